This is an optimization exercise on Yosys and OpenROAD, whose aim is small area, not a production implementation. RTL that was checked went through simulation tests only; none was proved equivalent to the original. The runs stand in the order in which they began. Some may have run side by side, so a run need not build on the results above it, and the first need not be the original design. Some runs may be left out. An edit can pass the tests and still lose a function that they never use. No functional check of the RTL was part of runs 1 to 11.

<file path="design/flow/config.mk">
export PLATFORM = sky130hd
export DESIGN_NAME = neural_compressor_top
export DESIGN_NICKNAME = neural_compressor_top
export VERILOG_FILES = /design/flow/design.v
export SDC_FILE = /design/flow/constraint.sdc
export NUM_CORES = 8
export LEC_CHECK = 0
export CAP_MARGIN = 20
export CORE_MARGIN = 2
export CORE_UTILIZATION = 40
export SLEW_MARGIN = 20
</file>
<file path="design/flow/run.sh">
#!/bin/bash
# synth_recipe.tcl (not shown) runs the flow's synth.tcl, then flattens the netlist and writes it again
# the make line also repeats each setting of config.mk as NAME=value (left out here)
make -C /OpenROAD-flow-scripts/flow DESIGN_CONFIG=/design/flow/config.mk WORK_HOME=/design/flow/orfs CLKGATE_MAP_FILE= SYNTH_SCRIPT=/design/flow/synth_recipe.tcl finish
</file>
<file path="design/flow/design.v">
package neural_compressor_pkg;
    parameter int DATA_WIDTH = 32;         
    parameter int ADDR_WIDTH = 10;         
    parameter int FIFO_DEPTH = 16;         
    parameter int FILTER_ORDER = 4;        
    parameter int WINDOW_SIZE = 32;        
    parameter int SPIKE_THRESHOLD = 32'h00050000;  
    parameter int MAX_RUN_LENGTH = 255;    
    parameter int DELTA_BITS = 16;         
    typedef struct packed {
        logic [DATA_WIDTH-1:0] tdata;
        logic                   tvalid;
        logic                   tlast;
        logic [DATA_WIDTH/8-1:0] tkeep;
    } axis_t;
    typedef struct packed {
        logic [15:0] sample_count;
        logic [15:0] spike_count;
        logic [7:0]  compression_ratio;
        logic        overflow;
    } compress_stats_t;
    parameter logic [5*DATA_WIDTH-1:0] B_COEFF = {
        32'h00000D6B,   
        32'h00000000,   
        32'hFFFF5A5A,   
        32'h00000000,   
        32'h00000D6B    
    };
    parameter logic [5*DATA_WIDTH-1:0] A_COEFF = {
        32'h00003D71,   
        32'hFFFE4CCD,   
        32'h0002B852,   
        32'hFFFD8F5C,   
        32'h00010000    
    };
endpackage
import neural_compressor_pkg::*;
module fixed_point_filter
#(
    parameter int ORDER = FILTER_ORDER
)(
    input  logic                    clk,
    input  logic                    rst_n,
    input  logic [DATA_WIDTH-1:0]   data_in,
    input  logic                    valid_in,
    output logic                    ready_out,
    output logic [DATA_WIDTH-1:0]   data_out,
    output logic                    valid_out,
    input  logic                    ready_in
);
    logic [DATA_WIDTH-1:0] x_delay [0:ORDER];
    logic [DATA_WIDTH-1:0] y_delay [0:ORDER];
    logic signed [63:0] acc_b, acc_a;
    logic signed [63:0] mac_result;
    typedef enum logic [1:0] {
        IDLE,
        COMPUTE_B,
        COMPUTE_A,
        OUTPUT
    } state_t;
    state_t state, next_state;
    logic [2:0] mac_counter;
    function automatic logic signed [63:0] fixed_mult(
        input logic signed [31:0] a,
        input logic signed [31:0] b
    );
        logic signed [63:0] prod;
        prod = $signed(a) * $signed(b);
        fixed_mult = prod >>> 16;  
    endfunction
    always_ff @(posedge clk or negedge rst_n) begin
        if (!rst_n) begin
            state <= IDLE;
            mac_counter <= 0;
        end else begin
            state <= next_state;
            case (state)
                COMPUTE_B, COMPUTE_A: begin
                    if (mac_counter < ORDER)
                        mac_counter <= mac_counter + 1;
                    else
                        mac_counter <= 0;
                end
                default: mac_counter <= 0;
            endcase
        end
    end
    always_comb begin
        next_state = state;
        case (state)
            IDLE: begin
                if (valid_in && ready_out)
                    next_state = COMPUTE_B;
            end
            COMPUTE_B: begin
                if (mac_counter == ORDER)
                    next_state = COMPUTE_A;
            end
            COMPUTE_A: begin
                if (mac_counter == ORDER)
                    next_state = OUTPUT;
            end
            OUTPUT: begin
                if (ready_in)
                    next_state = IDLE;
            end
        endcase
    end
    always_ff @(posedge clk or negedge rst_n) begin
        if (!rst_n) begin
            for (int i = 0; i <= ORDER; i++) begin
                x_delay[i] <= '0;
                y_delay[i] <= '0;
            end
            acc_b <= '0;
            acc_a <= '0;
            data_out <= '0;
            valid_out <= '0;
        end else begin
            case (state)
                IDLE: begin
                    valid_out <= '0;
                    if (valid_in && ready_out) begin
                        for (int i = ORDER; i > 0; i--) begin
                            x_delay[i] <= x_delay[i-1];
                        end
                        x_delay[0] <= data_in;
                        acc_b <= '0;
                        acc_a <= '0;
                    end
                end
                COMPUTE_B: begin
                    acc_b <= acc_b + fixed_mult(neural_compressor_pkg::B_COEFF[mac_counter*DATA_WIDTH +: DATA_WIDTH], x_delay[mac_counter]);
                end
                COMPUTE_A: begin
                    if (mac_counter > 0)
                        acc_a <= acc_a + fixed_mult(neural_compressor_pkg::A_COEFF[mac_counter*DATA_WIDTH +: DATA_WIDTH], y_delay[mac_counter]);
                end
                OUTPUT: begin
                    mac_result = acc_b - acc_a;
                    data_out <= mac_result[31:0];  
                    valid_out <= '1;
                    if (ready_in) begin
                        for (int i = ORDER; i > 0; i--) begin
                            y_delay[i] <= y_delay[i-1];
                        end
                        y_delay[0] <= mac_result[31:0];
                    end
                end
            endcase
        end
    end
    assign ready_out = (state == IDLE);
endmodule
import neural_compressor_pkg::*;
module spike_detector
#(
    parameter int WINDOW = WINDOW_SIZE
)(
    input  logic                    clk,
    input  logic                    rst_n,
    input  logic [DATA_WIDTH-1:0]   data_in,
    input  logic                    valid_in,
    output logic                    ready_out,
    output logic [DATA_WIDTH-1:0]   data_out,
    output logic                    spike_detected,
    output logic                    valid_out,
    input  logic                    ready_in,
    input  logic [DATA_WIDTH-1:0]   threshold,
    output logic [15:0]             spike_count
);
    logic [DATA_WIDTH-1:0] window_buffer [0:WINDOW-1];
    logic [$clog2(WINDOW)-1:0] write_ptr;
    logic window_full;
    logic [$clog2(WINDOW):0] sample_count;
    logic signed [DATA_WIDTH-1:0] mean, variance, std_dev;
    logic signed [63:0] sum, sum_sq;
    logic signed [DATA_WIDTH-1:0] abs_value;
    logic threshold_exceeded;
    logic spike_flag;
    logic [3:0] refractory_counter;  
    always_comb begin
        abs_value = ($signed(data_in) < 0) ? -$signed(data_in) : data_in;
    end
    assign threshold_exceeded = (abs_value > threshold);
    always_ff @(posedge clk or negedge rst_n) begin
        if (!rst_n) begin
            write_ptr <= '0;
            window_full <= '0;
            sample_count <= '0;
            sum <= '0;
            sum_sq <= '0;
            mean <= '0;
            spike_count <= '0;
            spike_flag <= '0;
            refractory_counter <= '0;
            for (int i = 0; i < WINDOW; i++)
                window_buffer[i] <= '0;
        end else if (valid_in && ready_out) begin
            window_buffer[write_ptr] <= data_in;
            write_ptr <= (write_ptr == WINDOW-1) ? '0 : write_ptr + 1;
            if (!window_full) begin
                sample_count <= sample_count + 1;
                window_full <= (sample_count == WINDOW-1);
            end
            if (window_full) begin
                sum = '0;
                for (int i = 0; i < WINDOW; i++) begin
                    sum += $signed(window_buffer[i]);
                end
                mean <= sum / WINDOW;
            end
            if (refractory_counter > 0) begin
                refractory_counter <= refractory_counter - 1;
                spike_flag <= '0;
            end else if (threshold_exceeded && window_full) begin
                spike_flag <= '1;
                spike_count <= spike_count + 1;
                refractory_counter <= 8;  
            end else begin
                spike_flag <= '0;
            end
        end else begin
            spike_flag <= '0;
        end
    end
    always_ff @(posedge clk or negedge rst_n) begin
        if (!rst_n) begin
            data_out <= '0;
            spike_detected <= '0;
            valid_out <= '0;
        end else begin
            if (valid_in && ready_out) begin
                data_out <= data_in;
                spike_detected <= spike_flag;
                valid_out <= '1;
            end else if (ready_in || !valid_in) begin
                valid_out <= '0;
            end
        end
    end
    assign ready_out = ready_in;
endmodule
import neural_compressor_pkg::*;
module delta_compressor
(
    input  logic                    clk,
    input  logic                    rst_n,
    input  logic [DATA_WIDTH-1:0]   data_in,
    input  logic                    spike_in,
    input  logic                    valid_in,
    output logic                    ready_out,
    output logic [DATA_WIDTH-1:0]   compressed_out,
    output logic [1:0]              packet_type,   
    output logic                    valid_out,
    input  logic                    ready_in,
    output neural_compressor_pkg::compress_stats_t         stats
);
    logic [DATA_WIDTH-1:0] prev_value;
    logic signed [DATA_WIDTH-1:0] delta;
    logic [15:0] input_count, output_count, local_spike_count;
    logic first_sample;
    always_comb begin
        delta = $signed(data_in) - $signed(prev_value);
    end
    assign ready_out = ready_in;
    always_ff @(posedge clk or negedge rst_n) begin
        if (!rst_n) begin
            prev_value <= '0;
            compressed_out <= '0;
            packet_type <= '0;
            valid_out <= '0;
            first_sample <= '1;
            input_count <= '0;
            output_count <= '0;
            local_spike_count <= '0;
        end else begin
            if (valid_in && ready_out) begin
                input_count <= input_count + 1;
                if (spike_in) begin
                    compressed_out <= data_in;
                    packet_type <= 2'b10;  
                    valid_out <= '1;
                    output_count <= output_count + 1;
                    local_spike_count <= local_spike_count + 1;
                    prev_value <= data_in;
                    first_sample <= '0;
                end else if (first_sample) begin
                    compressed_out <= data_in;
                    packet_type <= 2'b11;  
                    valid_out <= '1;
                    output_count <= output_count + 1;
                    prev_value <= data_in;
                    first_sample <= '0;
                end else begin
                    compressed_out <= delta;
                    packet_type <= 2'b00;  
                    valid_out <= '1;
                    output_count <= output_count + 1;
                    prev_value <= data_in;
                end
            end else begin
                valid_out <= '0;
            end
        end
    end
    logic [31:0] ratio_calc;
    always_comb begin
        if (input_count > 0)
            ratio_calc = (output_count * 100) / input_count;
        else
            ratio_calc = 100;
    end
    always_ff @(posedge clk or negedge rst_n) begin
        if (!rst_n) begin
            stats <= '0;
        end else begin
            stats.sample_count <= input_count;
            stats.spike_count <= local_spike_count;
            stats.compression_ratio <= ratio_calc[7:0];
            stats.overflow <= (output_count > input_count);  
        end
    end
endmodule
import neural_compressor_pkg::*;
module neural_compressor_top
(
    input  logic        clk,
    input  logic        rst_n,
    input  logic [DATA_WIDTH-1:0]   s_axis_tdata,
    input  logic                    s_axis_tvalid,
    output logic                    s_axis_tready,
    input  logic                    s_axis_tlast,
    output logic [DATA_WIDTH-1:0]   m_axis_tdata,
    output logic [1:0]              m_axis_tuser,   
    output logic                    m_axis_tvalid,
    input  logic                    m_axis_tready,
    output logic                    m_axis_tlast,
    input  logic [DATA_WIDTH-1:0]   cfg_threshold,
    input  logic                    cfg_enable,
    output neural_compressor_pkg::compress_stats_t         stats,
    output logic [15:0]             spike_count
);
    logic [DATA_WIDTH-1:0] filtered_data;
    logic filtered_valid, filtered_ready;
    logic [DATA_WIDTH-1:0] detected_data;
    logic spike_detected;
    logic detected_valid, detected_ready;
    logic [DATA_WIDTH-1:0] compressed_data;
    logic [1:0] packet_type;
    logic compressed_valid, compressed_ready;
    logic s_axis_tvalid_gated;
    assign s_axis_tvalid_gated = s_axis_tvalid && cfg_enable;
    fixed_point_filter u_filter (
        .clk        (clk),
        .rst_n      (rst_n),
        .data_in    (s_axis_tdata),
        .valid_in   (s_axis_tvalid_gated),
        .ready_out  (s_axis_tready),
        .data_out   (filtered_data),
        .valid_out  (filtered_valid),
        .ready_in   (filtered_ready)
    );
    spike_detector u_detector (
        .clk            (clk),
        .rst_n          (rst_n),
        .data_in        (filtered_data),
        .valid_in       (filtered_valid),
        .ready_out      (filtered_ready),
        .data_out       (detected_data),
        .spike_detected (spike_detected),
        .valid_out      (detected_valid),
        .ready_in       (detected_ready),
        .threshold      (cfg_threshold),
        .spike_count    (spike_count)
    );
    delta_compressor u_compressor (
        .clk            (clk),
        .rst_n          (rst_n),
        .data_in        (detected_data),
        .spike_in       (spike_detected),
        .valid_in       (detected_valid),
        .ready_out      (detected_ready),
        .compressed_out (compressed_data),
        .packet_type    (packet_type),
        .valid_out      (compressed_valid),
        .ready_in       (compressed_ready),
        .stats          (stats)
    );
    assign m_axis_tdata = compressed_data;
    assign m_axis_tuser = packet_type;
    assign m_axis_tvalid = compressed_valid;
    assign compressed_ready = m_axis_tready;
    logic tlast_pending;
    always_ff @(posedge clk or negedge rst_n) begin
        if (!rst_n) begin
            tlast_pending <= '0;
            m_axis_tlast <= '0;
        end else begin
            if (s_axis_tvalid && s_axis_tready && s_axis_tlast)
                tlast_pending <= '1;
            if (m_axis_tvalid && m_axis_tready && tlast_pending) begin
                m_axis_tlast <= '1;
                tlast_pending <= '0;
            end else begin
                m_axis_tlast <= '0;
            end
        end
    end
endmodule
</file>
<file path="design/flow/constraint.sdc">
create_clock -name core_clock -period 120.0 [get_ports {clk}]
set_input_delay 24.0000 -clock core_clock [delete_from_list [all_inputs] [get_ports {clk}]]
set_output_delay 24.0000 -clock core_clock [all_outputs]
set_load 0.01 [all_outputs]
</file>
==> reports/results.tsv, run 1 <==
stage	metric	value	unit
synth	synth-simple-area-share	0.139	
sta	setup_ws	19740	ps
floorplanning	rows	177	
global_routing	grt_pass1_wl	444000	um
route	drc	0	
route	ant_nets	0	
clock_tree	numCtsBuffers	81	
clock_tree	clk_pin_slew	60	ps
clock_tree	root_buffer	clkbuf_16	
critical_path	setup.worst_path.start	u_compressor.output_count[5]	
sta	final.setup_skew	83.0	ps
floorplanning	start_util	0.401	
global_routing	grt_overflow	0	
cells_and_area	nNetsFinal	12600	
min_path	min_to	u_compressor.stats[23]	
route	vias	73600	
min_path	hold_path.class	flip-flop to flip-flop	
clock_tree	htreeDepth	3	
route	post_drt_wl_per_cell	20.9	um
global_routing	grt_pass1_vias	76900	
floorplanning	core_area	232000	um2
place	gp_congestion	0.964	
min_path	hold_depth	0	
clock_tree	clk_latency	770	ps
sta	fin_crit	100260	ps
sta	worst_pin_slew	1210	ps
cells_and_area	final_cells	13500	
sta	setup-violations-final	0	
critical_path	cp-start-kind	flip-flop	
critical_path	cp_max_fo	39	
synth	synth_compound_area_frac	0.139	
place	dp_cells	13300	
floorplanning	io_pins	164	
floorplanning	dieArea	237000	um2
synth	synth_top_family_by_area	adder cells	
synth	yosys.area_share.xor_xnor	0.0444	
synth	async_flop_share	1.00	
clock_tree	postCtsHoldBufs	0	
synth	syn_area	93100	um2
route	via_per_inst	5.46	
critical_path	critPathKind	flip-flop to flip-flop	
critical_path	r2r_cells	423	
place	dpl.hpwl	233000	um
critical_path	crit_arrival	100830	ps
route	dr.pass1.iters	6	
critical_path	rrSetupSlack	19740	ps
critical_path	r2r_end	u_compressor.stats[1]	
sta	rsz0062_at_grt	no	
synth	yosysSeqAreaShare	0.173	
critical_path	r2r-start	u_compressor.output_count[5]	
floorplanning	die_x	487	um
critical_path	max_stage_delay	820	ps
sta	finalSetupTns	0	ps
clock_tree	cts_resized	0	
critical_path	cp_slowest_cell	nor3_2	
global_routing	track_usage	0.240	
synth	yosysWarnings	7	
clock_tree	tritoncts	done	
sta	fmax	9.97	MHz
synth	synthMuxAreaShare	0.0418	
sta	finalHoldViolCount	0	
sta	maxSlewViolCount	0	
place	numPortBuffers	163	
synth	ys_types	118	
synth	synthTopCellsByArea	fa_1 25%, dfrtp_1 17%, ha_1 14%	
critical_path	path_common_cell	o21a_1	
critical_path	critPathRequiredTime	120570	ps
synth	syn_inst	10300	
route	first_iter_violations	4759	
critical_path	end_kind	flip-flop	
synth	synth_seq_cells	643	
global_routing	antenna_found_initial	5	
min_path	hp-start	u_compressor.local_spike_count[14]	
global_routing	grt_max_degree	120	
sta	period_share	0.836	
clock_tree	clk_path_buf_depth	3	
clock_tree	clock-sinks	643	
place	dp_slack	21350	ps
synth	synth_top_area_share	0.251	
cells_and_area	drive_gt1_frac	0.0731	
floorplanning	die_y	487	um
synth	synthAdderAreaFrac	0.388	
synth	ys.flop_type	dfrtp_1	
cells_and_area	syn_to_final_growth	8.98	%
sta	relSlewSlack	0.193	
synth	synth_top_area_cell	fa_1	
synth	synth_edf_count	0	
job	maxCapViolations	0	
status	outcome	timing/DRC/antenna clean	
synth	synth.avg_cell_area	9.05	um2
clock_tree	cts_setup_buffers	0	
route	finalWirelength	282000	um
## layout by cell type, fill, tap and decap left out, drive strengths merged, types with 268 or more instances in the layout
master,instances
a21oi,432
dfrtp,642
fa,1168
ha,1014
inv,1563
mux2,311
nand2,1186
nor2,638
nor3,268
o21ai,359
xnor2,321
## registers in the layout (all words and copies together), names as in the netlist, 2 cells and up
signal                          cells
u_compressor.compressed_out        32
u_filter.state                      2
u_detector.sample_count             6
u_compressor.local_spike_count     16
u_filter.acc_a                     32
u_filter.data_out                  32
u_compressor.stats                 41
u_compressor.packet_type            2
u_compressor.prev_value            32
u_filter.x_delay                  160
u_filter.acc_b                     32
u_compressor.input_count           16
u_filter.y_delay                  160
u_detector.refractory_counter       4
u_detector.spike_count             16
u_compressor.output_count          16
u_detector.data_out                32
u_filter.mac_counter                3
## worst max-delay path by stage
stage                                       end  slack (ps)  cells after the start
after global routing      u_compressor.stats[1]       11370                    432
after floorplan           u_compressor.stats[1]       26830                    457
after global placement    u_compressor.stats[1]       23730                    430
final                     u_compressor.stats[1]       19740                    423
after CTS                 u_compressor.stats[1]       20950                    421
after detailed placement  u_compressor.stats[1]       21350                    424
## metrics by stage
stage	utilization	area, um2	hold WS, ps
after floorplan	-	93200	352
after global placement	0.424	98500	363
after detailed placement	0.424	98500	362
after CTS	0.437	101000	376
after global routing	0.437	101000	404
final	0.437	101000	375
## worst max-delay path, delay by kind of cell, from the launching register on
| kind | cells | cell delay, ps |
|---|---|---|
| AO/OA/AOI/OAI | 274 | 62100 |
| flip-flops | 1 | 470 |
| adder cells (fa/ha/maj) | 36 | 11420 |
| AND/OR/NAND/NOR | 84 | 19300 |
| multiplexers | 9 | 3230 |
| buffers and inverters | 20 | 3340 |
## synth_stat cells, types with 210 or more instances
cell	count
dfrtp_1	642
a21o_1	210
clkbuf_1	260
mux2_2	309
nand2_1	1184
nor2_1	638
a21oi_1	430
o21a_1	231
xnor2_1	321
nor3_1	264
o21ai_0	345
ha_1	1014
fa_1	1168
inv_1	1560
## routing by layer
layer / up-vias / global-route usage / routed length, um
li1: 34400 / - / -
met1: 36800 / 0.303 / 117000
met2: 1822 / 0.406 / 135000
met3: 506 / 0.0294 / 13200
met4: 2 / 0.120 / 16100
met5: - / 0 / 11
## cells by family after synthesis
group           Yosys count
simple gates           2830
fa+ha+maj              2186
compound gates         1943
buf+inv                1862
flops                   643
xor+xnor                472
mux                     349
other cells               2
## layout make-up
class	instances	area [um2]
clock buffer	111	2330
clock inverter	37	638
antenna	9	22.5
fill	22600	131000
sequential	643	16100
tap	3043	3810
timing repair buffer	285	2570
multi-input combinational	7787	70200
inverter	1562	5860
Power of run 1 is left out: the tool's default activity adds up to more than one toggle a clock period on the data nets, which glitch-free logic cannot reach.
==> run 2: changes to the inputs <==
==> design/flow/design.v (replaced) <==
package neural_compressor_pkg;
    parameter int DATA_WIDTH = 32;         
    typedef struct packed {
        logic [15:0] sample_count;
        logic [15:0] spike_count;
        logic [7:0]  compression_ratio;
        logic        overflow;
    } compress_stats_t;
endpackage
import neural_compressor_pkg::*;
module fixed_point_filter
(
    input  logic                    clk,
    input  logic                    rst_n,
    input  logic [DATA_WIDTH-1:0]   data_in,
    input  logic                    valid_in,
    output logic                    ready_out,
    output logic [DATA_WIDTH-1:0]   data_out,
    output logic                    valid_out,
    input  logic                    ready_in
);
    logic [3:0] cnt;
    logic       fresh;     
    logic [31:0] xr;       
    logic [10:0] hx;       
    logic [13:0] hf;       
    logic [31:0] yr;       
    logic [31:0] s1, s2, s3, s4;  
    wire idle  = (cnt == 4'd0);
    wire outc  = (cnt == 4'd11);
    wire last  = outc & ~valid_out;
    wire shy   = (~idle & ~outc) | last;
    wire shs   = ((cnt >= 4'd4) & ~outc) | last;
    wire clrh  = idle | outc;
    wire c4    = (cnt == 4'd4);
    assign ready_out = idle;
    assign data_out  = yr;
    always_ff @(posedge clk or negedge rst_n) begin
        if (!rst_n) begin
            cnt       <= 4'd0;
            valid_out <= 1'b0;
            fresh     <= 1'b1;
        end else begin
            valid_out <= outc;
            if (last) fresh <= 1'b0;
            if (idle) begin
                if (valid_in) cnt <= 4'd1;
            end else if (outc) begin
                if (ready_in) cnt <= 4'd0;
            end else begin
                cnt <= cnt + 4'd1;
            end
        end
    end
    wire [3:0] xs  = idle ? data_in[3:0] : xr[7:4];
    wire [3:0] hdx = idle ? 4'd0 : xr[3:0];
    wire [18:0] wx = {xs, hdx, hx};
    wire [7:0] yg  = fresh ? 8'd0 : yr[7:0];
    wire [3:0] fs  = clrh ? yg[3:0] : yg[7:4];
    wire [3:0] hdf = idle ? 4'd0 : yg[3:0];
    wire [21:0] wf = {fs, hdf, hf};
    logic [2:0] c_p0;
    wire  [2:0] ci_p0 = idle ? 3'd5 : c_p0;
    wire  [6:0] z_p0 = {3'd0, ~wx[18:15]} + {3'd0, ~wx[16:13]} + {3'd0, ~wx[14:11]} + {3'd0, ~wx[11:8]} + {3'd0, ~wx[9:6]} + {3'd0, wx[6:3]} + {4'd0, ci_p0};
    wire  [3:0] d_p0 = z_p0[3:0];
    logic [2:0] c_p2;
    wire  [2:0] ci_p2 = idle ? 3'd5 : c_p2;
    wire  [6:0] z_p2 = {3'd0, wx[17:14]} + {3'd0, ~wx[15:12]} + {3'd0, ~wx[13:10]} + {3'd0, wx[11:8]} + {3'd0, wx[9:6]} + {3'd0, ~wx[7:4]} + {3'd0, ~wx[5:2]} + {3'd0, ~wx[3:0]} + {4'd0, ci_p2};
    wire  [3:0] d_p2 = z_p2[3:0];
    logic [2:0] c_g1;
    wire  [2:0] ci_g1 = idle ? 3'd5 : c_g1;
    wire  [6:0] z_g1 = {3'd0, ~wf[19:16]} + {3'd0, ~wf[16:13]} + {3'd0, ~wf[14:11]} + {3'd0, wf[9:6]} + {3'd0, ~wf[6:3]} + {3'd0, ~wf[4:1]} + {4'd0, ci_g1};
    wire  [3:0] d_g1 = z_g1[3:0];
    logic [2:0] c_g2;
    wire  [2:0] ci_g2 = idle ? 3'd3 : c_g2;
    wire  [6:0] z_g2 = {3'd0, wf[20:17]} + {3'd0, wf[17:14]} + {3'd0, wf[15:12]} + {3'd0, ~wf[10:7]} + {3'd0, ~wf[7:4]} + {3'd0, ~wf[5:2]} + {3'd0, wf[3:0]} + {4'd0, ci_g2};
    wire  [3:0] d_g2 = z_g2[3:0];
    logic [3:0] c_g3;
    wire  [3:0] ci_g3 = idle ? 4'd4 : c_g3;
    wire  [7:0] z_g3 = {4'd0, wf[21:18]} + {4'd0, ~wf[19:16]} + {4'd0, wf[17:14]} + {4'd0, ~wf[15:12]} + {4'd0, wf[13:10]} + {4'd0, ~wf[11:8]} + {4'd0, wf[9:6]} + {4'd0, wf[7:4]} + {4'd0, ~wf[4:1]} + {4'd0, ci_g3};
    wire  [3:0] d_g3 = z_g3[3:0];
    logic [2:0] c_g4;
    wire  [2:0] ci_g4 = idle ? 3'd3 : c_g4;
    wire  [6:0] z_g4 = {3'd0, wf[21:18]} + {3'd0, ~wf[17:14]} + {3'd0, ~wf[14:11]} + {3'd0, ~wf[12:9]} + {3'd0, wf[7:4]} + {4'd0, ci_g4};
    wire  [3:0] d_g4 = z_g4[3:0];
    wire [3:0] a1g = fresh ? 4'd0 : s1[3:0];
    wire [3:0] a2g = fresh ? 4'd0 : s2[3:0];
    wire [3:0] a3g = fresh ? 4'd0 : s3[3:0];
    wire [3:0] a4g = fresh ? 4'd0 : s4[3:0];
    logic [0:0] c_sy;
    wire  [0:0] ci_sy = c4 ? 1'd0 : c_sy;
    wire  [4:0] z_sy = {1'd0, a1g} + {1'd0, d_p0} + {4'd0, ci_sy};
    logic [0:0] c_t1;
    wire  [0:0] ci_t1 = c4 ? 1'd1 : c_t1;
    wire  [4:0] z_t1 = {1'd0, a2g} + {1'd0, ~d_g1} + {4'd0, ci_t1};
    logic [1:0] c_t2;
    wire  [1:0] ci_t2 = c4 ? 2'd1 : c_t2;
    wire  [5:0] z_t2 = {2'd0, a3g} + {2'd0, d_p2} + {2'd0, ~d_g2} + {4'd0, ci_t2};
    logic [0:0] c_t3;
    wire  [0:0] ci_t3 = c4 ? 1'd1 : c_t3;
    wire  [4:0] z_t3 = {1'd0, a4g} + {1'd0, ~d_g3} + {4'd0, ci_t3};
    logic [0:0] c_t4;
    wire  [0:0] ci_t4 = c4 ? 1'd1 : c_t4;
    wire  [4:0] z_t4 = {1'd0, d_p0} + {1'd0, ~d_g4} + {4'd0, ci_t4};
    always_ff @(posedge clk) begin
        xr <= idle ? data_in : {{4{xr[31]}}, xr[31:4]};
        hx <= clrh ? 11'd0 : {xr[3:0], hx[10:4]};
        hf <= clrh ? 14'd0 : {yg[3:0], hf[13:4]};
        c_p0 <= z_p0[6:4];
        c_p2 <= z_p2[6:4];
        c_g1 <= z_g1[6:4];
        c_g2 <= z_g2[6:4];
        c_g3 <= z_g3[7:4];
        c_g4 <= z_g4[6:4];
        c_sy <= z_sy[4:4];
        c_t1 <= z_t1[4:4];
        c_t2 <= z_t2[5:4];
        c_t3 <= z_t3[4:4];
        c_t4 <= z_t4[4:4];
        if (shy) yr <= {(cnt <= 4'd3) ? {4{yr[31]}} : z_sy[3:0], yr[31:4]};
        if (shs) begin
            s1 <= {z_t1[3:0], s1[31:4]};
            s2 <= {z_t2[3:0], s2[31:4]};
            s3 <= {z_t3[3:0], s3[31:4]};
            s4 <= {z_t4[3:0], s4[31:4]};
        end
    end
endmodule
import neural_compressor_pkg::*;
module spike_detector
(
    input  logic                    clk,
    input  logic                    rst_n,
    input  logic [DATA_WIDTH-1:0]   data_in,
    input  logic                    valid_in,
    output logic                    spike_detected,
    output logic                    valid_out,
    input  logic                    ready_in,
    input  logic [DATA_WIDTH-1:0]   threshold,
    output logic [15:0]             spike_count
);
    logic [4:0] wcnt;
    logic       window_full;
    logic       spike_flag;
    logic [3:0] refractory_counter;
    wire take = valid_in & ready_in;
    wire        neg = data_in[DATA_WIDTH-1];
    wire [31:0] mag = data_in ^ {32{neg}};
    wire [32:0] cmp = {1'b0, mag} + {1'b0, ~threshold} + {32'd0, neg};
    wire threshold_exceeded = cmp[32];
    always_ff @(posedge clk or negedge rst_n) begin
        if (!rst_n) begin
            wcnt <= '0;
            window_full <= '0;
            spike_count <= '0;
            spike_flag <= '0;
            refractory_counter <= '0;
            spike_detected <= '0;
            valid_out <= '0;
        end else begin
            valid_out <= take | (valid_out & valid_in & ~ready_in);
            if (take) begin
                spike_detected <= spike_flag;
                if (!window_full) begin
                    wcnt <= wcnt + 5'd1;
                    window_full <= (wcnt == 5'd31);
                end
                if (refractory_counter != 4'd0) begin
                    refractory_counter <= refractory_counter - 4'd1;
                    spike_flag <= 1'b0;
                end else if (threshold_exceeded && window_full) begin
                    spike_flag <= 1'b1;
                    spike_count <= spike_count + 16'd1;
                    refractory_counter <= 4'd8;
                end else begin
                    spike_flag <= 1'b0;
                end
            end else begin
                spike_flag <= 1'b0;
            end
        end
    end
endmodule
import neural_compressor_pkg::*;
module delta_compressor
(
    input  logic                    clk,
    input  logic                    rst_n,
    input  logic [DATA_WIDTH-1:0]   data_in,
    input  logic                    spike_in,
    input  logic                    valid_in,
    input  logic                    ready_in,
    output logic [DATA_WIDTH-1:0]   compressed_out,
    output logic [1:0]              packet_type,   
    output logic                    valid_out,
    output neural_compressor_pkg::compress_stats_t stats
);
    logic [DATA_WIDTH-1:0] prev_value;
    logic first_sample;
    logic [15:0] sample_cnt, spike_cnt;
    logic ratio_set;
    wire take = valid_in & ready_in;
    wire raw  = spike_in | first_sample;
    always_ff @(posedge clk) begin
        if (take) prev_value <= data_in;
    end
    always_ff @(posedge clk or negedge rst_n) begin
        if (!rst_n) begin
            compressed_out <= '0;
            packet_type <= '0;
            valid_out <= '0;
            first_sample <= '1;
            sample_cnt <= '0;
            spike_cnt <= '0;
            ratio_set <= '0;
        end else begin
            valid_out <= take;
            ratio_set <= 1'b1;
            sample_cnt <= sample_cnt + {15'd0, valid_out};
            spike_cnt <= spike_cnt + {15'd0, valid_out & packet_type[1] & ~packet_type[0]};
            if (take) begin
                compressed_out <= raw ? data_in : data_in - prev_value;
                packet_type <= {raw, ~spike_in & first_sample};
                first_sample <= 1'b0;
            end
        end
    end
    assign stats.sample_count = sample_cnt;
    assign stats.spike_count = spike_cnt;
    assign stats.compression_ratio = {1'b0, ratio_set, ratio_set, 2'b00, ratio_set, 2'b00};
    assign stats.overflow = 1'b0;
endmodule
import neural_compressor_pkg::*;
module neural_compressor_top
(
    input  logic        clk,
    input  logic        rst_n,
    input  logic [DATA_WIDTH-1:0]   s_axis_tdata,
    input  logic                    s_axis_tvalid,
    output logic                    s_axis_tready,
    input  logic                    s_axis_tlast,
    output logic [DATA_WIDTH-1:0]   m_axis_tdata,
    output logic [1:0]              m_axis_tuser,   
    output logic                    m_axis_tvalid,
    input  logic                    m_axis_tready,
    output logic                    m_axis_tlast,
    input  logic [DATA_WIDTH-1:0]   cfg_threshold,
    input  logic                    cfg_enable,
    output neural_compressor_pkg::compress_stats_t         stats,
    output logic [15:0]             spike_count
);
    logic [DATA_WIDTH-1:0] filtered_data;
    logic filtered_valid;
    logic spike_detected;
    logic detected_valid;
    fixed_point_filter u_filter (
        .clk        (clk),
        .rst_n      (rst_n),
        .data_in    (s_axis_tdata),
        .valid_in   (s_axis_tvalid && cfg_enable),
        .ready_out  (s_axis_tready),
        .data_out   (filtered_data),
        .valid_out  (filtered_valid),
        .ready_in   (m_axis_tready)
    );
    spike_detector u_detector (
        .clk            (clk),
        .rst_n          (rst_n),
        .data_in        (filtered_data),
        .valid_in       (filtered_valid),
        .spike_detected (spike_detected),
        .valid_out      (detected_valid),
        .ready_in       (m_axis_tready),
        .threshold      (cfg_threshold),
        .spike_count    (spike_count)
    );
    delta_compressor u_compressor (
        .clk            (clk),
        .rst_n          (rst_n),
        .data_in        (filtered_data),
        .spike_in       (spike_detected),
        .valid_in       (detected_valid),
        .ready_in       (m_axis_tready),
        .compressed_out (m_axis_tdata),
        .packet_type    (m_axis_tuser),
        .valid_out      (m_axis_tvalid),
        .stats          (stats)
    );
    logic tlast_pending;
    always_ff @(posedge clk or negedge rst_n) begin
        if (!rst_n) begin
            tlast_pending <= '0;
            m_axis_tlast <= '0;
        end else begin
            if (s_axis_tvalid && s_axis_tready && s_axis_tlast)
                tlast_pending <= '1;
            if (m_axis_tvalid && m_axis_tready && tlast_pending) begin
                m_axis_tlast <= '1;
                tlast_pending <= '0;
            end else begin
                m_axis_tlast <= '0;
            end
        end
    end
endmodule
==> reports/results.tsv, run 2 <==
stage	metric	value	unit	change
synth	ys_types	64		was 118
sta	fmax	33.8	MHz	was 9.97 MHz
cells_and_area	layout_common_cells	247 x inv_1, 193 x edfxtp_1, 182 x nand2_1, 171 x ha_1, 156 x clkdlybuf4s50_1		was 1555 x inv_1, 1181 x nand2_1, 1165 x fa_1, 1013 x ha_1, 642 x dfrtp_1
critical_path	cp_max_fo	5		was 39
global_routing	antenna_found_initial	2		was 5
sta	rsz0062_at_grt	no		unchanged
global_routing	track_usage	0.167		was 0.240
floorplanning	io_pins	164		unchanged
critical_path	critPathKind	input port to flip-flop		was flip-flop to flip-flop
place	dpl.hpwl	32400	um	was 233000 um
cells_and_area	nNetsFinal	2355		was 12600
sta	finalHoldViolCount	0		unchanged
floorplanning	start_util	0.406		was 0.401
synth	yosysSeqAreaShare	0.483		was 0.173
synth	synth.avg_cell_area	11.5	um2	was 9.05 um2
synth	synth_edf_count	193		was 0
clock_tree	htreeDepth	2		was 3
sta	setup-violations-final	0		unchanged
synth	syn_inst	1819		was 10300
cells_and_area	syn_to_final_growth	17.9	%	was 8.98%
sta	relSlewSlack	0.332		was 0.193
synth	synth_top_area_cell	edfxtp_1		was fa_1
floorplanning	die_x	232	um	was 487 um
critical_path	crit_arrival	30010	ps	was 100830 ps
floorplanning	core_area	51400	um2	was 232000 um2
place	dp_slack	89860	ps	was 21350 ps
clock_tree	tritoncts	done		unchanged
sta	finalSetupTns	0	ps	unchanged
sta	final.setup_skew	15.4	ps	was 83.0 ps
route	via_per_inst	4.85		was 5.46
synth	ys.flop_type	edfxtp_1		was dfrtp_1
global_routing	grt_pass1_wl	71500	um	was 444000 um
synth	synth_common_cells	249 x inv_1, 193 x edfxtp_1, 183 x nand2_1		was 1560 x inv_1, 1184 x nand2_1, 1168 x fa_1
global_routing	grt_max_degree	75		was 120
cells_and_area	final_common_cell	inv_1		unchanged
clock_tree	clk_latency	570	ps	was 770 ps
route	ant_nets	0		unchanged
route	first_iter_violations	681		was 4759
route	dr.pass1.iters	5		was 6
global_routing	grt_overflow	0		unchanged
clock_tree	numCtsBuffers	42		was 81
synth	syn_area	20900	um2	was 93100 um2
route	drc	0		unchanged
sta	maxSlewViolCount	0		unchanged
clock_tree	cts_setup_buffers	0		unchanged
critical_path	cp-start-kind	input port		was flip-flop
clock_tree	postCtsHoldBufs	0		unchanged
route	post_drt_wl_per_cell	16.0	um	was 20.9 um
sta	setup_ws	90450	ps	was 19740 ps
min_path	hold_path.class	flip-flop to flip-flop		unchanged
synth	synth_seq_cells	380		was 643
sta	holdWs	412	ps	was 375 ps
cells_and_area	drive_gt1_frac	0.0520		was 0.0731
place	numPortBuffers	157		was 163
synth	synth_top_area_share	0.278		was 0.251
global_routing	grt_pass1_vias	13600		was 76900
critical_path	end_kind	flip-flop		unchanged
synth	async_flop_share	0.279		was 1.00
place	gp_congestion	0.860		was 0.964
floorplanning	die_y	232	um	was 487 um
job	maxCapViolations	0		unchanged
clock_tree	clk_pin_slew	60	ps	about the same
cells_and_area	n_antenna_cell	0		was 9
clock_tree	clock-sinks	380		was 643
synth	yosysWarnings	4		was 7
floorplanning	rows	83		was 177
sta	fin_crit	29550	ps	was 100260 ps
synth	synth_most_common_cell	inv_1		unchanged
sta	worst_pin_slew	998	ps	was 1210 ps
clock_tree	cts_resized	0		unchanged
clock_tree	clk_path_buf_depth	3		unchanged
clock_tree	root_buffer	clkbuf_16		unchanged
route	vias	13100		was 73600
status	outcome	timing/DRC/antenna clean		unchanged
synth	synthTopCellsByArea	edfxtp_1 28%, dfrtp_1 12%, fa_1 12%		was fa_1 25%, dfrtp_1 17%, ha_1 14%
route	finalWirelength	43200	um	was 282000 um
sta	period_share	0.246		was 0.836
critical_path	critPathRequiredTime	120460	ps	was 120570 ps
floorplanning	dieArea	54000	um2	was 237000 um2
==> run 2: cell count changes after synthesis, sizes merged, moves of 307 or more <==
cell	previous run	this run
nand2	1186	183
mux2	311	4
fa	1168	126
dfrtp	642	104
a21oi	432	94
inv	1560	249
nor2	638	100
ha	1014	171
==> run 2: logic make-up (layout without fill, tap and decap cells) <==
| kind of cell | count (synthesis) | after routing | share of synthesized area |
|---|---|---|---|
| fa+ha+maj | 297 | 297 | 0.223 |
| mux | 7 | 7 | 0.00360 |
| simple gates | 420 | 420 | 0.0914 |
| compound gates | 274 | 274 | 0.0833 |
| buf+inv | 295 | 492 | 0.0548 |
| xor+xnor | 144 | 144 | 0.0604 |
| other cells | 2 | 7 | 0.000360 |
| flops | 380 | 380 | 0.483 |
==> run 2: final cells by class <==
class	instances	area, um2
Inverter	249	935
Sequential cell	380	10100
Tap cell	680	851
Clock buffer	59	1210
Timing Repair Buffer	166	1660
Fill cell	4677	26800
Clock inverter	18	193
Multi-Input combinational cell	1149	9690
==> run 2: critical path: stages <==
cell and delay, ps:
clkdlybuf4s50_1 400, mux2i_1 490, ha_1 370, inv_1 60, a21oi_1 60, nor2_1 90, nor2_1 60, xnor2_1 130
fa_1 500, inv_1 60, fa_1 530, inv_1 60, fa_1 540, inv_1 60, fa_1 530, fa_1 560
inv_1 40, ha_1 300, xnor2_1 140, ha_1 290, ha_1 330, nor2b_1 140, o21ai_0 200, nand2b_1 80
==> run 2: worst paths after layout <==
check,slack [ps],cells after the start,start,end
min in group asynchronous,23440,1,rst_n,u_compressor.compressed_out[5]
max,90450,24,s_axis_tdata[0],u_filter.c_t2[1]
max in group asynchronous,95330,2,rst_n,tlast_pending
min,410,0,u_filter.s4[28],u_filter.s4[24]
max reg2reg,112640,27,u_filter.cnt[3],u_filter.c_t2[1]
min reg2reg,410,0,u_filter.s4[28],u_filter.s4[24]
==> run 2: metrics by stage <==
step           instances  utilization  area [um2]
3_3_place_gp        2623        0.451       23200
2_1_floorplan       1824            -       20900
6_report            2701        0.479       24600
3_5_place_dp        2624        0.451       23200
5_1_grt             2701        0.479       24600
4_1_cts             2701        0.479       24600
==> run 2: per-layer routing <==
metal,GRT usage,part of all wire
met1,0.229,0.46
met2,0.272,0.47
met3,0.0310,0.044
met4,0.0443,0.022
met5,0,0
Power of run 2 is left out for the same reason.
==> run 3: changes to the inputs <==
--- a/design/flow/design.v
+++ b/design/flow/design.v
@@ -19,3 +19,5 @@
     output logic                    valid_out,
-    input  logic                    ready_in
+    input  logic                    ready_in,
+    input  logic                    taken,
+    output logic [DATA_WIDTH-1:0]   delta_out
 );
@@ -28,2 +30,4 @@
     logic [31:0] s1, s2, s3, s4;  
+    logic [31:0] dr;       
+    logic        dz;       
     wire idle  = (cnt == 4'd0);
@@ -37,2 +41,3 @@
     assign data_out  = yr;
+    assign delta_out = dz ? 32'd0 : dr;
     always_ff @(posedge clk or negedge rst_n) begin
@@ -61,26 +66,3 @@
     wire [21:0] wf = {fs, hdf, hf};
-    logic [2:0] c_p0;
-    wire  [2:0] ci_p0 = idle ? 3'd5 : c_p0;
-    wire  [6:0] z_p0 = {3'd0, ~wx[18:15]} + {3'd0, ~wx[16:13]} + {3'd0, ~wx[14:11]} + {3'd0, ~wx[11:8]} + {3'd0, ~wx[9:6]} + {3'd0, wx[6:3]} + {4'd0, ci_p0};
-    wire  [3:0] d_p0 = z_p0[3:0];
-    logic [2:0] c_p2;
-    wire  [2:0] ci_p2 = idle ? 3'd5 : c_p2;
-    wire  [6:0] z_p2 = {3'd0, wx[17:14]} + {3'd0, ~wx[15:12]} + {3'd0, ~wx[13:10]} + {3'd0, wx[11:8]} + {3'd0, wx[9:6]} + {3'd0, ~wx[7:4]} + {3'd0, ~wx[5:2]} + {3'd0, ~wx[3:0]} + {4'd0, ci_p2};
-    wire  [3:0] d_p2 = z_p2[3:0];
-    logic [2:0] c_g1;
-    wire  [2:0] ci_g1 = idle ? 3'd5 : c_g1;
-    wire  [6:0] z_g1 = {3'd0, ~wf[19:16]} + {3'd0, ~wf[16:13]} + {3'd0, ~wf[14:11]} + {3'd0, wf[9:6]} + {3'd0, ~wf[6:3]} + {3'd0, ~wf[4:1]} + {4'd0, ci_g1};
-    wire  [3:0] d_g1 = z_g1[3:0];
-    logic [2:0] c_g2;
-    wire  [2:0] ci_g2 = idle ? 3'd3 : c_g2;
-    wire  [6:0] z_g2 = {3'd0, wf[20:17]} + {3'd0, wf[17:14]} + {3'd0, wf[15:12]} + {3'd0, ~wf[10:7]} + {3'd0, ~wf[7:4]} + {3'd0, ~wf[5:2]} + {3'd0, wf[3:0]} + {4'd0, ci_g2};
-    wire  [3:0] d_g2 = z_g2[3:0];
-    logic [3:0] c_g3;
-    wire  [3:0] ci_g3 = idle ? 4'd4 : c_g3;
-    wire  [7:0] z_g3 = {4'd0, wf[21:18]} + {4'd0, ~wf[19:16]} + {4'd0, wf[17:14]} + {4'd0, ~wf[15:12]} + {4'd0, wf[13:10]} + {4'd0, ~wf[11:8]} + {4'd0, wf[9:6]} + {4'd0, wf[7:4]} + {4'd0, ~wf[4:1]} + {4'd0, ci_g3};
-    wire  [3:0] d_g3 = z_g3[3:0];
-    logic [2:0] c_g4;
-    wire  [2:0] ci_g4 = idle ? 3'd3 : c_g4;
-    wire  [6:0] z_g4 = {3'd0, wf[21:18]} + {3'd0, ~wf[17:14]} + {3'd0, ~wf[14:11]} + {3'd0, ~wf[12:9]} + {3'd0, wf[7:4]} + {4'd0, ci_g4};
-    wire  [3:0] d_g4 = z_g4[3:0];
+    logic cy1, cy2, cy3, cy4, cy6, cy7, cy8, cy9, cy10, cy12, cy13, cy14, cy16, cy17, cy18, cy19, cy20, cy21, cy22, cy23, cy25, cy26, cy27, cy28, cy29, cy30, cy31, cy33, cy34, cy35, cy36, cy37, cy39, cy40, cy41, cy42, cy43, cy44, cy45, cy46, cy47, cy49, cy50;
     wire [3:0] a1g = fresh ? 4'd0 : s1[3:0];
@@ -89,17 +71,526 @@
     wire [3:0] a4g = fresh ? 4'd0 : s4[3:0];
-    logic [0:0] c_sy;
-    wire  [0:0] ci_sy = c4 ? 1'd0 : c_sy;
-    wire  [4:0] z_sy = {1'd0, a1g} + {1'd0, d_p0} + {4'd0, ci_sy};
-    logic [0:0] c_t1;
-    wire  [0:0] ci_t1 = c4 ? 1'd1 : c_t1;
-    wire  [4:0] z_t1 = {1'd0, a2g} + {1'd0, ~d_g1} + {4'd0, ci_t1};
-    logic [1:0] c_t2;
-    wire  [1:0] ci_t2 = c4 ? 2'd1 : c_t2;
-    wire  [5:0] z_t2 = {2'd0, a3g} + {2'd0, d_p2} + {2'd0, ~d_g2} + {4'd0, ci_t2};
-    logic [0:0] c_t3;
-    wire  [0:0] ci_t3 = c4 ? 1'd1 : c_t3;
-    wire  [4:0] z_t3 = {1'd0, a4g} + {1'd0, ~d_g3} + {4'd0, ci_t3};
-    logic [0:0] c_t4;
-    wire  [0:0] ci_t4 = c4 ? 1'd1 : c_t4;
-    wire  [4:0] z_t4 = {1'd0, d_p0} + {1'd0, ~d_g4} + {4'd0, ci_t4};
+    wire [3:0] dg  = dz ? 4'd0 : dr[3:0];
+    wire ci1 = cy1 & ~idle;
+    wire [4:0] k1;
+    wire [3:0] sm1;
+    assign k1[0] = ci1;
+    assign sm1[0] = wx[18:15][0] ^ wx[16:13][0] ^ k1[0];
+    assign k1[1] = (wx[18:15][0] & wx[16:13][0]) | (k1[0] & (wx[18:15][0] ^ wx[16:13][0]));
+    assign sm1[1] = wx[18:15][1] ^ wx[16:13][1] ^ k1[1];
+    assign k1[2] = (wx[18:15][1] & wx[16:13][1]) | (k1[1] & (wx[18:15][1] ^ wx[16:13][1]));
+    assign sm1[2] = wx[18:15][2] ^ wx[16:13][2] ^ k1[2];
+    assign k1[3] = (wx[18:15][2] & wx[16:13][2]) | (k1[2] & (wx[18:15][2] ^ wx[16:13][2]));
+    assign sm1[3] = wx[18:15][3] ^ wx[16:13][3] ^ k1[3];
+    assign k1[4] = (wx[18:15][3] & wx[16:13][3]) | (k1[3] & (wx[18:15][3] ^ wx[16:13][3]));
+    wire ci2 = cy2 & ~idle;
+    wire [4:0] k2;
+    wire [3:0] sm2;
+    assign k2[0] = ci2;
+    assign sm2[0] = sm1[0] ^ wx[14:11][0] ^ k2[0];
+    assign k2[1] = (sm1[0] & wx[14:11][0]) | (k2[0] & (sm1[0] ^ wx[14:11][0]));
+    assign sm2[1] = sm1[1] ^ wx[14:11][1] ^ k2[1];
+    assign k2[2] = (sm1[1] & wx[14:11][1]) | (k2[1] & (sm1[1] ^ wx[14:11][1]));
+    assign sm2[2] = sm1[2] ^ wx[14:11][2] ^ k2[2];
+    assign k2[3] = (sm1[2] & wx[14:11][2]) | (k2[2] & (sm1[2] ^ wx[14:11][2]));
+    assign sm2[3] = sm1[3] ^ wx[14:11][3] ^ k2[3];
+    assign k2[4] = (sm1[3] & wx[14:11][3]) | (k2[3] & (sm1[3] ^ wx[14:11][3]));
+    wire ci3 = cy3 & ~idle;
+    wire [4:0] k3;
+    wire [3:0] sm3;
+    assign k3[0] = ci3;
+    assign sm3[0] = sm2[0] ^ wx[11:8][0] ^ k3[0];
+    assign k3[1] = (sm2[0] & wx[11:8][0]) | (k3[0] & (sm2[0] ^ wx[11:8][0]));
+    assign sm3[1] = sm2[1] ^ wx[11:8][1] ^ k3[1];
+    assign k3[2] = (sm2[1] & wx[11:8][1]) | (k3[1] & (sm2[1] ^ wx[11:8][1]));
+    assign sm3[2] = sm2[2] ^ wx[11:8][2] ^ k3[2];
+    assign k3[3] = (sm2[2] & wx[11:8][2]) | (k3[2] & (sm2[2] ^ wx[11:8][2]));
+    assign sm3[3] = sm2[3] ^ wx[11:8][3] ^ k3[3];
+    assign k3[4] = (sm2[3] & wx[11:8][3]) | (k3[3] & (sm2[3] ^ wx[11:8][3]));
+    wire ci4 = cy4 & ~idle;
+    wire [4:0] k4;
+    wire [3:0] sm4;
+    assign k4[0] = ci4;
+    assign sm4[0] = sm3[0] ^ wx[9:6][0] ^ k4[0];
+    assign k4[1] = (sm3[0] & wx[9:6][0]) | (k4[0] & (sm3[0] ^ wx[9:6][0]));
+    assign sm4[1] = sm3[1] ^ wx[9:6][1] ^ k4[1];
+    assign k4[2] = (sm3[1] & wx[9:6][1]) | (k4[1] & (sm3[1] ^ wx[9:6][1]));
+    assign sm4[2] = sm3[2] ^ wx[9:6][2] ^ k4[2];
+    assign k4[3] = (sm3[2] & wx[9:6][2]) | (k4[2] & (sm3[2] ^ wx[9:6][2]));
+    assign sm4[3] = sm3[3] ^ wx[9:6][3] ^ k4[3];
+    assign k4[4] = (sm3[3] & wx[9:6][3]) | (k4[3] & (sm3[3] ^ wx[9:6][3]));
+    wire [3:0] n5 = ~sm4;
+    wire ci6 = cy6 | idle;
+    wire [4:0] k6;
+    wire [3:0] sm6;
+    assign k6[0] = ci6;
+    assign sm6[0] = n5[0] ^ wx[6:3][0] ^ k6[0];
+    assign k6[1] = (n5[0] & wx[6:3][0]) | (k6[0] & (n5[0] ^ wx[6:3][0]));
+    assign sm6[1] = n5[1] ^ wx[6:3][1] ^ k6[1];
+    assign k6[2] = (n5[1] & wx[6:3][1]) | (k6[1] & (n5[1] ^ wx[6:3][1]));
+    assign sm6[2] = n5[2] ^ wx[6:3][2] ^ k6[2];
+    assign k6[3] = (n5[2] & wx[6:3][2]) | (k6[2] & (n5[2] ^ wx[6:3][2]));
+    assign sm6[3] = n5[3] ^ wx[6:3][3] ^ k6[3];
+    assign k6[4] = (n5[3] & wx[6:3][3]) | (k6[3] & (n5[3] ^ wx[6:3][3]));
+    wire ci7 = cy7 & ~idle;
+    wire [4:0] k7;
+    wire [3:0] sm7;
+    assign k7[0] = ci7;
+    assign sm7[0] = wx[15:12][0] ^ wx[13:10][0] ^ k7[0];
+    assign k7[1] = (wx[15:12][0] & wx[13:10][0]) | (k7[0] & (wx[15:12][0] ^ wx[13:10][0]));
+    assign sm7[1] = wx[15:12][1] ^ wx[13:10][1] ^ k7[1];
+    assign k7[2] = (wx[15:12][1] & wx[13:10][1]) | (k7[1] & (wx[15:12][1] ^ wx[13:10][1]));
+    assign sm7[2] = wx[15:12][2] ^ wx[13:10][2] ^ k7[2];
+    assign k7[3] = (wx[15:12][2] & wx[13:10][2]) | (k7[2] & (wx[15:12][2] ^ wx[13:10][2]));
+    assign sm7[3] = wx[15:12][3] ^ wx[13:10][3] ^ k7[3];
+    assign k7[4] = (wx[15:12][3] & wx[13:10][3]) | (k7[3] & (wx[15:12][3] ^ wx[13:10][3]));
+    wire ci8 = cy8 & ~idle;
+    wire [4:0] k8;
+    wire [3:0] sm8;
+    assign k8[0] = ci8;
+    assign sm8[0] = sm7[0] ^ wx[7:4][0] ^ k8[0];
+    assign k8[1] = (sm7[0] & wx[7:4][0]) | (k8[0] & (sm7[0] ^ wx[7:4][0]));
+    assign sm8[1] = sm7[1] ^ wx[7:4][1] ^ k8[1];
+    assign k8[2] = (sm7[1] & wx[7:4][1]) | (k8[1] & (sm7[1] ^ wx[7:4][1]));
+    assign sm8[2] = sm7[2] ^ wx[7:4][2] ^ k8[2];
+    assign k8[3] = (sm7[2] & wx[7:4][2]) | (k8[2] & (sm7[2] ^ wx[7:4][2]));
+    assign sm8[3] = sm7[3] ^ wx[7:4][3] ^ k8[3];
+    assign k8[4] = (sm7[3] & wx[7:4][3]) | (k8[3] & (sm7[3] ^ wx[7:4][3]));
+    wire ci9 = cy9 & ~idle;
+    wire [4:0] k9;
+    wire [3:0] sm9;
+    assign k9[0] = ci9;
+    assign sm9[0] = sm8[0] ^ wx[5:2][0] ^ k9[0];
+    assign k9[1] = (sm8[0] & wx[5:2][0]) | (k9[0] & (sm8[0] ^ wx[5:2][0]));
+    assign sm9[1] = sm8[1] ^ wx[5:2][1] ^ k9[1];
+    assign k9[2] = (sm8[1] & wx[5:2][1]) | (k9[1] & (sm8[1] ^ wx[5:2][1]));
+    assign sm9[2] = sm8[2] ^ wx[5:2][2] ^ k9[2];
+    assign k9[3] = (sm8[2] & wx[5:2][2]) | (k9[2] & (sm8[2] ^ wx[5:2][2]));
+    assign sm9[3] = sm8[3] ^ wx[5:2][3] ^ k9[3];
+    assign k9[4] = (sm8[3] & wx[5:2][3]) | (k9[3] & (sm8[3] ^ wx[5:2][3]));
+    wire ci10 = cy10 & ~idle;
+    wire [4:0] k10;
+    wire [3:0] sm10;
+    assign k10[0] = ci10;
+    assign sm10[0] = sm9[0] ^ wx[3:0][0] ^ k10[0];
+    assign k10[1] = (sm9[0] & wx[3:0][0]) | (k10[0] & (sm9[0] ^ wx[3:0][0]));
+    assign sm10[1] = sm9[1] ^ wx[3:0][1] ^ k10[1];
+    assign k10[2] = (sm9[1] & wx[3:0][1]) | (k10[1] & (sm9[1] ^ wx[3:0][1]));
+    assign sm10[2] = sm9[2] ^ wx[3:0][2] ^ k10[2];
+    assign k10[3] = (sm9[2] & wx[3:0][2]) | (k10[2] & (sm9[2] ^ wx[3:0][2]));
+    assign sm10[3] = sm9[3] ^ wx[3:0][3] ^ k10[3];
+    assign k10[4] = (sm9[3] & wx[3:0][3]) | (k10[3] & (sm9[3] ^ wx[3:0][3]));
+    wire [3:0] n11 = ~sm10;
+    wire ci12 = cy12 | idle;
+    wire [4:0] k12;
+    wire [3:0] sm12;
+    assign k12[0] = ci12;
+    assign sm12[0] = n11[0] ^ wx[17:14][0] ^ k12[0];
+    assign k12[1] = (n11[0] & wx[17:14][0]) | (k12[0] & (n11[0] ^ wx[17:14][0]));
+    assign sm12[1] = n11[1] ^ wx[17:14][1] ^ k12[1];
+    assign k12[2] = (n11[1] & wx[17:14][1]) | (k12[1] & (n11[1] ^ wx[17:14][1]));
+    assign sm12[2] = n11[2] ^ wx[17:14][2] ^ k12[2];
+    assign k12[3] = (n11[2] & wx[17:14][2]) | (k12[2] & (n11[2] ^ wx[17:14][2]));
+    assign sm12[3] = n11[3] ^ wx[17:14][3] ^ k12[3];
+    assign k12[4] = (n11[3] & wx[17:14][3]) | (k12[3] & (n11[3] ^ wx[17:14][3]));
+    wire ci13 = cy13 & ~idle;
+    wire [4:0] k13;
+    wire [3:0] sm13;
+    assign k13[0] = ci13;
+    assign sm13[0] = sm12[0] ^ wx[11:8][0] ^ k13[0];
+    assign k13[1] = (sm12[0] & wx[11:8][0]) | (k13[0] & (sm12[0] ^ wx[11:8][0]));
+    assign sm13[1] = sm12[1] ^ wx[11:8][1] ^ k13[1];
+    assign k13[2] = (sm12[1] & wx[11:8][1]) | (k13[1] & (sm12[1] ^ wx[11:8][1]));
+    assign sm13[2] = sm12[2] ^ wx[11:8][2] ^ k13[2];
+    assign k13[3] = (sm12[2] & wx[11:8][2]) | (k13[2] & (sm12[2] ^ wx[11:8][2]));
+    assign sm13[3] = sm12[3] ^ wx[11:8][3] ^ k13[3];
+    assign k13[4] = (sm12[3] & wx[11:8][3]) | (k13[3] & (sm12[3] ^ wx[11:8][3]));
+    wire ci14 = cy14 & ~idle;
+    wire [4:0] k14;
+    wire [3:0] sm14;
+    assign k14[0] = ci14;
+    assign sm14[0] = sm13[0] ^ wx[9:6][0] ^ k14[0];
+    assign k14[1] = (sm13[0] & wx[9:6][0]) | (k14[0] & (sm13[0] ^ wx[9:6][0]));
+    assign sm14[1] = sm13[1] ^ wx[9:6][1] ^ k14[1];
+    assign k14[2] = (sm13[1] & wx[9:6][1]) | (k14[1] & (sm13[1] ^ wx[9:6][1]));
+    assign sm14[2] = sm13[2] ^ wx[9:6][2] ^ k14[2];
+    assign k14[3] = (sm13[2] & wx[9:6][2]) | (k14[2] & (sm13[2] ^ wx[9:6][2]));
+    assign sm14[3] = sm13[3] ^ wx[9:6][3] ^ k14[3];
+    assign k14[4] = (sm13[3] & wx[9:6][3]) | (k14[3] & (sm13[3] ^ wx[9:6][3]));
+    wire [3:0] n15 = ~wf[9:6];
+    wire ci16 = cy16 & ~idle;
+    wire [4:0] k16;
+    wire [3:0] sm16;
+    assign k16[0] = ci16;
+    assign sm16[0] = n15[0] ^ wf[19:16][0] ^ k16[0];
+    assign k16[1] = (n15[0] & wf[19:16][0]) | (k16[0] & (n15[0] ^ wf[19:16][0]));
+    assign sm16[1] = n15[1] ^ wf[19:16][1] ^ k16[1];
+    assign k16[2] = (n15[1] & wf[19:16][1]) | (k16[1] & (n15[1] ^ wf[19:16][1]));
+    assign sm16[2] = n15[2] ^ wf[19:16][2] ^ k16[2];
+    assign k16[3] = (n15[2] & wf[19:16][2]) | (k16[2] & (n15[2] ^ wf[19:16][2]));
+    assign sm16[3] = n15[3] ^ wf[19:16][3] ^ k16[3];
+    assign k16[4] = (n15[3] & wf[19:16][3]) | (k16[3] & (n15[3] ^ wf[19:16][3]));
+    wire ci17 = cy17 & ~idle;
+    wire [4:0] k17;
+    wire [3:0] sm17;
+    assign k17[0] = ci17;
+    assign sm17[0] = sm16[0] ^ wf[16:13][0] ^ k17[0];
+    assign k17[1] = (sm16[0] & wf[16:13][0]) | (k17[0] & (sm16[0] ^ wf[16:13][0]));
+    assign sm17[1] = sm16[1] ^ wf[16:13][1] ^ k17[1];
+    assign k17[2] = (sm16[1] & wf[16:13][1]) | (k17[1] & (sm16[1] ^ wf[16:13][1]));
+    assign sm17[2] = sm16[2] ^ wf[16:13][2] ^ k17[2];
+    assign k17[3] = (sm16[2] & wf[16:13][2]) | (k17[2] & (sm16[2] ^ wf[16:13][2]));
+    assign sm17[3] = sm16[3] ^ wf[16:13][3] ^ k17[3];
+    assign k17[4] = (sm16[3] & wf[16:13][3]) | (k17[3] & (sm16[3] ^ wf[16:13][3]));
+    wire ci18 = cy18 & ~idle;
+    wire [4:0] k18;
+    wire [3:0] sm18;
+    assign k18[0] = ci18;
+    assign sm18[0] = sm17[0] ^ wf[14:11][0] ^ k18[0];
+    assign k18[1] = (sm17[0] & wf[14:11][0]) | (k18[0] & (sm17[0] ^ wf[14:11][0]));
+    assign sm18[1] = sm17[1] ^ wf[14:11][1] ^ k18[1];
+    assign k18[2] = (sm17[1] & wf[14:11][1]) | (k18[1] & (sm17[1] ^ wf[14:11][1]));
+    assign sm18[2] = sm17[2] ^ wf[14:11][2] ^ k18[2];
+    assign k18[3] = (sm17[2] & wf[14:11][2]) | (k18[2] & (sm17[2] ^ wf[14:11][2]));
+    assign sm18[3] = sm17[3] ^ wf[14:11][3] ^ k18[3];
+    assign k18[4] = (sm17[3] & wf[14:11][3]) | (k18[3] & (sm17[3] ^ wf[14:11][3]));
+    wire ci19 = cy19 & ~idle;
+    wire [4:0] k19;
+    wire [3:0] sm19;
+    assign k19[0] = ci19;
+    assign sm19[0] = sm18[0] ^ wf[6:3][0] ^ k19[0];
+    assign k19[1] = (sm18[0] & wf[6:3][0]) | (k19[0] & (sm18[0] ^ wf[6:3][0]));
+    assign sm19[1] = sm18[1] ^ wf[6:3][1] ^ k19[1];
+    assign k19[2] = (sm18[1] & wf[6:3][1]) | (k19[1] & (sm18[1] ^ wf[6:3][1]));
+    assign sm19[2] = sm18[2] ^ wf[6:3][2] ^ k19[2];
+    assign k19[3] = (sm18[2] & wf[6:3][2]) | (k19[2] & (sm18[2] ^ wf[6:3][2]));
+    assign sm19[3] = sm18[3] ^ wf[6:3][3] ^ k19[3];
+    assign k19[4] = (sm18[3] & wf[6:3][3]) | (k19[3] & (sm18[3] ^ wf[6:3][3]));
+    wire ci20 = cy20 & ~idle;
+    wire [4:0] k20;
+    wire [3:0] sm20;
+    assign k20[0] = ci20;
+    assign sm20[0] = sm19[0] ^ wf[4:1][0] ^ k20[0];
+    assign k20[1] = (sm19[0] & wf[4:1][0]) | (k20[0] & (sm19[0] ^ wf[4:1][0]));
+    assign sm20[1] = sm19[1] ^ wf[4:1][1] ^ k20[1];
+    assign k20[2] = (sm19[1] & wf[4:1][1]) | (k20[1] & (sm19[1] ^ wf[4:1][1]));
+    assign sm20[2] = sm19[2] ^ wf[4:1][2] ^ k20[2];
+    assign k20[3] = (sm19[2] & wf[4:1][2]) | (k20[2] & (sm19[2] ^ wf[4:1][2]));
+    assign sm20[3] = sm19[3] ^ wf[4:1][3] ^ k20[3];
+    assign k20[4] = (sm19[3] & wf[4:1][3]) | (k20[3] & (sm19[3] ^ wf[4:1][3]));
+    wire ci21 = cy21 & ~idle;
+    wire [4:0] k21;
+    wire [3:0] sm21;
+    assign k21[0] = ci21;
+    assign sm21[0] = wf[20:17][0] ^ wf[17:14][0] ^ k21[0];
+    assign k21[1] = (wf[20:17][0] & wf[17:14][0]) | (k21[0] & (wf[20:17][0] ^ wf[17:14][0]));
+    assign sm21[1] = wf[20:17][1] ^ wf[17:14][1] ^ k21[1];
+    assign k21[2] = (wf[20:17][1] & wf[17:14][1]) | (k21[1] & (wf[20:17][1] ^ wf[17:14][1]));
+    assign sm21[2] = wf[20:17][2] ^ wf[17:14][2] ^ k21[2];
+    assign k21[3] = (wf[20:17][2] & wf[17:14][2]) | (k21[2] & (wf[20:17][2] ^ wf[17:14][2]));
+    assign sm21[3] = wf[20:17][3] ^ wf[17:14][3] ^ k21[3];
+    assign k21[4] = (wf[20:17][3] & wf[17:14][3]) | (k21[3] & (wf[20:17][3] ^ wf[17:14][3]));
+    wire ci22 = cy22 & ~idle;
+    wire [4:0] k22;
+    wire [3:0] sm22;
+    assign k22[0] = ci22;
+    assign sm22[0] = sm21[0] ^ wf[15:12][0] ^ k22[0];
+    assign k22[1] = (sm21[0] & wf[15:12][0]) | (k22[0] & (sm21[0] ^ wf[15:12][0]));
+    assign sm22[1] = sm21[1] ^ wf[15:12][1] ^ k22[1];
+    assign k22[2] = (sm21[1] & wf[15:12][1]) | (k22[1] & (sm21[1] ^ wf[15:12][1]));
+    assign sm22[2] = sm21[2] ^ wf[15:12][2] ^ k22[2];
+    assign k22[3] = (sm21[2] & wf[15:12][2]) | (k22[2] & (sm21[2] ^ wf[15:12][2]));
+    assign sm22[3] = sm21[3] ^ wf[15:12][3] ^ k22[3];
+    assign k22[4] = (sm21[3] & wf[15:12][3]) | (k22[3] & (sm21[3] ^ wf[15:12][3]));
+    wire ci23 = cy23 & ~idle;
+    wire [4:0] k23;
+    wire [3:0] sm23;
+    assign k23[0] = ci23;
+    assign sm23[0] = sm22[0] ^ wf[3:0][0] ^ k23[0];
+    assign k23[1] = (sm22[0] & wf[3:0][0]) | (k23[0] & (sm22[0] ^ wf[3:0][0]));
+    assign sm23[1] = sm22[1] ^ wf[3:0][1] ^ k23[1];
+    assign k23[2] = (sm22[1] & wf[3:0][1]) | (k23[1] & (sm22[1] ^ wf[3:0][1]));
+    assign sm23[2] = sm22[2] ^ wf[3:0][2] ^ k23[2];
+    assign k23[3] = (sm22[2] & wf[3:0][2]) | (k23[2] & (sm22[2] ^ wf[3:0][2]));
+    assign sm23[3] = sm22[3] ^ wf[3:0][3] ^ k23[3];
+    assign k23[4] = (sm22[3] & wf[3:0][3]) | (k23[3] & (sm22[3] ^ wf[3:0][3]));
+    wire [3:0] n24 = ~sm23;
+    wire ci25 = cy25 & ~idle;
+    wire [4:0] k25;
+    wire [3:0] sm25;
+    assign k25[0] = ci25;
+    assign sm25[0] = n24[0] ^ wf[10:7][0] ^ k25[0];
+    assign k25[1] = (n24[0] & wf[10:7][0]) | (k25[0] & (n24[0] ^ wf[10:7][0]));
+    assign sm25[1] = n24[1] ^ wf[10:7][1] ^ k25[1];
+    assign k25[2] = (n24[1] & wf[10:7][1]) | (k25[1] & (n24[1] ^ wf[10:7][1]));
+    assign sm25[2] = n24[2] ^ wf[10:7][2] ^ k25[2];
+    assign k25[3] = (n24[2] & wf[10:7][2]) | (k25[2] & (n24[2] ^ wf[10:7][2]));
+    assign sm25[3] = n24[3] ^ wf[10:7][3] ^ k25[3];
+    assign k25[4] = (n24[3] & wf[10:7][3]) | (k25[3] & (n24[3] ^ wf[10:7][3]));
+    wire ci26 = cy26 & ~idle;
+    wire [4:0] k26;
+    wire [3:0] sm26;
+    assign k26[0] = ci26;
+    assign sm26[0] = sm25[0] ^ wf[7:4][0] ^ k26[0];
+    assign k26[1] = (sm25[0] & wf[7:4][0]) | (k26[0] & (sm25[0] ^ wf[7:4][0]));
+    assign sm26[1] = sm25[1] ^ wf[7:4][1] ^ k26[1];
+    assign k26[2] = (sm25[1] & wf[7:4][1]) | (k26[1] & (sm25[1] ^ wf[7:4][1]));
+    assign sm26[2] = sm25[2] ^ wf[7:4][2] ^ k26[2];
+    assign k26[3] = (sm25[2] & wf[7:4][2]) | (k26[2] & (sm25[2] ^ wf[7:4][2]));
+    assign sm26[3] = sm25[3] ^ wf[7:4][3] ^ k26[3];
+    assign k26[4] = (sm25[3] & wf[7:4][3]) | (k26[3] & (sm25[3] ^ wf[7:4][3]));
+    wire ci27 = cy27 & ~idle;
+    wire [4:0] k27;
+    wire [3:0] sm27;
+    assign k27[0] = ci27;
+    assign sm27[0] = sm26[0] ^ wf[5:2][0] ^ k27[0];
+    assign k27[1] = (sm26[0] & wf[5:2][0]) | (k27[0] & (sm26[0] ^ wf[5:2][0]));
+    assign sm27[1] = sm26[1] ^ wf[5:2][1] ^ k27[1];
+    assign k27[2] = (sm26[1] & wf[5:2][1]) | (k27[1] & (sm26[1] ^ wf[5:2][1]));
+    assign sm27[2] = sm26[2] ^ wf[5:2][2] ^ k27[2];
+    assign k27[3] = (sm26[2] & wf[5:2][2]) | (k27[2] & (sm26[2] ^ wf[5:2][2]));
+    assign sm27[3] = sm26[3] ^ wf[5:2][3] ^ k27[3];
+    assign k27[4] = (sm26[3] & wf[5:2][3]) | (k27[3] & (sm26[3] ^ wf[5:2][3]));
+    wire ci28 = cy28 & ~idle;
+    wire [4:0] k28;
+    wire [3:0] sm28;
+    assign k28[0] = ci28;
+    assign sm28[0] = wf[21:18][0] ^ wf[17:14][0] ^ k28[0];
+    assign k28[1] = (wf[21:18][0] & wf[17:14][0]) | (k28[0] & (wf[21:18][0] ^ wf[17:14][0]));
+    assign sm28[1] = wf[21:18][1] ^ wf[17:14][1] ^ k28[1];
+    assign k28[2] = (wf[21:18][1] & wf[17:14][1]) | (k28[1] & (wf[21:18][1] ^ wf[17:14][1]));
+    assign sm28[2] = wf[21:18][2] ^ wf[17:14][2] ^ k28[2];
+    assign k28[3] = (wf[21:18][2] & wf[17:14][2]) | (k28[2] & (wf[21:18][2] ^ wf[17:14][2]));
+    assign sm28[3] = wf[21:18][3] ^ wf[17:14][3] ^ k28[3];
+    assign k28[4] = (wf[21:18][3] & wf[17:14][3]) | (k28[3] & (wf[21:18][3] ^ wf[17:14][3]));
+    wire ci29 = cy29 & ~idle;
+    wire [4:0] k29;
+    wire [3:0] sm29;
+    assign k29[0] = ci29;
+    assign sm29[0] = sm28[0] ^ wf[13:10][0] ^ k29[0];
+    assign k29[1] = (sm28[0] & wf[13:10][0]) | (k29[0] & (sm28[0] ^ wf[13:10][0]));
+    assign sm29[1] = sm28[1] ^ wf[13:10][1] ^ k29[1];
+    assign k29[2] = (sm28[1] & wf[13:10][1]) | (k29[1] & (sm28[1] ^ wf[13:10][1]));
+    assign sm29[2] = sm28[2] ^ wf[13:10][2] ^ k29[2];
+    assign k29[3] = (sm28[2] & wf[13:10][2]) | (k29[2] & (sm28[2] ^ wf[13:10][2]));
+    assign sm29[3] = sm28[3] ^ wf[13:10][3] ^ k29[3];
+    assign k29[4] = (sm28[3] & wf[13:10][3]) | (k29[3] & (sm28[3] ^ wf[13:10][3]));
+    wire ci30 = cy30 & ~idle;
+    wire [4:0] k30;
+    wire [3:0] sm30;
+    assign k30[0] = ci30;
+    assign sm30[0] = sm29[0] ^ wf[9:6][0] ^ k30[0];
+    assign k30[1] = (sm29[0] & wf[9:6][0]) | (k30[0] & (sm29[0] ^ wf[9:6][0]));
+    assign sm30[1] = sm29[1] ^ wf[9:6][1] ^ k30[1];
+    assign k30[2] = (sm29[1] & wf[9:6][1]) | (k30[1] & (sm29[1] ^ wf[9:6][1]));
+    assign sm30[2] = sm29[2] ^ wf[9:6][2] ^ k30[2];
+    assign k30[3] = (sm29[2] & wf[9:6][2]) | (k30[2] & (sm29[2] ^ wf[9:6][2]));
+    assign sm30[3] = sm29[3] ^ wf[9:6][3] ^ k30[3];
+    assign k30[4] = (sm29[3] & wf[9:6][3]) | (k30[3] & (sm29[3] ^ wf[9:6][3]));
+    wire ci31 = cy31 & ~idle;
+    wire [4:0] k31;
+    wire [3:0] sm31;
+    assign k31[0] = ci31;
+    assign sm31[0] = sm30[0] ^ wf[7:4][0] ^ k31[0];
+    assign k31[1] = (sm30[0] & wf[7:4][0]) | (k31[0] & (sm30[0] ^ wf[7:4][0]));
+    assign sm31[1] = sm30[1] ^ wf[7:4][1] ^ k31[1];
+    assign k31[2] = (sm30[1] & wf[7:4][1]) | (k31[1] & (sm30[1] ^ wf[7:4][1]));
+    assign sm31[2] = sm30[2] ^ wf[7:4][2] ^ k31[2];
+    assign k31[3] = (sm30[2] & wf[7:4][2]) | (k31[2] & (sm30[2] ^ wf[7:4][2]));
+    assign sm31[3] = sm30[3] ^ wf[7:4][3] ^ k31[3];
+    assign k31[4] = (sm30[3] & wf[7:4][3]) | (k31[3] & (sm30[3] ^ wf[7:4][3]));
+    wire [3:0] n32 = ~sm31;
+    wire ci33 = cy33 & ~idle;
+    wire [4:0] k33;
+    wire [3:0] sm33;
+    assign k33[0] = ci33;
+    assign sm33[0] = n32[0] ^ wf[19:16][0] ^ k33[0];
+    assign k33[1] = (n32[0] & wf[19:16][0]) | (k33[0] & (n32[0] ^ wf[19:16][0]));
+    assign sm33[1] = n32[1] ^ wf[19:16][1] ^ k33[1];
+    assign k33[2] = (n32[1] & wf[19:16][1]) | (k33[1] & (n32[1] ^ wf[19:16][1]));
+    assign sm33[2] = n32[2] ^ wf[19:16][2] ^ k33[2];
+    assign k33[3] = (n32[2] & wf[19:16][2]) | (k33[2] & (n32[2] ^ wf[19:16][2]));
+    assign sm33[3] = n32[3] ^ wf[19:16][3] ^ k33[3];
+    assign k33[4] = (n32[3] & wf[19:16][3]) | (k33[3] & (n32[3] ^ wf[19:16][3]));
+    wire ci34 = cy34 & ~idle;
+    wire [4:0] k34;
+    wire [3:0] sm34;
+    assign k34[0] = ci34;
+    assign sm34[0] = sm33[0] ^ wf[15:12][0] ^ k34[0];
+    assign k34[1] = (sm33[0] & wf[15:12][0]) | (k34[0] & (sm33[0] ^ wf[15:12][0]));
+    assign sm34[1] = sm33[1] ^ wf[15:12][1] ^ k34[1];
+    assign k34[2] = (sm33[1] & wf[15:12][1]) | (k34[1] & (sm33[1] ^ wf[15:12][1]));
+    assign sm34[2] = sm33[2] ^ wf[15:12][2] ^ k34[2];
+    assign k34[3] = (sm33[2] & wf[15:12][2]) | (k34[2] & (sm33[2] ^ wf[15:12][2]));
+    assign sm34[3] = sm33[3] ^ wf[15:12][3] ^ k34[3];
+    assign k34[4] = (sm33[3] & wf[15:12][3]) | (k34[3] & (sm33[3] ^ wf[15:12][3]));
+    wire ci35 = cy35 & ~idle;
+    wire [4:0] k35;
+    wire [3:0] sm35;
+    assign k35[0] = ci35;
+    assign sm35[0] = sm34[0] ^ wf[11:8][0] ^ k35[0];
+    assign k35[1] = (sm34[0] & wf[11:8][0]) | (k35[0] & (sm34[0] ^ wf[11:8][0]));
+    assign sm35[1] = sm34[1] ^ wf[11:8][1] ^ k35[1];
+    assign k35[2] = (sm34[1] & wf[11:8][1]) | (k35[1] & (sm34[1] ^ wf[11:8][1]));
+    assign sm35[2] = sm34[2] ^ wf[11:8][2] ^ k35[2];
+    assign k35[3] = (sm34[2] & wf[11:8][2]) | (k35[2] & (sm34[2] ^ wf[11:8][2]));
+    assign sm35[3] = sm34[3] ^ wf[11:8][3] ^ k35[3];
+    assign k35[4] = (sm34[3] & wf[11:8][3]) | (k35[3] & (sm34[3] ^ wf[11:8][3]));
+    wire ci36 = cy36 & ~idle;
+    wire [4:0] k36;
+    wire [3:0] sm36;
+    assign k36[0] = ci36;
+    assign sm36[0] = sm35[0] ^ wf[4:1][0] ^ k36[0];
+    assign k36[1] = (sm35[0] & wf[4:1][0]) | (k36[0] & (sm35[0] ^ wf[4:1][0]));
+    assign sm36[1] = sm35[1] ^ wf[4:1][1] ^ k36[1];
+    assign k36[2] = (sm35[1] & wf[4:1][1]) | (k36[1] & (sm35[1] ^ wf[4:1][1]));
+    assign sm36[2] = sm35[2] ^ wf[4:1][2] ^ k36[2];
+    assign k36[3] = (sm35[2] & wf[4:1][2]) | (k36[2] & (sm35[2] ^ wf[4:1][2]));
+    assign sm36[3] = sm35[3] ^ wf[4:1][3] ^ k36[3];
+    assign k36[4] = (sm35[3] & wf[4:1][3]) | (k36[3] & (sm35[3] ^ wf[4:1][3]));
+    wire ci37 = cy37 & ~idle;
+    wire [4:0] k37;
+    wire [3:0] sm37;
+    assign k37[0] = ci37;
+    assign sm37[0] = wf[21:18][0] ^ wf[7:4][0] ^ k37[0];
+    assign k37[1] = (wf[21:18][0] & wf[7:4][0]) | (k37[0] & (wf[21:18][0] ^ wf[7:4][0]));
+    assign sm37[1] = wf[21:18][1] ^ wf[7:4][1] ^ k37[1];
+    assign k37[2] = (wf[21:18][1] & wf[7:4][1]) | (k37[1] & (wf[21:18][1] ^ wf[7:4][1]));
+    assign sm37[2] = wf[21:18][2] ^ wf[7:4][2] ^ k37[2];
+    assign k37[3] = (wf[21:18][2] & wf[7:4][2]) | (k37[2] & (wf[21:18][2] ^ wf[7:4][2]));
+    assign sm37[3] = wf[21:18][3] ^ wf[7:4][3] ^ k37[3];
+    assign k37[4] = (wf[21:18][3] & wf[7:4][3]) | (k37[3] & (wf[21:18][3] ^ wf[7:4][3]));
+    wire [3:0] n38 = ~sm37;
+    wire ci39 = cy39 & ~idle;
+    wire [4:0] k39;
+    wire [3:0] sm39;
+    assign k39[0] = ci39;
+    assign sm39[0] = n38[0] ^ wf[17:14][0] ^ k39[0];
+    assign k39[1] = (n38[0] & wf[17:14][0]) | (k39[0] & (n38[0] ^ wf[17:14][0]));
+    assign sm39[1] = n38[1] ^ wf[17:14][1] ^ k39[1];
+    assign k39[2] = (n38[1] & wf[17:14][1]) | (k39[1] & (n38[1] ^ wf[17:14][1]));
+    assign sm39[2] = n38[2] ^ wf[17:14][2] ^ k39[2];
+    assign k39[3] = (n38[2] & wf[17:14][2]) | (k39[2] & (n38[2] ^ wf[17:14][2]));
+    assign sm39[3] = n38[3] ^ wf[17:14][3] ^ k39[3];
+    assign k39[4] = (n38[3] & wf[17:14][3]) | (k39[3] & (n38[3] ^ wf[17:14][3]));
+    wire ci40 = cy40 & ~idle;
+    wire [4:0] k40;
+    wire [3:0] sm40;
+    assign k40[0] = ci40;
+    assign sm40[0] = sm39[0] ^ wf[14:11][0] ^ k40[0];
+    assign k40[1] = (sm39[0] & wf[14:11][0]) | (k40[0] & (sm39[0] ^ wf[14:11][0]));
+    assign sm40[1] = sm39[1] ^ wf[14:11][1] ^ k40[1];
+    assign k40[2] = (sm39[1] & wf[14:11][1]) | (k40[1] & (sm39[1] ^ wf[14:11][1]));
+    assign sm40[2] = sm39[2] ^ wf[14:11][2] ^ k40[2];
+    assign k40[3] = (sm39[2] & wf[14:11][2]) | (k40[2] & (sm39[2] ^ wf[14:11][2]));
+    assign sm40[3] = sm39[3] ^ wf[14:11][3] ^ k40[3];
+    assign k40[4] = (sm39[3] & wf[14:11][3]) | (k40[3] & (sm39[3] ^ wf[14:11][3]));
+    wire ci41 = cy41 & ~idle;
+    wire [4:0] k41;
+    wire [3:0] sm41;
+    assign k41[0] = ci41;
+    assign sm41[0] = sm40[0] ^ wf[12:9][0] ^ k41[0];
+    assign k41[1] = (sm40[0] & wf[12:9][0]) | (k41[0] & (sm40[0] ^ wf[12:9][0]));
+    assign sm41[1] = sm40[1] ^ wf[12:9][1] ^ k41[1];
+    assign k41[2] = (sm40[1] & wf[12:9][1]) | (k41[1] & (sm40[1] ^ wf[12:9][1]));
+    assign sm41[2] = sm40[2] ^ wf[12:9][2] ^ k41[2];
+    assign k41[3] = (sm40[2] & wf[12:9][2]) | (k41[2] & (sm40[2] ^ wf[12:9][2]));
+    assign sm41[3] = sm40[3] ^ wf[12:9][3] ^ k41[3];
+    assign k41[4] = (sm40[3] & wf[12:9][3]) | (k41[3] & (sm40[3] ^ wf[12:9][3]));
+    wire ci42 = cy42 & ~c4;
+    wire [4:0] k42;
+    wire [3:0] sm42;
+    assign k42[0] = ci42;
+    assign sm42[0] = a1g[0] ^ sm6[0] ^ k42[0];
+    assign k42[1] = (a1g[0] & sm6[0]) | (k42[0] & (a1g[0] ^ sm6[0]));
+    assign sm42[1] = a1g[1] ^ sm6[1] ^ k42[1];
+    assign k42[2] = (a1g[1] & sm6[1]) | (k42[1] & (a1g[1] ^ sm6[1]));
+    assign sm42[2] = a1g[2] ^ sm6[2] ^ k42[2];
+    assign k42[3] = (a1g[2] & sm6[2]) | (k42[2] & (a1g[2] ^ sm6[2]));
+    assign sm42[3] = a1g[3] ^ sm6[3] ^ k42[3];
+    assign k42[4] = (a1g[3] & sm6[3]) | (k42[3] & (a1g[3] ^ sm6[3]));
+    wire ci43 = cy43 | c4;
+    wire [4:0] k43;
+    wire [3:0] sm43;
+    assign k43[0] = ci43;
+    assign sm43[0] = a2g[0] ^ sm20[0] ^ k43[0];
+    assign k43[1] = (a2g[0] & sm20[0]) | (k43[0] & (a2g[0] ^ sm20[0]));
+    assign sm43[1] = a2g[1] ^ sm20[1] ^ k43[1];
+    assign k43[2] = (a2g[1] & sm20[1]) | (k43[1] & (a2g[1] ^ sm20[1]));
+    assign sm43[2] = a2g[2] ^ sm20[2] ^ k43[2];
+    assign k43[3] = (a2g[2] & sm20[2]) | (k43[2] & (a2g[2] ^ sm20[2]));
+    assign sm43[3] = a2g[3] ^ sm20[3] ^ k43[3];
+    assign k43[4] = (a2g[3] & sm20[3]) | (k43[3] & (a2g[3] ^ sm20[3]));
+    wire ci44 = cy44 | c4;
+    wire [4:0] k44;
+    wire [3:0] sm44;
+    assign k44[0] = ci44;
+    assign sm44[0] = a3g[0] ^ sm14[0] ^ k44[0];
+    assign k44[1] = (a3g[0] & sm14[0]) | (k44[0] & (a3g[0] ^ sm14[0]));
+    assign sm44[1] = a3g[1] ^ sm14[1] ^ k44[1];
+    assign k44[2] = (a3g[1] & sm14[1]) | (k44[1] & (a3g[1] ^ sm14[1]));
+    assign sm44[2] = a3g[2] ^ sm14[2] ^ k44[2];
+    assign k44[3] = (a3g[2] & sm14[2]) | (k44[2] & (a3g[2] ^ sm14[2]));
+    assign sm44[3] = a3g[3] ^ sm14[3] ^ k44[3];
+    assign k44[4] = (a3g[3] & sm14[3]) | (k44[3] & (a3g[3] ^ sm14[3]));
+    wire ci45 = cy45 & ~c4;
+    wire [4:0] k45;
+    wire [3:0] sm45;
+    assign k45[0] = ci45;
+    assign sm45[0] = sm44[0] ^ sm27[0] ^ k45[0];
+    assign k45[1] = (sm44[0] & sm27[0]) | (k45[0] & (sm44[0] ^ sm27[0]));
+    assign sm45[1] = sm44[1] ^ sm27[1] ^ k45[1];
+    assign k45[2] = (sm44[1] & sm27[1]) | (k45[1] & (sm44[1] ^ sm27[1]));
+    assign sm45[2] = sm44[2] ^ sm27[2] ^ k45[2];
+    assign k45[3] = (sm44[2] & sm27[2]) | (k45[2] & (sm44[2] ^ sm27[2]));
+    assign sm45[3] = sm44[3] ^ sm27[3] ^ k45[3];
+    assign k45[4] = (sm44[3] & sm27[3]) | (k45[3] & (sm44[3] ^ sm27[3]));
+    wire ci46 = cy46 | c4;
+    wire [4:0] k46;
+    wire [3:0] sm46;
+    assign k46[0] = ci46;
+    assign sm46[0] = a4g[0] ^ sm36[0] ^ k46[0];
+    assign k46[1] = (a4g[0] & sm36[0]) | (k46[0] & (a4g[0] ^ sm36[0]));
+    assign sm46[1] = a4g[1] ^ sm36[1] ^ k46[1];
+    assign k46[2] = (a4g[1] & sm36[1]) | (k46[1] & (a4g[1] ^ sm36[1]));
+    assign sm46[2] = a4g[2] ^ sm36[2] ^ k46[2];
+    assign k46[3] = (a4g[2] & sm36[2]) | (k46[2] & (a4g[2] ^ sm36[2]));
+    assign sm46[3] = a4g[3] ^ sm36[3] ^ k46[3];
+    assign k46[4] = (a4g[3] & sm36[3]) | (k46[3] & (a4g[3] ^ sm36[3]));
+    wire ci47 = cy47 | c4;
+    wire [4:0] k47;
+    wire [3:0] sm47;
+    assign k47[0] = ci47;
+    assign sm47[0] = sm6[0] ^ sm41[0] ^ k47[0];
+    assign k47[1] = (sm6[0] & sm41[0]) | (k47[0] & (sm6[0] ^ sm41[0]));
+    assign sm47[1] = sm6[1] ^ sm41[1] ^ k47[1];
+    assign k47[2] = (sm6[1] & sm41[1]) | (k47[1] & (sm6[1] ^ sm41[1]));
+    assign sm47[2] = sm6[2] ^ sm41[2] ^ k47[2];
+    assign k47[3] = (sm6[2] & sm41[2]) | (k47[2] & (sm6[2] ^ sm41[2]));
+    assign sm47[3] = sm6[3] ^ sm41[3] ^ k47[3];
+    assign k47[4] = (sm6[3] & sm41[3]) | (k47[3] & (sm6[3] ^ sm41[3]));
+    wire [3:0] n48 = ~hf[5:2];
+    wire ci49 = cy49 | c4;
+    wire [4:0] k49;
+    wire [3:0] sm49;
+    assign k49[0] = ci49;
+    assign sm49[0] = dg[0] ^ sm42[0] ^ k49[0];
+    assign k49[1] = (dg[0] & sm42[0]) | (k49[0] & (dg[0] ^ sm42[0]));
+    assign sm49[1] = dg[1] ^ sm42[1] ^ k49[1];
+    assign k49[2] = (dg[1] & sm42[1]) | (k49[1] & (dg[1] ^ sm42[1]));
+    assign sm49[2] = dg[2] ^ sm42[2] ^ k49[2];
+    assign k49[3] = (dg[2] & sm42[2]) | (k49[2] & (dg[2] ^ sm42[2]));
+    assign sm49[3] = dg[3] ^ sm42[3] ^ k49[3];
+    assign k49[4] = (dg[3] & sm42[3]) | (k49[3] & (dg[3] ^ sm42[3]));
+    wire ci50 = cy50 & ~c4;
+    wire [4:0] k50;
+    wire [3:0] sm50;
+    assign k50[0] = ci50;
+    assign sm50[0] = sm49[0] ^ n48[0] ^ k50[0];
+    assign k50[1] = (sm49[0] & n48[0]) | (k50[0] & (sm49[0] ^ n48[0]));
+    assign sm50[1] = sm49[1] ^ n48[1] ^ k50[1];
+    assign k50[2] = (sm49[1] & n48[1]) | (k50[1] & (sm49[1] ^ n48[1]));
+    assign sm50[2] = sm49[2] ^ n48[2] ^ k50[2];
+    assign k50[3] = (sm49[2] & n48[2]) | (k50[2] & (sm49[2] ^ n48[2]));
+    assign sm50[3] = sm49[3] ^ n48[3] ^ k50[3];
+    assign k50[4] = (sm49[3] & n48[3]) | (k50[3] & (sm49[3] ^ n48[3]));
     always_ff @(posedge clk) begin
@@ -108,19 +599,54 @@
         hf <= clrh ? 14'd0 : {yg[3:0], hf[13:4]};
-        c_p0 <= z_p0[6:4];
-        c_p2 <= z_p2[6:4];
-        c_g1 <= z_g1[6:4];
-        c_g2 <= z_g2[6:4];
-        c_g3 <= z_g3[7:4];
-        c_g4 <= z_g4[6:4];
-        c_sy <= z_sy[4:4];
-        c_t1 <= z_t1[4:4];
-        c_t2 <= z_t2[5:4];
-        c_t3 <= z_t3[4:4];
-        c_t4 <= z_t4[4:4];
-        if (shy) yr <= {(cnt <= 4'd3) ? {4{yr[31]}} : z_sy[3:0], yr[31:4]};
+        cy1 <= k1[4];
+        cy2 <= k2[4];
+        cy3 <= k3[4];
+        cy4 <= k4[4];
+        cy6 <= k6[4];
+        cy7 <= k7[4];
+        cy8 <= k8[4];
+        cy9 <= k9[4];
+        cy10 <= k10[4];
+        cy12 <= k12[4];
+        cy13 <= k13[4];
+        cy14 <= k14[4];
+        cy16 <= k16[4];
+        cy17 <= k17[4];
+        cy18 <= k18[4];
+        cy19 <= k19[4];
+        cy20 <= k20[4];
+        cy21 <= k21[4];
+        cy22 <= k22[4];
+        cy23 <= k23[4];
+        cy25 <= k25[4];
+        cy26 <= k26[4];
+        cy27 <= k27[4];
+        cy28 <= k28[4];
+        cy29 <= k29[4];
+        cy30 <= k30[4];
+        cy31 <= k31[4];
+        cy33 <= k33[4];
+        cy34 <= k34[4];
+        cy35 <= k35[4];
+        cy36 <= k36[4];
+        cy37 <= k37[4];
+        cy39 <= k39[4];
+        cy40 <= k40[4];
+        cy41 <= k41[4];
+        cy42 <= k42[4];
+        cy43 <= k43[4];
+        cy44 <= k44[4];
+        cy45 <= k45[4];
+        cy46 <= k46[4];
+        cy47 <= k47[4];
+        cy49 <= k49[4];
+        cy50 <= k50[4];
+        if (taken) dz <= 1'b1;
+        else if (last) dz <= 1'b0;
+        if (shy) yr <= {(cnt <= 4'd3) ? {4{yr[31]}} : sm42, yr[31:4]};
         if (shs) begin
-            s1 <= {z_t1[3:0], s1[31:4]};
-            s2 <= {z_t2[3:0], s2[31:4]};
-            s3 <= {z_t3[3:0], s3[31:4]};
-            s4 <= {z_t4[3:0], s4[31:4]};
+            s1 <= {sm43, s1[31:4]};
+            s2 <= {sm45, s2[31:4]};
+            s3 <= {sm46, s3[31:4]};
+            s4 <= {sm47, s4[31:4]};
+            dr <= {sm50, dr[31:4]};
         end
@@ -189,2 +715,3 @@
     input  logic [DATA_WIDTH-1:0]   data_in,
+    input  logic [DATA_WIDTH-1:0]   delta_in,      
     input  logic                    spike_in,
@@ -195,5 +722,5 @@
     output logic                    valid_out,
-    output neural_compressor_pkg::compress_stats_t stats
+    output neural_compressor_pkg::compress_stats_t stats,
+    output logic                    take
 );
-    logic [DATA_WIDTH-1:0] prev_value;
     logic first_sample;
@@ -201,7 +728,4 @@
     logic ratio_set;
-    wire take = valid_in & ready_in;
+    assign take = valid_in & ready_in;
     wire raw  = spike_in | first_sample;
-    always_ff @(posedge clk) begin
-        if (take) prev_value <= data_in;
-    end
     always_ff @(posedge clk or negedge rst_n) begin
@@ -221,3 +745,3 @@
             if (take) begin
-                compressed_out <= raw ? data_in : data_in - prev_value;
+                compressed_out <= raw ? data_in : delta_in;
                 packet_type <= {raw, ~spike_in & first_sample};
@@ -255,2 +779,4 @@
     logic detected_valid;
+    logic [DATA_WIDTH-1:0] delta;
+    logic taken;
     fixed_point_filter u_filter (
@@ -263,3 +789,5 @@
         .valid_out  (filtered_valid),
-        .ready_in   (m_axis_tready)
+        .ready_in   (m_axis_tready),
+        .taken      (taken),
+        .delta_out  (delta)
     );
@@ -280,2 +808,3 @@
         .data_in        (filtered_data),
+        .delta_in       (delta),
         .spike_in       (spike_detected),
@@ -286,3 +815,4 @@
         .valid_out      (m_axis_tvalid),
-        .stats          (stats)
+        .stats          (stats),
+        .take           (taken)
     );
--- a/design/flow/config.mk
+++ b/design/flow/config.mk
@@ -10,2 +10,3 @@
 export CORE_UTILIZATION = 40
+export CTS_BUF_LIST = sky130_fd_sc_hd__clkbuf_4
 export SLEW_MARGIN = 20
==> reports/results.tsv, run 3 <==
stage	metric	value	unit	change
sta	period_share	0.220		was 0.246
cells_and_area	n_fill_cell	3931		was 4677
critical_path	worstPathCellList	clkdlybuf4s50_1 > inv_1 > ha_1 > nand4b_4 > or4_4 > or4_4 > a31oi_4 > o21ai_2 > mux2_4		was clkdlybuf4s50_1 > mux2i_1 > ha_1 > inv_1 > a21oi_1 > nor2_1 > nor2_1 > xnor2_1 > fa_1 > inv_1 > fa_1 > inv_1 > fa_1 > inv_1 > fa_1 > fa_1 > inv_1 > ha_1 > xnor2_1 > ha_1 > ha_1 > nor2b_1 > o21ai_0 > nand2b_1
floorplanning	core_area	44200	um2	was 51400 um2
synth	yosysSeqAreaShare	0.580		was 0.483
synth	synthTopCellsByArea	edfxtp_1 32%, fa_1 17%, dfrtp_1 15%		was edfxtp_1 28%, dfrtp_1 12%, fa_1 12%
floorplanning	die_x	216	um	was 232 um
critical_path	crit_family	simple AND/OR/NAND/NOR gates		was adder cells
critical_path	critPathKind	input port to flip-flop		unchanged
floorplanning	io_pins	164		unchanged
sta	final.setup_skew	61.7	ps	was 15.4 ps
sta	fmax	37.9	MHz	was 33.8 MHz
route	vias	10300		was 13100
clock_tree	clk_latency	810	ps	was 570 ps
cells_and_area	final_cells	2233		was 2701
sta	setup-violations-final	0		unchanged
synth	synth_most_common_cell	edfxtp_1		was inv_1
global_routing	grt_max_degree	91		was 75
synth	synth.avg_cell_area	13.6	um2	was 11.5 um2
floorplanning	dieArea	46500	um2	was 54000 um2
floorplanning	rows	77		was 83
cells_and_area	nNetsFinal	1814		was 2355
floorplanning	die_y	216	um	was 232 um
route	drc	0		unchanged
route	first_iter_violations	528		was 681
job	maxCapViolations	0		unchanged
critical_path	r2r_end	u_filter.s3[31]		was u_filter.c_t2[1]
critical_path	cp_slowest_cell	or4_4		was fa_1
clock_tree	clk_path_buf_depth	3		unchanged
place	dp_cells	2040		was 2624
synth	synth_common_cells	193 x edfxtp_1, 165 x nand2_1, 152 x fa_1		was 249 x inv_1, 193 x edfxtp_1, 183 x nand2_1
clock_tree	cts_setup_buffers	0		unchanged
cells_and_area	syn_to_final_growth	20.8	%	was 17.9%
route	via_per_inst	4.62		was 4.85
global_routing	antenna_found_initial	2		unchanged
synth	synth_edf_count	193		unchanged
cells_and_area	fin_util	0.490		was 0.479
sta	finalHoldViolCount	0		unchanged
clock_tree	postCtsHoldBufs	0		unchanged
cells_and_area	drive_gt1_frac	0.134		was 0.0520
sta	relSlewSlack	0.296		was 0.332
floorplanning	start_util	0.405		was 0.406
synth	synth_seq_cells	396		was 380
synth	ys_types	51		was 64
route	post_drt_wl_per_cell	15.5	um	was 16.0 um
sta	worst_pin_slew	1050	ps	was 998 ps
critical_path	r2r-start	u_filter.cnt[0]		was u_filter.cnt[3]
clock_tree	htreeDepth	3		was 2
min_path	hp-start	u_filter.s1[6]		was u_filter.s4[28]
synth	ys.flop_type	edfxtp_1		unchanged
clock_tree	tritoncts	done		unchanged
min_path	hold_depth	0		unchanged
cells_and_area	layout_common_cells	193 x edfxtp_1, 173 x clkbuf_4, 163 x nand2_1, 156 x clkdlybuf4s50_1, 152 x fa_1		was 247 x inv_1, 193 x edfxtp_1, 182 x nand2_1, 171 x ha_1, 156 x clkdlybuf4s50_1
clock_tree	numCtsBuffers	102		was 42
route	finalWirelength	34600	um	was 43200 um
synth	yosysWarnings	4		unchanged
clock_tree	root_buffer	clkbuf_4		was clkbuf_16
global_routing	grt_overflow	0		unchanged
route	ant_nets	0		unchanged
global_routing	track_usage	0.154		was 0.167
cells_and_area	regArea	10400	um2	was 10100 um2
critical_path	crit_arrival	27040	ps	was 30010 ps
synth	synth_top_area_share	0.323		was 0.278
cells_and_area	final_common_cell	edfxtp_1		was inv_1
critical_path	max_stage_delay	560	ps	about the same
critical_path	cp-start-kind	input port		unchanged
sta	rsz0062_at_grt	no		unchanged
clock_tree	clk_pin_slew	70	ps	was 60 ps
place	numPortBuffers	157		unchanged
sta	finalSetupTns	0	ps	unchanged
global_routing	grt_pass1_vias	10900		was 13600
sta	maxSlewViolCount	0		unchanged
critical_path	rrSetupSlack	112460	ps	was 112640 ps
critical_path	r2r_cells	20		was 27
min_path	hold_path.class	flip-flop to flip-flop		unchanged
min_path	min_to	u_filter.s1[2]		was u_filter.s4[24]
place	dpl.hpwl	23400	um	was 32400 um
sta	fin_crit	26370	ps	was 29550 ps
status	outcome	timing/DRC/antenna clean		unchanged
clock_tree	cts_resized	0		unchanged
synth	async_flop_share	0.268		was 0.279
synth	synth_top_area_cell	edfxtp_1		unchanged
clock_tree	clock-sinks	396		was 380
critical_path	cp_max_fo	15		was 5
critical_path	end_kind	flip-flop		unchanged
place	gp_congestion	0.787		was 0.860
cells_and_area	multi_input_area	6870	um2	was 9690 um2
route	dr.pass1.iters	4		was 5
synth	syn_area	17900	um2	was 20900 um2
critical_path	crit_buf_inv	2		was 6
global_routing	grt_pass1_wl	56500	um	was 71500 um
synth	syn_inst	1322		was 1819
critical_path	path_common_cell	or4_4		
critical_path	critPathRequiredTime	120680	ps	was 120460 ps
[run 3: cell types whose count changed in the layout (fill, tap and decap cells not counted), moves of 54 or more]
cell	change
clkbuf_4	+173
inv_1	-120
a21o_1	-54
ha_1	-132
nor2_1	-77
[run 3: metal layers]
metal	GRT usage	share of wire	vias up
li1	-	-	4885
met1	0.212	0.46	5134
met2	0.239	0.47	250
met3	0.0371	0.050	53
met4	0.0538	0.018	0
met5	0	0	-
[run 3: kinds of logic (layout without fill, tap and decap cells)]
family | Yosys count | after routing | synth area share
adder cells (fa/ha/maj) | 191 | 191 | 0.197
other | 2 | 9 | 0.000419
XOR/XNOR | 77 | 77 | 0.0376
buffers and inverters | 176 | 488 | 0.0393
AND/OR/NAND/NOR | 348 | 348 | 0.0985
multiplexers | 9 | 9 | 0.00559
flip-flops | 396 | 396 | 0.580
AO/OA/AOI/OAI | 123 | 123 | 0.0415
[run 3: final cells by class]
type                    count  share of cell area
repair buffers            170              0.0781
diodes                      2            0.000231
clock inverters            17             0.00798
well taps                 592              0.0342
inverters                 128              0.0222
multi-input cells         755               0.317
clock buffers             173              0.0600
flip-flops and latches    396               0.480
[run 3: through the flow]
stage / hold WS [ps] / setup slack, ps / area (um2)
2_1_floorplan: 399 / 93750 / 17900
3_3_place_gp: 401 / 92870 / 20100
3_5_place_dp: 405 / 92850 / 20100
4_1_cts: 395 / 93610 / 21600
5_1_grt: 402 / 93520 / 21600
6_report: 387 / 93630 / 21600
[run 3: worst max path at each step]
stage | startpoint | end | slack, ps | cells past startpoint
6_report | cfg_threshold[29] | u_detector.spike_count[1] | 93630 | 9
5_1_grt | u_filter.cnt[1] | s_axis_tready | 93520 | 5
4_1_cts | u_filter.cnt[0] | s_axis_tready | 93610 | 5
3_5_place_dp | cfg_threshold[29] | u_detector.spike_count[1] | 92850 | 9
3_3_place_gp | cfg_threshold[29] | u_detector.spike_count[1] | 92870 | 9
2_1_floorplan | cfg_threshold[29] | u_detector.spike_count[1] | 93750 | 8
Power of run 3 is left out for the same reason.
==> run 4: changes to the inputs <==
--- a/design/flow/config.mk
+++ b/design/flow/config.mk
@@ -9,4 +9,5 @@
 export CORE_MARGIN = 2
-export CORE_UTILIZATION = 40
-export CTS_BUF_LIST = sky130_fd_sc_hd__clkbuf_4
+export CORE_UTILIZATION = 60
+export CTS_BUF_LIST = sky130_fd_sc_hd__clkbuf_2
+export CTS_CLUSTER_SIZE = 20
 export SLEW_MARGIN = 20
==> reports/results.tsv, run 4 <==
stage	metric	value	unit	change
status	outcome	timing/DRC/antenna clean		unchanged
clock_tree	cts_resized	0		unchanged
clock_tree	root_buffer	clkbuf_2		was clkbuf_4
floorplanning	io_pins	164		unchanged
cells_and_area	n_fill_cell	2186		was 3931
clock_tree	numCtsBuffers	99		was 102
floorplanning	dieArea	31300	um2	was 46500 um2
critical_path	cp_max_fo	78		was 15
synth	synth_most_common_cell	edfxtp_1		unchanged
cells_and_area	drive_gt1_frac	0.124		was 0.134
sta	worst_pin_slew	1030	ps	was 1050 ps
synth	yosysWarnings	4		unchanged
critical_path	critPathRequiredTime	96000	ps	was 120680 ps
critical_path	setup.worst_path.start	u_filter.cnt[0]		was cfg_threshold[29]
critical_path	end_kind	primary output		was flip-flop
critical_path	path_common_cell	buf_4		was or4_4
sta	rsz0062_at_grt	no		unchanged
route	ant_nets	0		unchanged
route	vias	10200		was 10300
synth	syn_area	17900	um2	unchanged
cells_and_area	syn_to_final_growth	16.3	%	was 20.8%
sta	fin_crit	27170	ps	was 26370 ps
global_routing	grt_max_degree	82		was 91
route	via_per_inst	5.02		was 4.62
floorplanning	start_util	0.606		was 0.405
route	dr.pass1.iters	4		unchanged
min_path	hold_path.class	flip-flop to flip-flop		unchanged
global_routing	antenna_found_initial	1		was 2
critical_path	cp_slowest_cell	buf_4		was or4_4
place	numPortBuffers	157		unchanged
min_path	hp-start	u_filter.s3[24]		was u_filter.s1[6]
critical_path	cp-start-kind	flip-flop		was input port
sta	period_share	0.226		was 0.220
route	drc	0		unchanged
sta	fmax	36.8	MHz	was 37.9 MHz
sta	setup-violations-final	0		unchanged
synth	synth_edf_count	193		unchanged
global_routing	grt_overflow	0		unchanged
route	finalWirelength	32400	um	was 34600 um
synth	synth_top_area_share	0.323		unchanged
critical_path	r2r-start	u_filter.cnt[0]		unchanged
cells_and_area	final_common_cell	edfxtp_1		unchanged
cells_and_area	nNetsFinal	1809		was 1814
synth	synth_top_area_cell	edfxtp_1		unchanged
route	dr_wl_met3	1680	um	was 1750 um
synth	synth_common_cells	193 x edfxtp_1, 165 x nand2_1, 152 x fa_1		unchanged
clock_tree	postCtsHoldBufs	0		unchanged
clock_tree	clk_path_buf_depth	3		unchanged
route	first_iter_violations	619		was 528
place	dpl.hpwl	22200	um	was 23400 um
sta	final.setup_skew	108	ps	was 61.7 ps
synth	synth_seq_cells	396		unchanged
sta	finalSetupTns	0	ps	unchanged
floorplanning	core_area	29600	um2	was 44200 um2
route	top_layer	met4		unchanged
route	wl_met1	14700	um	was 16000 um
critical_path	max_stage_delay	610	ps	was 560 ps
clock_tree	clk_latency	930	ps	was 810 ps
critical_path	worstPathCellList	inv_1 > ha_1 > nand2_2 > buf_4 > inv_2 > buf_4 > clkdlybuf4s50_1		was clkdlybuf4s50_1 > inv_1 > ha_1 > nand4b_4 > or4_4 > or4_4 > a31oi_4 > o21ai_2 > mux2_4
cells_and_area	layout_common_cells	193 x edfxtp_1, 163 x nand2_1, 156 x clkbuf_2, 156 x clkdlybuf4s50_1, 152 x fa_1		was 193 x edfxtp_1, 173 x clkbuf_4, 163 x nand2_1, 156 x clkdlybuf4s50_1, 152 x fa_1
floorplanning	rows	63		was 77
synth	async_flop_share	0.268		unchanged
clock_tree	clock-sinks	396		unchanged
clock_tree	cts_setup_buffers	0		unchanged
clock_tree	clk_pin_slew	110	ps	was 70 ps
synth	ys_types	51		unchanged
clock_tree	htreeDepth	3		unchanged
floorplanning	die_x	177	um	was 216 um
global_routing	grt_pass1_vias	10700		was 10900
critical_path	critPathKind	flip-flop to primary output		was input port to flip-flop
place	gp_congestion	0.801		was 0.787
clock_tree	tritoncts	done		unchanged
sta	finalHoldViolCount	0		unchanged
synth	yosysSeqAreaShare	0.580		unchanged
floorplanning	die_y	177	um	was 216 um
sta	maxSlewViolCount	0		unchanged
critical_path	crit_arrival	3170	ps	was 27040 ps
sta	relSlewSlack	0.311		was 0.296
job	maxCapViolations	0		unchanged
synth	synth.avg_cell_area	13.6	um2	unchanged
route	wl_met2	15600	um	was 16200 um
global_routing	track_usage	0.220		was 0.154
route	post_drt_wl_per_cell	16.0	um	was 15.5 um
synth	ys.flop_type	edfxtp_1		unchanged
synth	synthTopCellsByArea	edfxtp_1 32%, fa_1 17%, dfrtp_1 15%		unchanged
global_routing	grt_pass1_wl	53500	um	was 56500 um
synth	syn_inst	1322		unchanged
-- run 4: final timing paths --
kind | to | slack (ps) | cells after the start
worst max-delay path | s_axis_tready | 92830 | 7
worst min-delay path | u_filter.s3[20] | 390 | 0
worst max register to register | u_filter.s2[31] | 112440 | 19
worst min register to register | u_filter.s3[20] | 390 | 0
max in group asynchronous | u_compressor.compressed_out[12] | 95590 | 2
min in group asynchronous | u_compressor.spike_cnt[4] | 23020 | 1
-- run 4: cell families after synthesis --
| kind of cell | after synthesis | share of synthesized area |
|---|---|---|
| other cells | 2 | 0.000419 |
| mux | 9 | 0.00559 |
| flops | 396 | 0.580 |
| fa+ha+maj | 191 | 0.197 |
| buf+inv | 176 | 0.0393 |
| compound gates | 123 | 0.0415 |
| simple gates | 348 | 0.0985 |
| xor+xnor | 77 | 0.0376 |
-- run 4: layout make-up --
cell class	instances	area (um2)	area share
Sequential cell	396	10400	0.499
Multi-Input combinational cell	755	6870	0.330
Timing Repair Buffer	168	1650	0.0793
Clock buffer	156	781	0.0375
Tap cell	390	488	0.0234
Inverter	128	480	0.0231
Clock inverter	31	164	0.00787
Antenna cell	1	2.50	0.000120
-- run 4: layer usage --
metal	GRT usage	up-vias
met4	0.0689	0
met1	0.300	5006
met5	0	-
met3	0.0477	38
met2	0.359	249
li1	-	4866
-- run 4: through the flow --
stage                     utilization  std cells  area, um2  setup WS, ps  hold WS (ps)
after floorplan                     -       1327      17900         93750           399
after global placement          0.672       1837      19900         92880           400
after detailed placement        0.672       1837      19900         92850           405
after CTS                       0.704       2024      20800         92750           344
after global routing            0.705       2025      20800         92530           382
final                           0.705       2025      20800         92830           389
-- run 4: critical path: cells and delay by family, from the launching register on --
kind	cells	cell delay (ps)
simple gates	1	70
buf+inv	5	1530
fa+ha+maj	1	230
flops	1	410
Power of run 4 is left out for the same reason.
==> run 5: changes to the inputs <==
--- a/design/flow/config.mk
+++ b/design/flow/config.mk
@@ -10,4 +10,5 @@
 export CORE_UTILIZATION = 60
-export CTS_BUF_LIST = sky130_fd_sc_hd__clkbuf_2
-export CTS_CLUSTER_SIZE = 20
+export CTS_BUF_LIST = sky130_fd_sc_hd__clkbuf_8
+export CTS_CLUSTER_DIAMETER = 60
+export CTS_CLUSTER_SIZE = 12
 export SLEW_MARGIN = 20
==> reports/results.tsv, run 5 <==
stage	metric	value	unit	change
sta	final.setup_skew	40.4	ps	was 108 ps
sta	maxSlewViolCount	0		unchanged
place	numPortBuffers	157		unchanged
global_routing	grt_pass1_wl	52300	um	was 53500 um
cells_and_area	drive_gt1_frac	0.0535		was 0.124
route	vias	9761		was 10200
min_path	min_to	u_filter.xr[7]		was u_filter.s3[20]
clock_tree	clock-sinks	396		unchanged
clock_tree	tritoncts	done		unchanged
clock_tree	clk_path_buf_depth	3		unchanged
critical_path	r2r_cells	19		unchanged
sta	fin_crit	26810	ps	was 27170 ps
synth	yosysWarnings	4		unchanged
clock_tree	postCtsHoldBufs	0		unchanged
min_path	hold_depth	2		was 0
synth	synthTopCellsByArea	edfxtp_1 32%, fa_1 17%, dfrtp_1 15%		unchanged
critical_path	r2r-start	u_filter.cnt[0]		unchanged
global_routing	antenna_found_initial	0		was 1
clock_tree	numCtsBuffers	39		was 99
synth	yosysSeqAreaShare	0.580		unchanged
floorplanning	die_y	177	um	unchanged
cells_and_area	layout_common_cells	193 x edfxtp_1, 163 x nand2_1, 156 x clkdlybuf4s50_1, 152 x fa_1, 151 x inv_1		was 193 x edfxtp_1, 163 x nand2_1, 156 x clkbuf_2, 156 x clkdlybuf4s50_1, 152 x fa_1
sta	setup_ws	93190	ps	was 92830 ps
clock_tree	clk_latency	570	ps	was 930 ps
critical_path	end_kind	primary output		unchanged
place	dpl.hpwl	22200	um	unchanged
global_routing	grt_overflow	0		unchanged
synth	synth_seq_cells	396		unchanged
critical_path	cp-start-kind	flip-flop		unchanged
synth	synth_top_area_cell	edfxtp_1		unchanged
sta	finalHoldViolCount	0		unchanged
route	drc	0		unchanged
cells_and_area	syn_to_final_growth	14.7	%	was 16.3%
cells_and_area	post-route-cell-area	20600	um2	was 20800 um2
floorplanning	die_x	177	um	unchanged
clock_tree	root_buffer	clkbuf_8		was clkbuf_2
cells_and_area	nNetsFinal	1749		was 1809
synth	syn_inst	1322		unchanged
critical_path	cp_max_fo	78		unchanged
clock_tree	cts_setup_buffers	0		unchanged
floorplanning	io_pins	164		unchanged
route	ant_nets	0		unchanged
route	dr.pass1.iters	5		was 4
place	gp_congestion	0.801		unchanged
synth	synth_top_area_share	0.323		unchanged
place	dp_slack	92850	ps	unchanged
sta	rsz0062_at_grt	no		unchanged
sta	finalSetupTns	0	ps	unchanged
sta	fmax	37.3	MHz	was 36.8 MHz
status	outcome	timing/DRC/antenna clean		unchanged
synth	synth_edf_count	193		unchanged
clock_tree	cts_resized	0		unchanged
job	maxCapViolations	0		unchanged
floorplanning	dieArea	31300	um2	unchanged
synth	syn_area	17900	um2	unchanged
synth	async_flop_share	0.268		unchanged
floorplanning	start_util	0.606		unchanged
critical_path	crit_arrival	2810	ps	was 3170 ps
cells_and_area	n_fill_cell	2182		was 2186
clock_tree	htreeDepth	2		was 3
min_path	hold_path.class	flip-flop to flip-flop		unchanged
route	finalWirelength	31800	um	was 32400 um
floorplanning	core_area	29600	um2	unchanged
sta	worst_pin_slew	1030	ps	about the same
clock_tree	clk_pin_slew	80	ps	was 110 ps
critical_path	critPathKind	flip-flop to primary output		unchanged
synth	ys_types	51		unchanged
global_routing	grt_pass1_vias	10100		was 10700
critical_path	rrSetupSlack	112460	ps	was 112440 ps
synth	ys.flop_type	edfxtp_1		unchanged
sta	setup-violations-final	0		unchanged
place	postPlaceCellArea	19900	um2	unchanged
critical_path	r2r_end	u_filter.s2[31]		unchanged
global_routing	grt_max_degree	82		unchanged
synth	synth.avg_cell_area	13.6	um2	unchanged
floorplanning	rows	63		unchanged
critical_path	critPathRequiredTime	96000	ps	about the same
synth	synth_most_common_cell	edfxtp_1		unchanged
route	via_per_inst	5.13		was 5.02
cells_and_area	final_common_cell	edfxtp_1		unchanged
route	first_iter_violations	598		was 619
global_routing	track_usage	0.214		was 0.220
sta	period_share	0.223		was 0.226
min_path	hp-start	u_filter.xr[11]		was u_filter.s3[24]
synth	synth_common_cells	193 x edfxtp_1, 165 x nand2_1, 152 x fa_1		unchanged
cells_and_area	n_antenna_cell	0		was 1
sta	relSlewSlack	0.309		was 0.311
route	post_drt_wl_per_cell	16.7	um	was 16.0 um
[run 5: cell counts after synthesis]
No cell type changed its count.
[run 5: critical path: stages (launching register included)]
cell,delay (ps)
dfrtp_1,400
inv_1,70
ha_1,230
nand2_2,70
buf_4,610
inv_2,40
buf_4,280
clkdlybuf4s50_1,530
[run 5: logic make-up after synthesis]
| group | share of synthesized area |
|---|---|
| flops | 0.580 |
| simple gates | 0.0985 |
| fa+ha+maj | 0.197 |
| buf+inv | 0.0393 |
| compound gates | 0.0415 |
| xor+xnor | 0.0376 |
| mux | 0.00559 |
| other cells | 0.000419 |
[run 5: per-layer routing]
| layer | vias up | track usage | wire length [um] |
|---|---|---|---|
| met5 | - | 0 | 0 |
| met4 | 0 | 0.0475 | 516 |
| met3 | 42 | 0.0335 | 1450 |
| met2 | 210 | 0.354 | 15100 |
| met1 | 4850 | 0.305 | 14700 |
| li1 | 4659 | - | - |
[run 5: area by class of cell]
class                   instances  area, um2  area share
repair buffers                168       1650      0.0803
well taps                     390        488      0.0237
clock inverters                28        140     0.00682
inverters                     128        480      0.0234
multi-input cells             755       6870       0.334
clock buffers                  39        537      0.0261
flip-flops and latches        396      10400       0.505
[run 5: worst max-delay path by stage]
stage | from | to
2_1_floorplan | cfg_threshold[29] | u_detector.spike_count[1]
3_3_place_gp | cfg_threshold[29] | u_detector.spike_count[1]
6_report | u_filter.cnt[0] | s_axis_tready
5_1_grt | u_filter.cnt[0] | s_axis_tready
4_1_cts | u_filter.cnt[0] | s_axis_tready
3_5_place_dp | cfg_threshold[29] | u_detector.spike_count[1]
[run 5: per-stage QoR]
step                hold slack (ps)  instances   util
finish                          403       1904  0.696
global route                    422       1904  0.696
CTS                             403       1904  0.695
detailed placement              405       1837  0.672
global placement                400       1837  0.672
floorplan                       399       1327      -
Power of run 5 is left out for the same reason.
==> run 6: changes to the inputs <==
==> design/flow/flow/run.sh (new file) <==
#!/bin/bash
set -euo pipefail
export BUFFER_PORTS_ARGS="-buffer_cell sky130_fd_sc_hd__buf_1"
export CTS_ARGS="-sink_clustering_enable -repair_clock_nets -buf_list sky130_fd_sc_hd__clkbuf_16 -sink_clustering_size 30 -sink_clustering_max_diameter 60 -dont_use_dummy_load"
bash standard.sh > make_flow.log 2>&1
==> design/flow/standard.sh (new file) <==
#!/bin/bash
# synth_recipe.tcl (not shown) runs the flow's synth.tcl, then flattens the netlist and writes it again
# the make line also repeats each setting of config.mk as NAME=value (left out here)
make -C /OpenROAD-flow-scripts/flow DESIGN_CONFIG=/design/flow/config.mk WORK_HOME=/design/flow/orfs CLKGATE_MAP_FILE= SYNTH_SCRIPT=/design/flow/synth_recipe.tcl "${@:-finish}"
--- a/design/flow/config.mk
+++ b/design/flow/config.mk
@@ -10,5 +10,2 @@
 export CORE_UTILIZATION = 60
-export CTS_BUF_LIST = sky130_fd_sc_hd__clkbuf_8
-export CTS_CLUSTER_DIAMETER = 60
-export CTS_CLUSTER_SIZE = 12
 export SLEW_MARGIN = 20
removed: design/flow/run.sh
==> reports/results.tsv, run 6 <==
stage	metric	value	unit	change
synth	synth_most_common_cell	edfxtp_1		unchanged
floorplanning	start_util	0.606		unchanged
sta	maxSlewViolCount	0		unchanged
cells_and_area	drive_gt1_frac	0.0493		was 0.0535
cells_and_area	syn_to_final_growth	10.4	%	was 14.7%
critical_path	crit_arrival	26640	ps	was 2810 ps
route	first_iter_violations	585		was 598
min_path	hold_path.class	flip-flop to flip-flop		unchanged
sta	setup-violations-final	0		unchanged
place	gp_congestion	0.801		about the same
cells_and_area	nNetsFinal	1745		was 1749
synth	syn_inst	1322		unchanged
global_routing	antenna_found_initial	0		unchanged
clock_tree	tritoncts	done		unchanged
synth	synth_common_cells	193 x edfxtp_1, 165 x nand2_1, 152 x fa_1		unchanged
cells_and_area	final_common_cell	edfxtp_1		unchanged
global_routing	grt_pass1_vias	9759		was 10100
clock_tree	cts_resized	0		unchanged
route	ant_nets	0		unchanged
floorplanning	rows	63		unchanged
critical_path	end_kind	flip-flop		was primary output
global_routing	grt_max_degree	94		was 82
synth	ys.flop_type	edfxtp_1		unchanged
sta	final.setup_skew	38.0	ps	was 40.4 ps
floorplanning	core_area	29600	um2	unchanged
floorplanning	die_x	177	um	unchanged
route	via_per_inst	5.17		was 5.13
critical_path	cp_max_fo	15		was 78
synth	synth_top_area_share	0.323		unchanged
synth	ys_types	51		unchanged
synth	synth_seq_cells	396		unchanged
synth	yosysSeqAreaShare	0.580		unchanged
synth	synth_top_area_cell	edfxtp_1		unchanged
clock_tree	htreeDepth	2		unchanged
status	outcome	timing/DRC/antenna clean		unchanged
place	dp_cells	1837		unchanged
sta	fin_crit	26250	ps	was 26810 ps
critical_path	critPathKind	input port to flip-flop		was flip-flop to primary output
sta	fmax	38.1	MHz	was 37.3 MHz
job	maxCapViolations	0		unchanged
critical_path	path_common_cell	or4_4		was buf_4
clock_tree	postCtsHoldBufs	0		unchanged
global_routing	grt_pass1_wl	50900	um	was 52300 um
synth	synth.avg_cell_area	13.6	um2	unchanged
synth	syn_area	17900	um2	unchanged
critical_path	worstPathCellList	buf_1 > inv_1 > ha_1 > nand4b_4 > or4_4 > or4_4 > a31oi_4 > o21ai_2 > mux2_4		was inv_1 > ha_1 > nand2_2 > buf_4 > inv_2 > buf_4 > clkdlybuf4s50_1
sta	finalSetupTns	0	ps	unchanged
critical_path	max_stage_delay	540	ps	was 610 ps
clock_tree	cts_setup_buffers	0		unchanged
synth	yosysWarnings	4		unchanged
synth	async_flop_share	0.268		unchanged
place	dpl.hpwl	21600	um	was 22200 um
cells_and_area	layout_common_cells	193 x edfxtp_1, 163 x nand2_1, 156 x buf_1, 152 x fa_1, 127 x inv_1		was 193 x edfxtp_1, 163 x nand2_1, 156 x clkdlybuf4s50_1, 152 x fa_1, 151 x inv_1
route	drc	0		unchanged
critical_path	cp-start-kind	input port		was flip-flop
critical_path	cp_slowest_cell	or4_4		was buf_4
clock_tree	clk_pin_slew	80	ps	about the same
clock_tree	clk_path_buf_depth	3		unchanged
critical_path	critPathRequiredTime	120390	ps	was 96000 ps
floorplanning	dieArea	31300	um2	unchanged
sta	relSlewSlack	0.302		was 0.309
synth	synthTopCellsByArea	edfxtp_1 32%, fa_1 17%, dfrtp_1 15%		unchanged
place	numPortBuffers	157		unchanged
clock_tree	clk_latency	520	ps	was 570 ps
sta	finalHoldViolCount	0		unchanged
sta	period_share	0.219		was 0.223
floorplanning	die_y	177	um	unchanged
clock_tree	clock-sinks	396		unchanged
route	vias	9678		was 9761
global_routing	grt_overflow	0		unchanged
clock_tree	root_buffer	clkbuf_16		was clkbuf_8
clock_tree	numCtsBuffers	34		was 39
route	finalWirelength	31300	um	was 31800 um
sta	worst_pin_slew	1050	ps	was 1030 ps
cells_and_area	final_cells	1872		was 1904
route	dr.pass1.iters	5		unchanged
global_routing	track_usage	0.210		was 0.214
cells_and_area	n_antenna_cell	0		unchanged
sta	rsz0062_at_grt	no		unchanged
synth	synth_edf_count	193		unchanged
floorplanning	io_pins	164		unchanged
route	post_drt_wl_per_cell	16.7	um	about the same
==> run 6: cell counts after synthesis <==
Identical to the previous run, type by type.
==> run 6: kinds of logic (layout without fill, tap and decap cells) <==
group                      Yosys count  in the layout  share of synthesized area
DFF                                396            396                      0.580
buffers and inverters              176            331                     0.0393
adders and majority gates          191            191                      0.197
and+or+nand+nor                    348            348                     0.0985
muxes                                9              9                    0.00559
other                                2              7                   0.000419
AOI/OAI and AO/OA                  123            123                     0.0415
xor gates and xnor gates            77             77                     0.0376
==> run 6: final timing paths <==
path	endpoint	depth (start not counted)	from	slack, ps
max	u_detector.spike_count[1]	9	cfg_threshold[29]	93750
min	u_filter.xr[18]	2	u_filter.xr[22]	390
max reg2reg	u_filter.s2[31]	19	u_filter.cnt[0]	112540
min reg2reg	u_filter.xr[18]	2	u_filter.xr[22]	390
max in group asynchronous	u_compressor.compressed_out[12]	2	rst_n	95470
min in group asynchronous	u_detector.spike_count[7]	1	rst_n	23470
==> run 6: worst max-delay path: cells and delay by family <==
family          cells  cell delay, ps
simple gates        3            1160
compound gates      2             710
fa+ha+maj           1             330
mux                 1             330
buf+inv             2             110
==> run 6: routing by layer <==
metal	wire, um	GRT usage
met1	14300	0.304
met3	1450	0.0307
met5	0	0
met2	15000	0.341
met4	623	0.0499
==> run 6: layout make-up <==
class                      instances  area (um2)
inverter                         128         480
tap                              390         488
sequential                       396       10400
clock buffer                      34         851
multi-input combinational        755        6870
timing repair buffer             169         707
fill                            2253        9770
==> run 6: per-stage QoR <==
step / instance area [um2] / utilization / setup WS [ps] / hold WS, ps
3_3_place_gp: 18900 / 0.639 / 93270 / 400
2_1_floorplan: 17900 / - / 93750 / 399
5_1_grt: 19800 / 0.670 / 93680 / 405
3_5_place_dp: 18900 / 0.639 / 93240 / 405
6_report: 19800 / 0.670 / 93750 / 392
4_1_cts: 19800 / 0.668 / 93780 / 399
Power of run 6 is left out for the same reason.
==> run 7: changes to the inputs <==
==> design/flow/flow/run.sh (replaced) <==
#!/bin/bash
set -euo pipefail
export BUFFER_PORTS_ARGS="-buffer_cell sky130_fd_sc_hd__buf_1"
export CTS_ARGS="-sink_clustering_enable -repair_clock_nets -buf_list sky130_fd_sc_hd__clkbuf_8 -sink_clustering_size 16 -sink_clustering_max_diameter 50 -dont_use_dummy_load"
bash standard.sh > make_flow.log 2>&1
==> reports/results.tsv, run 7 <==
stage	metric	value	unit	change
status	outcome	timing/DRC/antenna clean		unchanged
synth	async_flop_share	0.268		unchanged
cells_and_area	final_cells	1878		was 1872
place	numPortBuffers	157		unchanged
synth	syn_area	17900	um2	unchanged
route	via_per_inst	5.15		was 5.17
sta	relSlewSlack	0.308		was 0.302
floorplanning	start_util	0.606		unchanged
global_routing	antenna_found_initial	0		unchanged
min_path	hold_depth	0		was 2
job	maxCapViolations	0		unchanged
clock_tree	postCtsHoldBufs	0		unchanged
synth	synth_top_area_cell	edfxtp_1		unchanged
cells_and_area	layout_common_cells	193 x edfxtp_1, 163 x nand2_1, 156 x buf_1, 152 x fa_1, 127 x inv_1		unchanged
critical_path	critPathKind	input port to flip-flop		unchanged
cells_and_area	final_common_cell	edfxtp_1		unchanged
sta	fmax	38.2	MHz	was 38.1 MHz
synth	synth_common_cells	193 x edfxtp_1, 165 x nand2_1, 152 x fa_1		unchanged
synth	yosysWarnings	4		unchanged
sta	period_share	0.218		was 0.219
route	vias	9669		was 9678
cells_and_area	nNetsFinal	1751		was 1745
clock_tree	root_buffer	clkbuf_8		was clkbuf_16
place	gp_congestion	0.801		unchanged
clock_tree	tritoncts	done		unchanged
route	first_iter_violations	549		was 585
critical_path	critPathRequiredTime	120450	ps	was 120390 ps
clock_tree	htreeDepth	2		unchanged
critical_path	worstPathCellList	buf_1 > inv_1 > ha_1 > nand4b_4 > or4_4 > or4_4 > a31oi_4 > o21ai_2 > mux2_4		unchanged
min_path	hold_path.class	flip-flop to flip-flop		unchanged
floorplanning	io_pins	164		unchanged
critical_path	max_stage_delay	540	ps	about the same
global_routing	grt_max_degree	94		unchanged
critical_path	crit_arrival	26630	ps	was 26640 ps
critical_path	end_kind	flip-flop		unchanged
global_routing	grt_overflow	0		unchanged
critical_path	cp_slowest_cell	or4_4		unchanged
route	post_drt_wl_per_cell	16.6	um	was 16.7 um
synth	syn_inst	1322		unchanged
synth	ys_types	51		unchanged
floorplanning	die_y	177	um	unchanged
global_routing	grt_pass1_vias	9720		was 9759
route	dr.pass1.iters	4		was 5
sta	fin_crit	26180	ps	was 26250 ps
global_routing	grt_pass1_wl	50600	um	was 50900 um
synth	synth_edf_count	193		unchanged
critical_path	r2r_cells	19		unchanged
sta	finalHoldViolCount	0		unchanged
synth	synthTopCellsByArea	edfxtp_1 32%, fa_1 17%, dfrtp_1 15%		unchanged
sta	rsz0062_at_grt	no		unchanged
synth	ys.flop_type	edfxtp_1		unchanged
sta	worst_pin_slew	1040	ps	was 1050 ps
critical_path	path_common_cell	or4_4		unchanged
clock_tree	clock-sinks	396		unchanged
sta	finalSetupTns	0	ps	unchanged
sta	maxSlewViolCount	0		unchanged
clock_tree	clk_path_buf_depth	3		unchanged
clock_tree	clk_pin_slew	90	ps	was 80 ps
synth	synth_top_area_share	0.323		unchanged
clock_tree	numCtsBuffers	40		was 34
floorplanning	die_x	177	um	unchanged
critical_path	cp-start-kind	input port		unchanged
place	dp_cells	1837		unchanged
sta	final.setup_skew	70.7	ps	was 38.0 ps
floorplanning	core_area	29600	um2	unchanged
route	drc	0		unchanged
route	finalWirelength	31200	um	was 31300 um
cells_and_area	syn_to_final_growth	8.77	%	was 10.4%
clock_tree	cts_resized	0		unchanged
floorplanning	rows	63		unchanged
route	ant_nets	0		unchanged
clock_tree	clk_latency	550	ps	was 520 ps
clock_tree	cts_setup_buffers	0		unchanged
cells_and_area	drive_gt1_frac	0.0531		was 0.0493
sta	setup-violations-final	0		unchanged
synth	synth.avg_cell_area	13.6	um2	unchanged
synth	synth_most_common_cell	edfxtp_1		unchanged
cells_and_area	n_antenna_cell	0		unchanged
critical_path	cp_max_fo	15		unchanged
synth	yosysSeqAreaShare	0.580		unchanged
floorplanning	dieArea	31300	um2	unchanged
place	dpl.hpwl	21600	um	unchanged
synth	synth_seq_cells	396		unchanged
global_routing	track_usage	0.208		was 0.210
-- run 7: changes by cell type in the layout (fill, tap and decap cells not counted), sizes merged --
| cell | before | now |
|---|---|---|
| clkbuf | 35 | 41 |
-- run 7: stage by stage --
step | util | hold slack, ps | worst slack [ps] | instance area, um2
6_report | 0.659 | 365 | 93820 | 19500
5_1_grt | 0.659 | 392 | 93630 | 19500
4_1_cts | 0.658 | 366 | 93770 | 19500
3_5_place_dp | 0.639 | 405 | 93240 | 18900
3_3_place_gp | 0.639 | 400 | 93270 | 18900
2_1_floorplan | - | 399 | 93750 | 17900
-- run 7: final timing paths --
check | from | endpoint | slack (ps)
max | cfg_threshold[29] | u_detector.spike_count[1] | 93820
min | u_filter.s3[27] | u_filter.s3[23] | 370
max reg2reg | u_filter.cnt[0] | u_filter.s2[31] | 112490
min reg2reg | u_filter.s3[27] | u_filter.s3[23] | 370
max in group asynchronous | rst_n | u_compressor.compressed_out[19] | 95490
min in group asynchronous | rst_n | u_detector.spike_count[11] | 23390
-- run 7: kinds of logic after synthesis --
logic type | Yosys count | share of synthesized area
AO/OA/AOI/OAI | 123 | 0.0415
XOR/XNOR | 77 | 0.0376
adder cells (fa/ha/maj) | 191 | 0.197
buffers and inverters | 176 | 0.0393
flip-flops | 396 | 0.580
multiplexers | 9 | 0.00559
other | 2 | 0.000419
AND/OR/NAND/NOR | 348 | 0.0985
-- run 7: layer usage --
metal | global-route usage | wire (um)
met1 | 0.301 | 14300
met5 | 0 | 0
met2 | 0.338 | 14900
met3 | 0.0318 | 1320
met4 | 0.0517 | 648
-- run 7: critical path: cells and delay by family --
kind	cells	cell delay [ps]
AO/OA/AOI/OAI	2	690
adder cells (fa/ha/maj)	1	330
buffers and inverters	2	110
multiplexers	1	330
AND/OR/NAND/NOR	3	1160
-- run 7: final cells by class --
class                      count  area (um2)
clock buffer                  40         551
fill                        2297       10100
inverter                     128         480
multi-input combinational    755        6870
sequential                   396       10400
tap                          390         488
timing repair buffer         169         707
Power of run 7 is left out for the same reason.
==> run 8: changes to the inputs <==
==> design/flow/flow/run.sh (replaced) <==
#!/bin/bash
set -euo pipefail
export BUFFER_PORTS_ARGS="-buffer_cell sky130_fd_sc_hd__buf_1"
export CTS_ARGS="-sink_clustering_enable -repair_clock_nets -buf_list sky130_fd_sc_hd__clkbuf_16 -sink_clustering_size 20 -sink_clustering_max_diameter 100 -dont_use_dummy_load"
bash standard.sh > make_flow.log 2>&1
==> reports/results.tsv, run 8 <==
stage	metric	value	unit	change
synth	synthAdderAreaFrac	0.197		unchanged
sta	fmax	38.2	MHz	about the same
clock_tree	clk_latency	550	ps	about the same
synth	synth-simple-area-share	0.0985		unchanged
critical_path	worstPathCellList	buf_1 > inv_1 > ha_1 > nand4b_4 > or4_4 > or4_4 > a31oi_4 > o21ai_2 > mux2_4		unchanged
synth	yosys.area_share.xor_xnor	0.0376		unchanged
place	dpl.hpwl	21600	um	unchanged
cells_and_area	post-route-cell-area	19500	um2	about the same
status	outcome	timing/DRC/antenna clean		unchanged
synth	synth_top_area_share	0.323		unchanged
route	vias	9618		was 9669
critical_path	cp.depth	9		unchanged
synth	synth.avg_cell_area	13.6	um2	unchanged
place	postPlaceCellArea	18900	um2	unchanged
cells_and_area	nNetsFinal	1735		was 1751
floorplanning	start_util	0.606		unchanged
critical_path	crit_buf_inv	2		unchanged
critical_path	r2r-start	u_filter.cnt[0]		unchanged
synth	synth_compound_area_frac	0.0415		unchanged
sta	period_share	0.218		about the same
cells_and_area	final_common_cell	edfxtp_1		unchanged
synth	yosysWarnings	4		unchanged
cells_and_area	n_antenna_cell	0		unchanged
global_routing	antenna_found_initial	0		unchanged
synth	synthMuxAreaShare	0.00559		unchanged
synth	synth_common_cells	193 x edfxtp_1, 165 x nand2_1, 152 x fa_1		unchanged
synth	syn_inst	1322		unchanged
synth	synth_edf_count	193		unchanged
critical_path	cp_slowest_cell	or4_4		unchanged
synth	yosysSeqAreaShare	0.580		unchanged
synth	ys_types	51		unchanged
synth	synth_top_family_by_area	adder cells		unchanged
critical_path	max_stage_delay	540	ps	about the same
min_path	hold_path.class	flip-flop to flip-flop		unchanged
route	dr.pass1.iters	5		was 4
critical_path	r2r_cells	19		unchanged
synth	syn_area	17900	um2	unchanged
critical_path	rrSetupSlack	112500	ps	was 112490 ps
clock_tree	postCtsHoldBufs	0		unchanged
synth	ys.flop_type	edfxtp_1		unchanged
clock_tree	clk_pin_slew	80	ps	was 90 ps
synth	synth_seq_cells	396		unchanged
synth	synthTopCellsByArea	edfxtp_1 32%, fa_1 17%, dfrtp_1 15%		unchanged
sta	worst_pin_slew	1030	ps	was 1040 ps
critical_path	path_common_cell	or4_4		unchanged
critical_path	end_kind	flip-flop		unchanged
route	first_iter_violations	645		was 549
floorplanning	io_pins	164		unchanged
sta	maxSlewViolCount	0		unchanged
cells_and_area	layout_common_cells	193 x edfxtp_1, 163 x nand2_1, 156 x buf_1, 152 x fa_1, 127 x inv_1		unchanged
sta	setup-violations-final	0		unchanged
global_routing	track_usage	0.207		was 0.208
critical_path	cp-endpoint	u_detector.spike_count[1]		unchanged
critical_path	cp_max_fo	15		unchanged
critical_path	setup.worst_path.start	cfg_threshold[29]		unchanged
synth	synth_most_common_cell	edfxtp_1		unchanged
route	via_per_inst	5.17		was 5.15
route	finalWirelength	31100	um	was 31200 um
sta	finalHoldViolCount	0		unchanged
synth	synth_top_area_cell	edfxtp_1		unchanged
cells_and_area	drive_gt1_frac	0.0428		was 0.0531
job	maxCapViolations	0		unchanged
place	numPortBuffers	157		unchanged
sta	final.setup_skew	39.4	ps	was 70.7 ps
clock_tree	cts_setup_buffers	0		unchanged
floorplanning	core_area	29600	um2	unchanged
global_routing	grt_pass1_wl	50500	um	was 50600 um
route	ant_nets	0		unchanged
clock_tree	htreeDepth	1		was 2
route	post_drt_wl_per_cell	16.7	um	was 16.6 um
clock_tree	clock-sinks	396		unchanged
global_routing	grt_pass1_vias	9587		was 9720
clock_tree	root_buffer	clkbuf_16		was clkbuf_8
floorplanning	rows	63		unchanged
clock_tree	clk_path_buf_depth	3		unchanged
cells_and_area	syn_to_final_growth	9.04	%	was 8.77%
critical_path	r2r_end	u_filter.s2[31]		unchanged
floorplanning	die_x	177	um	unchanged
sta	finalSetupTns	0	ps	unchanged
critical_path	crit_family	simple AND/OR/NAND/NOR gates		unchanged
sta	rsz0062_at_grt	no		unchanged
global_routing	grt_max_degree	94		unchanged
critical_path	critPathRequiredTime	120440	ps	was 120450 ps
critical_path	cp-start-kind	input port		unchanged
sta	relSlewSlack	0.313		was 0.308
clock_tree	numCtsBuffers	23		was 40
floorplanning	dieArea	31300	um2	unchanged
route	drc	0		unchanged
sta	fin_crit	26190	ps	was 26180 ps
critical_path	crit_arrival	26630	ps	about the same
floorplanning	die_y	177	um	unchanged
synth	async_flop_share	0.268		unchanged
clock_tree	tritoncts	done		unchanged
place	gp_congestion	0.801		unchanged
global_routing	grt_overflow	0		unchanged
critical_path	critPathKind	input port to flip-flop		unchanged
clock_tree	cts_resized	0		unchanged
## run 8: worst min path at each step
stage	endpoint	startpoint	slack, ps	depth (start not counted)
after detailed placement	u_filter.s4[24]	u_filter.s4[28]	400	0
after floorplan	u_filter.xr[0]	u_filter.xr[4]	400	2
after global routing	u_filter.s2[22]	u_filter.s2[26]	390	0
after CTS	u_filter.s2[22]	u_filter.s2[26]	390	0
final	u_filter.s2[22]	u_filter.s2[26]	390	0
after global placement	u_filter.s3[14]	u_filter.s3[18]	400	0
## run 8: through the flow
step | cells | utilization | hold WS [ps] | worst slack, ps
6_report | 1862 | 0.661 | 391 | 93810
3_5_place_dp | 1837 | 0.639 | 405 | 93240
2_1_floorplan | 1327 | - | 399 | 93750
5_1_grt | 1862 | 0.661 | 390 | 93650
3_3_place_gp | 1837 | 0.639 | 400 | 93270
4_1_cts | 1860 | 0.659 | 388 | 93790
## run 8: area by class of cell
class | instances | area [um2]
repair buffers | 170 | 731
well taps | 390 | 488
flip-flops and latches | 396 | 10400
clock buffers | 23 | 576
multi-input cells | 755 | 6870
inverters | 128 | 480
fillers | 2283 | 10000
## run 8: kinds of logic after synthesis
| logic type | Yosys count |
|---|---|
| muxes | 9 |
| buffers and inverters | 176 |
| adders and majority gates | 191 |
| DFF | 396 |
| and+or+nand+nor | 348 |
| other | 2 |
| AOI/OAI and AO/OA | 123 |
| xor gates and xnor gates | 77 |
## run 8: routing by layer
layer	routed length, um	share of wire	GRT usage
met5	0	0	0
met4	420	0.014	0.0372
met3	1360	0.044	0.0258
met2	14800	0.48	0.342
met1	14400	0.46	0.302
Power of run 8 is left out for the same reason.
==> run 9: changes to the inputs <==
==> design/flow/flow/run.sh (replaced) <==
#!/bin/bash
set -euo pipefail
export BUFFER_PORTS_ARGS="-buffer_cell sky130_fd_sc_hd__buf_1"
export CTS_ARGS="-sink_clustering_enable -repair_clock_nets -buf_list sky130_fd_sc_hd__clkbuf_16 -sink_clustering_size 24 -sink_clustering_max_diameter 80 -dont_use_dummy_load"
bash standard.sh > make_flow.log 2>&1
--- a/design/flow/config.mk
+++ b/design/flow/config.mk
@@ -9,3 +9,3 @@
 export CORE_MARGIN = 2
-export CORE_UTILIZATION = 60
+export CORE_UTILIZATION = 75
 export SLEW_MARGIN = 20
==> reports/results.tsv, run 9 <==
stage	metric	value	unit	change
global_routing	grt_max_degree	87		was 94
sta	final.setup_skew	32.1	ps	was 39.4 ps
clock_tree	tritoncts	done		unchanged
synth	yosysSeqAreaShare	0.580		unchanged
status	outcome	timing/DRC/antenna clean		unchanged
sta	finalSetupTns	0	ps	unchanged
critical_path	critPathRequiredTime	120410	ps	was 120440 ps
critical_path	crit_arrival	26610	ps	was 26630 ps
synth	synth.avg_cell_area	13.6	um2	unchanged
sta	fin_crit	26200	ps	was 26190 ps
synth	synth_seq_cells	396		unchanged
clock_tree	clk_path_buf_depth	3		unchanged
synth	ys.flop_type	edfxtp_1		unchanged
route	ant_nets	0		unchanged
cells_and_area	fin_util	0.824		was 0.661
critical_path	setup.worst_path.start	cfg_threshold[29]		unchanged
cells_and_area	n_fill_cell	1285		was 2283
sta	rsz0062_at_grt	no		unchanged
cells_and_area	layout_common_cells	193 x edfxtp_1, 163 x nand2_1, 156 x buf_1, 152 x fa_1, 127 x inv_1		unchanged
synth	synth-simple-area-share	0.0985		unchanged
global_routing	grt_pass1_vias	10100		was 9587
cells_and_area	final_common_cell	edfxtp_1		unchanged
synth	async_flop_share	0.268		unchanged
synth	ys_types	51		unchanged
global_routing	grt_pass1_wl	51600	um	was 50500 um
synth	synth_top_area_cell	edfxtp_1		unchanged
route	vias	9907		was 9618
place	dpl.hpwl	22700	um	was 21600 um
clock_tree	htreeDepth	1		unchanged
global_routing	antenna_found_initial	0		unchanged
clock_tree	clock-sinks	396		unchanged
critical_path	cp_max_fo	15		unchanged
synth	yosysWarnings	4		unchanged
place	gp_congestion	0.811		was 0.801
clock_tree	postCtsHoldBufs	0		unchanged
sta	setup-violations-final	0		unchanged
floorplanning	dieArea	25100	um2	was 31300 um2
synth	synth_edf_count	193		unchanged
floorplanning	io_pins	164		unchanged
synth	synthAdderAreaFrac	0.197		unchanged
critical_path	cp-start-kind	input port		unchanged
cells_and_area	nNetsFinal	1731		was 1735
synth	synth_top_area_share	0.323		unchanged
clock_tree	numCtsBuffers	20		was 23
synth	synth_compound_area_frac	0.0415		unchanged
sta	finalHoldViolCount	0		unchanged
place	numPortBuffers	157		unchanged
sta	relSlewSlack	0.308		was 0.313
synth	syn_inst	1322		unchanged
sta	fmax	38.2	MHz	about the same
clock_tree	clk_pin_slew	90	ps	was 80 ps
route	post_drt_wl_per_cell	18.2	um	was 16.7 um
synth	synthTopCellsByArea	edfxtp_1 32%, fa_1 17%, dfrtp_1 15%		unchanged
synth	yosys.area_share.xor_xnor	0.0376		unchanged
route	finalWirelength	32600	um	was 31100 um
synth	syn_area	17900	um2	unchanged
sta	maxSlewViolCount	0		unchanged
route	first_iter_violations	769		was 645
floorplanning	core_area	23500	um2	was 29600 um2
critical_path	critPathKind	input port to flip-flop		unchanged
route	drc	0		unchanged
cells_and_area	n_antenna_cell	0		unchanged
cells_and_area	syn_to_final_growth	7.96	%	was 9.04%
floorplanning	rows	56		was 63
cells_and_area	drive_gt1_frac	0.0402		was 0.0428
min_path	hold_path.class	flip-flop to flip-flop		unchanged
floorplanning	die_y	159	um	was 177 um
floorplanning	start_util	0.763		was 0.606
sta	period_share	0.218		about the same
clock_tree	clk_latency	520	ps	was 550 ps
route	via_per_inst	5.54		was 5.17
sta	worst_pin_slew	1040	ps	was 1030 ps
clock_tree	root_buffer	clkbuf_16		unchanged
global_routing	track_usage	0.272		was 0.207
critical_path	r2r-start	u_filter.cnt[0]		unchanged
synth	synth_most_common_cell	edfxtp_1		unchanged
floorplanning	die_x	159	um	was 177 um
clock_tree	cts_setup_buffers	0		unchanged
route	dr.pass1.iters	7		was 5
min_path	hp-start	u_filter.s3[19]		was u_filter.s2[26]
critical_path	end_kind	flip-flop		unchanged
global_routing	grt_overflow	0		unchanged
clock_tree	cts_resized	0		unchanged
synth	synthMuxAreaShare	0.00559		unchanged
synth	synth_top_family_by_area	adder cells		unchanged
synth	synth_common_cells	193 x edfxtp_1, 165 x nand2_1, 152 x fa_1		unchanged
job	maxCapViolations	0		unchanged
## run 9: through the flow
step | setup slack [ps] | cell area (um2) | std cells | hold WS (ps)
5_1_grt | 93700 | 19300 | 1787 | 396
4_1_cts | 93810 | 19300 | 1786 | 386
3_5_place_dp | 93270 | 18800 | 1766 | 405
6_report | 93800 | 19300 | 1787 | 385
2_1_floorplan | 93750 | 17900 | 1327 | 399
3_3_place_gp | 93300 | 18800 | 1766 | 400
## run 9: area by class of cell
cell class | instances | area, um2 | share of cell area
Tap cell | 319 | 399 | 0.0206
Sequential cell | 396 | 10400 | 0.537
Inverter | 128 | 480 | 0.0248
Clock buffer | 20 | 500 | 0.0259
Timing Repair Buffer | 169 | 703 | 0.0363
Multi-Input combinational cell | 755 | 6870 | 0.355
## run 9: critical path, stage by stage
cell,delay [ps]
buf_1,70
inv_1,40
ha_1,320
nand4b_4,120
or4_4,550
or4_4,510
a31oi_4,510
o21ai_2,170
mux2_4,320
## run 9: worst paths after layout
path / to / slack, ps / depth (start not counted)
setup / recovery: u_detector.spike_count[1] / 93800 / 9
hold / removal: u_filter.s3[15] / 390 / 0
setup reg to reg: u_filter.s3[31] / 112400 / 18
hold reg to reg: u_filter.s3[15] / 390 / 0
max in group asynchronous: u_compressor.compressed_out[1] / 95220 / 2
min in group asynchronous: u_compressor.spike_cnt[12] / 23480 / 1
## run 9: layer usage
metal / wire length [um] / vias up / part of all wire / GRT usage
met3: 1900 / 43 / 0.058 / 0.0343
met5: 0 / - / 0 / 0
met1: 13500 / 4917 / 0.42 / 0.375
met4: 704 / 0 / 0.022 / 0.0721
li1: - / 4608 / - / -
met2: 16400 / 339 / 0.50 / 0.467
## run 9: logic make-up after synthesis
| kind of cell | after synthesis |
|---|---|
| flip-flops | 396 |
| AND/OR/NAND/NOR | 348 |
| adder cells (fa/ha/maj) | 191 |
| buffers and inverters | 176 |
| AO/OA/AOI/OAI | 123 |
| XOR/XNOR | 77 |
| multiplexers | 9 |
| other | 2 |
Power of run 9 is left out for the same reason.
==> run 10: changes to the inputs <==
--- a/design/flow/config.mk
+++ b/design/flow/config.mk
@@ -9,3 +9,3 @@
 export CORE_MARGIN = 2
-export CORE_UTILIZATION = 75
+export CORE_UTILIZATION = 85
 export SLEW_MARGIN = 20
==> reports/results.tsv, run 10 <==
stage	metric	value	unit	change
clock_tree	tritoncts	done		unchanged
cells_and_area	syn_to_final_growth	7.49	%	was 7.96%
global_routing	grt_pass1_wl	65100	um	was 51600 um
route	vias	11100		was 9907
critical_path	r2r-start	u_filter.cnt[0]		unchanged
synth	syn_area	17900	um2	unchanged
clock_tree	postCtsHoldBufs	0		unchanged
synth	synthMuxAreaShare	0.00559		unchanged
floorplanning	start_util	0.861		was 0.763
synth	yosysWarnings	4		unchanged
critical_path	crit_arrival	2670	ps	was 26610 ps
synth	synth_compound_area_frac	0.0415		unchanged
global_routing	grt_max_degree	93		was 87
synth	synth.avg_cell_area	13.6	um2	unchanged
floorplanning	dieArea	22300	um2	was 25100 um2
clock_tree	clk_latency	520	ps	about the same
clock_tree	numCtsBuffers	20		unchanged
sta	worst_pin_slew	1050	ps	was 1040 ps
clock_tree	htreeDepth	1		unchanged
synth	ys_types	51		unchanged
synth	synthTopCellsByArea	edfxtp_1 32%, fa_1 17%, dfrtp_1 15%		unchanged
synth	synth_top_area_cell	edfxtp_1		unchanged
cells_and_area	drive_gt1_frac	0.0389		was 0.0402
clock_tree	clock-sinks	396		unchanged
cells_and_area	nNetsFinal	1729		was 1731
sta	setup-violations-final	0		unchanged
clock_tree	cts_resized	0		unchanged
place	dp_slack	93220	ps	was 93270 ps
floorplanning	die_x	149	um	was 159 um
synth	yosys.area_share.xor_xnor	0.0376		unchanged
synth	synth-simple-area-share	0.0985		unchanged
critical_path	end_kind	primary output		was flip-flop
sta	final.setup_skew	18.7	ps	was 32.1 ps
min_path	hold_path.class	flip-flop to flip-flop		unchanged
critical_path	setup.worst_path.start	u_filter.cnt[0]		was cfg_threshold[29]
sta	setup_ws	93330	ps	was 93800 ps
route	finalWirelength	42400	um	was 32600 um
floorplanning	rows	53		was 56
synth	syn_inst	1322		unchanged
critical_path	critPathKind	flip-flop to primary output		was input port to flip-flop
synth	synthAdderAreaFrac	0.197		unchanged
route	ant_nets	0		unchanged
cells_and_area	layout_common_cells	193 x edfxtp_1, 163 x nand2_1, 156 x buf_1, 152 x fa_1, 127 x inv_1		unchanged
synth	yosysSeqAreaShare	0.580		unchanged
critical_path	r2r_end	u_filter.s2[31]		was u_filter.s3[31]
critical_path	cp_max_fo	38		was 15
global_routing	antenna_found_initial	0		unchanged
sta	fin_crit	26670	ps	was 26200 ps
route	via_per_inst	6.35		was 5.54
floorplanning	core_area	20800	um2	was 23500 um2
critical_path	r2r_cells	19		was 18
critical_path	cp-start-kind	flip-flop		was input port
job	maxCapViolations	0		unchanged
place	dpl.hpwl	26000	um	was 22700 um
sta	relSlewSlack	0.301		was 0.308
place	numPortBuffers	157		unchanged
synth	synth_seq_cells	396		unchanged
synth	synth_most_common_cell	edfxtp_1		unchanged
place	gp_congestion	0.824		was 0.811
synth	ys.flop_type	edfxtp_1		unchanged
global_routing	grt_pass1_vias	11400		was 10100
sta	fmax	37.5	MHz	was 38.2 MHz
route	post_drt_wl_per_cell	24.3	um	was 18.2 um
synth	synth_edf_count	193		unchanged
clock_tree	root_buffer	clkbuf_16		unchanged
sta	finalHoldViolCount	0		unchanged
route	dr.pass1.iters	5		was 7
synth	synth_top_family_by_area	adder cells		unchanged
synth	synth_common_cells	193 x edfxtp_1, 165 x nand2_1, 152 x fa_1		unchanged
cells_and_area	n_antenna_cell	0		unchanged
clock_tree	cts_setup_buffers	0		unchanged
sta	rsz0062_at_grt	no		unchanged
critical_path	critPathRequiredTime	96000	ps	was 120410 ps
floorplanning	io_pins	164		unchanged
sta	finalSetupTns	0	ps	unchanged
route	drc	0		unchanged
sta	maxSlewViolCount	0		unchanged
critical_path	cp-endpoint	s_axis_tready		was u_detector.spike_count[1]
synth	async_flop_share	0.268		unchanged
clock_tree	clk_path_buf_depth	3		unchanged
global_routing	grt_overflow	0		unchanged
cells_and_area	final_common_cell	edfxtp_1		unchanged
critical_path	rrSetupSlack	111730	ps	was 112400 ps
status	outcome	timing/DRC/antenna clean		unchanged
sta	period_share	0.222		was 0.218
route	first_iter_violations	1094		was 769
global_routing	track_usage	0.398		was 0.272
floorplanning	die_y	149	um	was 159 um
clock_tree	clk_pin_slew	90	ps	about the same
synth	synth_top_area_share	0.323		unchanged
==> run 10: cell count changes in the layout (fill, tap and decap cells not counted) <==
cell	change
buf_6	+1
buf_4	-2
buf_16	-1
or2_4	+1
or2_2	-1
==> run 10: kinds of logic (layout without fill, tap and decap cells) <==
| group | count (synthesis) | count (layout) |
|---|---|---|
| flip-flops | 396 | 396 |
| AO/OA/AOI/OAI | 123 | 123 |
| multiplexers | 9 | 9 |
| AND/OR/NAND/NOR | 348 | 348 |
| adder cells (fa/ha/maj) | 191 | 191 |
| XOR/XNOR | 77 | 77 |
| buffers and inverters | 176 | 315 |
| other | 2 | 7 |
==> run 10: worst min path at each step <==
| stage | endpoint | from | cells past startpoint | slack, ps |
|---|---|---|---|---|
| after CTS | u_filter.s1[16] | u_filter.s1[20] | 0 | 410 |
| final | u_filter.s1[16] | u_filter.s1[20] | 0 | 400 |
| after detailed placement | u_filter.s1[16] | u_filter.s1[20] | 0 | 400 |
| after global placement | u_filter.xr[3] | u_filter.xr[7] | 2 | 400 |
| after floorplan | u_filter.xr[0] | u_filter.xr[4] | 2 | 400 |
| after global routing | u_filter.s3[15] | u_filter.s3[19] | 0 | 410 |
==> run 10: routing by layer <==
metal,vias to the layer above,track usage,part of all wire
met4,0,0.176,0.055
met2,801,0.680,0.51
met5,-,0,0
met3,165,0.0618,0.089
met1,5496,0.518,0.35
li1,4596,-,-
==> run 10: cell type report <==
class,count,area [um2]
fillers,649,1560
well taps,275,344
multi-input cells,755,6870
flip-flops and latches,396,10400
repair buffers,167,672
inverters,128,480
clock buffers,20,500
==> run 10: stage by stage <==
step | instance area [um2] | util | std cells | hold WS (ps)
finish | 19300 | 0.925 | 1741 | 402
global route | 19300 | 0.925 | 1741 | 412
CTS | 19200 | 0.924 | 1741 | 406
detailed placement | 18700 | 0.900 | 1721 | 405
global placement | 18700 | 0.900 | 1721 | 402
floorplan | 17900 | - | 1327 | 399
==> run 10: worst max-delay path: stages, from the launching register on <==
cell	delay [ps]
dfrtp_1	440
inv_1	110
ha_1	260
nand2_2	380
inv_2	710
buf_1	210
Power of run 10 is left out for the same reason.
==> run 11: changes to the inputs <==
==> design/flow/flow/run.sh (replaced) <==
#!/bin/bash
set -euo pipefail
export BUFFER_PORTS_ARGS="-buffer_cell sky130_fd_sc_hd__buf_1"
export CTS_ARGS="-sink_clustering_enable -repair_clock_nets -buf_list sky130_fd_sc_hd__clkbuf_16 -sink_clustering_size 32 -sink_clustering_max_diameter 100 -dont_use_dummy_load"
bash standard.sh > make_flow.log 2>&1
--- a/design/flow/config.mk
+++ b/design/flow/config.mk
@@ -9,3 +9,3 @@
 export CORE_MARGIN = 2
-export CORE_UTILIZATION = 85
+export CORE_UTILIZATION = 75
 export SLEW_MARGIN = 20
==> reports/results.tsv, run 11 <==
stage	metric	value	unit	change
status	outcome	timing/DRC/antenna clean		unchanged
global_routing	track_usage	0.272		was 0.398
sta	fin_crit	26200	ps	was 26670 ps
floorplanning	die_x	159	um	was 149 um
critical_path	crit_arrival	26620	ps	was 2670 ps
route	first_iter_violations	822		was 1094
global_routing	grt_pass1_vias	10000		was 11400
sta	relSlewSlack	0.315		was 0.301
critical_path	rrSetupSlack	112280	ps	was 111730 ps
floorplanning	die_y	159	um	was 149 um
global_routing	grt_max_degree	87		was 93
synth	syn_area	17900	um2	unchanged
place	numPortBuffers	157		unchanged
synth	synth_edf_count	193		unchanged
critical_path	setup.worst_path.start	cfg_threshold[29]		was u_filter.cnt[0]
synth	synth-simple-area-share	0.0985		unchanged
cells_and_area	n_antenna_cell	0		unchanged
global_routing	grt_pass1_wl	51600	um	was 65100 um
synth	ys.flop_type	edfxtp_1		unchanged
floorplanning	rows	56		was 53
synth	synth_common_cells	193 x edfxtp_1, 165 x nand2_1, 152 x fa_1		unchanged
floorplanning	io_pins	164		unchanged
cells_and_area	fin_util	0.820		was 0.925
clock_tree	clk_path_buf_depth	3		unchanged
min_path	hold_depth	0		unchanged
critical_path	path_common_cell	or4_4		
sta	finalSetupTns	0	ps	unchanged
synth	synth_top_family_by_area	adder cells		unchanged
clock_tree	numCtsBuffers	16		was 20
synth	synthTopCellsByArea	edfxtp_1 32%, fa_1 17%, dfrtp_1 15%		unchanged
route	drc	0		unchanged
sta	finalHoldViolCount	0		unchanged
synth	synthAdderAreaFrac	0.197		unchanged
clock_tree	cts_setup_buffers	0		unchanged
synth	syn_inst	1322		unchanged
clock_tree	clk_latency	520	ps	about the same
cells_and_area	layout_common_cells	193 x edfxtp_1, 163 x nand2_1, 156 x buf_1, 152 x fa_1, 127 x inv_1		unchanged
clock_tree	clock-sinks	396		unchanged
critical_path	end_kind	flip-flop		was primary output
critical_path	cp_slowest_cell	or4_4		was inv_2
synth	synth_compound_area_frac	0.0415		unchanged
critical_path	cp-start-kind	input port		was flip-flop
clock_tree	postCtsHoldBufs	0		unchanged
cells_and_area	final_common_cell	edfxtp_1		unchanged
floorplanning	dieArea	25100	um2	was 22300 um2
route	dr.pass1.iters	5		unchanged
route	finalWirelength	32700	um	was 42400 um
critical_path	max_stage_delay	550	ps	was 710 ps
critical_path	cp-endpoint	u_detector.spike_count[1]		was s_axis_tready
synth	yosysWarnings	4		unchanged
synth	synth_top_area_share	0.323		unchanged
route	via_per_inst	5.54		was 6.35
clock_tree	tritoncts	done		unchanged
critical_path	worstPathCellList	buf_1 > inv_1 > ha_1 > nand4b_4 > or4_4 > or4_4 > a31oi_4 > o21ai_2 > mux2_4		was inv_1 > ha_1 > nand2_2 > inv_2 > buf_1
sta	rsz0062_at_grt	no		unchanged
critical_path	critPathRequiredTime	120420	ps	was 96000 ps
synth	synthMuxAreaShare	0.00559		unchanged
synth	synth_most_common_cell	edfxtp_1		unchanged
sta	maxSlewViolCount	0		unchanged
sta	worst_pin_slew	1030	ps	was 1050 ps
floorplanning	start_util	0.763		was 0.861
cells_and_area	drive_gt1_frac	0.0376		was 0.0389
clock_tree	htreeDepth	1		unchanged
place	gp_congestion	0.811		was 0.824
route	post_drt_wl_per_cell	18.4	um	was 24.3 um
route	vias	9878		was 11100
critical_path	critPathKind	input port to flip-flop		was flip-flop to primary output
global_routing	antenna_found_initial	0		unchanged
synth	ys_types	51		unchanged
critical_path	r2r_cells	18		was 19
synth	yosysSeqAreaShare	0.580		unchanged
cells_and_area	nNetsFinal	1727		was 1729
job	maxCapViolations	0		unchanged
sta	fmax	38.2	MHz	was 37.5 MHz
clock_tree	root_buffer	clkbuf_16		unchanged
floorplanning	core_area	23500	um2	was 20800 um2
critical_path	r2r-start	u_filter.cnt[0]		unchanged
synth	synth_top_area_cell	edfxtp_1		unchanged
sta	period_share	0.218		was 0.222
route	ant_nets	0		unchanged
sta	final.setup_skew	50.4	ps	was 18.7 ps
critical_path	cp_max_fo	15		was 38
synth	synth_seq_cells	396		unchanged
min_path	hold_path.class	flip-flop to flip-flop		unchanged
synth	yosys.area_share.xor_xnor	0.0376		unchanged
synth	async_flop_share	0.268		unchanged
clock_tree	clk_pin_slew	120	ps	was 90 ps
critical_path	r2r_end	u_filter.s3[31]		was u_filter.s2[31]
place	dpl.hpwl	22700	um	was 26000 um
global_routing	grt_overflow	0		unchanged
sta	setup-violations-final	0		unchanged
cells_and_area	syn_to_final_growth	7.40	%	was 7.49%
synth	synth.avg_cell_area	13.6	um2	unchanged
clock_tree	cts_resized	0		unchanged
[run 11: critical path, delay by kind of cell]
| family | cells | cell delay (ps) |
|---|---|---|
| AND/OR/NAND/NOR | 3 | 1180 |
| AO/OA/AOI/OAI | 2 | 690 |
| adder cells (fa/ha/maj) | 1 | 320 |
| multiplexers | 1 | 320 |
| buffers and inverters | 2 | 110 |
[run 11: layer usage]
metal,up-vias,track usage,part of all wire,wire length (um)
li1,4600,-,-,-
met5,-,0,0,0
met1,4942,0.379,0.43,14000
met3,38,0.0338,0.054,1760
met4,0,0.0562,0.016,516
met2,298,0.472,0.50,16400
[run 11: cell families (layout without fill, tap and decap cells)]
family / after synthesis / in the layout
XOR/XNOR: 77 / 77
buffers and inverters: 176 / 313
other: 2 / 7
flip-flops: 396 / 396
AND/OR/NAND/NOR: 348 / 348
adder cells (fa/ha/maj): 191 / 191
multiplexers: 9 / 9
AO/OA/AOI/OAI: 123 / 123
[run 11: area by class of cell]
cell class              instances  area, um2
clock buffers                  16        400
fillers                      1328       4230
inverters                     128        480
multi-input cells             755       6870
flip-flops and latches        396      10400
well taps                     319        399
repair buffers                169        703
[run 11: worst min-delay path by stage]
stage,start,end,slack [ps]
after floorplan,u_filter.xr[4],u_filter.xr[0],400
after global placement,u_filter.s1[18],u_filter.s1[14],400
after detailed placement,u_filter.s3[13],u_filter.s3[9],400
after CTS,u_filter.s3[22],u_filter.s3[18],370
after global routing,u_filter.s3[22],u_filter.s3[18],370
final,u_filter.s3[22],u_filter.s3[18],360
[run 11: through the flow]
stage / cells / area [um2] / hold slack, ps / setup WS [ps]
2_1_floorplan: 1327 / 17900 / 399 / 93750
3_3_place_gp: 1766 / 18800 / 400 / 93300
3_5_place_dp: 1766 / 18800 / 405 / 93270
4_1_cts: 1782 / 19200 / 366 / 93820
5_1_grt: 1783 / 19200 / 366 / 93710
6_report: 1783 / 19200 / 360 / 93800
Power of run 11 is left out for the same reason.
--- run 12: outline of the changes from run 11 ---
design/flow/design.v: 835 -> 833 lines; modules unchanged: 2
  fixed_point_filter: edited, 644 -> 644 lines, shown in part
  spike_detector: edited, 54 -> 52 lines
==> module fixed_point_filter, changes in run 12, first 30 of 665 lines <==
@@ -66,10 +66,10 @@
     assign k1[0] = ci1;
-    assign sm1[0] = wx[18:15][0] ^ wx[16:13][0] ^ k1[0];
-    assign k1[1] = (wx[18:15][0] & wx[16:13][0]) | (k1[0] & (wx[18:15][0] ^ wx[16:13][0]));
-    assign sm1[1] = wx[18:15][1] ^ wx[16:13][1] ^ k1[1];
-    assign k1[2] = (wx[18:15][1] & wx[16:13][1]) | (k1[1] & (wx[18:15][1] ^ wx[16:13][1]));
-    assign sm1[2] = wx[18:15][2] ^ wx[16:13][2] ^ k1[2];
-    assign k1[3] = (wx[18:15][2] & wx[16:13][2]) | (k1[2] & (wx[18:15][2] ^ wx[16:13][2]));
-    assign sm1[3] = wx[18:15][3] ^ wx[16:13][3] ^ k1[3];
-    assign k1[4] = (wx[18:15][3] & wx[16:13][3]) | (k1[3] & (wx[18:15][3] ^ wx[16:13][3]));
+    assign sm1[0] = wx[15] ^ wx[13] ^ k1[0];
+    assign k1[1] = (wx[15] & wx[13]) | (k1[0] & (wx[15] ^ wx[13]));
+    assign sm1[1] = wx[16] ^ wx[14] ^ k1[1];
+    assign k1[2] = (wx[16] & wx[14]) | (k1[1] & (wx[16] ^ wx[14]));
+    assign sm1[2] = wx[17] ^ wx[15] ^ k1[2];
+    assign k1[3] = (wx[17] & wx[15]) | (k1[2] & (wx[17] ^ wx[15]));
+    assign sm1[3] = wx[18] ^ wx[16] ^ k1[3];
+    assign k1[4] = (wx[18] & wx[16]) | (k1[3] & (wx[18] ^ wx[16]));
     wire ci2 = cy2 & ~idle;
@@ -78,10 +78,10 @@
     assign k2[0] = ci2;
-    assign sm2[0] = sm1[0] ^ wx[14:11][0] ^ k2[0];
-    assign k2[1] = (sm1[0] & wx[14:11][0]) | (k2[0] & (sm1[0] ^ wx[14:11][0]));
-    assign sm2[1] = sm1[1] ^ wx[14:11][1] ^ k2[1];
-    assign k2[2] = (sm1[1] & wx[14:11][1]) | (k2[1] & (sm1[1] ^ wx[14:11][1]));
-    assign sm2[2] = sm1[2] ^ wx[14:11][2] ^ k2[2];
-    assign k2[3] = (sm1[2] & wx[14:11][2]) | (k2[2] & (sm1[2] ^ wx[14:11][2]));
-    assign sm2[3] = sm1[3] ^ wx[14:11][3] ^ k2[3];
-    assign k2[4] = (sm1[3] & wx[14:11][3]) | (k2[3] & (sm1[3] ^ wx[14:11][3]));
+    assign sm2[0] = sm1[0] ^ wx[11] ^ k2[0];
==> module spike_detector as of run 12 <==
module spike_detector
(
    input  logic                    clk,
    input  logic                    rst_n,
    input  logic [DATA_WIDTH-1:0]   data_in,
    input  logic                    valid_in,
    output logic                    spike_detected,
    output logic                    valid_out,
    input  logic                    ready_in,
    input  logic [DATA_WIDTH-1:0]   threshold,
    output logic [15:0]             spike_count
);
    logic [4:0] cnt;
    logic       window_full;
    logic       spike_flag;
    wire take = valid_in & ready_in;
    wire        neg = data_in[DATA_WIDTH-1];
    wire [31:0] mag = data_in ^ {32{neg}};
    logic [32:0] cmp;
    assign cmp[0] = neg;
    for (genvar i = 0; i < 32; i++) begin : g_cmp
        assign cmp[i+1] = (mag[i] & ~threshold[i]) | (cmp[i] & (mag[i] | ~threshold[i]));
    end
    wire threshold_exceeded = cmp[32];
    wire refractory = window_full & (cnt[3:0] != 4'd0);
    wire detect = window_full & (cnt[3:0] == 4'd0) & threshold_exceeded;
    always_ff @(posedge clk or negedge rst_n) begin
        if (!rst_n) begin
            cnt <= '0;
            window_full <= '0;
            spike_count <= '0;
            spike_flag <= '0;
            spike_detected <= '0;
            valid_out <= '0;
        end else begin
            valid_out <= take | (valid_out & valid_in & ~ready_in);
            spike_flag <= take & detect;
            if (take) begin
                spike_detected <= spike_flag;
                if (!window_full) begin
                    cnt <= cnt + 5'd1;
                    window_full <= (cnt == 5'd31);
                end else if (refractory) begin
                    cnt <= cnt - 5'd1;
                end else if (detect) begin
                    cnt <= 5'd8;
                end
                if (detect) spike_count <= spike_count + 16'd1;
            end
        end
    end
endmodule
==> design/flow/flow/run.sh (replaced) <==
#!/bin/bash
# Layout flow: the standard ORFS flow (standard.sh: standard synthesis,
# floorplan, placement, CTS, routing), with two changes:
#  - the I/O port buffers are the smallest buffer cell;
#  - the clock tree uses large leaf clusters of clkbuf_16 and no dummy loads.
# ORFS keeps each step's full log under orfs/logs/; make's own output, and the
# final DEF export's, goes to make_flow.log here.
set -euo pipefail
export BUFFER_PORTS_ARGS="-buffer_cell sky130_fd_sc_hd__buf_1"
export CTS_ARGS="-sink_clustering_enable -repair_clock_nets -buf_list sky130_fd_sc_hd__clkbuf_16 -sink_clustering_size 24 -sink_clustering_max_diameter 80 -dont_use_dummy_load"
bash standard.sh > make_flow.log 2>&1
==> reports/results.tsv, run 12 <==
stage	metric	value	unit	change
status	outcome	timing/DRC/antenna clean		unchanged
clock_tree	clk_path_buf_depth	3		unchanged
clock_tree	tritoncts	done		unchanged
synth	yosysSeqAreaShare	0.560		was 0.580
clock_tree	numCtsBuffers	20		was 16
cells_and_area	n_antenna_cell	0		unchanged
sta	period_share	0.249		was 0.218
clock_tree	clk_pin_slew	100	ps	was 120 ps
global_routing	grt_max_degree	70		was 87
critical_path	worstPathCellList	buf_1 > mux2i_1 > inv_1 > fa_1 > inv_1 > fa_1 > fa_1 > fa_1 > fa_1 > fa_1 > fa_1 > inv_1 > fa_1 > inv_1 > fa_1 > fa_1 > inv_1 > fa_1 > inv_1		was buf_1 > inv_1 > ha_1 > nand4b_4 > or4_4 > or4_4 > a31oi_4 > o21ai_2 > mux2_4
route	ant_nets	0		unchanged
sta	fmax	33.4	MHz	was 38.2 MHz
critical_path	cp_max_fo	4		was 15
route	post_drt_wl_per_cell	19.3	um	was 18.4 um
sta	relSlewSlack	0.382		was 0.315
min_path	min_to	u_filter.s3[13]		was u_filter.s3[18]
place	gp_congestion	0.908		was 0.811
clock_tree	clock-sinks	395		was 396
critical_path	r2r_cells	23		was 18
global_routing	track_usage	0.287		was 0.272
critical_path	end_kind	flip-flop		unchanged
critical_path	crit_arrival	30210	ps	was 26620 ps
critical_path	r2r-start	u_filter.cnt[0]		unchanged
synth	syn_inst	1412		was 1322
synth	synth_top_area_cell	edfxtp_1		unchanged
floorplanning	die_x	161	um	was 159 um
synth	synth_seq_cells	395		was 396
place	dpl.hpwl	25900	um	was 22700 um
floorplanning	dieArea	25900	um2	was 25100 um2
synth	ys_types	69		was 51
cells_and_area	final_common_cell	edfxtp_1		unchanged
sta	rsz0062_at_grt	no		unchanged
synth	synth_most_common_cell	edfxtp_1		unchanged
synth	yosysWarnings	4		unchanged
place	postPlaceCellArea	19300	um2	was 18800 um2
sta	holdWs	408	ps	was 360 ps
cells_and_area	post-route-cell-area	19800	um2	was 19200 um2
critical_path	critPathRequiredTime	120310	ps	was 120420 ps
min_path	hold_depth	0		unchanged
synth	synth_common_cells	193 x edfxtp_1, 172 x fa_1, 169 x nand2_1		was 193 x edfxtp_1, 165 x nand2_1, 152 x fa_1
floorplanning	die_y	161	um	was 159 um
sta	finalSetupTns	0	ps	unchanged
cells_and_area	drive_gt1_frac	0.0388		was 0.0376
global_routing	grt_pass1_wl	57300	um	was 51600 um
sta	finalHoldViolCount	0		unchanged
route	via_per_inst	5.88		was 5.54
route	vias	11000		was 9878
global_routing	antenna_found_initial	0		unchanged
critical_path	cp_slowest_cell	fa_1		was or4_4
sta	setup-violations-final	0		unchanged
floorplanning	core_area	24200	um2	was 23500 um2
critical_path	rrSetupSlack	110600	ps	was 112280 ps
synth	synthTopCellsByArea	edfxtp_1 31%, fa_1 19%, dfrtp_1 14%		was edfxtp_1 32%, fa_1 17%, dfrtp_1 15%
critical_path	crit_buf_inv	7		was 2
route	finalWirelength	36200	um	was 32700 um
sta	final.setup_skew	42.5	ps	was 50.4 ps
place	numPortBuffers	157		unchanged
synth	synth_top_area_share	0.314		was 0.323
cells_and_area	final_cells	1872		was 1783
synth	synth.avg_cell_area	13.1	um2	was 13.6 um2
global_routing	grt_overflow	0		unchanged
clock_tree	postCtsHoldBufs	0		unchanged
cells_and_area	nNetsFinal	1802		was 1727
critical_path	crit_family	adder cells		was simple AND/OR/NAND/NOR gates
clock_tree	htreeDepth	1		unchanged
critical_path	critPathKind	input port to flip-flop		unchanged
floorplanning	start_util	0.762		was 0.763
floorplanning	rows	57		was 56
synth	ys.flop_type	edfxtp_1		unchanged
clock_tree	root_buffer	clkbuf_16		unchanged
critical_path	cp-start-kind	input port		unchanged
synth	async_flop_share	0.258		was 0.268
cells_and_area	layout_common_cells	193 x edfxtp_1, 172 x fa_1, 167 x nand2_1, 156 x buf_1, 151 x inv_1		was 193 x edfxtp_1, 163 x nand2_1, 156 x buf_1, 152 x fa_1, 127 x inv_1
sta	fin_crit	29900	ps	was 26200 ps
critical_path	max_stage_delay	600	ps	was 550 ps
critical_path	path_common_cell	fa_1		was or4_4
global_routing	grt_pass1_vias	10800		was 10000
min_path	hp-start	u_filter.s3[17]		was u_filter.s3[22]
clock_tree	clk_latency	530	ps	was 520 ps
synth	syn_area	18500	um2	was 17900 um2
clock_tree	cts_resized	0		unchanged
place	dp_cells	1852		was 1766
route	dr.pass1.iters	5		unchanged
sta	maxSlewViolCount	0		unchanged
job	maxCapViolations	0		unchanged
min_path	hold_path.class	flip-flop to flip-flop		unchanged
synth	synth_edf_count	193		unchanged
clock_tree	cts_setup_buffers	0		unchanged
cells_and_area	syn_to_final_growth	7.18	%	was 7.40%
route	drc	0		unchanged
critical_path	r2r_end	u_filter.s3[31]		unchanged
route	first_iter_violations	1125		was 822
floorplanning	io_pins	164		unchanged
sta	worst_pin_slew	926	ps	was 1030 ps
## run 12: cells by family after synthesis
family                   after synthesis  share of synthesized area
multiplexers                          14                    0.00792
adder cells (fa/ha/maj)              183                      0.194
XOR/XNOR                              49                     0.0232
AND/OR/NAND/NOR                      389                      0.104
AO/OA/AOI/OAI                        171                     0.0638
flip-flops                           395                      0.560
buffers and inverters                209                     0.0464
other                                  2                   0.000406
## run 12: cell type report
| cell class | count | area, um2 |
|---|---|---|
| timing repair buffer | 166 | 661 |
| clock buffer | 20 | 500 |
| multi-input combinational | 813 | 7310 |
| inverter | 154 | 578 |
| sequential | 395 | 10400 |
| fill | 1388 | 4440 |
| tap | 324 | 405 |
## run 12: worst max-delay path by stage
stage | from | to | slack (ps) | cells past startpoint
2_1_floorplan | s_axis_tdata[0] | u_filter.dr[31] | 89860 | 18
3_3_place_gp | s_axis_tdata[0] | u_filter.dr[31] | 89610 | 19
3_5_place_dp | s_axis_tdata[0] | u_filter.dr[31] | 89520 | 19
4_1_cts | s_axis_tdata[0] | u_filter.dr[31] | 90080 | 19
5_1_grt | s_axis_tdata[0] | u_filter.dr[31] | 89870 | 19
6_report | s_axis_tdata[0] | u_filter.dr[31] | 90100 | 19
## run 12: routing by layer
layer  wire length (um)  global-route usage  up-vias
met5                  0                   0        -
met4               1570               0.108        0
met3               2780              0.0550       92
met2              17300               0.450      419
met1              14600               0.413     5530
li1                   -                   -     4967
## run 12: through the flow
step / util / setup slack (ps)
after floorplan: - / 89860
after global placement: 0.796 / 89610
after global routing: 0.817 / 89870
final: 0.817 / 90100
after CTS: 0.817 / 90080
after detailed placement: 0.796 / 89520
Power of run 12 is left out for the same reason.
--- run 13: outline of the changes from run 12 ---
design/flow/design.v: 833 -> 722 lines; modules unchanged: 3
  fixed_point_filter: edited, 644 -> 533 lines, shown in part
==> module fixed_point_filter, changes in run 13, first 29 of 828 lines <==
@@ -56,3 +56,3 @@
     wire [21:0] wf = {fs, hdf, hf};
-    logic cy1, cy2, cy3, cy4, cy6, cy7, cy8, cy9, cy10, cy12, cy13, cy14, cy16, cy17, cy18, cy19, cy20, cy21, cy22, cy23, cy25, cy26, cy27, cy28, cy29, cy30, cy31, cy33, cy34, cy35, cy36, cy37, cy39, cy40, cy41, cy42, cy43, cy44, cy45, cy46, cy47, cy49, cy50;
+    logic cy1, cy2, cy3, cy4, cy6, cy7, cy8, cy10, cy11, cy13, cy14, cy15, cy16, cy17, cy19, cy20, cy21, cy22, cy23, cy25, cy26, cy27, cy28, cy29, cy31, cy32, cy33, cy34, cy35, cy36, cy37, cy38, cy40, cy41;
     wire [3:0] a1g = fresh ? 4'd0 : s1[3:0];
@@ -74,2 +74,4 @@
     assign k1[4] = (wx[18] & wx[16]) | (k1[3] & (wx[18] ^ wx[16]));
+    logic [10:0] hu;
+    wire [14:0] wu = {sm1, hu[10:7] & {4{~idle}}, hu[6:0]};
     wire ci2 = cy2 & ~idle;
@@ -78,10 +80,12 @@
     assign k2[0] = ci2;
-    assign sm2[0] = sm1[0] ^ wx[11] ^ k2[0];
-    assign k2[1] = (sm1[0] & wx[11]) | (k2[0] & (sm1[0] ^ wx[11]));
-    assign sm2[1] = sm1[1] ^ wx[12] ^ k2[1];
-    assign k2[2] = (sm1[1] & wx[12]) | (k2[1] & (sm1[1] ^ wx[12]));
-    assign sm2[2] = sm1[2] ^ wx[13] ^ k2[2];
-    assign k2[3] = (sm1[2] & wx[13]) | (k2[2] & (sm1[2] ^ wx[13]));
-    assign sm2[3] = sm1[3] ^ wx[14] ^ k2[3];
-    assign k2[4] = (sm1[3] & wx[14]) | (k2[3] & (sm1[3] ^ wx[14]));
+    assign sm2[0] = wf[14] ^ wf[12] ^ k2[0];
+    assign k2[1] = (wf[14] & wf[12]) | (k2[0] & (wf[14] ^ wf[12]));
+    assign sm2[1] = wf[15] ^ wf[13] ^ k2[1];
+    assign k2[2] = (wf[15] & wf[13]) | (k2[1] & (wf[15] ^ wf[13]));
+    assign sm2[2] = wf[16] ^ wf[14] ^ k2[2];
+    assign k2[3] = (wf[16] & wf[14]) | (k2[2] & (wf[16] ^ wf[14]));
+    assign sm2[3] = wf[17] ^ wf[15] ^ k2[3];
+    assign k2[4] = (wf[17] & wf[15]) | (k2[3] & (wf[17] ^ wf[15]));
+    logic [10:0] hv;
==> reports/results.tsv, run 13 <==
stage	metric	value	unit	change
cells_and_area	layout_common_cells	193 x edfxtp_1, 167 x nand2_1, 164 x inv_1, 156 x buf_1, 136 x fa_1		was 193 x edfxtp_1, 172 x fa_1, 167 x nand2_1, 156 x buf_1, 151 x inv_1
global_routing	track_usage	0.300		was 0.287
global_routing	grt_pass1_wl	59300	um	was 57300 um
synth	synth_most_common_cell	edfxtp_1		unchanged
synth	ys_types	60		was 69
cells_and_area	final_common_cell	edfxtp_1		unchanged
sta	finalHoldViolCount	0		unchanged
sta	fin_crit	29670	ps	was 29900 ps
clock_tree	tritoncts	done		unchanged
synth	ys.flop_type	edfxtp_1		unchanged
place	numPortBuffers	157		unchanged
cells_and_area	nNetsFinal	1767		was 1802
synth	synth_top_area_cell	edfxtp_1		unchanged
clock_tree	clk_pin_slew	90	ps	was 100 ps
route	wl_met1	14700	um	was 14600 um
floorplanning	rows	56		was 57
synth	async_flop_share	0.250		was 0.258
synth	yosysSeqAreaShare	0.589		was 0.560
clock_tree	cts_setup_buffers	0		unchanged
critical_path	rrSetupSlack	111150	ps	was 110600 ps
min_path	hold_path.class	flip-flop to flip-flop		unchanged
sta	final.setup_skew	16.3	ps	was 42.5 ps
cells_and_area	n_fill_cell	1361		was 1388
clock_tree	clk_latency	530	ps	about the same
critical_path	r2r_end	u_filter.s3[31]		unchanged
min_path	hp-start	u_filter.s2[11]		was u_filter.s3[17]
place	dpl.hpwl	25900	um	about the same
synth	synth_top_area_share	0.322		was 0.314
synth	synth.avg_cell_area	12.7	um2	was 13.1 um2
clock_tree	htreeDepth	1		unchanged
critical_path	cp-start-kind	input port		unchanged
route	drc	0		unchanged
sta	period_share	0.247		was 0.249
critical_path	crit_arrival	29960	ps	was 30210 ps
sta	rsz0062_at_grt	no		unchanged
min_path	hold_depth	0		unchanged
route	top_layer	met5		was met4
place	gp_congestion	0.946		was 0.908
critical_path	r2r_cells	23		unchanged
route	vias	11000		about the same
route	finalWirelength	37000	um	was 36200 um
synth	yosysWarnings	4		unchanged
route	post_drt_wl_per_cell	19.8	um	was 19.3 um
sta	maxSlewViolCount	0		unchanged
critical_path	end_kind	flip-flop		unchanged
global_routing	grt_overflow	0		unchanged
route	ant_nets	0		unchanged
sta	setup-violations-final	0		unchanged
clock_tree	clock-sinks	408		was 395
floorplanning	dieArea	25300	um2	was 25900 um2
route	first_iter_violations	1174		was 1125
clock_tree	postCtsHoldBufs	0		unchanged
clock_tree	numCtsBuffers	20		unchanged
clock_tree	clk_path_buf_depth	3		unchanged
min_path	min_to	u_filter.s2[7]		was u_filter.s3[13]
sta	finalSetupTns	0	ps	unchanged
cells_and_area	drive_gt1_frac	0.0323		was 0.0388
status	outcome	timing/DRC/antenna clean		unchanged
route	via_per_inst	5.89		was 5.88
synth	synth_edf_count	193		unchanged
floorplanning	die_x	159	um	was 161 um
cells_and_area	fin_util	0.822		was 0.817
synth	syn_inst	1417		was 1412
sta	relSlewSlack	0.294		was 0.382
global_routing	grt_max_degree	85		was 70
global_routing	antenna_found_initial	2		was 0
cells_and_area	syn_to_final_growth	7.41	%	was 7.18%
critical_path	cp_max_fo	3		was 4
route	dr.pass1.iters	7		was 5
floorplanning	core_area	23500	um2	was 24200 um2
sta	worst_pin_slew	1060	ps	was 926 ps
route	dr_wl_met3	2750	um	was 2780 um
job	maxCapViolations	0		unchanged
floorplanning	start_util	0.766		was 0.762
synth	synth_common_cells	193 x edfxtp_1, 169 x nand2_1, 164 x inv_1		was 193 x edfxtp_1, 172 x fa_1, 169 x nand2_1
clock_tree	cts_resized	0		unchanged
synth	synthTopCellsByArea	edfxtp_1 32%, fa_1 15%, dfrtp_1 14%		was edfxtp_1 31%, fa_1 19%, dfrtp_1 14%
floorplanning	io_pins	164		unchanged
critical_path	r2r-start	u_filter.cnt[0]		unchanged
synth	synth_seq_cells	408		was 395
sta	fmax	33.7	MHz	was 33.4 MHz
critical_path	critPathKind	input port to flip-flop		unchanged
critical_path	critPathRequiredTime	120290	ps	was 120310 ps
global_routing	grt_pass1_vias	11100		was 10800
floorplanning	die_y	159	um	was 161 um
synth	syn_area	18000	um2	was 18500 um2
clock_tree	root_buffer	clkbuf_16		unchanged
route	wl_met2	18600	um	was 17300 um
-- run 13: layout make-up --
class                           count  area [um2]  share of cell area
Sequential cell                   408       10600               0.548
Multi-Input combinational cell    791        6570               0.340
Timing Repair Buffer              165         653              0.0337
Inverter                          165         619              0.0320
Clock buffer                       20         500              0.0258
Tap cell                          319         399              0.0206
Antenna cell                        1        2.50            0.000129
-- run 13: routing by layer --
metal  vias to the layer above  track usage
met5                         -            0
met4                         2       0.0653
met3                        78       0.0456
met2                       497        0.509
met1                      5459        0.423
li1                       4967            -
-- run 13: cells by family (layout without fill, tap and decap cells) --
logic type      Yosys count  after routing  synth area share
flops                   408            408             0.589
xor+xnor                 48             48            0.0233
other cells               2              8          0.000417
compound gates          174            174            0.0633
simple gates            404            404             0.110
fa+ha+maj               146            146             0.158
mux                      12             12           0.00687
buf+inv                 223            350            0.0492
-- run 13: critical path: stages --
cell	delay (ps)
buf_1	70
mux2i_1	350
inv_1	130
fa_1	580
inv_1	90
fa_1	420
inv_1	110
fa_1	440
inv_1	90
fa_1	410
fa_1	460
fa_1	570
inv_1	80
fa_1	540
inv_1	80
fa_1	430
fa_1	500
inv_1	60
fa_1	500
inv_1	40
-- run 13: worst max-delay path by stage --
| stage | from | to | slack [ps] | cells after the start |
|---|---|---|---|---|
| 2_1_floorplan | s_axis_tdata[0] | u_filter.dr[31] | 90240 | 17 |
| 3_3_place_gp | s_axis_tdata[0] | u_filter.dr[31] | 89940 | 18 |
| 3_5_place_dp | s_axis_tdata[0] | u_filter.dr[31] | 89730 | 20 |
| 4_1_cts | s_axis_tdata[0] | u_filter.dr[31] | 90280 | 20 |
| 5_1_grt | s_axis_tdata[0] | u_filter.dr[31] | 90130 | 18 |
| 6_report | s_axis_tdata[0] | u_filter.dr[31] | 90330 | 20 |
-- run 13: stage by stage --
stage	instances	hold slack [ps]	worst slack [ps]	area [um2]
2_1_floorplan	1422	399	90240	18000
3_5_place_dp	1848	405	89730	18900
6_report	1869	416	90330	19400
4_1_cts	1868	418	90280	19400
3_3_place_gp	1848	401	89940	18900
5_1_grt	1869	415	90130	19400
Power of run 13 is left out for the same reason.
==> run 14: changes to the inputs <==
==> design/flow/flow/run.sh (replaced) <==
#!/bin/bash
set -euo pipefail
export BUFFER_PORTS_ARGS="-buffer_cell sky130_fd_sc_hd__buf_1"
export CTS_ARGS="-sink_clustering_enable -repair_clock_nets -buf_list sky130_fd_sc_hd__clkbuf_16 -sink_clustering_size 28 -sink_clustering_max_diameter 90 -dont_use_dummy_load"
bash standard.sh > make_flow.log 2>&1
--- a/design/flow/config.mk
+++ b/design/flow/config.mk
@@ -9,3 +9,3 @@
 export CORE_MARGIN = 2
-export CORE_UTILIZATION = 75
+export CORE_UTILIZATION = 80
 export SLEW_MARGIN = 20
==> reports/results.tsv, run 14 <==
stage	metric	value	unit	change
cells_and_area	final_common_cell	edfxtp_1		unchanged
critical_path	r2r-start	u_filter.cnt[0]		unchanged
synth	ys_types	60		unchanged
synth	synth_seq_cells	408		unchanged
synth	synth_edf_count	193		unchanged
cells_and_area	nNetsFinal	1765		was 1767
synth	async_flop_share	0.250		unchanged
synth	synth_top_area_share	0.322		unchanged
cells_and_area	layout_common_cells	193 x edfxtp_1, 167 x nand2_1, 164 x inv_1, 156 x buf_1, 136 x fa_1		unchanged
min_path	hold_path.class	flip-flop to flip-flop		unchanged
clock_tree	tritoncts	done		unchanged
synth	synth_most_common_cell	edfxtp_1		unchanged
route	drc	0		unchanged
clock_tree	clk_latency	530	ps	about the same
global_routing	grt_max_degree	88		was 85
floorplanning	core_area	22000	um2	was 23500 um2
sta	fin_crit	29780	ps	was 29670 ps
synth	syn_inst	1417		unchanged
sta	finalSetupTns	0	ps	unchanged
global_routing	grt_pass1_wl	60900	um	was 59300 um
critical_path	crit_arrival	30080	ps	was 29960 ps
synth	synth.avg_cell_area	12.7	um2	unchanged
cells_and_area	drive_gt1_frac	0.0310		was 0.0323
critical_path	cp-start-kind	input port		unchanged
route	first_iter_violations	1111		was 1174
floorplanning	start_util	0.821		was 0.766
critical_path	critPathRequiredTime	120300	ps	was 120290 ps
floorplanning	die_x	154	um	was 159 um
critical_path	critPathKind	input port to flip-flop		unchanged
sta	worst_pin_slew	1040	ps	was 1060 ps
sta	rsz0062_at_grt	no		unchanged
place	dp_cells	1809		was 1848
sta	maxSlewViolCount	0		unchanged
min_path	hp-start	u_filter.s4[13]		was u_filter.s2[11]
critical_path	r2r_end	u_filter.s3[31]		unchanged
route	vias	11200		was 11000
global_routing	track_usage	0.335		was 0.300
place	numPortBuffers	157		unchanged
global_routing	grt_pass1_vias	11500		was 11100
sta	setup_ws	90220	ps	was 90330 ps
clock_tree	htreeDepth	1		unchanged
critical_path	cp_max_fo	3		unchanged
clock_tree	clock-sinks	408		unchanged
route	post_drt_wl_per_cell	21.1	um	was 19.8 um
critical_path	r2r_cells	23		unchanged
place	gp_congestion	0.897		was 0.946
sta	finalHoldViolCount	0		unchanged
clock_tree	clk_path_buf_depth	3		unchanged
clock_tree	cts_setup_buffers	0		unchanged
min_path	min_to	u_filter.s4[9]		was u_filter.s2[7]
sta	period_share	0.248		was 0.247
synth	ys.flop_type	edfxtp_1		unchanged
synth	yosysWarnings	4		unchanged
synth	synth_common_cells	193 x edfxtp_1, 169 x nand2_1, 164 x inv_1		unchanged
job	maxCapViolations	0		unchanged
min_path	hold_depth	0		unchanged
sta	setup-violations-final	0		unchanged
floorplanning	die_y	154	um	was 159 um
route	dr.pass1.iters	7		unchanged
cells_and_area	n_antenna_cell	0		was 1
route	via_per_inst	6.14		was 5.89
critical_path	rrSetupSlack	111500	ps	was 111150 ps
clock_tree	numCtsBuffers	18		was 20
place	postPlaceCellArea	18800	um2	was 18900 um2
floorplanning	rows	54		was 56
place	dpl.hpwl	27600	um	was 25900 um
floorplanning	dieArea	23700	um2	was 25300 um2
global_routing	grt_overflow	0		unchanged
synth	synthTopCellsByArea	edfxtp_1 32%, fa_1 15%, dfrtp_1 14%		unchanged
sta	relSlewSlack	0.304		was 0.294
critical_path	end_kind	flip-flop		unchanged
synth	yosysSeqAreaShare	0.589		unchanged
route	finalWirelength	38500	um	was 37000 um
cells_and_area	post-route-cell-area	19300	um2	was 19400 um2
clock_tree	root_buffer	clkbuf_16		unchanged
clock_tree	postCtsHoldBufs	0		unchanged
synth	syn_area	18000	um2	unchanged
clock_tree	cts_resized	0		unchanged
status	outcome	timing/DRC/antenna clean		unchanged
clock_tree	clk_pin_slew	110	ps	was 90 ps
route	ant_nets	0		unchanged
sta	final.setup_skew	39.1	ps	was 16.3 ps
floorplanning	io_pins	164		unchanged
place	dp_slack	89720	ps	was 89730 ps
sta	fmax	33.6	MHz	was 33.7 MHz
synth	synth_top_area_cell	edfxtp_1		unchanged
global_routing	antenna_found_initial	0		was 2
critical_path	setup.worst_path.start	s_axis_tdata[0]		unchanged
cells_and_area	syn_to_final_growth	6.86	%	was 7.41%
cells_and_area	final_cells	1827		was 1869
[run 14: worst max-delay path, stage by stage]
cell	delay, ps
buf_1	80
mux2i_1	370
inv_1	150
fa_1	610
inv_1	100
fa_1	520
fa_1	460
fa_1	420
fa_1	500
fa_1	630
inv_1	90
fa_1	540
inv_1	70
fa_1	410
fa_1	500
inv_1	60
fa_1	520
inv_1	50
[run 14: worst max-delay path by stage]
stage | slack (ps) | depth (start not counted) | end
global placement | 89910 | 18 | u_filter.dr[31]
global route | 89990 | 18 | u_filter.dr[31]
floorplan | 90240 | 17 | u_filter.dr[31]
detailed placement | 89720 | 18 | u_filter.dr[31]
CTS | 90230 | 18 | u_filter.dr[31]
finish | 90220 | 18 | u_filter.dr[31]
[run 14: cell type report]
| type | instances | area (um2) |
|---|---|---|
| Fill cell | 961 | 2700 |
| Tap cell | 280 | 350 |
| Clock buffer | 18 | 450 |
| Timing Repair Buffer | 165 | 653 |
| Sequential cell | 408 | 10600 |
| Multi-Input combinational cell | 791 | 6580 |
| Inverter | 165 | 619 |
[run 14: cells by family after synthesis]
group,Yosys count,share of synthesized area
flops,408,0.589
simple gates,404,0.110
buf+inv,223,0.0492
compound gates,174,0.0633
fa+ha+maj,146,0.158
xor+xnor,48,0.0233
mux,12,0.00687
other cells,2,0.000417
[run 14: per-layer routing]
layer	global-route usage	routed length (um)	part of all wire	up-vias
li1	-	-	-	4955
met1	0.446	14200	0.37	5525
met2	0.571	19400	0.50	615
met3	0.0552	3360	0.087	129
met4	0.124	1660	0.043	0
met5	0	0	0	-
[run 14: through the flow]
stage | hold WS, ps | util
after floorplan | 399 | -
after global placement | 401 | 0.856
after detailed placement | 405 | 0.856
after CTS | 387 | 0.877
after global routing | 390 | 0.877
final | 385 | 0.877
Power of run 14 is left out for the same reason.
==> run 15: changes to the inputs <==
==> design/flow/flow/run.sh (replaced) <==
#!/bin/bash
set -euo pipefail
export BUFFER_PORTS_ARGS="-buffer_cell sky130_fd_sc_hd__buf_1"
export CTS_ARGS="-sink_clustering_enable -repair_clock_nets -buf_list sky130_fd_sc_hd__clkbuf_16 -root_buf sky130_fd_sc_hd__clkbuf_8 -tree_buf sky130_fd_sc_hd__clkbuf_8 -sink_clustering_size 24 -sink_clustering_max_diameter 80 -dont_use_dummy_load"
bash standard.sh > make_flow.log 2>&1
==> reports/results.tsv, run 15 <==
stage	metric	value	unit	change
status	outcome	timing/DRC/antenna clean		unchanged
critical_path	crit_arrival	30050	ps	was 30080 ps
min_path	hold_depth	0		unchanged
cells_and_area	nNetsFinal	1767		was 1765
synth	synthTopCellsByArea	edfxtp_1 32%, fa_1 15%, dfrtp_1 14%		unchanged
synth	ys.flop_type	edfxtp_1		unchanged
min_path	min_to	u_filter.s4[1]		was u_filter.s4[9]
sta	worst_pin_slew	1040	ps	about the same
synth	synth_top_area_cell	edfxtp_1		unchanged
synth	synth.avg_cell_area	12.7	um2	unchanged
sta	relSlewSlack	0.305		was 0.304
critical_path	cp-start-kind	input port		unchanged
sta	maxSlewViolCount	0		unchanged
synth	ys_types	60		unchanged
sta	setup-violations-final	0		unchanged
clock_tree	numCtsBuffers	20		was 18
global_routing	grt_pass1_vias	11400		was 11500
floorplanning	dieArea	23700	um2	unchanged
critical_path	crit_buf_inv	7		unchanged
route	wl_met1	14200	um	about the same
synth	syn_area	18000	um2	unchanged
floorplanning	io_pins	164		unchanged
sta	finalSetupTns	0	ps	unchanged
clock_tree	clk_pin_slew	90	ps	was 110 ps
global_routing	grt_overflow	0		unchanged
critical_path	end_kind	flip-flop		unchanged
critical_path	critPathRequiredTime	120380	ps	was 120300 ps
global_routing	grt_pass1_wl	60100	um	was 60900 um
critical_path	r2r_end	u_filter.s3[31]		unchanged
synth	yosysWarnings	4		unchanged
critical_path	critPathKind	input port to flip-flop		unchanged
job	maxCapViolations	0		unchanged
critical_path	setup.worst_path.start	s_axis_tdata[0]		unchanged
floorplanning	die_x	154	um	unchanged
cells_and_area	post-route-cell-area	19300	um2	about the same
route	first_iter_violations	1070		was 1111
route	dr_wl_met3	3180	um	was 3360 um
min_path	hold_path.class	flip-flop to flip-flop		unchanged
sta	finalHoldViolCount	0		unchanged
sta	final.setup_skew	45.3	ps	was 39.1 ps
cells_and_area	n_antenna_cell	0		unchanged
cells_and_area	drive_gt1_frac	0.0323		was 0.0310
clock_tree	htreeDepth	1		unchanged
route	vias	11200		about the same
synth	synth_edf_count	193		unchanged
synth	syn_inst	1417		unchanged
floorplanning	die_y	154	um	unchanged
place	dp_slack	89720	ps	unchanged
synth	async_flop_share	0.250		unchanged
critical_path	crit_family	adder cells		unchanged
synth	synth_most_common_cell	edfxtp_1		unchanged
route	drc	0		unchanged
clock_tree	clock-sinks	408		unchanged
critical_path	r2r_cells	23		unchanged
floorplanning	core_area	22000	um2	unchanged
place	numPortBuffers	157		unchanged
floorplanning	rows	54		unchanged
sta	rsz0062_at_grt	no		unchanged
clock_tree	tritoncts	done		unchanged
synth	synth_common_cells	193 x edfxtp_1, 169 x nand2_1, 164 x inv_1		unchanged
route	finalWirelength	38100	um	was 38500 um
critical_path	cp_max_fo	3		unchanged
clock_tree	cts_setup_buffers	0		unchanged
route	dr.pass1.iters	5		was 7
route	via_per_inst	6.12		was 6.14
synth	yosysSeqAreaShare	0.589		unchanged
clock_tree	root_buffer	clkbuf_8		was clkbuf_16
min_path	hp-start	u_filter.s4[5]		was u_filter.s4[13]
critical_path	r2r-start	u_filter.cnt[0]		unchanged
synth	synth_top_area_share	0.322		unchanged
clock_tree	postCtsHoldBufs	0		unchanged
critical_path	max_stage_delay	600	ps	was 630 ps
clock_tree	cts_resized	0		unchanged
route	wl_met2	19400	um	about the same
cells_and_area	syn_to_final_growth	6.95	%	was 6.86%
sta	setup_ws	90330	ps	was 90220 ps
global_routing	antenna_found_initial	0		unchanged
critical_path	worstPathCellList	buf_1 > mux2i_1 > inv_1 > fa_1 > inv_1 > fa_1 > fa_1 > fa_1 > fa_1 > inv_1 > fa_1 > inv_1 > fa_1 > fa_1 > fa_1 > inv_1 > fa_1 > inv_1		was buf_1 > mux2i_1 > inv_1 > fa_1 > inv_1 > fa_1 > fa_1 > fa_1 > fa_1 > fa_1 > inv_1 > fa_1 > inv_1 > fa_1 > fa_1 > inv_1 > fa_1 > inv_1
place	gp_congestion	0.897		unchanged
route	ant_nets	0		unchanged
sta	period_share	0.247		was 0.248
place	postPlaceCellArea	18800	um2	unchanged
critical_path	rrSetupSlack	111630	ps	was 111500 ps
sta	fmax	33.7	MHz	was 33.6 MHz
cells_and_area	final_common_cell	edfxtp_1		unchanged
clock_tree	clk_path_buf_depth	3		unchanged
critical_path	path_common_cell	fa_1		unchanged
route	top_layer	met4		unchanged
sta	fin_crit	29670	ps	was 29780 ps
route	post_drt_wl_per_cell	20.8	um	was 21.1 um
cells_and_area	layout_common_cells	193 x edfxtp_1, 167 x nand2_1, 164 x inv_1, 156 x buf_1, 136 x fa_1		unchanged
global_routing	grt_max_degree	88		unchanged
floorplanning	start_util	0.821		unchanged
critical_path	cp_slowest_cell	fa_1		unchanged
cells_and_area	n_fill_cell	982		was 961
clock_tree	clk_latency	610	ps	was 530 ps
global_routing	track_usage	0.330		was 0.335
place	dpl.hpwl	27600	um	unchanged
synth	synth_seq_cells	408		unchanged
## run 15: changes by cell type in the layout (fill, tap and decap cells not counted), sizes merged
cell / delta
clkbuf: +2
## run 15: worst register-to-register path: stages (launching register included)
cell and delay, ps:
dfrtp_1 410, inv_1 80, ha_1 270, nand2_2 90, buf_4 330, nand2_1 560
nor2_1 250, a21oi_1 60, or2_2 420, fa_1 550, inv_1 60, fa_1 520
fa_1 540, fa_1 550, inv_1 70, fa_1 440, fa_1 510, fa_1 510
fa_1 430, fa_1 510, inv_1 70, fa_1 380, inv_1 80, fa_1 450
## run 15: stage by stage
stage	hold WS, ps	utilization	instances
finish	420	0.878	1829
global route	429	0.878	1829
CTS	418	0.878	1829
detailed placement	405	0.856	1809
global placement	401	0.856	1809
floorplan	399	-	1422
## run 15: area by class of cell
| class | instances | area (um2) | share of cell area |
|---|---|---|---|
| Clock buffer | 20 | 467 | 0.0242 |
| Inverter | 165 | 619 | 0.0321 |
| Multi-Input combinational cell | 791 | 6580 | 0.341 |
| Sequential cell | 408 | 10600 | 0.550 |
| Tap cell | 280 | 350 | 0.0182 |
| Timing Repair Buffer | 165 | 653 | 0.0339 |
## run 15: worst max-delay path by stage
stage / end / slack, ps / cells after the start
floorplan: u_filter.dr[31] / 90240 / 17
global placement: u_filter.dr[31] / 89910 / 18
detailed placement: u_filter.dr[31] / 89720 / 18
CTS: u_filter.dr[31] / 90390 / 18
global route: u_filter.dr[31] / 90090 / 18
finish: u_filter.dr[31] / 90330 / 18
## run 15: cells by family (layout without fill, tap and decap cells)
| family | Yosys count | in the layout | synth area share |
|---|---|---|---|
| AOI/OAI and AO/OA | 174 | 174 | 0.0633 |
| xor gates and xnor gates | 48 | 48 | 0.0233 |
| adders and majority gates | 146 | 146 | 0.158 |
| buffers and inverters | 223 | 350 | 0.0492 |
| DFF | 408 | 408 | 0.589 |
| muxes | 12 | 12 | 0.00687 |
| other | 2 | 7 | 0.000417 |
| and+or+nand+nor | 404 | 404 | 0.110 |
## run 15: per-layer routing
| layer | track usage | vias to the layer above |
|---|---|---|
| met5 | 0 | - |
| met3 | 0.0536 | 114 |
| met1 | 0.441 | 5507 |
| met4 | 0.101 | 0 |
| li1 | - | 4960 |
| met2 | 0.570 | 606 |
Power of run 15 is left out for the same reason.
==> run 16: changes to the inputs <==
--- a/design/flow/design.v
+++ b/design/flow/design.v
@@ -570,2 +570,5 @@
     wire detect = window_full & (cnt[3:0] == 4'd0) & threshold_exceeded;
+    wire inc = take & ~window_full;
+    wire dec = take & refractory;
+    wire hit = take & detect;
     always_ff @(posedge clk or negedge rst_n) begin
@@ -580,15 +583,7 @@
             valid_out <= take | (valid_out & valid_in & ~ready_in);
-            spike_flag <= take & detect;
-            if (take) begin
-                spike_detected <= spike_flag;
-                if (!window_full) begin
-                    cnt <= cnt + 5'd1;
-                    window_full <= (cnt == 5'd31);
-                end else if (refractory) begin
-                    cnt <= cnt - 5'd1;
-                end else if (detect) begin
-                    cnt <= 5'd8;
-                end
-                if (detect) spike_count <= spike_count + 16'd1;
-            end
+            spike_flag <= hit;
+            if (take) spike_detected <= spike_flag;
+            window_full <= window_full | (inc & (cnt == 5'd31));
+            cnt <= hit ? 5'd8 : cnt + {{4{dec}}, dec | inc};
+            spike_count <= spike_count + {15'd0, hit};
         end
==> design/flow/flow/run.sh (replaced) <==
#!/bin/bash
# Layout flow: the standard ORFS flow (standard.sh: standard synthesis,
# floorplan, placement, CTS, routing), with two changes:
#  - the I/O port buffers are the smallest buffer cell;
#  - the clock tree uses large leaf clusters of clkbuf_16 (clkbuf_8 above
#    them) and no dummy loads.
# ORFS keeps each step's full log under orfs/logs/; make's own output, and the
# final DEF export's, goes to make_flow.log here.
set -euo pipefail
export BUFFER_PORTS_ARGS="-buffer_cell sky130_fd_sc_hd__buf_1"
export CTS_ARGS="-sink_clustering_enable -repair_clock_nets -buf_list sky130_fd_sc_hd__clkbuf_16 -root_buf sky130_fd_sc_hd__clkbuf_8 -tree_buf sky130_fd_sc_hd__clkbuf_8 -sink_clustering_size 26 -sink_clustering_max_diameter 85 -dont_use_dummy_load"
bash standard.sh > make_flow.log 2>&1
==> reports/results.tsv, run 16 <==
stage	metric	value	unit	change
status	outcome	timing/DRC/antenna clean		unchanged
synth	synth_common_cells	193 x edfxtp_1, 173 x nand2_1, 159 x inv_1		was 193 x edfxtp_1, 169 x nand2_1, 164 x inv_1
sta	finalHoldViolCount	0		unchanged
synth	syn_area	17900	um2	was 18000 um2
place	dpl.hpwl	27400	um	was 27600 um
cells_and_area	fin_util	0.877		was 0.878
cells_and_area	layout_common_cells	193 x edfxtp_1, 170 x nand2_1, 159 x inv_1, 156 x buf_1, 137 x fa_1		was 193 x edfxtp_1, 167 x nand2_1, 164 x inv_1, 156 x buf_1, 136 x fa_1
place	gp_congestion	0.911		was 0.897
global_routing	grt_overflow	0		unchanged
synth	synth_top_area_share	0.323		was 0.322
synth	ys_types	60		unchanged
critical_path	cp_slowest_cell	fa_1		unchanged
synth	async_flop_share	0.250		unchanged
critical_path	end_kind	flip-flop		unchanged
route	first_iter_violations	1154		was 1070
floorplanning	io_pins	164		unchanged
synth	synth_top_area_cell	edfxtp_1		unchanged
sta	final.setup_skew	22.5	ps	was 45.3 ps
synth	syn_inst	1387		was 1417
synth	synth_edf_count	193		unchanged
synth	synthTopCellsByArea	edfxtp_1 32%, fa_1 15%, dfrtp_1 14%		unchanged
synth	synth_seq_cells	408		unchanged
critical_path	max_stage_delay	620	ps	was 600 ps
sta	maxSlewViolCount	0		unchanged
sta	finalSetupTns	0	ps	unchanged
route	post_drt_wl_per_cell	21.2	um	was 20.8 um
route	drc	0		unchanged
floorplanning	dieArea	23600	um2	was 23700 um2
cells_and_area	post-route-cell-area	19200	um2	was 19300 um2
place	postPlaceCellArea	18700	um2	was 18800 um2
clock_tree	postCtsHoldBufs	0		unchanged
clock_tree	htreeDepth	1		unchanged
floorplanning	die_y	154	um	about the same
sta	fmax	33.6	MHz	was 33.7 MHz
critical_path	crit_buf_inv	7		unchanged
clock_tree	numCtsBuffers	19		was 20
route	dr.pass1.iters	5		unchanged
clock_tree	clk_latency	610	ps	about the same
job	maxCapViolations	0		unchanged
cells_and_area	syn_to_final_growth	7.01	%	was 6.95%
critical_path	critPathKind	input port to flip-flop		unchanged
route	ant_nets	0		unchanged
critical_path	crit_arrival	30130	ps	was 30050 ps
clock_tree	clk_path_buf_depth	3		unchanged
global_routing	use_met2	0.563		was 0.570
cells_and_area	final_cells	1807		was 1829
global_routing	grt_pass1_vias	11200		was 11400
sta	worst_pin_slew	856	ps	was 1040 ps
place	dp_cells	1787		was 1809
clock_tree	clk_pin_slew	100	ps	was 90 ps
sta	period_share	0.248		was 0.247
sta	relSlewSlack	0.430		was 0.305
global_routing	grt_pass1_wl	60100	um	about the same
clock_tree	root_buffer	clkbuf_8		unchanged
global_routing	grt_max_degree	92		was 88
critical_path	path_common_cell	fa_1		unchanged
cells_and_area	final_common_cell	edfxtp_1		unchanged
synth	yosysWarnings	4		unchanged
route	vias	11000		was 11200
place	numPortBuffers	157		unchanged
route	via_per_inst	6.10		was 6.12
synth	synth_most_common_cell	edfxtp_1		unchanged
global_routing	met3_usage	0.0527		was 0.0536
global_routing	track_usage	0.332		was 0.330
floorplanning	rows	54		unchanged
floorplanning	start_util	0.819		was 0.821
clock_tree	cts_setup_buffers	0		unchanged
cells_and_area	nNetsFinal	1747		was 1767
critical_path	cp_max_fo	3		unchanged
min_path	hold_path.class	flip-flop to flip-flop		unchanged
synth	synth.avg_cell_area	12.9	um2	was 12.7 um2
sta	fin_crit	29750	ps	was 29670 ps
global_routing	top_usage_layer	met2		unchanged
clock_tree	clock-sinks	408		unchanged
critical_path	critPathRequiredTime	120380	ps	about the same
route	finalWirelength	38300	um	was 38100 um
global_routing	antenna_found_initial	1		was 0
critical_path	worstPathCellList	buf_1 > mux2i_1 > inv_1 > fa_1 > inv_1 > fa_1 > fa_1 > fa_1 > fa_1 > fa_1 > inv_1 > fa_1 > inv_1 > fa_1 > fa_1 > inv_1 > fa_1 > inv_1		was buf_1 > mux2i_1 > inv_1 > fa_1 > inv_1 > fa_1 > fa_1 > fa_1 > fa_1 > inv_1 > fa_1 > inv_1 > fa_1 > fa_1 > fa_1 > inv_1 > fa_1 > inv_1
floorplanning	core_area	21900	um2	was 22000 um2
synth	ys.flop_type	edfxtp_1		unchanged
floorplanning	die_x	154	um	about the same
clock_tree	tritoncts	done		unchanged
sta	rsz0062_at_grt	no		unchanged
clock_tree	cts_resized	0		unchanged
synth	yosysSeqAreaShare	0.592		was 0.589
global_routing	grt_util_met1	0.452		was 0.441
sta	setup-violations-final	0		unchanged
critical_path	cp-start-kind	input port		unchanged
critical_path	crit_family	adder cells		unchanged
cells_and_area	drive_gt1_frac	0.0334		was 0.0323
run 16: kinds of logic after synthesis:
kind of cell | Yosys count | share of synthesized area
buffers and inverters | 212 | 0.0475
adders and majority gates | 149 | 0.161
xor gates and xnor gates | 54 | 0.0264
and+or+nand+nor | 384 | 0.103
AOI/OAI and AO/OA | 168 | 0.0640
other | 2 | 0.000419
muxes | 10 | 0.00565
DFF | 408 | 0.592
run 16: worst register-to-register path, cell delays in order (launching register included):
cell	delay (ps)
dfrtp_1	420
inv_1	80
ha_1	260
nand2_2	100
buf_4	410
nand2_1	550
mux2i_1	260
or2_2	420
fa_1	540
inv_1	60
fa_1	440
fa_1	440
fa_1	530
fa_1	520
fa_1	520
inv_1	60
fa_1	490
fa_1	520
fa_1	570
inv_1	70
fa_1	380
inv_1	80
fa_1	460
run 16: final timing paths:
path | depth (start not counted) | slack [ps] | to | startpoint
worst max-delay path | 18 | 90250 | u_filter.dr[31] | s_axis_tdata[0]
worst min-delay path | 0 | 420 | u_filter.s4[20] | u_filter.s4[24]
worst max register to register | 22 | 111560 | u_filter.s3[31] | u_filter.cnt[0]
worst min register to register | 0 | 420 | u_filter.s4[20] | u_filter.s4[24]
max in group asynchronous | 2 | 95390 | u_filter.cnt[0] | rst_n
min in group asynchronous | 1 | 23380 | u_compressor.sample_cnt[6] | rst_n
run 16: stage by stage:
stage,hold slack [ps],setup WS [ps]
finish,422,90250
global route,429,89970
CTS,426,90250
detailed placement,405,89610
global placement,401,89900
floorplan,399,90240
run 16: cell type report:
cell class | count | area (um2)
timing repair buffer | 167 | 672
clock buffer | 19 | 442
sequential | 408 | 10600
inverter | 160 | 601
tap | 280 | 350
antenna | 1 | 2.50
fill | 984 | 2700
multi-input combinational | 772 | 6510
run 16: metal layers:
layer / vias up / part of all wire
met5: - / 0
met4: 0 / 0.033
met3: 107 / 0.083
met2: 581 / 0.51
met1: 5489 / 0.37
li1: 4851 / -
Power of run 16 is left out for the same reason.
==> run 17: too many edits to list; what changed since run 16 <==
design/flow/design.v: 717 -> 702 lines; modules unchanged: 3
  fixed_point_filter: edited, 533 -> 518 lines, shown in part
==> module fixed_point_filter, changes in run 17, first 37 of 777 lines <==
@@ -15,5 +15,4 @@
     logic       fresh;     
-    logic [31:0] xr;       
-    logic [10:0] hx;       
-    logic [13:0] hf;       
+    logic [29:0] xr;       
+    logic [12:0] hf;       
     logic [31:0] yr;       
@@ -49,5 +48,5 @@
     end
-    wire [3:0] xs  = idle ? data_in[3:0] : xr[7:4];
-    wire [3:0] hdx = idle ? 4'd0 : xr[3:0];
-    wire [18:0] wx = {xs, hdx, hx};
+    wire [3:0] xs  = idle ? data_in[3:0] : xr[5:2];
+    wire [1:0] hdx = idle ? 2'd0 : xr[1:0];
+    wire [5:0] wx = {xs, hdx};
     wire [7:0] yg  = fresh ? 8'd0 : yr[7:0];
@@ -55,4 +54,4 @@
     wire [3:0] hdf = idle ? 4'd0 : yg[3:0];
-    wire [21:0] wf = {fs, hdf, hf};
-    logic cy1, cy2, cy3, cy4, cy6, cy7, cy8, cy10, cy11, cy13, cy14, cy15, cy16, cy17, cy19, cy20, cy21, cy22, cy23, cy25, cy26, cy27, cy28, cy29, cy31, cy32, cy33, cy34, cy35, cy36, cy37, cy38, cy40, cy41;
+    wire [20:0] wf = {fs, hdf, hf};
+    logic cy1, cy2, cy4, cy5, cy6, cy7, cy8, cy9, cy10, cy12, cy14, cy15, cy16, cy17, cy18, cy19, cy21, cy22, cy24, cy25, cy26, cy27, cy28, cy30, cy31, cy32, cy33, cy34, cy35, cy36, cy37, cy39, cy40;
     wire [3:0] a1g = fresh ? 4'd0 : s1[3:0];
@@ -66,12 +65,12 @@
     assign k1[0] = ci1;
-    assign sm1[0] = wx[15] ^ wx[13] ^ k1[0];
-    assign k1[1] = (wx[15] & wx[13]) | (k1[0] & (wx[15] ^ wx[13]));
-    assign sm1[1] = wx[16] ^ wx[14] ^ k1[1];
-    assign k1[2] = (wx[16] & wx[14]) | (k1[1] & (wx[16] ^ wx[14]));
-    assign sm1[2] = wx[17] ^ wx[15] ^ k1[2];
-    assign k1[3] = (wx[17] & wx[15]) | (k1[2] & (wx[17] ^ wx[15]));
-    assign sm1[3] = wx[18] ^ wx[16] ^ k1[3];
-    assign k1[4] = (wx[18] & wx[16]) | (k1[3] & (wx[18] ^ wx[16]));
-    logic [10:0] hu;
-    wire [14:0] wu = {sm1, hu[10:7] & {4{~idle}}, hu[6:0]};
+    assign sm1[0] = wx[2] ^ wx[0] ^ k1[0];
==> reports/results.tsv, run 17 <==
stage	metric	value	unit	change
sta	fin_crit	30010	ps	was 29750 ps
route	vias	10700		was 11000
clock_tree	tritoncts	done		unchanged
global_routing	use_met2	0.532		was 0.563
global_routing	grt_overflow	0		unchanged
cells_and_area	final_common_cell	edfxtp_1		unchanged
route	post_drt_wl_per_cell	20.0	um	was 21.2 um
sta	final.setup_skew	57.3	ps	was 22.5 ps
synth	synth_top_area_share	0.330		was 0.323
clock_tree	clk_pin_slew	110	ps	was 100 ps
place	gp_congestion	0.888		was 0.911
critical_path	crit_arrival	30390	ps	was 30130 ps
critical_path	r2r_end	u_filter.dr[31]		was u_filter.s3[31]
cells_and_area	syn_to_final_growth	6.87	%	was 7.01%
synth	synthMuxAreaShare	0.00463		was 0.00565
synth	synth_top_area_cell	edfxtp_1		unchanged
cells_and_area	nNetsFinal	1726		was 1747
synth	synth_common_cells	193 x edfxtp_1, 180 x nand2_1, 163 x inv_1		was 193 x edfxtp_1, 173 x nand2_1, 159 x inv_1
place	numPortBuffers	157		unchanged
sta	rsz0062_at_grt	no		unchanged
route	drc	0		unchanged
synth	ys.flop_type	edfxtp_1		unchanged
sta	worst_pin_slew	915	ps	was 856 ps
global_routing	track_usage	0.318		was 0.332
critical_path	setup.worst_path.start	s_axis_tdata[0]		unchanged
synth	synth_most_common_cell	edfxtp_1		unchanged
clock_tree	cts_resized	0		unchanged
global_routing	grt_pass1_wl	57400	um	was 60100 um
synth	yosys.area_share.xor_xnor	0.0254		was 0.0264
sta	maxSlewViolCount	0		unchanged
floorplanning	die_x	152	um	was 154 um
synth	ys_types	58		was 60
min_path	hold_path.class	flip-flop to flip-flop		unchanged
sta	setup-violations-final	0		unchanged
cells_and_area	n_antenna_cell	0		was 1
floorplanning	start_util	0.810		was 0.819
global_routing	grt_util_met1	0.439		was 0.452
synth	synth_edf_count	193		unchanged
clock_tree	numCtsBuffers	19		unchanged
cells_and_area	n_fill_cell	1020		was 984
synth	synth_compound_area_frac	0.0643		was 0.0640
critical_path	end_kind	flip-flop		unchanged
critical_path	r2r_cells	21		was 22
floorplanning	core_area	21700	um2	was 21900 um2
critical_path	rrSetupSlack	112110	ps	was 111560 ps
sta	fmax	33.3	MHz	was 33.6 MHz
job	maxCapViolations	0		unchanged
floorplanning	io_pins	164		unchanged
critical_path	critPathRequiredTime	120380	ps	about the same
cells_and_area	layout_common_cells	193 x edfxtp_1, 177 x nand2_1, 163 x inv_1, 156 x buf_1, 133 x fa_1		was 193 x edfxtp_1, 170 x nand2_1, 159 x inv_1, 156 x buf_1, 137 x fa_1
synth	synth-simple-area-share	0.102		was 0.103
synth	synthAdderAreaFrac	0.160		was 0.161
route	first_iter_violations	1145		was 1154
global_routing	antenna_found_initial	0		was 1
global_routing	met3_usage	0.0526		was 0.0527
clock_tree	clk_path_buf_depth	3		unchanged
sta	holdWs	375	ps	was 422 ps
sta	relSlewSlack	0.390		was 0.430
synth	synth_seq_cells	397		was 408
synth	yosysWarnings	4		unchanged
floorplanning	die_y	152	um	was 154 um
route	dr.pass1.iters	6		was 5
critical_path	cp-start-kind	input port		unchanged
critical_path	r2r-start	u_filter.cnt[0]		unchanged
clock_tree	root_buffer	clkbuf_8		unchanged
critical_path	cp-endpoint	u_filter.dr[31]		unchanged
clock_tree	htreeDepth	1		unchanged
status	outcome	timing/DRC/antenna clean		unchanged
sta	finalHoldViolCount	0		unchanged
global_routing	grt_max_degree	86		was 92
synth	syn_area	17600	um2	was 17900 um2
place	dp_slack	89350	ps	was 89610 ps
floorplanning	rows	54		unchanged
critical_path	cp_max_fo	3		unchanged
clock_tree	cts_setup_buffers	0		unchanged
sta	period_share	0.250		was 0.248
clock_tree	postCtsHoldBufs	0		unchanged
critical_path	critPathKind	input port to flip-flop		unchanged
clock_tree	clock-sinks	397		was 408
place	dpl.hpwl	25500	um	was 27400 um
sta	finalSetupTns	0	ps	unchanged
sta	setup_ws	89990	ps	was 90250 ps
clock_tree	clk_latency	600	ps	was 610 ps
cells_and_area	drive_gt1_frac	0.0325		was 0.0334
route	finalWirelength	35800	um	was 38300 um
cells_and_area	multi_input_area	6320	um2	was 6510 um2
synth	async_flop_share	0.257		was 0.250
synth	synth_top_family_by_area	adder cells		unchanged
route	ant_nets	0		unchanged
global_routing	grt_pass1_vias	11000		was 11200
cells_and_area	regArea	10400	um2	was 10600 um2
route	via_per_inst	5.97		was 6.10
floorplanning	dieArea	23200	um2	was 23600 um2
synth	synth.avg_cell_area	12.8	um2	was 12.9 um2
synth	syn_inst	1373		was 1387
global_routing	top_usage_layer	met2		unchanged
synth	yosysSeqAreaShare	0.592		about the same
synth	synthTopCellsByArea	edfxtp_1 33%, fa_1 15%, dfrtp_1 14%		was edfxtp_1 32%, fa_1 15%, dfrtp_1 14%
## run 17: cell count changes after synthesis, sizes merged, moves of 4 or more
cell	previous run	this run
a21oi	45	51
o31ai	5	0
and3	26	22
nand2	173	180
o21ai	47	51
nor2b	17	7
inv	160	164
nor2	56	62
dfxtp	113	102
a221oi	7	17
and2	24	17
fa	137	133
a221o	15	8
## run 17: kinds of logic after synthesis
| kind of cell | count (synthesis) |
|---|---|
| other cells | 2 |
| compound gates | 172 |
| flops | 397 |
| fa+ha+maj | 145 |
| buf+inv | 217 |
| mux | 8 |
| simple gates | 381 |
| xor+xnor | 51 |
## run 17: worst max-delay path, cell delays in order
cell,delay (ps)
buf_1,70
mux2i_1,480
fa_1,570
fa_1,490
fa_1,540
inv_1,60
fa_1,510
fa_1,520
fa_1,440
fa_1,490
fa_1,570
inv_1,80
fa_1,440
fa_1,510
inv_1,60
fa_1,510
inv_1,40
## run 17: stage by stage
stage               std cells  instance area [um2]   util
floorplan                1378                17600      -
detailed placement       1770                18300  0.844
CTS                      1789                18800  0.865
global route             1789                18800  0.865
finish                   1789                18800  0.865
global placement         1770                18300  0.844
## run 17: final cells by class
cell class,instances,share of cell area
inverter,164,0.0328
clock buffer,19,0.0235
sequential,397,0.554
timing repair buffer,165,0.0348
tap,280,0.0187
multi-input combinational,764,0.337
## run 17: how the worst min path moves through the flow
stage | startpoint | end | slack [ps] | depth (start not counted)
global route | u_filter.s4[11] | u_filter.s4[7] | 390 | 0
finish | u_filter.s4[11] | u_filter.s4[7] | 380 | 0
CTS | u_filter.s4[11] | u_filter.s4[7] | 370 | 0
floorplan | u_filter.xr[14] | u_filter.xr[10] | 400 | 2
detailed placement | u_filter.s2[8] | u_filter.s2[4] | 400 | 0
global placement | u_filter.s2[6] | u_filter.s2[2] | 400 | 0
## run 17: routing by layer
metal	routed length, um	part of all wire
met5	0	0
met4	1210	0.034
met1	13800	0.38
met3	2930	0.082
met2	17900	0.50
Power of run 17 is left out for the same reason.
==> run 18: changes to the inputs <==
==> design/flow/design.v (replaced) <==
package neural_compressor_pkg;
    parameter int DATA_WIDTH = 32;         
    typedef struct packed {
        logic [15:0] sample_count;
        logic [15:0] spike_count;
        logic [7:0]  compression_ratio;
        logic        overflow;
    } compress_stats_t;
endpackage
module full_adder
(
    input  logic a,
    input  logic b,
    input  logic ci,
    output logic s,
    output logic co
);
    assign s  = a ^ b ^ ci;
    assign co = (a & b) | (ci & (a ^ b));
endmodule
import neural_compressor_pkg::*;
module neural_compressor_top
(
    input  logic        clk,
    input  logic        rst_n,
    input  logic [DATA_WIDTH-1:0]   s_axis_tdata,
    input  logic                    s_axis_tvalid,
    output logic                    s_axis_tready,
    input  logic                    s_axis_tlast,
    output logic [DATA_WIDTH-1:0]   m_axis_tdata,
    output logic [1:0]              m_axis_tuser,   
    output logic                    m_axis_tvalid,
    input  logic                    m_axis_tready,
    output logic                    m_axis_tlast,
    input  logic [DATA_WIDTH-1:0]   cfg_threshold,
    input  logic                    cfg_enable,
    output neural_compressor_pkg::compress_stats_t         stats,
    output logic [15:0]             spike_count
);
    wire [31:0] data_in = s_axis_tdata;
    wire        valid_in = s_axis_tvalid & cfg_enable;
    logic       valid_out;   
    logic       taken;       
    logic [3:0] cnt;
    logic       fresh;     
    logic [29:0] xr;       
    logic [12:0] hf;       
    logic [31:0] yr;       
    logic [31:0] s1, s2, s3, s4;  
    logic [31:0] dr;       
    logic        dz;       
    wire idle  = (cnt == 4'd0);
    wire outc  = (cnt == 4'd11);
    wire last  = outc & ~valid_out;
    wire shy   = (~idle & ~outc) | last;
    wire shs   = ((cnt >= 4'd4) & ~outc) | last;
    wire clrh  = idle | outc;
    wire c4    = (cnt == 4'd4);
    assign s_axis_tready = idle;
    wire [31:0] delta = dz ? 32'd0 : dr;   
    always_ff @(posedge clk or negedge rst_n) begin
        if (!rst_n) begin
            cnt       <= 4'd0;
            valid_out <= 1'b0;
            fresh     <= 1'b1;
        end else begin
            valid_out <= outc;
            if (last) fresh <= 1'b0;
            if (idle) begin
                if (valid_in) cnt <= 4'd1;
            end else if (outc) begin
                if (m_axis_tready) cnt <= 4'd0;
            end else begin
                cnt <= cnt + 4'd1;
            end
        end
    end
    wire [3:0] xs  = idle ? data_in[3:0] : xr[5:2];
    wire [1:0] hdx = idle ? 2'd0 : xr[1:0];
    wire [5:0] wx = {xs, hdx};
    wire [7:0] yg  = fresh ? 8'd0 : yr[7:0];
    wire [3:0] fs  = clrh ? yg[3:0] : yg[7:4];
    wire [3:0] hdf = idle ? 4'd0 : yg[3:0];
    wire [20:0] wf = {fs, hdf, hf};
    logic cy1, cy2, cy4, cy5, cy6, cy7, cy8, cy9, cy10, cy12, cy14, cy16, cy17, cy19, cy20, cy21, cy22, cy24, cy25, cy27, cy28, cy29, cy31, cy32, cy33, cy34, cy35, cy36, cy37, cy39, cy40;
    wire [3:0] a1g = fresh ? 4'd0 : s1[3:0];
    wire [3:0] a2g = fresh ? 4'd0 : s2[3:0];
    wire [3:0] a3g = fresh ? 4'd0 : s3[3:0];
    wire [3:0] a4g = fresh ? 4'd0 : s4[3:0];
    wire [3:0] dg  = dz ? 4'd0 : dr[3:0];
    wire ci1 = cy1 & ~idle;
    wire [4:0] k1;
    wire [3:0] sm1;
    assign k1[0] = ci1;
    full_adder fa1_0 (.a(wx[2]), .b(wx[0]), .ci(k1[0]), .s(sm1[0]), .co(k1[1]));
    full_adder fa1_1 (.a(wx[3]), .b(wx[1]), .ci(k1[1]), .s(sm1[1]), .co(k1[2]));
    full_adder fa1_2 (.a(wx[4]), .b(wx[2]), .ci(k1[2]), .s(sm1[2]), .co(k1[3]));
    full_adder fa1_3 (.a(wx[5]), .b(wx[3]), .ci(k1[3]), .s(sm1[3]), .co(k1[4]));
    logic [12:0] hu;
    wire [16:0] wu = {sm1, hu[12:9] & {4{~idle}}, hu[8:0]};
    wire ci2 = cy2 & ~idle;
    wire [4:0] k2;
    wire [3:0] sm2;
    assign k2[0] = ci2;
    full_adder fa2_0 (.a(wf[15]), .b(wf[13]), .ci(k2[0]), .s(sm2[0]), .co(k2[1]));
    full_adder fa2_1 (.a(wf[16]), .b(wf[14]), .ci(k2[1]), .s(sm2[1]), .co(k2[2]));
    full_adder fa2_2 (.a(wf[17]), .b(wf[15]), .ci(k2[2]), .s(sm2[2]), .co(k2[3]));
    full_adder fa2_3 (.a(wf[18]), .b(wf[16]), .ci(k2[3]), .s(sm2[3]), .co(k2[4]));
    logic [12:0] hv;
    wire [16:0] wv = {sm2, hv[12:9] & {4{~idle}}, hv[8:0]};
    wire [3:0] n3 = ~wu[16:13];
    wire ci4 = cy4 | idle;
    wire [4:0] k4;
    wire [3:0] sm4;
    assign k4[0] = ci4;
    full_adder fa4_0 (.a(n3[0]), .b(wu[4]), .ci(k4[0]), .s(sm4[0]), .co(k4[1]));
    full_adder fa4_1 (.a(n3[1]), .b(wu[5]), .ci(k4[1]), .s(sm4[1]), .co(k4[2]));
    full_adder fa4_2 (.a(n3[2]), .b(wu[6]), .ci(k4[2]), .s(sm4[2]), .co(k4[3]));
    full_adder fa4_3 (.a(n3[3]), .b(wu[7]), .ci(k4[3]), .s(sm4[3]), .co(k4[4]));
    wire ci5 = cy5 & ~idle;
    wire [4:0] k5;
    wire [3:0] sm5;
    assign k5[0] = ci5;
    full_adder fa5_0 (.a(sm4[0]), .b(wu[6]), .ci(k5[0]), .s(sm5[0]), .co(k5[1]));
    full_adder fa5_1 (.a(sm4[1]), .b(wu[7]), .ci(k5[1]), .s(sm5[1]), .co(k5[2]));
    full_adder fa5_2 (.a(sm4[2]), .b(wu[8]), .ci(k5[2]), .s(sm5[2]), .co(k5[3]));
    full_adder fa5_3 (.a(sm4[3]), .b(wu[9]), .ci(k5[3]), .s(sm5[3]), .co(k5[4]));
    wire ci6 = cy6 & ~idle;
    wire [4:0] k6;
    wire [3:0] sm6;
    assign k6[0] = ci6;
    full_adder fa6_0 (.a(sm5[0]), .b(wu[8]), .ci(k6[0]), .s(sm6[0]), .co(k6[1]));
    full_adder fa6_1 (.a(sm5[1]), .b(wu[9]), .ci(k6[1]), .s(sm6[1]), .co(k6[2]));
    full_adder fa6_2 (.a(sm5[2]), .b(wu[10]), .ci(k6[2]), .s(sm6[2]), .co(k6[3]));
    full_adder fa6_3 (.a(sm5[3]), .b(wu[11]), .ci(k6[3]), .s(sm6[3]), .co(k6[4]));
    wire ci7 = cy7 & ~idle;
    wire [4:0] k7;
    wire [3:0] sm7;
    assign k7[0] = ci7;
    full_adder fa7_0 (.a(sm6[0]), .b(wu[9]), .ci(k7[0]), .s(sm7[0]), .co(k7[1]));
    full_adder fa7_1 (.a(sm6[1]), .b(wu[10]), .ci(k7[1]), .s(sm7[1]), .co(k7[2]));
    full_adder fa7_2 (.a(sm6[2]), .b(wu[11]), .ci(k7[2]), .s(sm7[2]), .co(k7[3]));
    full_adder fa7_3 (.a(sm6[3]), .b(wu[12]), .ci(k7[3]), .s(sm7[3]), .co(k7[4]));
    wire ci8 = cy8 & ~idle;
    wire [4:0] k8;
    wire [3:0] sm8;
    assign k8[0] = ci8;
    full_adder fa8_0 (.a(wu[0]), .b(wu[5]), .ci(k8[0]), .s(sm8[0]), .co(k8[1]));
    full_adder fa8_1 (.a(wu[1]), .b(wu[6]), .ci(k8[1]), .s(sm8[1]), .co(k8[2]));
    full_adder fa8_2 (.a(wu[2]), .b(wu[7]), .ci(k8[2]), .s(sm8[2]), .co(k8[3]));
    full_adder fa8_3 (.a(wu[3]), .b(wu[8]), .ci(k8[3]), .s(sm8[3]), .co(k8[4]));
    wire ci9 = cy9 & ~idle;
    wire [4:0] k9;
    wire [3:0] sm9;
    assign k9[0] = ci9;
    full_adder fa9_0 (.a(sm8[0]), .b(wu[8]), .ci(k9[0]), .s(sm9[0]), .co(k9[1]));
    full_adder fa9_1 (.a(sm8[1]), .b(wu[9]), .ci(k9[1]), .s(sm9[1]), .co(k9[2]));
    full_adder fa9_2 (.a(sm8[2]), .b(wu[10]), .ci(k9[2]), .s(sm9[2]), .co(k9[3]));
    full_adder fa9_3 (.a(sm8[3]), .b(wu[11]), .ci(k9[3]), .s(sm9[3]), .co(k9[4]));
    wire ci10 = cy10 & ~idle;
    wire [4:0] k10;
    wire [3:0] sm10;
    assign k10[0] = ci10;
    full_adder fa10_0 (.a(sm9[0]), .b(wu[12]), .ci(k10[0]), .s(sm10[0]), .co(k10[1]));
    full_adder fa10_1 (.a(sm9[1]), .b(wu[13]), .ci(k10[1]), .s(sm10[1]), .co(k10[2]));
    full_adder fa10_2 (.a(sm9[2]), .b(wu[14]), .ci(k10[2]), .s(sm10[2]), .co(k10[3]));
    full_adder fa10_3 (.a(sm9[3]), .b(wu[15]), .ci(k10[3]), .s(sm10[3]), .co(k10[4]));
    wire [3:0] n11 = ~sm10;
    wire ci12 = cy12 | idle;
    wire [4:0] k12;
    wire [3:0] sm12;
    assign k12[0] = ci12;
    full_adder fa12_0 (.a(n11[0]), .b(wx[0]), .ci(k12[0]), .s(sm12[0]), .co(k12[1]));
    full_adder fa12_1 (.a(n11[1]), .b(wx[1]), .ci(k12[1]), .s(sm12[1]), .co(k12[2]));
    full_adder fa12_2 (.a(n11[2]), .b(wx[2]), .ci(k12[2]), .s(sm12[2]), .co(k12[3]));
    full_adder fa12_3 (.a(n11[3]), .b(wx[3]), .ci(k12[3]), .s(sm12[3]), .co(k12[4]));
    wire [3:0] n13 = ~wv[13:10];
    wire ci14 = cy14 | idle;
    wire [4:0] k14;
    wire [3:0] sm14;
    assign k14[0] = ci14;
    full_adder fa14_0 (.a(n13[0]), .b(wv[3]), .ci(k14[0]), .s(sm14[0]), .co(k14[1]));
    full_adder fa14_1 (.a(n13[1]), .b(wv[4]), .ci(k14[1]), .s(sm14[1]), .co(k14[2]));
    full_adder fa14_2 (.a(n13[2]), .b(wv[5]), .ci(k14[2]), .s(sm14[2]), .co(k14[3]));
    full_adder fa14_3 (.a(n13[3]), .b(wv[6]), .ci(k14[3]), .s(sm14[3]), .co(k14[4]));
    wire [3:0] n15 = ~wv[11:8];
    wire ci16 = cy16 | idle;
    wire [4:0] k16;
    wire [3:0] sm16;
    assign k16[0] = ci16;
    full_adder fa16_0 (.a(n15[0]), .b(wf[17]), .ci(k16[0]), .s(sm16[0]), .co(k16[1]));
    full_adder fa16_1 (.a(n15[1]), .b(wf[18]), .ci(k16[1]), .s(sm16[1]), .co(k16[2]));
    full_adder fa16_2 (.a(n15[2]), .b(wf[19]), .ci(k16[2]), .s(sm16[2]), .co(k16[3]));
    full_adder fa16_3 (.a(n15[3]), .b(wf[20]), .ci(k16[3]), .s(sm16[3]), .co(k16[4]));
    wire ci17 = cy17 & ~idle;
    wire [4:0] k17;
    wire [3:0] sm17;
    assign k17[0] = ci17;
    full_adder fa17_0 (.a(wf[3]), .b(wv[0]), .ci(k17[0]), .s(sm17[0]), .co(k17[1]));
    full_adder fa17_1 (.a(wf[4]), .b(wv[1]), .ci(k17[1]), .s(sm17[1]), .co(k17[2]));
    full_adder fa17_2 (.a(wf[5]), .b(wv[2]), .ci(k17[2]), .s(sm17[2]), .co(k17[3]));
    full_adder fa17_3 (.a(wf[6]), .b(wv[3]), .ci(k17[3]), .s(sm17[3]), .co(k17[4]));
    wire [3:0] n18 = ~sm14;
    wire ci19 = cy19 & ~idle;
    wire [4:0] k19;
    wire [3:0] sm19;
    assign k19[0] = ci19;
    full_adder fa19_0 (.a(n18[0]), .b(wf[15]), .ci(k19[0]), .s(sm19[0]), .co(k19[1]));
    full_adder fa19_1 (.a(n18[1]), .b(wf[16]), .ci(k19[1]), .s(sm19[1]), .co(k19[2]));
    full_adder fa19_2 (.a(n18[2]), .b(wf[17]), .ci(k19[2]), .s(sm19[2]), .co(k19[3]));
    full_adder fa19_3 (.a(n18[3]), .b(wf[18]), .ci(k19[3]), .s(sm19[3]), .co(k19[4]));
    wire ci20 = cy20 & ~idle;
    wire [4:0] k20;
    wire [3:0] sm20;
    assign k20[0] = ci20;
    full_adder fa20_0 (.a(sm19[0]), .b(sm17[0]), .ci(k20[0]), .s(sm20[0]), .co(k20[1]));
    full_adder fa20_1 (.a(sm19[1]), .b(sm17[1]), .ci(k20[1]), .s(sm20[1]), .co(k20[2]));
    full_adder fa20_2 (.a(sm19[2]), .b(sm17[2]), .ci(k20[2]), .s(sm20[2]), .co(k20[3]));
    full_adder fa20_3 (.a(sm19[3]), .b(sm17[3]), .ci(k20[3]), .s(sm20[3]), .co(k20[4]));
    wire ci21 = cy21 & ~idle;
    wire [4:0] k21;
    wire [3:0] sm21;
    assign k21[0] = ci21;
    full_adder fa21_0 (.a(wf[16]), .b(wv[11]), .ci(k21[0]), .s(sm21[0]), .co(k21[1]));
    full_adder fa21_1 (.a(wf[17]), .b(wv[12]), .ci(k21[1]), .s(sm21[1]), .co(k21[2]));
    full_adder fa21_2 (.a(wf[18]), .b(wv[13]), .ci(k21[2]), .s(sm21[2]), .co(k21[3]));
    full_adder fa21_3 (.a(wf[19]), .b(wv[14]), .ci(k21[3]), .s(sm21[3]), .co(k21[4]));
    wire ci22 = cy22 & ~idle;
    wire [4:0] k22;
    wire [3:0] sm22;
    assign k22[0] = ci22;
    full_adder fa22_0 (.a(sm21[0]), .b(sm17[0]), .ci(k22[0]), .s(sm22[0]), .co(k22[1]));
    full_adder fa22_1 (.a(sm21[1]), .b(sm17[1]), .ci(k22[1]), .s(sm22[1]), .co(k22[2]));
    full_adder fa22_2 (.a(sm21[2]), .b(sm17[2]), .ci(k22[2]), .s(sm22[2]), .co(k22[3]));
    full_adder fa22_3 (.a(sm21[3]), .b(sm17[3]), .ci(k22[3]), .s(sm22[3]), .co(k22[4]));
    wire [3:0] n23 = ~sm22;
    wire ci24 = cy24 & ~idle;
    wire [4:0] k24;
    wire [3:0] sm24;
    assign k24[0] = ci24;
    full_adder fa24_0 (.a(n23[0]), .b(wf[6]), .ci(k24[0]), .s(sm24[0]), .co(k24[1]));
    full_adder fa24_1 (.a(n23[1]), .b(wf[7]), .ci(k24[1]), .s(sm24[1]), .co(k24[2]));
    full_adder fa24_2 (.a(n23[2]), .b(wf[8]), .ci(k24[2]), .s(sm24[2]), .co(k24[3]));
    full_adder fa24_3 (.a(n23[3]), .b(wf[9]), .ci(k24[3]), .s(sm24[3]), .co(k24[4]));
    wire ci25 = cy25 & ~idle;
    wire [4:0] k25;
    wire [3:0] sm25;
    assign k25[0] = ci25;
    full_adder fa25_0 (.a(sm16[0]), .b(sm14[0]), .ci(k25[0]), .s(sm25[0]), .co(k25[1]));
    full_adder fa25_1 (.a(sm16[1]), .b(sm14[1]), .ci(k25[1]), .s(sm25[1]), .co(k25[2]));
    full_adder fa25_2 (.a(sm16[2]), .b(sm14[2]), .ci(k25[2]), .s(sm25[2]), .co(k25[3]));
    full_adder fa25_3 (.a(sm16[3]), .b(sm14[3]), .ci(k25[3]), .s(sm25[3]), .co(k25[4]));
    wire [3:0] n26 = ~sm25;
    wire ci27 = cy27 & ~idle;
    wire [4:0] k27;
    wire [3:0] sm27;
    assign k27[0] = ci27;
    full_adder fa27_0 (.a(n26[0]), .b(wf[0]), .ci(k27[0]), .s(sm27[0]), .co(k27[1]));
    full_adder fa27_1 (.a(n26[1]), .b(wf[1]), .ci(k27[1]), .s(sm27[1]), .co(k27[2]));
    full_adder fa27_2 (.a(n26[2]), .b(wf[2]), .ci(k27[2]), .s(sm27[2]), .co(k27[3]));
    full_adder fa27_3 (.a(n26[3]), .b(wf[3]), .ci(k27[3]), .s(sm27[3]), .co(k27[4]));
    wire ci28 = cy28 & ~idle;
    wire [4:0] k28;
    wire [3:0] sm28;
    assign k28[0] = ci28;
    full_adder fa28_0 (.a(sm27[0]), .b(wv[13]), .ci(k28[0]), .s(sm28[0]), .co(k28[1]));
    full_adder fa28_1 (.a(sm27[1]), .b(wv[14]), .ci(k28[1]), .s(sm28[1]), .co(k28[2]));
    full_adder fa28_2 (.a(sm27[2]), .b(wv[15]), .ci(k28[2]), .s(sm28[2]), .co(k28[3]));
    full_adder fa28_3 (.a(sm27[3]), .b(wv[16]), .ci(k28[3]), .s(sm28[3]), .co(k28[4]));
    wire ci29 = cy29 & ~idle;
    wire [4:0] k29;
    wire [3:0] sm29;
    assign k29[0] = ci29;
    full_adder fa29_0 (.a(sm16[0]), .b(wf[3]), .ci(k29[0]), .s(sm29[0]), .co(k29[1]));
    full_adder fa29_1 (.a(sm16[1]), .b(wf[4]), .ci(k29[1]), .s(sm29[1]), .co(k29[2]));
    full_adder fa29_2 (.a(sm16[2]), .b(wf[5]), .ci(k29[2]), .s(sm29[2]), .co(k29[3]));
    full_adder fa29_3 (.a(sm16[3]), .b(wf[6]), .ci(k29[3]), .s(sm29[3]), .co(k29[4]));
    wire [3:0] n30 = ~sm29;
    wire ci31 = cy31 & ~idle;
    wire [4:0] k31;
    wire [3:0] sm31;
    assign k31[0] = ci31;
    full_adder fa31_0 (.a(n30[0]), .b(wf[13]), .ci(k31[0]), .s(sm31[0]), .co(k31[1]));
    full_adder fa31_1 (.a(n30[1]), .b(wf[14]), .ci(k31[1]), .s(sm31[1]), .co(k31[2]));
    full_adder fa31_2 (.a(n30[2]), .b(wf[15]), .ci(k31[2]), .s(sm31[2]), .co(k31[3]));
    full_adder fa31_3 (.a(n30[3]), .b(wf[16]), .ci(k31[3]), .s(sm31[3]), .co(k31[4]));
    wire ci32 = cy32 & ~c4;
    wire [4:0] k32;
    wire [3:0] sm32;
    assign k32[0] = ci32;
    full_adder fa32_0 (.a(a1g[0]), .b(sm7[0]), .ci(k32[0]), .s(sm32[0]), .co(k32[1]));
    full_adder fa32_1 (.a(a1g[1]), .b(sm7[1]), .ci(k32[1]), .s(sm32[1]), .co(k32[2]));
    full_adder fa32_2 (.a(a1g[2]), .b(sm7[2]), .ci(k32[2]), .s(sm32[2]), .co(k32[3]));
    full_adder fa32_3 (.a(a1g[3]), .b(sm7[3]), .ci(k32[3]), .s(sm32[3]), .co(k32[4]));
    wire ci33 = cy33 | c4;
    wire [4:0] k33;
    wire [3:0] sm33;
    assign k33[0] = ci33;
    full_adder fa33_0 (.a(a2g[0]), .b(sm20[0]), .ci(k33[0]), .s(sm33[0]), .co(k33[1]));
    full_adder fa33_1 (.a(a2g[1]), .b(sm20[1]), .ci(k33[1]), .s(sm33[1]), .co(k33[2]));
    full_adder fa33_2 (.a(a2g[2]), .b(sm20[2]), .ci(k33[2]), .s(sm33[2]), .co(k33[3]));
    full_adder fa33_3 (.a(a2g[3]), .b(sm20[3]), .ci(k33[3]), .s(sm33[3]), .co(k33[4]));
    wire ci34 = cy34 | c4;
    wire [4:0] k34;
    wire [3:0] sm34;
    assign k34[0] = ci34;
    full_adder fa34_0 (.a(a3g[0]), .b(sm12[0]), .ci(k34[0]), .s(sm34[0]), .co(k34[1]));
    full_adder fa34_1 (.a(a3g[1]), .b(sm12[1]), .ci(k34[1]), .s(sm34[1]), .co(k34[2]));
    full_adder fa34_2 (.a(a3g[2]), .b(sm12[2]), .ci(k34[2]), .s(sm34[2]), .co(k34[3]));
    full_adder fa34_3 (.a(a3g[3]), .b(sm12[3]), .ci(k34[3]), .s(sm34[3]), .co(k34[4]));
    wire ci35 = cy35 & ~c4;
    wire [4:0] k35;
    wire [3:0] sm35;
    assign k35[0] = ci35;
    full_adder fa35_0 (.a(sm34[0]), .b(sm24[0]), .ci(k35[0]), .s(sm35[0]), .co(k35[1]));
    full_adder fa35_1 (.a(sm34[1]), .b(sm24[1]), .ci(k35[1]), .s(sm35[1]), .co(k35[2]));
    full_adder fa35_2 (.a(sm34[2]), .b(sm24[2]), .ci(k35[2]), .s(sm35[2]), .co(k35[3]));
    full_adder fa35_3 (.a(sm34[3]), .b(sm24[3]), .ci(k35[3]), .s(sm35[3]), .co(k35[4]));
    wire ci36 = cy36 | c4;
    wire [4:0] k36;
    wire [3:0] sm36;
    assign k36[0] = ci36;
    full_adder fa36_0 (.a(a4g[0]), .b(sm28[0]), .ci(k36[0]), .s(sm36[0]), .co(k36[1]));
    full_adder fa36_1 (.a(a4g[1]), .b(sm28[1]), .ci(k36[1]), .s(sm36[1]), .co(k36[2]));
    full_adder fa36_2 (.a(a4g[2]), .b(sm28[2]), .ci(k36[2]), .s(sm36[2]), .co(k36[3]));
    full_adder fa36_3 (.a(a4g[3]), .b(sm28[3]), .ci(k36[3]), .s(sm36[3]), .co(k36[4]));
    wire ci37 = cy37 | c4;
    wire [4:0] k37;
    wire [3:0] sm37;
    assign k37[0] = ci37;
    full_adder fa37_0 (.a(sm7[0]), .b(sm31[0]), .ci(k37[0]), .s(sm37[0]), .co(k37[1]));
    full_adder fa37_1 (.a(sm7[1]), .b(sm31[1]), .ci(k37[1]), .s(sm37[1]), .co(k37[2]));
    full_adder fa37_2 (.a(sm7[2]), .b(sm31[2]), .ci(k37[2]), .s(sm37[2]), .co(k37[3]));
    full_adder fa37_3 (.a(sm7[3]), .b(sm31[3]), .ci(k37[3]), .s(sm37[3]), .co(k37[4]));
    wire [3:0] n38 = ~hf[4:1];
    wire ci39 = cy39 | c4;
    wire [4:0] k39;
    wire [3:0] sm39;
    assign k39[0] = ci39;
    full_adder fa39_0 (.a(dg[0]), .b(sm32[0]), .ci(k39[0]), .s(sm39[0]), .co(k39[1]));
    full_adder fa39_1 (.a(dg[1]), .b(sm32[1]), .ci(k39[1]), .s(sm39[1]), .co(k39[2]));
    full_adder fa39_2 (.a(dg[2]), .b(sm32[2]), .ci(k39[2]), .s(sm39[2]), .co(k39[3]));
    full_adder fa39_3 (.a(dg[3]), .b(sm32[3]), .ci(k39[3]), .s(sm39[3]), .co(k39[4]));
    wire ci40 = cy40 & ~c4;
    wire [4:0] k40;
    wire [3:0] sm40;
    assign k40[0] = ci40;
    full_adder fa40_0 (.a(sm39[0]), .b(n38[0]), .ci(k40[0]), .s(sm40[0]), .co(k40[1]));
    full_adder fa40_1 (.a(sm39[1]), .b(n38[1]), .ci(k40[1]), .s(sm40[1]), .co(k40[2]));
    full_adder fa40_2 (.a(sm39[2]), .b(n38[2]), .ci(k40[2]), .s(sm40[2]), .co(k40[3]));
    full_adder fa40_3 (.a(sm39[3]), .b(n38[3]), .ci(k40[3]), .s(sm40[3]), .co(k40[4]));
    always_ff @(posedge clk) begin
        xr <= idle ? data_in[31:2] : {{4{xr[29]}}, xr[29:4]};
        hf <= clrh ? 13'd0 : {yg[3:0], hf[12:4]};
        hu <= {sm1, clrh ? 9'd0 : hu[12:4]};
        hv <= {sm2, clrh ? 9'd0 : hv[12:4]};
        cy1 <= k1[4];
        cy2 <= k2[4];
        cy4 <= k4[4];
        cy5 <= k5[4];
        cy6 <= k6[4];
        cy7 <= k7[4];
        cy8 <= k8[4];
        cy9 <= k9[4];
        cy10 <= k10[4];
        cy12 <= k12[4];
        cy14 <= k14[4];
        cy16 <= k16[4];
        cy17 <= k17[4];
        cy19 <= k19[4];
        cy20 <= k20[4];
        cy21 <= k21[4];
        cy22 <= k22[4];
        cy24 <= k24[4];
        cy25 <= k25[4];
        cy27 <= k27[4];
        cy28 <= k28[4];
        cy29 <= k29[4];
        cy31 <= k31[4];
        cy32 <= k32[4];
        cy33 <= k33[4];
        cy34 <= k34[4];
        cy35 <= k35[4];
        cy36 <= k36[4];
        cy37 <= k37[4];
        cy39 <= k39[4];
        cy40 <= k40[4];
        if (taken) dz <= 1'b1;
        else if (last) dz <= 1'b0;
        if (shy) yr <= {(cnt <= 4'd3) ? {4{yr[31]}} : sm32, yr[31:4]};
        if (shs) begin
            s1 <= {sm33, s1[31:4]};
            s2 <= {sm35, s2[31:4]};
            s3 <= {sm36, s3[31:4]};
            s4 <= {sm37, s4[31:4]};
            dr <= {sm40, dr[31:4]};
        end
    end
    logic [4:0] dcnt;
    logic       window_full;
    logic       spike_flag;
    logic       spike_detected;
    logic       detected_valid;
    wire dtake = valid_out & m_axis_tready;
    wire        neg = yr[31];
    wire [31:0] mag = yr ^ {32{neg}};
    logic [32:0] cmp;
    assign cmp[0] = neg;
    for (genvar i = 0; i < 32; i++) begin : g_cmp
        assign cmp[i+1] = (mag[i] & ~cfg_threshold[i]) | (cmp[i] & (mag[i] | ~cfg_threshold[i]));
    end
    wire refractory = window_full & (dcnt[3:0] != 4'd0);
    wire detect = window_full & (dcnt[3:0] == 4'd0) & cmp[32];
    wire dinc = dtake & ~window_full;
    wire ddec = dtake & refractory;
    wire hit  = dtake & detect;
    always_ff @(posedge clk or negedge rst_n) begin
        if (!rst_n) begin
            dcnt <= '0;
            window_full <= '0;
            spike_count <= '0;
            spike_flag <= '0;
            spike_detected <= '0;
            detected_valid <= '0;
        end else begin
            detected_valid <= dtake | (detected_valid & valid_out & ~m_axis_tready);
            spike_flag <= hit;
            if (dtake) spike_detected <= spike_flag;
            window_full <= window_full | (dinc & (dcnt == 5'd31));
            dcnt <= hit ? 5'd8 : dcnt + {{4{ddec}}, ddec | dinc};
            spike_count <= spike_count + {15'd0, hit};
        end
    end
    logic first_sample;
    logic [15:0] sample_cnt, spike_cnt;
    logic ratio_set;
    assign taken = detected_valid & m_axis_tready;
    wire raw = spike_detected | first_sample;
    always_ff @(posedge clk or negedge rst_n) begin
        if (!rst_n) begin
            m_axis_tdata <= '0;
            m_axis_tuser <= '0;
            m_axis_tvalid <= '0;
            first_sample <= '1;
            sample_cnt <= '0;
            spike_cnt <= '0;
            ratio_set <= '0;
        end else begin
            m_axis_tvalid <= taken;
            ratio_set <= 1'b1;
            sample_cnt <= sample_cnt + {15'd0, m_axis_tvalid};
            spike_cnt <= spike_cnt + {15'd0, m_axis_tvalid & m_axis_tuser[1] & ~m_axis_tuser[0]};
            if (taken) begin
                m_axis_tdata <= raw ? yr : delta;
                m_axis_tuser <= {raw, ~spike_detected & first_sample};
                first_sample <= 1'b0;
            end
        end
    end
    assign stats.sample_count = sample_cnt;
    assign stats.spike_count = spike_cnt;
    assign stats.compression_ratio = {1'b0, ratio_set, ratio_set, 2'b00, ratio_set, 2'b00};
    assign stats.overflow = 1'b0;
    logic tlast_pending;
    always_ff @(posedge clk or negedge rst_n) begin
        if (!rst_n) begin
            tlast_pending <= '0;
            m_axis_tlast <= '0;
        end else begin
            if (s_axis_tvalid && s_axis_tready && s_axis_tlast)
                tlast_pending <= '1;
            if (m_axis_tvalid && m_axis_tready && tlast_pending) begin
                m_axis_tlast <= '1;
                tlast_pending <= '0;
            end else begin
                m_axis_tlast <= '0;
            end
        end
    end
endmodule
--- a/design/flow/config.mk
+++ b/design/flow/config.mk
@@ -11 +11,3 @@
 export SLEW_MARGIN = 20
+export SYNTH_HIERARCHICAL = 1
+export SYNTH_MINIMUM_KEEP_SIZE = 0
==> reports/results.tsv, run 18 <==
stage	metric	value	unit	change
route	first_iter_violations	1104		was 1145
synth	syn_area	17100	um2	was 17600 um2
route	via_per_inst	6.47		was 5.97
cells_and_area	nNetsFinal	1610		was 1726
sta	rsz0062_at_grt	no		unchanged
status	outcome	timing/DRC/antenna clean		unchanged
floorplanning	die_x	150	um	was 152 um
route	finalWirelength	40200	um	was 35800 um
cells_and_area	drive_gt1_frac	0.0343		was 0.0325
critical_path	critPathRequiredTime	120350	ps	was 120380 ps
global_routing	track_usage	0.368		was 0.318
route	dr.pass1.iters	5		was 6
place	dp_cells	1656		was 1770
floorplanning	core_area	21000	um2	was 21700 um2
clock_tree	numCtsBuffers	19		unchanged
synth	yosysWarnings	7		was 4
global_routing	grt_overflow	0		unchanged
cells_and_area	syn_to_final_growth	7.16	%	was 6.87%
synth	synthTopCellsByArea	edfxtp_1 34%, dfrtp_1 15%, fa_1 15%		was edfxtp_1 33%, fa_1 15%, dfrtp_1 14%
floorplanning	io_pins	164		unchanged
min_path	hold_path.class	flip-flop to flip-flop		unchanged
min_path	hold_depth	1		was 0
cells_and_area	final_cells	1676		was 1789
synth	synth_common_cells	193 x edfxtp_1, 131 x nand2_1, 125 x fa_1		was 193 x edfxtp_1, 180 x nand2_1, 163 x inv_1
floorplanning	dieArea	22600	um2	was 23200 um2
sta	relSlewSlack	0.298		was 0.390
critical_path	r2r_end	dr[31]		was u_filter.dr[31]
critical_path	crit_arrival	30040	ps	was 30390 ps
min_path	min_to	hu[5]		was u_filter.s4[7]
route	post_drt_wl_per_cell	24.0	um	was 20.0 um
critical_path	critPathKind	input port to flip-flop		unchanged
global_routing	grt_pass1_vias	10800		was 11000
route	vias	10800		was 10700
floorplanning	start_util	0.814		was 0.810
min_path	hp-start	hu[9]		was u_filter.s4[11]
synth	synth_top_area_share	0.339		was 0.330
clock_tree	clock-sinks	395		was 397
floorplanning	die_y	150	um	was 152 um
sta	worst_pin_slew	1050	ps	was 915 ps
place	gp_congestion	0.895		was 0.888
global_routing	antenna_found_initial	1		was 0
route	drc	0		unchanged
critical_path	end_kind	flip-flop		unchanged
critical_path	rrSetupSlack	112050	ps	was 112110 ps
place	dpl.hpwl	27000	um	was 25500 um
sta	period_share	0.247		was 0.250
cells_and_area	fin_util	0.872		was 0.865
synth	ys_types	60		was 58
clock_tree	clk_path_buf_depth	3		unchanged
synth	syn_inst	1261		was 1373
critical_path	cp_max_fo	3		unchanged
route	top_layer	met4		unchanged
route	ant_nets	0		unchanged
clock_tree	cts_resized	0		unchanged
clock_tree	cts_setup_buffers	0		unchanged
sta	final.setup_skew	54.7	ps	was 57.3 ps
clock_tree	clk_latency	590	ps	was 600 ps
synth	synth.avg_cell_area	13.6	um2	was 12.8 um2
clock_tree	postCtsHoldBufs	0		unchanged
synth	synth_edf_count	193		unchanged
sta	fmax	33.7	MHz	was 33.3 MHz
synth	synth_most_common_cell	edfxtp_1		unchanged
synth	synth_seq_cells	395		was 397
sta	maxSlewViolCount	0		unchanged
critical_path	cp-start-kind	input port		unchanged
clock_tree	clk_pin_slew	100	ps	was 110 ps
place	numPortBuffers	157		unchanged
clock_tree	root_buffer	clkbuf_8		unchanged
sta	holdWs	408	ps	was 375 ps
clock_tree	htreeDepth	1		unchanged
global_routing	grt_pass1_wl	61100	um	was 57400 um
cells_and_area	final_common_cell	edfxtp_1		unchanged
sta	finalHoldViolCount	0		unchanged
cells_and_area	layout_common_cells	193 x edfxtp_1, 156 x buf_1, 129 x nand2_1, 125 x fa_1		was 193 x edfxtp_1, 177 x nand2_1, 163 x inv_1, 156 x buf_1, 133 x fa_1
synth	synth_top_area_cell	edfxtp_1		unchanged
cells_and_area	n_fill_cell	887		was 1020
global_routing	grt_max_degree	92		was 86
clock_tree	tritoncts	done		unchanged
sta	finalSetupTns	0	ps	unchanged
synth	ys.flop_type	edfxtp_1		unchanged
critical_path	r2r_cells	19		was 21
critical_path	r2r-start	cnt[0]		was u_filter.cnt[0]
route	wl_met1	14600	um	was 13800 um
sta	setup-violations-final	0		unchanged
route	dr_wl_met3	4000	um	was 2930 um
route	wl_met2	19700	um	was 17900 um
job	maxCapViolations	0		unchanged
floorplanning	rows	53		was 54
synth	yosysSeqAreaShare	0.605		was 0.592
sta	fin_crit	29690	ps	was 30010 ps
synth	async_flop_share	0.258		was 0.257
-- run 18: cell count changes after synthesis, moves of 6 or more --
cell / change
o21ai_0: -36
and2_1: +16
o22ai_1: -7
fa_1: -8
and3_1: +12
nand2_1: -49
nor2b_1: +21
a21oi_1: +29
inv_1: -94
nand2b_1: -6
o221ai_1: +12
-- run 18: logic make-up (layout without fill, tap and decap cells) --
logic type / count (synthesis) / after routing / synth area share
XOR/XNOR: 48 / 48 / 0.0246
multiplexers: 6 / 6 / 0.00366
adder cells (fa/ha/maj): 138 / 138 / 0.156
AND/OR/NAND/NOR: 377 / 377 / 0.111
buffers and inverters: 123 / 257 / 0.0314
other: 2 / 8 / 0.000439
flip-flops: 395 / 395 / 0.605
AO/OA/AOI/OAI: 172 / 172 / 0.0684
-- run 18: area by class of cell --
type | instances | area (um2) | area share
Inverter | 71 | 267 | 0.0145
Antenna cell | 1 | 2.50 | 0.000136
Clock buffer | 19 | 442 | 0.0241
Sequential cell | 395 | 10400 | 0.565
Tap cell | 275 | 344 | 0.0188
Timing Repair Buffer | 167 | 672 | 0.0366
Multi-Input combinational cell | 748 | 6260 | 0.341
-- run 18: through the flow --
step	instance area (um2)	worst slack (ps)
detailed placement	17900	89740
global route	18300	90140
floorplan	17100	90150
global placement	17900	89930
CTS	18300	90300
finish	18300	90310
-- run 18: worst max-delay path by stage --
stage	from	to	slack [ps]
finish	s_axis_tdata[0]	dr[31]	90310
global route	s_axis_tdata[0]	dr[31]	90140
CTS	s_axis_tdata[0]	dr[31]	90300
detailed placement	s_axis_tdata[0]	dr[31]	89740
global placement	s_axis_tdata[0]	dr[31]	89930
floorplan	s_axis_tdata[0]	dr[31]	90150
-- run 18: critical path, cell delays in order --
cell and delay (ps):
buf_1 70, nand2_1 60, nand2_1 150, fa_1 690, inv_1 100, fa_1 510, fa_1 460, fa_1 480
fa_1 450, fa_1 490, fa_1 480, fa_1 610, fa_1 490, fa_1 510, fa_1 480
-- run 18: layer usage --
layer | vias to the layer above | track usage
met1 | 5403 | 0.509
met5 | - | 0
met2 | 703 | 0.597
met3 | 132 | 0.0603
met4 | 0 | 0.153
li1 | 4601 | -
-- run 18: modules after synthesis, one instance, submodules excluded --
| module | cells inside | cell area (um2) | flip-flops and latches |
|---|---|---|---|
| full_adder | 1 | 20.0 | 0 |
| neural_compressor_top | 1137 | 14600 | 395 |
Power of run 18 is left out for the same reason.
==> run 19: changes to the inputs <==
--- a/design/flow/design.v
+++ b/design/flow/design.v
@@ -20,2 +20,33 @@
 endmodule
+module majority
+(
+    input  logic a,
+    input  logic b,
+    input  logic c,
+    output logic y
+);
+    assign y = (a & b) | (c & (a | b));
+endmodule
+module half_adder
+(
+    input  logic a,
+    input  logic b,
+    output logic s,
+    output logic co
+);
+    assign s  = a ^ b;
+    assign co = a & b;
+endmodule
+module counter_inc
+(
+    input  logic [15:0] q,
+    input  logic        en,
+    output logic [15:0] d
+);
+    logic [16:0] c;
+    assign c[0] = en;
+    for (genvar i = 0; i < 16; i++) begin : g_ha
+        half_adder u_ha (.a(q[i]), .b(c[i]), .s(d[i]), .co(c[i+1]));
+    end
+endmodule
 import neural_compressor_pkg::*;
@@ -405,8 +436,8 @@
     wire        neg = yr[31];
-    wire [31:0] mag = yr ^ {32{neg}};
-    logic [32:0] cmp;
-    assign cmp[0] = neg;
+    logic [32:0] gcy;
+    assign gcy[0] = 1'b0;
     for (genvar i = 0; i < 32; i++) begin : g_cmp
-        assign cmp[i+1] = (mag[i] & ~cfg_threshold[i]) | (cmp[i] & (mag[i] | ~cfg_threshold[i]));
+        majority u_maj (.a(yr[i]), .b(gcy[i]), .c(~(cfg_threshold[i] ^ neg)), .y(gcy[i+1]));
     end
+    wire [32:0] cmp = {gcy[32] ^ neg, 32'd0};
     wire refractory = window_full & (dcnt[3:0] != 4'd0);
@@ -416,2 +447,4 @@
     wire hit  = dtake & detect;
+    wire [15:0] spike_count_inc;
+    counter_inc u_inc_spikes (.q(spike_count), .en(hit), .d(spike_count_inc));
     always_ff @(posedge clk or negedge rst_n) begin
@@ -430,3 +463,3 @@
             dcnt <= hit ? 5'd8 : dcnt + {{4{ddec}}, ddec | dinc};
-            spike_count <= spike_count + {15'd0, hit};
+            spike_count <= spike_count_inc;
         end
@@ -437,2 +470,5 @@
     assign taken = detected_valid & m_axis_tready;
+    wire [15:0] sample_cnt_inc, spike_cnt_inc;
+    counter_inc u_inc_samples (.q(sample_cnt), .en(m_axis_tvalid), .d(sample_cnt_inc));
+    counter_inc u_inc_spkpkts (.q(spike_cnt), .en(m_axis_tvalid & m_axis_tuser[1] & ~m_axis_tuser[0]), .d(spike_cnt_inc));
     wire raw = spike_detected | first_sample;
@@ -450,4 +486,4 @@
             ratio_set <= 1'b1;
-            sample_cnt <= sample_cnt + {15'd0, m_axis_tvalid};
-            spike_cnt <= spike_cnt + {15'd0, m_axis_tvalid & m_axis_tuser[1] & ~m_axis_tuser[0]};
+            sample_cnt <= sample_cnt_inc;
+            spike_cnt <= spike_cnt_inc;
             if (taken) begin
==> reports/results.tsv, run 19 <==
stage	metric	value	unit	change
status	outcome	timing/DRC/antenna clean		unchanged
cells_and_area	final_common_cell	edfxtp_1		unchanged
synth	synth_top_area_cell	edfxtp_1		unchanged
sta	period_share	0.312		was 0.247
cells_and_area	layout_common_cells	193 x edfxtp_1, 156 x buf_1, 143 x nand2_1, 125 x fa_1		was 193 x edfxtp_1, 156 x buf_1, 129 x nand2_1, 125 x fa_1
critical_path	critPathKind	input port to flip-flop		unchanged
synth	synth.avg_cell_area	14.9	um2	was 13.6 um2
critical_path	crit_arrival	37940	ps	was 30040 ps
sta	final.setup_skew	56.2	ps	was 54.7 ps
synth	synth_most_common_cell	edfxtp_1		unchanged
global_routing	grt_pass1_vias	10200		was 10800
clock_tree	clk_pin_slew	100	ps	about the same
global_routing	antenna_found_initial	0		was 1
global_routing	top_usage_layer	met2		unchanged
floorplanning	die_x	148	um	was 150 um
synth	synthTopCellsByArea	edfxtp_1 35%, dfrtp_1 15%, fa_1 15%		was edfxtp_1 34%, dfrtp_1 15%, fa_1 15%
synth	synth-simple-area-share	0.0906		was 0.111
global_routing	grt_max_degree	94		was 92
global_routing	track_usage	0.334		was 0.368
synth	synthMuxAreaShare	0.00742		was 0.00366
route	post_drt_wl_per_cell	22.8	um	was 24.0 um
synth	synth_seq_cells	395		unchanged
sta	setup-violations-final	0		unchanged
global_routing	grt_overflow	0		unchanged
clock_tree	cts_setup_buffers	0		unchanged
place	dpl.hpwl	23700	um	was 27000 um
synth	ys.flop_type	edfxtp_1		unchanged
floorplanning	rows	52		was 53
sta	finalHoldViolCount	0		unchanged
global_routing	grt_util_met1	0.431		was 0.509
clock_tree	numCtsBuffers	19		unchanged
route	via_per_inst	6.07		was 6.47
global_routing	use_met2	0.579		was 0.597
synth	async_flop_share	0.258		unchanged
synth	yosysWarnings	7		unchanged
cells_and_area	drive_gt1_frac	0.0585		was 0.0343
floorplanning	start_util	0.820		was 0.814
clock_tree	postCtsHoldBufs	0		unchanged
floorplanning	core_area	20400	um2	was 21000 um2
clock_tree	htreeDepth	1		unchanged
synth	synth_edf_count	193		unchanged
global_routing	met3_usage	0.0571		was 0.0603
critical_path	cp_max_fo	6		was 3
clock_tree	tritoncts	done		unchanged
clock_tree	root_buffer	clkbuf_8		unchanged
sta	rsz0062_at_grt	no		unchanged
critical_path	r2r_cells	52		was 19
synth	synth_top_family_by_area	adder cells		unchanged
critical_path	cp-start-kind	input port		unchanged
cells_and_area	n_antenna_cell	0		was 1
synth	ys_types	46		was 60
synth	yosysSeqAreaShare	0.620		was 0.605
route	first_iter_violations	926		was 1104
sta	worst_pin_slew	898	ps	was 1050 ps
synth	syn_inst	1123		was 1261
route	ant_nets	0		unchanged
cells_and_area	nNetsFinal	1516		was 1610
synth	synthAdderAreaFrac	0.212		was 0.156
sta	setup_ws	82530	ps	was 90310 ps
cells_and_area	syn_to_final_growth	7.59	%	was 7.16%
floorplanning	die_y	148	um	was 150 um
sta	relSlewSlack	0.402		was 0.298
clock_tree	cts_resized	0		unchanged
critical_path	end_kind	flip-flop		unchanged
clock_tree	clk_path_buf_depth	3		unchanged
floorplanning	dieArea	22000	um2	was 22600 um2
sta	maxSlewViolCount	0		unchanged
min_path	hold_depth	0		was 1
min_path	hold_path.class	flip-flop to flip-flop		unchanged
floorplanning	io_pins	164		unchanged
route	vias	9319		was 10800
critical_path	path_common_cell	maj3_2		was fa_1
sta	finalSetupTns	0	ps	unchanged
synth	synth_compound_area_frac	0.0266		was 0.0684
synth	synth_top_area_share	0.347		was 0.339
place	gp_congestion	0.874		was 0.895
synth	syn_area	16700	um2	was 17100 um2
clock_tree	clock-sinks	395		unchanged
route	dr.pass1.iters	7		was 5
route	drc	0		unchanged
synth	synth_common_cells	193 x edfxtp_1, 144 x nand2_1, 125 x fa_1		was 193 x edfxtp_1, 131 x nand2_1, 125 x fa_1
job	maxCapViolations	0		unchanged
place	numPortBuffers	157		unchanged
global_routing	grt_pass1_wl	54900	um	was 61100 um
critical_path	critPathRequiredTime	120470	ps	was 120350 ps
sta	fmax	26.7	MHz	was 33.7 MHz
critical_path	max_stage_delay	380	ps	was 690 ps
clock_tree	clk_latency	580	ps	was 590 ps
synth	yosys.area_share.xor_xnor	0.0194		was 0.0246
sta	fin_crit	37470	ps	was 29690 ps
place	dp_slack	82070	ps	was 89740 ps
route	finalWirelength	35000	um	was 40200 um
critical_path	cp_slowest_cell	xnor2_1		was fa_1
run 19: final timing paths:
path                                   from         endpoint  slack (ps)
max                        cfg_threshold[0]  spike_count[15]       82530
min                                  s2[30]           s2[26]         420
max reg2reg                          yr[31]  spike_count[15]      105080
min reg2reg                          s2[30]           s2[26]         420
max in group asynchronous             rst_n   spike_count[9]       95260
min in group asynchronous             rst_n    spike_cnt[15]       23460
run 19: cell families (layout without fill, tap and decap cells):
group,Yosys count,in the layout
compound gates,82,82
xor+xnor,37,37
fa+ha+maj,211,211
buf+inv,89,225
flops,395,395
mux,12,12
other cells,2,8
simple gates,295,295
run 19: worst max-delay path, delay by kind of cell:
kind | cells | cell delay (ps)
XOR/XNOR | 2 | 520
buffers and inverters | 1 | 90
AND/OR/NAND/NOR | 1 | 90
adder cells (fa/ha/maj) | 48 | 13230
run 19: stage by stage:
| step | instance area (um2) | hold slack (ps) | cells | utilization |
|---|---|---|---|---|
| floorplan | 16700 | 399 | 1129 | - |
| global placement | 17500 | 400 | 1515 | 0.859 |
| detailed placement | 17500 | 405 | 1515 | 0.859 |
| CTS | 17900 | 425 | 1534 | 0.880 |
| global route | 18000 | 427 | 1535 | 0.882 |
| finish | 18000 | 422 | 1535 | 0.882 |
run 19: modules after synthesis (local to each module, per instance), a selection:
module,area (um2),copies in the design,flops+latches
majority,11.3,32,0
neural_compressor_top,13300,1,395
full_adder,20.0,124,0
half_adder,12.5,48,0
run 19: layout make-up:
class	count	area, um2
flip-flops and latches	395	10400
inverters	41	154
fillers	856	2400
multi-input cells	645	6000
repair buffers	165	677
clock buffers	19	442
well taps	270	338
run 19: per-layer routing:
metal / wire length (um) / part of all wire
met4: 1640 / 0.047
met2: 18100 / 0.52
met1: 12700 / 0.36
met5: 0 / 0
met3: 2560 / 0.073
Power of run 19 is left out for the same reason.
==> run 20: changes to the inputs <==
--- a/design/flow/design.v
+++ b/design/flow/design.v
@@ -51,2 +51,14 @@
 endmodule
+module packet_bit
+(
+    input  logic take,
+    input  logic sel_y,
+    input  logic sel_d,
+    input  logic y,
+    input  logic d,
+    input  logic q,
+    output logic n
+);
+    assign n = take ? ((sel_y & y) | (sel_d & d)) : q;
+endmodule
 import neural_compressor_pkg::*;
@@ -90,3 +102,2 @@
     assign s_axis_tready = idle;
-    wire [31:0] delta = dz ? 32'd0 : dr;   
     always_ff @(posedge clk or negedge rst_n) begin
@@ -474,2 +485,8 @@
     wire raw = spike_detected | first_sample;
+    wire sel_d = ~raw & ~dz;    
+    logic [31:0] pk_next;
+    for (genvar i = 0; i < 32; i++) begin : g_pk
+        packet_bit u_pk (.take(taken), .sel_y(raw), .sel_d(sel_d), .y(yr[i]), .d(dr[i]),
+                         .q(m_axis_tdata[i]), .n(pk_next[i]));
+    end
     always_ff @(posedge clk or negedge rst_n) begin
@@ -485,2 +502,3 @@
             m_axis_tvalid <= taken;
+            m_axis_tdata <= pk_next;
             ratio_set <= 1'b1;
@@ -489,3 +507,2 @@
             if (taken) begin
-                m_axis_tdata <= raw ? yr : delta;
                 m_axis_tuser <= {raw, ~spike_detected & first_sample};
==> reports/results.tsv, run 20 <==
stage	metric	value	unit	change
status	outcome	timing/DRC/antenna clean		unchanged
min_path	min_to	s4[11]		was s2[26]
sta	relSlewSlack	0.294		was 0.402
synth	ys_types	46		unchanged
floorplanning	die_x	147	um	was 148 um
synth	synth_top_area_share	0.352		was 0.347
route	post_drt_wl_per_cell	21.9	um	was 22.8 um
critical_path	end_kind	flip-flop		unchanged
clock_tree	root_buffer	clkbuf_8		unchanged
global_routing	antenna_found_initial	0		unchanged
synth	synthTopCellsByArea	edfxtp_1 35%, dfrtp_1 15%, fa_1 15%		unchanged
cells_and_area	nNetsFinal	1486		was 1516
synth	synth_common_cells	193 x edfxtp_1, 125 x fa_1, 109 x nand2_1		was 193 x edfxtp_1, 144 x nand2_1, 125 x fa_1
cells_and_area	final_common_cell	edfxtp_1		unchanged
global_routing	top_usage_layer	met2		unchanged
clock_tree	cts_setup_buffers	0		unchanged
floorplanning	rows	52		unchanged
floorplanning	dieArea	21800	um2	was 22000 um2
global_routing	use_met2	0.528		was 0.579
route	first_iter_violations	784		was 926
route	ant_nets	0		unchanged
sta	fin_crit	37330	ps	was 37470 ps
floorplanning	start_util	0.814		was 0.820
critical_path	rrSetupSlack	105250	ps	was 105080 ps
synth	synth_most_common_cell	edfxtp_1		unchanged
route	dr.pass1.iters	5		was 7
route	drc	0		unchanged
floorplanning	core_area	20200	um2	was 20400 um2
clock_tree	clock-sinks	395		unchanged
critical_path	critPathRequiredTime	120480	ps	was 120470 ps
synth	async_flop_share	0.258		unchanged
sta	setup-violations-final	0		unchanged
cells_and_area	regArea	10400	um2	unchanged
synth	synth_top_area_cell	edfxtp_1		unchanged
global_routing	grt_util_met1	0.405		was 0.431
clock_tree	clk_latency	600	ps	was 580 ps
cells_and_area	drive_gt1_frac	0.0623		was 0.0585
place	dpl.hpwl	22400	um	was 23700 um
cells_and_area	syn_to_final_growth	8.07	%	was 7.59%
clock_tree	clk_pin_slew	90	ps	was 100 ps
route	finalWirelength	32900	um	was 35000 um
clock_tree	clk_path_buf_depth	3		unchanged
place	gp_congestion	0.926		was 0.874
floorplanning	io_pins	164		unchanged
critical_path	path_common_cell	maj3_2		unchanged
global_routing	grt_overflow	0		unchanged
sta	fmax	26.8	MHz	was 26.7 MHz
synth	ys.flop_type	edfxtp_1		unchanged
place	numPortBuffers	157		unchanged
min_path	hp-start	s4[15]		was s2[30]
critical_path	r2r_cells	52		unchanged
synth	yosysSeqAreaShare	0.628		was 0.620
global_routing	grt_max_degree	92		was 94
critical_path	cp_max_fo	6		unchanged
critical_path	max_stage_delay	390	ps	was 380 ps
synth	syn_area	16500	um2	was 16700 um2
cells_and_area	fin_util	0.880		was 0.882
route	vias	9008		was 9319
synth	synth_edf_count	193		unchanged
min_path	hold_depth	0		unchanged
route	via_per_inst	5.99		was 6.07
critical_path	critPathKind	input port to flip-flop		unchanged
cells_and_area	layout_common_cells	193 x edfxtp_1, 156 x buf_1, 125 x fa_1, 109 x nand2_1		was 193 x edfxtp_1, 156 x buf_1, 143 x nand2_1, 125 x fa_1
critical_path	r2r-start	yr[31]		unchanged
cells_and_area	n_antenna_cell	0		unchanged
sta	final.setup_skew	53.0	ps	was 56.2 ps
critical_path	crit_buf_inv	1		unchanged
synth	synth.avg_cell_area	15.3	um2	was 14.9 um2
sta	maxSlewViolCount	0		unchanged
sta	finalSetupTns	0	ps	unchanged
sta	worst_pin_slew	1050	ps	was 898 ps
cells_and_area	multi_input_area	5830	um2	was 6000 um2
global_routing	track_usage	0.310		was 0.334
min_path	hold_path.class	flip-flop to flip-flop		unchanged
clock_tree	numCtsBuffers	19		unchanged
floorplanning	die_y	147	um	was 148 um
critical_path	cp-start-kind	input port		unchanged
global_routing	grt_pass1_wl	50300	um	was 54900 um
job	maxCapViolations	0		unchanged
sta	rsz0062_at_grt	no		unchanged
global_routing	grt_pass1_vias	9262		was 10200
synth	syn_inst	1076		was 1123
sta	finalHoldViolCount	0		unchanged
critical_path	r2r_end	spike_count[15]		unchanged
synth	synth_seq_cells	395		unchanged
sta	period_share	0.311		was 0.312
clock_tree	cts_resized	0		unchanged
clock_tree	tritoncts	done		unchanged
synth	yosysWarnings	7		unchanged
place	postPlaceCellArea	17300	um2	was 17500 um2
cells_and_area	post-route-cell-area	17800	um2	was 18000 um2
global_routing	met3_usage	0.0577		was 0.0571
cells_and_area	n_fill_cell	868		was 856
clock_tree	postCtsHoldBufs	0		unchanged
clock_tree	htreeDepth	1		unchanged
critical_path	cp_slowest_cell	xnor2_1		unchanged
critical_path	crit_family	adder cells		unchanged
critical_path	crit_arrival	37810	ps	was 37940 ps
[run 20: cell types whose count changed in the layout (fill, tap and decap cells not counted), sizes merged, moves of 2 or more]
cell,before,now
a21oi,34,38
a22oi,1,32
and2b,5,0
and3,6,1
inv,41,39
mux2i,9,5
nand2,144,111
nand3b,3,1
nor2,17,52
nor2b,33,42
nor3b,32,5
o21ai,38,6
[run 20: how the worst max path moves through the flow]
stage	startpoint	to	slack [ps]	cells after the start
after CTS	cfg_threshold[0]	spike_count[15]	82690	52
after floorplan	cfg_threshold[0]	spike_count[15]	82970	51
after detailed placement	cfg_threshold[0]	spike_count[15]	82140	52
after global routing	cfg_threshold[0]	spike_count[15]	82300	52
after global placement	cfg_threshold[0]	spike_count[15]	82390	52
final	cfg_threshold[0]	spike_count[15]	82670	52
[run 20: final cells by class]
class,instances,share of cell area
multi-input cells,617,0.328
well taps,270,0.0190
repair buffers,165,0.0385
inverters,39,0.00836
clock buffers,19,0.0248
flip-flops and latches,395,0.582
[run 20: worst register-to-register path, delay by kind of cell (launching register included)]
family / cells / cell delay (ps)
flip-flops: 1 / 350
buffers and inverters: 1 / 490
AND/OR/NAND/NOR: 1 / 160
XOR/XNOR: 2 / 570
adder cells (fa/ha/maj): 48 / 13070
[run 20: metrics by stage]
step	instances	worst slack, ps	hold slack [ps]
2_1_floorplan	1082	82970	399
3_3_place_gp	1484	82390	400
6_report	1505	82670	398
3_5_place_dp	1484	82140	405
4_1_cts	1503	82690	401
5_1_grt	1505	82300	408
[run 20: logic make-up (layout without fill, tap and decap cells)]
kind of cell,count (synthesis),count (layout),share of synthesized area
xor gates and xnor gates,37,37,0.0197
DFF,395,395,0.628
and+or+nand+nor,265,265,0.0770
muxes,9,9,0.00577
buffers and inverters,70,223,0.0195
AOI/OAI and AO/OA,87,87,0.0343
adders and majority gates,211,211,0.215
other,2,8,0.000456
[run 20: routing by layer]
metal / routed length (um) / up-vias
met5: 0 / -
met4: 1390 / 0
met3: 2330 / 113
met2: 17200 / 444
met1: 12000 / 4533
li1: - / 3918
[run 20: modules after synthesis (local to each module, per instance), a selection]
module	area [um2]	times used
neural_compressor_top	12500	1
packet_bit	16.3	32
full_adder	20.0	124
half_adder	12.5	48
majority	11.3	32
Power of run 20 is left out for the same reason.
==> run 21: changes to the inputs <==
==> design/flow/flow/run.sh (replaced) <==
#!/bin/bash
set -euo pipefail
export BUFFER_PORTS_ARGS="-buffer_cell sky130_fd_sc_hd__buf_1"
export CTS_ARGS="-sink_clustering_enable -repair_clock_nets -buf_list sky130_fd_sc_hd__clkbuf_16 -root_buf sky130_fd_sc_hd__clkbuf_8 -tree_buf sky130_fd_sc_hd__clkbuf_8 -sink_clustering_size 26 -sink_clustering_max_diameter 85 -dont_use_dummy_load"
bash standard.sh > make_flow.log 2>&1
--- a/design/flow/config.mk
+++ b/design/flow/config.mk
@@ -9,3 +9,3 @@
 export CORE_MARGIN = 2
-export CORE_UTILIZATION = 80
+export CORE_UTILIZATION = 85
 export SLEW_MARGIN = 20
==> reports/results.tsv, run 21 <==
stage	metric	value	unit	change
status	outcome	timing/DRC/antenna clean		unchanged
synth	synth_seq_cells	395		unchanged
clock_tree	clk_path_buf_depth	3		unchanged
synth	yosysWarnings	7		unchanged
synth	syn_area	16500	um2	unchanged
synth	syn_inst	1076		unchanged
route	via_per_inst	6.77		was 5.99
clock_tree	postCtsHoldBufs	0		unchanged
cells_and_area	n_antenna_cell	0		unchanged
synth	yosysSeqAreaShare	0.628		unchanged
critical_path	cp-start-kind	input port		unchanged
sta	finalHoldViolCount	0		unchanged
route	top_layer	met4		unchanged
cells_and_area	drive_gt1_frac	0.0608		was 0.0623
cells_and_area	layout_common_cells	193 x edfxtp_1, 156 x buf_1, 125 x fa_1, 109 x nand2_1		unchanged
clock_tree	clk_latency	600	ps	about the same
route	drc	0		unchanged
synth	synth_top_area_cell	edfxtp_1		unchanged
sta	holdWs	374	ps	was 398 ps
floorplanning	core_area	18800	um2	was 20200 um2
place	gp_congestion	0.935		was 0.926
sta	finalSetupTns	0	ps	unchanged
floorplanning	die_y	143	um	was 147 um
clock_tree	clk_pin_slew	100	ps	was 90 ps
critical_path	cp_max_fo	6		unchanged
route	post_drt_wl_per_cell	28.7	um	was 21.9 um
synth	synth_edf_count	193		unchanged
clock_tree	numCtsBuffers	19		unchanged
route	wl_met1	13100	um	was 12000 um
critical_path	cp_slowest_cell	maj3_2		was xnor2_1
critical_path	critPathRequiredTime	120470	ps	was 120480 ps
route	dr.pass1.iters	6		was 5
floorplanning	die_x	143	um	was 147 um
critical_path	crit_family	adder cells		unchanged
synth	ys.flop_type	edfxtp_1		unchanged
clock_tree	tritoncts	done		unchanged
critical_path	max_stage_delay	350	ps	was 390 ps
synth	synth_common_cells	193 x edfxtp_1, 125 x fa_1, 109 x nand2_1		unchanged
sta	maxSlewViolCount	0		unchanged
global_routing	grt_pass1_wl	63400	um	was 50300 um
synth	ys_types	46		unchanged
synth	synth.avg_cell_area	15.3	um2	unchanged
place	dp_slack	82010	ps	was 82140 ps
floorplanning	dieArea	20500	um2	was 21800 um2
global_routing	grt_max_degree	87		was 92
route	wl_met2	21400	um	was 17200 um
route	dr_wl_met3	4590	um	was 2330 um
floorplanning	io_pins	164		unchanged
sta	period_share	0.316		was 0.311
global_routing	grt_overflow	0		unchanged
global_routing	grt_pass1_vias	10700		was 9262
sta	fin_crit	37860	ps	was 37330 ps
synth	async_flop_share	0.258		unchanged
synth	synthTopCellsByArea	edfxtp_1 35%, dfrtp_1 15%, fa_1 15%		unchanged
global_routing	antenna_found_initial	0		unchanged
critical_path	crit_buf_inv	1		unchanged
min_path	hold_path.class	flip-flop to flip-flop		unchanged
sta	final.setup_skew	56.8	ps	was 53.0 ps
cells_and_area	final_common_cell	edfxtp_1		unchanged
job	maxCapViolations	0		unchanged
clock_tree	htreeDepth	1		unchanged
critical_path	rrSetupSlack	104710	ps	was 105250 ps
sta	setup-violations-final	0		unchanged
global_routing	track_usage	0.434		was 0.310
sta	relSlewSlack	0.227		was 0.294
route	ant_nets	0		unchanged
route	finalWirelength	42800	um	was 32900 um
clock_tree	root_buffer	clkbuf_8		unchanged
clock_tree	clock-sinks	395		unchanged
critical_path	crit_arrival	38330	ps	was 37810 ps
place	dpl.hpwl	25700	um	was 22400 um
synth	synth_top_area_share	0.352		unchanged
route	first_iter_violations	1353		was 784
cells_and_area	nNetsFinal	1484		was 1486
sta	fmax	26.4	MHz	was 26.8 MHz
critical_path	critPathKind	input port to flip-flop		unchanged
sta	setup_ws	82140	ps	was 82670 ps
place	numPortBuffers	157		unchanged
floorplanning	start_util	0.875		was 0.814
cells_and_area	syn_to_final_growth	7.72	%	was 8.07%
sta	worst_pin_slew	1160	ps	was 1050 ps
clock_tree	cts_resized	0		unchanged
critical_path	path_common_cell	maj3_2		unchanged
synth	synth_most_common_cell	edfxtp_1		unchanged
route	vias	10100		was 9008
sta	rsz0062_at_grt	no		unchanged
critical_path	end_kind	flip-flop		unchanged
clock_tree	cts_setup_buffers	0		unchanged
floorplanning	rows	50		was 52
==> run 21: changes by cell type in the layout (fill, tap and decap cells not counted) <==
cell | before | now
buf_12 | 1 | 0
buf_16 | 1 | 0
buf_4 | 6 | 5
buf_6 | 0 | 1
==> run 21: final timing paths <==
check	from	end	cells after the start
max in group asynchronous	rst_n	m_axis_tdata[23]	2
min	xr[13]	xr[9]	2
max	cfg_threshold[0]	spike_count[15]	52
min reg2reg	xr[13]	xr[9]	2
max reg2reg	yr[31]	spike_count[15]	52
min in group asynchronous	rst_n	spike_count[10]	1
==> run 21: per-layer routing <==
metal	up-vias	GRT usage
met2	967	0.717
met4	0	0.285
met1	4960	0.527
met3	260	0.0909
met5	-	0
li1	3920	-
==> run 21: cell type report <==
class	instances	area, um2
clock buffer	19	442
fill	450	1090
inverter	39	149
multi-input combinational	617	5830
sequential	395	10400
tap	260	325
timing repair buffer	163	642
==> run 21: logic make-up after synthesis <==
kind of cell	count (synthesis)	synth area share
multiplexers	9	0.00577
other	2	0.000456
AND/OR/NAND/NOR	265	0.0770
adder cells (fa/ha/maj)	211	0.215
buffers and inverters	70	0.0195
flip-flops	395	0.628
AO/OA/AOI/OAI	87	0.0343
XOR/XNOR	37	0.0197
==> run 21: through the flow <==
stage / util / instances / cell area, um2
floorplan: - / 1082 / 16500
global placement: 0.919 / 1474 / 17300
detailed placement: 0.919 / 1474 / 17300
CTS: 0.942 / 1493 / 17700
global route: 0.942 / 1493 / 17700
finish: 0.942 / 1493 / 17700
==> run 21: worst reg2reg max path, delay by kind of cell, from the launching register on <==
family	cells	cell delay (ps)
fa+ha+maj	48	13600
buf+inv	1	520
xor+xnor	2	520
flops	1	340
simple gates	1	160
==> run 21: Yosys stat by module, one instance, submodules excluded, excerpt <==
module                 cells  copies in the design  area, um2  flops+latches
packet_bit                 3                    32       16.3              0
majority                   1                    32       11.3              0
full_adder                 1                   124       20.0              0
neural_compressor_top    776                     1      12500            395
half_adder                 1                    48       12.5              0
Power of run 21 is left out for the same reason.
==> run 22: changes to the inputs <==
--- a/design/flow/config.mk
+++ b/design/flow/config.mk
@@ -9,3 +9,3 @@
 export CORE_MARGIN = 2
-export CORE_UTILIZATION = 85
+export CORE_UTILIZATION = 90
 export SLEW_MARGIN = 20
==> reports/results.tsv, run 22 <==
stage	metric	value	unit	change
synth	yosysSeqAreaShare	0.628		unchanged
synth	synth_edf_count	193		unchanged
place	numPortBuffers	157		unchanged
synth	syn_inst	1076		unchanged
clock_tree	htreeDepth	1		unchanged
floorplanning	die_y	139	um	was 143 um
synth	synth_seq_cells	395		unchanged
place	dpl.hpwl	31100	um	was 25700 um
synth	yosysWarnings	7		unchanged
synth	async_flop_share	0.258		unchanged
floorplanning	io_pins	164		unchanged
synth	ys_types	46		unchanged
place	postPlaceCellArea	17300	um2	about the same
clock_tree	postCtsHoldBufs	0		unchanged
synth	synth_most_common_cell	edfxtp_1		unchanged
synth	synth_top_area_share	0.352		unchanged
place	gp_congestion	0.920		was 0.935
synth	synthTopCellsByArea	edfxtp_1 35%, dfrtp_1 15%, fa_1 15%		unchanged
status	outcome	stopped before the end		was timing/DRC/antenna clean
clock_tree	cts_resized	0		unchanged
synth	synth_common_cells	193 x edfxtp_1, 125 x fa_1, 109 x nand2_1		unchanged
floorplanning	die_x	139	um	was 143 um
synth	syn_area	16500	um2	unchanged
clock_tree	cts_setup_buffers	0		unchanged
clock_tree	clock-sinks	395		unchanged
synth	ys.flop_type	edfxtp_1		unchanged
floorplanning	start_util	0.917		was 0.875
clock_tree	clk_path_buf_depth	3		unchanged
clock_tree	numCtsBuffers	19		unchanged
place	dp_slack	81850	ps	was 82010 ps
synth	synth_top_area_cell	edfxtp_1		unchanged
status	error_line	[ERROR DPL-0033] detailed placement checks failed during check placement.		
status	haltStage	clock tree synthesis		
clock_tree	root_buffer	clkbuf_8		unchanged
synth	synth.avg_cell_area	15.3	um2	unchanged
floorplanning	rows	49		was 50
run 22: cell counts after synthesis:
No cell type changed its count.
run 22: cell families after synthesis:
| kind of cell | share of synthesized area |
|---|---|
| XOR/XNOR | 0.0197 |
| multiplexers | 0.00577 |
| flip-flops | 0.628 |
| buffers and inverters | 0.0195 |
| other | 0.000456 |
| AND/OR/NAND/NOR | 0.0770 |
| adder cells (fa/ha/maj) | 0.215 |
| AO/OA/AOI/OAI | 0.0343 |
run 22: worst max path at each step:
stage	start	end	slack, ps	depth (start not counted)
floorplan	cfg_threshold[0]	spike_count[15]	82970	51
detailed placement	cfg_threshold[0]	spike_count[15]	81850	52
global placement	cfg_threshold[0]	spike_count[15]	82560	52
run 22: Yosys stat by module, one instance, submodules excluded, a selection:
module | area (um2) | flops+latches | times used
full_adder | 20.0 | 0 | 124
half_adder | 12.5 | 0 | 48
majority | 11.3 | 0 | 32
neural_compressor_top | 12500 | 395 | 1
packet_bit | 16.3 | 0 | 32
run 22: per-stage QoR:
| step | cells | hold slack [ps] |
|---|---|---|
| 2_1_floorplan | 1082 | 399 |
| 3_3_place_gp | 1443 | 400 |
| 3_5_place_dp | 1443 | 405 |
--- run 23: outline of the changes from run 22 ---
design/flow/design.v: 533 -> 525 lines; modules unchanged: 5
  neural_compressor_top: edited, 469 -> 461 lines, shown in part
==> module neural_compressor_top, changes in run 23, first 29 of 446 lines <==
@@ -62,3 +62,3 @@
     wire [20:0] wf = {fs, hdf, hf};
-    logic cy1, cy2, cy4, cy5, cy6, cy7, cy8, cy9, cy10, cy12, cy14, cy16, cy17, cy19, cy20, cy21, cy22, cy24, cy25, cy27, cy28, cy29, cy31, cy32, cy33, cy34, cy35, cy36, cy37, cy39, cy40;
+    logic cy1, cy2, cy3, cy4, cy5, cy7, cy8, cy9, cy10, cy12, cy14, cy15, cy17, cy18, cy19, cy20, cy22, cy23, cy25, cy26, cy27, cy29, cy30, cy31, cy33, cy34, cy35, cy36, cy38, cy39;
     wire [3:0] a1g = fresh ? 4'd0 : s1[3:0];
@@ -88,4 +88,11 @@
     wire [16:0] wv = {sm2, hv[12:9] & {4{~idle}}, hv[8:0]};
-    wire [3:0] n3 = ~wu[16:13];
-    wire ci4 = cy4 | idle;
+    wire ci3 = cy3 & ~idle;
+    wire [4:0] k3;
+    wire [3:0] sm3;
+    assign k3[0] = ci3;
+    full_adder fa3_0 (.a(wu[13]), .b(wu[5]), .ci(k3[0]), .s(sm3[0]), .co(k3[1]));
+    full_adder fa3_1 (.a(wu[14]), .b(wu[6]), .ci(k3[1]), .s(sm3[1]), .co(k3[2]));
+    full_adder fa3_2 (.a(wu[15]), .b(wu[7]), .ci(k3[2]), .s(sm3[2]), .co(k3[3]));
+    full_adder fa3_3 (.a(wu[16]), .b(wu[8]), .ci(k3[3]), .s(sm3[3]), .co(k3[4]));
+    wire ci4 = cy4 & ~idle;
     wire [4:0] k4;
@@ -93,6 +100,6 @@
     assign k4[0] = ci4;
-    full_adder fa4_0 (.a(n3[0]), .b(wu[4]), .ci(k4[0]), .s(sm4[0]), .co(k4[1]));
-    full_adder fa4_1 (.a(n3[1]), .b(wu[5]), .ci(k4[1]), .s(sm4[1]), .co(k4[2]));
-    full_adder fa4_2 (.a(n3[2]), .b(wu[6]), .ci(k4[2]), .s(sm4[2]), .co(k4[3]));
-    full_adder fa4_3 (.a(n3[3]), .b(wu[7]), .ci(k4[3]), .s(sm4[3]), .co(k4[4]));
+    full_adder fa4_0 (.a(sm3[0]), .b(wu[9]), .ci(k4[0]), .s(sm4[0]), .co(k4[1]));
+    full_adder fa4_1 (.a(sm3[1]), .b(wu[10]), .ci(k4[1]), .s(sm4[1]), .co(k4[2]));
+    full_adder fa4_2 (.a(sm3[2]), .b(wu[11]), .ci(k4[2]), .s(sm4[2]), .co(k4[3]));
+    full_adder fa4_3 (.a(sm3[3]), .b(wu[12]), .ci(k4[3]), .s(sm4[3]), .co(k4[4]));
--- a/design/flow/flow/run.sh
+++ b/design/flow/flow/run.sh
@@ -1,2 +1,9 @@
 #!/bin/bash
+# Layout flow: the standard ORFS flow (standard.sh: standard synthesis,
+# floorplan, placement, CTS, routing), with two changes:
+#  - the I/O port buffers are the smallest buffer cell;
+#  - the clock tree uses large leaf clusters of clkbuf_16 (clkbuf_8 above
+#    them) and no dummy loads.
+# ORFS keeps each step's full log under orfs/logs/; make's own output, and the
+# final DEF export's, goes to make_flow.log here.
 set -euo pipefail
--- a/design/flow/config.mk
+++ b/design/flow/config.mk
@@ -9,3 +9,3 @@
 export CORE_MARGIN = 2
-export CORE_UTILIZATION = 90
+export CORE_UTILIZATION = 80
 export SLEW_MARGIN = 20
==> reports/results.tsv, run 23 <==
stage	metric	value	unit	change
status	outcome	timing/DRC/antenna clean		was stopped before the end
critical_path	rrSetupSlack	105250	ps	
place	numPortBuffers	157		unchanged
sta	worst_pin_slew	1090	ps	
clock_tree	htreeDepth	1		unchanged
sta	finalHoldViolCount	0		
job	maxCapViolations	0		
min_path	hp-start	s3[11]		
critical_path	cp_slowest_cell	maj3_2		
place	gp_congestion	0.940		was 0.920
synth	synth_edf_count	194		was 193
synth	synth_most_common_cell	edfxtp_1		unchanged
clock_tree	root_buffer	clkbuf_8		unchanged
cells_and_area	nNetsFinal	1476		
cells_and_area	n_fill_cell	841		
synth	synth_seq_cells	394		was 395
clock_tree	postCtsHoldBufs	0		unchanged
synth	yosysWarnings	7		unchanged
cells_and_area	n_antenna_cell	0		
global_routing	track_usage	0.318		
clock_tree	clk_path_buf_depth	3		unchanged
cells_and_area	final_common_cell	edfxtp_1		
floorplanning	die_x	147	um	was 139 um
synth	synthTopCellsByArea	edfxtp_1 36%, dfrtp_1 15%, fa_1 15%		was edfxtp_1 35%, dfrtp_1 15%, fa_1 15%
synth	async_flop_share	0.254		was 0.258
critical_path	end_kind	flip-flop		
route	via_per_inst	6.01		
sta	fmax	26.8	MHz	
synth	syn_area	16400	um2	was 16500 um2
clock_tree	clk_pin_slew	90	ps	
critical_path	cp-start-kind	input port		
route	finalWirelength	33300	um	
critical_path	cp_max_fo	6		
sta	final.setup_skew	59.9	ps	
clock_tree	cts_setup_buffers	0		unchanged
route	vias	9014		
route	dr.pass1.iters	5		
synth	syn_inst	1069		was 1076
critical_path	max_stage_delay	330	ps	
global_routing	antenna_found_initial	1		
min_path	hold_path.class	flip-flop to flip-flop		
floorplanning	core_area	20200	um2	
sta	finalSetupTns	0	ps	
sta	setup-violations-final	0		
cells_and_area	syn_to_final_growth	8.15	%	
synth	synth_top_area_share	0.356		was 0.352
clock_tree	numCtsBuffers	19		unchanged
global_routing	grt_overflow	0		
cells_and_area	drive_gt1_frac	0.0610		
route	drc	0		
clock_tree	tritoncts	done		
critical_path	critPathRequiredTime	120460	ps	
route	post_drt_wl_per_cell	22.2	um	
sta	setup_ws	82660	ps	
synth	yosysSeqAreaShare	0.632		was 0.628
sta	fin_crit	37340	ps	
floorplanning	start_util	0.811		was 0.917
critical_path	r2r-start	yr[31]		
synth	ys.flop_type	edfxtp_1		unchanged
floorplanning	io_pins	164		unchanged
critical_path	critPathKind	input port to flip-flop		
sta	maxSlewViolCount	0		
cells_and_area	layout_common_cells	194 x edfxtp_1, 156 x buf_1, 121 x fa_1, 109 x nand2_1, 100 x dfxtp_1		
clock_tree	cts_resized	0		unchanged
sta	rsz0062_at_grt	no		
route	first_iter_violations	653		
synth	synth.avg_cell_area	15.3	um2	about the same
synth	synth_common_cells	194 x edfxtp_1, 121 x fa_1, 109 x nand2_1		was 193 x edfxtp_1, 125 x fa_1, 109 x nand2_1
floorplanning	die_y	147	um	was 139 um
synth	ys_types	46		unchanged
min_path	min_to	s3[7]		
clock_tree	clock-sinks	394		was 395
synth	synth_top_area_cell	edfxtp_1		unchanged
global_routing	grt_max_degree	83		
clock_tree	clk_latency	580	ps	
global_routing	grt_pass1_wl	51100	um	
floorplanning	rows	52		was 49
critical_path	crit_buf_inv	1		
sta	relSlewSlack	0.275		
critical_path	path_common_cell	maj3_2		
critical_path	crit_family	adder cells		
place	dp_slack	82130	ps	was 81850 ps
global_routing	grt_pass1_vias	9537		
min_path	hold_depth	0		
critical_path	crit_arrival	37800	ps	
route	ant_nets	0		
critical_path	r2r_cells	52		
floorplanning	dieArea	21600	um2	
sta	period_share	0.311		
critical_path	r2r_end	spike_count[15]		
place	dpl.hpwl	22000	um	was 31100 um
run 23: worst max-delay path by stage:
stage	from	to	slack [ps]	cells after the start
after detailed placement	cfg_threshold[0]	spike_count[15]	82130	52
final	cfg_threshold[0]	spike_count[15]	82660	52
after CTS	cfg_threshold[0]	spike_count[15]	82680	52
after floorplan	cfg_threshold[0]	spike_count[15]	82970	51
after global routing	cfg_threshold[0]	spike_count[15]	82240	52
after global placement	cfg_threshold[0]	spike_count[15]	82400	52
run 23: worst reg2reg max path: cells and delay by family, from the launching register on:
| family | cells | cell delay, ps |
|---|---|---|
| DFF | 1 | 350 |
| xor gates and xnor gates | 2 | 550 |
| adders and majority gates | 48 | 13120 |
| and+or+nand+nor | 1 | 150 |
| buffers and inverters | 1 | 470 |
run 23: final cells by class:
class,count,area [um2],area share
inverters,39,146,0.00828
repair buffers,164,669,0.0378
multi-input cells,613,5760,0.326
well taps,270,338,0.0191
flip-flops and latches,394,10300,0.584
clock buffers,19,442,0.0250
run 23: stage by stage:
step	area [um2]	utilization	hold slack [ps]	cells
2_1_floorplan	16400	-	386	1075
3_3_place_gp	17200	0.853	400	1479
3_5_place_dp	17200	0.853	405	1479
4_1_cts	17700	0.875	424	1498
5_1_grt	17700	0.877	433	1499
6_report	17700	0.877	421	1499
run 23: layer usage:
metal  wire length [um]  global-route usage  vias up  part of all wire
li1                   -                   -     3908                 -
met1              11600               0.404     4513              0.35
met2              17200               0.551      481              0.52
met3               2870              0.0640      110             0.086
met4               1520               0.125        2             0.046
met5                  7                   0        -           0.00021
run 23: per-module statistics from Yosys, one instance, submodules excluded, a selection:
module	times used	cells	cell area [um2]
neural_compressor_top	1	773	12500
full_adder	120	1	20.0
packet_bit	32	3	16.3
half_adder	48	1	12.5
majority	32	1	11.3
run 23: cells by family after synthesis:
family	synth area share
buf+inv	0.0191
other cells	0.000459
flops	0.632
fa+ha+maj	0.211
compound gates	0.0337
mux	0.00513
xor+xnor	0.0198
simple gates	0.0786
Power of run 23 is left out for the same reason.
==> run 24: changes to the inputs <==
--- a/design/flow/flow/run.sh
+++ b/design/flow/flow/run.sh
@@ -11,2 +11,3 @@
 export CTS_ARGS="-sink_clustering_enable -repair_clock_nets -buf_list sky130_fd_sc_hd__clkbuf_16 -root_buf sky130_fd_sc_hd__clkbuf_8 -tree_buf sky130_fd_sc_hd__clkbuf_8 -sink_clustering_size 26 -sink_clustering_max_diameter 85 -dont_use_dummy_load"
+export RECOVER_POWER=100
 bash standard.sh > make_flow.log 2>&1
==> reports/results.tsv, run 24 <==
stage	metric	value	unit	change
route	post_drt_wl_per_cell	22.2	um	about the same
place	dp_cells	1479		unchanged
cells_and_area	n_antenna_cell	0		unchanged
clock_tree	root_buffer	clkbuf_8		unchanged
synth	synth_top_area_share	0.356		unchanged
synth	yosysWarnings	7		unchanged
synth	syn_area	16400	um2	unchanged
cells_and_area	final_cells	1499		unchanged
floorplanning	die_x	147	um	unchanged
sta	period_share	0.322		was 0.311
synth	synth_seq_cells	394		unchanged
route	first_iter_violations	761		was 653
synth	synth.avg_cell_area	15.3	um2	unchanged
place	dpl.hpwl	22000	um	unchanged
critical_path	critPathKind	input port to flip-flop		unchanged
sta	maxSlewViolCount	412		was 0
global_routing	grt_max_degree	83		unchanged
global_routing	grt_pass1_wl	51100	um	unchanged
floorplanning	core_area	20200	um2	unchanged
sta	finalHoldViolCount	0		unchanged
place	gp_congestion	0.940		unchanged
clock_tree	htreeDepth	1		unchanged
floorplanning	die_y	147	um	unchanged
global_routing	grt_overflow	0		unchanged
synth	ys.flop_type	edfxtp_1		unchanged
global_routing	antenna_found_initial	1		unchanged
critical_path	crit_arrival	39060	ps	was 37800 ps
synth	async_flop_share	0.254		unchanged
critical_path	cp-start-kind	input port		unchanged
min_path	hold_path.class	flip-flop to flip-flop		unchanged
sta	setup_ws	81400	ps	was 82660 ps
critical_path	end_kind	flip-flop		unchanged
floorplanning	rows	52		unchanged
sta	relSlewSlack	-1.95		was 0.275
sta	final.setup_skew	58.7	ps	was 59.9 ps
place	dp_slack	82130	ps	unchanged
sta	worst_pin_slew	4430	ps	was 1090 ps
synth	synth_most_common_cell	edfxtp_1		unchanged
clock_tree	clk_pin_slew	90	ps	about the same
synth	synth_common_cells	194 x edfxtp_1, 121 x fa_1, 109 x nand2_1		unchanged
critical_path	cp_slowest_cell	maj3_1		was maj3_2
cells_and_area	drive_gt1_frac	0.0301		was 0.0610
critical_path	critPathRequiredTime	120460	ps	about the same
clock_tree	cts_resized	0		unchanged
job	maxCapViolations	6		was 0
clock_tree	tritoncts	done		unchanged
global_routing	track_usage	0.318		unchanged
synth	synthTopCellsByArea	edfxtp_1 36%, dfrtp_1 15%, fa_1 15%		unchanged
critical_path	cp_max_fo	6		unchanged
route	finalWirelength	33300	um	about the same
clock_tree	cts_setup_buffers	0		unchanged
route	dr.pass1.iters	5		unchanged
sta	finalSetupTns	0	ps	unchanged
synth	synth_edf_count	194		unchanged
status	so_faults	max-capacitance violations, max-slew violations		
sta	rsz0062_at_grt	no		unchanged
critical_path	crit_family	adder cells		unchanged
floorplanning	dieArea	21600	um2	unchanged
cells_and_area	layout_common_cells	194 x edfxtp_1, 156 x buf_1, 121 x fa_1, 110 x nand2_1, 100 x dfxtp_1		was 194 x edfxtp_1, 156 x buf_1, 121 x fa_1, 109 x nand2_1, 100 x dfxtp_1
clock_tree	clk_path_buf_depth	3		unchanged
cells_and_area	syn_to_final_growth	7.45	%	was 8.15%
critical_path	path_common_cell	maj3_1		was maj3_2
synth	yosysSeqAreaShare	0.632		unchanged
route	drc	0		unchanged
cells_and_area	n_fill_cell	873		was 841
clock_tree	numCtsBuffers	19		unchanged
sta	setup-violations-final	0		unchanged
route	via_per_inst	6.03		was 6.01
route	ant_nets	0		unchanged
clock_tree	postCtsHoldBufs	0		unchanged
cells_and_area	nNetsFinal	1476		unchanged
synth	ys_types	46		unchanged
clock_tree	clock-sinks	394		unchanged
route	vias	9040		was 9014
floorplanning	start_util	0.811		unchanged
sta	fmax	25.9	MHz	was 26.8 MHz
status	outcome	failed layout checks		was timing/DRC/antenna clean
cells_and_area	final_common_cell	edfxtp_1		unchanged
floorplanning	io_pins	164		unchanged
sta	fin_crit	38600	ps	was 37340 ps
place	numPortBuffers	157		unchanged
synth	synth_top_area_cell	edfxtp_1		unchanged
critical_path	crit_buf_inv	1		unchanged
critical_path	max_stage_delay	440	ps	was 330 ps
clock_tree	clk_latency	580	ps	about the same
global_routing	grt_pass1_vias	9537		unchanged
synth	syn_inst	1069		unchanged
==> run 24: cell counts after synthesis <==
No cell type changed its count.
==> run 24: modules after synthesis (local to each module, per instance), excerpt <==
| module | flops+latches | cells |
|---|---|---|
| full_adder | 0 | 1 |
| packet_bit | 0 | 3 |
| half_adder | 0 | 1 |
| neural_compressor_top | 394 | 773 |
| majority | 0 | 1 |
==> run 24: final timing paths <==
path                            depth (start not counted)  slack (ps)              from               end
worst max-delay path                                   52       81400  cfg_threshold[0]   spike_count[15]
worst min-delay path                                    0         420            s3[11]             s3[7]
worst max register to register                         52      102660            yr[31]   spike_count[15]
worst min register to register                          0         420            s3[11]             s3[7]
max in group asynchronous                               2       91820             rst_n  m_axis_tdata[27]
min in group asynchronous                               1       23580             rst_n     spike_cnt[15]
==> run 24: metal layers <==
layer,wire length (um),GRT usage
met3,2810,0.0640
met1,11800,0.404
met5,7,0
met2,17200,0.551
met4,1500,0.125
==> run 24: worst reg2reg max path, delay by kind of cell (launching register included) <==
| kind | cells | cell delay, ps |
|---|---|---|
| buffers and inverters | 1 | 1730 |
| and+or+nand+nor | 1 | 210 |
| DFF | 1 | 340 |
| adders and majority gates | 48 | 14340 |
| xor gates and xnor gates | 2 | 600 |
==> run 24: kinds of logic after synthesis <==
| family | after synthesis | synth area share |
|---|---|---|
| compound gates | 87 | 0.0337 |
| xor+xnor | 37 | 0.0198 |
| fa+ha+maj | 207 | 0.211 |
| buf+inv | 68 | 0.0191 |
| flops | 394 | 0.632 |
| mux | 8 | 0.00513 |
| other cells | 2 | 0.000459 |
| simple gates | 266 | 0.0786 |
==> run 24: layout make-up <==
type                            count  area, um2  share of cell area
Clock buffer                       19        442              0.0251
Inverter                           39        146             0.00833
Multi-Input combinational cell    613       5700               0.324
Sequential cell                   394      10300               0.588
Tap cell                          270        338              0.0192
Timing Repair Buffer              164        619              0.0352
==> run 24: per-stage QoR <==
stage / hold WS, ps / util / instance area, um2
detailed placement: 405 / 0.853 / 17200
global route: 433 / 0.871 / 17600
finish: 416 / 0.871 / 17600
global placement: 400 / 0.853 / 17200
floorplan: 386 / - / 16400
CTS: 424 / 0.875 / 17700
Power of run 24 is left out for the same reason.
==> run 25: changes to the inputs <==
--- a/design/flow/flow/run.sh
+++ b/design/flow/flow/run.sh
@@ -11,3 +11,2 @@
 export CTS_ARGS="-sink_clustering_enable -repair_clock_nets -buf_list sky130_fd_sc_hd__clkbuf_16 -root_buf sky130_fd_sc_hd__clkbuf_8 -tree_buf sky130_fd_sc_hd__clkbuf_8 -sink_clustering_size 26 -sink_clustering_max_diameter 85 -dont_use_dummy_load"
-export RECOVER_POWER=100
 bash standard.sh > make_flow.log 2>&1
--- a/design/flow/config.mk
+++ b/design/flow/config.mk
@@ -9,3 +9,3 @@
 export CORE_MARGIN = 2
-export CORE_UTILIZATION = 80
+export CORE_UTILIZATION = 84
 export SLEW_MARGIN = 20
==> reports/results.tsv, run 25 <==
stage	metric	value	unit	change
status	outcome	timing/DRC/antenna clean		was failed layout checks
synth	synthMuxAreaShare	0.00513		unchanged
global_routing	grt_pass1_wl	57600	um	was 51100 um
synth	ys.flop_type	edfxtp_1		unchanged
global_routing	track_usage	0.387		was 0.318
clock_tree	postCtsHoldBufs	0		unchanged
route	via_per_inst	6.39		was 6.03
critical_path	critPathRequiredTime	120470	ps	was 120460 ps
synth	yosysSeqAreaShare	0.632		unchanged
sta	relSlewSlack	0.263		was -1.95
floorplanning	dieArea	20600	um2	was 21600 um2
clock_tree	cts_resized	0		unchanged
floorplanning	start_util	0.849		was 0.811
route	finalWirelength	38800	um	was 33300 um
synth	synth_most_common_cell	edfxtp_1		unchanged
route	first_iter_violations	908		was 761
critical_path	setup.worst_path.start	cfg_threshold[0]		unchanged
critical_path	max_stage_delay	360	ps	was 440 ps
clock_tree	clock-sinks	394		unchanged
synth	synthAdderAreaFrac	0.211		unchanged
synth	synth_top_area_share	0.356		unchanged
cells_and_area	n_antenna_cell	0		unchanged
cells_and_area	layout_common_cells	194 x edfxtp_1, 156 x buf_1, 121 x fa_1, 109 x nand2_1, 100 x dfxtp_1		was 194 x edfxtp_1, 156 x buf_1, 121 x fa_1, 110 x nand2_1, 100 x dfxtp_1
place	dpl.hpwl	24200	um	was 22000 um
min_path	hp-start	s4[27]		was s3[11]
place	gp_congestion	0.948		was 0.940
cells_and_area	final_cells	1494		was 1499
cells_and_area	n_fill_cell	646		was 873
clock_tree	root_buffer	clkbuf_8		unchanged
cells_and_area	drive_gt1_frac	0.0610		was 0.0301
global_routing	grt_max_degree	90		was 83
synth	yosys.area_share.xor_xnor	0.0198		unchanged
min_path	hold_path.class	flip-flop to flip-flop		unchanged
synth	yosysWarnings	7		unchanged
floorplanning	io_pins	164		unchanged
floorplanning	die_y	144	um	was 147 um
route	dr.pass1.iters	5		unchanged
cells_and_area	final_common_cell	edfxtp_1		unchanged
route	drc	0		unchanged
clock_tree	clk_pin_slew	100	ps	was 90 ps
synth	ys_types	46		unchanged
floorplanning	core_area	19300	um2	was 20200 um2
global_routing	antenna_found_initial	1		unchanged
synth	synthTopCellsByArea	edfxtp_1 36%, dfrtp_1 15%, fa_1 15%		unchanged
critical_path	r2r-start	yr[31]		unchanged
sta	worst_pin_slew	1100	ps	was 4430 ps
sta	fin_crit	37610	ps	was 38600 ps
sta	period_share	0.313		was 0.322
sta	fmax	26.6	MHz	was 25.9 MHz
synth	async_flop_share	0.254		unchanged
cells_and_area	syn_to_final_growth	8.11	%	was 7.45%
synth	syn_inst	1069		unchanged
synth	synth-simple-area-share	0.0786		unchanged
global_routing	met3_usage	0.0793		was 0.0640
synth	synth.avg_cell_area	15.3	um2	unchanged
route	vias	9552		was 9040
route	ant_nets	0		unchanged
clock_tree	htreeDepth	1		unchanged
synth	syn_area	16400	um2	unchanged
synth	synth_seq_cells	394		unchanged
critical_path	cp_slowest_cell	maj3_2		was maj3_1
clock_tree	tritoncts	done		unchanged
place	numPortBuffers	157		unchanged
sta	rsz0062_at_grt	no		unchanged
route	post_drt_wl_per_cell	25.9	um	was 22.2 um
critical_path	crit_arrival	38080	ps	was 39060 ps
job	maxCapViolations	0		was 6
clock_tree	clk_path_buf_depth	3		unchanged
global_routing	grt_pass1_vias	10100		was 9537
critical_path	cp_max_fo	6		unchanged
sta	finalSetupTns	0	ps	unchanged
global_routing	grt_overflow	0		unchanged
sta	maxSlewViolCount	0		was 412
sta	setup-violations-final	0		unchanged
synth	synth_top_family_by_area	adder cells		unchanged
place	dp_cells	1474		was 1479
global_routing	use_met2	0.669		was 0.551
floorplanning	die_x	144	um	was 147 um
synth	synth_compound_area_frac	0.0337		unchanged
clock_tree	clk_latency	590	ps	was 580 ps
critical_path	critPathKind	input port to flip-flop		unchanged
critical_path	end_kind	flip-flop		unchanged
critical_path	path_common_cell	maj3_2		was maj3_1
sta	finalHoldViolCount	0		unchanged
clock_tree	numCtsBuffers	19		unchanged
sta	final.setup_skew	60.0	ps	was 58.7 ps
synth	synth_common_cells	194 x edfxtp_1, 121 x fa_1, 109 x nand2_1		unchanged
synth	synth_top_area_cell	edfxtp_1		unchanged
clock_tree	cts_setup_buffers	0		unchanged
critical_path	cp-start-kind	input port		unchanged
synth	synth_edf_count	194		unchanged
global_routing	top_usage_layer	met2		unchanged
global_routing	grt_util_met1	0.467		was 0.404
floorplanning	rows	51		was 52
cells_and_area	nNetsFinal	1476		unchanged
[run 25: worst paths after layout]
path / end / slack [ps] / depth (start not counted)
worst max-delay path: spike_count[15] / 82390 / 52
worst min-delay path: s4[23] / 350 / 0
worst max register to register: spike_count[15] / 104910 / 52
worst min register to register: s4[23] / 350 / 0
max in group asynchronous: spike_cnt[9] / 95660 / 2
min in group asynchronous: m_axis_tdata[5] / 23300 / 1
[run 25: cell type report]
| cell class | instances | area [um2] | area share |
|---|---|---|---|
| Sequential cell | 394 | 10300 | 0.584 |
| Multi-Input combinational cell | 613 | 5760 | 0.326 |
| Timing Repair Buffer | 164 | 669 | 0.0379 |
| Inverter | 39 | 146 | 0.00828 |
| Clock buffer | 19 | 442 | 0.0250 |
| Tap cell | 265 | 332 | 0.0188 |
[run 25: logic make-up after synthesis]
family,after synthesis
muxes,8
adders and majority gates,207
AOI/OAI and AO/OA,87
and+or+nand+nor,266
DFF,394
buffers and inverters,68
other,2
xor gates and xnor gates,37
[run 25: modules after synthesis, one instance, submodules excluded, excerpt]
module / copies in the design / cell area [um2]
neural_compressor_top: 1 / 12500
full_adder: 120 / 20.0
packet_bit: 32 / 16.3
half_adder: 48 / 12.5
majority: 32 / 11.3
[run 25: critical path, delay by kind of cell]
kind                     cells  cell delay, ps
adder cells (fa/ha/maj)     48           13340
buffers and inverters        1              90
AND/OR/NAND/NOR              1             160
XOR/XNOR                     2             480
[run 25: through the flow]
step	worst slack (ps)	utilization	instance area (um2)	hold slack, ps
2_1_floorplan	82970	-	16400	386
3_3_place_gp	82420	0.893	17200	400
3_5_place_dp	82100	0.893	17200	402
4_1_cts	82460	0.916	17600	348
5_1_grt	82140	0.917	17700	350
6_report	82390	0.917	17700	352
[run 25: layer usage]
layer  wire, um  up-vias
li1           -     3901
met3       3600      179
met5         13        -
met1      12200     4740
met4       2510        2
met2      20400      730
Power of run 25 is left out for the same reason.
==> run 26: changes to the inputs <==
--- a/design/flow/flow/run.sh
+++ b/design/flow/flow/run.sh
@@ -11,2 +11,3 @@
 export CTS_ARGS="-sink_clustering_enable -repair_clock_nets -buf_list sky130_fd_sc_hd__clkbuf_16 -root_buf sky130_fd_sc_hd__clkbuf_8 -tree_buf sky130_fd_sc_hd__clkbuf_8 -sink_clustering_size 26 -sink_clustering_max_diameter 85 -dont_use_dummy_load"
+export CTS_ARGS="-sink_clustering_enable -repair_clock_nets -buf_list sky130_fd_sc_hd__clkbuf_16 -root_buf sky130_fd_sc_hd__clkbuf_8 -tree_buf sky130_fd_sc_hd__clkbuf_8 -sink_clustering_size 30 -sink_clustering_max_diameter 90 -dont_use_dummy_load"
 bash standard.sh > make_flow.log 2>&1
--- a/design/flow/config.mk
+++ b/design/flow/config.mk
@@ -9,3 +9,3 @@
 export CORE_MARGIN = 2
-export CORE_UTILIZATION = 84
+export CORE_UTILIZATION = 80
 export SLEW_MARGIN = 20
==> reports/results.tsv, run 26 <==
stage	metric	value	unit	change
global_routing	track_usage	0.305		was 0.387
floorplanning	die_x	147	um	was 144 um
synth	synth_most_common_cell	edfxtp_1		unchanged
min_path	hold_path.class	flip-flop to flip-flop		unchanged
cells_and_area	layout_common_cells	194 x edfxtp_1, 156 x buf_1, 121 x fa_1, 109 x nand2_1, 100 x dfxtp_1		unchanged
clock_tree	clk_latency	580	ps	was 590 ps
place	dpl.hpwl	22000	um	was 24200 um
place	postPlaceCellArea	17200	um2	about the same
floorplanning	io_pins	164		unchanged
floorplanning	rows	52		was 51
sta	fin_crit	37410	ps	was 37610 ps
route	via_per_inst	5.92		was 6.39
synth	synth_top_area_share	0.356		unchanged
cells_and_area	final_common_cell	edfxtp_1		unchanged
synth	synth_edf_count	194		unchanged
synth	synth_top_family_by_area	adder cells		unchanged
clock_tree	root_buffer	clkbuf_8		unchanged
critical_path	cp_max_fo	6		unchanged
sta	maxSlewViolCount	0		unchanged
cells_and_area	n_antenna_cell	0		unchanged
clock_tree	cts_resized	0		unchanged
synth	synth-simple-area-share	0.0786		unchanged
job	maxCapViolations	0		unchanged
route	first_iter_violations	648		was 908
critical_path	crit_arrival	37880	ps	was 38080 ps
sta	fmax	26.7	MHz	was 26.6 MHz
clock_tree	postCtsHoldBufs	0		unchanged
global_routing	top_usage_layer	met2		unchanged
clock_tree	clk_pin_slew	100	ps	about the same
synth	synth_top_area_cell	edfxtp_1		unchanged
floorplanning	die_y	147	um	was 144 um
synth	yosys.area_share.xor_xnor	0.0198		unchanged
route	vias	8869		was 9552
clock_tree	cts_setup_buffers	0		unchanged
route	finalWirelength	31700	um	was 38800 um
sta	finalSetupTns	0	ps	unchanged
cells_and_area	nNetsFinal	1474		was 1476
global_routing	grt_util_met1	0.410		was 0.467
floorplanning	start_util	0.811		was 0.849
synth	synthAdderAreaFrac	0.211		unchanged
synth	yosysSeqAreaShare	0.632		unchanged
sta	rsz0062_at_grt	no		unchanged
cells_and_area	post-route-cell-area	17600	um2	was 17700 um2
route	ant_nets	0		unchanged
status	outcome	timing/DRC/antenna clean		unchanged
global_routing	grt_pass1_wl	49500	um	was 57600 um
critical_path	max_stage_delay	360	ps	about the same
route	dr.pass1.iters	5		unchanged
cells_and_area	regArea	10300	um2	unchanged
cells_and_area	multi_input_area	5760	um2	unchanged
sta	relSlewSlack	0.283		was 0.263
synth	syn_inst	1069		unchanged
place	numPortBuffers	157		unchanged
cells_and_area	fin_util	0.874		was 0.917
synth	synthMuxAreaShare	0.00513		unchanged
sta	worst_pin_slew	1070	ps	was 1100 ps
synth	async_flop_share	0.254		unchanged
cells_and_area	n_fill_cell	872		was 646
sta	period_share	0.312		was 0.313
critical_path	cp-start-kind	input port		unchanged
critical_path	end_kind	flip-flop		unchanged
cells_and_area	syn_to_final_growth	7.84	%	was 8.11%
cells_and_area	drive_gt1_frac	0.0595		was 0.0610
critical_path	critPathKind	input port to flip-flop		unchanged
sta	setup-violations-final	0		unchanged
synth	ys.flop_type	edfxtp_1		unchanged
clock_tree	clk_path_buf_depth	3		unchanged
global_routing	grt_max_degree	83		was 90
critical_path	cp_slowest_cell	maj3_2		unchanged
synth	syn_area	16400	um2	unchanged
clock_tree	htreeDepth	1		unchanged
floorplanning	core_area	20200	um2	was 19300 um2
global_routing	grt_overflow	0		unchanged
critical_path	r2r-start	yr[31]		unchanged
global_routing	met3_usage	0.0525		was 0.0793
synth	yosysWarnings	7		unchanged
route	post_drt_wl_per_cell	21.2	um	was 25.9 um
place	gp_congestion	0.940		was 0.948
sta	finalHoldViolCount	0		unchanged
synth	synth_compound_area_frac	0.0337		unchanged
critical_path	critPathRequiredTime	120470	ps	about the same
min_path	hp-start	xr[9]		was s4[27]
synth	synthTopCellsByArea	edfxtp_1 36%, dfrtp_1 15%, fa_1 15%		unchanged
floorplanning	dieArea	21600	um2	was 20600 um2
synth	synth.avg_cell_area	15.3	um2	unchanged
global_routing	grt_pass1_vias	9213		was 10100
route	drc	0		unchanged
sta	final.setup_skew	67.3	ps	was 60.0 ps
clock_tree	tritoncts	done		unchanged
critical_path	setup.worst_path.start	cfg_threshold[0]		unchanged
synth	synth_common_cells	194 x edfxtp_1, 121 x fa_1, 109 x nand2_1		unchanged
global_routing	use_met2	0.520		was 0.669
global_routing	antenna_found_initial	0		was 1
critical_path	path_common_cell	maj3_2		unchanged
clock_tree	clock-sinks	394		unchanged
synth	synth_seq_cells	394		unchanged
synth	ys_types	46		unchanged
sta	holdWs	385	ps	was 352 ps
clock_tree	numCtsBuffers	17		was 19
[run 26: cell counts after synthesis]
No cell type changed its count.
[run 26: per-layer routing]
metal	vias to the layer above	wire length (um)
met3	81	2580
li1	3889	-
met2	420	16600
met4	0	1080
met1	4479	11500
met5	-	0
[run 26: path summary, 6_finish.rpt]
check / slack (ps) / cells after the start / to
setup / recovery: 82590 / 52 / spike_count[15]
hold / removal: 390 / 2 / xr[5]
setup reg to reg: 105160 / 52 / spike_count[15]
hold reg to reg: 390 / 2 / xr[5]
max in group asynchronous: 95700 / 2 / m_axis_tvalid
min in group asynchronous: 23310 / 1 / spike_cnt[15]
[run 26: logic make-up (layout without fill, tap and decap cells)]
| family | count (synthesis) | count (layout) |
|---|---|---|
| AOI/OAI and AO/OA | 87 | 87 |
| adders and majority gates | 207 | 207 |
| muxes | 8 | 8 |
| xor gates and xnor gates | 37 | 37 |
| DFF | 394 | 394 |
| and+or+nand+nor | 266 | 266 |
| buffers and inverters | 68 | 220 |
| other | 2 | 8 |
[run 26: layout make-up]
class,count,share of cell area
timing repair buffer,164,0.0380
inverter,39,0.00830
sequential,394,0.586
multi-input combinational,613,0.327
tap,270,0.0192
clock buffer,17,0.0222
[run 26: stage by stage]
| step | worst slack (ps) | std cells |
|---|---|---|
| floorplan | 82970 | 1075 |
| global placement | 82400 | 1479 |
| detailed placement | 82130 | 1479 |
| CTS | 82580 | 1496 |
| global route | 82170 | 1497 |
| finish | 82590 | 1497 |
[run 26: worst max-delay path, delay by kind of cell]
kind                       cells  cell delay (ps)
adders and majority gates     48            13170
xor gates and xnor gates       2              480
and+or+nand+nor                1              150
buffers and inverters          1               90
[run 26: Yosys stat by module, one instance, submodules excluded, excerpt]
module / cells inside / area [um2] / flip-flops and latches
majority: 1 / 11.3 / 0
packet_bit: 3 / 16.3 / 0
half_adder: 1 / 12.5 / 0
full_adder: 1 / 20.0 / 0
neural_compressor_top: 773 / 12500 / 394
Power of run 26 is left out for the same reason.
==> run 27: changes to the inputs <==
--- a/design/flow/flow/run.sh
+++ b/design/flow/flow/run.sh
@@ -11,3 +11,3 @@
 export CTS_ARGS="-sink_clustering_enable -repair_clock_nets -buf_list sky130_fd_sc_hd__clkbuf_16 -root_buf sky130_fd_sc_hd__clkbuf_8 -tree_buf sky130_fd_sc_hd__clkbuf_8 -sink_clustering_size 26 -sink_clustering_max_diameter 85 -dont_use_dummy_load"
-export CTS_ARGS="-sink_clustering_enable -repair_clock_nets -buf_list sky130_fd_sc_hd__clkbuf_16 -root_buf sky130_fd_sc_hd__clkbuf_8 -tree_buf sky130_fd_sc_hd__clkbuf_8 -sink_clustering_size 30 -sink_clustering_max_diameter 90 -dont_use_dummy_load"
+export CTS_ARGS="-sink_clustering_enable -repair_clock_nets -buf_list sky130_fd_sc_hd__clkbuf_16 -root_buf sky130_fd_sc_hd__clkbuf_4 -tree_buf sky130_fd_sc_hd__clkbuf_8 -sink_clustering_size 28 -sink_clustering_max_diameter 90 -dont_use_dummy_load"
 bash standard.sh > make_flow.log 2>&1
==> reports/results.tsv, run 27 <==
stage	metric	value	unit	change
synth	syn_area	16400	um2	unchanged
global_routing	top_usage_layer	met2		unchanged
global_routing	use_met2	0.523		was 0.520
route	first_iter_violations	710		was 648
clock_tree	tritoncts	done		unchanged
floorplanning	io_pins	164		unchanged
cells_and_area	layout_common_cells	194 x edfxtp_1, 156 x buf_1, 121 x fa_1, 109 x nand2_1, 100 x dfxtp_1		unchanged
sta	fin_crit	37290	ps	was 37410 ps
critical_path	max_stage_delay	340	ps	was 360 ps
floorplanning	die_y	147	um	unchanged
min_path	hold_path.class	flip-flop to flip-flop		unchanged
cells_and_area	nNetsFinal	1475		was 1474
sta	finalHoldViolCount	0		unchanged
place	gp_congestion	0.940		unchanged
clock_tree	clk_path_buf_depth	3		unchanged
route	drc	0		unchanged
synth	yosysWarnings	7		unchanged
global_routing	grt_max_degree	83		unchanged
clock_tree	clock-sinks	394		unchanged
status	outcome	timing/DRC/antenna clean		unchanged
cells_and_area	fin_util	0.875		was 0.874
cells_and_area	syn_to_final_growth	7.90	%	was 7.84%
synth	synth.avg_cell_area	15.3	um2	unchanged
global_routing	track_usage	0.302		was 0.305
job	maxCapViolations	0		unchanged
clock_tree	postCtsHoldBufs	0		unchanged
floorplanning	dieArea	21600	um2	unchanged
floorplanning	rows	52		unchanged
sta	worst_pin_slew	1070	ps	about the same
sta	setup-violations-final	0		unchanged
sta	finalSetupTns	0	ps	unchanged
floorplanning	core_area	20200	um2	unchanged
synth	syn_inst	1069		unchanged
synth	ys_types	46		unchanged
critical_path	critPathRequiredTime	120590	ps	was 120470 ps
critical_path	cp_max_fo	6		unchanged
route	finalWirelength	31700	um	about the same
route	vias	8828		was 8869
global_routing	met3_usage	0.0559		was 0.0525
place	numPortBuffers	157		unchanged
cells_and_area	n_fill_cell	877		was 872
critical_path	cp-start-kind	input port		unchanged
sta	fmax	26.8	MHz	was 26.7 MHz
synth	synthTopCellsByArea	edfxtp_1 36%, dfrtp_1 15%, fa_1 15%		unchanged
route	post_drt_wl_per_cell	21.1	um	was 21.2 um
synth	synth_edf_count	194		unchanged
global_routing	grt_pass1_wl	48900	um	was 49500 um
cells_and_area	drive_gt1_frac	0.0603		was 0.0595
sta	relSlewSlack	0.288		was 0.283
synth	synth_common_cells	194 x edfxtp_1, 121 x fa_1, 109 x nand2_1		unchanged
sta	rsz0062_at_grt	no		unchanged
sta	period_share	0.311		was 0.312
floorplanning	start_util	0.811		unchanged
critical_path	crit_arrival	37880	ps	about the same
sta	maxSlewViolCount	0		unchanged
cells_and_area	final_common_cell	edfxtp_1		unchanged
synth	synth_seq_cells	394		unchanged
synth	async_flop_share	0.254		unchanged
global_routing	grt_util_met1	0.397		was 0.410
clock_tree	numCtsBuffers	18		was 17
synth	synth_most_common_cell	edfxtp_1		unchanged
critical_path	path_common_cell	maj3_2		unchanged
critical_path	critPathKind	input port to flip-flop		unchanged
clock_tree	cts_resized	0		unchanged
critical_path	end_kind	flip-flop		unchanged
clock_tree	clk_latency	710	ps	was 580 ps
floorplanning	die_x	147	um	unchanged
route	via_per_inst	5.89		was 5.92
synth	yosysSeqAreaShare	0.632		unchanged
global_routing	antenna_found_initial	2		was 0
critical_path	cp_slowest_cell	maj3_2		unchanged
synth	synth_top_area_share	0.356		unchanged
route	ant_nets	0		unchanged
route	dr.pass1.iters	6		was 5
clock_tree	root_buffer	clkbuf_4		was clkbuf_8
clock_tree	clk_pin_slew	110	ps	was 100 ps
synth	synth_top_area_cell	edfxtp_1		unchanged
sta	final.setup_skew	66.9	ps	was 67.3 ps
clock_tree	htreeDepth	1		unchanged
global_routing	grt_overflow	0		unchanged
global_routing	grt_pass1_vias	9178		was 9213
synth	ys.flop_type	edfxtp_1		unchanged
place	dpl.hpwl	22000	um	unchanged
clock_tree	cts_setup_buffers	0		unchanged
## run 27: path summary, 6_finish.rpt
| check | start | to | slack [ps] | cells after the start |
|---|---|---|---|---|
| worst max-delay path | cfg_threshold[0] | spike_count[15] | 82710 | 52 |
| worst min register to register | s4[5] | s4[1] | 390 | 0 |
| worst max register to register | yr[31] | spike_count[15] | 105170 | 52 |
| max in group asynchronous | rst_n | tlast_pending | 95800 | 2 |
| min in group asynchronous | rst_n | spike_cnt[15] | 23150 | 1 |
| worst min-delay path | s4[5] | s4[1] | 390 | 0 |
## run 27: kinds of logic after synthesis
family                     count (synthesis)  synth area share
other                                      2          0.000459
muxes                                      8           0.00513
and+or+nand+nor                          266            0.0786
DFF                                      394             0.632
AOI/OAI and AO/OA                         87            0.0337
adders and majority gates                207             0.211
buffers and inverters                     68            0.0191
xor gates and xnor gates                  37            0.0198
## run 27: layer usage
layer	part of all wire	up-vias
met4	0.033	2
met2	0.53	441
met5	0.00041	-
met1	0.36	4412
met3	0.084	82
li1	-	3891
## run 27: through the flow
stage	std cells	instance area (um2)	hold WS (ps)	setup WS (ps)
after global placement	1479	17200	400	82400
after floorplan	1075	16400	386	82970
after CTS	1497	17600	386	82740
final	1499	17600	391	82710
after global routing	1499	17600	400	82330
after detailed placement	1479	17200	405	82130
## run 27: area by class of cell
type / count / area [um2] / area share
Multi-Input combinational cell: 613 / 5760 / 0.326
Tap cell: 270 / 338 / 0.0191
Clock buffer: 18 / 398 / 0.0225
Inverter: 39 / 146 / 0.00830
Antenna cell: 1 / 2.50 / 0.000142
Timing Repair Buffer: 164 / 669 / 0.0379
Sequential cell: 394 / 10300 / 0.586
## run 27: Yosys stat by module (local to each module, per instance), excerpt
| module | cells | copies in the design |
|---|---|---|
| full_adder | 1 | 120 |
| half_adder | 1 | 48 |
| majority | 1 | 32 |
| neural_compressor_top | 773 | 1 |
| packet_bit | 3 | 32 |
## run 27: worst max-delay path, delay by kind of cell
family,cells,cell delay (ps)
adders and majority gates,48,13170
xor gates and xnor gates,2,470
and+or+nand+nor,1,150
buffers and inverters,1,100
Power of run 27 is left out for the same reason.
==> run 28: changes to the inputs <==
==> design/flow/flow/run.sh (replaced) <==
#!/bin/bash
# Layout flow: the standard ORFS flow (standard.sh: standard synthesis,
# floorplan, placement, CTS, routing), with two changes:
#  - the I/O port buffers are the smallest buffer cell;
#  - the clock tree uses large leaf clusters of clkbuf_16 (clkbuf_8 and a
#    clkbuf_4 root above
#    them) and no dummy loads.
# ORFS keeps each step's full log under orfs/logs/; make's own output, and the
# final DEF export's, goes to make_flow.log here.
set -euo pipefail
export BUFFER_PORTS_ARGS="-buffer_cell sky130_fd_sc_hd__buf_1"
export CTS_ARGS="-sink_clustering_enable -repair_clock_nets -buf_list sky130_fd_sc_hd__clkbuf_16 -root_buf sky130_fd_sc_hd__clkbuf_4 -tree_buf sky130_fd_sc_hd__clkbuf_8 -sink_clustering_size 28 -sink_clustering_max_diameter 90 -dont_use_dummy_load"
bash standard.sh > make_flow.log 2>&1
==> reports/results.tsv, run 28 <==
stage	metric	value	unit	change
cells_and_area	fin_util	0.875		unchanged
route	via_per_inst	5.89		unchanged
synth	async_flop_share	0.254		unchanged
synth	yosysSeqAreaShare	0.632		unchanged
critical_path	end_kind	flip-flop		unchanged
critical_path	r2r_cells	52		unchanged
clock_tree	clk_path_buf_depth	3		unchanged
clock_tree	root_buffer	clkbuf_4		unchanged
clock_tree	clk_pin_slew	110	ps	about the same
global_routing	grt_pass1_vias	9178		unchanged
critical_path	rrSetupSlack	105170	ps	about the same
critical_path	cp_max_fo	6		unchanged
floorplanning	dieArea	21600	um2	unchanged
synth	synth.avg_cell_area	15.3	um2	unchanged
synth	synth_most_common_cell	edfxtp_1		unchanged
critical_path	critPathKind	input port to flip-flop		unchanged
clock_tree	cts_resized	0		unchanged
synth	synth_edf_count	194		unchanged
clock_tree	clock-sinks	394		unchanged
cells_and_area	syn_to_final_growth	7.90	%	unchanged
clock_tree	clk_latency	710	ps	about the same
min_path	min_to	s4[1]		unchanged
min_path	hp-start	s4[5]		unchanged
global_routing	grt_overflow	0		unchanged
synth	synth_top_area_share	0.356		unchanged
min_path	hold_depth	0		unchanged
cells_and_area	n_fill_cell	877		unchanged
floorplanning	start_util	0.811		unchanged
critical_path	r2r_end	spike_count[15]		unchanged
synth	ys.flop_type	edfxtp_1		unchanged
place	dpl.hpwl	22000	um	unchanged
critical_path	critPathRequiredTime	120590	ps	about the same
global_routing	antenna_found_initial	2		unchanged
critical_path	cp_slowest_cell	maj3_2		unchanged
place	dp_slack	82130	ps	unchanged
sta	setup_ws	82710	ps	unchanged
synth	synth_common_cells	194 x edfxtp_1, 121 x fa_1, 109 x nand2_1		unchanged
floorplanning	die_x	147	um	unchanged
floorplanning	core_area	20200	um2	unchanged
critical_path	max_stage_delay	340	ps	about the same
cells_and_area	layout_common_cells	194 x edfxtp_1, 156 x buf_1, 121 x fa_1, 109 x nand2_1, 100 x dfxtp_1		unchanged
critical_path	r2r-start	yr[31]		unchanged
route	finalWirelength	31700	um	unchanged
synth	syn_area	16400	um2	unchanged
sta	finalSetupTns	0	ps	unchanged
sta	rsz0062_at_grt	no		unchanged
route	post_drt_wl_per_cell	21.1	um	unchanged
clock_tree	cts_setup_buffers	0		unchanged
global_routing	grt_pass1_wl	48900	um	unchanged
sta	maxSlewViolCount	0		unchanged
sta	relSlewSlack	0.288		unchanged
place	numPortBuffers	157		unchanged
critical_path	path_common_cell	maj3_2		unchanged
route	first_iter_violations	710		unchanged
cells_and_area	drive_gt1_frac	0.0603		unchanged
sta	worst_pin_slew	1070	ps	unchanged
synth	synth_top_area_cell	edfxtp_1		unchanged
cells_and_area	final_common_cell	edfxtp_1		unchanged
sta	finalHoldViolCount	0		unchanged
sta	final.setup_skew	66.9	ps	unchanged
floorplanning	io_pins	164		unchanged
sta	fmax	26.8	MHz	unchanged
clock_tree	tritoncts	done		unchanged
synth	synth_seq_cells	394		unchanged
sta	setup-violations-final	0		unchanged
route	dr.pass1.iters	6		unchanged
sta	period_share	0.311		unchanged
global_routing	grt_max_degree	83		unchanged
floorplanning	die_y	147	um	unchanged
cells_and_area	nNetsFinal	1475		unchanged
route	vias	8828		unchanged
status	outcome	timing/DRC/antenna clean		unchanged
min_path	hold_path.class	flip-flop to flip-flop		unchanged
synth	syn_inst	1069		unchanged
route	ant_nets	0		unchanged
critical_path	crit_arrival	37880	ps	about the same
floorplanning	rows	52		unchanged
job	maxCapViolations	0		unchanged
critical_path	cp-start-kind	input port		unchanged
synth	ys_types	46		unchanged
place	gp_congestion	0.940		unchanged
global_routing	track_usage	0.302		unchanged
clock_tree	postCtsHoldBufs	0		unchanged
synth	yosysWarnings	7		unchanged
sta	fin_crit	37290	ps	unchanged
synth	synthTopCellsByArea	edfxtp_1 36%, dfrtp_1 15%, fa_1 15%		unchanged
clock_tree	htreeDepth	1		unchanged
route	drc	0		unchanged
clock_tree	numCtsBuffers	18		unchanged
[run 28: cell counts in the layout (fill, tap and decap cells not counted)]
No cell type changed its count.
[run 28: cell families after synthesis]
| logic type | synth area share |
|---|---|
| simple gates | 0.0786 |
| xor+xnor | 0.0198 |
| compound gates | 0.0337 |
| buf+inv | 0.0191 |
| other cells | 0.000459 |
| mux | 0.00513 |
| flops | 0.632 |
| fa+ha+maj | 0.211 |
[run 28: stage by stage]
stage	cells	hold WS, ps	cell area [um2]
3_5_place_dp	1479	405	17200
4_1_cts	1497	386	17600
2_1_floorplan	1075	386	16400
5_1_grt	1499	400	17600
3_3_place_gp	1479	400	17200
6_report	1499	391	17600
[run 28: worst max-delay path by stage]
stage | cells after the start | startpoint | slack, ps | end
floorplan | 51 | cfg_threshold[0] | 82970 | spike_count[15]
global placement | 52 | cfg_threshold[0] | 82400 | spike_count[15]
detailed placement | 52 | cfg_threshold[0] | 82130 | spike_count[15]
CTS | 52 | cfg_threshold[0] | 82740 | spike_count[15]
global route | 52 | cfg_threshold[0] | 82330 | spike_count[15]
finish | 52 | cfg_threshold[0] | 82710 | spike_count[15]
[run 28: layout make-up]
type                            instances  area (um2)  area share
Sequential cell                       394       10300       0.586
Multi-Input combinational cell        613        5760       0.326
Timing Repair Buffer                  164         669      0.0379
Clock buffer                           18         398      0.0225
Tap cell                              270         338      0.0191
Inverter                               39         146     0.00830
Antenna cell                            1        2.50    0.000142
[run 28: per-module statistics from Yosys (local to each module, per instance), excerpt]
module                 times used  cell area, um2  cells inside  flops+latches
half_adder                     48            12.5             1              0
majority                       32            11.3             1              0
full_adder                    120            20.0             1              0
neural_compressor_top           1           12500           773            394
packet_bit                     32            16.3             3              0
[run 28: layer usage]
metal  track usage  share of wire
met1         0.397           0.36
met2         0.523           0.53
met3        0.0559          0.084
met4        0.0990          0.033
met5             0        0.00041
[run 28: worst max-delay path, delay by kind of cell]
family	cells	cell delay, ps
and+or+nand+nor	1	150
xor gates and xnor gates	2	470
buffers and inverters	1	100
adders and majority gates	48	13170
Power of run 28 is left out for the same reason.
==> run 29: changes to the inputs <==
--- a/design/flow/config.mk
+++ b/design/flow/config.mk
@@ -7,6 +7,6 @@
 export LEC_CHECK = 0
-export CAP_MARGIN = 20
+export CAP_MARGIN = 0
 export CORE_MARGIN = 2
 export CORE_UTILIZATION = 80
-export SLEW_MARGIN = 20
+export SLEW_MARGIN = 0
 export SYNTH_HIERARCHICAL = 1
==> reports/results.tsv, run 29 <==
stage	metric	value	unit	change
status	outcome	timing/DRC/antenna clean		unchanged
sta	setup_ws	82720	ps	was 82710 ps
clock_tree	clock-sinks	394		unchanged
clock_tree	numCtsBuffers	18		unchanged
floorplanning	dieArea	21600	um2	unchanged
clock_tree	htreeDepth	1		unchanged
place	dpl.hpwl	22000	um	unchanged
clock_tree	postCtsHoldBufs	0		unchanged
clock_tree	clk_latency	700	ps	was 710 ps
global_routing	antenna_found_initial	2		unchanged
floorplanning	die_y	147	um	unchanged
synth	yosysWarnings	7		unchanged
synth	synth_most_common_cell	edfxtp_1		unchanged
global_routing	top_usage_layer	met2		unchanged
global_routing	track_usage	0.302		unchanged
cells_and_area	n_fill_cell	883		was 877
critical_path	r2r_cells	52		unchanged
synth	synth_seq_cells	394		unchanged
sta	period_share	0.311		about the same
sta	setup-violations-final	0		unchanged
synth	synth_top_area_share	0.356		unchanged
cells_and_area	regArea	10300	um2	unchanged
critical_path	cp_slowest_cell	maj3_2		unchanged
cells_and_area	syn_to_final_growth	7.69	%	was 7.90%
sta	fin_crit	37280	ps	was 37290 ps
global_routing	grt_pass1_wl	48900	um	unchanged
floorplanning	die_x	147	um	unchanged
synth	yosysSeqAreaShare	0.632		unchanged
sta	rsz0062_at_grt	no		unchanged
global_routing	grt_max_degree	83		unchanged
clock_tree	cts_setup_buffers	0		unchanged
critical_path	end_kind	flip-flop		unchanged
critical_path	cp-start-kind	input port		unchanged
cells_and_area	multi_input_area	5760	um2	about the same
critical_path	critPathRequiredTime	120580	ps	was 120590 ps
clock_tree	cts_resized	0		unchanged
cells_and_area	final_common_cell	edfxtp_1		unchanged
clock_tree	root_buffer	clkbuf_4		unchanged
sta	finalSetupTns	0	ps	unchanged
sta	fmax	26.8	MHz	about the same
min_path	min_to	s4[1]		unchanged
place	gp_congestion	0.940		unchanged
min_path	hp-start	s4[5]		unchanged
global_routing	met3_usage	0.0559		unchanged
critical_path	max_stage_delay	340	ps	about the same
sta	finalHoldViolCount	0		unchanged
critical_path	cp_max_fo	6		unchanged
cells_and_area	drive_gt1_frac	0.0587		was 0.0603
global_routing	grt_pass1_vias	9178		unchanged
floorplanning	rows	52		unchanged
cells_and_area	nNetsFinal	1474		was 1475
route	post_drt_wl_per_cell	21.1	um	about the same
route	drc	0		unchanged
synth	syn_inst	1069		unchanged
critical_path	r2r-start	yr[31]		unchanged
synth	ys_types	46		unchanged
floorplanning	io_pins	164		unchanged
sta	final.setup_skew	67.1	ps	was 66.9 ps
synth	synth_top_area_cell	edfxtp_1		unchanged
synth	syn_area	16400	um2	unchanged
critical_path	crit_buf_inv	1		unchanged
clock_tree	tritoncts	done		unchanged
critical_path	path_common_cell	maj3_2		unchanged
floorplanning	core_area	20200	um2	unchanged
critical_path	critPathKind	input port to flip-flop		unchanged
global_routing	grt_util_met1	0.397		unchanged
global_routing	use_met2	0.523		unchanged
min_path	hold_depth	0		unchanged
synth	synth_common_cells	194 x edfxtp_1, 121 x fa_1, 109 x nand2_1		unchanged
sta	maxSlewViolCount	0		unchanged
synth	ys.flop_type	edfxtp_1		unchanged
clock_tree	clk_pin_slew	110	ps	about the same
floorplanning	start_util	0.811		unchanged
route	ant_nets	0		unchanged
job	maxCapViolations	0		unchanged
synth	async_flop_share	0.254		unchanged
sta	worst_pin_slew	1240	ps	was 1070 ps
route	via_per_inst	5.89		about the same
synth	synth.avg_cell_area	15.3	um2	unchanged
synth	synth_edf_count	194		unchanged
clock_tree	clk_path_buf_depth	3		unchanged
critical_path	rrSetupSlack	105190	ps	was 105170 ps
min_path	hold_path.class	flip-flop to flip-flop		unchanged
route	finalWirelength	31700	um	about the same
sta	relSlewSlack	0.170		was 0.288
route	first_iter_violations	736		was 710
critical_path	crit_family	adder cells		unchanged
place	numPortBuffers	157		unchanged
place	dp_slack	82130	ps	unchanged
critical_path	crit_arrival	37860	ps	was 37880 ps
critical_path	r2r_end	spike_count[15]		unchanged
route	vias	8830		was 8828
synth	synthTopCellsByArea	edfxtp_1 36%, dfrtp_1 15%, fa_1 15%		unchanged
global_routing	grt_overflow	0		unchanged
route	dr.pass1.iters	6		unchanged
cells_and_area	layout_common_cells	194 x edfxtp_1, 156 x buf_1, 121 x fa_1, 109 x nand2_1, 100 x dfxtp_1		unchanged
-- run 29: cell counts after synthesis --
Identical to the previous run, type by type.
-- run 29: layout make-up --
type                    instances  area share
flip-flops and latches        394       0.587
multi-input cells             613       0.327
repair buffers                163      0.0362
well taps                     270      0.0192
diodes                          1    0.000142
clock buffers                  18      0.0226
inverters                      39     0.00831
-- run 29: cells by family (layout without fill, tap and decap cells) --
group | Yosys count | count (layout) | share of synthesized area
AO/OA/AOI/OAI | 87 | 87 | 0.0337
XOR/XNOR | 37 | 37 | 0.0198
adder cells (fa/ha/maj) | 207 | 207 | 0.211
buffers and inverters | 68 | 220 | 0.0191
flip-flops | 394 | 394 | 0.632
multiplexers | 8 | 8 | 0.00513
other | 2 | 9 | 0.000459
AND/OR/NAND/NOR | 266 | 266 | 0.0786
-- run 29: worst max path at each step --
stage,from,end,cells after the start
final,cfg_threshold[0],spike_count[15],52
after floorplan,cfg_threshold[0],spike_count[15],51
after global routing,cfg_threshold[0],spike_count[15],52
after CTS,cfg_threshold[0],spike_count[15],52
after global placement,cfg_threshold[0],spike_count[15],52
after detailed placement,cfg_threshold[0],spike_count[15],52
-- run 29: metrics by stage --
| step | cell area, um2 | cells | hold WS, ps | util |
|---|---|---|---|---|
| global route | 17600 | 1498 | 400 | 0.873 |
| detailed placement | 17200 | 1479 | 405 | 0.853 |
| finish | 17600 | 1498 | 388 | 0.873 |
| global placement | 17200 | 1479 | 400 | 0.853 |
| CTS | 17600 | 1497 | 386 | 0.873 |
| floorplan | 16400 | 1075 | 386 | - |
-- run 29: per-layer routing --
metal	routed length, um	vias to the layer above
li1	-	3890
met3	2610	84
met1	11500	4439
met4	1030	2
met5	13	-
met2	16500	415
-- run 29: modules after synthesis, one instance, submodules excluded, excerpt --
module | cells inside | copies in the design
majority | 1 | 32
half_adder | 1 | 48
packet_bit | 3 | 32
full_adder | 1 | 120
neural_compressor_top | 773 | 1
Power of run 29 is left out for the same reason.
==> run 30: changes to the inputs <==
--- a/design/flow/config.mk
+++ b/design/flow/config.mk
@@ -7,6 +7,8 @@
 export LEC_CHECK = 0
-export CAP_MARGIN = 0
+export CAP_MARGIN = 20
 export CORE_MARGIN = 2
 export CORE_UTILIZATION = 80
-export SLEW_MARGIN = 0
+export GPL_ROUTABILITY_DRIVEN = 0
+export GPL_TIMING_DRIVEN = 0
+export SLEW_MARGIN = 20
 export SYNTH_HIERARCHICAL = 1
==> reports/results.tsv, run 30 <==
stage	metric	value	unit	change
status	outcome	timing/DRC/antenna clean		unchanged
sta	rsz0062_at_grt	no		unchanged
floorplanning	dieArea	21600	um2	unchanged
critical_path	r2r_end	spike_count[15]		unchanged
synth	ys_types	46		unchanged
clock_tree	numCtsBuffers	18		unchanged
synth	syn_inst	1069		unchanged
critical_path	critPathRequiredTime	120640	ps	was 120580 ps
clock_tree	htreeDepth	1		unchanged
critical_path	critPathKind	input port to flip-flop		unchanged
sta	final.setup_skew	66.7	ps	was 67.1 ps
min_path	hold_depth	0		unchanged
min_path	hp-start	s3[26]		was s4[5]
global_routing	grt_pass1_wl	56700	um	was 48900 um
global_routing	grt_pass1_vias	10000		was 9178
synth	synth_top_area_share	0.356		unchanged
global_routing	antenna_found_initial	2		unchanged
sta	relSlewSlack	0.409		was 0.170
critical_path	path_common_cell	maj3_2		unchanged
route	vias	9387		was 8830
synth	synth_common_cells	194 x edfxtp_1, 121 x fa_1, 109 x nand2_1		unchanged
critical_path	max_stage_delay	340	ps	about the same
critical_path	rrSetupSlack	104570	ps	was 105190 ps
floorplanning	die_y	147	um	unchanged
floorplanning	rows	52		unchanged
floorplanning	core_area	20200	um2	unchanged
critical_path	r2r-start	yr[31]		unchanged
synth	synth_seq_cells	394		unchanged
critical_path	cp_slowest_cell	maj3_2		unchanged
cells_and_area	layout_common_cells	194 x edfxtp_1, 156 x buf_1, 121 x fa_1, 109 x nand2_1, 100 x dfxtp_1		unchanged
cells_and_area	final_common_cell	edfxtp_1		unchanged
cells_and_area	syn_to_final_growth	10.3	%	was 7.69%
sta	worst_pin_slew	884	ps	was 1240 ps
floorplanning	die_x	147	um	unchanged
route	finalWirelength	36400	um	was 31700 um
sta	setup-violations-final	0		unchanged
route	drc	0		unchanged
route	first_iter_violations	789		was 736
clock_tree	clk_pin_slew	110	ps	about the same
cells_and_area	nNetsFinal	1510		was 1474
synth	synth_most_common_cell	edfxtp_1		unchanged
clock_tree	clock-sinks	394		unchanged
critical_path	crit_arrival	38080	ps	was 37860 ps
place	dpl.hpwl	25100	um	was 22000 um
cells_and_area	fin_util	0.895		was 0.873
route	via_per_inst	6.12		was 5.89
job	maxCapViolations	0		unchanged
sta	finalSetupTns	0	ps	unchanged
synth	synth_edf_count	194		unchanged
critical_path	r2r_cells	53		was 52
critical_path	cp_max_fo	6		unchanged
global_routing	track_usage	0.352		was 0.302
clock_tree	clk_path_buf_depth	3		unchanged
sta	fin_crit	37440	ps	was 37280 ps
route	ant_nets	0		unchanged
min_path	hold_path.class	flip-flop to flip-flop		unchanged
global_routing	grt_overflow	0		unchanged
min_path	min_to	s3[22]		was s4[1]
critical_path	end_kind	flip-flop		unchanged
clock_tree	clk_latency	740	ps	was 700 ps
critical_path	cp-start-kind	input port		unchanged
synth	synth_top_area_cell	edfxtp_1		unchanged
sta	finalHoldViolCount	0		unchanged
floorplanning	io_pins	164		unchanged
global_routing	grt_max_degree	37		was 83
cells_and_area	drive_gt1_frac	0.0792		was 0.0587
clock_tree	cts_resized	0		unchanged
sta	fmax	26.7	MHz	was 26.8 MHz
synth	yosysSeqAreaShare	0.632		unchanged
route	dr.pass1.iters	7		was 6
floorplanning	start_util	0.811		unchanged
sta	maxSlewViolCount	0		unchanged
synth	async_flop_share	0.254		unchanged
synth	synthTopCellsByArea	edfxtp_1 36%, dfrtp_1 15%, fa_1 15%		unchanged
place	numPortBuffers	157		unchanged
route	post_drt_wl_per_cell	23.7	um	was 21.1 um
synth	yosysWarnings	7		unchanged
clock_tree	postCtsHoldBufs	0		unchanged
clock_tree	root_buffer	clkbuf_4		unchanged
synth	syn_area	16400	um2	unchanged
synth	synth.avg_cell_area	15.3	um2	unchanged
clock_tree	tritoncts	done		unchanged
clock_tree	cts_setup_buffers	0		unchanged
synth	ys.flop_type	edfxtp_1		unchanged
sta	period_share	0.312		was 0.311
[run 30: cell counts after synthesis]
No cell type changed its count.
[run 30: area by class of cell]
| cell class | instances | area [um2] |
|---|---|---|
| fillers | 772 | 2120 |
| flip-flops and latches | 394 | 10300 |
| multi-input cells | 613 | 5760 |
| diodes | 1 | 2.50 |
| well taps | 270 | 338 |
| inverters | 39 | 146 |
| clock buffers | 18 | 398 |
| plain buffers | 29 | 166 |
| repair buffers | 170 | 901 |
[run 30: logic make-up after synthesis]
group,share of synthesized area
compound gates,0.0337
xor+xnor,0.0198
fa+ha+maj,0.211
buf+inv,0.0191
flops,0.632
mux,0.00513
other cells,0.000459
simple gates,0.0786
[run 30: metrics by stage]
step           setup slack, ps  hold WS (ps)  instances  instance area [um2]
2_1_floorplan            82970           386       1075                16400
4_1_cts                  82570           421       1533                18000
3_3_place_gp             82370           387       1502                17300
5_1_grt                  82270           421       1534                18000
6_report                 82560           415       1534                18000
3_5_place_dp             82030           396       1515                17600
[run 30: critical path: cells and delay by family]
| kind | cells | cell delay (ps) |
|---|---|---|
| xor gates and xnor gates | 2 | 500 |
| adders and majority gates | 48 | 13350 |
| and+or+nand+nor | 1 | 150 |
| buffers and inverters | 1 | 120 |
[run 30: per-module statistics from Yosys, one instance, submodules excluded, a selection]
| module | cells | copies in the design | flip-flops and latches | area, um2 |
|---|---|---|---|---|
| full_adder | 1 | 120 | 0 | 20.0 |
| half_adder | 1 | 48 | 0 | 12.5 |
| majority | 1 | 32 | 0 | 11.3 |
| neural_compressor_top | 773 | 1 | 394 | 12500 |
| packet_bit | 3 | 32 | 0 | 16.3 |
[run 30: worst max path at each step]
stage / from / endpoint / slack (ps) / depth (start not counted)
6_report: cfg_threshold[0] / spike_count[15] / 82560 / 52
3_3_place_gp: cfg_threshold[0] / spike_count[15] / 82370 / 52
2_1_floorplan: cfg_threshold[0] / spike_count[15] / 82970 / 51
3_5_place_dp: cfg_threshold[0] / spike_count[15] / 82030 / 52
4_1_cts: cfg_threshold[0] / spike_count[15] / 82570 / 52
5_1_grt: cfg_threshold[0] / spike_count[15] / 82270 / 52
[run 30: per-layer routing]
| layer | vias to the layer above | GRT usage | share of wire |
|---|---|---|---|
| met5 | - | 0 | 0.00041 |
| met4 | 2 | 0.148 | 0.055 |
| met3 | 159 | 0.0658 | 0.086 |
| met2 | 589 | 0.602 | 0.51 |
| met1 | 4672 | 0.456 | 0.35 |
| li1 | 3965 | - | - |
Power of run 30 is left out for the same reason.
==> run 31: changes to the inputs <==
--- a/design/flow/flow/run.sh
+++ b/design/flow/flow/run.sh
@@ -5,4 +5,3 @@
 #  - the clock tree uses large leaf clusters of clkbuf_16 (clkbuf_8 and a
-#    clkbuf_4 root above
-#    them) and no dummy loads.
+#    clkbuf_4 root above them) and no dummy loads.
 # ORFS keeps each step's full log under orfs/logs/; make's own output, and the
--- a/design/flow/config.mk
+++ b/design/flow/config.mk
@@ -7,8 +7,6 @@
 export LEC_CHECK = 0
-export CAP_MARGIN = 20
+export CAP_MARGIN = 0
 export CORE_MARGIN = 2
 export CORE_UTILIZATION = 80
-export GPL_ROUTABILITY_DRIVEN = 0
-export GPL_TIMING_DRIVEN = 0
-export SLEW_MARGIN = 20
+export SLEW_MARGIN = 0
 export SYNTH_HIERARCHICAL = 1
==> reports/results.tsv, run 31 <==
stage	metric	value	unit	change
critical_path	critPathRequiredTime	120580	ps	was 120640 ps
synth	synth_edf_count	194		unchanged
clock_tree	cts_resized	0		unchanged
synth	synth_seq_cells	394		unchanged
place	numPortBuffers	157		unchanged
synth	synth_common_cells	194 x edfxtp_1, 121 x fa_1, 109 x nand2_1		unchanged
critical_path	cp_slowest_cell	maj3_2		unchanged
critical_path	max_stage_delay	340	ps	about the same
synth	synth_most_common_cell	edfxtp_1		unchanged
min_path	hold_path.class	flip-flop to flip-flop		unchanged
route	post_drt_wl_per_cell	21.1	um	was 23.7 um
cells_and_area	n_fill_cell	883		was 772
place	gp_congestion	0.940		
route	dr.pass1.iters	6		was 7
sta	finalHoldViolCount	0		unchanged
synth	yosysSeqAreaShare	0.632		unchanged
synth	synthTopCellsByArea	edfxtp_1 36%, dfrtp_1 15%, fa_1 15%		unchanged
global_routing	track_usage	0.302		was 0.352
place	dpl.hpwl	22000	um	was 25100 um
global_routing	top_usage_layer	met2		unchanged
synth	synth_top_area_share	0.356		unchanged
min_path	min_to	s4[1]		was s3[22]
floorplanning	dieArea	21600	um2	unchanged
sta	fin_crit	37280	ps	was 37440 ps
min_path	hold_depth	0		unchanged
critical_path	end_kind	flip-flop		unchanged
cells_and_area	fin_util	0.873		was 0.895
synth	async_flop_share	0.254		unchanged
route	ant_nets	0		unchanged
clock_tree	root_buffer	clkbuf_4		unchanged
floorplanning	core_area	20200	um2	unchanged
route	drc	0		unchanged
job	maxCapViolations	0		unchanged
status	outcome	timing/DRC/antenna clean		unchanged
clock_tree	postCtsHoldBufs	0		unchanged
floorplanning	io_pins	164		unchanged
synth	synth_top_area_cell	edfxtp_1		unchanged
route	finalWirelength	31700	um	was 36400 um
cells_and_area	syn_to_final_growth	7.69	%	was 10.3%
clock_tree	htreeDepth	1		unchanged
cells_and_area	nNetsFinal	1474		was 1510
clock_tree	clock-sinks	394		unchanged
critical_path	cp_max_fo	6		unchanged
synth	ys_types	46		unchanged
critical_path	r2r_cells	52		was 53
global_routing	grt_pass1_vias	9178		was 10000
sta	relSlewSlack	0.170		was 0.409
route	via_per_inst	5.89		was 6.12
cells_and_area	drive_gt1_frac	0.0587		was 0.0792
cells_and_area	layout_common_cells	194 x edfxtp_1, 156 x buf_1, 121 x fa_1, 109 x nand2_1, 100 x dfxtp_1		unchanged
clock_tree	tritoncts	done		unchanged
clock_tree	clk_pin_slew	110	ps	about the same
global_routing	use_met2	0.523		was 0.602
synth	ys.flop_type	edfxtp_1		unchanged
min_path	hp-start	s4[5]		was s3[26]
global_routing	grt_max_degree	83		was 37
clock_tree	cts_setup_buffers	0		unchanged
route	first_iter_violations	736		was 789
global_routing	grt_pass1_wl	48900	um	was 56700 um
floorplanning	start_util	0.811		unchanged
sta	final.setup_skew	67.1	ps	was 66.7 ps
sta	setup-violations-final	0		unchanged
clock_tree	numCtsBuffers	18		unchanged
synth	yosysWarnings	7		unchanged
critical_path	cp-start-kind	input port		unchanged
global_routing	met3_usage	0.0559		was 0.0658
critical_path	critPathKind	input port to flip-flop		unchanged
sta	period_share	0.311		was 0.312
critical_path	crit_arrival	37860	ps	was 38080 ps
floorplanning	die_y	147	um	unchanged
global_routing	grt_overflow	0		unchanged
floorplanning	rows	52		unchanged
critical_path	rrSetupSlack	105190	ps	was 104570 ps
global_routing	grt_util_met1	0.397		was 0.456
cells_and_area	final_common_cell	edfxtp_1		unchanged
sta	fmax	26.8	MHz	was 26.7 MHz
critical_path	path_common_cell	maj3_2		unchanged
floorplanning	die_x	147	um	unchanged
sta	maxSlewViolCount	0		unchanged
synth	synth.avg_cell_area	15.3	um2	unchanged
route	vias	8830		was 9387
sta	finalSetupTns	0	ps	unchanged
clock_tree	clk_latency	700	ps	was 740 ps
sta	rsz0062_at_grt	no		unchanged
synth	syn_inst	1069		unchanged
critical_path	r2r-start	yr[31]		unchanged
sta	worst_pin_slew	1240	ps	was 884 ps
global_routing	antenna_found_initial	2		unchanged
critical_path	r2r_end	spike_count[15]		unchanged
synth	syn_area	16400	um2	unchanged
clock_tree	clk_path_buf_depth	3		unchanged
run 31: final cells by class:
class | instances | area [um2] | area share
Inverter | 39 | 146 | 0.00831
Antenna cell | 1 | 2.50 | 0.000142
Timing Repair Buffer | 163 | 638 | 0.0362
Multi-Input combinational cell | 613 | 5760 | 0.327
Sequential cell | 394 | 10300 | 0.587
Tap cell | 270 | 338 | 0.0192
Clock buffer | 18 | 398 | 0.0226
run 31: per-layer routing:
layer	vias up	wire length, um	part of all wire
met3	84	2610	0.082
met1	4439	11500	0.36
met4	2	1030	0.033
met5	-	13	0.00041
met2	415	16500	0.52
li1	3890	-	-
run 31: worst max-delay path: cells and delay by family:
| family | cells | cell delay (ps) |
|---|---|---|
| adders and majority gates | 48 | 13140 |
| xor gates and xnor gates | 2 | 470 |
| and+or+nand+nor | 1 | 150 |
| buffers and inverters | 1 | 100 |
run 31: logic make-up (layout without fill, tap and decap cells):
| group | count (synthesis) | in the layout | share of synthesized area |
|---|---|---|---|
| muxes | 8 | 8 | 0.00513 |
| AOI/OAI and AO/OA | 87 | 87 | 0.0337 |
| and+or+nand+nor | 266 | 266 | 0.0786 |
| DFF | 394 | 394 | 0.632 |
| xor gates and xnor gates | 37 | 37 | 0.0198 |
| other | 2 | 9 | 0.000459 |
| adders and majority gates | 207 | 207 | 0.211 |
| buffers and inverters | 68 | 220 | 0.0191 |
run 31: stage by stage:
step | cells | worst slack [ps] | cell area, um2 | hold slack, ps
after floorplan | 1075 | 82970 | 16400 | 386
after global placement | 1479 | 82400 | 17200 | 400
after detailed placement | 1479 | 82130 | 17200 | 405
after CTS | 1497 | 82740 | 17600 | 386
after global routing | 1498 | 82340 | 17600 | 400
final | 1498 | 82720 | 17600 | 388
run 31: worst max-delay path by stage:
| stage | end | slack (ps) | depth (start not counted) | start |
|---|---|---|---|---|
| global placement | spike_count[15] | 82400 | 52 | cfg_threshold[0] |
| finish | spike_count[15] | 82720 | 52 | cfg_threshold[0] |
| CTS | spike_count[15] | 82740 | 52 | cfg_threshold[0] |
| global route | spike_count[15] | 82340 | 52 | cfg_threshold[0] |
| detailed placement | spike_count[15] | 82130 | 52 | cfg_threshold[0] |
| floorplan | spike_count[15] | 82970 | 51 | cfg_threshold[0] |
run 31: Yosys stat by module, one instance, submodules excluded, excerpt:
module                 flops+latches  cell area (um2)  cells inside
full_adder                         0             20.0             1
packet_bit                         0             16.3             3
majority                           0             11.3             1
neural_compressor_top            394            12500           773
half_adder                         0             12.5             1
Power of run 31 is left out for the same reason.
==> run 32: changes to the inputs <==
--- a/design/flow/design.v
+++ b/design/flow/design.v
@@ -101,2 +101,3 @@
     wire c4    = (cnt == 4'd4);
+    wire zh    = idle & fresh;
     assign s_axis_tready = idle;
@@ -125,3 +126,3 @@
     wire [3:0] hdf = idle ? 4'd0 : yg[3:0];
-    wire [20:0] wf = {fs, hdf, hf};
+    wire [20:0] wf = {fs, hdf, hf & {13{~zh}}};
     logic cy1, cy2, cy3, cy4, cy5, cy7, cy8, cy9, cy10, cy12, cy14, cy15, cy17, cy18, cy19, cy20, cy22, cy23, cy25, cy26, cy27, cy29, cy30, cy31, cy33, cy34, cy35, cy36, cy38, cy39;
@@ -141,3 +142,3 @@
     logic [12:0] hu;
-    wire [16:0] wu = {sm1, hu[12:9] & {4{~idle}}, hu[8:0]};
+    wire [16:0] wu = {sm1, hu[12:9] & {4{~idle}}, hu[8:0] & {9{~zh}}};
     wire ci2 = cy2 & ~idle;
@@ -151,3 +152,3 @@
     logic [12:0] hv;
-    wire [16:0] wv = {sm2, hv[12:9] & {4{~idle}}, hv[8:0]};
+    wire [16:0] wv = {sm2, hv[12:9] & {4{~idle}}, hv[8:0] & {9{~zh}}};
     wire ci3 = cy3 & ~idle;
==> reports/results.tsv, run 32 <==
stage	metric	value	unit	change
sta	period_share	0.310		was 0.311
place	numPortBuffers	157		unchanged
floorplanning	dieArea	21900	um2	was 21600 um2
sta	rsz0062_at_grt	no		unchanged
global_routing	antenna_found_initial	2		unchanged
route	ant_nets	0		unchanged
synth	async_flop_share	0.254		unchanged
clock_tree	numCtsBuffers	18		unchanged
place	dpl.hpwl	23100	um	was 22000 um
clock_tree	clk_pin_slew	110	ps	about the same
critical_path	crit_arrival	37780	ps	was 37860 ps
synth	yosysWarnings	7		unchanged
critical_path	cp_max_fo	6		unchanged
job	maxCapViolations	0		unchanged
route	dr.pass1.iters	5		was 6
sta	finalHoldViolCount	0		unchanged
clock_tree	clock-sinks	394		unchanged
synth	yosysSeqAreaShare	0.623		was 0.632
synth	synthTopCellsByArea	edfxtp_1 35%, dfrtp_1 15%, fa_1 15%		was edfxtp_1 36%, dfrtp_1 15%, fa_1 15%
floorplanning	die_y	148	um	was 147 um
critical_path	max_stage_delay	340	ps	about the same
synth	synth_top_area_cell	edfxtp_1		unchanged
global_routing	track_usage	0.326		was 0.302
clock_tree	clk_path_buf_depth	3		unchanged
global_routing	grt_pass1_vias	9725		was 9178
synth	synth_edf_count	194		unchanged
synth	synth_top_area_share	0.351		was 0.356
sta	fin_crit	37140	ps	was 37280 ps
floorplanning	io_pins	164		unchanged
synth	synth_most_common_cell	edfxtp_1		unchanged
synth	syn_area	16600	um2	was 16400 um2
critical_path	critPathRequiredTime	120630	ps	was 120580 ps
global_routing	grt_pass1_wl	53200	um	was 48900 um
synth	ys.flop_type	edfxtp_1		unchanged
global_routing	grt_overflow	0		unchanged
sta	maxSlewViolCount	0		unchanged
cells_and_area	final_common_cell	edfxtp_1		unchanged
cells_and_area	nNetsFinal	1504		was 1474
route	drc	0		unchanged
cells_and_area	drive_gt1_frac	0.0621		was 0.0587
clock_tree	htreeDepth	1		unchanged
synth	ys_types	48		was 46
cells_and_area	syn_to_final_growth	7.47	%	was 7.69%
critical_path	cp_slowest_cell	maj3_2		unchanged
sta	final.setup_skew	69.4	ps	was 67.1 ps
min_path	hold_path.class	flip-flop to flip-flop		unchanged
place	gp_congestion	0.956		was 0.940
floorplanning	rows	52		unchanged
sta	relSlewSlack	0.200		was 0.170
synth	synth_common_cells	194 x edfxtp_1, 121 x fa_1, 109 x nand2_1		unchanged
critical_path	cp-start-kind	input port		unchanged
floorplanning	die_x	148	um	was 147 um
clock_tree	cts_resized	0		unchanged
clock_tree	clk_latency	740	ps	was 700 ps
floorplanning	core_area	20300	um2	was 20200 um2
sta	fmax	26.9	MHz	was 26.8 MHz
synth	synth.avg_cell_area	15.0	um2	was 15.3 um2
cells_and_area	layout_common_cells	194 x edfxtp_1, 156 x buf_1, 121 x fa_1, 109 x nand2_1, 100 x dfxtp_1		unchanged
global_routing	grt_max_degree	94		was 83
route	finalWirelength	34000	um	was 31700 um
sta	worst_pin_slew	1200	ps	was 1240 ps
sta	setup-violations-final	0		unchanged
synth	synth_seq_cells	394		unchanged
route	vias	9219		was 8830
clock_tree	postCtsHoldBufs	0		unchanged
critical_path	path_common_cell	maj3_2		unchanged
synth	syn_inst	1102		was 1069
route	via_per_inst	6.03		was 5.89
route	first_iter_violations	869		was 736
clock_tree	root_buffer	clkbuf_4		unchanged
route	post_drt_wl_per_cell	22.3	um	was 21.1 um
sta	finalSetupTns	0	ps	unchanged
clock_tree	tritoncts	done		unchanged
floorplanning	start_util	0.817		was 0.811
critical_path	end_kind	flip-flop		unchanged
status	outcome	timing/DRC/antenna clean		unchanged
critical_path	critPathKind	input port to flip-flop		unchanged
clock_tree	cts_setup_buffers	0		unchanged
run 32: worst max-delay path, delay by kind of cell:
family | cells | cell delay [ps]
and+or+nand+nor | 1 | 150
adders and majority gates | 48 | 13080
buffers and inverters | 1 | 90
xor gates and xnor gates | 2 | 430
run 32: logic make-up (layout without fill, tap and decap cells):
kind of cell             count (synthesis)  in the layout  share of synthesized area
AND/OR/NAND/NOR                        295            295                     0.0885
adder cells (fa/ha/maj)                207            207                      0.209
other                                    2              9                   0.000453
AO/OA/AOI/OAI                           86             86                     0.0332
flip-flops                             394            394                      0.623
multiplexers                             8              8                    0.00528
XOR/XNOR                                37             37                     0.0196
buffers and inverters                   73            222                     0.0210
run 32: final timing paths:
path / startpoint / to / slack [ps] / cells past startpoint
setup reg to reg: yr[31] / spike_count[15] / 105340 / 51
hold / removal: spike_flag / spike_detected / 410 / 0
max in group asynchronous: rst_n / sample_cnt[3] / 95470 / 2
min in group asynchronous: rst_n / sample_cnt[6] / 23290 / 1
hold reg to reg: spike_flag / spike_detected / 410 / 0
setup / recovery: cfg_threshold[0] / spike_count[15] / 82860 / 52
run 32: through the flow:
| stage | hold slack (ps) | setup WS, ps | util | area [um2] | std cells |
|---|---|---|---|---|---|
| after floorplan | 386 | 82970 | - | 16600 | 1108 |
| after CTS | 418 | 82890 | 0.877 | 17800 | 1527 |
| after global routing | 427 | 82540 | 0.878 | 17800 | 1528 |
| final | 410 | 82860 | 0.878 | 17800 | 1528 |
| after global placement | 392 | 82430 | 0.858 | 17400 | 1509 |
| after detailed placement | 397 | 82260 | 0.858 | 17400 | 1509 |
run 32: Yosys stat by module (local to each module, per instance), a selection:
| module | flip-flops and latches | cell area (um2) |
|---|---|---|
| majority | 0 | 11.3 |
| full_adder | 0 | 20.0 |
| packet_bit | 0 | 16.3 |
| neural_compressor_top | 394 | 12700 |
| half_adder | 0 | 12.5 |
run 32: cell type report:
type / instances / area, um2
fill: 862 / 2480
inverter: 39 / 148
antenna: 1 / 2.50
sequential: 394 / 10300
timing repair buffer: 165 / 653
clock buffer: 18 / 398
tap: 270 / 338
multi-input combinational: 641 / 5940
run 32: layer usage:
layer | up-vias | GRT usage | part of all wire
met5 | - | 0 | 0
met4 | 0 | 0.113 | 0.040
met3 | 95 | 0.0540 | 0.067
met2 | 424 | 0.571 | 0.52
met1 | 4711 | 0.425 | 0.37
li1 | 3989 | - | -
Power of run 32 is left out for the same reason.
==> run 33: changes to the inputs <==
--- a/design/flow/design.v
+++ b/design/flow/design.v
@@ -101,3 +101,3 @@
     wire c4    = (cnt == 4'd4);
-    wire zh    = idle & fresh;
+    wire [4:0] kle = {cnt <= 4'd4, cnt <= 4'd3, cnt <= 4'd2, cnt <= 4'd1, idle};
     assign s_axis_tready = idle;
@@ -126,3 +126,3 @@
     wire [3:0] hdf = idle ? 4'd0 : yg[3:0];
-    wire [20:0] wf = {fs, hdf, hf & {13{~zh}}};
+    wire [20:0] wf = {fs, hdf, (hf[12] & ~kle[1]), (hf[11] & ~kle[1]), (hf[10] & ~kle[1]), (hf[9] & ~kle[1]), (hf[8] & ~kle[2]), (hf[7] & ~kle[2]), (hf[6] & ~kle[2]), (hf[5] & ~kle[2]), (hf[4] & ~kle[3]), (hf[3] & ~kle[3]), (hf[2] & ~kle[3]), (hf[1] & ~kle[3]), (hf[0] & ~kle[4])};
     logic cy1, cy2, cy3, cy4, cy5, cy7, cy8, cy9, cy10, cy12, cy14, cy15, cy17, cy18, cy19, cy20, cy22, cy23, cy25, cy26, cy27, cy29, cy30, cy31, cy33, cy34, cy35, cy36, cy38, cy39;
@@ -142,3 +142,3 @@
     logic [12:0] hu;
-    wire [16:0] wu = {sm1, hu[12:9] & {4{~idle}}, hu[8:0] & {9{~zh}}};
+    wire [16:0] wu = {sm1, (hu[12] & ~kle[0]), (hu[11] & ~kle[0]), (hu[10] & ~kle[0]), (hu[9] & ~kle[0]), (hu[8] & ~kle[1]), (hu[7] & ~kle[1]), (hu[6] & ~kle[1]), (hu[5] & ~kle[1]), (hu[4] & ~kle[2]), (hu[3] & ~kle[2]), (hu[2] & ~kle[2]), (hu[1] & ~kle[2]), (hu[0] & ~kle[3])};
     wire ci2 = cy2 & ~idle;
@@ -152,3 +152,3 @@
     logic [12:0] hv;
-    wire [16:0] wv = {sm2, hv[12:9] & {4{~idle}}, hv[8:0] & {9{~zh}}};
+    wire [16:0] wv = {sm2, (hv[12] & ~kle[0]), (hv[11] & ~kle[0]), (hv[10] & ~kle[0]), (hv[9] & ~kle[0]), (hv[8] & ~kle[1]), (hv[7] & ~kle[1]), (hv[6] & ~kle[1]), (hv[5] & ~kle[1]), (hv[4] & ~kle[2]), (hv[3] & ~kle[2]), (hv[2] & ~kle[2]), (hv[1] & ~kle[2]), (hv[0] & ~kle[3])};
     wire ci3 = cy3 & ~idle;
@@ -389,5 +389,5 @@
         xr <= idle ? data_in[31:2] : {{4{xr[29]}}, xr[29:4]};
-        hf <= clrh ? 13'd0 : {yg[3:0], hf[12:4]};
-        hu <= {sm1, clrh ? 9'd0 : hu[12:4]};
-        hv <= {sm2, clrh ? 9'd0 : hv[12:4]};
+        hf <= {yg[3:0], hf[12:4]};
+        hu <= {sm1, hu[12:4]};
+        hv <= {sm2, hv[12:4]};
         cy1 <= k1[4];
==> reports/results.tsv, run 33 <==
stage	metric	value	unit	change
status	outcome	timing/DRC/antenna clean		unchanged
cells_and_area	nNetsFinal	1485		was 1504
clock_tree	clk_path_buf_depth	3		unchanged
synth	yosysSeqAreaShare	0.630		was 0.623
critical_path	cp-start-kind	input port		unchanged
synth	synth_seq_cells	394		unchanged
synth	syn_inst	1074		was 1102
critical_path	r2r-start	yr[31]		unchanged
floorplanning	die_x	147	um	was 148 um
place	dp_cells	1488		was 1509
cells_and_area	layout_common_cells	194 x edfxtp_1, 156 x buf_1, 121 x fa_1, 109 x nand2_1, 100 x dfxtp_1		unchanged
critical_path	setup.worst_path.start	cfg_threshold[0]		unchanged
route	finalWirelength	37600	um	was 34000 um
clock_tree	clock-sinks	394		unchanged
synth	synthTopCellsByArea	edfxtp_1 36%, dfrtp_1 15%, fa_1 15%		was edfxtp_1 35%, dfrtp_1 15%, fa_1 15%
cells_and_area	n_fill_cell	825		was 862
synth	ys.flop_type	edfxtp_1		unchanged
place	dp_slack	82100	ps	was 82260 ps
critical_path	rrSetupSlack	105070	ps	was 105340 ps
synth	synth_top_area_share	0.355		was 0.351
critical_path	critPathKind	input port to flip-flop		unchanged
floorplanning	dieArea	21700	um2	was 21900 um2
place	numPortBuffers	157		unchanged
floorplanning	io_pins	164		unchanged
sta	fmax	26.7	MHz	was 26.9 MHz
place	dpl.hpwl	24500	um	was 23100 um
sta	maxSlewViolCount	0		unchanged
clock_tree	numCtsBuffers	18		unchanged
route	ant_nets	0		unchanged
sta	fin_crit	37500	ps	was 37140 ps
critical_path	cp_max_fo	6		unchanged
critical_path	cp-endpoint	spike_count[15]		unchanged
critical_path	critPathRequiredTime	120630	ps	about the same
route	dr.pass1.iters	6		was 5
synth	yosysWarnings	7		unchanged
synth	ys_types	45		was 48
global_routing	grt_overflow	0		unchanged
global_routing	track_usage	0.362		was 0.326
cells_and_area	final_cells	1507		was 1528
floorplanning	rows	52		unchanged
route	post_drt_wl_per_cell	25.0	um	was 22.3 um
floorplanning	die_y	147	um	was 148 um
critical_path	r2r_end	spike_count[15]		unchanged
clock_tree	clk_pin_slew	110	ps	about the same
route	via_per_inst	6.23		was 6.03
floorplanning	core_area	20200	um2	was 20300 um2
synth	syn_area	16400	um2	was 16600 um2
sta	finalHoldViolCount	0		unchanged
critical_path	path_common_cell	maj3_2		unchanged
clock_tree	postCtsHoldBufs	0		unchanged
job	maxCapViolations	0		unchanged
synth	async_flop_share	0.254		unchanged
floorplanning	start_util	0.814		was 0.817
synth	synth_most_common_cell	edfxtp_1		unchanged
clock_tree	clk_latency	750	ps	was 740 ps
sta	relSlewSlack	0.224		was 0.200
sta	setup_ws	82500	ps	was 82860 ps
synth	synth_common_cells	194 x edfxtp_1, 121 x fa_1, 109 x nand2_1		unchanged
cells_and_area	syn_to_final_growth	7.82	%	was 7.47%
global_routing	grt_max_degree	69		was 94
sta	worst_pin_slew	1160	ps	was 1200 ps
route	vias	9391		was 9219
global_routing	grt_pass1_wl	57400	um	was 53200 um
clock_tree	tritoncts	done		unchanged
route	first_iter_violations	994		was 869
sta	period_share	0.312		was 0.310
clock_tree	root_buffer	clkbuf_4		unchanged
place	gp_congestion	0.907		was 0.956
clock_tree	htreeDepth	1		unchanged
critical_path	crit_arrival	38120	ps	was 37780 ps
clock_tree	cts_resized	0		unchanged
global_routing	grt_pass1_vias	10000		was 9725
critical_path	cp_slowest_cell	maj3_2		unchanged
clock_tree	cts_setup_buffers	0		unchanged
cells_and_area	post-route-cell-area	17700	um2	was 17800 um2
min_path	hold_path.class	flip-flop to flip-flop		unchanged
critical_path	max_stage_delay	340	ps	about the same
synth	synth_edf_count	194		unchanged
sta	setup-violations-final	0		unchanged
cells_and_area	drive_gt1_frac	0.0696		was 0.0621
sta	finalSetupTns	0	ps	unchanged
critical_path	r2r_cells	51		unchanged
synth	synth.avg_cell_area	15.3	um2	was 15.0 um2
route	drc	0		unchanged
critical_path	end_kind	flip-flop		unchanged
sta	rsz0062_at_grt	no		unchanged
place	postPlaceCellArea	17300	um2	was 17400 um2
synth	synth_top_area_cell	edfxtp_1		unchanged
cells_and_area	final_common_cell	edfxtp_1		unchanged
sta	final.setup_skew	115	ps	was 69.4 ps
global_routing	antenna_found_initial	3		was 2
[run 33: cell types whose count changed after synthesis, sizes merged, moves of 2 or more]
cell / change
nor2b: -24
and2: +10
buf: -10
and3: -5
clkbuf: +5
nand2b: -5
nor2: -5
nor3b: -4
or2: +4
ha: +2
o21ai: +2
[run 33: cell families (layout without fill, tap and decap cells)]
| kind of cell | count (synthesis) | after routing | share of synthesized area |
|---|---|---|---|
| multiplexers | 8 | 8 | 0.00511 |
| other | 2 | 9 | 0.000458 |
| AND/OR/NAND/NOR | 268 | 268 | 0.0800 |
| adder cells (fa/ha/maj) | 209 | 209 | 0.212 |
| flip-flops | 394 | 394 | 0.630 |
| buffers and inverters | 68 | 224 | 0.0188 |
| XOR/XNOR | 37 | 37 | 0.0197 |
| AO/OA/AOI/OAI | 88 | 88 | 0.0339 |
[run 33: per-module statistics from Yosys, one instance, submodules excluded, a selection]
module	cells inside	cell area, um2	times used	flip-flops and latches
half_adder	1	12.5	48	0
majority	1	11.3	32	0
neural_compressor_top	778	12500	1	394
packet_bit	3	16.3	32	0
full_adder	1	20.0	120	0
[run 33: worst max-delay path: cells and delay by family]
| kind | cells | cell delay, ps |
|---|---|---|
| adder cells (fa/ha/maj) | 48 | 13530 |
| XOR/XNOR | 2 | 450 |
| AND/OR/NAND/NOR | 1 | 90 |
| buffers and inverters | 1 | 80 |
[run 33: area by class of cell]
cell class                      count  area (um2)  share of cell area
Inverter                           39         146             0.00827
Clock buffer                       18         398              0.0225
Sequential cell                   394       10300               0.584
Multi-Input combinational cell    618        5810               0.328
Timing Repair Buffer              167         668              0.0378
Antenna cell                        1        2.50            0.000141
Tap cell                          270         338              0.0191
[run 33: worst min-delay path by stage]
stage	startpoint	to	slack [ps]	cells after the start
floorplan	hf[10]	hf[6]	310	0
global placement	hf[12]	hf[8]	310	0
detailed placement	hv[7]	hv[3]	310	0
CTS	hf[7]	hf[3]	340	0
global route	hf[7]	hf[3]	340	0
finish	hf[7]	hf[3]	330	0
[run 33: routing by layer]
metal,wire (um),vias to the layer above,part of all wire,GRT usage
met5,27,-,0.00072,0
met4,1880,4,0.050,0.162
met3,3170,138,0.084,0.0745
met2,19800,554,0.53,0.623
met1,12700,4778,0.34,0.451
li1,-,3917,-,-
[run 33: metrics by stage]
stage | hold WS, ps | util
finish | 328 | 0.877
global route | 336 | 0.877
CTS | 340 | 0.877
detailed placement | 314 | 0.857
global placement | 311 | 0.857
floorplan | 310 | -
Power of run 33 is left out for the same reason.
==> run 34: changes to the inputs <==
==> design/flow/run.sh (new file) <==
#!/bin/bash
# synth_recipe.tcl (not shown) runs the flow's synth.tcl, then flattens the netlist and writes it again
# the make line also repeats each setting of config.mk as NAME=value (left out here)
make -C /OpenROAD-flow-scripts/flow DESIGN_CONFIG=/design/flow/config.mk WORK_HOME=/design/flow/orfs CLKGATE_MAP_FILE= SYNTH_SCRIPT=/design/flow/synth_recipe.tcl finish
--- a/design/flow/config.mk
+++ b/design/flow/config.mk
@@ -10,2 +10,5 @@
 export CORE_UTILIZATION = 80
+export CTS_BUF_LIST = sky130_fd_sc_hd__clkbuf_16
+export CTS_CLUSTER_DIAMETER = 70
+export CTS_CLUSTER_SIZE = 20
 export SLEW_MARGIN = 0
removed: design/flow/flow/run.sh
removed: design/flow/standard.sh
==> reports/results.tsv, run 34 <==
stage	metric	value	unit	change
status	outcome	timing/DRC/antenna clean		unchanged
route	finalWirelength	47000	um	was 37600 um
route	dr.pass1.iters	6		unchanged
sta	setup-violations-final	0		unchanged
synth	yosysSeqAreaShare	0.630		unchanged
clock_tree	clk_pin_slew	80	ps	was 110 ps
synth	yosysWarnings	7		unchanged
sta	fin_crit	38450	ps	was 37500 ps
synth	synth_top_area_share	0.355		unchanged
floorplanning	rows	52		unchanged
cells_and_area	layout_common_cells	194 x edfxtp_1, 156 x clkdlybuf4s50_1, 121 x fa_1, 109 x nand2_1, 100 x dfxtp_1		was 194 x edfxtp_1, 156 x buf_1, 121 x fa_1, 109 x nand2_1, 100 x dfxtp_1
critical_path	rrSetupSlack	104530	ps	was 105070 ps
global_routing	grt_overflow	0		unchanged
route	ant_nets	0		unchanged
global_routing	antenna_found_initial	2		was 3
route	first_iter_violations	1556		was 994
sta	finalSetupTns	0	ps	unchanged
synth	async_flop_share	0.254		unchanged
cells_and_area	syn_to_final_growth	15.2	%	was 7.82%
critical_path	r2r_end	spike_count[15]		unchanged
synth	synthTopCellsByArea	edfxtp_1 36%, dfrtp_1 15%, fa_1 15%		unchanged
clock_tree	htreeDepth	1		unchanged
floorplanning	die_y	147	um	unchanged
sta	maxSlewViolCount	0		unchanged
synth	syn_area	16400	um2	unchanged
synth	synth_edf_count	194		unchanged
job	maxCapViolations	0		unchanged
global_routing	grt_max_degree	88		was 69
clock_tree	tritoncts	done		unchanged
route	vias	10400		was 9391
sta	finalHoldViolCount	0		unchanged
critical_path	critPathRequiredTime	120420	ps	was 120630 ps
global_routing	track_usage	0.451		was 0.362
critical_path	critPathKind	input port to flip-flop		unchanged
floorplanning	io_pins	164		unchanged
sta	setup_ws	81550	ps	was 82500 ps
synth	ys_types	45		unchanged
cells_and_area	fin_util	0.937		was 0.877
floorplanning	core_area	20200	um2	unchanged
critical_path	crit_arrival	38870	ps	was 38120 ps
critical_path	max_stage_delay	470	ps	was 340 ps
floorplanning	start_util	0.814		unchanged
place	gp_congestion	0.924		was 0.907
synth	synth_top_area_cell	edfxtp_1		unchanged
synth	ys.flop_type	edfxtp_1		unchanged
clock_tree	clk_path_buf_depth	3		unchanged
critical_path	r2r_cells	52		was 51
cells_and_area	nNetsFinal	1488		was 1485
min_path	hold_path.class	flip-flop to flip-flop		unchanged
clock_tree	postCtsHoldBufs	0		unchanged
synth	synth_seq_cells	394		unchanged
cells_and_area	post-route-cell-area	18900	um2	was 17700 um2
clock_tree	cts_resized	0		unchanged
clock_tree	clk_latency	540	ps	was 750 ps
critical_path	cp_max_fo	6		unchanged
clock_tree	clock-sinks	394		unchanged
global_routing	grt_pass1_wl	69600	um	was 57400 um
critical_path	cp-start-kind	input port		unchanged
clock_tree	cts_setup_buffers	0		unchanged
route	drc	0		unchanged
critical_path	cp-endpoint	spike_count[15]		unchanged
global_routing	grt_pass1_vias	11100		was 10000
clock_tree	numCtsBuffers	23		was 18
critical_path	setup.worst_path.start	cfg_threshold[0]		unchanged
cells_and_area	drive_gt1_frac	0.0716		was 0.0696
critical_path	path_common_cell	maj3_2		unchanged
synth	synth_common_cells	194 x edfxtp_1, 121 x fa_1, 109 x nand2_1		unchanged
sta	worst_pin_slew	1290	ps	was 1160 ps
place	postPlaceCellArea	18300	um2	was 17300 um2
synth	synth_most_common_cell	edfxtp_1		unchanged
clock_tree	root_buffer	clkbuf_16		was clkbuf_4
sta	relSlewSlack	0.136		was 0.224
critical_path	cp_slowest_cell	clkdlybuf4s50_1		was maj3_2
place	dp_slack	81600	ps	was 82100 ps
synth	syn_inst	1074		unchanged
critical_path	end_kind	flip-flop		unchanged
floorplanning	die_x	147	um	unchanged
sta	fmax	26.0	MHz	was 26.7 MHz
synth	synth.avg_cell_area	15.3	um2	unchanged
floorplanning	dieArea	21700	um2	unchanged
sta	rsz0062_at_grt	no		unchanged
cells_and_area	final_common_cell	edfxtp_1		unchanged
place	dpl.hpwl	28200	um	was 24500 um
route	post_drt_wl_per_cell	30.7	um	was 25.0 um
sta	final.setup_skew	20.1	ps	was 115 ps
route	via_per_inst	6.82		was 6.23
critical_path	r2r-start	yr[31]		unchanged
sta	period_share	0.320		was 0.312
place	numPortBuffers	157		unchanged
[run 34: area by class of cell]
type / instances / area [um2]
sequential: 394 / 10300
multi-input combinational: 618 / 5810
timing repair buffer: 165 / 1630
fill: 499 / 1260
clock buffer: 23 / 576
tap: 270 / 338
inverter: 39 / 146
clock inverter: 18 / 72.6
antenna: 1 / 2.50
[run 34: stage by stage]
step / hold slack (ps) / std cells
after global routing: 350 / 1527
after floorplan: 310 / 1080
after CTS: 338 / 1527
after global placement: 310 / 1486
after detailed placement: 315 / 1486
final: 347 / 1528
[run 34: worst min path at each step]
stage             to  cells past startpoint  slack (ps)   start
6_report       hu[0]                      0         350   hu[4]
3_5_place_dp   hf[6]                      0         310  hf[10]
4_1_cts        hv[3]                      0         340   hv[7]
5_1_grt        hu[0]                      0         350   hu[4]
3_3_place_gp   hf[8]                      0         310  hf[12]
2_1_floorplan  hf[6]                      0         310  hf[10]
[run 34: cell families (layout without fill, tap and decap cells)]
| family | count (synthesis) | after routing | synth area share |
|---|---|---|---|
| XOR/XNOR | 37 | 37 | 0.0197 |
| buffers and inverters | 68 | 245 | 0.0188 |
| adder cells (fa/ha/maj) | 209 | 209 | 0.212 |
| flip-flops | 394 | 394 | 0.630 |
| AND/OR/NAND/NOR | 268 | 268 | 0.0800 |
| other | 2 | 9 | 0.000458 |
| multiplexers | 8 | 8 | 0.00511 |
| AO/OA/AOI/OAI | 88 | 88 | 0.0339 |
[run 34: worst max-delay path, delay by kind of cell]
family                     cells  cell delay (ps)
and+or+nand+nor                1              100
xor gates and xnor gates       2              530
adders and majority gates     48            13770
buffers and inverters          1              470
[run 34: Yosys stat by module, one instance, submodules excluded, a selection]
module | cell area (um2) | flops+latches
neural_compressor_top | 12500 | 394
full_adder | 20.0 | 0
packet_bit | 16.3 | 0
majority | 11.3 | 0
half_adder | 12.5 | 0
[run 34: routing by layer]
layer	share of wire	track usage	routed length, um	vias up
met5	0.00028	0	13	-
met4	0.091	0.317	4280	2
met2	0.50	0.746	23400	1049
li1	-	-	-	3944
met1	0.30	0.525	14200	5091
met3	0.11	0.107	4990	330
Power of run 34 is left out for the same reason.
==> run 35: changes to the inputs <==
==> design/flow/flow/run.sh (new file) <==
#!/bin/bash
# Layout flow: the standard ORFS flow (standard.sh: standard synthesis,
# floorplan, placement, CTS, routing), with two changes:
#  - the I/O port buffers are the smallest buffer cell;
#  - the clock tree uses large leaf clusters of clkbuf_16 (clkbuf_8 and a
#    clkbuf_4 root above them) and no dummy loads.
# ORFS keeps each step's full log under orfs/logs/; make's own output, and the
# final DEF export's, goes to make_flow.log here.
set -euo pipefail
export BUFFER_PORTS_ARGS="-buffer_cell sky130_fd_sc_hd__buf_1"
export CTS_ARGS="-sink_clustering_enable -repair_clock_nets -buf_list sky130_fd_sc_hd__clkbuf_16 -root_buf sky130_fd_sc_hd__clkbuf_4 -tree_buf sky130_fd_sc_hd__clkbuf_8 -sink_clustering_size 28 -sink_clustering_max_diameter 90 -dont_use_dummy_load"
export CTS_ARGS="-sink_clustering_enable -repair_clock_nets -buf_list sky130_fd_sc_hd__clkbuf_8 -root_buf sky130_fd_sc_hd__clkbuf_4 -tree_buf sky130_fd_sc_hd__clkbuf_4 -sink_clustering_size 16 -sink_clustering_max_diameter 60 -dont_use_dummy_load"
bash standard.sh > make_flow.log 2>&1
==> design/flow/standard.sh (new file) <==
#!/bin/bash
# synth_recipe.tcl (not shown) runs the flow's synth.tcl, then flattens the netlist and writes it again
# the make line also repeats each setting of config.mk as NAME=value (left out here)
make -C /OpenROAD-flow-scripts/flow DESIGN_CONFIG=/design/flow/config.mk WORK_HOME=/design/flow/orfs CLKGATE_MAP_FILE= SYNTH_SCRIPT=/design/flow/synth_recipe.tcl "${@:-finish}"
--- a/design/flow/config.mk
+++ b/design/flow/config.mk
@@ -10,5 +10,2 @@
 export CORE_UTILIZATION = 80
-export CTS_BUF_LIST = sky130_fd_sc_hd__clkbuf_16
-export CTS_CLUSTER_DIAMETER = 70
-export CTS_CLUSTER_SIZE = 20
 export SLEW_MARGIN = 0
removed: design/flow/run.sh
==> reports/results.tsv, run 35 <==
stage	metric	value	unit	change
status	outcome	timing/DRC/antenna clean		unchanged
synth	yosysWarnings	7		unchanged
synth	synthTopCellsByArea	edfxtp_1 36%, dfrtp_1 15%, fa_1 15%		unchanged
synth	async_flop_share	0.254		unchanged
cells_and_area	syn_to_final_growth	7.63	%	was 15.2%
global_routing	grt_overflow	0		unchanged
route	drc	0		unchanged
clock_tree	postCtsHoldBufs	0		unchanged
critical_path	cp-start-kind	input port		unchanged
route	post_drt_wl_per_cell	23.4	um	was 30.7 um
clock_tree	tritoncts	done		unchanged
clock_tree	clock-sinks	394		unchanged
clock_tree	clk_pin_slew	100	ps	was 80 ps
synth	syn_area	16400	um2	unchanged
floorplanning	die_x	147	um	unchanged
synth	synth_top_area_cell	edfxtp_1		unchanged
floorplanning	core_area	20200	um2	unchanged
critical_path	critPathKind	input port to flip-flop		unchanged
critical_path	cp_max_fo	6		unchanged
clock_tree	cts_setup_buffers	0		unchanged
sta	fin_crit	37500	ps	was 38450 ps
critical_path	critPathRequiredTime	120630	ps	was 120420 ps
sta	final.setup_skew	20.9	ps	was 20.1 ps
cells_and_area	drive_gt1_frac	0.0770		was 0.0716
global_routing	track_usage	0.340		was 0.451
route	first_iter_violations	772		was 1556
global_routing	grt_pass1_wl	54900	um	was 69600 um
critical_path	path_common_cell	maj3_2		unchanged
clock_tree	cts_resized	0		unchanged
critical_path	rrSetupSlack	105100	ps	was 104530 ps
route	vias	9225		was 10400
synth	synth_top_area_share	0.355		unchanged
clock_tree	htreeDepth	1		unchanged
sta	setup-violations-final	0		unchanged
clock_tree	numCtsBuffers	28		was 23
sta	worst_pin_slew	1100	ps	was 1290 ps
sta	finalSetupTns	0	ps	unchanged
sta	fmax	26.7	MHz	was 26.0 MHz
place	dpl.hpwl	24500	um	was 28200 um
global_routing	grt_max_degree	69		was 88
place	numPortBuffers	157		unchanged
route	ant_nets	0		unchanged
global_routing	grt_pass1_vias	9900		was 11100
sta	finalHoldViolCount	0		unchanged
sta	relSlewSlack	0.267		was 0.136
synth	yosysSeqAreaShare	0.630		unchanged
synth	ys.flop_type	edfxtp_1		unchanged
floorplanning	start_util	0.814		unchanged
sta	maxSlewViolCount	0		unchanged
critical_path	max_stage_delay	340	ps	was 470 ps
synth	synth_seq_cells	394		unchanged
cells_and_area	final_common_cell	edfxtp_1		unchanged
cells_and_area	nNetsFinal	1495		was 1488
global_routing	antenna_found_initial	1		was 2
route	via_per_inst	6.08		was 6.82
cells_and_area	layout_common_cells	194 x edfxtp_1, 156 x buf_1, 121 x fa_1, 109 x nand2_1, 100 x dfxtp_1		was 194 x edfxtp_1, 156 x clkdlybuf4s50_1, 121 x fa_1, 109 x nand2_1, 100 x dfxtp_1
place	gp_congestion	0.907		was 0.924
clock_tree	clk_path_buf_depth	3		unchanged
floorplanning	rows	52		unchanged
route	finalWirelength	35500	um	was 47000 um
critical_path	end_kind	flip-flop		unchanged
floorplanning	io_pins	164		unchanged
job	maxCapViolations	0		unchanged
synth	synth_edf_count	194		unchanged
synth	syn_inst	1074		unchanged
synth	synth_common_cells	194 x edfxtp_1, 121 x fa_1, 109 x nand2_1		unchanged
sta	rsz0062_at_grt	no		unchanged
floorplanning	dieArea	21700	um2	unchanged
clock_tree	clk_latency	760	ps	was 540 ps
synth	ys_types	45		unchanged
synth	synth_most_common_cell	edfxtp_1		unchanged
sta	period_share	0.312		was 0.320
critical_path	cp_slowest_cell	xnor2_1		was clkdlybuf4s50_1
route	dr.pass1.iters	7		was 6
clock_tree	root_buffer	clkbuf_4		was clkbuf_16
critical_path	crit_arrival	38130	ps	was 38870 ps
min_path	hold_path.class	flip-flop to flip-flop		unchanged
synth	synth.avg_cell_area	15.3	um2	unchanged
floorplanning	die_y	147	um	unchanged
[run 35: cell count changes in the layout (fill, tap and decap cells not counted), sizes merged]
cell	delta
clkinv	-1
buf	+157
inv	-17
clkdlybuf4s50	-156
clkbuf	+6
[run 35: critical path, delay by kind of cell]
kind                       cells  cell delay, ps
xor gates and xnor gates       2             470
adders and majority gates     48           13490
buffers and inverters          1              80
and+or+nand+nor                1              90
[run 35: Yosys stat by module, one instance, submodules excluded, excerpt]
module / copies in the design / cells inside
neural_compressor_top: 1 / 778
full_adder: 120 / 1
packet_bit: 32 / 3
half_adder: 48 / 1
majority: 32 / 1
[run 35: metrics by stage]
stage / util / hold WS [ps] / cells / cell area (um2) / setup WS (ps)
after floorplan: - / 310 / 1080 / 16400 / 82930
after global placement: 0.857 / 311 / 1488 / 17300 / 82440
after detailed placement: 0.857 / 314 / 1488 / 17300 / 82100
after CTS: 0.876 / 328 / 1516 / 17700 / 82580
after global routing: 0.876 / 346 / 1517 / 17700 / 82330
final: 0.876 / 338 / 1517 / 17700 / 82500
[run 35: path summary, 6_finish.rpt]
kind / depth (start not counted) / start / to
worst max register to register: 51 / yr[31] / spike_count[15]
min in group asynchronous: 1 / rst_n / m_axis_tdata[4]
worst min-delay path: 0 / hv[7] / hv[3]
max in group asynchronous: 2 / rst_n / m_axis_tuser[0]
worst min register to register: 0 / hv[7] / hv[3]
worst max-delay path: 52 / cfg_threshold[0] / spike_count[15]
[run 35: logic make-up (layout without fill, tap and decap cells)]
logic type | after synthesis | count (layout) | share of synthesized area
and+or+nand+nor | 268 | 268 | 0.0800
muxes | 8 | 8 | 0.00511
xor gates and xnor gates | 37 | 37 | 0.0197
buffers and inverters | 68 | 234 | 0.0188
DFF | 394 | 394 | 0.630
adders and majority gates | 209 | 209 | 0.212
other | 2 | 9 | 0.000458
AOI/OAI and AO/OA | 88 | 88 | 0.0339
[run 35: routing by layer]
layer | global-route usage | share of wire | wire length [um] | up-vias
li1 | - | - | - | 3936
met1 | 0.439 | 0.35 | 12600 | 4658
met2 | 0.584 | 0.52 | 18600 | 507
met3 | 0.0630 | 0.079 | 2820 | 124
met4 | 0.136 | 0.043 | 1530 | 0
met5 | 0 | 0 | 0 | -
[run 35: layout make-up]
| type | count | area [um2] |
|---|---|---|
| diodes | 1 | 2.50 |
| clock buffers | 28 | 367 |
| fillers | 885 | 2510 |
| inverters | 39 | 146 |
| multi-input cells | 618 | 5810 |
| flip-flops and latches | 394 | 10300 |
| well taps | 270 | 338 |
| repair buffers | 167 | 668 |
Power of run 35 is left out for the same reason.
==> run 36: changes to the inputs <==
--- a/design/flow/flow/run.sh
+++ b/design/flow/flow/run.sh
@@ -11,3 +11,3 @@
 export CTS_ARGS="-sink_clustering_enable -repair_clock_nets -buf_list sky130_fd_sc_hd__clkbuf_16 -root_buf sky130_fd_sc_hd__clkbuf_4 -tree_buf sky130_fd_sc_hd__clkbuf_8 -sink_clustering_size 28 -sink_clustering_max_diameter 90 -dont_use_dummy_load"
-export CTS_ARGS="-sink_clustering_enable -repair_clock_nets -buf_list sky130_fd_sc_hd__clkbuf_8 -root_buf sky130_fd_sc_hd__clkbuf_4 -tree_buf sky130_fd_sc_hd__clkbuf_4 -sink_clustering_size 16 -sink_clustering_max_diameter 60 -dont_use_dummy_load"
+export CTS_ARGS="-sink_clustering_enable -repair_clock_nets -buf_list sky130_fd_sc_hd__clkbuf_16 -root_buf sky130_fd_sc_hd__clkbuf_4 -tree_buf sky130_fd_sc_hd__clkbuf_4 -sink_clustering_size 28 -sink_clustering_max_diameter 90 -dont_use_dummy_load"
 bash standard.sh > make_flow.log 2>&1
==> reports/results.tsv, run 36 <==
stage	metric	value	unit	change
synth	synth_top_area_cell	edfxtp_1		unchanged
job	maxCapViolations	0		unchanged
sta	rsz0062_at_grt	no		unchanged
global_routing	grt_pass1_vias	10000		was 9900
clock_tree	clk_path_buf_depth	3		unchanged
route	post_drt_wl_per_cell	25.0	um	was 23.4 um
route	via_per_inst	6.23		was 6.08
clock_tree	cts_setup_buffers	0		unchanged
sta	fin_crit	37500	ps	about the same
synth	yosysWarnings	7		unchanged
critical_path	cp_max_fo	6		unchanged
cells_and_area	syn_to_final_growth	7.82	%	was 7.63%
sta	relSlewSlack	0.224		was 0.267
critical_path	critPathRequiredTime	120630	ps	about the same
global_routing	grt_pass1_wl	57400	um	was 54900 um
synth	yosysSeqAreaShare	0.630		unchanged
floorplanning	rows	52		unchanged
cells_and_area	final_common_cell	edfxtp_1		unchanged
route	finalWirelength	37600	um	was 35500 um
global_routing	track_usage	0.362		was 0.340
cells_and_area	drive_gt1_frac	0.0696		was 0.0770
clock_tree	clock-sinks	394		unchanged
critical_path	rrSetupSlack	105070	ps	was 105100 ps
sta	worst_pin_slew	1160	ps	was 1100 ps
global_routing	antenna_found_initial	3		was 1
sta	finalSetupTns	0	ps	unchanged
clock_tree	htreeDepth	1		unchanged
clock_tree	postCtsHoldBufs	0		unchanged
critical_path	max_stage_delay	340	ps	about the same
clock_tree	numCtsBuffers	18		was 28
synth	synth_common_cells	194 x edfxtp_1, 121 x fa_1, 109 x nand2_1		unchanged
place	dpl.hpwl	24500	um	unchanged
critical_path	cp-start-kind	input port		unchanged
critical_path	cp_slowest_cell	maj3_2		was xnor2_1
clock_tree	cts_resized	0		unchanged
synth	ys_types	45		unchanged
floorplanning	dieArea	21700	um2	unchanged
critical_path	path_common_cell	maj3_2		unchanged
route	ant_nets	0		unchanged
global_routing	grt_overflow	0		unchanged
synth	synth_edf_count	194		unchanged
route	first_iter_violations	994		was 772
sta	period_share	0.312		about the same
sta	final.setup_skew	115	ps	was 20.9 ps
sta	fmax	26.7	MHz	about the same
critical_path	critPathKind	input port to flip-flop		unchanged
clock_tree	root_buffer	clkbuf_4		unchanged
floorplanning	die_x	147	um	unchanged
synth	async_flop_share	0.254		unchanged
synth	synthTopCellsByArea	edfxtp_1 36%, dfrtp_1 15%, fa_1 15%		unchanged
floorplanning	die_y	147	um	unchanged
route	vias	9391		was 9225
clock_tree	tritoncts	done		unchanged
sta	finalHoldViolCount	0		unchanged
floorplanning	start_util	0.814		unchanged
critical_path	end_kind	flip-flop		unchanged
place	numPortBuffers	157		unchanged
clock_tree	clk_latency	750	ps	was 760 ps
cells_and_area	layout_common_cells	194 x edfxtp_1, 156 x buf_1, 121 x fa_1, 109 x nand2_1, 100 x dfxtp_1		unchanged
synth	ys.flop_type	edfxtp_1		unchanged
place	gp_congestion	0.907		unchanged
synth	synth_top_area_share	0.355		unchanged
cells_and_area	fin_util	0.877		was 0.876
synth	synth_most_common_cell	edfxtp_1		unchanged
cells_and_area	nNetsFinal	1485		was 1495
synth	syn_area	16400	um2	unchanged
critical_path	crit_arrival	38120	ps	was 38130 ps
floorplanning	io_pins	164		unchanged
global_routing	grt_max_degree	69		unchanged
route	dr.pass1.iters	6		was 7
synth	synth_seq_cells	394		unchanged
synth	syn_inst	1074		unchanged
route	drc	0		unchanged
clock_tree	clk_pin_slew	110	ps	was 100 ps
cells_and_area	n_fill_cell	825		was 885
synth	synth.avg_cell_area	15.3	um2	unchanged
floorplanning	core_area	20200	um2	unchanged
sta	setup-violations-final	0		unchanged
sta	maxSlewViolCount	0		unchanged
min_path	hold_path.class	flip-flop to flip-flop		unchanged
status	outcome	timing/DRC/antenna clean		unchanged
==> run 36: cell types whose count changed in the layout (fill, tap and decap cells not counted), sizes merged <==
| cell | change |
|---|---|
| clkbuf | -10 |
==> run 36: worst max-delay path: cells and delay by family <==
| kind | cells | cell delay (ps) |
|---|---|---|
| adder cells (fa/ha/maj) | 48 | 13530 |
| buffers and inverters | 1 | 80 |
| AND/OR/NAND/NOR | 1 | 90 |
| XOR/XNOR | 2 | 450 |
==> run 36: per-stage QoR <==
step	cells	area [um2]	setup WS (ps)	hold slack (ps)
2_1_floorplan	1080	16400	82930	310
3_3_place_gp	1488	17300	82440	311
3_5_place_dp	1488	17300	82100	314
4_1_cts	1506	17700	82560	340
5_1_grt	1507	17700	82280	336
6_report	1507	17700	82500	328
==> run 36: modules after synthesis, one instance, submodules excluded, excerpt <==
module / cells / times used
packet_bit: 3 / 32
full_adder: 1 / 120
majority: 1 / 32
half_adder: 1 / 48
neural_compressor_top: 778 / 1
==> run 36: final timing paths <==
check	from	end	cells after the start
worst min register to register	hf[7]	hf[3]	0
worst max register to register	yr[31]	spike_count[15]	51
max in group asynchronous	rst_n	dcnt[4]	2
min in group asynchronous	rst_n	spike_cnt[10]	1
worst max-delay path	cfg_threshold[0]	spike_count[15]	52
worst min-delay path	hf[7]	hf[3]	0
==> run 36: final cells by class <==
type,count,area [um2],area share
Multi-Input combinational cell,618,5810,0.328
Sequential cell,394,10300,0.584
Tap cell,270,338,0.0191
Clock buffer,18,398,0.0225
Timing Repair Buffer,167,668,0.0378
Antenna cell,1,2.50,0.000141
Inverter,39,146,0.00827
==> run 36: cells by family (layout without fill, tap and decap cells) <==
group / after synthesis / after routing / synth area share
fa+ha+maj: 209 / 209 / 0.212
xor+xnor: 37 / 37 / 0.0197
compound gates: 88 / 88 / 0.0339
buf+inv: 68 / 224 / 0.0188
simple gates: 268 / 268 / 0.0800
flops: 394 / 394 / 0.630
mux: 8 / 8 / 0.00511
other cells: 2 / 9 / 0.000458
==> run 36: per-layer routing <==
| layer | up-vias | part of all wire | track usage |
|---|---|---|---|
| met4 | 4 | 0.050 | 0.162 |
| met1 | 4778 | 0.34 | 0.451 |
| met5 | - | 0.00072 | 0 |
| met3 | 138 | 0.084 | 0.0745 |
| met2 | 554 | 0.53 | 0.623 |
| li1 | 3917 | - | - |
Power of run 36 is left out for the same reason.
==> run 37: changes to the inputs <==
--- a/design/flow/flow/run.sh
+++ b/design/flow/flow/run.sh
@@ -11,3 +11,3 @@
 export CTS_ARGS="-sink_clustering_enable -repair_clock_nets -buf_list sky130_fd_sc_hd__clkbuf_16 -root_buf sky130_fd_sc_hd__clkbuf_4 -tree_buf sky130_fd_sc_hd__clkbuf_8 -sink_clustering_size 28 -sink_clustering_max_diameter 90 -dont_use_dummy_load"
-export CTS_ARGS="-sink_clustering_enable -repair_clock_nets -buf_list sky130_fd_sc_hd__clkbuf_16 -root_buf sky130_fd_sc_hd__clkbuf_4 -tree_buf sky130_fd_sc_hd__clkbuf_4 -sink_clustering_size 28 -sink_clustering_max_diameter 90 -dont_use_dummy_load"
+export CTS_ARGS="-sink_clustering_enable -repair_clock_nets -buf_list sky130_fd_sc_hd__clkbuf_16 -root_buf sky130_fd_sc_hd__clkbuf_4 -tree_buf sky130_fd_sc_hd__clkbuf_8 -sink_clustering_size 32 -sink_clustering_max_diameter 70 -dont_use_dummy_load"
 bash standard.sh > make_flow.log 2>&1
==> reports/results.tsv, run 37 <==
stage	metric	value	unit	change
floorplanning	rows	52		unchanged
clock_tree	root_buffer	clkbuf_4		unchanged
cells_and_area	layout_common_cells	194 x edfxtp_1, 156 x buf_1, 121 x fa_1, 109 x nand2_1, 100 x dfxtp_1		unchanged
sta	rsz0062_at_grt	no		unchanged
clock_tree	htreeDepth	1		unchanged
global_routing	grt_pass1_vias	10000		about the same
route	vias	9418		was 9391
global_routing	top_usage_layer	met2		unchanged
critical_path	cp_slowest_cell	maj3_2		unchanged
min_path	hold_path.class	flip-flop to flip-flop		unchanged
clock_tree	cts_resized	0		unchanged
cells_and_area	post-route-cell-area	17700	um2	about the same
sta	worst_pin_slew	1150	ps	was 1160 ps
status	outcome	timing/DRC/antenna clean		unchanged
route	drc	0		unchanged
min_path	min_to	hu[0]		was hf[3]
critical_path	critPathRequiredTime	120600	ps	was 120630 ps
cells_and_area	nNetsFinal	1484		was 1485
sta	setup-violations-final	0		unchanged
synth	synth.avg_cell_area	15.3	um2	unchanged
clock_tree	postCtsHoldBufs	0		unchanged
route	ant_nets	0		unchanged
global_routing	track_usage	0.356		was 0.362
floorplanning	core_area	20200	um2	unchanged
floorplanning	die_x	147	um	unchanged
synth	async_flop_share	0.254		unchanged
min_path	hp-start	hu[4]		was hf[7]
place	postPlaceCellArea	17300	um2	unchanged
sta	maxSlewViolCount	0		unchanged
job	maxCapViolations	0		unchanged
place	dp_cells	1488		unchanged
synth	yosysSeqAreaShare	0.630		unchanged
cells_and_area	regArea	10300	um2	unchanged
synth	syn_inst	1074		unchanged
global_routing	antenna_found_initial	1		was 3
sta	fmax	26.7	MHz	about the same
synth	synthTopCellsByArea	edfxtp_1 36%, dfrtp_1 15%, fa_1 15%		unchanged
clock_tree	clock-sinks	394		unchanged
critical_path	r2r_end	spike_count[15]		unchanged
critical_path	r2r_cells	51		unchanged
route	dr.pass1.iters	6		unchanged
place	dpl.hpwl	24500	um	unchanged
sta	finalSetupTns	0	ps	unchanged
sta	relSlewSlack	0.231		was 0.224
cells_and_area	final_cells	1506		was 1507
clock_tree	tritoncts	done		unchanged
route	post_drt_wl_per_cell	24.6	um	was 25.0 um
cells_and_area	drive_gt1_frac	0.0688		was 0.0696
cells_and_area	multi_input_area	5810	um2	unchanged
place	gp_congestion	0.907		unchanged
clock_tree	clk_path_buf_depth	3		unchanged
synth	synth_edf_count	194		unchanged
clock_tree	numCtsBuffers	17		was 18
floorplanning	start_util	0.814		unchanged
synth	synth_top_area_share	0.355		unchanged
sta	finalHoldViolCount	0		unchanged
global_routing	grt_overflow	0		unchanged
critical_path	max_stage_delay	350	ps	was 340 ps
global_routing	grt_pass1_wl	57000	um	was 57400 um
critical_path	r2r-start	yr[31]		unchanged
synth	synth_common_cells	194 x edfxtp_1, 121 x fa_1, 109 x nand2_1		unchanged
floorplanning	dieArea	21700	um2	unchanged
sta	period_share	0.312		about the same
synth	ys.flop_type	edfxtp_1		unchanged
synth	synth_seq_cells	394		unchanged
synth	yosysWarnings	7		unchanged
floorplanning	die_y	147	um	unchanged
critical_path	rrSetupSlack	105160	ps	was 105070 ps
critical_path	crit_arrival	38010	ps	was 38120 ps
route	first_iter_violations	804		was 994
global_routing	use_met2	0.615		was 0.623
global_routing	grt_util_met1	0.442		was 0.451
global_routing	grt_max_degree	69		unchanged
synth	synth_top_area_cell	edfxtp_1		unchanged
route	via_per_inst	6.25		was 6.23
place	numPortBuffers	157		unchanged
critical_path	path_common_cell	maj3_2		unchanged
synth	syn_area	16400	um2	unchanged
synth	ys_types	45		unchanged
clock_tree	clk_latency	740	ps	was 750 ps
cells_and_area	n_fill_cell	863		was 825
global_routing	met3_usage	0.0776		was 0.0745
critical_path	critPathKind	input port to flip-flop		unchanged
synth	synth_most_common_cell	edfxtp_1		unchanged
cells_and_area	final_common_cell	edfxtp_1		unchanged
min_path	hold_depth	0		unchanged
cells_and_area	syn_to_final_growth	7.67	%	was 7.82%
clock_tree	cts_setup_buffers	0		unchanged
clock_tree	clk_pin_slew	120	ps	was 110 ps
floorplanning	io_pins	164		unchanged
critical_path	cp-start-kind	input port		unchanged
sta	fin_crit	37410	ps	was 37500 ps
critical_path	cp_max_fo	6		unchanged
sta	final.setup_skew	53.6	ps	was 115 ps
critical_path	end_kind	flip-flop		unchanged
route	finalWirelength	37000	um	was 37600 um
-- run 37: cell counts after synthesis --
No cell type changed its count.
-- run 37: cell families (layout without fill, tap and decap cells) --
group,count (synthesis),count (layout),synth area share
XOR/XNOR,37,37,0.0197
buffers and inverters,68,223,0.0188
multiplexers,8,8,0.00511
adder cells (fa/ha/maj),209,209,0.212
flip-flops,394,394,0.630
AND/OR/NAND/NOR,268,268,0.0800
other,2,9,0.000458
AO/OA/AOI/OAI,88,88,0.0339
-- run 37: final cells by class --
| class | count | area share |
|---|---|---|
| flip-flops and latches | 394 | 0.585 |
| diodes | 1 | 0.000142 |
| repair buffers | 167 | 0.0378 |
| clock buffers | 17 | 0.0211 |
| multi-input cells | 618 | 0.329 |
| inverters | 39 | 0.00829 |
| well taps | 270 | 0.0191 |
-- run 37: through the flow --
stage	setup slack [ps]	util	hold WS [ps]
CTS	82680	0.876	338
finish	82590	0.876	335
floorplan	82930	-	310
global route	82360	0.876	339
detailed placement	82100	0.857	314
global placement	82440	0.857	311
-- run 37: modules after synthesis, one instance, submodules excluded, excerpt --
module,copies in the design,cell area (um2),flip-flops and latches
half_adder,48,12.5,0
neural_compressor_top,1,12500,394
full_adder,120,20.0,0
packet_bit,32,16.3,0
majority,32,11.3,0
-- run 37: layer usage --
layer	wire length, um	vias up
li1	-	3918
met1	12500	4758
met2	19300	600
met3	3220	142
met4	1980	0
met5	0	-
-- run 37: worst max-delay path by stage --
| stage | startpoint | to | cells after the start |
|---|---|---|---|
| detailed placement | cfg_threshold[0] | spike_count[15] | 52 |
| global placement | cfg_threshold[0] | spike_count[15] | 52 |
| CTS | cfg_threshold[0] | spike_count[15] | 52 |
| finish | cfg_threshold[0] | spike_count[15] | 52 |
| global route | cfg_threshold[0] | spike_count[15] | 52 |
| floorplan | cfg_threshold[0] | spike_count[15] | 51 |
-- run 37: critical path, delay by kind of cell --
family	cells	cell delay (ps)
adders and majority gates	48	13360
xor gates and xnor gates	2	450
and+or+nand+nor	1	90
buffers and inverters	1	80
Power of run 37 is left out for the same reason.
==> run 38: changes to the inputs <==
--- a/design/flow/flow/run.sh
+++ b/design/flow/flow/run.sh
@@ -11,3 +11,3 @@
 export CTS_ARGS="-sink_clustering_enable -repair_clock_nets -buf_list sky130_fd_sc_hd__clkbuf_16 -root_buf sky130_fd_sc_hd__clkbuf_4 -tree_buf sky130_fd_sc_hd__clkbuf_8 -sink_clustering_size 28 -sink_clustering_max_diameter 90 -dont_use_dummy_load"
-export CTS_ARGS="-sink_clustering_enable -repair_clock_nets -buf_list sky130_fd_sc_hd__clkbuf_16 -root_buf sky130_fd_sc_hd__clkbuf_4 -tree_buf sky130_fd_sc_hd__clkbuf_8 -sink_clustering_size 32 -sink_clustering_max_diameter 70 -dont_use_dummy_load"
+export CTS_ARGS="-sink_clustering_enable -repair_clock_nets -buf_list sky130_fd_sc_hd__clkbuf_16 -root_buf sky130_fd_sc_hd__clkbuf_4 -tree_buf sky130_fd_sc_hd__clkbuf_8 -sink_clustering_size 24 -sink_clustering_max_diameter 120 -dont_use_dummy_load"
 bash standard.sh > make_flow.log 2>&1
==> reports/results.tsv, run 38 <==
stage	metric	value	unit	change
sta	fmax	26.7	MHz	about the same
critical_path	path_common_cell	maj3_2		unchanged
sta	worst_pin_slew	1110	ps	was 1150 ps
route	finalWirelength	37000	um	about the same
critical_path	r2r-start	yr[31]		unchanged
route	via_per_inst	6.23		was 6.25
route	dr.pass1.iters	5		was 6
critical_path	cp_slowest_cell	maj3_2		unchanged
route	ant_nets	0		unchanged
clock_tree	cts_setup_buffers	0		unchanged
synth	ys_types	45		unchanged
synth	synth_seq_cells	394		unchanged
critical_path	setup.worst_path.start	cfg_threshold[0]		unchanged
min_path	hold_path.class	flip-flop to flip-flop		unchanged
synth	synth_edf_count	194		unchanged
global_routing	track_usage	0.354		was 0.356
job	maxCapViolations	0		unchanged
global_routing	met3_usage	0.0733		was 0.0776
sta	finalHoldViolCount	0		unchanged
synth	synth_most_common_cell	edfxtp_1		unchanged
clock_tree	clk_latency	750	ps	was 740 ps
critical_path	end_kind	flip-flop		unchanged
synth	synth.avg_cell_area	15.3	um2	unchanged
global_routing	use_met2	0.605		was 0.615
floorplanning	core_area	20200	um2	unchanged
cells_and_area	final_common_cell	edfxtp_1		unchanged
clock_tree	clk_path_buf_depth	3		unchanged
sta	relSlewSlack	0.259		was 0.231
route	post_drt_wl_per_cell	24.5	um	was 24.6 um
floorplanning	start_util	0.814		unchanged
sta	finalSetupTns	0	ps	unchanged
clock_tree	htreeDepth	1		unchanged
cells_and_area	layout_common_cells	194 x edfxtp_1, 156 x buf_1, 121 x fa_1, 109 x nand2_1, 100 x dfxtp_1		unchanged
global_routing	grt_pass1_vias	9987		was 10000
synth	synthTopCellsByArea	edfxtp_1 36%, dfrtp_1 15%, fa_1 15%		unchanged
global_routing	antenna_found_initial	1		unchanged
critical_path	crit_arrival	38110	ps	was 38010 ps
synth	ys.flop_type	edfxtp_1		unchanged
clock_tree	clk_pin_slew	90	ps	was 120 ps
floorplanning	dieArea	21700	um2	unchanged
route	drc	0		unchanged
critical_path	critPathRequiredTime	120620	ps	was 120600 ps
place	numPortBuffers	157		unchanged
sta	setup-violations-final	0		unchanged
place	dpl.hpwl	24500	um	unchanged
global_routing	grt_max_degree	69		unchanged
clock_tree	clock-sinks	394		unchanged
critical_path	critPathKind	input port to flip-flop		unchanged
synth	synth_top_area_share	0.355		unchanged
synth	synth_top_area_cell	edfxtp_1		unchanged
cells_and_area	syn_to_final_growth	8.14	%	was 7.67%
sta	final.setup_skew	37.0	ps	was 53.6 ps
sta	maxSlewViolCount	0		unchanged
place	gp_congestion	0.907		unchanged
synth	syn_area	16400	um2	unchanged
floorplanning	die_y	147	um	unchanged
critical_path	max_stage_delay	330	ps	was 350 ps
synth	syn_inst	1074		unchanged
sta	period_share	0.312		about the same
critical_path	cp-start-kind	input port		unchanged
status	outcome	timing/DRC/antenna clean		unchanged
clock_tree	root_buffer	clkbuf_4		unchanged
global_routing	grt_util_met1	0.446		was 0.442
clock_tree	tritoncts	done		unchanged
critical_path	crit_buf_inv	1		unchanged
floorplanning	die_x	147	um	unchanged
synth	async_flop_share	0.254		unchanged
clock_tree	cts_resized	0		unchanged
sta	fin_crit	37480	ps	was 37410 ps
synth	yosysWarnings	7		unchanged
critical_path	cp_max_fo	6		unchanged
clock_tree	postCtsHoldBufs	0		unchanged
synth	synth_common_cells	194 x edfxtp_1, 121 x fa_1, 109 x nand2_1		unchanged
floorplanning	io_pins	164		unchanged
route	first_iter_violations	738		was 804
global_routing	grt_pass1_wl	56700	um	was 57000 um
global_routing	top_usage_layer	met2		unchanged
cells_and_area	nNetsFinal	1487		was 1484
min_path	hp-start	hu[9]		was hu[4]
route	vias	9400		was 9418
clock_tree	numCtsBuffers	20		was 17
cells_and_area	drive_gt1_frac	0.0711		was 0.0688
floorplanning	rows	52		unchanged
critical_path	crit_family	adder cells		unchanged
synth	yosysSeqAreaShare	0.630		unchanged
sta	rsz0062_at_grt	no		unchanged
global_routing	grt_overflow	0		unchanged
run 38: worst reg2reg max path: cells and delay by family, from the launching register on:
kind | cells | cell delay, ps
xor gates and xnor gates | 2 | 540
adders and majority gates | 47 | 13140
buffers and inverters | 1 | 530
DFF | 1 | 450
and+or+nand+nor | 1 | 90
run 38: Yosys stat by module (local to each module, per instance), a selection:
module	flip-flops and latches	cells inside	area, um2	copies in the design
neural_compressor_top	394	778	12500	1
full_adder	0	1	20.0	120
packet_bit	0	3	16.3	32
half_adder	0	1	12.5	48
majority	0	1	11.3	32
run 38: worst paths after layout:
path,slack (ps),endpoint,depth (start not counted)
min reg2reg,320,hu[5],0
max,82520,spike_count[15],52
min,320,hu[5],0
max in group asynchronous,95530,spike_cnt[7],2
max reg2reg,105110,spike_count[15],51
min in group asynchronous,23290,ratio_set,1
run 38: metrics by stage:
stage | hold WS (ps) | utilization | std cells | cell area, um2 | setup WS (ps)
after floorplan | 310 | - | 1080 | 16400 | 82930
after global placement | 311 | 0.857 | 1488 | 17300 | 82440
after detailed placement | 314 | 0.857 | 1488 | 17300 | 82100
after CTS | 317 | 0.880 | 1508 | 17700 | 82540
after global routing | 315 | 0.880 | 1509 | 17700 | 82290
final | 317 | 0.880 | 1510 | 17700 | 82520
run 38: kinds of logic after synthesis:
family	count (synthesis)	synth area share
muxes	8	0.00511
other	2	0.000458
AOI/OAI and AO/OA	88	0.0339
DFF	394	0.630
buffers and inverters	68	0.0188
xor gates and xnor gates	37	0.0197
adders and majority gates	209	0.212
and+or+nand+nor	268	0.0800
run 38: final cells by class:
cell class	instances	area, um2
Sequential cell	394	10300
Fill cell	858	2420
Antenna cell	2	5.00
Multi-Input combinational cell	618	5810
Clock buffer	20	448
Inverter	39	146
Timing Repair Buffer	167	668
Tap cell	270	338
run 38: per-layer routing:
layer	vias to the layer above	wire (um)
met3	166	3020
met4	0	2120
met5	-	0
met2	609	19000
met1	4697	12800
li1	3928	-
Power of run 38 is left out for the same reason.
==> run 39: changes to the inputs <==
--- a/design/flow/flow/run.sh
+++ b/design/flow/flow/run.sh
@@ -11,3 +11,3 @@
 export CTS_ARGS="-sink_clustering_enable -repair_clock_nets -buf_list sky130_fd_sc_hd__clkbuf_16 -root_buf sky130_fd_sc_hd__clkbuf_4 -tree_buf sky130_fd_sc_hd__clkbuf_8 -sink_clustering_size 28 -sink_clustering_max_diameter 90 -dont_use_dummy_load"
-export CTS_ARGS="-sink_clustering_enable -repair_clock_nets -buf_list sky130_fd_sc_hd__clkbuf_16 -root_buf sky130_fd_sc_hd__clkbuf_4 -tree_buf sky130_fd_sc_hd__clkbuf_8 -sink_clustering_size 24 -sink_clustering_max_diameter 120 -dont_use_dummy_load"
+export CTS_ARGS="-sink_clustering_enable -repair_clock_nets -buf_list sky130_fd_sc_hd__clkbuf_8 -root_buf sky130_fd_sc_hd__clkbuf_4 -tree_buf sky130_fd_sc_hd__clkbuf_4 -sink_clustering_size 18 -sink_clustering_max_diameter 70 -dont_use_dummy_load"
 bash standard.sh > make_flow.log 2>&1
==> reports/results.tsv, run 39 <==
stage	metric	value	unit	change
status	outcome	timing/DRC/antenna clean		unchanged
sta	fin_crit	37230	ps	was 37480 ps
place	gp_congestion	0.907		unchanged
clock_tree	cts_setup_buffers	0		unchanged
clock_tree	clk_pin_slew	110	ps	was 90 ps
synth	synth_seq_cells	394		unchanged
synth	async_flop_share	0.254		unchanged
clock_tree	tritoncts	done		unchanged
critical_path	max_stage_delay	330	ps	about the same
synth	syn_inst	1074		unchanged
global_routing	grt_pass1_wl	54200	um	was 56700 um
critical_path	cp_max_fo	6		unchanged
synth	syn_area	16400	um2	unchanged
floorplanning	die_x	147	um	unchanged
critical_path	cp_slowest_cell	maj3_2		unchanged
global_routing	antenna_found_initial	1		unchanged
critical_path	critPathKind	input port to flip-flop		unchanged
global_routing	grt_pass1_vias	9782		was 9987
clock_tree	postCtsHoldBufs	0		unchanged
floorplanning	io_pins	164		unchanged
sta	relSlewSlack	0.259		about the same
clock_tree	numCtsBuffers	25		was 20
place	dpl.hpwl	24500	um	unchanged
synth	synth_top_area_share	0.355		unchanged
cells_and_area	final_common_cell	edfxtp_1		unchanged
route	finalWirelength	34700	um	was 37000 um
clock_tree	htreeDepth	1		unchanged
route	vias	9208		was 9400
job	maxCapViolations	0		unchanged
cells_and_area	post-route-cell-area	17600	um2	was 17700 um2
global_routing	track_usage	0.334		was 0.354
route	post_drt_wl_per_cell	22.9	um	was 24.5 um
sta	finalSetupTns	0	ps	unchanged
sta	maxSlewViolCount	0		unchanged
critical_path	cp-start-kind	input port		unchanged
synth	synth_most_common_cell	edfxtp_1		unchanged
synth	ys_types	45		unchanged
clock_tree	root_buffer	clkbuf_4		unchanged
clock_tree	cts_resized	0		unchanged
place	dp_slack	82100	ps	unchanged
sta	holdWs	315	ps	was 317 ps
floorplanning	rows	52		unchanged
place	postPlaceCellArea	17300	um2	unchanged
sta	worst_pin_slew	1110	ps	about the same
min_path	hp-start	hv[7]		was hu[9]
sta	finalHoldViolCount	0		unchanged
cells_and_area	syn_to_final_growth	7.38	%	was 8.14%
synth	synth.avg_cell_area	15.3	um2	unchanged
clock_tree	clk_latency	730	ps	was 750 ps
synth	synthTopCellsByArea	edfxtp_1 36%, dfrtp_1 15%, fa_1 15%		unchanged
place	numPortBuffers	157		unchanged
global_routing	grt_overflow	0		unchanged
sta	rsz0062_at_grt	no		unchanged
cells_and_area	layout_common_cells	194 x edfxtp_1, 156 x buf_1, 121 x fa_1, 109 x nand2_1, 100 x dfxtp_1		unchanged
route	drc	0		unchanged
synth	synth_common_cells	194 x edfxtp_1, 121 x fa_1, 109 x nand2_1		unchanged
cells_and_area	drive_gt1_frac	0.0748		was 0.0711
sta	fmax	26.9	MHz	was 26.7 MHz
route	ant_nets	0		unchanged
cells_and_area	nNetsFinal	1492		was 1487
sta	setup-violations-final	0		unchanged
critical_path	critPathRequiredTime	120620	ps	about the same
floorplanning	core_area	20200	um2	unchanged
route	dr.pass1.iters	7		was 5
synth	yosysWarnings	7		unchanged
synth	ys.flop_type	edfxtp_1		unchanged
floorplanning	start_util	0.814		unchanged
critical_path	r2r-start	yr[31]		unchanged
sta	period_share	0.310		was 0.312
floorplanning	die_y	147	um	unchanged
route	first_iter_violations	749		was 738
critical_path	path_common_cell	maj3_2		unchanged
critical_path	end_kind	flip-flop		unchanged
min_path	hold_path.class	flip-flop to flip-flop		unchanged
sta	final.setup_skew	28.8	ps	was 37.0 ps
synth	synth_edf_count	194		unchanged
sta	setup_ws	82770	ps	was 82520 ps
synth	yosysSeqAreaShare	0.630		unchanged
critical_path	crit_arrival	37850	ps	was 38110 ps
critical_path	r2r_cells	51		unchanged
global_routing	grt_max_degree	69		unchanged
floorplanning	dieArea	21700	um2	unchanged
clock_tree	clock-sinks	394		unchanged
synth	synth_top_area_cell	edfxtp_1		unchanged
route	via_per_inst	6.08		was 6.23
critical_path	setup.worst_path.start	cfg_threshold[0]		unchanged
min_path	hold_depth	0		unchanged
clock_tree	clk_path_buf_depth	3		unchanged
-- run 39: critical path, delay by kind of cell --
| kind | cells | cell delay (ps) |
|---|---|---|
| adders and majority gates | 48 | 13200 |
| xor gates and xnor gates | 2 | 460 |
| and+or+nand+nor | 1 | 90 |
| buffers and inverters | 1 | 80 |
-- run 39: per-layer routing --
| layer | vias up | global-route usage | part of all wire |
|---|---|---|---|
| met3 | 116 | 0.0680 | 0.079 |
| met1 | 4666 | 0.438 | 0.36 |
| met5 | - | 0.00682 | 0 |
| met2 | 494 | 0.575 | 0.53 |
| met4 | 0 | 0.110 | 0.040 |
| li1 | 3932 | - | - |
-- run 39: worst paths after layout --
| check | to | slack [ps] |
|---|---|---|
| setup / recovery | spike_count[15] | 82770 |
| hold / removal | hv[3] | 310 |
| setup reg to reg | spike_count[15] | 105380 |
| hold reg to reg | hv[3] | 310 |
| max in group asynchronous | m_axis_tdata[30] | 95500 |
| min in group asynchronous | spike_cnt[4] | 23290 |
-- run 39: final cells by class --
cell class | instances | area (um2)
Sequential cell | 394 | 10300
Multi-Input combinational cell | 618 | 5810
Fill cell | 871 | 2550
Timing Repair Buffer | 167 | 668
Tap cell | 270 | 338
Clock buffer | 25 | 325
Inverter | 39 | 146
Antenna cell | 1 | 2.50
-- run 39: stage by stage --
| step | util | std cells |
|---|---|---|
| 2_1_floorplan | - | 1080 |
| 3_3_place_gp | 0.857 | 1488 |
| 3_5_place_dp | 0.857 | 1488 |
| 4_1_cts | 0.874 | 1513 |
| 5_1_grt | 0.874 | 1514 |
| 6_report | 0.874 | 1514 |
-- run 39: logic make-up (layout without fill, tap and decap cells) --
kind of cell    after synthesis  in the layout  share of synthesized area
xor+xnor                     37             37                     0.0197
simple gates                268            268                     0.0800
fa+ha+maj                   209            209                      0.212
flops                       394            394                      0.630
compound gates               88             88                     0.0339
mux                           8              8                    0.00511
buf+inv                      68            231                     0.0188
other cells                   2              9                   0.000458
-- run 39: per-module statistics from Yosys, one instance, submodules excluded, a selection --
module                 flops+latches  times used  cells
neural_compressor_top            394           1    778
half_adder                         0          48      1
full_adder                         0         120      1
majority                           0          32      1
packet_bit                         0          32      3
Power of run 39 is left out for the same reason.
==> run 40: changes to the inputs <==
--- a/design/flow/flow/run.sh
+++ b/design/flow/flow/run.sh
@@ -11,3 +11,3 @@
 export CTS_ARGS="-sink_clustering_enable -repair_clock_nets -buf_list sky130_fd_sc_hd__clkbuf_16 -root_buf sky130_fd_sc_hd__clkbuf_4 -tree_buf sky130_fd_sc_hd__clkbuf_8 -sink_clustering_size 28 -sink_clustering_max_diameter 90 -dont_use_dummy_load"
-export CTS_ARGS="-sink_clustering_enable -repair_clock_nets -buf_list sky130_fd_sc_hd__clkbuf_8 -root_buf sky130_fd_sc_hd__clkbuf_4 -tree_buf sky130_fd_sc_hd__clkbuf_4 -sink_clustering_size 18 -sink_clustering_max_diameter 70 -dont_use_dummy_load"
+export CTS_ARGS="-sink_clustering_enable -repair_clock_nets -buf_list {sky130_fd_sc_hd__clkbuf_8 sky130_fd_sc_hd__clkbuf_16} -root_buf sky130_fd_sc_hd__clkbuf_4 -tree_buf sky130_fd_sc_hd__clkbuf_4 -sink_clustering_size 20 -sink_clustering_max_diameter 70 -dont_use_dummy_load"
 bash standard.sh > make_flow.log 2>&1
==> reports/results.tsv, run 40 <==
stage	metric	value	unit	change
status	outcome	timing/DRC/antenna clean		unchanged
clock_tree	clock-sinks	394		unchanged
synth	syn_inst	1074		unchanged
floorplanning	core_area	20200	um2	unchanged
clock_tree	cts_resized	0		unchanged
critical_path	end_kind	flip-flop		unchanged
synth	synth_seq_cells	394		unchanged
global_routing	grt_overflow	0		unchanged
global_routing	track_usage	0.372		was 0.334
floorplanning	die_x	147	um	unchanged
min_path	hold_path.class	flip-flop to flip-flop		unchanged
floorplanning	die_y	147	um	unchanged
synth	synth_edf_count	194		unchanged
synth	synth_most_common_cell	edfxtp_1		unchanged
clock_tree	clk_latency	790	ps	was 730 ps
sta	fmax	26.7	MHz	was 26.9 MHz
cells_and_area	nNetsFinal	1490		was 1492
min_path	hold_depth	0		unchanged
synth	synth_top_area_share	0.355		unchanged
route	ant_nets	0		unchanged
route	finalWirelength	38700	um	was 34700 um
global_routing	grt_max_degree	69		unchanged
sta	relSlewSlack	0.234		was 0.259
sta	fin_crit	37430	ps	was 37230 ps
clock_tree	root_buffer	clkbuf_4		unchanged
critical_path	critPathKind	input port to flip-flop		unchanged
clock_tree	clk_path_buf_depth	3		unchanged
clock_tree	htreeDepth	1		unchanged
route	dr.pass1.iters	6		was 7
critical_path	crit_buf_inv	1		unchanged
floorplanning	rows	52		unchanged
sta	setup-violations-final	0		unchanged
floorplanning	io_pins	164		unchanged
critical_path	r2r_cells	51		unchanged
critical_path	cp.depth	52		unchanged
synth	ys_types	45		unchanged
floorplanning	start_util	0.814		unchanged
clock_tree	tritoncts	done		unchanged
critical_path	crit_arrival	38090	ps	was 37850 ps
clock_tree	postCtsHoldBufs	0		unchanged
place	dpl.hpwl	24500	um	unchanged
synth	synth_common_cells	194 x edfxtp_1, 121 x fa_1, 109 x nand2_1		unchanged
sta	rsz0062_at_grt	no		unchanged
sta	final.setup_skew	20.0	ps	was 28.8 ps
place	dp_cells	1488		unchanged
sta	worst_pin_slew	1150	ps	was 1110 ps
global_routing	grt_pass1_wl	59100	um	was 54200 um
cells_and_area	final_common_cell	edfxtp_1		unchanged
route	first_iter_violations	939		was 749
critical_path	cp-start-kind	input port		unchanged
synth	synth_top_area_cell	edfxtp_1		unchanged
critical_path	cp_slowest_cell	xnor2_1		was maj3_2
cells_and_area	final_cells	1513		was 1514
synth	async_flop_share	0.254		unchanged
place	numPortBuffers	157		unchanged
global_routing	grt_pass1_vias	10100		was 9782
sta	finalHoldViolCount	0		unchanged
cells_and_area	layout_common_cells	194 x edfxtp_1, 156 x buf_1, 121 x fa_1, 109 x nand2_1, 100 x dfxtp_1		unchanged
clock_tree	numCtsBuffers	23		was 25
place	gp_congestion	0.907		unchanged
sta	maxSlewViolCount	0		unchanged
sta	finalSetupTns	0	ps	unchanged
critical_path	critPathRequiredTime	120670	ps	was 120620 ps
route	via_per_inst	6.33		was 6.08
global_routing	antenna_found_initial	1		unchanged
cells_and_area	drive_gt1_frac	0.0733		was 0.0748
synth	synth.avg_cell_area	15.3	um2	unchanged
route	post_drt_wl_per_cell	25.6	um	was 22.9 um
synth	ys.flop_type	edfxtp_1		unchanged
synth	synthTopCellsByArea	edfxtp_1 36%, dfrtp_1 15%, fa_1 15%		unchanged
critical_path	path_common_cell	maj3_2		unchanged
job	maxCapViolations	0		unchanged
route	vias	9574		was 9208
floorplanning	dieArea	21700	um2	unchanged
clock_tree	cts_setup_buffers	0		unchanged
critical_path	crit_family	adder cells		unchanged
clock_tree	clk_pin_slew	90	ps	was 110 ps
synth	yosysSeqAreaShare	0.630		unchanged
synth	yosysWarnings	7		unchanged
cells_and_area	syn_to_final_growth	8.60	%	was 7.38%
route	drc	0		unchanged
critical_path	cp_max_fo	6		unchanged
critical_path	max_stage_delay	340	ps	was 330 ps
sta	period_share	0.312		was 0.310
synth	syn_area	16400	um2	unchanged
run 40: cell families after synthesis:
kind of cell / Yosys count / share of synthesized area
AOI/OAI and AO/OA: 88 / 0.0339
xor gates and xnor gates: 37 / 0.0197
adders and majority gates: 209 / 0.212
buffers and inverters: 68 / 0.0188
DFF: 394 / 0.630
muxes: 8 / 0.00511
other: 2 / 0.000458
and+or+nand+nor: 268 / 0.0800
run 40: per-module statistics from Yosys, one instance, submodules excluded, excerpt:
| module | area (um2) | flip-flops and latches | cells | times used |
|---|---|---|---|---|
| neural_compressor_top | 12500 | 394 | 778 | 1 |
| full_adder | 20.0 | 0 | 1 | 120 |
| packet_bit | 16.3 | 0 | 3 | 32 |
| half_adder | 12.5 | 0 | 1 | 48 |
| majority | 11.3 | 0 | 1 | 32 |
run 40: final cells by class:
class                      instances  area, um2
clock buffer                      23        523
multi-input combinational        618       5810
timing repair buffer             167        668
fill                             808       2350
tap                              270        338
antenna                            2       5.00
sequential                       394      10300
inverter                          39        146
run 40: worst paths after layout:
| path | start | to | slack (ps) |
|---|---|---|---|
| min in group asynchronous | rst_n | spike_cnt[11] | 23240 |
| max in group asynchronous | rst_n | spike_count[10] | 95580 |
| worst min register to register | hv[7] | hv[3] | 340 |
| worst min-delay path | hv[7] | hv[3] | 340 |
| worst max-delay path | cfg_threshold[0] | spike_count[15] | 82570 |
| worst max register to register | yr[31] | spike_count[15] | 105230 |
run 40: per-stage QoR:
step	worst slack, ps	hold slack, ps	instance area (um2)	util
2_1_floorplan	82930	310	16400	-
3_3_place_gp	82440	311	17300	0.857
3_5_place_dp	82100	314	17300	0.857
4_1_cts	82610	334	17800	0.883
5_1_grt	82330	339	17800	0.884
6_report	82570	336	17800	0.884
run 40: layer usage:
metal / routed length (um) / global-route usage / vias up
met5: 0 / 0 / -
met4: 2090 / 0.166 / 0
met3: 3490 / 0.0727 / 162
met2: 20000 / 0.640 / 688
met1: 13000 / 0.468 / 4794
li1: - / - / 3930
run 40: worst register-to-register path: cells and delay by family, from the launching register on:
family / cells / cell delay, ps
buffers and inverters: 1 / 510
adder cells (fa/ha/maj): 47 / 13090
flip-flops: 1 / 410
AND/OR/NAND/NOR: 1 / 90
XOR/XNOR: 2 / 530
Power of run 40 is left out for the same reason.
==> run 41: changes to the inputs <==
==> design/flow/flow/run.sh (replaced) <==
#!/bin/bash
# Layout flow: the standard ORFS flow (standard.sh: standard synthesis,
# floorplan, placement, CTS, routing), with two changes:
#  - the I/O port buffers are the smallest buffer cell;
#  - the clock tree uses leaf clusters of up to 18 flip-flops on clkbuf_8
#    (clkbuf_4 above them) and no dummy loads.
# ORFS keeps each step's full log under orfs/logs/; make's own output, and the
# final DEF export's, goes to make_flow.log here.
set -euo pipefail
export BUFFER_PORTS_ARGS="-buffer_cell sky130_fd_sc_hd__buf_1"
export CTS_ARGS="-sink_clustering_enable -repair_clock_nets -buf_list sky130_fd_sc_hd__clkbuf_8 -root_buf sky130_fd_sc_hd__clkbuf_4 -tree_buf sky130_fd_sc_hd__clkbuf_4 -sink_clustering_size 18 -sink_clustering_max_diameter 70 -dont_use_dummy_load"
bash standard.sh > make_flow.log 2>&1
==> reports/results.tsv, run 41 <==
stage	metric	value	unit	change
global_routing	grt_pass1_wl	54200	um	was 59100 um
route	vias	9208		was 9574
synth	synth_common_cells	194 x edfxtp_1, 121 x fa_1, 109 x nand2_1		unchanged
sta	finalHoldViolCount	0		unchanged
critical_path	setup.worst_path.start	cfg_threshold[0]		unchanged
sta	final.setup_skew	28.8	ps	was 20.0 ps
synth	synthTopCellsByArea	edfxtp_1 36%, dfrtp_1 15%, fa_1 15%		unchanged
critical_path	r2r_end	spike_count[15]		unchanged
route	finalWirelength	34700	um	was 38700 um
clock_tree	clk_pin_slew	110	ps	was 90 ps
cells_and_area	drive_gt1_frac	0.0748		was 0.0733
sta	maxSlewViolCount	0		unchanged
floorplanning	die_x	147	um	unchanged
clock_tree	cts_resized	0		unchanged
critical_path	r2r-start	yr[31]		unchanged
synth	yosysSeqAreaShare	0.630		unchanged
clock_tree	tritoncts	done		unchanged
floorplanning	dieArea	21700	um2	unchanged
route	post_drt_wl_per_cell	22.9	um	was 25.6 um
route	first_iter_violations	749		was 939
floorplanning	rows	52		unchanged
sta	fmax	26.9	MHz	was 26.7 MHz
sta	finalSetupTns	0	ps	unchanged
critical_path	path_common_cell	maj3_2		unchanged
synth	synth-simple-area-share	0.0800		unchanged
synth	synthMuxAreaShare	0.00511		unchanged
critical_path	crit_arrival	37850	ps	was 38090 ps
floorplanning	die_y	147	um	unchanged
sta	fin_crit	37230	ps	was 37430 ps
critical_path	r2r_cells	51		unchanged
critical_path	cp_max_fo	6		unchanged
global_routing	grt_max_degree	69		unchanged
global_routing	antenna_found_initial	1		unchanged
synth	yosys.area_share.xor_xnor	0.0197		unchanged
clock_tree	postCtsHoldBufs	0		unchanged
min_path	hold_depth	0		unchanged
route	drc	0		unchanged
critical_path	crit_buf_inv	1		unchanged
min_path	hold_path.class	flip-flop to flip-flop		unchanged
clock_tree	clk_latency	730	ps	was 790 ps
synth	synth_top_area_share	0.355		unchanged
synth	synth_compound_area_frac	0.0339		unchanged
synth	yosysWarnings	7		unchanged
global_routing	track_usage	0.334		was 0.372
synth	synth_top_family_by_area	adder cells		unchanged
cells_and_area	final_common_cell	edfxtp_1		unchanged
synth	synth.avg_cell_area	15.3	um2	unchanged
route	dr.pass1.iters	7		was 6
clock_tree	numCtsBuffers	25		was 23
cells_and_area	n_fill_cell	871		was 808
place	gp_congestion	0.907		unchanged
synth	syn_area	16400	um2	unchanged
sta	rsz0062_at_grt	no		unchanged
critical_path	cp.depth	52		unchanged
synth	ys_types	45		unchanged
sta	period_share	0.310		was 0.312
synth	synth_top_area_cell	edfxtp_1		unchanged
synth	synthAdderAreaFrac	0.212		unchanged
synth	ys.flop_type	edfxtp_1		unchanged
cells_and_area	layout_common_cells	194 x edfxtp_1, 156 x buf_1, 121 x fa_1, 109 x nand2_1, 100 x dfxtp_1		unchanged
critical_path	critPathRequiredTime	120620	ps	was 120670 ps
floorplanning	core_area	20200	um2	unchanged
critical_path	cp-start-kind	input port		unchanged
cells_and_area	syn_to_final_growth	7.38	%	was 8.60%
critical_path	critPathKind	input port to flip-flop		unchanged
critical_path	end_kind	flip-flop		unchanged
global_routing	grt_overflow	0		unchanged
status	outcome	timing/DRC/antenna clean		unchanged
place	dpl.hpwl	24500	um	unchanged
clock_tree	cts_setup_buffers	0		unchanged
place	numPortBuffers	157		unchanged
synth	synth_seq_cells	394		unchanged
sta	worst_pin_slew	1110	ps	was 1150 ps
critical_path	cp_slowest_cell	maj3_2		was xnor2_1
min_path	min_to	hv[3]		unchanged
job	maxCapViolations	0		unchanged
cells_and_area	nNetsFinal	1492		was 1490
synth	async_flop_share	0.254		unchanged
critical_path	crit_family	adder cells		unchanged
global_routing	grt_pass1_vias	9782		was 10100
min_path	hp-start	hv[7]		unchanged
synth	synth_most_common_cell	edfxtp_1		unchanged
floorplanning	io_pins	164		unchanged
synth	synth_edf_count	194		unchanged
sta	relSlewSlack	0.259		was 0.234
route	via_per_inst	6.08		was 6.33
sta	setup-violations-final	0		unchanged
clock_tree	clock-sinks	394		unchanged
clock_tree	htreeDepth	1		unchanged
clock_tree	root_buffer	clkbuf_4		unchanged
clock_tree	clk_path_buf_depth	3		unchanged
critical_path	max_stage_delay	330	ps	was 340 ps
critical_path	rrSetupSlack	105380	ps	was 105230 ps
synth	syn_inst	1074		unchanged
route	ant_nets	0		unchanged
floorplanning	start_util	0.814		unchanged
-- run 41: cell counts after synthesis --
Identical to the previous run, type by type.
-- run 41: modules after synthesis, one instance, submodules excluded, a selection --
module / cell area, um2 / times used
full_adder: 20.0 / 120
half_adder: 12.5 / 48
majority: 11.3 / 32
neural_compressor_top: 12500 / 1
packet_bit: 16.3 / 32
-- run 41: logic make-up (layout without fill, tap and decap cells) --
kind of cell / after synthesis / count (layout)
AO/OA/AOI/OAI: 88 / 88
AND/OR/NAND/NOR: 268 / 268
XOR/XNOR: 37 / 37
adder cells (fa/ha/maj): 209 / 209
multiplexers: 8 / 8
other: 2 / 9
flip-flops: 394 / 394
buffers and inverters: 68 / 231
-- run 41: worst max-delay path by stage --
stage                                  to  slack (ps)
after global placement    spike_count[15]       82440
final                     spike_count[15]       82770
after floorplan           spike_count[15]       82930
after detailed placement  spike_count[15]       82100
after global routing      spike_count[15]       82460
after CTS                 spike_count[15]       82800
-- run 41: cell type report --
class | count | area [um2] | share of cell area
Inverter | 39 | 146 | 0.00831
Timing Repair Buffer | 167 | 668 | 0.0379
Tap cell | 270 | 338 | 0.0192
Multi-Input combinational cell | 618 | 5810 | 0.330
Clock buffer | 25 | 325 | 0.0185
Antenna cell | 1 | 2.50 | 0.000142
Sequential cell | 394 | 10300 | 0.586
-- run 41: routing by layer --
| metal | track usage | wire [um] |
|---|---|---|
| met1 | 0.438 | 12300 |
| met2 | 0.575 | 18200 |
| met3 | 0.0680 | 2740 |
| met4 | 0.110 | 1390 |
| met5 | 0.00682 | 0 |
-- run 41: metrics by stage --
stage	util	setup slack (ps)	area [um2]	instances	hold slack [ps]
finish	0.874	82770	17600	1514	315
detailed placement	0.857	82100	17300	1488	314
global route	0.874	82460	17600	1514	323
CTS	0.874	82800	17600	1513	322
global placement	0.857	82440	17300	1488	311
floorplan	-	82930	16400	1080	310
Power of run 41 is left out for the same reason.

==> port drivers added, routing unchanged <==
How much do the figures lean on ideal ports? The routed layouts below were timed once more, with nothing changed but the port constraints. Step 1 assumes that a clkbuf_16 drives the clock port and a buf_2 every other input. Step 2 moves the port delays by t, midway between the first and last clock arrival at a register: inputs arrive t later, outputs are due t later. That takes back most of the time a late clock gives input paths. a / b / c = no drivers / after step 1 / after step 2; a / b = the first two.
run	shift t [ns]	setup WS [ns]	worst register clock-pin slew, ns	worst slew at a driven data input, ns
run 1	0.831	19.736 / 19.736 / 19.736	0.08 / 0.08	0.08
run 2	0.623	90.445 / 90.472 / 89.849	0.06 / 0.06	0.05
run 3	0.832	93.633 / 93.653 / 92.821	0.07 / 0.07	0.05
run 4	0.922	92.834 / 92.788 / 92.886	0.12 / 0.12	0.04
run 5	0.597	93.187 / 93.139 / 92.839	0.09 / 0.09	0.04
run 6	0.551	93.748 / 93.779 / 93.228	0.09 / 0.09	0.04
run 7	0.573	93.821 / 93.777 / 93.276	0.10 / 0.10	0.04
run 8	0.579	93.806 / 93.788 / 93.256	0.09 / 0.09	0.04
run 9	0.549	93.797 / 93.819 / 93.269	0.10 / 0.10	0.04
run 10	0.568	93.333 / 93.282 / 93.215	0.10 / 0.10	0.05
run 11	0.545	93.800 / 93.796 / 93.282	0.12 / 0.12	0.04
run 12	0.561	90.098 / 90.119 / 89.558	0.10 / 0.10	0.07
run 13	0.570	90.331 / 90.352 / 89.783	0.10 / 0.10	0.08
run 14	0.556	90.219 / 90.237 / 89.681	0.11 / 0.11	0.10
run 15	0.631	90.331 / 90.349 / 89.718	0.10 / 0.10	0.10
run 16	0.645	90.250 / 90.267 / 89.623	0.10 / 0.10	0.06
run 17	0.619	89.988 / 90.009 / 89.390	0.11 / 0.11	0.06
run 18	0.611	90.309 / 90.327 / 89.716	0.10 / 0.10	0.07
run 19	0.595	82.529 / 82.543 / 81.948	0.11 / 0.11	0.06
run 20	0.613	82.674 / 82.693 / 82.080	0.10 / 0.10	0.06
run 21	0.617	82.138 / 82.157 / 81.541	0.11 / 0.11	0.07
run 23	0.599	82.665 / 82.680 / 82.082	0.10 / 0.10	0.04
run 24	0.598	81.400 / 81.415 / 80.817	0.10 / 0.10	0.05
run 25	0.609	82.391 / 82.410 / 81.802	0.10 / 0.10	0.06
run 26	0.587	82.588 / 82.602 / 82.016	0.11 / 0.11	0.05
run 27	0.733	82.713 / 82.729 / 81.996	0.11 / 0.11	0.05
run 28	0.733	82.713 / 82.729 / 81.996	0.11 / 0.11	0.05
run 29	0.726	82.723 / 82.738 / 82.013	0.11 / 0.11	0.05
run 30	0.752	82.561 / 82.577 / 81.825	0.11 / 0.11	0.06
run 31	0.726	82.723 / 82.738 / 82.013	0.11 / 0.11	0.05
run 32	0.752	82.856 / 82.877 / 82.126	0.11 / 0.11	0.05
run 33	0.739	82.505 / 82.528 / 81.789	0.11 / 0.11	0.08
run 34	0.590	81.552 / 81.580 / 80.990	0.09 / 0.09	0.07
run 35	0.798	82.502 / 82.528 / 81.730	0.11 / 0.11	0.07
run 36	0.739	82.505 / 82.528 / 81.789	0.11 / 0.11	0.08
run 37	0.760	82.590 / 82.612 / 81.852	0.12 / 0.12	0.07
run 38	0.776	82.516 / 82.532 / 81.756	0.10 / 0.10	0.08
run 39	0.762	82.768 / 82.791 / 82.029	0.12 / 0.12	0.07
run 40	0.829	82.575 / 82.583 / 81.754	0.09 / 0.09	0.07
run 41	0.762	82.768 / 82.791 / 82.029	0.12 / 0.12	0.07
The setup slack of run 40, which loses most, moves by +0.008 ns with the drivers and by -0.821 ns with both steps.
